Source: an optimization exercise on an open RTL-to-GDS flow (aim: small area, a short achievable clock period and few clock cycles). Production flows keep margins and buffers that such runs may drop.
Where RTL was checked, it was by simulation tests only, not by an equivalence proof against the original.
Runs are listed by start time; runs that overlapped did not see each other's results, and the first one shown may already differ from the original design.
Not every run is shown, and edits may drop behaviour that the tests do not exercise.
Function not checked in runs 3 to 6, 15, 16 and 22: the RTL went through the layout flow alone.
Power is estimated from default activity; no workload was simulated.

**flow/design.v**
```verilog
typedef enum logic [2:0] {
	S_IDLE,
	S_UART_RX,
	S_Milestone2,
	S_Milestone1
} top_state_type;
typedef enum logic [31:0] {
	M1_IDLE,
	LI_0,
	LI_1,
	LI_2,
	LI_3,
	LI_4,
	LI_5,
	LI_6,
	LI_7,
	LI_8,
	LI_9,
	CC_10,
	CC_11,
	CC_12,
	CC_13,
	CC_14,
	CC_15,
	CC_16,
	CC_17,
	CC_18,
	CC_19,
	CC_20,
	CC_21,
	CC_22,	
	CC_23,
	CC_24,
	CC_25,
	CC_26,
	CC_27,
	CC_28,
	CC_29,
	LO_30,
	LO_31,
	LO_32,
	LO_33,
	LO_34,
	LO_35,
	LO_36,
	LO_37,
	LO_38,
	LO_39,
	LO_40,
	LO_41,
	LO_42,
	LO_43,
	LO_44,
	LO_45,
	LO_46,
	LO_47,
	LO_48,
	LO_49,
	LO_50,
	LO_51,
	LO_52,
	LO_53,
	LO_54,
	LO_55,
	LO_56,
	LO_57,
	LO_58,
	LO_59,
	LO_60,
	LO_61,
	LO_62,
	LO_63,
	LO_64,
	LO_65,
	LO_66,
	LO_finish,
	M1_finish
} M1_state_type;
typedef enum logic [31:0] {
	M2_IDLE,
	LI_FS_0,
	LI_FS_1,
	CC_FS_2,
	CC_FS_3,
	CC_FS_4,
	CC_FS_5,
	CC_FS_6,
	CC_FS_7,
	CC_FS_8,
	CC_FS_9,
	LO_FS_10,
	LO_FS_11,
	LO_FS_12,
	LO_FS_13,
	LO_FS_14,
	LO_FS_15,
	LO_FS_16,
	LO_FS_17,
	LO_FS_17_5,
	LI_CT_18,
	LI_CT_19,
	CC_CT_20,
	CC_CT_21,
	CC_CT_22,
	CC_CT_23,
	CC_CT_24,
	CC_CT_25,
	CC_CT_26,
	CC_CT_27,
	LO_CT_28,
	LO_CT_29,
	LO_CT_30,
	LO_CT_31,
	LO_CT_32,
	LO_CT_33,
	LO_CT_34,
	LI_CS_FS_35,
	LI_CS_FS_35_5,
	LI_CS_FS_36,
	LI_CS_FS_37,
	CC_CS_FS_38,
	CC_CS_FS_39,
	CC_CS_FS_40,
	CC_CS_FS_41,
	CC_CS_FS_42,
	CC_CS_FS_43,
	CC_CS_FS_44,
	CC_CS_FS_45,
	LO_CS_FS_46,
	LO_CS_FS_47,
	LO_CS_FS_48,
	LO_CS_FS_49,
	LO_CS_FS_50,
	LO_CS_FS_51,
	LO_CS_FS_52,
	LI_WS_CT_53,
	LI_WS_CT_54,
	LI_WS_CT_55,
	CC_WS_CT_56,
	CC_WS_CT_57,
	CC_WS_CT_58,
	CC_WS_CT_59,
	CC_WS_CT_60,
	CC_WS_CT_61,
	CC_WS_CT_62,
	CC_WS_CT_63,
	LO_WS_CT_64,
	LO_WS_CT_65,
	LO_WS_CT_66,
	LO_WS_CT_67,
	LO_WS_CT_68,
	LO_WS_CT_69,
	LO_WS_CT_70,
	LO_IF_71,
	L2_finish,
	M2_finish
} M2_state_type;
typedef enum logic [1:0] {
	S_RXC_IDLE,
	S_RXC_SYNC,
	S_RXC_ASSEMBLE_DATA,
	S_RXC_STOP_BIT
} RX_Controller_state_type;
typedef enum logic [2:0] {
	S_US_IDLE,
	S_US_STRIP_FILE_HEADER_1,
	S_US_STRIP_FILE_HEADER_2,
	S_US_START_FIRST_BYTE_RECEIVE,
	S_US_WRITE_FIRST_BYTE,
	S_US_START_SECOND_BYTE_RECEIVE,
	S_US_WRITE_SECOND_BYTE
} UART_SRAM_state_type;
typedef enum logic [3:0] {
	S_VS_WAIT_NEW_PIXEL_ROW,
	S_VS_NEW_PIXEL_ROW_DELAY_1,
	S_VS_NEW_PIXEL_ROW_DELAY_2,
	S_VS_NEW_PIXEL_ROW_DELAY_3,
	S_VS_NEW_PIXEL_ROW_DELAY_4,
	S_VS_NEW_PIXEL_ROW_DELAY_5,
	S_VS_FETCH_PIXEL_DATA_0,
	S_VS_FETCH_PIXEL_DATA_1,
	S_VS_FETCH_PIXEL_DATA_2,
	S_VS_FETCH_PIXEL_DATA_3
} VGA_SRAM_state_type;
`timescale 1ns/100ps
`default_nettype none
module Milestone1(
	 input logic Clock,
	 input logic resetn,
	 input logic start,
	 input logic  [15:0] SRAM_read_data,
	 output logic [15:0] SRAM_write_data,
	 output logic done,
	 output logic SRAM_we_n,
	 output logic [17:0] SRAM_address 
);
M1_state_type M1_state;
logic [17:0] data_counter;  
logic [17:0] y_counter;  
logic [17:0] y_loop_counter;
logic [17:0] RGB_write_counter;
logic [7:0] Y,U,V;  
logic [31:0] Uj,Vj; 
logic [7:0] u_6;  
logic [7:0] u_5;
logic [7:0] u_4;
logic [7:0] u_3;
logic [7:0] u_2;
logic [7:0] u_1;  
logic [7:0] v_6;
logic [7:0] v_5;
logic [7:0] v_4;
logic [7:0] v_3;
logic [7:0] v_2;
logic [7:0] v_1;
parameter 
		U_START_ADDRESS   = 18'd38400,  
		V_START_ADDRESS   = 18'd57600,  
		RGB_START_ADDRESS = 18'd146944,  
		Y_START_ADDRESS = 18'd0;  
logic [17:0] RGB_address;
logic signed[31:0] coeff;  
logic [8:0]  Mult_op_U;  		 
logic signed[8:0] Mult_op_C;   
logic [8:0]  Mult_op_V;  		 
logic [31:0] Mult_op_UVY;  	 
logic [31:0] op_UVY_math;   
logic [31:0] MULTI_RGB; 
logic [15:0] RGB_data[2:0];  
logic [15:0] UVY_data[2:0]; 
logic [31:0] Mult_result_U, Mult_result_V;
logic [63:0] Mult_result_long_U, Mult_result_long_V;
logic [31:0] op_U_extended, op_V_extended, op_C_extended;
logic [31:0] Reven, Geven, Beven, Rodd, Godd, Bodd;
logic [31:0] RE, GE, BE, RO, GO, BO;
always @(posedge Clock or negedge resetn) begin
    if (~resetn)begin
		Mult_op_U <= 9'd0;
		Mult_op_C <= 9'sd0;
		Mult_op_V <= 9'd0;
		Mult_op_UVY <= 32'd0;
		Reven <= 32'd0;
		Geven <= 32'd0;
		Beven <= 32'd0;
		Rodd <= 32'd0;
		Godd <= 32'd0;
		Bodd <= 32'd0;
		UVY_data[0] <= 16'd0;
		UVY_data[1] <= 16'd0;
		UVY_data[2] <= 16'd0;
		coeff <= 32'sd0;
		SRAM_we_n <= 1'b1;	
		SRAM_address <= 18'd0;
		SRAM_write_data <= 16'd0;
		done <= 1'b0;		
		u_6 <= 8'd0;
		u_5 <= 8'd0;
		u_4 <= 8'd0;
		u_3 <= 8'd0;
		u_2 <= 8'd0;
		u_1 <= 8'd0;
		v_6 <= 8'd0;
		v_5 <= 8'd0;
		v_4 <= 8'd0;
		v_3 <= 8'd0;
		v_2 <= 8'd0;
		v_1 <= 8'd0;
		Uj <= 32'd0;
		Vj <= 32'd0;
		Y <= 8'd0;
		U <= 8'd0;
		V <= 8'd0;
		data_counter <= 18'd0;
		y_counter <= 18'd0;
		y_loop_counter <= 18'd0;
		RGB_write_counter <= 18'd0;
		RGB_address <= RGB_START_ADDRESS;
		M1_state <= M1_IDLE;		
	end else begin
		case (M1_state)
		M1_IDLE: begin
			done <= 1'b0;
			if (start) begin
				M1_state <= LI_0;
				SRAM_we_n <= 1'b1;  
				SRAM_address <= data_counter + U_START_ADDRESS;  
				Mult_op_U <= 9'd0;
				Mult_op_C <= 9'sd0;
				Mult_op_V <= 9'd0;
				Mult_op_UVY <= 32'd0;
				Reven <= 32'd0;
				Geven <= 32'd0;
				Beven <= 32'd0;
				Rodd <= 32'd0;
				Godd <= 32'd0;
				Bodd <= 32'd0;
				coeff <= 32'sd0;
				done <= 1'b0;		
				u_6 <= 8'd0;
				u_5 <= 8'd0;
				u_4 <= 8'd0;
				u_3 <= 8'd0;
				u_2 <= 8'd0;
				u_1 <= 8'd0;
				v_6 <= 8'd0;
				v_5 <= 8'd0;
				v_4 <= 8'd0;
				v_3 <= 8'd0;
				v_2 <= 8'd0;
				v_1 <= 8'd0;
				Uj <= 32'd0;
				Vj <= 32'd0;
				Y <= 8'd0;
				U <= 8'd0;
				V <= 8'd0;
			end
		end 
		LI_0: begin
			SRAM_address <= data_counter + V_START_ADDRESS; 
            M1_state <= LI_1;			
		end
		LI_1 : begin
			SRAM_address <= y_counter + Y_START_ADDRESS; 
			data_counter <= data_counter + 18'd1;
			M1_state <= LI_2;
		end
		LI_2 : begin
			UVY_data[2] <= SRAM_read_data; 
			u_4 <= SRAM_read_data[7:0]; 
			u_3 <= SRAM_read_data[15:8]; 
			u_2 <= SRAM_read_data[15:8]; 
			u_1 <= SRAM_read_data[15:8]; 
			Uj <= 32'd128;
			Vj <= 32'd128;
			y_counter <= y_counter + 18'd1;
			M1_state <= LI_3;
		end		
		LI_3 : begin
		   SRAM_address <= data_counter + U_START_ADDRESS; 
			UVY_data[1] <= SRAM_read_data; 
			v_4 <= SRAM_read_data[7:0]; 
			v_3 <= SRAM_read_data[15:8]; 
			v_2 <= SRAM_read_data[15:8]; 
			v_1 <= SRAM_read_data[15:8]; 
			Mult_op_U <= u_1;  
			Mult_op_C <= 9'sd21; 
			Mult_op_V <= SRAM_read_data[15:8]; 
			M1_state <= LI_4;
		end		
		LI_4 : begin
			SRAM_address <= data_counter + V_START_ADDRESS; 
			UVY_data[0] <= SRAM_read_data; 
			Mult_op_U <= u_2;    
			Mult_op_C <= -9'sd52; 
			Mult_op_V <= v_2;
			Uj <= Uj + Mult_result_U;
			Vj <= Vj + Mult_result_V;
			M1_state <= LI_5;	
		end	
		LI_5 : begin
		   Mult_op_U <= u_3;   
			Mult_op_C <= 9'sd159; 
			Mult_op_V <= v_3;
			Uj <= Uj + Mult_result_U;
			Vj <= Vj + Mult_result_V;
			Y <= UVY_data[0][15:8]; 
			U <= UVY_data[2][15:8]; 
			V <= UVY_data[1][15:8]; 
			coeff <= 32'sd76284;  
			Mult_op_UVY <= UVY_data[0][15:8]; 
			data_counter <= data_counter + 18'd1;
			M1_state <= LI_6;
		end	
		LI_6 : begin
		   UVY_data[2] <= SRAM_read_data; 
		   Mult_op_U <= u_4;   
			Mult_op_C <= 9'sd159; 
			Mult_op_V <= v_4;
			Uj <= Uj + Mult_result_U;
			Vj <= Vj + Mult_result_V;
			u_6 <= SRAM_read_data[7:0]; 
			u_5 <= SRAM_read_data[15:8]; 
			coeff <= 32'sd104595;  
			Mult_op_UVY <= V;  
			Reven <= 32'd0 + MULTI_RGB; 
			Geven <= 32'd0 + MULTI_RGB; 
			Beven <= 32'd0 + MULTI_RGB; 
			M1_state <= LI_7;
		end
		LI_7 : begin
		   UVY_data[1] <= SRAM_read_data; 
		   Mult_op_U <= u_5;  
			Mult_op_C <= -9'sd52; 
			Mult_op_V <= SRAM_read_data[15:8]; 
			Uj <= Uj + Mult_result_U;
			Vj <= Vj + Mult_result_V;
			v_6 <= SRAM_read_data[7:0]; 
			v_5 <= SRAM_read_data[15:8]; 
			coeff <= -32'sd25624;  
			Mult_op_UVY <= U;
			Reven <= Reven + MULTI_RGB; 
			M1_state <= LI_8;
		end
		LI_8 : begin
		   Mult_op_U <= u_6;   
			Mult_op_C <= 9'sd21; 
			Mult_op_V <= v_6;
			Uj <= Uj + Mult_result_U;
			Vj <= Vj + Mult_result_V;
			coeff <= -32'sd53281;  
			Mult_op_UVY <= V;
			Geven <= Geven + MULTI_RGB; 
			M1_state <= LI_9;
		end
		LI_9 : begin
			SRAM_address <= data_counter + U_START_ADDRESS; 
			Uj <= (Uj + Mult_result_U) >>> 8;
			Vj <= (Vj + Mult_result_V) >>> 8;
			coeff <= 32'sd132251;  
			Mult_op_UVY <= U;
			Geven <= Geven + MULTI_RGB; 
			M1_state <= CC_10;
		end
		CC_10: begin
			SRAM_address <= data_counter + V_START_ADDRESS; 
			Y <= UVY_data[0][7:0]; 
			U <= Uj[7:0]; 
			V <= Vj[7:0]; 
			u_1 <= u_2; 
			u_2 <= u_3; 
			u_3 <= u_4; 
			u_4 <= u_5; 
			u_5 <= u_6; 
			v_1 <= v_2; 
			v_2 <= v_3; 
			v_3 <= v_4; 
			v_4 <= v_5; 
			v_5 <= v_6; 
			coeff <= 32'sd76284;  
			Mult_op_UVY <= UVY_data[0][7:0];  
			Beven <= Beven + MULTI_RGB; 
			M1_state <= CC_11;
		end
		CC_11: begin
			SRAM_address <= y_counter + Y_START_ADDRESS; 
			Uj <= 32'd128;
			Vj <= 32'd128;
			coeff <= 32'sd104595;  
			Mult_op_UVY <= V;
			Rodd <= 32'd0 + MULTI_RGB; 
			Godd <= 32'd0 + MULTI_RGB; 
			Bodd <= 32'd0 + MULTI_RGB; 
			data_counter <= data_counter + 18'd1;
			M1_state <= CC_12;
		end
		CC_12: begin
			UVY_data[2] <= SRAM_read_data; 
			Mult_op_U <= u_1; 
			Mult_op_C <= 9'sd21; 
			Mult_op_V <= v_1; 
			coeff <= -32'sd25624;  
			Mult_op_UVY <= U;
			Rodd <= Rodd + MULTI_RGB; 
			y_counter <= y_counter + 18'd1;
			M1_state <= CC_13;
		end	
		CC_13: begin
			UVY_data[1] <= SRAM_read_data; 
			u_6 <= UVY_data[2][15:8]; 
			Mult_op_U <= u_2;   
			Mult_op_C <= -9'sd52; 
			Mult_op_V <= v_2;
			Uj <= Uj + Mult_result_U;
			Vj <= Vj + Mult_result_V;
			coeff <= -32'sd53281;  
			Mult_op_UVY <= V;
			Godd <= Godd + MULTI_RGB; 
			M1_state <= CC_14;
		end
		CC_14: begin
			SRAM_address <= RGB_address + RGB_write_counter;
			RGB_write_counter <= RGB_write_counter + 18'd1;
			SRAM_we_n <= 1'b0;  
			SRAM_write_data <= {RE[7:0], GE[7:0]};
			UVY_data[0] <= SRAM_read_data; 
			v_6 <= UVY_data[1][15:8]; 
		   Mult_op_U <= u_3;   
			Mult_op_C <= 9'sd159; 
			Mult_op_V <= v_3;
			Uj <= Uj + Mult_result_U;
			Vj <= Vj + Mult_result_V;
			coeff <= 32'sd132251;  
			Mult_op_UVY <= U;
			Godd <= Godd + MULTI_RGB; 
			M1_state <= CC_15;
		end
		CC_15 : begin
			SRAM_address <= RGB_address + RGB_write_counter;
			RGB_write_counter <= RGB_write_counter + 18'd1;
			SRAM_write_data <= {BE[7:0], RO[7:0]};
			Y <= UVY_data[0][15:8]; 
			U <= u_3; 
			V <= v_3; 
		   Mult_op_U <= u_4;   
			Mult_op_C <= 9'sd159; 
			Mult_op_V <= v_4;
			Uj <= Uj + Mult_result_U;
			Vj <= Vj + Mult_result_V;
			coeff <= 32'sd76284;  
			Mult_op_UVY <= UVY_data[0][15:8]; 
			Bodd <= Bodd + MULTI_RGB; 
			M1_state <= CC_16;
		end
		CC_16 : begin
			SRAM_address <= RGB_address + RGB_write_counter;
			RGB_write_counter <= RGB_write_counter + 18'd1;
			SRAM_write_data <= {GO[7:0], BO[7:0]};
		   Mult_op_U <= u_5;   
			Mult_op_C <= -9'sd52; 
			Mult_op_V <= v_5; 
			Uj <= Uj + Mult_result_U;
			Vj <= Vj + Mult_result_V;
			coeff <= 32'sd104595;  
			Mult_op_UVY <= V;
			Reven <= 32'd0 + MULTI_RGB; 
			Geven <= 32'd0 + MULTI_RGB; 
			Beven <= 32'd0 + MULTI_RGB; 
			M1_state <= CC_17;
		end
		CC_17 : begin
			SRAM_we_n <= 1'b1;  
		   Mult_op_U <= u_6;   
			Mult_op_C <= 9'sd21; 
			Mult_op_V <= v_6;
			Uj <= Uj + Mult_result_U;
			Vj <= Vj + Mult_result_V;
			coeff <= -32'sd25624;  
			Mult_op_UVY <= U;
			Reven <= Reven + MULTI_RGB; 
			M1_state <= CC_18;
		end
		CC_18: begin
			coeff <= -32'sd53281;  
			Mult_op_UVY <= V;
			Geven <= Geven + MULTI_RGB; 
			M1_state <= CC_19;
		end
		CC_19: begin
			Uj <= (Uj + Mult_result_U) >>> 8;
			Vj <= (Vj + Mult_result_V) >>> 8;
			coeff <= 32'sd132251;  
			Mult_op_UVY <= U;
			Geven <= Geven + MULTI_RGB; 
			M1_state <= CC_20;
		end
		CC_20: begin
			Y <= UVY_data[0][7:0]; 
			U <= Uj[7:0]; 
			V <= Vj[7:0]; 
			u_1 <= u_2; 
			u_2 <= u_3; 
			u_3 <= u_4; 
			u_4 <= u_5; 
			u_5 <= u_6; 
			v_1 <= v_2; 
			v_2 <= v_3; 
			v_3 <= v_4; 
			v_4 <= v_5; 
			v_5 <= v_6; 
			coeff <= 32'sd76284;  
			Mult_op_UVY <= UVY_data[0][7:0];  
			Beven <= Beven + MULTI_RGB; 
			M1_state <= CC_21;
		end
		CC_21: begin
			SRAM_address <= y_counter + Y_START_ADDRESS; 
			Uj <= 32'd128;
			Vj <= 32'd128;
			coeff <= 32'sd104595;  
			Mult_op_UVY <= V;
			Rodd <= 32'd0 + MULTI_RGB; 
			Godd <= 32'd0 + MULTI_RGB; 
			Bodd <= 32'd0 + MULTI_RGB; 
			M1_state <= CC_22;
		end
		CC_22: begin
			Mult_op_U <= u_1; 
			Mult_op_C <= 9'sd21; 
			Mult_op_V <= v_1; 
			coeff <= -32'sd25624;  
			Mult_op_UVY <= U;
			Rodd <= Rodd + MULTI_RGB; 
			y_counter <= y_counter + 18'd1;
			M1_state <= CC_23;
		end	
		CC_23: begin
			u_6 <= UVY_data[2][7:0]; 
			Mult_op_U <= u_2;   
			Mult_op_C <= -9'sd52; 
			Mult_op_V <= v_2;
			Uj <= Uj + Mult_result_U;
			Vj <= Vj + Mult_result_V;
			coeff <= -32'sd53281;  
			Mult_op_UVY <= V;
			Godd <= Godd + MULTI_RGB; 
			M1_state <= CC_24;
		end
		CC_24: begin
			SRAM_address <= RGB_address + RGB_write_counter;
			RGB_write_counter <= RGB_write_counter + 18'd1;
			SRAM_we_n <= 1'b0;  
			SRAM_write_data <= {RE[7:0], GE[7:0]};
			UVY_data[0] <= SRAM_read_data; 
			v_6 <= UVY_data[1][7:0]; 
		   Mult_op_U <= u_3;   
			Mult_op_C <= 9'sd159; 
			Mult_op_V <= v_3;
			Uj <= Uj + Mult_result_U;
			Vj <= Vj + Mult_result_V;
			coeff <= 32'sd132251;  
			Mult_op_UVY <= U;
			Godd <= Godd + MULTI_RGB; 
			M1_state <= CC_25;
		end
		CC_25 : begin
			SRAM_address <= RGB_address + RGB_write_counter;
			RGB_write_counter <= RGB_write_counter + 18'd1;
			SRAM_write_data <= {BE[7:0], RO[7:0]};
			Y <= UVY_data[0][15:8]; 
			U <= u_3; 
			V <= v_3; 
		   Mult_op_U <= u_4;   
			Mult_op_C <= 9'sd159; 
			Mult_op_V <= v_4;
			Uj <= Uj + Mult_result_U;
			Vj <= Vj + Mult_result_V;
			coeff <= 32'sd76284;  
			Mult_op_UVY <= UVY_data[0][15:8]; 
			Bodd <= Bodd + MULTI_RGB; 
			M1_state <= CC_26;
		end
		CC_26 : begin
			SRAM_address <= RGB_address + RGB_write_counter;
			RGB_write_counter <= RGB_write_counter + 18'd1;
			SRAM_write_data <= {GO[7:0], BO[7:0]};
		   Mult_op_U <= u_5;   
			Mult_op_C <= -9'sd52; 
			Mult_op_V <= v_5; 
			Uj <= Uj + Mult_result_U;
			Vj <= Vj + Mult_result_V;
			coeff <= 32'sd104595;  
			Mult_op_UVY <= V;
			Reven <= 32'd0 + MULTI_RGB; 
			Geven <= 32'd0 + MULTI_RGB; 
			Beven <= 32'd0 + MULTI_RGB; 
			M1_state <= CC_27;
		end
		CC_27 : begin
			SRAM_we_n <= 1'b1;  
		   Mult_op_U <= u_6;   
			Mult_op_C <= 9'sd21; 
			Mult_op_V <= v_6;
			Uj <= Uj + Mult_result_U;
			Vj <= Vj + Mult_result_V;
			coeff <= -32'sd25624;  
			Mult_op_UVY <= U;
			Reven <= Reven + MULTI_RGB; 
			M1_state <= CC_28;
		end
		CC_28 : begin
			coeff <= -32'sd53281;  
			Mult_op_UVY <= V;
			Geven <= Geven + MULTI_RGB; 
			M1_state <= CC_29;
		end
		CC_29 : begin
			Uj <= (Uj + Mult_result_U) >>> 8;
			Vj <= (Vj + Mult_result_V) >>> 8;
			coeff <= 32'sd132251;  
			Mult_op_UVY <= U;
			Geven <= Geven + MULTI_RGB; 
			if (y_counter - y_loop_counter == 18'd157) begin
				M1_state <= LO_30;  
			end else begin
				M1_state <= CC_10;  
				SRAM_address <= data_counter + U_START_ADDRESS; 
			end
		end
		LO_30: begin
			Y <= UVY_data[0][7:0]; 
			U <= Uj[7:0]; 
			V <= Vj[7:0]; 
			u_1 <= u_2; 
			u_2 <= u_3; 
			u_3 <= u_4; 
			u_4 <= u_5; 
			u_5 <= u_6; 
			u_6 <= u_6; 
			v_1 <= v_2; 
			v_2 <= v_3; 
			v_3 <= v_4; 
			v_4 <= v_5; 
			v_5 <= v_6; 
			v_6 <= v_6; 
			coeff <= 32'sd76284;  
			Mult_op_UVY <= UVY_data[0][7:0];  
			Beven <= Beven + MULTI_RGB; 
			M1_state <= LO_31;
		end
		LO_31: begin
			SRAM_address <= y_counter + Y_START_ADDRESS; 
			Uj <= 32'd128;
			Vj <= 32'd128;
			coeff <= 32'sd104595;  
			Mult_op_UVY <= V;
			Rodd <= 32'd0 + MULTI_RGB; 
			Godd <= 32'd0 + MULTI_RGB; 
			Bodd <= 32'd0 + MULTI_RGB; 
			data_counter <= data_counter + 18'd1;
			M1_state <= LO_32;
		end
		LO_32: begin
			Mult_op_U <= u_1; 
			Mult_op_C <= 9'sd21; 
			Mult_op_V <= v_1; 
			coeff <= -32'sd25624;  
			Mult_op_UVY <= U;
			Rodd <= Rodd + MULTI_RGB; 
			y_counter <= y_counter + 18'd1;
			M1_state <= LO_33;
		end	
		LO_33: begin
			Mult_op_U <= u_2;   
			Mult_op_C <= -9'sd52; 
			Mult_op_V <= v_2;
			Uj <= Uj + Mult_result_U;
			Vj <= Vj + Mult_result_V;
			coeff <= -32'sd53281;  
			Mult_op_UVY <= V;
			Godd <= Godd + MULTI_RGB; 
			M1_state <= LO_34;
		end
		LO_34: begin
			SRAM_address <= RGB_address + RGB_write_counter;
			RGB_write_counter <= RGB_write_counter + 18'd1;
			SRAM_we_n <= 1'b0;  
			SRAM_write_data <= {RE[7:0], GE[7:0]};
			UVY_data[0] <= SRAM_read_data; 
		   Mult_op_U <= u_3;   
			Mult_op_C <= 9'sd159; 
			Mult_op_V <= v_3;
			Uj <= Uj + Mult_result_U;
			Vj <= Vj + Mult_result_V;
			coeff <= 32'sd132251;  
			Mult_op_UVY <= U;
			Godd <= Godd + MULTI_RGB; 
			M1_state <= LO_35;
		end
		LO_35 : begin
			SRAM_address <= RGB_address + RGB_write_counter;
			RGB_write_counter <= RGB_write_counter + 18'd1;
			SRAM_write_data <= {BE[7:0], RO[7:0]};
			Y <= UVY_data[0][15:8]; 
			U <= u_3; 
			V <= v_3; 
		   Mult_op_U <= u_4;   
			Mult_op_C <= 9'sd159; 
			Mult_op_V <= v_4;
			Uj <= Uj + Mult_result_U;
			Vj <= Vj + Mult_result_V;
			coeff <= 32'sd76284;  
			Mult_op_UVY <= UVY_data[0][15:8]; 
			Bodd <= Bodd + MULTI_RGB; 
			M1_state <= LO_36;
		end
		LO_36 : begin
			SRAM_address <= RGB_address + RGB_write_counter;
			RGB_write_counter <= RGB_write_counter + 18'd1;
			SRAM_write_data <= {GO[7:0], BO[7:0]};
		   Mult_op_U <= u_5;   
			Mult_op_C <= -9'sd52; 
			Mult_op_V <= v_5; 
			Uj <= Uj + Mult_result_U;
			Vj <= Vj + Mult_result_V;
			coeff <= 32'sd104595;  
			Mult_op_UVY <= V;
			Reven <= 32'd0 + MULTI_RGB; 
			Geven <= 32'd0 + MULTI_RGB; 
			Beven <= 32'd0 + MULTI_RGB; 
			M1_state <= LO_37;
		end
		LO_37 : begin
			SRAM_we_n <= 1'b1;  
		   Mult_op_U <= u_6;   
			Mult_op_C <= 9'sd21; 
			Mult_op_V <= v_6;
			Uj <= Uj + Mult_result_U;
			Vj <= Vj + Mult_result_V;
			coeff <= -32'sd25624;  
			Mult_op_UVY <= U;
			Reven <= Reven + MULTI_RGB; 
			M1_state <= LO_38;
		end
		LO_38: begin
			coeff <= -32'sd53281;  
			Mult_op_UVY <= V;
			Geven <= Geven + MULTI_RGB; 
			M1_state <= LO_39;
		end
		LO_39: begin
			Uj <= (Uj + Mult_result_U) >>> 8;
			Vj <= (Vj + Mult_result_V) >>> 8;
			coeff <= 32'sd132251;  
			Mult_op_UVY <= U;
			Geven <= Geven + MULTI_RGB; 
			M1_state <= LO_40;
		end
		LO_40: begin
			Y <= UVY_data[0][7:0]; 
			U <= Uj[7:0]; 
			V <= Vj[7:0]; 
			u_1 <= u_2; 
			u_2 <= u_3; 
			u_3 <= u_4; 
			u_4 <= u_5; 
			u_5 <= u_6; 
			u_6 <= u_6; 
			v_1 <= v_2; 
			v_2 <= v_3; 
			v_3 <= v_4; 
			v_4 <= v_5; 
			v_5 <= v_6; 
			v_6 <= v_6; 
			coeff <= 32'sd76284;  
			Mult_op_UVY <= UVY_data[0][7:0];  
			Beven <= Beven + MULTI_RGB; 
			M1_state <= LO_41;
		end
		LO_41: begin
			SRAM_address <= y_counter + Y_START_ADDRESS; 
			Uj <= 32'd128;
			Vj <= 32'd128;
			coeff <= 32'sd104595;  
			Mult_op_UVY <= V;
			Rodd <= 32'd0 + MULTI_RGB; 
			Godd <= 32'd0 + MULTI_RGB; 
			Bodd <= 32'd0 + MULTI_RGB; 
			M1_state <= LO_42;
		end
		LO_42: begin
			Mult_op_U <= u_1; 
			Mult_op_C <= 9'sd21; 
			Mult_op_V <= v_1; 
			coeff <= -32'sd25624;  
			Mult_op_UVY <= U;
			Rodd <= Rodd + MULTI_RGB; 
			y_counter <= y_counter + 18'd1;
			M1_state <= LO_43;
		end	
		LO_43: begin
			Mult_op_U <= u_2;   
			Mult_op_C <= -9'sd52; 
			Mult_op_V <= v_2;
			Uj <= Uj + Mult_result_U;
			Vj <= Vj + Mult_result_V;
			coeff <= -32'sd53281;  
			Mult_op_UVY <= V;
			Godd <= Godd + MULTI_RGB; 
			M1_state <= LO_44;
		end
		LO_44: begin
			SRAM_address <= RGB_address + RGB_write_counter;
			RGB_write_counter <= RGB_write_counter + 18'd1;
			SRAM_we_n <= 1'b0;  
			SRAM_write_data <= {RE[7:0], GE[7:0]};
			UVY_data[0] <= SRAM_read_data; 
		   Mult_op_U <= u_3;   
			Mult_op_C <= 9'sd159; 
			Mult_op_V <= v_3;
			Uj <= Uj + Mult_result_U;
			Vj <= Vj + Mult_result_V;
			coeff <= 32'sd132251;  
			Mult_op_UVY <= U;
			Godd <= Godd + MULTI_RGB; 
			M1_state <= LO_45;
		end
		LO_45 : begin
			SRAM_address <= RGB_address + RGB_write_counter;
			RGB_write_counter <= RGB_write_counter + 18'd1;
			SRAM_write_data <= {BE[7:0], RO[7:0]};
			Y <= UVY_data[0][15:8]; 
			U <= u_3; 
			V <= v_3; 
		   Mult_op_U <= u_4;   
			Mult_op_C <= 9'sd159; 
			Mult_op_V <= v_4;
			Uj <= Uj + Mult_result_U;
			Vj <= Vj + Mult_result_V;
			coeff <= 32'sd76284;  
			Mult_op_UVY <= UVY_data[0][15:8]; 
			Bodd <= Bodd + MULTI_RGB; 
			M1_state <= LO_46;
		end
		LO_46 : begin
			SRAM_address <= RGB_address + RGB_write_counter;
			RGB_write_counter <= RGB_write_counter + 18'd1;
			SRAM_write_data <= {GO[7:0], BO[7:0]};
		   Mult_op_U <= u_5;   
			Mult_op_C <= -9'sd52; 
			Mult_op_V <= v_5; 
			Uj <= Uj + Mult_result_U;
			Vj <= Vj + Mult_result_V;
			coeff <= 32'sd104595;  
			Mult_op_UVY <= V;
			Reven <= 32'd0 + MULTI_RGB; 
			Geven <= 32'd0 + MULTI_RGB; 
			Beven <= 32'd0 + MULTI_RGB; 
			M1_state <= LO_47;
		end
		LO_47 : begin
			SRAM_we_n <= 1'b1;  
		   Mult_op_U <= u_6;   
			Mult_op_C <= 9'sd21; 
			Mult_op_V <= v_6;
			Uj <= Uj + Mult_result_U;
			Vj <= Vj + Mult_result_V;
			coeff <= -32'sd25624;  
			Mult_op_UVY <= U;
			Reven <= Reven + MULTI_RGB; 
			M1_state <= LO_48;
		end
		LO_48 : begin	
			coeff <= -32'sd53281;  
			Mult_op_UVY <= V;
			Geven <= Geven + MULTI_RGB; 
			M1_state <= LO_49;
		end
		LO_49 : begin
			Uj <= (Uj + Mult_result_U) >>> 8;
			Vj <= (Vj + Mult_result_V) >>> 8;
			coeff <= 32'sd132251;  
			Mult_op_UVY <= U;
			Geven <= Geven + MULTI_RGB; 
			M1_state <= LO_50;
		end
		LO_50: begin
			Y <= UVY_data[0][7:0]; 
			U <= Uj[7:0]; 
			V <= Vj[7:0]; 
			u_1 <= u_2; 
			u_2 <= u_3; 
			u_3 <= u_4; 
			u_4 <= u_5; 
			u_5 <= u_6; 
			u_6 <= u_6; 
			v_1 <= v_2; 
			v_2 <= v_3; 
			v_3 <= v_4; 
			v_4 <= v_5; 
			v_5 <= v_6; 
			v_6 <= v_6; 
			coeff <= 32'sd76284;  
			Mult_op_UVY <= UVY_data[0][7:0];  
			Beven <= Beven + MULTI_RGB; 
			M1_state <= LO_51;
		end
		LO_51: begin
			SRAM_address <= y_counter + Y_START_ADDRESS; 
			Uj <= 32'd128;
			Vj <= 32'd128;
			coeff <= 32'sd104595;  
			Mult_op_UVY <= V;
			Rodd <= 32'd0 + MULTI_RGB; 
			Godd <= 32'd0 + MULTI_RGB; 
			Bodd <= 32'd0 + MULTI_RGB; 
			data_counter <= data_counter + 18'd1;
			M1_state <= LO_52;
		end
		LO_52: begin
			Mult_op_U <= u_1; 
			Mult_op_C <= 9'sd21; 
			Mult_op_V <= v_1; 
			coeff <= -32'sd25624;  
			Mult_op_UVY <= U;
			Rodd <= Rodd + MULTI_RGB; 
			y_counter <= y_counter + 18'd1;
			M1_state <= LO_53;
		end	
		LO_53: begin
			Mult_op_U <= u_2;   
			Mult_op_C <= -9'sd52; 
			Mult_op_V <= v_2;
			Uj <= Uj + Mult_result_U;
			Vj <= Vj + Mult_result_V;
			coeff <= -32'sd53281;  
			Mult_op_UVY <= V;
			Godd <= Godd + MULTI_RGB; 
			M1_state <= LO_54;
		end
		LO_54: begin
			SRAM_address <= RGB_address + RGB_write_counter;
			RGB_write_counter <= RGB_write_counter + 18'd1;
			SRAM_we_n <= 1'b0;  
			SRAM_write_data <= {RE[7:0], GE[7:0]};
			UVY_data[0] <= SRAM_read_data; 
		   Mult_op_U <= u_3;   
			Mult_op_C <= 9'sd159; 
			Mult_op_V <= v_3;
			Uj <= Uj + Mult_result_U;
			Vj <= Vj + Mult_result_V;
			coeff <= 32'sd132251;  
			Mult_op_UVY <= U;
			Godd <= Godd + MULTI_RGB; 
			M1_state <= LO_55;
		end
		LO_55 : begin
			SRAM_address <= RGB_address + RGB_write_counter;
			RGB_write_counter <= RGB_write_counter + 18'd1;
			SRAM_write_data <= {BE[7:0], RO[7:0]};
			Y <= UVY_data[0][15:8]; 
			U <= u_3; 
			V <= v_3; 
		   Mult_op_U <= u_4;   
			Mult_op_C <= 9'sd159; 
			Mult_op_V <= v_4;
			Uj <= Uj + Mult_result_U;
			Vj <= Vj + Mult_result_V;
			coeff <= 32'sd76284;  
			Mult_op_UVY <= UVY_data[0][15:8]; 
			Bodd <= Bodd + MULTI_RGB; 
			M1_state <= LO_56;
		end
		LO_56 : begin
			SRAM_address <= RGB_address + RGB_write_counter;
			RGB_write_counter <= RGB_write_counter + 18'd1;
			SRAM_write_data <= {GO[7:0], BO[7:0]};
		   Mult_op_U <= u_5;   
			Mult_op_C <= -9'sd52; 
			Mult_op_V <= v_5; 
			Uj <= Uj + Mult_result_U;
			Vj <= Vj + Mult_result_V;
			coeff <= 32'sd104595;  
			Mult_op_UVY <= V;
			Reven <= 32'd0 + MULTI_RGB; 
			Geven <= 32'd0 + MULTI_RGB; 
			Beven <= 32'd0 + MULTI_RGB; 
			M1_state <= LO_57;
		end
		LO_57 : begin
			SRAM_we_n <= 1'b1;  
		   Mult_op_U <= u_6;   
			Mult_op_C <= 9'sd21; 
			Mult_op_V <= v_6;
			Uj <= Uj + Mult_result_U;
			Vj <= Vj + Mult_result_V;
			coeff <= -32'sd25624;  
			Mult_op_UVY <= U;
			Reven <= Reven + MULTI_RGB; 
			M1_state <= LO_58;
		end
		LO_58: begin
			coeff <= -32'sd53281;  
			Mult_op_UVY <= V;
			Geven <= Geven + MULTI_RGB; 
			M1_state <= LO_59;
		end
		LO_59: begin
			Uj <= (Uj + Mult_result_U) >>> 8;
			Vj <= (Vj + Mult_result_V) >>> 8;
			coeff <= 32'sd132251;  
			Mult_op_UVY <= U;
			Geven <= Geven + MULTI_RGB; 
			M1_state <= LO_60;
		end
		LO_60: begin
			Y <= UVY_data[0][7:0]; 
			U <= Uj[7:0]; 
			V <= Vj[7:0]; 
			coeff <= 32'sd76284;  
			Mult_op_UVY <= UVY_data[0][7:0];  
			Beven <= Beven + MULTI_RGB; 
			M1_state <= LO_61;
		end
		LO_61: begin
			coeff <= 32'sd104595;  
			Mult_op_UVY <= V;
			Rodd <= 32'd0 + MULTI_RGB; 
			Godd <= 32'd0 + MULTI_RGB; 
			Bodd <= 32'd0 + MULTI_RGB; 
			M1_state <= LO_62;
		end
		LO_62: begin
			coeff <= -32'sd25624;  
			Mult_op_UVY <= U;
			Rodd <= Rodd + MULTI_RGB; 
			M1_state <= LO_63;
		end	
		LO_63: begin
			coeff <= -32'sd53281;  
			Mult_op_UVY <= V;
			Godd <= Godd + MULTI_RGB; 
			M1_state <= LO_64;
		end
		LO_64: begin
			SRAM_address <= RGB_address + RGB_write_counter;
			RGB_write_counter <= RGB_write_counter + 18'd1;
			SRAM_we_n <= 1'b0;  
			SRAM_write_data <= {RE[7:0], GE[7:0]};
			coeff <= 32'sd132251;  
			Mult_op_UVY <= U;
			Godd <= Godd + MULTI_RGB; 
			M1_state <= LO_65;
		end
		LO_65 : begin
			SRAM_address <= RGB_address + RGB_write_counter;
			RGB_write_counter <= RGB_write_counter + 18'd1;
			SRAM_write_data <= {BE[7:0], RO[7:0]};
			coeff <= 32'sd76284;  
			Mult_op_UVY <= UVY_data[0][15:8]; 
			Bodd <= Bodd + MULTI_RGB; 
			M1_state <= LO_66;
		end
		LO_66 : begin
			SRAM_address <= RGB_address + RGB_write_counter;
			RGB_write_counter <= RGB_write_counter + 18'd1;
			SRAM_write_data <= {GO[7:0], BO[7:0]};
			M1_state <= LO_finish;
		end
      LO_finish : begin
			SRAM_we_n <= 1'b1;  
			if (y_counter == 18'd38400) begin  
				M1_state <= M1_finish;
			end
			else begin  
				data_counter <= data_counter - 18'd2;
				y_loop_counter <= y_counter;
				M1_state <= M1_IDLE;
			end
		end
		M1_finish : begin
			done <= 1'b1;
			M1_state <= M1_IDLE;
		end
		default : M1_state <= M1_IDLE;
		endcase
	end  
end
assign op_U_extended = {23'd0, Mult_op_U};  
assign op_C_extended = {{23{Mult_op_C[8]}},Mult_op_C};  
assign op_V_extended = {23'd0, Mult_op_V};  
assign Mult_result_long_U = op_U_extended * op_C_extended;
assign Mult_result_U = Mult_result_long_U[31:0];
assign Mult_result_long_V = op_V_extended * op_C_extended;
assign Mult_result_V = Mult_result_long_V[31:0];
assign op_UVY_math = (coeff == 32'sd76284) ? Mult_op_UVY - 32'd16 : Mult_op_UVY - 32'd128; 
assign MULTI_RGB = coeff * op_UVY_math;  
assign RE = (Reven[31]) ? 8'd0 : (|Reven[30:24]) ? 8'd255 : Reven[23:16];
assign GE = (Geven[31]) ? 8'd0 : (|Geven[30:24]) ? 8'd255 : Geven[23:16];
assign BE = (Beven[31]) ? 8'd0 : (|Beven[30:24]) ? 8'd255 : Beven[23:16];
assign RO = (Rodd[31]) ? 8'd0 : (|Rodd[30:24]) ? 8'd255 : Rodd[23:16];
assign GO = (Godd[31]) ? 8'd0 : (|Godd[30:24]) ? 8'd255 : Godd[23:16];
assign BO = (Bodd[31]) ? 8'd0 : (|Bodd[30:24]) ? 8'd255 : Bodd[23:16];
endmodule
```
**flow/run.sh**
```bash
#!/bin/bash
# synth_recipe.tcl (not shown) runs the flow's synth.tcl, then flattens the netlist and writes it again
# the make line also repeats each setting of config.mk as NAME=value (left out here)
make -C /OpenROAD-flow-scripts/flow DESIGN_CONFIG=/design/flow/config.mk WORK_HOME=/design/flow/orfs CLKGATE_MAP_FILE= SYNTH_SCRIPT=/design/flow/synth_recipe.tcl finish
```
**flow/config.mk**
```make
export PLATFORM = sky130hd
export DESIGN_NAME = Milestone1
export DESIGN_NICKNAME = Milestone1
export VERILOG_FILES = /design/flow/design.v
export SDC_FILE = /design/flow/constraint.sdc
export NUM_CORES = 4
export LEC_CHECK = 0
export CAP_MARGIN = 20
export CORE_MARGIN = 2
export CORE_UTILIZATION = 40
export SLEW_MARGIN = 20
```
**flow/constraint.sdc**
```tcl
create_clock -name core_clock -period 11.0 [get_ports {Clock}]
set_input_delay 2.2000 -clock core_clock [delete_from_list [all_inputs] [get_ports {Clock}]]
set_output_delay 2.2000 -clock core_clock [all_outputs]
set_load 0.01 [all_outputs]
```
==> qor.yml, run 1 <==
timing:
  hold_viol: 0
  tns_ps: 0
  fmax_mhz: 96.7
  slew-limit-headroom_pct: 26.4
  finalCritPeriodShare_pct: 94.0
  period_minus_slack_ps: 10340
  fin_skew_ps: 48.7
  tightest_slew_ps: 1100
  setup_viol: 0
  grt_setup_unrepaired: "no"
  drv_slew: 0
detailed_routing:
  drc: 0
  ant_nets: 0
  first_pass_iters: 7
  routed_via_density: 5.64
  wl_um: 158000
  dr_total_vias: 43400
  wire_per_inst_um: 20.6
  drt_iter0_markers: 3733
logic_synthesis:
  yosysMostFrequentCell: "inv_1"
  ys_async_sr_fraction_pct: 100
  synth_top_area_share_pct: 25.9
  synth_area_per_cell_um2: 9.50
  ys.flop_type: "dfrtp_1"
  yosysTopAreaCell: "dfrtp_1"
  ys_top_cells_by_count: "771 x inv_1, 571 x dfrtp_1, 509 x fa_1"
  yosys_warnings: 2
  synth_area_um2: 55200
  synth_edf_count: 0
  yosysSeqAreaShare_pct: 25.9
  synth_area_leaders: "dfrtp_1 26%, fa_1 18%, ha_1 11%, inv_1 5.2%, xnor2_1 3.6%"
  synth_cells: 5813
  ys_ff_latch: 572
  ys_types: 98
die:
  core-area_um2: 137000
  die_w_um: 376
  die_area_um2: 141000
  initial_utilization_pct: 40.2
  rows: 136
  ioPinCount: 55
  die_h_um: 376
hold_path:
  min_path_cells: 2
  hp-class: "reg -> reg"
  min_delay_worst_endpoint: "U[5]"
  hold_start: "U[5]"
clock_network:
  cts_tree: "built"
  clkSinkCount: 572
  numCtsBuffers: 71
  clk_pin_slew_ps: 60
  clk_path_buf_depth: 3
  root_buffer: "clkbuf_16"
  h-tree-depth: 3
  insertion_delay_ps: 690
global_routing:
  grt_overflow: 0
  grt_usage_pct: 22.5
  antenna_found_initial: 11
  grt_pass1_vias: 44400
  grt_max_degree: 162
  grt_pass1_wl_um: 252000
worst_setup_path:
  crit_fanout: 13
  r2r_cells: 37
  r2r_start: "coeff[17]"
  rrSetupSlack_ps: 660
  crit_top_cell: "fa_1"
  critPathKind: "reg -> reg"
  critical_path_arrival_ps: 10880
  critPathLaunchType: "register"
  critPathRequiredTime_ps: 11540
  cp_slowest_cell: "fa_1"
  r2r-end: "Rodd[31]"
  crit_path_max_incr_delay_ps: 590
  cp-end-kind: "register"
placed_design:
  hpwl_um: 121000
  gp_congestion: 0.936
  portBuffers: 54
layout:
  area_growth_pct: 9.71
  antenna_cells: 0
  final_nets: 6844
  fill_cells: 13100
  drive_gt1_share_pct: 6.16
flow_run:
  cap_violations: 0
outcome:
  outcome: "complete, no violations"
[layout make-up]
type,instances,area (µm²),share of cell area [%]
tap,1794,2240,3.70
clock inverter,27,413,0.681
inverter,774,2910,4.80
multi-input combinational,4277,37400,61.8
timing repair buffer,140,1220,2.01
clock buffer,104,2070,3.42
sequential,572,14300,23.6
[flip-flops by register name (all words and copies together), names as in the netlist, 18 cells and up]
signal             count
Godd                  32
Uj                    32
Geven                 32
Vj                    32
UVY_data              48
SRAM_address          18
Bodd                  32
y_counter             18
Beven                 32
RGB_write_counter     18
data_counter          18
y_loop_counter        18
Reven                 32
Rodd                  32
[through the flow]
| stage | area [µm²] | setup slack (ps) | hold WS (ps) | instances | utilization [%] |
|---|---|---|---|---|---|
| finish | 60600 | 656 | 475 | 7688 | 44.1 |
| global route | 60600 | 9.26 | 495 | 7688 | 44.1 |
| CTS | 60500 | 373 | 478 | 7686 | 44.1 |
| detailed placement | 58000 | 419 | 462 | 7555 | 42.2 |
| global placement | 58000 | 573 | 459 | 7555 | 42.2 |
| floorplan | 55200 | 1500 | 446 | 5818 | - |
[critical path: cells and delay by family, from the launching register on]
kind | cells | cell delay, ps
buffers and inverters | 7 | 920
adder cells (fa/ha/maj) | 10 | 4600
AND/OR/NAND/NOR | 9 | 1460
AO/OA/AOI/OAI | 10 | 2300
XOR/XNOR | 1 | 350
flip-flops | 1 | 550
[layout by cell type (no fill, tap or decap), drive strengths merged, types with 16 or more instances in the layout]
cell	netlist	layout
xor2	123	123
nor2	277	277
and2	184	184
mux2	75	75
buf	46	87
and3	33	33
clkdlybuf4s50	0	53
a31oi	29	29
nor2b	42	42
dfrtp	571	571
a22oi	53	53
nand2	503	503
nor4	26	26
nor3b	17	17
inv	772	777
xnor2	232	232
a221o	163	163
o211ai	51	51
a21o	90	90
or3	33	33
a21oi	280	280
nand3	88	88
a41oi	32	32
o31ai	16	16
fa	509	509
nand2b	67	67
a22o	19	19
clkbuf	149	104
or2	24	24
o21ai	308	308
nor3	83	83
o21a	37	37
a222oi	103	103
o21bai	41	41
nand4	27	27
ha	480	480
a211oi	36	36
o221ai	16	16
[repair_timing]
item                       CTS  global route
hold endpoints to repair     0             0
resized for setup            0            10
hold buffers                 0             0
setup endpoints to repair    0            14
buffers inserted             0             2
[per-layer routing]
layer  share of wire [%]  global-route usage (%)  vias to the layer above
li1                    -                       -                    20300
met1                  45                    30.6                    21600
met2                  47                    37.1                     1154
met3                 5.0                    3.04                      279
met4                 3.0                    7.05                       14
met5               0.054                       0                        -
[logic make-up (layout without fill, tap and decap cells)]
logic type	Yosys count	in the layout	synth area share, %
AO/OA/AOI/OAI	1392	1392	17.9
XOR/XNOR	355	355	5.66
adder cells (fa/ha/maj)	989	989	29.3
buffers and inverters	969	1045	6.71
flip-flops	572	572	25.9
multiplexers	88	88	1.78
other	1	6	0.00679
AND/OR/NAND/NOR	1447	1447	12.7
[worst max-delay path by stage]
| stage | from | to | cells past startpoint |
|---|---|---|---|
| floorplan | coeff[30] | Bodd[31] | 38 |
| CTS | coeff[30] | Bodd[31] | 37 |
| finish | coeff[17] | Rodd[31] | 37 |
| global route | coeff[17] | Bodd[31] | 35 |
| global placement | coeff[17] | Godd[31] | 32 |
| detailed placement | coeff[30] | Godd[31] | 38 |
Testbench counts, summed over its fixed seeds: cycles 2,316,966.
Power of run 1 is not shown: default switching activity piles up to over one toggle a cycle in this logic, so the estimate is an artifact.
==> inputs of run 2 (changes only) <==
==> flow/design.v (replaced) <==
typedef enum logic [2:0] {
	S_IDLE,
	S_UART_RX,
	S_Milestone2,
	S_Milestone1
} top_state_type;
typedef enum logic [31:0] {
	M1_IDLE,
	LI_0,
	LI_1,
	LI_2,
	LI_3,
	LI_4,
	LI_5,
	LI_6,
	LI_7,
	LI_8,
	LI_9,
	CC_10,
	CC_11,
	CC_12,
	CC_13,
	CC_14,
	CC_15,
	CC_16,
	CC_17,
	CC_18,
	CC_19,
	CC_20,
	CC_21,
	CC_22,	
	CC_23,
	CC_24,
	CC_25,
	CC_26,
	CC_27,
	CC_28,
	CC_29,
	LO_30,
	LO_31,
	LO_32,
	LO_33,
	LO_34,
	LO_35,
	LO_36,
	LO_37,
	LO_38,
	LO_39,
	LO_40,
	LO_41,
	LO_42,
	LO_43,
	LO_44,
	LO_45,
	LO_46,
	LO_47,
	LO_48,
	LO_49,
	LO_50,
	LO_51,
	LO_52,
	LO_53,
	LO_54,
	LO_55,
	LO_56,
	LO_57,
	LO_58,
	LO_59,
	LO_60,
	LO_61,
	LO_62,
	LO_63,
	LO_64,
	LO_65,
	LO_66,
	LO_finish,
	M1_finish
} M1_state_type;
typedef enum logic [31:0] {
	M2_IDLE,
	LI_FS_0,
	LI_FS_1,
	CC_FS_2,
	CC_FS_3,
	CC_FS_4,
	CC_FS_5,
	CC_FS_6,
	CC_FS_7,
	CC_FS_8,
	CC_FS_9,
	LO_FS_10,
	LO_FS_11,
	LO_FS_12,
	LO_FS_13,
	LO_FS_14,
	LO_FS_15,
	LO_FS_16,
	LO_FS_17,
	LO_FS_17_5,
	LI_CT_18,
	LI_CT_19,
	CC_CT_20,
	CC_CT_21,
	CC_CT_22,
	CC_CT_23,
	CC_CT_24,
	CC_CT_25,
	CC_CT_26,
	CC_CT_27,
	LO_CT_28,
	LO_CT_29,
	LO_CT_30,
	LO_CT_31,
	LO_CT_32,
	LO_CT_33,
	LO_CT_34,
	LI_CS_FS_35,
	LI_CS_FS_35_5,
	LI_CS_FS_36,
	LI_CS_FS_37,
	CC_CS_FS_38,
	CC_CS_FS_39,
	CC_CS_FS_40,
	CC_CS_FS_41,
	CC_CS_FS_42,
	CC_CS_FS_43,
	CC_CS_FS_44,
	CC_CS_FS_45,
	LO_CS_FS_46,
	LO_CS_FS_47,
	LO_CS_FS_48,
	LO_CS_FS_49,
	LO_CS_FS_50,
	LO_CS_FS_51,
	LO_CS_FS_52,
	LI_WS_CT_53,
	LI_WS_CT_54,
	LI_WS_CT_55,
	CC_WS_CT_56,
	CC_WS_CT_57,
	CC_WS_CT_58,
	CC_WS_CT_59,
	CC_WS_CT_60,
	CC_WS_CT_61,
	CC_WS_CT_62,
	CC_WS_CT_63,
	LO_WS_CT_64,
	LO_WS_CT_65,
	LO_WS_CT_66,
	LO_WS_CT_67,
	LO_WS_CT_68,
	LO_WS_CT_69,
	LO_WS_CT_70,
	LO_IF_71,
	L2_finish,
	M2_finish
} M2_state_type;
typedef enum logic [1:0] {
	S_RXC_IDLE,
	S_RXC_SYNC,
	S_RXC_ASSEMBLE_DATA,
	S_RXC_STOP_BIT
} RX_Controller_state_type;
typedef enum logic [2:0] {
	S_US_IDLE,
	S_US_STRIP_FILE_HEADER_1,
	S_US_STRIP_FILE_HEADER_2,
	S_US_START_FIRST_BYTE_RECEIVE,
	S_US_WRITE_FIRST_BYTE,
	S_US_START_SECOND_BYTE_RECEIVE,
	S_US_WRITE_SECOND_BYTE
} UART_SRAM_state_type;
typedef enum logic [3:0] {
	S_VS_WAIT_NEW_PIXEL_ROW,
	S_VS_NEW_PIXEL_ROW_DELAY_1,
	S_VS_NEW_PIXEL_ROW_DELAY_2,
	S_VS_NEW_PIXEL_ROW_DELAY_3,
	S_VS_NEW_PIXEL_ROW_DELAY_4,
	S_VS_NEW_PIXEL_ROW_DELAY_5,
	S_VS_FETCH_PIXEL_DATA_0,
	S_VS_FETCH_PIXEL_DATA_1,
	S_VS_FETCH_PIXEL_DATA_2,
	S_VS_FETCH_PIXEL_DATA_3
} VGA_SRAM_state_type;
`timescale 1ns/100ps
`default_nettype none
module Milestone1(
	 input logic Clock,
	 input logic resetn,
	 input logic start,
	 input logic  [15:0] SRAM_read_data,
	 output logic [15:0] SRAM_write_data,
	 output logic done,
	 output logic SRAM_we_n,
	 output logic [17:0] SRAM_address
);
localparam logic [17:0] U_START   = 18'd38400;
localparam logic [17:0] V_START   = 18'd57600;
localparam logic [17:0] RGB_START = 18'd146944;
logic        run, fin;
logic [2:0]  ph;           
logic        odd;          
logic        wr_en;        
logic [15:0] yaddr;        
logic [14:0] cw;           
logic [17:0] waddr;        
logic [7:0]  qw;           
logic [7:0]  uw0, uw1, uw2, uw3, uw4, uw5;
logic [7:0]  vw0, vw1, vw2, vw3, vw4, vw5;
logic [7:0]  ustage;
logic [15:0] vstage;
logic [15:0] yreg;
logic [7:0]  uodd, vodd;
logic [7:0] iw0, iw1, iw2, iw3, iw4, iw5;
logic [7:0] e0, e1, e2, e3, e4, e5;
logic [15:0] isum;
logic [7:0]  iout;
assign iw0 = (ph == 3'd4) ? uw0 : vw0;
assign iw1 = (ph == 3'd4) ? uw1 : vw1;
assign iw2 = (ph == 3'd4) ? uw2 : vw2;
assign iw3 = (ph == 3'd4) ? uw3 : vw3;
assign iw4 = (ph == 3'd4) ? uw4 : vw4;
assign iw5 = (ph == 3'd4) ? uw5 : vw5;
wire q_first  = (qw == 8'd0);
wire q_second = (qw == 8'd1);
wire q_157    = (qw == 8'd157);
wire q_158    = (qw == 8'd158);
wire q_last   = (qw == 8'd159);
assign e0 = q_first ? iw2 : q_second ? iw1 : iw0;
assign e1 = q_first ? iw2 : iw1;
assign e2 = iw2;
assign e3 = q_last ? iw2 : iw3;
assign e4 = q_last ? iw2 : q_158 ? iw3 : iw4;
assign e5 = q_last ? iw2 : q_158 ? iw3 : q_157 ? iw4 : iw5;
assign isum = 16'd159 * ({8'd0, e2} + {8'd0, e3})
            - 16'd52  * ({8'd0, e1} + {8'd0, e4})
            + 16'd21  * ({8'd0, e0} + {8'd0, e5})
            + 16'd128;
assign iout = isum[15:8];
function automatic [7:0] clip(input logic [27:0] x);
	clip = x[27] ? 8'd0 : (|x[26:24]) ? 8'd255 : x[23:16];
endfunction
function automatic [7:0] f_r(input logic [7:0] y, input logic [7:0] v);
	logic [7:0] yn, vn;
	logic [27:0] s;
	yn = ~y; vn = ~v;
	s = ({20'd0, yn} << 2) + ({20'd0, y} << 9) + ({20'd0, y} << 11) + ({20'd0, y} << 13) + ({20'd0, y} << 16)
	  + {20'd0, vn} + ({20'd0, v} << 2) + ({20'd0, v} << 4) + ({20'd0, v} << 7) + ({20'd0, vn} << 11)
	  + ({20'd0, v} << 13) + ({20'd0, vn} << 15) + ({20'd0, v} << 17) + 28'd244947397;
	f_r = clip(s);
endfunction
function automatic [7:0] f_g(input logic [7:0] y, input logic [7:0] u, input logic [7:0] v);
	logic [7:0] yn, un, vn;
	logic [27:0] s;
	yn = ~y; un = ~u; vn = ~v;
	s = ({20'd0, yn} << 2) + ({20'd0, y} << 9) + ({20'd0, y} << 11) + ({20'd0, y} << 13) + ({20'd0, y} << 16)
	  + ({20'd0, u} << 3) + ({20'd0, un} << 5) + ({20'd0, un} << 10) + ({20'd0, u} << 13) + ({20'd0, un} << 15)
	  + {20'd0, vn} + ({20'd0, vn} << 5) + ({20'd0, vn} << 12) + ({20'd0, v} << 14) + ({20'd0, vn} << 16)
	  + 28'd250924037;
	f_g = clip(s);
endfunction
function automatic [7:0] f_b(input logic [7:0] y, input logic [7:0] u);
	logic [7:0] yn, un;
	logic [27:0] s;
	yn = ~y; un = ~u;
	s = ({20'd0, yn} << 2) + ({20'd0, y} << 9) + ({20'd0, y} << 11) + ({20'd0, y} << 13) + ({20'd0, y} << 16)
	  + {20'd0, un} + ({20'd0, un} << 2) + ({20'd0, u} << 5) + ({20'd0, u} << 7) + ({20'd0, u} << 10)
	  + ({20'd0, u} << 17) + 28'd250284489;
	f_b = clip(s);
endfunction
wire r_odd = (ph == 3'd2);
wire g_odd = (ph == 3'd3);
wire b_odd = (ph == 3'd3);
wire [7:0] r_out = f_r(r_odd ? yreg[7:0] : yreg[15:8], r_odd ? vodd : vw2);
wire [7:0] g_out = f_g(g_odd ? yreg[7:0] : yreg[15:8], g_odd ? uodd : uw2, g_odd ? vodd : vw2);
wire [7:0] b_out = f_b(b_odd ? yreg[7:0] : yreg[15:8], b_odd ? uodd : uw2);
wire        last_pair = (yaddr == 16'd38400);
wire [14:0] cw_next   = odd ? cw : cw + 15'd1;    
wire [17:0] u_addr    = U_START + {3'd0, cw_next};
wire [17:0] v_addr    = V_START + {3'd0, cw_next};
always_ff @(posedge Clock) begin
	if (ph == 3'd2) begin
		uw0 <= uw1; uw1 <= uw2; uw2 <= uw3; uw3 <= uw4; uw4 <= uw5;
		vw0 <= vw1; vw1 <= vw2; vw2 <= vw3; vw3 <= vw4; vw4 <= vw5;
		if (!odd) begin
			uw5 <= SRAM_read_data[15:8];
			ustage <= SRAM_read_data[7:0];
			vw5 <= vstage[15:8];
		end else begin
			uw5 <= ustage;
			vw5 <= vstage[7:0];
			vstage <= SRAM_read_data;
		end
	end
	if (ph == 3'd3) yreg <= SRAM_read_data;
	if (ph == 3'd4) uodd <= iout;
	if (ph == 3'd0) vodd <= iout;
	case (ph)
		3'd1:    SRAM_write_data <= {r_out, g_out};
		3'd2:    SRAM_write_data <= {b_out, r_out};
		default: SRAM_write_data <= {g_out, b_out};
	endcase
end
always_ff @(posedge Clock or negedge resetn) begin
	if (!resetn) begin
		run   <= 1'b0;
		fin   <= 1'b0;
		done  <= 1'b0;
		ph    <= 3'd4;
		odd   <= 1'b0;         
		wr_en <= 1'b0;
		yaddr <= 16'hFFFB;     
		cw    <= 15'h7FFF;     
		waddr <= RGB_START;
		qw    <= 8'd155;       
		SRAM_we_n <= 1'b1;
		SRAM_address <= 18'd0;
	end else begin
		done <= 1'b0;
		if ((run || (start && !fin)) && !(run && ph == 3'd4 && last_pair)) begin
			if (!run) run <= 1'b1;
			ph <= (ph == 3'd4) ? 3'd0 : ph + 3'd1;
			case (ph)
				3'd4: begin  
					odd   <= ~odd;
					cw    <= cw_next;
					yaddr <= yaddr + 16'd1;
					if (yaddr == 16'd0) wr_en <= 1'b1;
					SRAM_we_n <= 1'b1;
					SRAM_address <= odd ? u_addr : v_addr;
				end
				3'd0: begin  
					SRAM_we_n <= 1'b1;
					SRAM_address <= {2'd0, yaddr};
				end
				default: begin  
					SRAM_we_n <= ~wr_en;
					SRAM_address <= waddr;
					if (wr_en) waddr <= waddr + 18'd1;
					if (ph == 3'd2) qw <= (qw == 8'd159) ? 8'd0 : qw + 8'd1;
				end
			endcase
		end else if (run) begin
			run  <= 1'b0;
			fin  <= 1'b1;
			done <= 1'b1;
			SRAM_we_n <= 1'b1;
		end
	end
end
endmodule
==> qor.yml, run 2 <==
outcome:
  outcome: "complete, no violations"
layout:
  largest_registers: "SRAM_address x18, waddr x18"
  final_cell_area_um2: 27500  # -55%
  final_nets: 3004  # -56%
  final_common_cell: "ha_1"
  layout_common_cells: "366 x ha_1, 360 x inv_1, 216 x fa_1"
  antenna_cells: 0  # unchanged
  drive_gt1_share_pct: 9.24  # +3.1 points
  area_growth_pct: 9.60  # about the same
global_routing:
  grt_usage_pct: 19.0  # -3.4 points
  antenna_found_initial: 2  # -9
  grt_pass1_wl_um: 97000  # -61%
  grt_max_degree: 85  # -48%
  grt_pass1_vias: 17700  # -60%
  grt_overflow: 0  # unchanged
logic_synthesis:
  ys_top_cells_by_count: "367 x ha_1, 361 x inv_1, 216 x fa_1"
  synth_area_leaders: "ha_1 18%, edfxtp_1 18%, fa_1 17%, inv_1 5.4%, dfstp_2 4.5%"
  ys_types: 100  # +2.0%
  synth_fa_ha_area_share_pct: 35.5  # +6.2 points
  synth_xor_area_share_pct: 5.00  # -0.66 points
  yosysSeqAreaShare_pct: 28.0  # +2.1 points
  yosys_warnings: 1  # -1
  yosysTopAreaCell: "ha_1"
  synth_edf_count: 152  # +152
  ys_ff_latch: 252  # -56%
  ys.flop_type: "edfxtp_1"
  synth_top_family_by_area: "adder cells"
  synth_top_area_share_pct: 18.3  # -7.6 points
  yosysMostFrequentCell: "ha_1"
  ys_async_sr_fraction_pct: 33.3  # -67 points
  synth_area_per_cell_um2: 10.7  # +12%
  synth_area_um2: 25100  # -54%
  synthMuxAreaShare_pct: 5.57  # +3.8 points
  synth_cells: 2353  # -60%
  yosys.area_share.simple_pct: 8.71  # -4.0 points
  synth_compound_area_share_pct: 10.9  # -7.0 points
detailed_routing:
  first_pass_iters: 6  # -1
  drt_iter0_markers: 1213  # -68%
  drc: 0  # unchanged
  routed_via_density: 5.30  # -6.0%
  wl_um: 60200  # -62%
  ant_nets: 0  # unchanged
  dr_total_vias: 17300  # -60%
  wire_per_inst_um: 18.5  # -10%
placed_design:
  gp_congestion: 0.906  # -3.2%
  hpwl_um: 49300  # -59%
  portBuffers: 54  # unchanged
  dpl_cell_area_um2: 26600  # -54%
  place_ws_ps: 1210  # +787 ps
worst_setup_path:
  cp-startpoint: "qw[3]"
  r2r_start: "qw[3]"
  critPathKind: "reg -> reg"
  critPathLaunchType: "register"
  cp_slowest_cell: "nor4_1"
  critPathRequiredTime_ps: 11300  # -240 ps
  r2r_cells: 32  # -14%
  crit_fanout: 24  # +11
  crit_top_cell: "fa_1"
  crit_path_max_incr_delay_ps: 570  # -20 ps
  rrSetupSlack_ps: 1170  # +510 ps
  cp-end-kind: "register"
  r2r-end: "uodd[7]"
  critical_path_arrival_ps: 10130  # -750 ps
timing:
  drv_slew: 0  # unchanged
  fin_skew_ps: 11.9  # -36.8 ps
  hold_viol: 0  # unchanged
  worst_hold_slack_ps: 444  # -30.2 ps
  period_minus_slack_ps: 9830  # -512 ps
  setup_viol: 0  # unchanged
  grt_setup_unrepaired: "no"
  tightest_slew_ps: 1020  # -80.5 ps
  finalCritPeriodShare_pct: 89.4  # -4.7 points
  fmax_mhz: 102  # +5.2%
  slew-limit-headroom_pct: 31.5  # +5.2 points
  tns_ps: 0  # unchanged
  setup_ws_ps: 1170  # +512 ps
clock_network:
  clk_path_buf_depth: 3  # unchanged
  post_cts_buffers: 0  # unchanged
  insertion_delay_ps: 560  # -130 ps
  cts_resized: 0  # unchanged
  root_buffer: "clkbuf_16"
  clk_pin_slew_ps: 60  # about the same
  h-tree-depth: 1  # -2
  cts_hold_buf: 0  # unchanged
  numCtsBuffers: 27  # -62%
  cts_tree: "built"
  clkSinkCount: 252  # -56%
die:
  core-area_um2: 61900  # -55%
  die_w_um: 255  # -32%
  die_area_um2: 64900  # -54%
  rows: 91  # -33%
  die_h_um: 255  # -32%
  ioPinCount: 55  # unchanged
  initial_utilization_pct: 40.6  # +0.36 points
hold_path:
  min_delay_worst_endpoint: "uw2[5]"
  hp-class: "reg -> reg"
  hold_start: "uw3[5]"
  min_path_cells: 0  # -2
flow_run:
  cap_violations: 0  # unchanged
## run 2: cell count changes after synthesis, moves of 119 or more
cell	delta
a21oi_1	-154
a221o_1	-163
and2_1	-174
clkbuf_1	-119
dfrtp_1	-530
edfxtp_1	+152
fa_1	-293
inv_1	-410
nand2_1	-367
nor2_1	-170
o21ai_0	-218
xnor2_1	-129
## run 2: how the worst max path moves through the flow
| stage | end | cells past startpoint |
|---|---|---|
| after floorplan | uodd[6] | 34 |
| after global placement | uodd[6] | 32 |
| after detailed placement | vodd[7] | 32 |
| after CTS | uodd[7] | 32 |
| after global routing | uodd[7] | 32 |
| final | uodd[7] | 32 |
## run 2: layout make-up
type | instances | area (µm²)
Multi-Input combinational cell | 1686 | 16500
Timing Repair Buffer | 71 | 669
Clock inverter | 19 | 210
Clock buffer | 31 | 711
Sequential cell | 252 | 7040
Tap cell | 837 | 1050
Fill cell | 5890 | 34400
Inverter | 364 | 1370
## run 2: cell families after synthesis
family / Yosys count
adder cells (fa/ha/maj): 583
AND/OR/NAND/NOR: 440
flip-flops: 252
XOR/XNOR: 140
AO/OA/AOI/OAI: 409
buffers and inverters: 415
multiplexers: 114
## run 2: worst max-delay path, delay by kind of cell (launching register included)
family,cells,cell delay [ps]
fa+ha+maj,11,4470
mux,1,310
compound gates,7,1450
xor+xnor,3,480
simple gates,5,1950
buf+inv,5,360
flops,1,550
## run 2: metrics by stage
step | util [%] | cells
after floorplan | - | 2353
after global placement | 43.0 | 3210
after detailed placement | 43.0 | 3210
after CTS | 44.5 | 3260
after global routing | 44.5 | 3260
final | 44.5 | 3260
## run 2: per-layer routing
layer	vias to the layer above	global-route usage [%]	part of all wire, %
li1	8223	-	-
met1	8583	26.9	46
met2	404	30.3	46
met3	64	3.70	6.0
met4	2	4.33	2.1
met5	-	0	0.018
Testbench counts for the RTL of run 2, summed over its fixed seeds: cycles 1,152,156.
Power of run 2 is left out for the same reason.
==> inputs of run 3 (changes only) <==
==> flow/design.v (replaced) <==
typedef enum logic [2:0] {
	S_IDLE,
	S_UART_RX,
	S_Milestone2,
	S_Milestone1
} top_state_type;
typedef enum logic [31:0] {
	M1_IDLE,
	LI_0,
	LI_1,
	LI_2,
	LI_3,
	LI_4,
	LI_5,
	LI_6,
	LI_7,
	LI_8,
	LI_9,
	CC_10,
	CC_11,
	CC_12,
	CC_13,
	CC_14,
	CC_15,
	CC_16,
	CC_17,
	CC_18,
	CC_19,
	CC_20,
	CC_21,
	CC_22,	
	CC_23,
	CC_24,
	CC_25,
	CC_26,
	CC_27,
	CC_28,
	CC_29,
	LO_30,
	LO_31,
	LO_32,
	LO_33,
	LO_34,
	LO_35,
	LO_36,
	LO_37,
	LO_38,
	LO_39,
	LO_40,
	LO_41,
	LO_42,
	LO_43,
	LO_44,
	LO_45,
	LO_46,
	LO_47,
	LO_48,
	LO_49,
	LO_50,
	LO_51,
	LO_52,
	LO_53,
	LO_54,
	LO_55,
	LO_56,
	LO_57,
	LO_58,
	LO_59,
	LO_60,
	LO_61,
	LO_62,
	LO_63,
	LO_64,
	LO_65,
	LO_66,
	LO_finish,
	M1_finish
} M1_state_type;
typedef enum logic [31:0] {
	M2_IDLE,
	LI_FS_0,
	LI_FS_1,
	CC_FS_2,
	CC_FS_3,
	CC_FS_4,
	CC_FS_5,
	CC_FS_6,
	CC_FS_7,
	CC_FS_8,
	CC_FS_9,
	LO_FS_10,
	LO_FS_11,
	LO_FS_12,
	LO_FS_13,
	LO_FS_14,
	LO_FS_15,
	LO_FS_16,
	LO_FS_17,
	LO_FS_17_5,
	LI_CT_18,
	LI_CT_19,
	CC_CT_20,
	CC_CT_21,
	CC_CT_22,
	CC_CT_23,
	CC_CT_24,
	CC_CT_25,
	CC_CT_26,
	CC_CT_27,
	LO_CT_28,
	LO_CT_29,
	LO_CT_30,
	LO_CT_31,
	LO_CT_32,
	LO_CT_33,
	LO_CT_34,
	LI_CS_FS_35,
	LI_CS_FS_35_5,
	LI_CS_FS_36,
	LI_CS_FS_37,
	CC_CS_FS_38,
	CC_CS_FS_39,
	CC_CS_FS_40,
	CC_CS_FS_41,
	CC_CS_FS_42,
	CC_CS_FS_43,
	CC_CS_FS_44,
	CC_CS_FS_45,
	LO_CS_FS_46,
	LO_CS_FS_47,
	LO_CS_FS_48,
	LO_CS_FS_49,
	LO_CS_FS_50,
	LO_CS_FS_51,
	LO_CS_FS_52,
	LI_WS_CT_53,
	LI_WS_CT_54,
	LI_WS_CT_55,
	CC_WS_CT_56,
	CC_WS_CT_57,
	CC_WS_CT_58,
	CC_WS_CT_59,
	CC_WS_CT_60,
	CC_WS_CT_61,
	CC_WS_CT_62,
	CC_WS_CT_63,
	LO_WS_CT_64,
	LO_WS_CT_65,
	LO_WS_CT_66,
	LO_WS_CT_67,
	LO_WS_CT_68,
	LO_WS_CT_69,
	LO_WS_CT_70,
	LO_IF_71,
	L2_finish,
	M2_finish
} M2_state_type;
typedef enum logic [1:0] {
	S_RXC_IDLE,
	S_RXC_SYNC,
	S_RXC_ASSEMBLE_DATA,
	S_RXC_STOP_BIT
} RX_Controller_state_type;
typedef enum logic [2:0] {
	S_US_IDLE,
	S_US_STRIP_FILE_HEADER_1,
	S_US_STRIP_FILE_HEADER_2,
	S_US_START_FIRST_BYTE_RECEIVE,
	S_US_WRITE_FIRST_BYTE,
	S_US_START_SECOND_BYTE_RECEIVE,
	S_US_WRITE_SECOND_BYTE
} UART_SRAM_state_type;
typedef enum logic [3:0] {
	S_VS_WAIT_NEW_PIXEL_ROW,
	S_VS_NEW_PIXEL_ROW_DELAY_1,
	S_VS_NEW_PIXEL_ROW_DELAY_2,
	S_VS_NEW_PIXEL_ROW_DELAY_3,
	S_VS_NEW_PIXEL_ROW_DELAY_4,
	S_VS_NEW_PIXEL_ROW_DELAY_5,
	S_VS_FETCH_PIXEL_DATA_0,
	S_VS_FETCH_PIXEL_DATA_1,
	S_VS_FETCH_PIXEL_DATA_2,
	S_VS_FETCH_PIXEL_DATA_3
} VGA_SRAM_state_type;
`timescale 1ns/100ps
`default_nettype none
module Milestone1(
	 input logic Clock,
	 input logic resetn,
	 input logic start,
	 input logic  [15:0] SRAM_read_data,
	 output logic [15:0] SRAM_write_data,
	 output logic done,
	 output logic SRAM_we_n,
	 output logic [17:0] SRAM_address
);
localparam logic [17:0] U_START   = 18'd38400;
localparam logic [17:0] V_START   = 18'd57600;
localparam logic [17:0] RGB_START = 18'd146944;
logic        run, fin;
logic [4:0]  ph;           
logic        odd;          
logic        wr_en;        
logic [15:0] yaddr;        
logic [17:0] waddr;        
logic [7:0]  qw;           
logic [7:0]  uw0, uw1, uw2, uw3, uw4, uw5;
logic [7:0]  vw0, vw1, vw2, vw3, vw4, vw5;
logic [7:0]  ustage;
logic [15:0] vstage;
logic [15:0] yreg;
logic [7:0]  uodd, vodd;
logic [7:0] iw0, iw1, iw2, iw3, iw4, iw5;
logic [7:0] e0, e1, e2, e3, e4, e5;
logic [8:0] ip1, ip2, ip3;       
logic [7:0] iout;
wire isel_u = ph[3];
assign iw0 = isel_u ? uw0 : vw0;
assign iw1 = isel_u ? uw1 : vw1;
assign iw2 = isel_u ? uw2 : vw2;
assign iw3 = isel_u ? uw3 : vw3;
assign iw4 = isel_u ? uw4 : vw4;
assign iw5 = isel_u ? uw5 : vw5;
wire q_first  = (qw == 8'd0);
wire q_second = (qw == 8'd1);
wire q_157    = (qw == 8'd157);
wire q_158    = (qw == 8'd158);
wire q_last   = (qw == 8'd159);
assign e0 = q_first ? iw2 : q_second ? iw1 : iw0;
assign e1 = q_first ? iw2 : iw1;
assign e2 = iw2;
assign e3 = q_last ? iw2 : iw3;
assign e4 = q_last ? iw2 : q_158 ? iw3 : iw4;
assign e5 = q_last ? iw2 : q_158 ? iw3 : q_157 ? iw4 : iw5;
always_ff @(posedge Clock) begin
	ip1 <= {1'b0, e2} + {1'b0, e3};
	ip2 <= {1'b0, e1} + {1'b0, e4};
	ip3 <= {1'b0, e0} + {1'b0, e5};
end
interp_tree u_interp (.p1(ip1), .p2(ip2), .p3(ip3), .o(iout));
wire r_odd = ph[2];
wire g_odd = ph[3];
wire b_odd = ph[3];
logic [7:0] r_out, g_out, b_out;
csc_r u_r (.y(r_odd ? yreg[7:0] : yreg[15:8]), .v(r_odd ? vodd : vw2), .o(r_out));
csc_g u_g (.y(g_odd ? yreg[7:0] : yreg[15:8]), .u(g_odd ? uodd : uw2), .v(g_odd ? vodd : vw2), .o(g_out));
csc_b u_b (.y(b_odd ? yreg[7:0] : yreg[15:8]), .u(b_odd ? uodd : uw2), .o(b_out));
wire        last_pair = (yaddr == 16'd38400);
wire        y_neg     = yaddr[15] & ~wr_en;    
wire [17:0] c_addr    = {{3{y_neg}}, yaddr[15:1]} + (odd ? U_START + 18'd2 : V_START + 18'd3);
always_ff @(posedge Clock) begin
	if (ph[2]) begin
		uw0 <= uw1; uw1 <= uw2; uw2 <= uw3; uw3 <= uw4; uw4 <= uw5;
		vw0 <= vw1; vw1 <= vw2; vw2 <= vw3; vw3 <= vw4; vw4 <= vw5;
		if (!odd) begin
			uw5 <= SRAM_read_data[15:8];
			ustage <= SRAM_read_data[7:0];
			vw5 <= vstage[15:8];
		end else begin
			uw5 <= ustage;
			vw5 <= vstage[7:0];
			vstage <= SRAM_read_data;
		end
	end
	if (ph[3]) yreg <= SRAM_read_data;
	if (ph[4]) uodd <= iout;
	if (ph[0]) vodd <= iout;
	SRAM_write_data <= ph[1] ? {r_out, g_out} : ph[2] ? {b_out, r_out} : {g_out, b_out};
end
always_ff @(posedge Clock) begin
	if (ph[4]) SRAM_address <= c_addr;
	else if (ph[0]) SRAM_address <= {2'd0, yaddr};
	else SRAM_address <= waddr;
end
always_ff @(posedge Clock or negedge resetn) begin
	if (!resetn) begin
		run   <= 1'b0;
		fin   <= 1'b0;
		done  <= 1'b0;
		ph    <= 5'b10000;
		odd   <= 1'b0;         
		wr_en <= 1'b0;
		yaddr <= 16'hFFFB;     
		waddr <= RGB_START;
		qw    <= 8'd155;       
		SRAM_we_n <= 1'b1;
	end else begin
		done <= 1'b0;
		if ((run || (start && !fin)) && !(run && ph[4] && last_pair)) begin
			if (!run) run <= 1'b1;
			ph <= {ph[3:0], ph[4]};
			if (ph[4]) begin  
				odd   <= ~odd;
				yaddr <= yaddr + 16'd1;
				if (yaddr == 16'd0) wr_en <= 1'b1;
			end
			if (ph[4] || ph[0]) SRAM_we_n <= 1'b1;
			else begin  
				SRAM_we_n <= ~wr_en;
				if (wr_en) waddr <= waddr + 18'd1;
			end
			if (ph[2]) qw <= (qw == 8'd159) ? 8'd0 : qw + 8'd1;
		end else if (run) begin
			run  <= 1'b0;
			fin  <= 1'b1;
			done <= 1'b1;
			SRAM_we_n <= 1'b1;
		end
	end
end
endmodule
module csc_r(input logic [7:0] y, input logic [7:0] v, output logic [7:0] o);
wire r_0 = y[6] ^ y[4];
wire r_1 = y[6] & y[4];
wire r_2 = y[7] ^ y[5] ^ y[3];
wire r_3 = (y[7] & y[5]) | (y[7] & y[3]) | (y[5] & y[3]);
wire r_4 = y[0] ^ ~v[5];
wire r_5 = y[0] & ~v[5];
wire r_6 = y[6] ^ y[4] ^ y[1];
wire r_7 = (y[6] & y[4]) | (y[6] & y[1]) | (y[4] & y[1]);
wire r_8 = ~v[6] ^ v[4];
wire r_9 = ~v[6] & v[4];
wire r_10 = y[7] ^ y[5] ^ y[2];
wire r_11 = (y[7] & y[5]) | (y[7] & y[2]) | (y[5] & y[2]);
wire r_12 = ~v[7] ^ v[5];
wire r_13 = ~v[7] & v[5];
wire r_14 = y[6] ^ y[3] ^ v[6];
wire r_15 = (y[6] & y[3]) | (y[6] & v[6]) | (y[3] & v[6]);
wire r_16 = y[7] ^ y[4];
wire r_17 = y[7] & y[4];
wire r_18 = ~y[4] ^ ~v[6];
wire r_19 = ~y[4] & ~v[6];
wire r_20 = ~y[5] ^ ~v[7] ^ v[5];
wire r_21 = (~y[5] & ~v[7]) | (~y[5] & v[5]) | (~v[7] & v[5]);
wire r_22 = v[3] ^ v[0];
wire r_23 = v[3] & v[0];
wire r_24 = ~y[6] ^ v[6] ^ v[4];
wire r_25 = (~y[6] & v[6]) | (~y[6] & v[4]) | (v[6] & v[4]);
wire r_26 = ~v[1];
wire r_27 = ~y[7] ^ y[0] ^ v[7];
wire r_28 = (~y[7] & y[0]) | (~y[7] & v[7]) | (y[0] & v[7]);
wire r_29 = v[5] ^ v[2];
wire r_30 = v[5] & v[2];
wire r_31 = y[1] ^ v[6];
wire r_32 = y[1] & v[6];
wire r_33 = y[2] ^ y[0] ^ v[7];
wire r_34 = (y[2] & y[0]) | (y[2] & v[7]) | (y[0] & v[7]);
wire r_35 = v[4] ^ ~v[0];
wire r_36 = v[4] & ~v[0];
wire r_37 = y[3] ^ y[1] ^ v[5];
wire r_38 = (y[3] & y[1]) | (y[3] & v[5]) | (y[1] & v[5]);
wire r_39 = ~~v[1];
wire r_40 = y[4] ^ y[2] ^ y[0];
wire r_41 = (y[4] & y[2]) | (y[4] & y[0]) | (y[2] & y[0]);
wire r_42 = v[6] ^ ~v[2] ^ v[0];
wire r_43 = (v[6] & ~v[2]) | (v[6] & v[0]) | (~v[2] & v[0]);
wire r_44 = y[5] ^ y[3] ^ y[1];
wire r_45 = (y[5] & y[3]) | (y[5] & y[1]) | (y[3] & y[1]);
wire r_46 = v[7] ^ ~v[3] ^ v[1];
wire r_47 = (v[7] & ~v[3]) | (v[7] & v[1]) | (~v[3] & v[1]);
wire r_48 = r_0 ^ y[2] ^ ~v[4];
wire r_49 = (r_0 & y[2]) | (r_0 & ~v[4]) | (y[2] & ~v[4]);
wire r_50 = ~(v[2] ^ ~v[0]);
wire r_51 = v[2] | ~v[0];
wire r_52 = r_1 ^ r_2 ^ r_4;
wire r_53 = (r_1 & r_2) | (r_1 & r_4) | (r_2 & r_4);
wire r_54 = ~(v[3] ^ ~v[1]);
wire r_55 = v[3] | ~v[1];
wire r_56 = r_3 ^ r_5 ^ r_6;
wire r_57 = (r_3 & r_5) | (r_3 & r_6) | (r_5 & r_6);
wire r_58 = r_8 ^ ~v[2] ^ v[0];
wire r_59 = (r_8 & ~v[2]) | (r_8 & v[0]) | (~v[2] & v[0]);
wire r_60 = r_7 ^ r_9 ^ r_10;
wire r_61 = (r_7 & r_9) | (r_7 & r_10) | (r_9 & r_10);
wire r_62 = r_12 ^ ~v[3] ^ v[1];
wire r_63 = (r_12 & ~v[3]) | (r_12 & v[1]) | (~v[3] & v[1]);
wire r_64 = r_11 ^ r_13 ^ r_14;
wire r_65 = (r_11 & r_13) | (r_11 & r_14) | (r_13 & r_14);
wire r_66 = ~(~v[4] ^ v[2]);
wire r_67 = ~v[4] | v[2];
wire r_68 = r_15 ^ r_16 ^ v[7];
wire r_69 = (r_15 & r_16) | (r_15 & v[7]) | (r_16 & v[7]);
wire r_70 = ~(~v[5] ^ v[3]);
wire r_71 = ~v[5] | v[3];
wire r_72 = r_17 ^ y[5] ^ ~v[6];
wire r_73 = (r_17 & y[5]) | (r_17 & ~v[6]) | (y[5] & ~v[6]);
wire r_74 = ~y[0] ^ ~v[2];
wire r_75 = ~y[0] & ~v[2];
wire r_76 = ~y[1] ^ ~v[3];
wire r_77 = ~y[1] & ~v[3];
wire r_78 = ~y[2] ^ ~v[4] ^ v[2];
wire r_79 = (~y[2] & ~v[4]) | (~y[2] & v[2]) | (~v[4] & v[2]);
wire r_80 = ~y[3] ^ ~v[5] ^ v[3];
wire r_81 = (~y[3] & ~v[5]) | (~y[3] & v[3]) | (~v[5] & v[3]);
wire r_82 = r_18 ^ v[4] ^ v[2];
wire r_83 = (r_18 & v[4]) | (r_18 & v[2]) | (v[4] & v[2]);
wire r_84 = r_19 ^ r_20 ^ r_22;
wire r_85 = (r_19 & r_20) | (r_19 & r_22) | (r_20 & r_22);
wire r_86 = r_21 ^ r_23 ^ r_24;
wire r_87 = (r_21 & r_23) | (r_21 & r_24) | (r_23 & r_24);
wire r_88 = r_25 ^ v[1] ^ r_27;
wire r_89 = (r_25 & v[1]) | (r_25 & r_27) | (v[1] & r_27);
wire r_90 = r_28 ^ r_30 ^ r_31;
wire r_91 = (r_28 & r_30) | (r_28 & r_31) | (r_30 & r_31);
wire r_92 = r_32 ^ r_33 ^ r_35;
wire r_93 = (r_32 & r_33) | (r_32 & r_35) | (r_33 & r_35);
wire r_94 = r_34 ^ r_36 ^ r_37;
wire r_95 = (r_34 & r_36) | (r_34 & r_37) | (r_36 & r_37);
wire r_96 = r_38 ^ ~v[1] ^ r_40;
wire r_97 = (r_38 & ~v[1]) | (r_38 & r_40) | (~v[1] & r_40);
wire r_98 = r_41 ^ r_43 ^ r_44;
wire r_99 = (r_41 & r_43) | (r_41 & r_44) | (r_43 & r_44);
wire r_100 = r_45 ^ r_47 ^ r_48;
wire r_101 = (r_45 & r_47) | (r_45 & r_48) | (r_47 & r_48);
wire r_102 = r_49 ^ r_51 ^ r_52;
wire r_103 = (r_49 & r_51) | (r_49 & r_52) | (r_51 & r_52);
wire r_104 = r_53 ^ r_55 ^ r_56;
wire r_105 = (r_53 & r_55) | (r_53 & r_56) | (r_55 & r_56);
wire r_106 = r_57 ^ r_59 ^ r_60;
wire r_107 = (r_57 & r_59) | (r_57 & r_60) | (r_59 & r_60);
wire r_108 = r_61 ^ r_63 ^ r_64;
wire r_109 = (r_61 & r_63) | (r_61 & r_64) | (r_63 & r_64);
wire r_110 = r_65 ^ r_67 ^ r_68;
wire r_111 = (r_65 & r_67) | (r_65 & r_68) | (r_67 & r_68);
wire r_112 = r_69 ^ r_71 ^ r_72;
wire r_113 = (r_69 & r_71) | (r_69 & r_72) | (r_71 & r_72);
wire r_114 = r_73 ^ y[6] ^ ~v[7];
wire r_115 = (r_73 & y[6]) | (r_73 & ~v[7]) | (y[6] & ~v[7]);
wire r_116 = y[7] ^ v[6];
wire r_117 = y[7] & v[6];
wire r_118 = r_74 ^ v[0];
wire r_119 = r_74 & v[0];
wire r_120 = r_75 ^ r_76 ^ v[1];
wire r_121 = (r_75 & r_76) | (r_75 & v[1]) | (r_76 & v[1]);
wire r_122 = r_77 ^ r_78 ^ v[0];
wire r_123 = (r_77 & r_78) | (r_77 & v[0]) | (r_78 & v[0]);
wire r_124 = r_79 ^ r_80 ^ v[1];
wire r_125 = (r_79 & r_80) | (r_79 & v[1]) | (r_80 & v[1]);
wire r_126 = ~(r_81 ^ r_82);
wire r_127 = r_81 | r_82;
wire r_128 = ~(r_83 ^ r_84);
wire r_129 = r_83 | r_84;
wire r_130 = r_85 ^ r_86 ^ r_26;
wire r_131 = (r_85 & r_86) | (r_85 & r_26) | (r_86 & r_26);
wire r_132 = r_87 ^ r_88 ^ r_29;
wire r_133 = (r_87 & r_88) | (r_87 & r_29) | (r_88 & r_29);
wire r_134 = r_89 ^ r_90 ^ v[3];
wire r_135 = (r_89 & r_90) | (r_89 & v[3]) | (r_90 & v[3]);
wire r_136 = ~(r_91 ^ r_92);
wire r_137 = r_91 | r_92;
wire r_138 = r_93 ^ r_94 ^ r_39;
wire r_139 = (r_93 & r_94) | (r_93 & r_39) | (r_94 & r_39);
wire r_140 = r_95 ^ r_96 ^ r_42;
wire r_141 = (r_95 & r_96) | (r_95 & r_42) | (r_96 & r_42);
wire r_142 = r_97 ^ r_98 ^ r_46;
wire r_143 = (r_97 & r_98) | (r_97 & r_46) | (r_98 & r_46);
wire r_144 = r_99 ^ r_100 ^ r_50;
wire r_145 = (r_99 & r_100) | (r_99 & r_50) | (r_100 & r_50);
wire r_146 = r_101 ^ r_102 ^ r_54;
wire r_147 = (r_101 & r_102) | (r_101 & r_54) | (r_102 & r_54);
wire r_148 = r_103 ^ r_104 ^ r_58;
wire r_149 = (r_103 & r_104) | (r_103 & r_58) | (r_104 & r_58);
wire r_150 = r_105 ^ r_106 ^ r_62;
wire r_151 = (r_105 & r_106) | (r_105 & r_62) | (r_106 & r_62);
wire r_152 = r_107 ^ r_108 ^ r_66;
wire r_153 = (r_107 & r_108) | (r_107 & r_66) | (r_108 & r_66);
wire r_154 = r_109 ^ r_110 ^ r_70;
wire r_155 = (r_109 & r_110) | (r_109 & r_70) | (r_110 & r_70);
wire r_156 = r_111 ^ r_112 ^ v[4];
wire r_157 = (r_111 & r_112) | (r_111 & v[4]) | (r_112 & v[4]);
wire r_158 = r_113 ^ r_114 ^ v[5];
wire r_159 = (r_113 & r_114) | (r_113 & v[5]) | (r_114 & v[5]);
wire r_160 = ~(r_115 ^ r_116);
wire r_161 = r_115 | r_116;
wire r_162 = r_117 ^ v[7];
wire r_163 = r_117 & v[7];
wire [27:0] r_a = {1'b1, 1'b1, r_163, r_161, r_159, r_157, r_155, r_153, r_151, r_149, r_147, r_145, r_143, r_141, r_139, r_137, r_135, r_133, r_131, r_129, r_127, r_125, r_123, r_121, r_119, r_118, ~v[1], ~v[0]};
wire [27:0] r_b = {1'b0, 1'b0, 1'b1, r_162, r_160, r_158, r_156, r_154, r_152, r_150, r_148, r_146, r_144, r_142, r_140, r_138, r_136, r_134, r_132, r_130, r_128, r_126, r_124, r_122, r_120, 1'b1, 1'b0, 1'b1};
wire [27:0] r_s = r_a + r_b;
assign o = r_s[27] ? 8'd0 : (|r_s[26:24]) ? 8'd255 : r_s[23:16];
endmodule
module csc_g(input logic [7:0] y, input logic [7:0] u, input logic [7:0] v, output logic [7:0] o);
wire g_0 = y[7] ^ y[5];
wire g_1 = y[7] & y[5];
wire g_2 = y[6] ^ y[4];
wire g_3 = y[6] & y[4];
wire g_4 = y[7] ^ y[5];
wire g_5 = y[7] & y[5];
wire g_6 = y[5] ^ y[3] ^ y[1];
wire g_7 = (y[5] & y[3]) | (y[5] & y[1]) | (y[3] & y[1]);
wire g_8 = y[6] ^ y[4] ^ y[2];
wire g_9 = (y[6] & y[4]) | (y[6] & y[2]) | (y[4] & y[2]);
wire g_10 = ~u[5] ^ u[2] ^ ~u[0];
wire g_11 = (~u[5] & u[2]) | (~u[5] & ~u[0]) | (u[2] & ~u[0]);
wire g_12 = g_0 ^ y[3] ^ y[0];
wire g_13 = (g_0 & y[3]) | (g_0 & y[0]) | (y[3] & y[0]);
wire g_14 = ~u[6] ^ u[3] ^ ~u[1];
wire g_15 = (~u[6] & u[3]) | (~u[6] & ~u[1]) | (u[3] & ~u[1]);
wire g_16 = ~v[4] ^ v[2];
wire g_17 = ~v[4] & v[2];
wire g_18 = g_1 ^ g_2 ^ y[1];
wire g_19 = (g_1 & g_2) | (g_1 & y[1]) | (g_2 & y[1]);
wire g_20 = ~u[7] ^ u[4] ^ ~u[2];
wire g_21 = (~u[7] & u[4]) | (~u[7] & ~u[2]) | (u[4] & ~u[2]);
wire g_22 = ~v[5] ^ v[3] ^ ~v[1];
wire g_23 = (~v[5] & v[3]) | (~v[5] & ~v[1]) | (v[3] & ~v[1]);
wire g_24 = g_3 ^ g_4 ^ y[2];
wire g_25 = (g_3 & g_4) | (g_3 & y[2]) | (g_4 & y[2]);
wire g_26 = u[5] ^ ~u[3] ^ ~v[6];
wire g_27 = (u[5] & ~u[3]) | (u[5] & ~v[6]) | (~u[3] & ~v[6]);
wire g_28 = ~(v[4] ^ ~v[2]);
wire g_29 = v[4] | ~v[2];
wire g_30 = g_5 ^ y[6] ^ y[3];
wire g_31 = (g_5 & y[6]) | (g_5 & y[3]) | (y[6] & y[3]);
wire g_32 = u[6] ^ ~u[4] ^ ~v[7];
wire g_33 = (u[6] & ~u[4]) | (u[6] & ~v[7]) | (~u[4] & ~v[7]);
wire g_34 = v[5] ^ ~v[3];
wire g_35 = v[5] & ~v[3];
wire g_36 = y[7] ^ y[4] ^ u[7];
wire g_37 = (y[7] & y[4]) | (y[7] & u[7]) | (y[4] & u[7]);
wire g_38 = ~u[5] ^ v[6] ^ ~v[4];
wire g_39 = (~u[5] & v[6]) | (~u[5] & ~v[4]) | (v[6] & ~v[4]);
wire g_40 = y[5] ^ ~u[6];
wire g_41 = y[5] & ~u[6];
wire g_42 = ~y[3] ^ u[2];
wire g_43 = ~y[3] & u[2];
wire g_44 = ~y[4] ^ u[3] ^ ~u[1];
wire g_45 = (~y[4] & u[3]) | (~y[4] & ~u[1]) | (u[3] & ~u[1]);
wire g_46 = ~y[5] ^ u[4] ^ ~u[2];
wire g_47 = (~y[5] & u[4]) | (~y[5] & ~u[2]) | (u[4] & ~u[2]);
wire g_48 = ~y[6] ^ u[5];
wire g_49 = ~y[6] & u[5];
wire g_50 = ~y[7] ^ y[0] ^ u[6];
wire g_51 = (~y[7] & y[0]) | (~y[7] & u[6]) | (y[0] & u[6]);
wire g_52 = y[1] ^ u[7] ^ ~u[5];
wire g_53 = (y[1] & u[7]) | (y[1] & ~u[5]) | (u[7] & ~u[5]);
wire g_54 = ~u[0] ^ ~v[5];
wire g_55 = ~u[0] & ~v[5];
wire g_56 = y[2] ^ y[0] ^ ~u[6];
wire g_57 = (y[2] & y[0]) | (y[2] & ~u[6]) | (y[0] & ~u[6]);
wire g_58 = ~(~u[1] ^ ~v[6]);
wire g_59 = ~u[1] | ~v[6];
wire g_60 = y[3] ^ y[1] ^ ~u[7];
wire g_61 = (y[3] & y[1]) | (y[3] & ~u[7]) | (y[1] & ~u[7]);
wire g_62 = ~u[2] ^ ~v[7] ^ ~v[0];
wire g_63 = (~u[2] & ~v[7]) | (~u[2] & ~v[0]) | (~v[7] & ~v[0]);
wire g_64 = y[4] ^ y[2] ^ y[0];
wire g_65 = (y[4] & y[2]) | (y[4] & y[0]) | (y[2] & y[0]);
wire g_66 = ~u[3] ^ u[0] ^ ~v[1];
wire g_67 = (~u[3] & u[0]) | (~u[3] & ~v[1]) | (u[0] & ~v[1]);
wire g_68 = g_6 ^ ~u[4] ^ u[1];
wire g_69 = (g_6 & ~u[4]) | (g_6 & u[1]) | (~u[4] & u[1]);
wire g_70 = ~(~v[2] ^ v[0]);
wire g_71 = ~v[2] | v[0];
wire g_72 = g_7 ^ g_8 ^ g_10;
wire g_73 = (g_7 & g_8) | (g_7 & g_10) | (g_8 & g_10);
wire g_74 = ~(~v[3] ^ v[1]);
wire g_75 = ~v[3] | v[1];
wire g_76 = g_9 ^ g_11 ^ g_12;
wire g_77 = (g_9 & g_11) | (g_9 & g_12) | (g_11 & g_12);
wire g_78 = g_14 ^ g_16 ^ ~v[0];
wire g_79 = (g_14 & g_16) | (g_14 & ~v[0]) | (g_16 & ~v[0]);
wire g_80 = g_13 ^ g_15 ^ g_17;
wire g_81 = (g_13 & g_15) | (g_13 & g_17) | (g_15 & g_17);
wire g_82 = g_18 ^ g_20 ^ g_22;
wire g_83 = (g_18 & g_20) | (g_18 & g_22) | (g_20 & g_22);
wire g_84 = g_19 ^ g_21 ^ g_23;
wire g_85 = (g_19 & g_21) | (g_19 & g_23) | (g_21 & g_23);
wire g_86 = g_24 ^ g_26 ^ g_28;
wire g_87 = (g_24 & g_26) | (g_24 & g_28) | (g_26 & g_28);
wire g_88 = g_25 ^ g_27 ^ g_29;
wire g_89 = (g_25 & g_27) | (g_25 & g_29) | (g_27 & g_29);
wire g_90 = g_30 ^ g_32 ^ g_34;
wire g_91 = (g_30 & g_32) | (g_30 & g_34) | (g_32 & g_34);
wire g_92 = g_31 ^ g_33 ^ g_35;
wire g_93 = (g_31 & g_33) | (g_31 & g_35) | (g_33 & g_35);
wire g_94 = ~(g_36 ^ g_38);
wire g_95 = g_36 | g_38;
wire g_96 = g_37 ^ g_39 ^ g_40;
wire g_97 = (g_37 & g_39) | (g_37 & g_40) | (g_39 & g_40);
wire g_98 = ~(v[7] ^ ~v[5]);
wire g_99 = v[7] | ~v[5];
wire g_100 = g_41 ^ y[6] ^ ~u[7];
wire g_101 = (g_41 & y[6]) | (g_41 & ~u[7]) | (y[6] & ~u[7]);
wire g_102 = ~~v[6];
wire g_103 = y[7] ^ ~v[7];
wire g_104 = y[7] & ~v[7];
wire g_105 = g_42 ^ ~u[0];
wire g_106 = g_42 & ~u[0];
wire g_107 = g_43 ^ g_44 ^ ~v[6];
wire g_108 = (g_43 & g_44) | (g_43 & ~v[6]) | (g_44 & ~v[6]);
wire g_109 = g_45 ^ g_46 ^ ~v[7];
wire g_110 = (g_45 & g_46) | (g_45 & ~v[7]) | (g_46 & ~v[7]);
wire g_111 = g_47 ^ g_48 ^ ~u[3];
wire g_112 = (g_47 & g_48) | (g_47 & ~u[3]) | (g_48 & ~u[3]);
wire g_113 = g_49 ^ g_50 ^ ~u[4];
wire g_114 = (g_49 & g_50) | (g_49 & ~u[4]) | (g_50 & ~u[4]);
wire g_115 = g_51 ^ g_52 ^ g_54;
wire g_116 = (g_51 & g_52) | (g_51 & g_54) | (g_52 & g_54);
wire g_117 = g_53 ^ g_55 ^ g_56;
wire g_118 = (g_53 & g_55) | (g_53 & g_56) | (g_55 & g_56);
wire g_119 = g_57 ^ g_59 ^ g_60;
wire g_120 = (g_57 & g_59) | (g_57 & g_60) | (g_59 & g_60);
wire g_121 = g_61 ^ g_63 ^ g_64;
wire g_122 = (g_61 & g_63) | (g_61 & g_64) | (g_63 & g_64);
wire g_123 = g_65 ^ g_67 ^ g_68;
wire g_124 = (g_65 & g_67) | (g_65 & g_68) | (g_67 & g_68);
wire g_125 = g_69 ^ g_71 ^ g_72;
wire g_126 = (g_69 & g_71) | (g_69 & g_72) | (g_71 & g_72);
wire g_127 = g_73 ^ g_75 ^ g_76;
wire g_128 = (g_73 & g_75) | (g_73 & g_76) | (g_75 & g_76);
wire g_129 = g_77 ^ g_79 ^ g_80;
wire g_130 = (g_77 & g_79) | (g_77 & g_80) | (g_79 & g_80);
wire g_131 = g_81 ^ g_83 ^ g_84;
wire g_132 = (g_81 & g_83) | (g_81 & g_84) | (g_83 & g_84);
wire g_133 = g_85 ^ g_87 ^ g_88;
wire g_134 = (g_85 & g_87) | (g_85 & g_88) | (g_87 & g_88);
wire g_135 = g_89 ^ g_91 ^ g_92;
wire g_136 = (g_89 & g_91) | (g_89 & g_92) | (g_91 & g_92);
wire g_137 = g_93 ^ g_95 ^ g_96;
wire g_138 = (g_93 & g_95) | (g_93 & g_96) | (g_95 & g_96);
wire g_139 = g_97 ^ g_99 ^ g_100;
wire g_140 = (g_97 & g_99) | (g_97 & g_100) | (g_99 & g_100);
wire g_141 = g_101 ^ ~v[6] ^ g_103;
wire g_142 = (g_101 & ~v[6]) | (g_101 & g_103) | (~v[6] & g_103);
wire g_143 = ~y[0] ^ ~v[2];
wire g_144 = ~y[0] & ~v[2];
wire g_145 = ~y[1] ^ u[0] ^ ~v[3];
wire g_146 = (~y[1] & u[0]) | (~y[1] & ~v[3]) | (u[0] & ~v[3]);
wire g_147 = ~y[2] ^ u[1] ^ ~v[4];
wire g_148 = (~y[2] & u[1]) | (~y[2] & ~v[4]) | (u[1] & ~v[4]);
wire g_149 = g_105 ^ ~v[5] ^ ~v[0];
wire g_150 = (g_105 & ~v[5]) | (g_105 & ~v[0]) | (~v[5] & ~v[0]);
wire g_151 = g_106 ^ g_107 ^ ~v[1];
wire g_152 = (g_106 & g_107) | (g_106 & ~v[1]) | (g_107 & ~v[1]);
wire g_153 = g_108 ^ g_109 ^ ~v[2];
wire g_154 = (g_108 & g_109) | (g_108 & ~v[2]) | (g_109 & ~v[2]);
wire g_155 = g_110 ^ g_111 ^ ~v[3];
wire g_156 = (g_110 & g_111) | (g_110 & ~v[3]) | (g_111 & ~v[3]);
wire g_157 = g_112 ^ g_113 ^ ~v[4];
wire g_158 = (g_112 & g_113) | (g_112 & ~v[4]) | (g_113 & ~v[4]);
wire g_159 = ~(g_114 ^ g_115);
wire g_160 = g_114 | g_115;
wire g_161 = g_116 ^ g_117 ^ g_58;
wire g_162 = (g_116 & g_117) | (g_116 & g_58) | (g_117 & g_58);
wire g_163 = g_118 ^ g_119 ^ g_62;
wire g_164 = (g_118 & g_119) | (g_118 & g_62) | (g_119 & g_62);
wire g_165 = g_120 ^ g_121 ^ g_66;
wire g_166 = (g_120 & g_121) | (g_120 & g_66) | (g_121 & g_66);
wire g_167 = g_122 ^ g_123 ^ g_70;
wire g_168 = (g_122 & g_123) | (g_122 & g_70) | (g_123 & g_70);
wire g_169 = g_124 ^ g_125 ^ g_74;
wire g_170 = (g_124 & g_125) | (g_124 & g_74) | (g_125 & g_74);
wire g_171 = g_126 ^ g_127 ^ g_78;
wire g_172 = (g_126 & g_127) | (g_126 & g_78) | (g_127 & g_78);
wire g_173 = g_128 ^ g_129 ^ g_82;
wire g_174 = (g_128 & g_129) | (g_128 & g_82) | (g_129 & g_82);
wire g_175 = g_130 ^ g_131 ^ g_86;
wire g_176 = (g_130 & g_131) | (g_130 & g_86) | (g_131 & g_86);
wire g_177 = g_132 ^ g_133 ^ g_90;
wire g_178 = (g_132 & g_133) | (g_132 & g_90) | (g_133 & g_90);
wire g_179 = g_134 ^ g_135 ^ g_94;
wire g_180 = (g_134 & g_135) | (g_134 & g_94) | (g_135 & g_94);
wire g_181 = g_136 ^ g_137 ^ g_98;
wire g_182 = (g_136 & g_137) | (g_136 & g_98) | (g_137 & g_98);
wire g_183 = g_138 ^ g_139 ^ g_102;
wire g_184 = (g_138 & g_139) | (g_138 & g_102) | (g_139 & g_102);
wire g_185 = ~(g_140 ^ g_141);
wire g_186 = g_140 | g_141;
wire g_187 = g_142 ^ g_104;
wire g_188 = g_142 & g_104;
wire [27:0] g_a = {1'b1, 1'b1, g_188, g_186, g_184, g_182, g_180, g_178, g_176, g_174, g_172, g_170, g_168, g_166, g_164, g_162, g_160, g_158, g_156, g_154, g_152, g_150, g_148, g_146, g_144, g_143, ~v[1], ~v[0]};
wire [27:0] g_b = {1'b0, 1'b0, 1'b1, g_187, g_185, g_183, g_181, g_179, g_177, g_175, g_173, g_171, g_169, g_167, g_165, g_163, g_161, g_159, g_157, g_155, g_153, g_151, g_149, g_147, g_145, 1'b1, 1'b0, 1'b1};
wire [27:0] g_s = g_a + g_b;
assign o = g_s[27] ? 8'd0 : (|g_s[26:24]) ? 8'd255 : g_s[23:16];
endmodule
module csc_b(input logic [7:0] y, input logic [7:0] u, output logic [7:0] o);
wire b_0 = ~y[4] ^ ~u[6];
wire b_1 = ~y[4] & ~u[6];
wire b_2 = ~y[5] ^ ~u[7] ^ ~u[5];
wire b_3 = (~y[5] & ~u[7]) | (~y[5] & ~u[5]) | (~u[7] & ~u[5]);
wire b_4 = u[2] ^ u[0];
wire b_5 = u[2] & u[0];
wire b_6 = ~y[6] ^ ~u[6] ^ u[3];
wire b_7 = (~y[6] & ~u[6]) | (~y[6] & u[3]) | (~u[6] & u[3]);
wire b_8 = ~u[1];
wire b_9 = ~y[7] ^ y[0] ^ ~u[7];
wire b_10 = (~y[7] & y[0]) | (~y[7] & ~u[7]) | (y[0] & ~u[7]);
wire b_11 = u[4] ^ u[2];
wire b_12 = u[4] & u[2];
wire b_13 = y[1] ^ u[5] ^ u[3];
wire b_14 = (y[1] & u[5]) | (y[1] & u[3]) | (u[5] & u[3]);
wire b_15 = y[2] ^ y[0] ^ u[6];
wire b_16 = (y[2] & y[0]) | (y[2] & u[6]) | (y[0] & u[6]);
wire b_17 = u[4] ^ u[1];
wire b_18 = u[4] & u[1];
wire b_19 = y[3] ^ y[1] ^ u[7];
wire b_20 = (y[3] & y[1]) | (y[3] & u[7]) | (y[1] & u[7]);
wire b_21 = u[5] ^ u[2];
wire b_22 = u[5] & u[2];
wire b_23 = y[4] ^ y[2] ^ y[0];
wire b_24 = (y[4] & y[2]) | (y[4] & y[0]) | (y[2] & y[0]);
wire b_25 = u[6] ^ u[3];
wire b_26 = u[6] & u[3];
wire b_27 = y[5] ^ y[3] ^ y[1];
wire b_28 = (y[5] & y[3]) | (y[5] & y[1]) | (y[3] & y[1]);
wire b_29 = u[7] ^ u[4];
wire b_30 = u[7] & u[4];
wire b_31 = y[6] ^ y[4] ^ y[2];
wire b_32 = (y[6] & y[4]) | (y[6] & y[2]) | (y[4] & y[2]);
wire b_33 = y[7] ^ y[5] ^ y[3];
wire b_34 = (y[7] & y[5]) | (y[7] & y[3]) | (y[5] & y[3]);
wire b_35 = y[0] ^ u[6];
wire b_36 = y[0] & u[6];
wire b_37 = y[6] ^ y[4] ^ y[1];
wire b_38 = (y[6] & y[4]) | (y[6] & y[1]) | (y[4] & y[1]);
wire b_39 = ~(u[7] ^ u[0]);
wire b_40 = u[7] | u[0];
wire b_41 = y[7] ^ y[5] ^ y[2];
wire b_42 = (y[7] & y[5]) | (y[7] & y[2]) | (y[5] & y[2]);
wire b_43 = y[6] ^ y[3];
wire b_44 = y[6] & y[3];
wire b_45 = ~y[1] ^ ~u[3];
wire b_46 = ~y[1] & ~u[3];
wire b_47 = ~y[2] ^ ~u[4];
wire b_48 = ~y[2] & ~u[4];
wire b_49 = ~y[3] ^ ~u[5] ^ ~u[3];
wire b_50 = (~y[3] & ~u[5]) | (~y[3] & ~u[3]) | (~u[5] & ~u[3]);
wire b_51 = b_0 ^ ~u[4] ^ u[1];
wire b_52 = (b_0 & ~u[4]) | (b_0 & u[1]) | (~u[4] & u[1]);
wire b_53 = b_1 ^ b_2 ^ b_4;
wire b_54 = (b_1 & b_2) | (b_1 & b_4) | (b_2 & b_4);
wire b_55 = b_3 ^ b_5 ^ b_6;
wire b_56 = (b_3 & b_5) | (b_3 & b_6) | (b_5 & b_6);
wire b_57 = b_7 ^ u[1] ^ b_9;
wire b_58 = (b_7 & u[1]) | (b_7 & b_9) | (u[1] & b_9);
wire b_59 = b_10 ^ b_12 ^ b_13;
wire b_60 = (b_10 & b_12) | (b_10 & b_13) | (b_12 & b_13);
wire b_61 = b_14 ^ b_15 ^ b_17;
wire b_62 = (b_14 & b_15) | (b_14 & b_17) | (b_15 & b_17);
wire b_63 = b_16 ^ b_18 ^ b_19;
wire b_64 = (b_16 & b_18) | (b_16 & b_19) | (b_18 & b_19);
wire b_65 = b_20 ^ b_22 ^ b_23;
wire b_66 = (b_20 & b_22) | (b_20 & b_23) | (b_22 & b_23);
wire b_67 = b_24 ^ b_26 ^ b_27;
wire b_68 = (b_24 & b_26) | (b_24 & b_27) | (b_26 & b_27);
wire b_69 = b_28 ^ b_30 ^ b_31;
wire b_70 = (b_28 & b_30) | (b_28 & b_31) | (b_30 & b_31);
wire b_71 = b_32 ^ b_33 ^ b_35;
wire b_72 = (b_32 & b_33) | (b_32 & b_35) | (b_33 & b_35);
wire b_73 = b_34 ^ b_36 ^ b_37;
wire b_74 = (b_34 & b_36) | (b_34 & b_37) | (b_36 & b_37);
wire b_75 = b_38 ^ b_40 ^ b_41;
wire b_76 = (b_38 & b_40) | (b_38 & b_41) | (b_40 & b_41);
wire b_77 = b_42 ^ b_43 ^ u[2];
wire b_78 = (b_42 & b_43) | (b_42 & u[2]) | (b_43 & u[2]);
wire b_79 = b_44 ^ y[7] ^ y[4];
wire b_80 = (b_44 & y[7]) | (b_44 & y[4]) | (y[7] & y[4]);
wire b_81 = y[5] ^ u[4];
wire b_82 = y[5] & u[4];
wire b_83 = y[6] ^ u[5];
wire b_84 = y[6] & u[5];
wire b_85 = y[7] ^ u[6];
wire b_86 = y[7] & u[6];
wire b_87 = ~y[0] ^ ~u[2];
wire b_88 = ~y[0] & ~u[2];
wire b_89 = ~(b_45 ^ ~u[1]);
wire b_90 = b_45 | ~u[1];
wire b_91 = b_46 ^ b_47 ^ ~u[2];
wire b_92 = (b_46 & b_47) | (b_46 & ~u[2]) | (b_47 & ~u[2]);
wire b_93 = b_48 ^ b_49 ^ u[0];
wire b_94 = (b_48 & b_49) | (b_48 & u[0]) | (b_49 & u[0]);
wire b_95 = ~(b_50 ^ b_51);
wire b_96 = b_50 | b_51;
wire b_97 = ~(b_52 ^ b_53);
wire b_98 = b_52 | b_53;
wire b_99 = b_54 ^ b_55 ^ b_8;
wire b_100 = (b_54 & b_55) | (b_54 & b_8) | (b_55 & b_8);
wire b_101 = b_56 ^ b_57 ^ b_11;
wire b_102 = (b_56 & b_57) | (b_56 & b_11) | (b_57 & b_11);
wire b_103 = b_58 ^ b_59 ^ u[0];
wire b_104 = (b_58 & b_59) | (b_58 & u[0]) | (b_59 & u[0]);
wire b_105 = ~(b_60 ^ b_61);
wire b_106 = b_60 | b_61;
wire b_107 = b_62 ^ b_63 ^ b_21;
wire b_108 = (b_62 & b_63) | (b_62 & b_21) | (b_63 & b_21);
wire b_109 = b_64 ^ b_65 ^ b_25;
wire b_110 = (b_64 & b_65) | (b_64 & b_25) | (b_65 & b_25);
wire b_111 = b_66 ^ b_67 ^ b_29;
wire b_112 = (b_66 & b_67) | (b_66 & b_29) | (b_67 & b_29);
wire b_113 = b_68 ^ b_69 ^ u[5];
wire b_114 = (b_68 & b_69) | (b_68 & u[5]) | (b_69 & u[5]);
wire b_115 = ~(b_70 ^ b_71);
wire b_116 = b_70 | b_71;
wire b_117 = b_72 ^ b_73 ^ b_39;
wire b_118 = (b_72 & b_73) | (b_72 & b_39) | (b_73 & b_39);
wire b_119 = b_74 ^ b_75 ^ u[1];
wire b_120 = (b_74 & b_75) | (b_74 & u[1]) | (b_75 & u[1]);
wire b_121 = ~(b_76 ^ b_77);
wire b_122 = b_76 | b_77;
wire b_123 = b_78 ^ b_79 ^ u[3];
wire b_124 = (b_78 & b_79) | (b_78 & u[3]) | (b_79 & u[3]);
wire b_125 = ~(b_80 ^ b_81);
wire b_126 = b_80 | b_81;
wire b_127 = ~(b_82 ^ b_83);
wire b_128 = b_82 | b_83;
wire b_129 = ~(b_84 ^ b_85);
wire b_130 = b_84 | b_85;
wire b_131 = b_86 ^ u[7];
wire b_132 = b_86 & u[7];
wire [27:0] b_a = {1'b1, 1'b1, b_132, b_130, b_128, b_126, b_124, b_122, b_120, b_118, b_116, b_114, b_112, b_110, b_108, b_106, b_104, b_102, b_100, b_98, b_96, b_94, b_92, b_90, b_88, b_87, ~u[1], ~u[0]};
wire [27:0] b_b = {1'b0, 1'b0, 1'b1, b_131, b_129, b_127, b_125, b_123, b_121, b_119, b_117, b_115, b_113, b_111, b_109, b_107, b_105, b_103, b_101, b_99, b_97, b_95, b_93, b_91, b_89, ~u[0], 1'b0, 1'b1};
wire [27:0] b_s = b_a + b_b;
assign o = b_s[27] ? 8'd0 : (|b_s[26:24]) ? 8'd255 : b_s[23:16];
endmodule
module interp_tree(input logic [8:0] p1, input logic [8:0] p2, input logic [8:0] p3, output logic [7:0] o);
wire it_0 = ~p1[7] ^ p1[2];
wire it_1 = ~p1[7] & p1[2];
wire it_2 = ~p1[8] ^ p1[3];
wire it_3 = ~p1[8] & p1[3];
wire it_4 = ~p1[5] ^ p1[0];
wire it_5 = ~p1[5] & p1[0];
wire it_6 = ~p1[6] ^ p1[1] ^ ~p2[4];
wire it_7 = (~p1[6] & p1[1]) | (~p1[6] & ~p2[4]) | (p1[1] & ~p2[4]);
wire it_8 = p2[2] ^ ~p2[0] ^ p3[6];
wire it_9 = (p2[2] & ~p2[0]) | (p2[2] & p3[6]) | (~p2[0] & p3[6]);
wire it_10 = it_0 ^ p1[0] ^ ~p2[5];
wire it_11 = (it_0 & p1[0]) | (it_0 & ~p2[5]) | (p1[0] & ~p2[5]);
wire it_12 = p2[3] ^ ~p2[1] ^ p3[7];
wire it_13 = (p2[3] & ~p2[1]) | (p2[3] & p3[7]) | (~p2[1] & p3[7]);
wire it_14 = p3[5] ^ p3[3];
wire it_15 = p3[5] & p3[3];
wire it_16 = it_1 ^ it_2 ^ p1[1];
wire it_17 = (it_1 & it_2) | (it_1 & p1[1]) | (it_2 & p1[1]);
wire it_18 = ~p2[6] ^ p2[4] ^ ~p2[2];
wire it_19 = (~p2[6] & p2[4]) | (~p2[6] & ~p2[2]) | (p2[4] & ~p2[2]);
wire it_20 = p3[8] ^ p3[6] ^ p3[4];
wire it_21 = (p3[8] & p3[6]) | (p3[8] & p3[4]) | (p3[6] & p3[4]);
wire it_22 = it_3 ^ p1[4] ^ p1[2];
wire it_23 = (it_3 & p1[4]) | (it_3 & p1[2]) | (p1[4] & p1[2]);
wire it_24 = ~p2[7] ^ p2[5] ^ ~p2[3];
wire it_25 = (~p2[7] & p2[5]) | (~p2[7] & ~p2[3]) | (p2[5] & ~p2[3]);
wire it_26 = ~(p3[7] ^ p3[5]);
wire it_27 = p3[7] | p3[5];
wire it_28 = p1[5] ^ p1[3] ^ ~p2[8];
wire it_29 = (p1[5] & p1[3]) | (p1[5] & ~p2[8]) | (p1[3] & ~p2[8]);
wire it_30 = p2[6] ^ ~p2[4] ^ p3[8];
wire it_31 = (p2[6] & ~p2[4]) | (p2[6] & p3[8]) | (~p2[4] & p3[8]);
wire it_32 = ~p3[6];
wire it_33 = p1[6] ^ p1[4] ^ p2[7];
wire it_34 = (p1[6] & p1[4]) | (p1[6] & p2[7]) | (p1[4] & p2[7]);
wire it_35 = p1[7] ^ p1[5];
wire it_36 = p1[7] & p1[5];
wire it_37 = ~p1[2] ^ ~p2[0];
wire it_38 = ~p1[2] & ~p2[0];
wire it_39 = ~p1[3] ^ ~p2[1];
wire it_40 = ~p1[3] & ~p2[1];
wire it_41 = ~p1[4] ^ ~p2[2] ^ p2[0];
wire it_42 = (~p1[4] & ~p2[2]) | (~p1[4] & p2[0]) | (~p2[2] & p2[0]);
wire it_43 = p3[4] ^ p3[2];
wire it_44 = p3[4] & p3[2];
wire it_45 = it_4 ^ ~p2[3] ^ p2[1];
wire it_46 = (it_4 & ~p2[3]) | (it_4 & p2[1]) | (~p2[3] & p2[1]);
wire it_47 = p3[5] ^ p3[3] ^ p3[1];
wire it_48 = (p3[5] & p3[3]) | (p3[5] & p3[1]) | (p3[3] & p3[1]);
wire it_49 = it_5 ^ it_6 ^ it_8;
wire it_50 = (it_5 & it_6) | (it_5 & it_8) | (it_6 & it_8);
wire it_51 = ~(p3[4] ^ p3[2]);
wire it_52 = p3[4] | p3[2];
wire it_53 = it_7 ^ it_9 ^ it_10;
wire it_54 = (it_7 & it_9) | (it_7 & it_10) | (it_9 & it_10);
wire it_55 = ~(it_12 ^ it_14);
wire it_56 = it_12 | it_14;
wire it_57 = it_11 ^ it_13 ^ it_15;
wire it_58 = (it_11 & it_13) | (it_11 & it_15) | (it_13 & it_15);
wire it_59 = it_16 ^ it_18 ^ it_20;
wire it_60 = (it_16 & it_18) | (it_16 & it_20) | (it_18 & it_20);
wire it_61 = it_17 ^ it_19 ^ it_21;
wire it_62 = (it_17 & it_19) | (it_17 & it_21) | (it_19 & it_21);
wire it_63 = it_22 ^ it_24 ^ it_26;
wire it_64 = (it_22 & it_24) | (it_22 & it_26) | (it_24 & it_26);
wire it_65 = it_23 ^ it_25 ^ it_27;
wire it_66 = (it_23 & it_25) | (it_23 & it_27) | (it_25 & it_27);
wire it_67 = it_28 ^ it_30 ^ it_32;
wire it_68 = (it_28 & it_30) | (it_28 & it_32) | (it_30 & it_32);
wire it_69 = it_29 ^ it_31 ^ p3[6];
wire it_70 = (it_29 & it_31) | (it_29 & p3[6]) | (it_31 & p3[6]);
wire it_71 = it_33 ^ ~p2[5] ^ p3[7];
wire it_72 = (it_33 & ~p2[5]) | (it_33 & p3[7]) | (~p2[5] & p3[7]);
wire it_73 = it_34 ^ it_35 ^ p2[8];
wire it_74 = (it_34 & it_35) | (it_34 & p2[8]) | (it_35 & p2[8]);
wire it_75 = ~(~p2[6] ^ p3[8]);
wire it_76 = ~p2[6] | p3[8];
wire it_77 = it_36 ^ p1[8] ^ p1[6];
wire it_78 = (it_36 & p1[8]) | (it_36 & p1[6]) | (p1[8] & p1[6]);
wire it_79 = ~~p2[7];
wire it_80 = p1[7] ^ ~p2[8];
wire it_81 = p1[7] & ~p2[8];
wire it_82 = it_37 ^ p3[2];
wire it_83 = it_37 & p3[2];
wire it_84 = it_38 ^ it_39 ^ p3[3];
wire it_85 = (it_38 & it_39) | (it_38 & p3[3]) | (it_39 & p3[3]);
wire it_86 = it_40 ^ it_41 ^ it_43;
wire it_87 = (it_40 & it_41) | (it_40 & it_43) | (it_41 & it_43);
wire it_88 = it_42 ^ it_44 ^ it_45;
wire it_89 = (it_42 & it_44) | (it_42 & it_45) | (it_44 & it_45);
wire it_90 = it_46 ^ it_48 ^ it_49;
wire it_91 = (it_46 & it_48) | (it_46 & it_49) | (it_48 & it_49);
wire it_92 = it_50 ^ it_52 ^ it_53;
wire it_93 = (it_50 & it_52) | (it_50 & it_53) | (it_52 & it_53);
wire it_94 = it_54 ^ it_56 ^ it_57;
wire it_95 = (it_54 & it_56) | (it_54 & it_57) | (it_56 & it_57);
wire it_96 = it_58 ^ it_60 ^ it_61;
wire it_97 = (it_58 & it_60) | (it_58 & it_61) | (it_60 & it_61);
wire it_98 = it_62 ^ it_64 ^ it_65;
wire it_99 = (it_62 & it_64) | (it_62 & it_65) | (it_64 & it_65);
wire it_100 = it_66 ^ it_68 ^ it_69;
wire it_101 = (it_66 & it_68) | (it_66 & it_69) | (it_68 & it_69);
wire it_102 = it_70 ^ it_72 ^ it_73;
wire it_103 = (it_70 & it_72) | (it_70 & it_73) | (it_72 & it_73);
wire it_104 = it_74 ^ it_76 ^ it_77;
wire it_105 = (it_74 & it_76) | (it_74 & it_77) | (it_76 & it_77);
wire it_106 = it_78 ^ ~p2[7] ^ it_80;
wire it_107 = (it_78 & ~p2[7]) | (it_78 & it_80) | (~p2[7] & it_80);
wire it_108 = ~p1[0] ^ p3[0];
wire it_109 = ~p1[0] & p3[0];
wire it_110 = ~p1[1] ^ p3[1];
wire it_111 = ~p1[1] & p3[1];
wire it_112 = ~(it_82 ^ p3[0]);
wire it_113 = it_82 | p3[0];
wire it_114 = it_83 ^ it_84 ^ p3[1];
wire it_115 = (it_83 & it_84) | (it_83 & p3[1]) | (it_84 & p3[1]);
wire it_116 = it_85 ^ it_86 ^ p3[0];
wire it_117 = (it_85 & it_86) | (it_85 & p3[0]) | (it_86 & p3[0]);
wire it_118 = it_87 ^ it_88 ^ it_47;
wire it_119 = (it_87 & it_88) | (it_87 & it_47) | (it_88 & it_47);
wire it_120 = it_89 ^ it_90 ^ it_51;
wire it_121 = (it_89 & it_90) | (it_89 & it_51) | (it_90 & it_51);
wire it_122 = it_91 ^ it_92 ^ it_55;
wire it_123 = (it_91 & it_92) | (it_91 & it_55) | (it_92 & it_55);
wire it_124 = it_93 ^ it_94 ^ it_59;
wire it_125 = (it_93 & it_94) | (it_93 & it_59) | (it_94 & it_59);
wire it_126 = it_95 ^ it_96 ^ it_63;
wire it_127 = (it_95 & it_96) | (it_95 & it_63) | (it_96 & it_63);
wire it_128 = it_97 ^ it_98 ^ it_67;
wire it_129 = (it_97 & it_98) | (it_97 & it_67) | (it_98 & it_67);
wire it_130 = it_99 ^ it_100 ^ it_71;
wire it_131 = (it_99 & it_100) | (it_99 & it_71) | (it_100 & it_71);
wire it_132 = it_101 ^ it_102 ^ it_75;
wire it_133 = (it_101 & it_102) | (it_101 & it_75) | (it_102 & it_75);
wire it_134 = it_103 ^ it_104 ^ it_79;
wire it_135 = (it_103 & it_104) | (it_103 & it_79) | (it_104 & it_79);
wire it_136 = ~(it_105 ^ it_106);
wire it_137 = it_105 | it_106;
wire it_138 = it_107 ^ it_81 ^ p1[8];
wire it_139 = (it_107 & it_81) | (it_107 & p1[8]) | (it_81 & p1[8]);
wire [15:0] it_a = {it_137, it_135, it_133, it_131, it_129, it_127, it_125, it_123, it_121, it_119, it_117, it_115, it_113, it_111, it_109, it_108};
wire [15:0] it_b = {it_138, it_136, it_134, it_132, it_130, it_128, it_126, it_124, it_122, it_120, it_118, it_116, it_114, it_112, it_110, 1'b1};
wire [15:0] it_s = it_a + it_b;
assign o = it_s[15:8];
endmodule
==> qor.yml, run 3 <==
worst_setup_path:
  r2r-end: "SRAM_write_data[8]"
  r2r_cells: 22  # -31%
  crit_path_max_incr_delay_ps: 920  # +350 ps
  critical_path_arrival_ps: 7840  # -2290 ps
  rrSetupSlack_ps: 3580  # +2410 ps
  crit_top_cell: "inv_1"
  cp_slowest_cell: "dfrtp_4"
  critPathKind: "reg -> reg"
  worstPathCellList: "buf_4, mux2i_1, buf_4, inv_1, fa_1, inv_1, fa_1, inv_1, fa_1, inv_1, fa_1, inv_1, ha_1, nand3_1, nor3_1, nand3_1, o21ai_0, o211ai_1, a221oi_1, nand2_1, o21ai_0, o211ai_1"
  r2r_start: "ph[3]"
  crit_fanout: 55  # +130%
  critPathLaunchType: "register"
  critPathRequiredTime_ps: 11420  # +120 ps
  cp-end-kind: "register"
placed_design:
  portBuffers: 54  # unchanged
  hpwl_um: 45700  # -7.3%
  place_ws_ps: 3310  # +2100 ps
  dpl.cell_count: 2900  # -9.7%
  gp_congestion: 0.938  # +3.4%
layout:
  area_growth_pct: 10.6
  drive_gt1_share_pct: 7.50  # -1.7 points
  antenna_cells: 0  # unchanged
  final_common_cell: "inv_1"
  fill_cells: 5285  # -10%
  fin_util_pct: 44.8  # +0.33 points
  layout_common_cells: "439 x inv_1, 222 x ha_1, 216 x fa_1"
  final_nets: 2639  # -12%
  finalNonFillerCells: 2948  # -9.6%
  largest_registers: "SRAM_address x18, waddr x18"
global_routing:
  met3_usage_pct: 2.33  # -1.4 points
  top_usage_layer: "met2"
  antenna_found_initial: 0  # -2
  grt_max_degree: 69  # -19%
  grt_overflow: 0  # unchanged
  gr-usage-met2_pct: 33.0  # +2.7 points
  grt_usage_pct: 19.8  # +0.75 points
  grt_pass1_vias: 15700  # -11%
  grt_pass1_wl_um: 88700  # -8.6%
  use_met1_pct: 28.0  # +1.2 points
timing:
  grt_setup_unrepaired: "no"
  finalCritPeriodShare_pct: 67.5  # -22 points
  hold_viol: 0  # unchanged
  setup_viol: 0  # unchanged
  tns_ps: 0  # unchanged
  slew-limit-headroom_pct: 27.3  # -4.2 points
  period_minus_slack_ps: 7420  # -2410 ps
  fin_skew_ps: 25.5  # +13.7 ps
  setup_ws_ps: 3580  # +2410 ps
  drv_slew: 0  # unchanged
  fmax_mhz: 135  # +32%
  tightest_slew_ps: 1060  # +40.3 ps
detailed_routing:
  wire_per_inst_um: 18.9  # +2.3%
  drc: 0  # unchanged
  dr_total_vias: 15300  # -12%
  ant_nets: 0  # unchanged
  routed_via_density: 5.19  # -2.1%
  drt_iter0_markers: 983  # -19%
  first_pass_iters: 5  # -1
  wl_um: 55700  # -7.5%
logic_synthesis:
  synth_area_per_cell_um2: 10.5  # -1.4%
  yosysMostFrequentCell: "inv_1"
  synth_area_leaders: "edfxtp_1 20%, fa_1 19%, ha_1 12%, inv_1 7.4%, dfxtp_1 5.5%"
  synth_top_area_share_pct: 20.4  # +2.2 points
  ys_async_sr_fraction_pct: 19.9  # -13 points
  yosys_warnings: 1  # unchanged
  synth_cells: 2120  # -9.9%
  ys_top_cells_by_count: "439 x inv_1, 222 x ha_1, 216 x fa_1"
  ys_types: 75  # -25%
  yosysTopAreaCell: "edfxtp_1"
  synth_area_um2: 22300  # -11%
  yosysSeqAreaShare_pct: 32.0  # +4.0 points
  synth_edf_count: 152  # unchanged
  ys_ff_latch: 266  # +5.6%
  ys.flop_type: "edfxtp_1"
flow_run:
  cap_violations: 0  # unchanged
clock_network:
  cts_hold_buf: 0  # unchanged
  clkSinkCount: 266  # +5.6%
  post_cts_buffers: 0  # unchanged
  insertion_delay_ps: 560  # about the same
  cts_tree: "built"
  root_buffer: "clkbuf_16"
  clk_path_buf_depth: 3  # unchanged
  cts_resized: 0  # unchanged
  clk_pin_slew_ps: 80  # +20 ps
  numCtsBuffers: 27  # unchanged
  h-tree-depth: 1  # unchanged
die:
  initial_utilization_pct: 40.5  # -0.061 points
  die_w_um: 240  # -5.7%
  ioPinCount: 55  # unchanged
  core-area_um2: 55100  # -11%
  rows: 86  # -5.5%
  die_area_um2: 57700  # -11%
  die_h_um: 240  # -5.7%
hold_path:
  hold_start: "uw3[7]"
  hp-class: "reg -> reg"
  min_path_cells: 0  # unchanged
  min_delay_worst_endpoint: "uw2[7]"
outcome:
  outcome: "complete, no violations"
-- run 3: cell types whose count changed after synthesis, moves of 12 or more --
cell	before	now
dfstp_2	43	28
o21ai_1	24	3
nand2_1	134	111
xnor2_1	101	75
ha_1	367	222
a21oi_1	124	112
dfrtp_1	41	25
nor2_1	107	67
inv_1	361	439
o21ai_0	70	97
dfxtp_1	16	61
-- run 3: how the worst max path moves through the flow --
stage	start	end	cells after the start
after CTS	ph[3]	SRAM_write_data[8]	19
after detailed placement	ph[3]	SRAM_write_data[8]	19
after floorplan	ph[2]	SRAM_write_data[11]	22
after global routing	ph[3]	SRAM_write_data[0]	22
after global placement	ph[3]	SRAM_write_data[0]	19
final	ph[3]	SRAM_write_data[8]	22
-- run 3: metrics by stage --
stage | hold slack [ps] | instance area [µm²]
6_report | 443 | 24700
5_1_grt | 459 | 24700
4_1_cts | 443 | 24700
3_5_place_dp | 433 | 23800
3_3_place_gp | 430 | 23800
2_1_floorplan | 421 | 22300
-- run 3: worst max-delay path, delay by kind of cell, from the launching register on --
| family | cells | cell delay (ps) |
|---|---|---|
| adders and majority gates | 5 | 2430 |
| AOI/OAI and AO/OA | 5 | 1820 |
| buffers and inverters | 7 | 1140 |
| DFF | 1 | 920 |
| and+or+nand+nor | 4 | 680 |
| muxes | 1 | 270 |
-- run 3: per-layer routing --
| layer | share of wire (%) | vias up |
|---|---|---|
| met1 | 46 | 7687 |
| li1 | - | 7229 |
| met4 | 1.5 | 0 |
| met3 | 4.8 | 49 |
| met2 | 48 | 323 |
| met5 | 0 | - |
-- run 3: layout make-up --
cell class	count	area, µm²	share of cell area, %
clock inverters	18	188	0.760
clock buffers	29	683	2.77
multi-input cells	1367	13300	54.1
flip-flops and latches	266	7150	29.0
well taps	748	936	3.79
inverters	440	1650	6.69
repair buffers	80	728	2.95
-- run 3: cell families (layout without fill, tap and decap cells) --
logic type / after synthesis / count (layout) / share of synthesized area, %
AO/OA/AOI/OAI: 383 / 383 / 10.7
XOR/XNOR: 100 / 100 / 3.92
adder cells (fa/ha/maj): 438 / 438 / 31.8
buffers and inverters: 487 / 567 / 8.25
flip-flops: 266 / 266 / 32.0
multiplexers: 104 / 104 / 5.75
AND/OR/NAND/NOR: 342 / 342 / 7.53
Power of run 3 is left out for the same reason.
==> inputs of run 4 (changes only) <==
--- a/flow/config.mk
+++ b/flow/config.mk
@@ -5,7 +5,9 @@
 export SDC_FILE = /design/flow/constraint.sdc
 export NUM_CORES = 4
 export LEC_CHECK = 0
+export ABC_CLOCK_PERIOD_IN_PS = 5000
 export CAP_MARGIN = 20
 export CORE_MARGIN = 2
-export CORE_UTILIZATION = 40
+export CORE_UTILIZATION = 60
+export SETUP_SLACK_MARGIN = 5
 export SLEW_MARGIN = 20
==> qor.yml, run 4 <==
timing:
  tns_ps: 0  # unchanged
  fmax_mhz: 171  # +27%
  fin_skew_ps: 63.9  # +38.3 ps
  grt_setup_unrepaired: "yes"
  drv_slew: 0  # unchanged
  finalCritPeriodShare_pct: 53.2  # -14 points
  setup_ws_ps: 5150  # +1570 ps
  worst_hold_slack_ps: 452  # +8.60 ps
  setup_viol: 0  # unchanged
  tightest_slew_ps: 921  # -139 ps
  hold_viol: 0  # unchanged
  slew-limit-headroom_pct: 38.6  # +11 points
  period_minus_slack_ps: 5850  # -1570 ps
clock_network:
  cts_tree: "built"
  numCtsBuffers: 28  # +3.7%
  root_buffer: "clkbuf_16"
  clk_path_buf_depth: 3  # unchanged
  clk_pin_slew_ps: 70  # about the same
  insertion_delay_ps: 600  # +40 ps
  h-tree-depth: 1  # unchanged
  clkSinkCount: 266  # unchanged
logic_synthesis:
  synth_edf_count: 152  # unchanged
  yosysSeqAreaShare_pct: 32.0  # unchanged
  yosysMostFrequentCell: "inv_1"
  yosys_warnings: 1  # unchanged
  synth_area_per_cell_um2: 10.5  # unchanged
  ys_ff_latch: 266  # unchanged
  synth_area_um2: 22300  # unchanged
  ys_top_cells_by_count: "439 x inv_1, 222 x ha_1, 216 x fa_1"
  ys_async_sr_fraction_pct: 19.9  # unchanged
  synth_cells: 2120  # unchanged
  yosysTopAreaCell: "edfxtp_1"
  synth_area_leaders: "edfxtp_1 20%, fa_1 19%, ha_1 12%, inv_1 7.4%, dfxtp_1 5.5%"
  synth_top_area_share_pct: 20.4  # unchanged
  ys.flop_type: "edfxtp_1"
  ys_types: 75  # unchanged
detailed_routing:
  wl_um: 55600  # -0.19%
  drt_iter0_markers: 1146  # +17%
  ant_nets: 0  # unchanged
  first_pass_iters: 5  # unchanged
  wire_per_inst_um: 20.5  # +8.8%
  dr_total_vias: 15600  # +1.9%
  drc: 0  # unchanged
  routed_via_density: 5.76  # +11%
die:
  die_w_um: 197  # -18%
  ioPinCount: 55  # unchanged
  rows: 70  # -19%
  die_h_um: 197  # -18%
  initial_utilization_pct: 61.0  # +20 points
  die_area_um2: 38800  # -33%
  core-area_um2: 36600  # -34%
layout:
  antenna_cells: 0  # unchanged
  largest_registers: "SRAM_address x18, waddr x18"
  final_common_cell: "inv_1"
  layout_common_cells: "430 x inv_1, 222 x ha_1, 215 x fa_1"
  area_growth_pct: 12.9
  fill_cells: 2857  # -46%
  drive_gt1_share_pct: 11.2  # +3.7 points
  final_nets: 2672  # +1.3%
outcome:
  outcome: "complete, no violations"
worst_setup_path:
  cp-end-kind: "register"
  r2r-end: "SRAM_write_data[14]"
  cp_slowest_cell: "fa_1"
  critPathLaunchType: "register"
  crit_top_cell: "fa_1"
  path_buf_inv: 4  # -3
  critical_path_arrival_ps: 6300  # -1540 ps
  crit_path_max_incr_delay_ps: 560  # -360 ps
  critPathKind: "reg -> reg"
  cp_num_cells: 17  # -23%
  r2r_start: "ph[3]"
  critPathRequiredTime_ps: 11460  # +40 ps
  r2r_cells: 17  # -23%
  critPathTopFamily: "adder cells"
  rrSetupSlack_ps: 5150  # +1570 ps
  crit_fanout: 10  # -82%
  worstPathCellList: "buf_12, mux2i_4, clkinvlp_4, fa_1, inv_1, fa_1, inv_1, fa_1, ha_1, nand4_1, or4_1, or4_4, and2_4, a211o_1, a21o_1, o32ai_2, a211oi_2"
  cp-startpoint: "ph[3]"
placed_design:
  gp_congestion: 0.925  # -1.3%
  portBuffers: 54  # unchanged
  place_ws_ps: 3890  # +576 ps
  hpwl_um: 43800  # -4.3%
global_routing:
  gr-usage-met2_pct: 47.1  # +14 points
  grt_pass1_wl_um: 88300  # -0.48%
  grt_overflow: 0  # unchanged
  antenna_found_initial: 0  # unchanged
  use_met1_pct: 41.3  # +13 points
  grt_max_degree: 58  # -16%
  met3_usage_pct: 6.88  # +4.5 points
  top_usage_layer: "met2"
  grt_usage_pct: 29.7  # +9.9 points
  grt_pass1_vias: 16100  # +2.3%
hold_path:
  hp-class: "reg -> reg"
  min_delay_worst_endpoint: "uw2[0]"
  hold_start: "uw3[0]"
  min_path_cells: 0  # unchanged
flow_run:
  cap_violations: 0  # unchanged
-- run 4: logic make-up (layout without fill, tap and decap cells) --
family	Yosys count	count (layout)	share of synthesized area (%)
adders and majority gates	438	438	31.8
buffers and inverters	487	604	8.25
DFF	266	266	32.0
muxes	104	104	5.75
xor gates and xnor gates	100	100	3.92
and+or+nand+nor	342	342	7.53
AOI/OAI and AO/OA	383	383	10.7
-- run 4: worst reg2reg max path, delay by kind of cell (launching register included) --
kind | cells | cell delay (ps)
adders and majority gates | 4 | 1890
muxes | 1 | 330
DFF | 1 | 510
buffers and inverters | 4 | 570
and+or+nand+nor | 4 | 1400
AOI/OAI and AO/OA | 4 | 1020
-- run 4: how the worst max path moves through the flow --
stage / to
2_1_floorplan: SRAM_write_data[0]
3_3_place_gp: SRAM_write_data[0]
3_5_place_dp: SRAM_write_data[8]
4_1_cts: SRAM_write_data[14]
5_1_grt: SRAM_write_data[14]
6_report: SRAM_write_data[14]
-- run 4: layer usage --
metal / up-vias / share of wire (%)
li1: 7306 / -
met2: 485 / 46
met4: 0 / 2.8
met5: - / 0
met3: 102 / 7.5
met1: 7688 / 44
-- run 4: timing repair --
action	4_1_cts	5_1_grt
pin swaps	0	5
gates resized for setup	26	36
hold buffers	0	0
cloned	1	0
endpoints found under the setup margin	16	16
setup buffers	19	21
-- run 4: through the flow --
| stage | utilization, % | std cells | area [µm²] |
|---|---|---|---|
| 2_1_floorplan | - | 2120 | 22500 |
| 3_5_place_dp | 64.3 | 2612 | 23500 |
| 4_1_cts | 68.0 | 2684 | 24900 |
| 6_report | 68.8 | 2705 | 25200 |
| 5_1_grt | 68.8 | 2705 | 25200 |
| 3_3_place_gp | 64.3 | 2612 | 23500 |
-- run 4: area by class of cell --
cell class	count	area [µm²]	share of cell area (%)
tap	468	586	2.32
clock buffer	35	811	3.22
multi-input combinational	1367	13700	54.3
clock inverter	17	194	0.770
inverter	440	1670	6.64
sequential	266	7150	28.4
timing repair buffer	112	1090	4.34
Power of run 4 is left out for the same reason.
==> inputs of run 5 (changes only) <==
--- a/flow/design.v
+++ b/flow/design.v
@@ -212,20 +212,16 @@
 logic [7:0]  uodd, vodd;
 logic [7:0] iw0, iw1, iw2, iw3, iw4, iw5;
 logic [7:0] e0, e1, e2, e3, e4, e5;
-logic [8:0] ip1, ip2, ip3;       
+logic [8:0] ip1, ip2, ip3;
 logic [7:0] iout;
-wire isel_u = ph[3];
-assign iw0 = isel_u ? uw0 : vw0;
-assign iw1 = isel_u ? uw1 : vw1;
-assign iw2 = isel_u ? uw2 : vw2;
-assign iw3 = isel_u ? uw3 : vw3;
-assign iw4 = isel_u ? uw4 : vw4;
-assign iw5 = isel_u ? uw5 : vw5;
-wire q_first  = (qw == 8'd0);
-wire q_second = (qw == 8'd1);
-wire q_157    = (qw == 8'd157);
-wire q_158    = (qw == 8'd158);
-wire q_last   = (qw == 8'd159);
+logic       q_first, q_second, q_157, q_158, q_last;    
+wire isel_v = ph[3];
+assign iw0 = isel_v ? vw0 : uw0;
+assign iw1 = isel_v ? vw1 : uw1;
+assign iw2 = isel_v ? vw2 : uw2;
+assign iw3 = isel_v ? vw3 : uw3;
+assign iw4 = isel_v ? vw4 : uw4;
+assign iw5 = isel_v ? vw5 : uw5;
 assign e0 = q_first ? iw2 : q_second ? iw1 : iw0;
 assign e1 = q_first ? iw2 : iw1;
 assign e2 = iw2;
@@ -238,13 +234,24 @@
 	ip3 <= {1'b0, e0} + {1'b0, e5};
 end
 interp_tree u_interp (.p1(ip1), .p2(ip2), .p3(ip3), .o(iout));
-wire r_odd = ph[2];
-wire g_odd = ph[3];
-wire b_odd = ph[3];
+logic [7:0] ry, rv, gy, gu, gv, by, bu;
 logic [7:0] r_out, g_out, b_out;
-csc_r u_r (.y(r_odd ? yreg[7:0] : yreg[15:8]), .v(r_odd ? vodd : vw2), .o(r_out));
-csc_g u_g (.y(g_odd ? yreg[7:0] : yreg[15:8]), .u(g_odd ? uodd : uw2), .v(g_odd ? vodd : vw2), .o(g_out));
-csc_b u_b (.y(b_odd ? yreg[7:0] : yreg[15:8]), .u(b_odd ? uodd : uw2), .o(b_out));
+logic [7:0] ro, go, bo;
+always_ff @(posedge Clock) begin
+	ry <= ph[0] ? yreg[7:0] : yreg[15:8];
+	rv <= ph[0] ? vodd : vw2;
+	gy <= ph[1] ? yreg[7:0] : yreg[15:8];
+	gu <= ph[1] ? uodd : uw2;
+	gv <= ph[1] ? vodd : vw2;
+	by <= ph[1] ? yreg[7:0] : yreg[15:8];
+	bu <= ph[1] ? uodd : uw2;
+	ro <= r_out;
+	go <= g_out;
+	bo <= b_out;
+end
+csc_r u_r (.y(ry), .v(rv), .o(r_out));
+csc_g u_g (.y(gy), .u(gu), .v(gv), .o(g_out));
+csc_b u_b (.y(by), .u(bu), .o(b_out));
 wire        last_pair = (yaddr == 16'd38400);
 wire        y_neg     = yaddr[15] & ~wr_en;    
 wire [17:0] c_addr    = {{3{y_neg}}, yaddr[15:1]} + (odd ? U_START + 18'd2 : V_START + 18'd3);
@@ -263,9 +270,9 @@
 		end
 	end
 	if (ph[3]) yreg <= SRAM_read_data;
-	if (ph[4]) uodd <= iout;
-	if (ph[0]) vodd <= iout;
-	SRAM_write_data <= ph[1] ? {r_out, g_out} : ph[2] ? {b_out, r_out} : {g_out, b_out};
+	if (ph[0]) uodd <= iout;
+	if (ph[4]) vodd <= iout;
+	SRAM_write_data <= ph[1] ? {ro, go} : ph[2] ? {bo, ro} : {go, bo};
 end
 always_ff @(posedge Clock) begin
 	if (ph[4]) SRAM_address <= c_addr;
@@ -283,6 +290,11 @@
 		yaddr <= 16'hFFFB;     
 		waddr <= RGB_START;
 		qw    <= 8'd155;       
+		q_first  <= 1'b0;
+		q_second <= 1'b0;
+		q_157    <= 1'b0;
+		q_158    <= 1'b0;
+		q_last   <= 1'b0;
 		SRAM_we_n <= 1'b1;
 	end else begin
 		done <= 1'b0;
@@ -299,7 +311,14 @@
 				SRAM_we_n <= ~wr_en;
 				if (wr_en) waddr <= waddr + 18'd1;
 			end
-			if (ph[2]) qw <= (qw == 8'd159) ? 8'd0 : qw + 8'd1;
+			if (ph[2]) begin
+				qw       <= q_last ? 8'd0 : qw + 8'd1;
+				q_first  <= q_last;
+				q_second <= q_first;
+				q_157    <= (qw == 8'd156);
+				q_158    <= q_157;
+				q_last   <= q_158;
+			end
 		end else if (run) begin
 			run  <= 1'b0;
 			fin  <= 1'b1;
==> qor.yml, run 5 <==
clock_network:
  clkSinkCount: 335  # +26%
  h-tree-depth: 2  # +1
  clk_pin_slew_ps: 60  # about the same
  cts_tree: "built"
  root_buffer: "clkbuf_16"
  clk_path_buf_depth: 3  # unchanged
  cts_resized: 0  # -100%
  numCtsBuffers: 37  # +32%
  insertion_delay_ps: 560  # -40 ps
  cts_hold_buf: 0  # unchanged
  post_cts_buffers: 0  # -19
layout:
  layout_common_cells: "421 x inv_1, 219 x fa_1, 219 x ha_1"
  finalNonFillerCells: 2698  # -0.26%
  final_common_cell: "inv_1"
  final_nets: 2608  # -2.4%
  area_growth_pct: 9.95
  drive_gt1_share_pct: 9.63  # -1.6 points
  antenna_cells: 0  # unchanged
  fill_cells: 2938  # +2.8%
  largest_registers: "SRAM_address x18, waddr x18"
  fin_util_pct: 67.0  # -1.9 points
detailed_routing:
  drt_iter0_markers: 920  # -20%
  dr_total_vias: 14900  # -4.3%
  first_pass_iters: 5  # unchanged
  drc: 0  # unchanged
  ant_nets: 0  # unchanged
  wl_um: 52800  # -5.0%
  wire_per_inst_um: 19.6  # -4.7%
  routed_via_density: 5.53  # -4.1%
logic_synthesis:
  ys_ff_latch: 335  # +26%
  yosys.area_share.simple_pct: 5.82  # -1.7 points
  synthMuxAreaShare_pct: 7.13  # +1.4 points
  yosysMostFrequentCell: "inv_1"
  ys.flop_type: "edfxtp_1"
  yosysTopAreaCell: "edfxtp_1"
  ys_async_sr_fraction_pct: 17.3  # -2.6 points
  synth_area_per_cell_um2: 11.2  # +6.4%
  synth_xor_area_share_pct: 3.87  # -0.054 points
  ys_top_cells_by_count: "421 x inv_1, 219 x fa_1, 219 x ha_1"
  ys_types: 72  # -4.0%
  synth_top_family_by_area: "adder cells"
  synth_compound_area_share_pct: 9.05  # -1.7 points
  yosys_warnings: 1  # unchanged
  synth_fa_ha_area_share_pct: 30.3  # -1.6 points
  synth_area_um2: 23500  # +5.5%
  yosysSeqAreaShare_pct: 36.3  # +4.3 points
  synth_edf_count: 152  # unchanged
  synth_cells: 2102  # -0.85%
  synth_area_leaders: "edfxtp_1 19%, fa_1 19%, ha_1 12%, dfxtp_1 11%, inv_1 6.7%"
  synth_top_area_share_pct: 19.4  # -1.1 points
hold_path:
  hp-class: "reg -> reg"
worst_setup_path:
  cp-end-kind: "register"
  critical_path_arrival_ps: 5700  # -600 ps
  crit_path_max_incr_delay_ps: 760  # +200 ps
  critPathLaunchType: "register"
  path_buf_inv: 4  # unchanged
  critPathRequiredTime_ps: 11420  # -40 ps
  crit_fanout: 11  # +1
  rrSetupSlack_ps: 5720  # +560 ps
  cp_slowest_cell: "dfxtp_1"
  critPathTopFamily: "adder cells"
  critPathKind: "reg -> reg"
  worstPathCellList: "inv_1, fa_1, fa_1, inv_1, fa_1, inv_1, fa_1, inv_1, ha_1, a21oi_1, nand2_1, o31a_4, a41oi_4, nor3b_4, a31oi_1"
placed_design:
  hpwl_um: 42000  # -4.1%
  place_ws_ps: 5730  # +1850 ps
  portBuffers: 54  # unchanged
  gp_congestion: 0.932  # +0.77%
  dpl.cell_count: 2630  # +0.69%
timing:
  period_minus_slack_ps: 5280  # -565 ps
  tns_ps: 0  # unchanged
  grt_setup_unrepaired: "no"
  tightest_slew_ps: 994  # +73.3 ps
  setup_viol: 0  # unchanged
  setup_ws_ps: 5720  # +565 ps
  drv_slew: 0  # unchanged
  fmax_mhz: 189  # +11%
  fin_skew_ps: 13.6  # -50.2 ps
  finalCritPeriodShare_pct: 48.0  # -5.1 points
  hold_viol: 0  # unchanged
  slew-limit-headroom_pct: 33.7  # -4.9 points
die:
  core-area_um2: 38600  # +5.6%
  die_h_um: 202  # +2.6%
  die_area_um2: 40800  # +5.3%
  die_w_um: 202  # +2.6%
  rows: 72  # +2.9%
  initial_utilization_pct: 60.9  # about the same
  ioPinCount: 55  # unchanged
global_routing:
  antenna_found_initial: 2  # +2
  grt_usage_pct: 27.1  # -2.6 points
  grt_pass1_vias: 15500  # -3.6%
  grt_overflow: 0  # unchanged
  grt_max_degree: 68  # +17%
  grt_pass1_wl_um: 84800  # -3.9%
flow_run:
  cap_violations: 0  # unchanged
outcome:
  outcome: "complete, no violations"
==> run 5: area by class of cell <==
| cell class | instances | area [µm²] | share of cell area (%) |
|---|---|---|---|
| clock buffer | 45 | 998 | 3.86 |
| clock inverter | 23 | 310 | 1.20 |
| inverter | 421 | 1580 | 6.11 |
| multi-input combinational | 1298 | 13200 | 51.1 |
| sequential | 335 | 8570 | 33.1 |
| tap | 518 | 648 | 2.50 |
| timing repair buffer | 58 | 566 | 2.19 |
==> run 5: worst reg2reg max path: stages, from the launching register on <==
cell,delay (ps)
dfxtp_1,760
inv_1,360
fa_1,500
fa_1,520
inv_1,50
fa_1,470
inv_1,50
fa_1,490
inv_1,40
ha_1,370
a21oi_1,300
nand2_1,120
o31a_4,380
a41oi_4,260
nor3b_4,380
a31oi_1,90
==> run 5: worst paths after layout <==
| path | from | to | cells after the start |
|---|---|---|---|
| max in group asynchronous | resetn | ph[3] | 2 |
| hold / removal | fin | fin | 2 |
| min in group asynchronous | resetn | waddr[2] | 2 |
| setup reg to reg | bu[4] | go[7] | 15 |
| setup / recovery | bu[4] | go[7] | 15 |
| hold reg to reg | fin | fin | 2 |
==> run 5: logic make-up (layout without fill, tap and decap cells) <==
family,after synthesis,in the layout
fa+ha+maj,438,438
mux,138,138
flops,335,335
xor+xnor,104,104
compound gates,333,333
buf+inv,469,547
simple gates,285,285
==> run 5: layer usage <==
layer | routed length (µm) | global-route usage [%] | up-vias | part of all wire, %
li1 | - | - | 7063 | -
met1 | 23500 | 36.7 | 7454 | 44
met2 | 25600 | 45.2 | 320 | 49
met3 | 2480 | 4.89 | 68 | 4.7
met4 | 1190 | 7.27 | 2 | 2.3
met5 | 13 | 0 | - | 0.025
==> run 5: through the flow <==
step / hold WS, ps / area [µm²]
6_report: 445 / 25900
5_1_grt: 460 / 25900
4_1_cts: 448 / 25900
3_5_place_dp: 431 / 24600
3_3_place_gp: 427 / 24600
2_1_floorplan: 414 / 23500
Power of run 5 is left out for the same reason.
==> inputs of run 6 (changes only) <==
--- a/flow/config.mk
+++ b/flow/config.mk
@@ -5,7 +5,7 @@
 export SDC_FILE = /design/flow/constraint.sdc
 export NUM_CORES = 4
 export LEC_CHECK = 0
-export ABC_CLOCK_PERIOD_IN_PS = 5000
+export ABC_CLOCK_PERIOD_IN_PS = 3500
 export CAP_MARGIN = 20
 export CORE_MARGIN = 2
 export CORE_UTILIZATION = 60
==> qor.yml, run 6 <==
flow_run:
  cap_violations: 0  # unchanged
layout:
  final_common_cell: "inv_1"
  final_nets: 2608  # unchanged
  fin_util_pct: 67.0  # unchanged
  fill_cells: 2938  # unchanged
  largest_registers: "SRAM_address x18, waddr x18"
  ff_latch_area_um2: 8570  # unchanged
  multiInputGateArea_um2: 13200  # unchanged
  area_growth_pct: 9.95  # unchanged
  layout_common_cells: "421 x inv_1, 219 x fa_1, 219 x ha_1"
  antenna_cells: 0  # unchanged
  drive_gt1_share_pct: 9.63  # unchanged
logic_synthesis:
  synth_area_leaders: "edfxtp_1 19%, fa_1 19%, ha_1 12%, dfxtp_1 11%, inv_1 6.7%"
  yosysMostFrequentCell: "inv_1"
  synth_compound_area_share_pct: 9.05  # unchanged
  yosysSeqAreaShare_pct: 36.3  # unchanged
  ys_async_sr_fraction_pct: 17.3  # unchanged
  synth_area_per_cell_um2: 11.2  # unchanged
  ys_types: 72  # unchanged
  yosys.area_share.simple_pct: 5.82  # unchanged
  synth_xor_area_share_pct: 3.87  # unchanged
  ys.flop_type: "edfxtp_1"
  synthMuxAreaShare_pct: 7.13  # unchanged
  synth_area_um2: 23500  # unchanged
  ys_top_cells_by_count: "421 x inv_1, 219 x fa_1, 219 x ha_1"
  synth_cells: 2102  # unchanged
  synth_fa_ha_area_share_pct: 30.3  # unchanged
  synth_top_family_by_area: "adder cells"
  ys_ff_latch: 335  # unchanged
  yosysTopAreaCell: "edfxtp_1"
  yosys_warnings: 1  # unchanged
  synth_edf_count: 152  # unchanged
  synth_top_area_share_pct: 19.4  # unchanged
die:
  rows: 72  # unchanged
  die_w_um: 202  # unchanged
  die_h_um: 202  # unchanged
  initial_utilization_pct: 60.9  # unchanged
  die_area_um2: 40800  # unchanged
  core-area_um2: 38600  # unchanged
  ioPinCount: 55  # unchanged
timing:
  period_minus_slack_ps: 5280  # unchanged
  finalCritPeriodShare_pct: 48.0  # unchanged
  fmax_mhz: 189  # unchanged
  slew-limit-headroom_pct: 33.7  # unchanged
  fin_skew_ps: 13.6  # unchanged
  setup_viol: 0  # unchanged
  tns_ps: 0  # unchanged
  drv_slew: 0  # unchanged
  hold_viol: 0  # unchanged
  grt_setup_unrepaired: "no"
  tightest_slew_ps: 994  # unchanged
detailed_routing:
  wire_per_inst_um: 19.6  # unchanged
  routed_via_density: 5.53  # unchanged
  ant_nets: 0  # unchanged
  drt_iter0_markers: 920  # unchanged
  drc: 0  # unchanged
  wl_um: 52800  # unchanged
  dr_total_vias: 14900  # unchanged
  first_pass_iters: 5  # unchanged
clock_network:
  cts_resized: 0  # unchanged
  clk_path_buf_depth: 3  # unchanged
  clkSinkCount: 335  # unchanged
  cts_hold_buf: 0  # unchanged
  root_buffer: "clkbuf_16"
  cts_tree: "built"
  numCtsBuffers: 37  # unchanged
  insertion_delay_ps: 560  # about the same
  post_cts_buffers: 0  # unchanged
  clk_pin_slew_ps: 60  # about the same
  h-tree-depth: 2  # unchanged
global_routing:
  grt_usage_pct: 27.1  # unchanged
  grt_pass1_vias: 15500  # unchanged
  grt_max_degree: 68  # unchanged
  grt_overflow: 0  # unchanged
  antenna_found_initial: 2  # unchanged
  grt_pass1_wl_um: 84800  # unchanged
worst_setup_path:
  rrSetupSlack_ps: 5720  # about the same
  critPathRequiredTime_ps: 11420  # about the same
  critPathLaunchType: "register"
  critPathKind: "reg -> reg"
  cp-end-kind: "register"
  crit_fanout: 11  # unchanged
  critical_path_arrival_ps: 5700  # about the same
placed_design:
  hpwl_um: 42000  # unchanged
  portBuffers: 54  # unchanged
  gp_congestion: 0.932  # unchanged
outcome:
  outcome: "complete, no violations"
hold_path:
  hp-class: "reg -> reg"
-- run 6: cell counts in the layout (fill, tap and decap cells not counted) --
Identical to the previous run, type by type.
-- run 6: worst paths after layout --
check / end / cells after the start / startpoint
hold / removal: fin / 2 / fin
hold reg to reg: fin / 2 / fin
max in group asynchronous: ph[3] / 2 / resetn
min in group asynchronous: waddr[2] / 2 / resetn
setup / recovery: go[7] / 15 / bu[4]
setup reg to reg: go[7] / 15 / bu[4]
-- run 6: stage by stage --
stage	instance area [µm²]	instances	setup WS, ps	hold WS, ps
6_report	25900	2698	5720	445
5_1_grt	25900	2698	5370	460
3_5_place_dp	24600	2630	5730	431
3_3_place_gp	24600	2630	5790	427
4_1_cts	25900	2698	5710	448
2_1_floorplan	23500	2102	6120	414
-- run 6: layout make-up --
type                       count  share of cell area, %
multi-input combinational   1298                   51.1
sequential                   335                   33.1
inverter                     421                   6.11
clock buffer                  45                   3.86
tap                          518                   2.50
timing repair buffer          58                   2.19
clock inverter                23                   1.20
-- run 6: kinds of logic (layout without fill, tap and decap cells) --
family	count (synthesis)	after routing
multiplexers	138	138
AND/OR/NAND/NOR	285	285
flip-flops	335	335
XOR/XNOR	104	104
adder cells (fa/ha/maj)	438	438
AO/OA/AOI/OAI	333	333
buffers and inverters	469	547
-- run 6: critical path, stage by stage (launching register included) --
cell,delay (ps)
dfxtp_1,760
inv_1,350
fa_1,500
fa_1,520
inv_1,50
fa_1,470
inv_1,50
fa_1,490
inv_1,40
ha_1,370
a21oi_1,300
nand2_1,120
o31a_4,380
a41oi_4,260
nor3b_4,380
a31oi_1,90
-- run 6: per-layer routing --
layer / up-vias / GRT usage (%) / part of all wire, %
met3: 68 / 4.89 / 4.7
met2: 320 / 45.2 / 49
met5: - / 0 / 0.025
met4: 2 / 7.27 / 2.3
li1: 7063 / - / -
met1: 7454 / 36.7 / 44
Power of run 6 is left out for the same reason.
==> inputs of run 7 (changes only) <==
--- a/flow/design.v
+++ b/flow/design.v
@@ -198,6 +198,7 @@
 localparam logic [17:0] V_START   = 18'd57600;
 localparam logic [17:0] RGB_START = 18'd146944;
 logic        run, fin;
+logic        start_r;      
 logic [4:0]  ph;           
 logic        odd;          
 logic        wr_en;        
@@ -235,8 +236,11 @@
 end
 interp_tree u_interp (.p1(ip1), .p2(ip2), .p3(ip3), .o(iout));
 logic [7:0] ry, rv, gy, gu, gv, by, bu;
-logic [7:0] r_out, g_out, b_out;
-logic [7:0] ro, go, bo;
+logic [11:0] r_out, g_out, b_out;    
+logic [11:0] ro, go, bo;
+function automatic [7:0] clip(input logic [11:0] x);
+	clip = x[11] ? 8'd0 : (|x[10:8]) ? 8'd255 : x[7:0];
+endfunction
 always_ff @(posedge Clock) begin
 	ry <= ph[0] ? yreg[7:0] : yreg[15:8];
 	rv <= ph[0] ? vodd : vw2;
@@ -272,7 +276,7 @@
 	if (ph[3]) yreg <= SRAM_read_data;
 	if (ph[0]) uodd <= iout;
 	if (ph[4]) vodd <= iout;
-	SRAM_write_data <= ph[1] ? {ro, go} : ph[2] ? {bo, ro} : {go, bo};
+	SRAM_write_data <= ph[1] ? {clip(ro), clip(go)} : ph[2] ? {clip(bo), clip(ro)} : {clip(go), clip(bo)};
 end
 always_ff @(posedge Clock) begin
 	if (ph[4]) SRAM_address <= c_addr;
@@ -284,6 +288,7 @@
 		run   <= 1'b0;
 		fin   <= 1'b0;
 		done  <= 1'b0;
+		start_r <= 1'b0;
 		ph    <= 5'b10000;
 		odd   <= 1'b0;         
 		wr_en <= 1'b0;
@@ -298,7 +303,8 @@
 		SRAM_we_n <= 1'b1;
 	end else begin
 		done <= 1'b0;
-		if ((run || (start && !fin)) && !(run && ph[4] && last_pair)) begin
+		start_r <= start;
+		if ((run || (start_r && !fin)) && !(run && ph[4] && last_pair)) begin
 			if (!run) run <= 1'b1;
 			ph <= {ph[3:0], ph[4]};
 			if (ph[4]) begin  
@@ -328,7 +334,7 @@
 	end
 end
 endmodule
-module csc_r(input logic [7:0] y, input logic [7:0] v, output logic [7:0] o);
+module csc_r(input logic [7:0] y, input logic [7:0] v, output logic [11:0] o);
 wire r_0 = y[6] ^ y[4];
 wire r_1 = y[6] & y[4];
 wire r_2 = y[7] ^ y[5] ^ y[3];
@@ -496,9 +502,9 @@
 wire [27:0] r_a = {1'b1, 1'b1, r_163, r_161, r_159, r_157, r_155, r_153, r_151, r_149, r_147, r_145, r_143, r_141, r_139, r_137, r_135, r_133, r_131, r_129, r_127, r_125, r_123, r_121, r_119, r_118, ~v[1], ~v[0]};
 wire [27:0] r_b = {1'b0, 1'b0, 1'b1, r_162, r_160, r_158, r_156, r_154, r_152, r_150, r_148, r_146, r_144, r_142, r_140, r_138, r_136, r_134, r_132, r_130, r_128, r_126, r_124, r_122, r_120, 1'b1, 1'b0, 1'b1};
 wire [27:0] r_s = r_a + r_b;
-assign o = r_s[27] ? 8'd0 : (|r_s[26:24]) ? 8'd255 : r_s[23:16];
+assign o = r_s[27:16];
 endmodule
-module csc_g(input logic [7:0] y, input logic [7:0] u, input logic [7:0] v, output logic [7:0] o);
+module csc_g(input logic [7:0] y, input logic [7:0] u, input logic [7:0] v, output logic [11:0] o);
 wire g_0 = y[7] ^ y[5];
 wire g_1 = y[7] & y[5];
 wire g_2 = y[6] ^ y[4];
@@ -691,9 +697,9 @@
 wire [27:0] g_a = {1'b1, 1'b1, g_188, g_186, g_184, g_182, g_180, g_178, g_176, g_174, g_172, g_170, g_168, g_166, g_164, g_162, g_160, g_158, g_156, g_154, g_152, g_150, g_148, g_146, g_144, g_143, ~v[1], ~v[0]};
 wire [27:0] g_b = {1'b0, 1'b0, 1'b1, g_187, g_185, g_183, g_181, g_179, g_177, g_175, g_173, g_171, g_169, g_167, g_165, g_163, g_161, g_159, g_157, g_155, g_153, g_151, g_149, g_147, g_145, 1'b1, 1'b0, 1'b1};
 wire [27:0] g_s = g_a + g_b;
-assign o = g_s[27] ? 8'd0 : (|g_s[26:24]) ? 8'd255 : g_s[23:16];
+assign o = g_s[27:16];
 endmodule
-module csc_b(input logic [7:0] y, input logic [7:0] u, output logic [7:0] o);
+module csc_b(input logic [7:0] y, input logic [7:0] u, output logic [11:0] o);
 wire b_0 = ~y[4] ^ ~u[6];
 wire b_1 = ~y[4] & ~u[6];
 wire b_2 = ~y[5] ^ ~u[7] ^ ~u[5];
@@ -830,7 +836,7 @@
 wire [27:0] b_a = {1'b1, 1'b1, b_132, b_130, b_128, b_126, b_124, b_122, b_120, b_118, b_116, b_114, b_112, b_110, b_108, b_106, b_104, b_102, b_100, b_98, b_96, b_94, b_92, b_90, b_88, b_87, ~u[1], ~u[0]};
 wire [27:0] b_b = {1'b0, 1'b0, 1'b1, b_131, b_129, b_127, b_125, b_123, b_121, b_119, b_117, b_115, b_113, b_111, b_109, b_107, b_105, b_103, b_101, b_99, b_97, b_95, b_93, b_91, b_89, ~u[0], 1'b0, 1'b1};
 wire [27:0] b_s = b_a + b_b;
-assign o = b_s[27] ? 8'd0 : (|b_s[26:24]) ? 8'd255 : b_s[23:16];
+assign o = b_s[27:16];
 endmodule
 module interp_tree(input logic [8:0] p1, input logic [8:0] p2, input logic [8:0] p3, output logic [7:0] o);
 wire it_0 = ~p1[7] ^ p1[2];
--- a/flow/config.mk
+++ b/flow/config.mk
@@ -5,7 +5,6 @@
 export SDC_FILE = /design/flow/constraint.sdc
 export NUM_CORES = 4
 export LEC_CHECK = 0
-export ABC_CLOCK_PERIOD_IN_PS = 3500
 export CAP_MARGIN = 20
 export CORE_MARGIN = 2
 export CORE_UTILIZATION = 60
==> qor.yml, run 7 <==
global_routing:
  grt_overflow: 0  # unchanged
  antenna_found_initial: 0  # -2
  grt_pass1_wl_um: 85100  # +0.29%
  grt_max_degree: 77  # +13%
  grt_pass1_vias: 15600  # +0.48%
  grt_usage_pct: 26.9  # -0.18 points
logic_synthesis:
  yosysSeqAreaShare_pct: 36.9  # +0.60 points
  synth_cells: 2163  # +2.9%
  ys_ff_latch: 348  # +3.9%
  yosysMostFrequentCell: "inv_1"
  synth_area_um2: 23900  # +1.4%
  synth_edf_count: 152  # unchanged
  synth_area_per_cell_um2: 11.0  # -1.4%
  synth_area_leaders: "edfxtp_1 19%, fa_1 18%, dfxtp_1 11%, ha_1 11%, inv_1 6.8%"
  ys_top_cells_by_count: "433 x inv_1, 219 x fa_1, 219 x ha_1"
  synth_top_area_share_pct: 19.1  # -0.27 points
  ys_types: 80  # +11%
  yosysTopAreaCell: "edfxtp_1"
  ys_async_sr_fraction_pct: 17.0  # -0.36 points
  ys.flop_type: "edfxtp_1"
  yosys_warnings: 1  # unchanged
layout:
  final_common_cell: "inv_1"
  final_nets: 2664  # +2.1%
  ff_latch_area_um2: 8830  # +3.1%
  antenna_cells: 0  # unchanged
  largest_registers: "SRAM_address x18, waddr x18"
  final_cell_area_um2: 26000  # +0.58%
  multiInputGateArea_um2: 13200  # -0.46%
  layout_common_cells: "433 x inv_1, 219 x fa_1, 219 x ha_1"
  drive_gt1_share_pct: 9.97  # +0.34 points
  fill_cells: 3114  # +6.0%
  area_growth_pct: 9.04
die:
  initial_utilization_pct: 60.5  # -0.40 points
  core-area_um2: 39500  # +2.1%
  die_h_um: 203  # +0.69%
  ioPinCount: 55  # unchanged
  die_w_um: 203  # +0.69%
  die_area_um2: 41400  # +1.4%
  rows: 73  # +1.4%
flow_run:
  cap_violations: 0  # unchanged
placed_design:
  portBuffers: 54  # unchanged
  place_ws_ps: 6070  # +332 ps
  gp_congestion: 0.936  # +0.46%
  dpl_cell_area_um2: 24800  # +1.1%
  hpwl_um: 42000  # about the same
timing:
  grt_setup_unrepaired: "no"
  setup_ws_ps: 6020  # +304 ps
  fin_skew_ps: 19.9  # +6.25 ps
  finalCritPeriodShare_pct: 45.3  # -2.8 points
  slew-limit-headroom_pct: 25.3  # -8.4 points
  period_minus_slack_ps: 4980  # -304 ps
  fmax_mhz: 201  # +6.1%
  setup_viol: 0  # unchanged
  tightest_slew_ps: 1110  # +112 ps
  hold_viol: 0  # unchanged
  drv_slew: 0  # unchanged
  tns_ps: 0  # unchanged
clock_network:
  root_buffer: "clkbuf_16"
  cts_hold_buf: 0  # unchanged
  post_cts_buffers: 0  # unchanged
  cts_resized: 0  # unchanged
  cts_tree: "built"
  clk_pin_slew_ps: 60  # about the same
  clkSinkCount: 348  # +3.9%
  clk_path_buf_depth: 3  # unchanged
  insertion_delay_ps: 560  # about the same
  h-tree-depth: 2  # unchanged
  numCtsBuffers: 39  # +5.4%
detailed_routing:
  dr_total_vias: 15100  # +1.2%
  ant_nets: 0  # unchanged
  drt_iter0_markers: 789  # -14%
  drc: 0  # unchanged
  wire_per_inst_um: 19.3  # -1.5%
  wl_um: 53200  # +0.85%
  first_pass_iters: 5  # unchanged
  routed_via_density: 5.46  # -1.2%
worst_setup_path:
  path_buf_inv: 1  # -3
  rrSetupSlack_ps: 6020  # +300 ps
  crit_fanout: 7  # -4
  crit_path_max_incr_delay_ps: 640  # -120 ps
  critPathLaunchType: "register"
  worstPathCellList: "inv_1, fa_1, xor2_1, xnor2_1, fa_1, fa_1, ha_1, and3_1, a221oi_1, nor2_1, a31oi_1, a21bo_2, nand3_1, a211oi_1"
  cp_slowest_cell: "fa_1"
  cp-end-kind: "register"
  critical_path_arrival_ps: 5450  # -250 ps
  critPathTopFamily: "adder cells"
  crit_top_cell: "fa_1"
  critPathRequiredTime_ps: 11470  # +50 ps
  critPathKind: "reg -> reg"
hold_path:
  hp-class: "reg -> reg"
outcome:
  outcome: "complete, no violations"
## run 7: routing by layer
metal  wire [µm]  track usage (%)  part of all wire (%)
met1       23700             36.2                    44
met2       25600             44.7                    48
met3        2280             4.35                   4.3
met4        1700             9.15                   3.2
met5           0                0                     0
## run 7: final timing paths
path,to,cells past startpoint,startpoint
worst min-delay path,uw2[5],0,uw3[5]
worst max-delay path,go[11],14,by[2]
worst min register to register,uw2[5],0,uw3[5]
min in group asynchronous,fin,2,resetn
max in group asynchronous,ph[3],2,resetn
worst max register to register,go[11],14,by[2]
## run 7: cell type report
class	instances	area share, %
Inverter	433	6.24
Timing Repair Buffer	59	2.20
Clock buffer	43	3.81
Tap cell	525	2.52
Multi-Input combinational cell	1326	50.5
Sequential cell	348	33.9
Clock inverter	28	0.774
## run 7: stage by stage
step	hold slack (ps)	cells	util, %
after floorplan	418	2163	-
after global placement	433	2691	62.9
after detailed placement	435	2691	62.9
after CTS	447	2762	66.0
after global routing	456	2762	66.0
final	445	2762	66.0
## run 7: cell families after synthesis
logic type | synth area share [%]
mux | 6.39
simple gates | 7.48
flops | 36.9
xor+xnor | 3.74
compound gates | 7.64
buf+inv | 7.97
fa+ha+maj | 29.8
## run 7: worst register-to-register path: cells and delay by family (launching register included)
kind                       cells  cell delay (ps)
adders and majority gates      4             1900
xor gates and xnor gates       2              420
AOI/OAI and AO/OA              4             1360
DFF                            1              550
and+or+nand+nor                3              400
buffers and inverters          1              270
Testbench counts for the RTL of run 7, summed over its fixed seeds: cycles 1,152,162.
Power of run 7 is not shown: the default activity estimate is doubtful for this run.
==> inputs of run 8 (changes only) <==
==> flow/flow/run.sh (new file) <==
#!/bin/bash
# Standard layout (standard.sh) with a larger setup repair margin, so
# that timing repair aims for a shorter clock period than the constraint.
set -euo pipefail
MARGIN=${MARGIN:-7}
sed -e "s/SETUP_SLACK_MARGIN=[0-9.]*/SETUP_SLACK_MARGIN=$MARGIN/" standard.sh > standard_margin.sh
grep -q "SETUP_SLACK_MARGIN=$MARGIN" standard_margin.sh
bash standard_margin.sh > layout.log 2>&1
==> flow/standard.sh (new file) <==
#!/bin/bash
# synth_recipe.tcl (not shown) runs the flow's synth.tcl, then flattens the netlist and writes it again
# the make line also repeats each setting of config.mk as NAME=value (left out here)
make -C /OpenROAD-flow-scripts/flow DESIGN_CONFIG=/design/flow/config.mk WORK_HOME=/design/flow/orfs CLKGATE_MAP_FILE= SYNTH_SCRIPT=/design/flow/synth_recipe.tcl "${@:-finish}"
removed: flow/run.sh
==> qor.yml, run 8 <==
logic_synthesis:
  synth_area_um2: 23900  # unchanged
  synth_xor_area_share_pct: 3.74  # unchanged
  ys.flop_type: "edfxtp_1"
  yosysSeqAreaShare_pct: 36.9  # unchanged
  synth_area_per_cell_um2: 11.0  # unchanged
  yosys_warnings: 1  # unchanged
  ys_top_cells_by_count: "433 x inv_1, 219 x fa_1, 219 x ha_1"
  synth_fa_ha_area_share_pct: 29.8  # unchanged
  yosysTopAreaCell: "edfxtp_1"
  synth_cells: 2163  # unchanged
  synth_top_area_share_pct: 19.1  # unchanged
  synth_area_leaders: "edfxtp_1 19%, fa_1 18%, dfxtp_1 11%, ha_1 11%, inv_1 6.8%"
  ys_async_sr_fraction_pct: 17.0  # unchanged
  yosysMostFrequentCell: "inv_1"
  yosys.area_share.simple_pct: 7.48  # unchanged
  synth_edf_count: 152  # unchanged
  synth_top_family_by_area: "adder cells"
  synth_compound_area_share_pct: 7.64  # unchanged
  ys_types: 80  # unchanged
  ys_ff_latch: 348  # unchanged
  synthMuxAreaShare_pct: 6.39  # unchanged
clock_network:
  clk_path_buf_depth: 3  # unchanged
  insertion_delay_ps: 540  # -20 ps
  numCtsBuffers: 37  # -5.1%
  clk_pin_slew_ps: 60  # about the same
  root_buffer: "clkbuf_16"
  cts_tree: "built"
  clkSinkCount: 348  # unchanged
  h-tree-depth: 2  # unchanged
global_routing:
  grt_max_degree: 91  # +18%
  gr-usage-met2_pct: 46.9  # +2.3 points
  met3_usage_pct: 3.15  # -1.2 points
  grt_pass1_vias: 16100  # +3.0%
  grt_overflow: 0  # unchanged
  grt_pass1_wl_um: 88500  # +4.0%
  antenna_found_initial: 0  # unchanged
  grt_usage_pct: 27.7  # +0.78 points
  top_usage_layer: "met2"
  use_met1_pct: 38.3  # +2.1 points
worst_setup_path:
  r2r-end: "go[11]"
  rrSetupSlack_ps: 6850  # +830 ps
  crit_fanout: 6  # -1
  critical_path_arrival_ps: 4600  # -850 ps
  cp-end-kind: "register"
  critPathLaunchType: "register"
  critPathRequiredTime_ps: 11440  # -30 ps
  r2r_cells: 15  # +1
  critPathKind: "reg -> reg"
  r2r_start: "by[5]"
placed_design:
  hpwl_um: 41200  # -1.8%
  dpl_cell_area_um2: 24900  # +0.35%
  place_ws_ps: 6350  # +288 ps
  dpl.cell_count: 2690  # -0.037%
  gp_congestion: 0.911  # -2.7%
  portBuffers: 54  # unchanged
hold_path:
  hold_start: "vw3[7]"
  min_path_cells: 0  # unchanged
  hp-class: "reg -> reg"
  min_delay_worst_endpoint: "vw2[7]"
die:
  die_h_um: 203  # unchanged
  die_area_um2: 41400  # unchanged
  initial_utilization_pct: 60.5  # unchanged
  core-area_um2: 39500  # unchanged
  ioPinCount: 55  # unchanged
  die_w_um: 203  # unchanged
  rows: 73  # unchanged
detailed_routing:
  drc: 0  # unchanged
  ant_nets: 0  # unchanged
  dr_total_vias: 15500  # +2.9%
  routed_via_density: 5.46  # about the same
  drt_iter0_markers: 769  # -2.5%
  wl_um: 55700  # +4.6%
  wire_per_inst_um: 19.6  # +1.5%
  first_pass_iters: 5  # unchanged
timing:
  grt_setup_unrepaired: "yes"
  tightest_slew_ps: 1020  # -82.4 ps
  drv_slew: 0  # unchanged
  tns_ps: 0  # unchanged
  slew-limit-headroom_pct: 31.8  # +6.4 points
  finalCritPeriodShare_pct: 37.8  # -7.5 points
  fin_skew_ps: 19.4  # -0.416 ps
  fmax_mhz: 241  # +20%
  setup_ws_ps: 6850  # +827 ps
  period_minus_slack_ps: 4150  # -827 ps
  setup_viol: 0  # unchanged
  hold_viol: 0  # unchanged
layout:
  layout_common_cells: "390 x inv_1, 204 x fa_1, 185 x ha_1"
  finalNonFillerCells: 2845  # +3.0%
  area_growth_pct: 17.4
  antenna_cells: 0  # unchanged
  final_nets: 2748  # +3.2%
  drive_gt1_share_pct: 22.0  # +12 points
  ff_latch_area_um2: 8950  # +1.4%
  largest_registers: "SRAM_address x18, waddr x18"
  fill_cells: 2899  # -6.9%
  final_cell_area_um2: 28000  # +7.7%
  multiInputGateArea_um2: 14200  # +7.9%
  final_common_cell: "inv_1"
flow_run:
  cap_violations: 0  # unchanged
outcome:
  outcome: "complete, no violations"
run 8: worst max-delay path: stages, from the launching register on:
cell and delay [ps]:
dfxtp_4 420, ha_4 240, fa_2 390, fa_1 430, fa_1 540, inv_1 50
fa_1 490, inv_2 50, ha_4 250, a21o_1 170, a21o_1 160, a21oi_2 120
o21ai_2 90, a32oi_2 280, nand3_4 130, a211oi_2 260
run 8: what timing repair did:
action                                  CTS  global route
resized for setup                       151           122
hold buffers                              0             0
endpoints found under the setup margin   45            43
pin swaps                                68            96
buffers inserted                         44            42
run 8: kinds of logic (layout without fill, tap and decap cells):
kind of cell             after synthesis  in the layout
AND/OR/NAND/NOR                      367            367
multiplexers                         124            124
adder cells (fa/ha/maj)              438            438
buffers and inverters                489            646
XOR/XNOR                             102            102
AO/OA/AOI/OAI                        295            295
flip-flops                           348            348
run 8: final cells by class:
cell class,instances,area share [%]
clock buffers,49,3.76
repair buffers,145,4.68
multi-input cells,1326,50.6
inverters,433,5.96
flip-flops and latches,348,31.9
well taps,525,2.34
clock inverters,19,0.679
run 8: worst max path at each step:
stage	slack, ps	depth (start not counted)	endpoint	from
finish	6850	15	go[11]	by[5]
global route	6660	14	go[11]	by[2]
CTS	6820	17	uodd[5]	ip1[7]
detailed placement	6350	15	go[11]	bu[0]
global placement	6490	15	go[11]	bu[0]
floorplan	6980	15	go[11]	bu[1]
run 8: per-layer routing:
| metal | vias up | part of all wire [%] |
|---|---|---|
| li1 | 7366 | - |
| met1 | 7787 | 45 |
| met2 | 284 | 50 |
| met3 | 84 | 3.5 |
| met4 | 0 | 2.4 |
| met5 | - | 0 |
run 8: through the flow:
| stage | util [%] | hold slack, ps |
|---|---|---|
| 6_report | 71.0 | 452 |
| 2_1_floorplan | - | 418 |
| 4_1_cts | 68.8 | 452 |
| 5_1_grt | 71.0 | 465 |
| 3_5_place_dp | 63.2 | 436 |
| 3_3_place_gp | 63.2 | 431 |
Power of run 8 is not shown: the default activity estimate is doubtful for this run.
==> inputs of run 9 (changes only) <==
==> flow/design.v (replaced) <==
typedef enum logic [2:0] {
	S_IDLE,
	S_UART_RX,
	S_Milestone2,
	S_Milestone1
} top_state_type;
typedef enum logic [31:0] {
	M1_IDLE,
	LI_0,
	LI_1,
	LI_2,
	LI_3,
	LI_4,
	LI_5,
	LI_6,
	LI_7,
	LI_8,
	LI_9,
	CC_10,
	CC_11,
	CC_12,
	CC_13,
	CC_14,
	CC_15,
	CC_16,
	CC_17,
	CC_18,
	CC_19,
	CC_20,
	CC_21,
	CC_22,	
	CC_23,
	CC_24,
	CC_25,
	CC_26,
	CC_27,
	CC_28,
	CC_29,
	LO_30,
	LO_31,
	LO_32,
	LO_33,
	LO_34,
	LO_35,
	LO_36,
	LO_37,
	LO_38,
	LO_39,
	LO_40,
	LO_41,
	LO_42,
	LO_43,
	LO_44,
	LO_45,
	LO_46,
	LO_47,
	LO_48,
	LO_49,
	LO_50,
	LO_51,
	LO_52,
	LO_53,
	LO_54,
	LO_55,
	LO_56,
	LO_57,
	LO_58,
	LO_59,
	LO_60,
	LO_61,
	LO_62,
	LO_63,
	LO_64,
	LO_65,
	LO_66,
	LO_finish,
	M1_finish
} M1_state_type;
typedef enum logic [31:0] {
	M2_IDLE,
	LI_FS_0,
	LI_FS_1,
	CC_FS_2,
	CC_FS_3,
	CC_FS_4,
	CC_FS_5,
	CC_FS_6,
	CC_FS_7,
	CC_FS_8,
	CC_FS_9,
	LO_FS_10,
	LO_FS_11,
	LO_FS_12,
	LO_FS_13,
	LO_FS_14,
	LO_FS_15,
	LO_FS_16,
	LO_FS_17,
	LO_FS_17_5,
	LI_CT_18,
	LI_CT_19,
	CC_CT_20,
	CC_CT_21,
	CC_CT_22,
	CC_CT_23,
	CC_CT_24,
	CC_CT_25,
	CC_CT_26,
	CC_CT_27,
	LO_CT_28,
	LO_CT_29,
	LO_CT_30,
	LO_CT_31,
	LO_CT_32,
	LO_CT_33,
	LO_CT_34,
	LI_CS_FS_35,
	LI_CS_FS_35_5,
	LI_CS_FS_36,
	LI_CS_FS_37,
	CC_CS_FS_38,
	CC_CS_FS_39,
	CC_CS_FS_40,
	CC_CS_FS_41,
	CC_CS_FS_42,
	CC_CS_FS_43,
	CC_CS_FS_44,
	CC_CS_FS_45,
	LO_CS_FS_46,
	LO_CS_FS_47,
	LO_CS_FS_48,
	LO_CS_FS_49,
	LO_CS_FS_50,
	LO_CS_FS_51,
	LO_CS_FS_52,
	LI_WS_CT_53,
	LI_WS_CT_54,
	LI_WS_CT_55,
	CC_WS_CT_56,
	CC_WS_CT_57,
	CC_WS_CT_58,
	CC_WS_CT_59,
	CC_WS_CT_60,
	CC_WS_CT_61,
	CC_WS_CT_62,
	CC_WS_CT_63,
	LO_WS_CT_64,
	LO_WS_CT_65,
	LO_WS_CT_66,
	LO_WS_CT_67,
	LO_WS_CT_68,
	LO_WS_CT_69,
	LO_WS_CT_70,
	LO_IF_71,
	L2_finish,
	M2_finish
} M2_state_type;
typedef enum logic [1:0] {
	S_RXC_IDLE,
	S_RXC_SYNC,
	S_RXC_ASSEMBLE_DATA,
	S_RXC_STOP_BIT
} RX_Controller_state_type;
typedef enum logic [2:0] {
	S_US_IDLE,
	S_US_STRIP_FILE_HEADER_1,
	S_US_STRIP_FILE_HEADER_2,
	S_US_START_FIRST_BYTE_RECEIVE,
	S_US_WRITE_FIRST_BYTE,
	S_US_START_SECOND_BYTE_RECEIVE,
	S_US_WRITE_SECOND_BYTE
} UART_SRAM_state_type;
typedef enum logic [3:0] {
	S_VS_WAIT_NEW_PIXEL_ROW,
	S_VS_NEW_PIXEL_ROW_DELAY_1,
	S_VS_NEW_PIXEL_ROW_DELAY_2,
	S_VS_NEW_PIXEL_ROW_DELAY_3,
	S_VS_NEW_PIXEL_ROW_DELAY_4,
	S_VS_NEW_PIXEL_ROW_DELAY_5,
	S_VS_FETCH_PIXEL_DATA_0,
	S_VS_FETCH_PIXEL_DATA_1,
	S_VS_FETCH_PIXEL_DATA_2,
	S_VS_FETCH_PIXEL_DATA_3
} VGA_SRAM_state_type;
`timescale 1ns/100ps
`default_nettype none
module Milestone1(
	 input logic Clock,
	 input logic resetn,
	 input logic start,
	 input logic  [15:0] SRAM_read_data,
	 output logic [15:0] SRAM_write_data,
	 output logic done,
	 output logic SRAM_we_n,
	 output logic [17:0] SRAM_address
);
localparam logic [17:0] U_START   = 18'd38400;
localparam logic [17:0] V_START   = 18'd57600;
localparam logic [17:0] RGB_START = 18'd146944;
logic        run, fin;
logic        start_r;      
logic [4:0]  ph;           
logic        odd;          
logic        wr_en;        
logic [15:0] yaddr;        
logic [17:0] waddr;        
logic [7:0]  qw;           
logic [7:0]  uw0, uw1, uw2, uw3, uw4, uw5;
logic [7:0]  vw0, vw1, vw2, vw3, vw4, vw5;
logic [7:0]  ustage;
logic [15:0] vstage;
logic [15:0] yreg;
logic [7:0]  uodd, vodd;
logic [7:0] iw0, iw1, iw2, iw3, iw4, iw5;
logic [7:0] e0, e1, e2, e3, e4, e5;
logic [8:0] ip1, ip2, ip3;
logic [7:0] ia, ib;              
logic       ic;                  
logic [7:0] it_a, it_b;
logic       it_c;
logic [7:0] iout;
logic       q_first, q_second, q_156, q_157, q_158, q_last;    
wire [7:0] vnew = odd ? vstage[7:0] : vstage[15:8];
wire isel_v = ph[2];
assign iw0 = isel_v ? vw1  : uw0;
assign iw1 = isel_v ? vw2  : uw1;
assign iw2 = isel_v ? vw3  : uw2;
assign iw3 = isel_v ? vw4  : uw3;
assign iw4 = isel_v ? vw5  : uw4;
assign iw5 = isel_v ? vnew : uw5;
wire c_first  = isel_v ? q_last   : q_first;
wire c_second = isel_v ? q_first  : q_second;
wire c_157    = isel_v ? q_156    : q_157;
wire c_158    = isel_v ? q_157    : q_158;
wire c_last   = isel_v ? q_158    : q_last;
assign e0 = c_first ? iw2 : c_second ? iw1 : iw0;
assign e1 = c_first ? iw2 : iw1;
assign e2 = iw2;
assign e3 = c_last ? iw2 : iw3;
assign e4 = c_last ? iw2 : c_158 ? iw3 : iw4;
assign e5 = c_last ? iw2 : c_158 ? iw3 : c_157 ? iw4 : iw5;
always_ff @(posedge Clock) begin
	ip1 <= {1'b0, e2} + {1'b0, e3};
	ip2 <= {1'b0, e1} + {1'b0, e4};
	ip3 <= {1'b0, e0} + {1'b0, e5};
	ia  <= it_a;
	ib  <= it_b;
	ic  <= it_c;
end
interp_tree u_interp (.p1(ip1), .p2(ip2), .p3(ip3), .a(it_a), .b(it_b), .c(it_c));
assign iout = ia + ib + {7'd0, ic};
logic [7:0] ry, rv, gy, gu, gv, by, bu;
logic [8:0] gs;       
logic [11:0] r_out, g_out, b_out;    
logic [11:0] ro, go, bo;
function automatic [7:0] clip(input logic [11:0] x);
	clip = x[11] ? 8'd0 : (|x[10:8]) ? 8'd255 : x[7:0];
endfunction
always_ff @(posedge Clock) begin
	ry <= ph[0] ? yreg[7:0] : yreg[15:8];
	rv <= ph[0] ? vodd : vw2;
	gy <= ph[1] ? yreg[7:0] : yreg[15:8];
	gu <= ph[1] ? uodd : uw2;
	gv <= ph[1] ? vodd : vw2;
	gs <= ph[1] ? {1'b0, uodd} + {1'b0, vodd} : {1'b0, uw2} + {1'b0, vw2};
	by <= ph[1] ? yreg[7:0] : yreg[15:8];
	bu <= ph[1] ? uodd : uw2;
	ro <= r_out;
	go <= g_out;
	bo <= b_out;
end
csc_r u_r (.y(ry), .v(rv), .o(r_out));
csc_g u_g (.y(gy), .u(gu), .v(gv), .s(gs), .o(g_out));
csc_b u_b (.y(by), .u(bu), .o(b_out));
wire        last_pair = (yaddr == 16'd38400);
wire        y_neg     = yaddr[15] & ~wr_en;    
wire [17:0] c_addr    = {{3{y_neg}}, yaddr[15:1]} + (odd ? U_START + 18'd2 : V_START + 18'd3);
always_ff @(posedge Clock) begin
	if (ph[2]) begin
		uw0 <= uw1; uw1 <= uw2; uw2 <= uw3; uw3 <= uw4; uw4 <= uw5;
		vw0 <= vw1; vw1 <= vw2; vw2 <= vw3; vw3 <= vw4; vw4 <= vw5;
		if (!odd) begin
			uw5 <= SRAM_read_data[15:8];
			ustage <= SRAM_read_data[7:0];
			vw5 <= vstage[15:8];
		end else begin
			uw5 <= ustage;
			vw5 <= vstage[7:0];
			vstage <= SRAM_read_data;
		end
	end
	if (ph[3]) yreg <= SRAM_read_data;
	if (ph[0]) uodd <= iout;
	if (ph[4]) vodd <= iout;
	SRAM_write_data <= ph[1] ? {clip(ro), clip(go)} : ph[2] ? {clip(bo), clip(ro)} : {clip(go), clip(bo)};
end
always_ff @(posedge Clock) begin
	if (ph[4]) SRAM_address <= c_addr;
	else if (ph[0]) SRAM_address <= {2'd0, yaddr};
	else SRAM_address <= waddr;
end
always_ff @(posedge Clock or negedge resetn) begin
	if (!resetn) begin
		run   <= 1'b0;
		fin   <= 1'b0;
		done  <= 1'b0;
		start_r <= 1'b0;
		ph    <= 5'b10000;
		odd   <= 1'b0;         
		wr_en <= 1'b0;
		yaddr <= 16'hFFFB;     
		waddr <= RGB_START;
		qw    <= 8'd155;       
		q_first  <= 1'b0;
		q_second <= 1'b0;
		q_156    <= 1'b0;
		q_157    <= 1'b0;
		q_158    <= 1'b0;
		q_last   <= 1'b0;
		SRAM_we_n <= 1'b1;
	end else begin
		done <= 1'b0;
		start_r <= start;
		if ((run || (start_r && !fin)) && !(run && ph[4] && last_pair)) begin
			if (!run) run <= 1'b1;
			ph <= {ph[3:0], ph[4]};
			if (ph[4]) begin  
				odd   <= ~odd;
				yaddr <= yaddr + 16'd1;
				if (yaddr == 16'd0) wr_en <= 1'b1;
			end
			if (ph[4] || ph[0]) SRAM_we_n <= 1'b1;
			else begin  
				SRAM_we_n <= ~wr_en;
				if (wr_en) waddr <= waddr + 18'd1;
			end
			if (ph[2]) begin
				qw       <= q_last ? 8'd0 : qw + 8'd1;
				q_first  <= q_last;
				q_second <= q_first;
				q_156    <= (qw == 8'd155);
				q_157    <= q_156;
				q_158    <= q_157;
				q_last   <= q_158;
			end
		end else if (run) begin
			run  <= 1'b0;
			fin  <= 1'b1;
			done <= 1'b1;
			SRAM_we_n <= 1'b1;
		end
	end
end
endmodule
module csc_r(input logic [7:0] y, input logic [7:0] v, output logic [11:0] o);
wire r_0 = y[7] ^ y[5] ^ y[3];
wire r_1 = (y[7] & y[5]) | (y[7] & y[3]) | (y[5] & y[3]);
wire r_2 = y[0] ^ v[5];
wire r_3 = y[0] & v[5];
wire r_4 = y[6] ^ y[4] ^ y[1];
wire r_5 = (y[6] & y[4]) | (y[6] & y[1]) | (y[4] & y[1]);
wire r_6 = v[6] ^ v[5];
wire r_7 = v[6] & v[5];
wire r_8 = y[7] ^ y[5] ^ y[2];
wire r_9 = (y[7] & y[5]) | (y[7] & y[2]) | (y[5] & y[2]);
wire r_10 = v[7] ^ v[6];
wire r_11 = v[7] & v[6];
wire r_12 = y[6] ^ y[3];
wire r_13 = y[6] & y[3];
wire r_14 = ~y[4] ^ v[6];
wire r_15 = ~y[4] & v[6];
wire r_16 = ~y[5] ^ v[7] ^ v[6];
wire r_17 = (~y[5] & v[7]) | (~y[5] & v[6]) | (v[7] & v[6]);
wire r_18 = v[3] ^ v[0];
wire r_19 = v[3] & v[0];
wire r_20 = ~y[6] ^ v[7] ^ v[4];
wire r_21 = (~y[6] & v[7]) | (~y[6] & v[4]) | (v[7] & v[4]);
wire r_22 = ~y[7] ^ y[0] ^ v[5];
wire r_23 = (~y[7] & y[0]) | (~y[7] & v[5]) | (y[0] & v[5]);
wire r_24 = y[2] ^ y[0];
wire r_25 = y[2] & y[0];
wire r_26 = y[3] ^ y[1] ^ v[5];
wire r_27 = (y[3] & y[1]) | (y[3] & v[5]) | (y[1] & v[5]);
wire r_28 = v[1] ^ v[0];
wire r_29 = v[1] & v[0];
wire r_30 = y[4] ^ y[2] ^ y[0];
wire r_31 = (y[4] & y[2]) | (y[4] & y[0]) | (y[2] & y[0]);
wire r_32 = v[6] ^ v[2] ^ v[1];
wire r_33 = (v[6] & v[2]) | (v[6] & v[1]) | (v[2] & v[1]);
wire r_34 = y[5] ^ y[3] ^ y[1];
wire r_35 = (y[5] & y[3]) | (y[5] & y[1]) | (y[3] & y[1]);
wire r_36 = v[7] ^ v[3] ^ v[2];
wire r_37 = (v[7] & v[3]) | (v[7] & v[2]) | (v[3] & v[2]);
wire r_38 = y[6] ^ y[4] ^ y[2];
wire r_39 = (y[6] & y[4]) | (y[6] & y[2]) | (y[4] & y[2]);
wire r_40 = v[4] ^ v[3] ^ v[0];
wire r_41 = (v[4] & v[3]) | (v[4] & v[0]) | (v[3] & v[0]);
wire r_42 = r_0 ^ r_2 ^ v[4];
wire r_43 = (r_0 & r_2) | (r_0 & v[4]) | (r_2 & v[4]);
wire r_44 = ~(v[1] ^ v[0]);
wire r_45 = v[1] | v[0];
wire r_46 = r_1 ^ r_3 ^ r_4;
wire r_47 = (r_1 & r_3) | (r_1 & r_4) | (r_3 & r_4);
wire r_48 = r_6 ^ v[2] ^ v[1];
wire r_49 = (r_6 & v[2]) | (r_6 & v[1]) | (v[2] & v[1]);
wire r_50 = r_5 ^ r_7 ^ r_8;
wire r_51 = (r_5 & r_7) | (r_5 & r_8) | (r_7 & r_8);
wire r_52 = r_10 ^ v[3] ^ v[2];
wire r_53 = (r_10 & v[3]) | (r_10 & v[2]) | (v[3] & v[2]);
wire r_54 = r_9 ^ r_11 ^ r_12;
wire r_55 = (r_9 & r_11) | (r_9 & r_12) | (r_11 & r_12);
wire r_56 = v[7] ^ v[4] ^ v[3];
wire r_57 = (v[7] & v[4]) | (v[7] & v[3]) | (v[4] & v[3]);
wire r_58 = r_13 ^ y[7] ^ y[4];
wire r_59 = (r_13 & y[7]) | (r_13 & y[4]) | (y[7] & y[4]);
wire r_60 = v[5] ^ v[4];
wire r_61 = v[5] & v[4];
wire r_62 = y[5] ^ v[6] ^ v[5];
wire r_63 = (y[5] & v[6]) | (y[5] & v[5]) | (v[6] & v[5]);
wire r_64 = ~y[0] ^ v[2];
wire r_65 = ~y[0] & v[2];
wire r_66 = ~y[1] ^ v[3];
wire r_67 = ~y[1] & v[3];
wire r_68 = ~y[2] ^ v[4] ^ v[3];
wire r_69 = (~y[2] & v[4]) | (~y[2] & v[3]) | (v[4] & v[3]);
wire r_70 = ~y[3] ^ v[5] ^ v[4];
wire r_71 = (~y[3] & v[5]) | (~y[3] & v[4]) | (v[5] & v[4]);
wire r_72 = r_14 ^ v[5] ^ v[2];
wire r_73 = (r_14 & v[5]) | (r_14 & v[2]) | (v[5] & v[2]);
wire r_74 = r_15 ^ r_16 ^ r_18;
wire r_75 = (r_15 & r_16) | (r_15 & r_18) | (r_16 & r_18);
wire r_76 = r_17 ^ r_19 ^ r_20;
wire r_77 = (r_17 & r_19) | (r_17 & r_20) | (r_19 & r_20);
wire r_78 = r_21 ^ r_22 ^ v[2];
wire r_79 = (r_21 & r_22) | (r_21 & v[2]) | (r_22 & v[2]);
wire r_80 = r_23 ^ y[1] ^ v[6];
wire r_81 = (r_23 & y[1]) | (r_23 & v[6]) | (y[1] & v[6]);
wire r_82 = r_24 ^ v[7] ^ v[4];
wire r_83 = (r_24 & v[7]) | (r_24 & v[4]) | (v[7] & v[4]);
wire r_84 = r_25 ^ r_26 ^ r_28;
wire r_85 = (r_25 & r_26) | (r_25 & r_28) | (r_26 & r_28);
wire r_86 = r_27 ^ r_29 ^ r_30;
wire r_87 = (r_27 & r_29) | (r_27 & r_30) | (r_29 & r_30);
wire r_88 = r_31 ^ r_33 ^ r_34;
wire r_89 = (r_31 & r_33) | (r_31 & r_34) | (r_33 & r_34);
wire r_90 = r_35 ^ r_37 ^ r_38;
wire r_91 = (r_35 & r_37) | (r_35 & r_38) | (r_37 & r_38);
wire r_92 = r_39 ^ r_41 ^ r_42;
wire r_93 = (r_39 & r_41) | (r_39 & r_42) | (r_41 & r_42);
wire r_94 = r_43 ^ r_45 ^ r_46;
wire r_95 = (r_43 & r_45) | (r_43 & r_46) | (r_45 & r_46);
wire r_96 = r_47 ^ r_49 ^ r_50;
wire r_97 = (r_47 & r_49) | (r_47 & r_50) | (r_49 & r_50);
wire r_98 = r_51 ^ r_53 ^ r_54;
wire r_99 = (r_51 & r_53) | (r_51 & r_54) | (r_53 & r_54);
wire r_100 = r_55 ^ r_57 ^ r_58;
wire r_101 = (r_55 & r_57) | (r_55 & r_58) | (r_57 & r_58);
wire r_102 = r_59 ^ r_61 ^ r_62;
wire r_103 = (r_59 & r_61) | (r_59 & r_62) | (r_61 & r_62);
wire r_104 = r_63 ^ y[6] ^ v[7];
wire r_105 = (r_63 & y[6]) | (r_63 & v[7]) | (y[6] & v[7]);
wire r_106 = r_64 ^ v[1];
wire r_107 = r_64 & v[1];
wire r_108 = r_65 ^ r_66 ^ v[2];
wire r_109 = (r_65 & r_66) | (r_65 & v[2]) | (r_66 & v[2]);
wire r_110 = r_67 ^ r_68 ^ v[0];
wire r_111 = (r_67 & r_68) | (r_67 & v[0]) | (r_68 & v[0]);
wire r_112 = r_69 ^ r_70 ^ v[1];
wire r_113 = (r_69 & r_70) | (r_69 & v[1]) | (r_70 & v[1]);
wire r_114 = ~(r_71 ^ r_72);
wire r_115 = r_71 | r_72;
wire r_116 = ~(r_73 ^ r_74);
wire r_117 = r_73 | r_74;
wire r_118 = r_75 ^ r_76 ^ v[1];
wire r_119 = (r_75 & r_76) | (r_75 & v[1]) | (r_76 & v[1]);
wire r_120 = ~(r_77 ^ r_78);
wire r_121 = r_77 | r_78;
wire r_122 = r_79 ^ r_80 ^ v[3];
wire r_123 = (r_79 & r_80) | (r_79 & v[3]) | (r_80 & v[3]);
wire r_124 = r_81 ^ r_82 ^ v[0];
wire r_125 = (r_81 & r_82) | (r_81 & v[0]) | (r_82 & v[0]);
wire r_126 = ~(r_83 ^ r_84);
wire r_127 = r_83 | r_84;
wire r_128 = r_85 ^ r_86 ^ r_32;
wire r_129 = (r_85 & r_86) | (r_85 & r_32) | (r_86 & r_32);
wire r_130 = r_87 ^ r_88 ^ r_36;
wire r_131 = (r_87 & r_88) | (r_87 & r_36) | (r_88 & r_36);
wire r_132 = r_89 ^ r_90 ^ r_40;
wire r_133 = (r_89 & r_90) | (r_89 & r_40) | (r_90 & r_40);
wire r_134 = r_91 ^ r_92 ^ r_44;
wire r_135 = (r_91 & r_92) | (r_91 & r_44) | (r_92 & r_44);
wire r_136 = r_93 ^ r_94 ^ r_48;
wire r_137 = (r_93 & r_94) | (r_93 & r_48) | (r_94 & r_48);
wire r_138 = r_95 ^ r_96 ^ r_52;
wire r_139 = (r_95 & r_96) | (r_95 & r_52) | (r_96 & r_52);
wire r_140 = r_97 ^ r_98 ^ r_56;
wire r_141 = (r_97 & r_98) | (r_97 & r_56) | (r_98 & r_56);
wire r_142 = r_99 ^ r_100 ^ r_60;
wire r_143 = (r_99 & r_100) | (r_99 & r_60) | (r_100 & r_60);
wire r_144 = ~(r_101 ^ r_102);
wire r_145 = r_101 | r_102;
wire r_146 = r_103 ^ r_104 ^ v[6];
wire r_147 = (r_103 & r_104) | (r_103 & v[6]) | (r_104 & v[6]);
wire r_148 = r_105 ^ y[7] ^ v[7];
wire r_149 = (r_105 & y[7]) | (r_105 & v[7]) | (y[7] & v[7]);
wire [27:0] r_a = {1'b1, 1'b1, 1'b1, r_149, r_147, r_145, r_143, r_141, r_139, r_137, r_135, r_133, r_131, r_129, r_127, r_125, r_123, r_121, r_119, r_117, r_115, r_113, r_111, r_109, r_107, r_106, v[1], v[0]};
wire [27:0] r_b = {1'b0, 1'b0, 1'b0, 1'b1, r_148, r_146, r_144, r_142, r_140, r_138, r_136, r_134, r_132, r_130, r_128, r_126, r_124, r_122, r_120, r_118, r_116, r_114, r_112, r_110, r_108, 1'b1, v[0], 1'b0};
wire [27:0] r_s = r_a + r_b;
assign o = r_s[27:16];
endmodule
module csc_g(input logic [7:0] y, input logic [7:0] u, input logic [7:0] v, input logic [8:0] s, output logic [11:0] o);
wire g_0 = y[4] ^ y[2];
wire g_1 = y[4] & y[2];
wire g_2 = y[5] ^ y[3] ^ y[1];
wire g_3 = (y[5] & y[3]) | (y[5] & y[1]) | (y[3] & y[1]);
wire g_4 = y[6] ^ y[4] ^ y[2];
wire g_5 = (y[6] & y[4]) | (y[6] & y[2]) | (y[4] & y[2]);
wire g_6 = ~u[5] ^ u[2];
wire g_7 = ~u[5] & u[2];
wire g_8 = y[7] ^ y[5] ^ y[3];
wire g_9 = (y[7] & y[5]) | (y[7] & y[3]) | (y[5] & y[3]);
wire g_10 = y[0] ^ ~u[6] ^ u[3];
wire g_11 = (y[0] & ~u[6]) | (y[0] & u[3]) | (~u[6] & u[3]);
wire g_12 = ~v[4] ^ ~v[2];
wire g_13 = ~v[4] & ~v[2];
wire g_14 = y[6] ^ y[4] ^ y[1];
wire g_15 = (y[6] & y[4]) | (y[6] & y[1]) | (y[4] & y[1]);
wire g_16 = ~u[7] ^ u[4] ^ ~v[5];
wire g_17 = (~u[7] & u[4]) | (~u[7] & ~v[5]) | (u[4] & ~v[5]);
wire g_18 = ~v[3] ^ ~s[2];
wire g_19 = ~v[3] & ~s[2];
wire g_20 = y[7] ^ y[5] ^ y[2];
wire g_21 = (y[7] & y[5]) | (y[7] & y[2]) | (y[5] & y[2]);
wire g_22 = u[5] ^ ~v[6] ^ ~v[4];
wire g_23 = (u[5] & ~v[6]) | (u[5] & ~v[4]) | (~v[6] & ~v[4]);
wire g_24 = ~~s[3];
wire g_25 = y[6] ^ y[3] ^ u[6];
wire g_26 = (y[6] & y[3]) | (y[6] & u[6]) | (y[3] & u[6]);
wire g_27 = ~v[7] ^ ~v[5];
wire g_28 = ~v[7] & ~v[5];
wire g_29 = y[7] ^ y[4] ^ u[7];
wire g_30 = (y[7] & y[4]) | (y[7] & u[7]) | (y[4] & u[7]);
wire g_31 = ~y[3] ^ u[2];
wire g_32 = ~y[3] & u[2];
wire g_33 = ~y[4] ^ u[3] ^ ~v[6];
wire g_34 = (~y[4] & u[3]) | (~y[4] & ~v[6]) | (u[3] & ~v[6]);
wire g_35 = ~y[5] ^ u[4] ^ ~v[7];
wire g_36 = (~y[5] & u[4]) | (~y[5] & ~v[7]) | (u[4] & ~v[7]);
wire g_37 = ~y[6] ^ u[5];
wire g_38 = ~y[6] & u[5];
wire g_39 = ~y[7] ^ y[0] ^ u[6];
wire g_40 = (~y[7] & y[0]) | (~y[7] & u[6]) | (y[0] & u[6]);
wire g_41 = y[1] ^ u[7];
wire g_42 = y[1] & u[7];
wire g_43 = y[2] ^ y[0] ^ ~u[1];
wire g_44 = (y[2] & y[0]) | (y[2] & ~u[1]) | (y[0] & ~u[1]);
wire g_45 = y[3] ^ y[1] ^ ~u[2];
wire g_46 = (y[3] & y[1]) | (y[3] & ~u[2]) | (y[1] & ~u[2]);
wire g_47 = g_0 ^ y[0] ^ ~u[3];
wire g_48 = (g_0 & y[0]) | (g_0 & ~u[3]) | (y[0] & ~u[3]);
wire g_49 = u[0] ^ ~v[1];
wire g_50 = u[0] & ~v[1];
wire g_51 = g_1 ^ g_2 ^ ~u[4];
wire g_52 = (g_1 & g_2) | (g_1 & ~u[4]) | (g_2 & ~u[4]);
wire g_53 = u[1] ^ ~v[2] ^ ~v[0];
wire g_54 = (u[1] & ~v[2]) | (u[1] & ~v[0]) | (~v[2] & ~v[0]);
wire g_55 = g_3 ^ g_4 ^ g_6;
wire g_56 = (g_3 & g_4) | (g_3 & g_6) | (g_4 & g_6);
wire g_57 = ~v[3] ^ ~v[1] ^ ~s[0];
wire g_58 = (~v[3] & ~v[1]) | (~v[3] & ~s[0]) | (~v[1] & ~s[0]);
wire g_59 = g_5 ^ g_7 ^ g_8;
wire g_60 = (g_5 & g_7) | (g_5 & g_8) | (g_7 & g_8);
wire g_61 = g_10 ^ g_12 ^ ~s[1];
wire g_62 = (g_10 & g_12) | (g_10 & ~s[1]) | (g_12 & ~s[1]);
wire g_63 = g_9 ^ g_11 ^ g_13;
wire g_64 = (g_9 & g_11) | (g_9 & g_13) | (g_11 & g_13);
wire g_65 = g_14 ^ g_16 ^ g_18;
wire g_66 = (g_14 & g_16) | (g_14 & g_18) | (g_16 & g_18);
wire g_67 = g_15 ^ g_17 ^ g_19;
wire g_68 = (g_15 & g_17) | (g_15 & g_19) | (g_17 & g_19);
wire g_69 = g_20 ^ g_22 ^ g_24;
wire g_70 = (g_20 & g_22) | (g_20 & g_24) | (g_22 & g_24);
wire g_71 = g_21 ^ g_23 ^ ~s[3];
wire g_72 = (g_21 & g_23) | (g_21 & ~s[3]) | (g_23 & ~s[3]);
wire g_73 = g_25 ^ g_27 ^ ~s[4];
wire g_74 = (g_25 & g_27) | (g_25 & ~s[4]) | (g_27 & ~s[4]);
wire g_75 = g_26 ^ g_28 ^ g_29;
wire g_76 = (g_26 & g_28) | (g_26 & g_29) | (g_28 & g_29);
wire g_77 = ~(~v[6] ^ ~s[5]);
wire g_78 = ~v[6] | ~s[5];
wire g_79 = g_30 ^ y[5] ^ ~v[7];
wire g_80 = (g_30 & y[5]) | (g_30 & ~v[7]) | (y[5] & ~v[7]);
wire g_81 = ~~s[6];
wire g_82 = g_31 ^ ~v[5];
wire g_83 = g_31 & ~v[5];
wire g_84 = g_32 ^ g_33 ^ ~s[1];
wire g_85 = (g_32 & g_33) | (g_32 & ~s[1]) | (g_33 & ~s[1]);
wire g_86 = g_34 ^ g_35 ^ ~s[2];
wire g_87 = (g_34 & g_35) | (g_34 & ~s[2]) | (g_35 & ~s[2]);
wire g_88 = g_36 ^ g_37 ^ ~s[3];
wire g_89 = (g_36 & g_37) | (g_36 & ~s[3]) | (g_37 & ~s[3]);
wire g_90 = g_38 ^ g_39 ^ ~s[4];
wire g_91 = (g_38 & g_39) | (g_38 & ~s[4]) | (g_39 & ~s[4]);
wire g_92 = g_40 ^ g_41 ^ ~u[0];
wire g_93 = (g_40 & g_41) | (g_40 & ~u[0]) | (g_41 & ~u[0]);
wire g_94 = g_42 ^ g_43 ^ ~s[6];
wire g_95 = (g_42 & g_43) | (g_42 & ~s[6]) | (g_43 & ~s[6]);
wire g_96 = g_44 ^ g_45 ^ ~v[0];
wire g_97 = (g_44 & g_45) | (g_44 & ~v[0]) | (g_45 & ~v[0]);
wire g_98 = g_46 ^ g_47 ^ g_49;
wire g_99 = (g_46 & g_47) | (g_46 & g_49) | (g_47 & g_49);
wire g_100 = g_48 ^ g_50 ^ g_51;
wire g_101 = (g_48 & g_50) | (g_48 & g_51) | (g_50 & g_51);
wire g_102 = g_52 ^ g_54 ^ g_55;
wire g_103 = (g_52 & g_54) | (g_52 & g_55) | (g_54 & g_55);
wire g_104 = g_56 ^ g_58 ^ g_59;
wire g_105 = (g_56 & g_58) | (g_56 & g_59) | (g_58 & g_59);
wire g_106 = g_60 ^ g_62 ^ g_63;
wire g_107 = (g_60 & g_62) | (g_60 & g_63) | (g_62 & g_63);
wire g_108 = g_64 ^ g_66 ^ g_67;
wire g_109 = (g_64 & g_66) | (g_64 & g_67) | (g_66 & g_67);
wire g_110 = g_68 ^ g_70 ^ g_71;
wire g_111 = (g_68 & g_70) | (g_68 & g_71) | (g_70 & g_71);
wire g_112 = g_72 ^ g_74 ^ g_75;
wire g_113 = (g_72 & g_74) | (g_72 & g_75) | (g_74 & g_75);
wire g_114 = g_76 ^ g_78 ^ g_79;
wire g_115 = (g_76 & g_78) | (g_76 & g_79) | (g_78 & g_79);
wire g_116 = g_80 ^ ~s[6] ^ y[6];
wire g_117 = (g_80 & ~s[6]) | (g_80 & y[6]) | (~s[6] & y[6]);
wire g_118 = ~y[0] ^ ~v[2];
wire g_119 = ~y[0] & ~v[2];
wire g_120 = ~y[1] ^ u[0] ^ ~v[3];
wire g_121 = (~y[1] & u[0]) | (~y[1] & ~v[3]) | (u[0] & ~v[3]);
wire g_122 = ~y[2] ^ u[1] ^ ~v[4];
wire g_123 = (~y[2] & u[1]) | (~y[2] & ~v[4]) | (u[1] & ~v[4]);
wire g_124 = ~(g_82 ^ ~s[0]);
wire g_125 = g_82 | ~s[0];
wire g_126 = ~(g_83 ^ g_84);
wire g_127 = g_83 | g_84;
wire g_128 = ~(g_85 ^ g_86);
wire g_129 = g_85 | g_86;
wire g_130 = ~(g_87 ^ g_88);
wire g_131 = g_87 | g_88;
wire g_132 = ~(g_89 ^ g_90);
wire g_133 = g_89 | g_90;
wire g_134 = g_91 ^ g_92 ^ ~s[5];
wire g_135 = (g_91 & g_92) | (g_91 & ~s[5]) | (g_92 & ~s[5]);
wire g_136 = ~(g_93 ^ g_94);
wire g_137 = g_93 | g_94;
wire g_138 = g_95 ^ g_96 ^ ~s[7];
wire g_139 = (g_95 & g_96) | (g_95 & ~s[7]) | (g_96 & ~s[7]);
wire g_140 = g_97 ^ g_98 ^ ~s[8];
wire g_141 = (g_97 & g_98) | (g_97 & ~s[8]) | (g_98 & ~s[8]);
wire g_142 = g_99 ^ g_100 ^ g_53;
wire g_143 = (g_99 & g_100) | (g_99 & g_53) | (g_100 & g_53);
wire g_144 = g_101 ^ g_102 ^ g_57;
wire g_145 = (g_101 & g_102) | (g_101 & g_57) | (g_102 & g_57);
wire g_146 = g_103 ^ g_104 ^ g_61;
wire g_147 = (g_103 & g_104) | (g_103 & g_61) | (g_104 & g_61);
wire g_148 = g_105 ^ g_106 ^ g_65;
wire g_149 = (g_105 & g_106) | (g_105 & g_65) | (g_106 & g_65);
wire g_150 = g_107 ^ g_108 ^ g_69;
wire g_151 = (g_107 & g_108) | (g_107 & g_69) | (g_108 & g_69);
wire g_152 = g_109 ^ g_110 ^ g_73;
wire g_153 = (g_109 & g_110) | (g_109 & g_73) | (g_110 & g_73);
wire g_154 = g_111 ^ g_112 ^ g_77;
wire g_155 = (g_111 & g_112) | (g_111 & g_77) | (g_112 & g_77);
wire g_156 = g_113 ^ g_114 ^ g_81;
wire g_157 = (g_113 & g_114) | (g_113 & g_81) | (g_114 & g_81);
wire g_158 = g_115 ^ g_116 ^ ~s[7];
wire g_159 = (g_115 & g_116) | (g_115 & ~s[7]) | (g_116 & ~s[7]);
wire g_160 = g_117 ^ y[7] ^ ~s[8];
wire g_161 = (g_117 & y[7]) | (g_117 & ~s[8]) | (y[7] & ~s[8]);
wire [27:0] g_a = {1'b1, 1'b1, 1'b1, g_161, g_159, g_157, g_155, g_153, g_151, g_149, g_147, g_145, g_143, g_141, g_139, g_137, g_135, g_133, g_131, g_129, g_127, g_125, g_123, g_121, g_119, g_118, ~v[1], ~v[0]};
wire [27:0] g_b = {1'b0, 1'b0, 1'b0, 1'b1, g_160, g_158, g_156, g_154, g_152, g_150, g_148, g_146, g_144, g_142, g_140, g_138, g_136, g_134, g_132, g_130, g_128, g_126, g_124, g_122, g_120, 1'b1, 1'b0, 1'b1};
wire [27:0] g_s = g_a + g_b;
assign o = g_s[27:16];
endmodule
module csc_b(input logic [7:0] y, input logic [7:0] u, output logic [11:0] o);
wire b_0 = ~y[4] ^ ~u[6];
wire b_1 = ~y[4] & ~u[6];
wire b_2 = ~y[5] ^ ~u[7] ^ ~u[5];
wire b_3 = (~y[5] & ~u[7]) | (~y[5] & ~u[5]) | (~u[7] & ~u[5]);
wire b_4 = u[2] ^ u[0];
wire b_5 = u[2] & u[0];
wire b_6 = ~y[6] ^ ~u[6] ^ u[3];
wire b_7 = (~y[6] & ~u[6]) | (~y[6] & u[3]) | (~u[6] & u[3]);
wire b_8 = ~u[1];
wire b_9 = ~y[7] ^ y[0] ^ ~u[7];
wire b_10 = (~y[7] & y[0]) | (~y[7] & ~u[7]) | (y[0] & ~u[7]);
wire b_11 = u[4] ^ u[2];
wire b_12 = u[4] & u[2];
wire b_13 = y[1] ^ u[5] ^ u[3];
wire b_14 = (y[1] & u[5]) | (y[1] & u[3]) | (u[5] & u[3]);
wire b_15 = y[2] ^ y[0] ^ u[6];
wire b_16 = (y[2] & y[0]) | (y[2] & u[6]) | (y[0] & u[6]);
wire b_17 = u[4] ^ u[1];
wire b_18 = u[4] & u[1];
wire b_19 = y[3] ^ y[1] ^ u[7];
wire b_20 = (y[3] & y[1]) | (y[3] & u[7]) | (y[1] & u[7]);
wire b_21 = u[5] ^ u[2];
wire b_22 = u[5] & u[2];
wire b_23 = y[4] ^ y[2] ^ y[0];
wire b_24 = (y[4] & y[2]) | (y[4] & y[0]) | (y[2] & y[0]);
wire b_25 = u[6] ^ u[3];
wire b_26 = u[6] & u[3];
wire b_27 = y[5] ^ y[3] ^ y[1];
wire b_28 = (y[5] & y[3]) | (y[5] & y[1]) | (y[3] & y[1]);
wire b_29 = u[7] ^ u[4];
wire b_30 = u[7] & u[4];
wire b_31 = y[6] ^ y[4] ^ y[2];
wire b_32 = (y[6] & y[4]) | (y[6] & y[2]) | (y[4] & y[2]);
wire b_33 = y[7] ^ y[5] ^ y[3];
wire b_34 = (y[7] & y[5]) | (y[7] & y[3]) | (y[5] & y[3]);
wire b_35 = y[0] ^ u[6];
wire b_36 = y[0] & u[6];
wire b_37 = y[6] ^ y[4] ^ y[1];
wire b_38 = (y[6] & y[4]) | (y[6] & y[1]) | (y[4] & y[1]);
wire b_39 = ~(u[7] ^ u[0]);
wire b_40 = u[7] | u[0];
wire b_41 = y[7] ^ y[5] ^ y[2];
wire b_42 = (y[7] & y[5]) | (y[7] & y[2]) | (y[5] & y[2]);
wire b_43 = y[6] ^ y[3];
wire b_44 = y[6] & y[3];
wire b_45 = ~y[1] ^ ~u[3];
wire b_46 = ~y[1] & ~u[3];
wire b_47 = ~y[2] ^ ~u[4];
wire b_48 = ~y[2] & ~u[4];
wire b_49 = ~y[3] ^ ~u[5] ^ ~u[3];
wire b_50 = (~y[3] & ~u[5]) | (~y[3] & ~u[3]) | (~u[5] & ~u[3]);
wire b_51 = b_0 ^ ~u[4] ^ u[1];
wire b_52 = (b_0 & ~u[4]) | (b_0 & u[1]) | (~u[4] & u[1]);
wire b_53 = b_1 ^ b_2 ^ b_4;
wire b_54 = (b_1 & b_2) | (b_1 & b_4) | (b_2 & b_4);
wire b_55 = b_3 ^ b_5 ^ b_6;
wire b_56 = (b_3 & b_5) | (b_3 & b_6) | (b_5 & b_6);
wire b_57 = b_7 ^ u[1] ^ b_9;
wire b_58 = (b_7 & u[1]) | (b_7 & b_9) | (u[1] & b_9);
wire b_59 = b_10 ^ b_12 ^ b_13;
wire b_60 = (b_10 & b_12) | (b_10 & b_13) | (b_12 & b_13);
wire b_61 = b_14 ^ b_15 ^ b_17;
wire b_62 = (b_14 & b_15) | (b_14 & b_17) | (b_15 & b_17);
wire b_63 = b_16 ^ b_18 ^ b_19;
wire b_64 = (b_16 & b_18) | (b_16 & b_19) | (b_18 & b_19);
wire b_65 = b_20 ^ b_22 ^ b_23;
wire b_66 = (b_20 & b_22) | (b_20 & b_23) | (b_22 & b_23);
wire b_67 = b_24 ^ b_26 ^ b_27;
wire b_68 = (b_24 & b_26) | (b_24 & b_27) | (b_26 & b_27);
wire b_69 = b_28 ^ b_30 ^ b_31;
wire b_70 = (b_28 & b_30) | (b_28 & b_31) | (b_30 & b_31);
wire b_71 = b_32 ^ b_33 ^ b_35;
wire b_72 = (b_32 & b_33) | (b_32 & b_35) | (b_33 & b_35);
wire b_73 = b_34 ^ b_36 ^ b_37;
wire b_74 = (b_34 & b_36) | (b_34 & b_37) | (b_36 & b_37);
wire b_75 = b_38 ^ b_40 ^ b_41;
wire b_76 = (b_38 & b_40) | (b_38 & b_41) | (b_40 & b_41);
wire b_77 = b_42 ^ b_43 ^ u[2];
wire b_78 = (b_42 & b_43) | (b_42 & u[2]) | (b_43 & u[2]);
wire b_79 = b_44 ^ y[7] ^ y[4];
wire b_80 = (b_44 & y[7]) | (b_44 & y[4]) | (y[7] & y[4]);
wire b_81 = y[5] ^ u[4];
wire b_82 = y[5] & u[4];
wire b_83 = y[6] ^ u[5];
wire b_84 = y[6] & u[5];
wire b_85 = y[7] ^ u[6];
wire b_86 = y[7] & u[6];
wire b_87 = ~y[0] ^ ~u[2];
wire b_88 = ~y[0] & ~u[2];
wire b_89 = ~(b_45 ^ ~u[1]);
wire b_90 = b_45 | ~u[1];
wire b_91 = b_46 ^ b_47 ^ ~u[2];
wire b_92 = (b_46 & b_47) | (b_46 & ~u[2]) | (b_47 & ~u[2]);
wire b_93 = b_48 ^ b_49 ^ u[0];
wire b_94 = (b_48 & b_49) | (b_48 & u[0]) | (b_49 & u[0]);
wire b_95 = ~(b_50 ^ b_51);
wire b_96 = b_50 | b_51;
wire b_97 = ~(b_52 ^ b_53);
wire b_98 = b_52 | b_53;
wire b_99 = b_54 ^ b_55 ^ b_8;
wire b_100 = (b_54 & b_55) | (b_54 & b_8) | (b_55 & b_8);
wire b_101 = b_56 ^ b_57 ^ b_11;
wire b_102 = (b_56 & b_57) | (b_56 & b_11) | (b_57 & b_11);
wire b_103 = b_58 ^ b_59 ^ u[0];
wire b_104 = (b_58 & b_59) | (b_58 & u[0]) | (b_59 & u[0]);
wire b_105 = ~(b_60 ^ b_61);
wire b_106 = b_60 | b_61;
wire b_107 = b_62 ^ b_63 ^ b_21;
wire b_108 = (b_62 & b_63) | (b_62 & b_21) | (b_63 & b_21);
wire b_109 = b_64 ^ b_65 ^ b_25;
wire b_110 = (b_64 & b_65) | (b_64 & b_25) | (b_65 & b_25);
wire b_111 = b_66 ^ b_67 ^ b_29;
wire b_112 = (b_66 & b_67) | (b_66 & b_29) | (b_67 & b_29);
wire b_113 = b_68 ^ b_69 ^ u[5];
wire b_114 = (b_68 & b_69) | (b_68 & u[5]) | (b_69 & u[5]);
wire b_115 = ~(b_70 ^ b_71);
wire b_116 = b_70 | b_71;
wire b_117 = b_72 ^ b_73 ^ b_39;
wire b_118 = (b_72 & b_73) | (b_72 & b_39) | (b_73 & b_39);
wire b_119 = b_74 ^ b_75 ^ u[1];
wire b_120 = (b_74 & b_75) | (b_74 & u[1]) | (b_75 & u[1]);
wire b_121 = ~(b_76 ^ b_77);
wire b_122 = b_76 | b_77;
wire b_123 = b_78 ^ b_79 ^ u[3];
wire b_124 = (b_78 & b_79) | (b_78 & u[3]) | (b_79 & u[3]);
wire b_125 = ~(b_80 ^ b_81);
wire b_126 = b_80 | b_81;
wire b_127 = ~(b_82 ^ b_83);
wire b_128 = b_82 | b_83;
wire b_129 = ~(b_84 ^ b_85);
wire b_130 = b_84 | b_85;
wire b_131 = b_86 ^ u[7];
wire b_132 = b_86 & u[7];
wire [27:0] b_a = {1'b1, 1'b1, b_132, b_130, b_128, b_126, b_124, b_122, b_120, b_118, b_116, b_114, b_112, b_110, b_108, b_106, b_104, b_102, b_100, b_98, b_96, b_94, b_92, b_90, b_88, b_87, ~u[1], ~u[0]};
wire [27:0] b_b = {1'b0, 1'b0, 1'b1, b_131, b_129, b_127, b_125, b_123, b_121, b_119, b_117, b_115, b_113, b_111, b_109, b_107, b_105, b_103, b_101, b_99, b_97, b_95, b_93, b_91, b_89, ~u[0], 1'b0, 1'b1};
wire [27:0] b_s = b_a + b_b;
assign o = b_s[27:16];
endmodule
module interp_tree(input logic [8:0] p1, input logic [8:0] p2, input logic [8:0] p3,
                   output logic [7:0] a, output logic [7:0] b, output logic c);
wire it_0 = ~p1[7] ^ p1[2];
wire it_1 = ~p1[7] & p1[2];
wire it_2 = ~p1[8] ^ p1[3];
wire it_3 = ~p1[8] & p1[3];
wire it_4 = ~p1[5] ^ p1[0];
wire it_5 = ~p1[5] & p1[0];
wire it_6 = ~p1[6] ^ p1[1] ^ ~p2[4];
wire it_7 = (~p1[6] & p1[1]) | (~p1[6] & ~p2[4]) | (p1[1] & ~p2[4]);
wire it_8 = p2[2] ^ ~p2[0] ^ p3[6];
wire it_9 = (p2[2] & ~p2[0]) | (p2[2] & p3[6]) | (~p2[0] & p3[6]);
wire it_10 = it_0 ^ p1[0] ^ ~p2[5];
wire it_11 = (it_0 & p1[0]) | (it_0 & ~p2[5]) | (p1[0] & ~p2[5]);
wire it_12 = p2[3] ^ ~p2[1] ^ p3[7];
wire it_13 = (p2[3] & ~p2[1]) | (p2[3] & p3[7]) | (~p2[1] & p3[7]);
wire it_14 = p3[5] ^ p3[3];
wire it_15 = p3[5] & p3[3];
wire it_16 = it_1 ^ it_2 ^ p1[1];
wire it_17 = (it_1 & it_2) | (it_1 & p1[1]) | (it_2 & p1[1]);
wire it_18 = ~p2[6] ^ p2[4] ^ ~p2[2];
wire it_19 = (~p2[6] & p2[4]) | (~p2[6] & ~p2[2]) | (p2[4] & ~p2[2]);
wire it_20 = p3[8] ^ p3[6] ^ p3[4];
wire it_21 = (p3[8] & p3[6]) | (p3[8] & p3[4]) | (p3[6] & p3[4]);
wire it_22 = it_3 ^ p1[4] ^ p1[2];
wire it_23 = (it_3 & p1[4]) | (it_3 & p1[2]) | (p1[4] & p1[2]);
wire it_24 = ~p2[7] ^ p2[5] ^ ~p2[3];
wire it_25 = (~p2[7] & p2[5]) | (~p2[7] & ~p2[3]) | (p2[5] & ~p2[3]);
wire it_26 = ~(p3[7] ^ p3[5]);
wire it_27 = p3[7] | p3[5];
wire it_28 = p1[5] ^ p1[3] ^ ~p2[8];
wire it_29 = (p1[5] & p1[3]) | (p1[5] & ~p2[8]) | (p1[3] & ~p2[8]);
wire it_30 = p2[6] ^ ~p2[4] ^ p3[8];
wire it_31 = (p2[6] & ~p2[4]) | (p2[6] & p3[8]) | (~p2[4] & p3[8]);
wire it_32 = ~p3[6];
wire it_33 = p1[6] ^ p1[4] ^ p2[7];
wire it_34 = (p1[6] & p1[4]) | (p1[6] & p2[7]) | (p1[4] & p2[7]);
wire it_35 = p1[7] ^ p1[5];
wire it_36 = p1[7] & p1[5];
wire it_37 = ~p1[2] ^ ~p2[0];
wire it_38 = ~p1[2] & ~p2[0];
wire it_39 = ~p1[3] ^ ~p2[1];
wire it_40 = ~p1[3] & ~p2[1];
wire it_41 = ~p1[4] ^ ~p2[2] ^ p2[0];
wire it_42 = (~p1[4] & ~p2[2]) | (~p1[4] & p2[0]) | (~p2[2] & p2[0]);
wire it_43 = p3[4] ^ p3[2];
wire it_44 = p3[4] & p3[2];
wire it_45 = it_4 ^ ~p2[3] ^ p2[1];
wire it_46 = (it_4 & ~p2[3]) | (it_4 & p2[1]) | (~p2[3] & p2[1]);
wire it_47 = p3[5] ^ p3[3] ^ p3[1];
wire it_48 = (p3[5] & p3[3]) | (p3[5] & p3[1]) | (p3[3] & p3[1]);
wire it_49 = it_5 ^ it_6 ^ it_8;
wire it_50 = (it_5 & it_6) | (it_5 & it_8) | (it_6 & it_8);
wire it_51 = ~(p3[4] ^ p3[2]);
wire it_52 = p3[4] | p3[2];
wire it_53 = it_7 ^ it_9 ^ it_10;
wire it_54 = (it_7 & it_9) | (it_7 & it_10) | (it_9 & it_10);
wire it_55 = ~(it_12 ^ it_14);
wire it_56 = it_12 | it_14;
wire it_57 = it_11 ^ it_13 ^ it_15;
wire it_58 = (it_11 & it_13) | (it_11 & it_15) | (it_13 & it_15);
wire it_59 = it_16 ^ it_18 ^ it_20;
wire it_60 = (it_16 & it_18) | (it_16 & it_20) | (it_18 & it_20);
wire it_61 = it_17 ^ it_19 ^ it_21;
wire it_62 = (it_17 & it_19) | (it_17 & it_21) | (it_19 & it_21);
wire it_63 = it_22 ^ it_24 ^ it_26;
wire it_64 = (it_22 & it_24) | (it_22 & it_26) | (it_24 & it_26);
wire it_65 = it_23 ^ it_25 ^ it_27;
wire it_66 = (it_23 & it_25) | (it_23 & it_27) | (it_25 & it_27);
wire it_67 = it_28 ^ it_30 ^ it_32;
wire it_68 = (it_28 & it_30) | (it_28 & it_32) | (it_30 & it_32);
wire it_69 = it_29 ^ it_31 ^ p3[6];
wire it_70 = (it_29 & it_31) | (it_29 & p3[6]) | (it_31 & p3[6]);
wire it_71 = it_33 ^ ~p2[5] ^ p3[7];
wire it_72 = (it_33 & ~p2[5]) | (it_33 & p3[7]) | (~p2[5] & p3[7]);
wire it_73 = it_34 ^ it_35 ^ p2[8];
wire it_74 = (it_34 & it_35) | (it_34 & p2[8]) | (it_35 & p2[8]);
wire it_75 = ~(~p2[6] ^ p3[8]);
wire it_76 = ~p2[6] | p3[8];
wire it_77 = it_36 ^ p1[8] ^ p1[6];
wire it_78 = (it_36 & p1[8]) | (it_36 & p1[6]) | (p1[8] & p1[6]);
wire it_79 = ~~p2[7];
wire it_80 = p1[7] ^ ~p2[8];
wire it_81 = p1[7] & ~p2[8];
wire it_82 = it_37 ^ p3[2];
wire it_83 = it_37 & p3[2];
wire it_84 = it_38 ^ it_39 ^ p3[3];
wire it_85 = (it_38 & it_39) | (it_38 & p3[3]) | (it_39 & p3[3]);
wire it_86 = it_40 ^ it_41 ^ it_43;
wire it_87 = (it_40 & it_41) | (it_40 & it_43) | (it_41 & it_43);
wire it_88 = it_42 ^ it_44 ^ it_45;
wire it_89 = (it_42 & it_44) | (it_42 & it_45) | (it_44 & it_45);
wire it_90 = it_46 ^ it_48 ^ it_49;
wire it_91 = (it_46 & it_48) | (it_46 & it_49) | (it_48 & it_49);
wire it_92 = it_50 ^ it_52 ^ it_53;
wire it_93 = (it_50 & it_52) | (it_50 & it_53) | (it_52 & it_53);
wire it_94 = it_54 ^ it_56 ^ it_57;
wire it_95 = (it_54 & it_56) | (it_54 & it_57) | (it_56 & it_57);
wire it_96 = it_58 ^ it_60 ^ it_61;
wire it_97 = (it_58 & it_60) | (it_58 & it_61) | (it_60 & it_61);
wire it_98 = it_62 ^ it_64 ^ it_65;
wire it_99 = (it_62 & it_64) | (it_62 & it_65) | (it_64 & it_65);
wire it_100 = it_66 ^ it_68 ^ it_69;
wire it_101 = (it_66 & it_68) | (it_66 & it_69) | (it_68 & it_69);
wire it_102 = it_70 ^ it_72 ^ it_73;
wire it_103 = (it_70 & it_72) | (it_70 & it_73) | (it_72 & it_73);
wire it_104 = it_74 ^ it_76 ^ it_77;
wire it_105 = (it_74 & it_76) | (it_74 & it_77) | (it_76 & it_77);
wire it_106 = it_78 ^ ~p2[7] ^ it_80;
wire it_107 = (it_78 & ~p2[7]) | (it_78 & it_80) | (~p2[7] & it_80);
wire it_108 = ~p1[0] ^ p3[0];
wire it_109 = ~p1[0] & p3[0];
wire it_110 = ~p1[1] ^ p3[1];
wire it_111 = ~p1[1] & p3[1];
wire it_112 = ~(it_82 ^ p3[0]);
wire it_113 = it_82 | p3[0];
wire it_114 = it_83 ^ it_84 ^ p3[1];
wire it_115 = (it_83 & it_84) | (it_83 & p3[1]) | (it_84 & p3[1]);
wire it_116 = it_85 ^ it_86 ^ p3[0];
wire it_117 = (it_85 & it_86) | (it_85 & p3[0]) | (it_86 & p3[0]);
wire it_118 = it_87 ^ it_88 ^ it_47;
wire it_119 = (it_87 & it_88) | (it_87 & it_47) | (it_88 & it_47);
wire it_120 = it_89 ^ it_90 ^ it_51;
wire it_121 = (it_89 & it_90) | (it_89 & it_51) | (it_90 & it_51);
wire it_122 = it_91 ^ it_92 ^ it_55;
wire it_123 = (it_91 & it_92) | (it_91 & it_55) | (it_92 & it_55);
wire it_124 = it_93 ^ it_94 ^ it_59;
wire it_125 = (it_93 & it_94) | (it_93 & it_59) | (it_94 & it_59);
wire it_126 = it_95 ^ it_96 ^ it_63;
wire it_127 = (it_95 & it_96) | (it_95 & it_63) | (it_96 & it_63);
wire it_128 = it_97 ^ it_98 ^ it_67;
wire it_129 = (it_97 & it_98) | (it_97 & it_67) | (it_98 & it_67);
wire it_130 = it_99 ^ it_100 ^ it_71;
wire it_131 = (it_99 & it_100) | (it_99 & it_71) | (it_100 & it_71);
wire it_132 = it_101 ^ it_102 ^ it_75;
wire it_133 = (it_101 & it_102) | (it_101 & it_75) | (it_102 & it_75);
wire it_134 = it_103 ^ it_104 ^ it_79;
wire it_135 = (it_103 & it_104) | (it_103 & it_79) | (it_104 & it_79);
wire it_136 = ~(it_105 ^ it_106);
wire it_137 = it_105 | it_106;
wire it_138 = it_107 ^ it_81 ^ p1[8];
wire it_139 = (it_107 & it_81) | (it_107 & p1[8]) | (it_81 & p1[8]);
wire [15:0] it_a = {it_137, it_135, it_133, it_131, it_129, it_127, it_125, it_123, it_121, it_119, it_117, it_115, it_113, it_111, it_109, it_108};
wire [15:0] it_b = {it_138, it_136, it_134, it_132, it_130, it_128, it_126, it_124, it_122, it_120, it_118, it_116, it_114, it_112, it_110, 1'b1};
wire [8:0] it_lo = {1'b0, it_a[7:0]} + {1'b0, it_b[7:0]};
assign a = it_a[15:8];
assign b = it_b[15:8];
assign c = it_lo[8];
endmodule
==> qor.yml, run 9 <==
outcome:
  outcome: "complete, no violations"
placed_design:
  place_ws_ps: 6420  # +69.8 ps
  dpl_cell_area_um2: 25400  # +1.9%
  gp_congestion: 0.929  # +2.0%
  hpwl_um: 43400  # +5.1%
  portBuffers: 54  # unchanged
layout:
  final_nets: 2838  # +3.3%
  area_growth_pct: 13.7
  multiInputGateArea_um2: 13700  # -3.1%
  layout_common_cells: "422 x inv_1, 205 x ha_1, 200 x fa_1"
  fill_cells: 3042  # +4.9%
  ff_latch_area_um2: 9160  # +2.3%
  final_common_cell: "inv_1"
  drive_gt1_share_pct: 14.7  # -7.3 points
  largest_registers: "SRAM_address x18, waddr x18"
  final_cell_area_um2: 27700  # -1.1%
worst_setup_path:
  r2r-end: "go[5]"
  crit_fanout: 4  # -2
  critPathLaunchType: "register"
  critPathKind: "reg -> reg"
  critical_path_arrival_ps: 4450  # -150 ps
  crit_path_max_incr_delay_ps: 510  # -30 ps
  cp-end-kind: "register"
  worstPathCellList: "clkinvlp_4, fa_2, fa_1, inv_2, fa_1, inv_2, fa_1, inv_2, ha_4, a21o_1, a21oi_2, nor2b_1, a311oi_2, a21oi_1, xor2_1"
  rrSetupSlack_ps: 6990  # +150 ps
  critPathRequiredTime_ps: 11450  # about the same
  r2r_cells: 15  # unchanged
  cp_slowest_cell: "fa_1"
  r2r_start: "by[5]"
timing:
  finalCritPeriodShare_pct: 36.4  # -1.3 points
  drv_slew: 0  # unchanged
  period_minus_slack_ps: 4010  # -147 ps
  setup_viol: 0  # unchanged
  setup_ws_ps: 6990  # +147 ps
  tns_ps: 0  # unchanged
  fmax_mhz: 250  # +3.7%
  tightest_slew_ps: 970  # -53.6 ps
  fin_skew_ps: 47.2  # +27.8 ps
  grt_setup_unrepaired: "yes"
  hold_viol: 0  # unchanged
  slew-limit-headroom_pct: 35.3  # +3.6 points
logic_synthesis:
  yosysMostFrequentCell: "inv_1"
  synth_cells: 2298  # +6.2%
  yosysTopAreaCell: "edfxtp_1"
  ys_async_sr_fraction_pct: 16.4  # -0.52 points
  synth_area_per_cell_um2: 10.6  # -3.9%
  ys_ff_latch: 365  # +4.9%
  synth_top_area_share_pct: 17.7  # -1.4 points
  synth_area_leaders: "edfxtp_1 18%, fa_1 17%, dfxtp_1 13%, ha_1 11%, inv_1 6.9%"
  ys_types: 85  # +6.3%
  synth_edf_count: 144  # -5.3%
  yosysSeqAreaShare_pct: 37.3  # +0.35 points
  ys_top_cells_by_count: "446 x inv_1, 220 x ha_1, 207 x fa_1"
  yosys_warnings: 1  # unchanged
  ys.flop_type: "dfxtp_1"
  synth_area_um2: 24400  # +2.1%
die:
  die_w_um: 206  # +1.0%
  rows: 73  # unchanged
  die_h_um: 206  # +1.0%
  core-area_um2: 39900  # +1.2%
  ioPinCount: 55  # unchanged
  initial_utilization_pct: 61.0  # +0.54 points
  die_area_um2: 42200  # +2.0%
pwr:
  ir_drop_mv: 0.286
  leakage_nw: 12.2
  powerDensity_nw_per_um2: 146
  power_mw: 4.04
detailed_routing:
  drc: 0  # unchanged
  wire_per_inst_um: 19.2  # -1.9%
  wl_um: 56600  # +1.7%
  ant_nets: 0  # unchanged
  dr_total_vias: 16100  # +3.7%
  drt_iter0_markers: 874  # +14%
  first_pass_iters: 5  # unchanged
  routed_via_density: 5.46  # about the same
clock_network:
  cts_tree: "built"
  clkSinkCount: 365  # +4.9%
  clk_pin_slew_ps: 60  # about the same
  h-tree-depth: 2  # unchanged
  root_buffer: "clkbuf_16"
  numCtsBuffers: 42  # +14%
  clk_path_buf_depth: 3  # unchanged
  insertion_delay_ps: 600  # +60 ps
  cts_hold_buf: 0  # unchanged
flow_run:
  cap_violations: 0  # unchanged
hold_path:
  hold_start: "uw4[1]"
  min_delay_worst_endpoint: "uw3[1]"
  min_path_cells: 0  # unchanged
  hp-class: "reg -> reg"
global_routing:
  grt_overflow: 0  # unchanged
  grt_pass1_vias: 16900  # +5.1%
  grt_usage_pct: 27.9  # +0.20 points
  grt_max_degree: 76  # -16%
  antenna_found_initial: 1  # +1
  grt_pass1_wl_um: 90000  # +1.7%
[run 9: layout make-up]
class / instances / share of cell area [%]
Inverter: 448 / 6.23
Multi-Input combinational cell: 1428 / 49.6
Tap cell: 525 / 2.37
Timing Repair Buffer: 107 / 3.54
Clock buffer: 60 / 4.18
Clock inverter: 17 / 0.993
Sequential cell: 365 / 33.1
Antenna cell: 1 / 0.00903
[run 9: worst max-delay path by stage]
stage	start	end	slack [ps]
after global placement	ph[2]	ip3[8]	6560
after CTS	by[7]	go[8]	6990
after floorplan	by[6]	go[5]	7000
final	by[5]	go[5]	6990
after global routing	by[5]	go[4]	6850
after detailed placement	ph[2]	ip3[8]	6420
[run 9: kinds of logic (layout without fill, tap and decap cells)]
family          count (synthesis)  after routing  share of synthesized area [%]
compound gates                353            353                           8.95
xor+xnor                      112            112                           4.03
fa+ha+maj                     429            429                           28.4
buf+inv                       505            632                           7.94
flops                         365            365                           37.3
mux                           127            127                           5.63
other cells                     0              1                              0
simple gates                  407            407                           7.78
[run 9: per-layer routing]
layer / GRT usage [%] / routed length, µm / up-vias / part of all wire [%]
met2: 47.0 / 27300 / 344 / 48
met5: 0 / 0 / - / 0
met4: 10.6 / 2070 / 0 / 3.7
met1: 36.4 / 24600 / 7900 / 43
met3: 4.32 / 2690 / 119 / 4.8
li1: - / - / 7737 / -
[run 9: worst max-delay path: cells and delay by family, from the launching register on]
kind	cells	cell delay [ps]
compound gates	4	820
xor+xnor	1	150
fa+ha+maj	5	2210
buf+inv	4	270
flops	1	370
simple gates	1	70
[run 9: stage by stage]
stage	instances	utilization (%)	hold slack, ps
detailed placement	2830	63.7	425
finish	2951	69.4	435
floorplan	2298	-	414
CTS	2935	68.5	438
global route	2951	69.4	455
global placement	2830	63.7	424
[run 9: repair_timing]
item	in CTS	in global routing
resized for setup	74	61
pin swaps	14	22
endpoints found under the setup margin	45	30
setup buffers	28	15
[run 9: power breakdown]
group	switching [mW]	total (mW)	internal, mW	leakage, nW
sequential	0.0477	1.57	1.52	3.37
clock	0.573	1.43	0.858	0.680
combinational	0.582	1.04	0.457	8.13
total	1.20	4.04	2.83	12.2
Testbench counts for the RTL of run 9, summed over its fixed seeds: cycles 1,152,162.
==> inputs of run 10 (changes only) <==
==> flow/flow/run.sh (replaced) <==
#!/bin/bash
# The standard layout (standard.sh) with two changes:
#  - timing repair aims MARGIN ns below the clock period (SETUP_SLACK_MARGIN);
#  - after the standard synthesis, flow/polarity.py removes inverters around
#    full adders (a full adder with all inputs and outputs inverted is the
#    same full adder); registers are untouched.
set -euo pipefail
MARGIN=${MARGIN:-7.3}
sed -e "s/SETUP_SLACK_MARGIN=[0-9.]*/SETUP_SLACK_MARGIN=$MARGIN/" standard.sh > standard_margin.sh
grep -q "SETUP_SLACK_MARGIN=$MARGIN" standard_margin.sh
bash standard_margin.sh synth > synth.log 2>&1
RES=orfs/results/${FLOW_PLATFORM}/Milestone1/base
cp $RES/1_2_yosys.v 1_2_yosys.orig.v
python3 flow/polarity.py 1_2_yosys.orig.v $RES/1_2_yosys.v > polarity.log 2>&1
rm -f $RES/1_synth.odb $RES/1_synth.sdc
bash standard_margin.sh > layout.log 2>&1
==> flow/flow/polarity.py (new file) <==
#!/usr/bin/env python3
"""Removes inverters around full adders in a mapped sky130 netlist.

A full adder is self-dual: FA(~a, ~b, ~c) = (~sum, ~cout). Yosys' adder
extraction often leaves inverters on full-adder inputs and outputs; this
pass chooses, per full adder, whether to use it "flipped" (inverted inputs
and outputs) so that as few inverters as possible remain, then rewrites the
netlist. Registers and all other cells are untouched; the logic function of
every register input and output port is unchanged.

usage: polarity.py in.v out.v
"""
import re, sys, random

OUT_PINS = {"X", "Y", "Q", "Q_N", "SUM", "COUT", "HI", "LO"}
FA_IN = ("A", "B", "CIN")
INV = "sky130_fd_sc_hd__inv_1"

src = open(sys.argv[1]).read()
cell_re = re.compile(r"^  (sky130_fd_sc_hd__\w+) (\\\S+ |\S+) \((.*?)\n  \);\n", re.S | re.M)
pin_re = re.compile(r"\.(\w+)\(([^()]*)\)")

cells = []   # [type, name, [(pin, net)], span]
for m in cell_re.finditer(src):
    pins = [(p, n.strip()) for p, n in pin_re.findall(m.group(3))]
    cells.append([m.group(1), m.group(2), pins, m.span()])

# module ports: never rename or remove the nets they are on
hdr = src[:cells[0][3][0]]
ports = set()
for m in re.finditer(r"^\s*(input|output)\s*(\[\d+:\d+\])?\s*(\S+);", hdr, re.M):
    ports.add(m.group(3))
def is_port(net):
    return net.split("[")[0].lstrip("\\").strip() in ports or net.startswith("\\") and net[1:].split("[")[0] in ports

driver = {}
loads = {}
for i, (t, name, pins, _) in enumerate(cells):
    for p, n in pins:
        if p in OUT_PINS:
            driver[n] = (i, p)
        else:
            loads.setdefault(n, []).append((i, p))

# removable inverters: output net internal
removable = set()
for i, (t, name, pins, _) in enumerate(cells):
    if t == INV:
        d = dict(pins)
        if not is_port(d["Y"]) and d["Y"] not in ("1'h0", "1'h1"):
            removable.add(i)

def lit(net, depth=0):
    """(base net, polarity) of a net through removable inverters."""
    if net in driver and driver[net][0] in removable and depth < 50:
        a = dict(cells[driver[net][0]][2])["A"]
        b, p = lit(a, depth + 1)
        return b, p ^ 1
    return net, 0

# consumers of every base net
cons = {}          # base -> list of (cell, pin, r)
for i, (t, name, pins, _) in enumerate(cells):
    if i in removable:
        continue
    for p, n in pins:
        if p in OUT_PINS:
            continue
        b, r = lit(n)
        cons.setdefault(b, []).append((i, p, r))
# ports that are driven through an inverter chain: keep these inverters (skip)
fa = [i for i, c in enumerate(cells) if c[0] == "sky130_fd_sc_hd__fa_1" or c[0].startswith("sky130_fd_sc_hd__fa_")]
faset = set(fa)
flip = {i: 0 for i in fa}

def drv_flip(b):
    if b in driver and driver[b][0] in faset:
        return flip[driver[b][0]]
    return 0

def need_inv(b):
    d = drv_flip(b)
    for (i, p, r) in cons.get(b, []):
        rr = r ^ (flip[i] if (i in faset and p in FA_IN) else 0)
        if rr != d:
            return 1
    return 0

# nets touched by each FA
touch = {}
for i in fa:
    d = dict(cells[i][2])
    s = set()
    for p in FA_IN:
        s.add(lit(d[p])[0])
    s.add(d["SUM"]); s.add(d["COUT"])
    touch[i] = s

base_nets = set(cons.keys())
before = sum(need_inv(b) for b in base_nets)
improved = True
rounds = 0
while improved and rounds < 50:
    improved = False
    rounds += 1
    for i in fa:
        nets = touch[i]
        c0 = sum(need_inv(b) for b in nets)
        flip[i] ^= 1
        c1 = sum(need_inv(b) for b in nets)
        if c1 < c0:
            improved = True
        else:
            flip[i] ^= 1
after = sum(need_inv(b) for b in base_nets)

# rewrite
new_inv = {}    # base -> inverted net name
decls = []
k = [0]
def inv_net(b):
    if b not in new_inv:
        n = f"_polinv_{k[0]}_"
        k[0] += 1
        new_inv[b] = n
        decls.append(f"  wire {n};\n")
    return new_inv[b]

def esc(n):
    return n + " " if n.startswith("\\") else n


out_cells = {}
for i, (t, name, pins, span) in enumerate(cells):
    if i in removable:
        out_cells[i] = ""
        continue
    newpins = []
    for p, n in pins:
        if p in OUT_PINS:
            newpins.append((p, n))
            continue
        b, r = lit(n)
        rr = r ^ (flip[i] if (i in faset and p in FA_IN) else 0)
        d = drv_flip(b)
        newpins.append((p, b if rr == d else inv_net(b)))
    body = ",\n".join(f"    .{p}({esc(n)})" for p, n in newpins)
    out_cells[i] = f"  {t} {name} (\n{body}\n  );\n"

inv_cells = []
for j, (b, n) in enumerate(sorted(new_inv.items(), key=lambda x: x[1])):
    inv_cells.append(f"  {INV} _polinv_cell_{j}_ (\n    .A({esc(b)}),\n    .Y({n})\n  );\n")

res = []
pos = 0
for i, (t, name, pins, span) in enumerate(cells):
    if i == 0:
        res.append(src[pos:span[0]])
        res.extend(decls)
    else:
        res.append(src[pos:span[0]])
    res.append(out_cells[i])
    pos = span[1]
    if i == len(cells) - 1:
        res.extend(inv_cells)
res.append(src[pos:])
open(sys.argv[2], "w").write("".join(res))
print(f"full adders {len(fa)}, flipped {sum(flip.values())}; inverters: {len(removable)} removable,"
      f" needed before {before}, after {after}, written {len(new_inv)}")
==> qor.yml, run 10 <==
clock_network:
  clk_pin_slew_ps: 60  # about the same
  numCtsBuffers: 39  # -7.1%
  clk_path_buf_depth: 3  # unchanged
  h-tree-depth: 2  # unchanged
  root_buffer: "clkbuf_16"
  cts_tree: "built"
  clkSinkCount: 365  # unchanged
  insertion_delay_ps: 550  # -50 ps
timing:
  grt_setup_unrepaired: "yes"
  slew-limit-headroom_pct: 44.0  # +8.7 points
  period_minus_slack_ps: 3960  # -41.7 ps
  finalCritPeriodShare_pct: 36.0  # -0.38 points
  hold_viol: 0  # unchanged
  drv_slew: 0  # unchanged
  fin_skew_ps: 20.9  # -26.3 ps
  tns_ps: 0  # unchanged
  fmax_mhz: 252  # +1.1%
  setup_viol: 0  # unchanged
  tightest_slew_ps: 840  # -130 ps
detailed_routing:
  first_pass_iters: 5  # unchanged
  drt_iter0_markers: 984  # +13%
  routed_via_density: 5.62  # +3.1%
  wire_per_inst_um: 20.1  # +4.7%
  drc: 0  # unchanged
  ant_nets: 0  # unchanged
  dr_total_vias: 15600  # -3.1%
  wl_um: 55700  # -1.6%
global_routing:
  grt_max_degree: 84  # +11%
  antenna_found_initial: 1  # unchanged
  grt_overflow: 0  # unchanged
  grt_pass1_vias: 16300  # -3.4%
  grt_pass1_wl_um: 88800  # -1.3%
  grt_usage_pct: 27.9  # +0.042 points
layout:
  largest_registers: "SRAM_address x18, waddr x18"
  area_growth_pct: 16.7
  final_cell_area_um2: 27600  # -0.51%
  final_nets: 2675  # -5.7%
  final_common_cell: "inv_1"
  drive_gt1_share_pct: 19.2  # +4.5 points
  layout_common_cells: "237 x inv_1, 197 x ha_1, 188 x fa_1"
  antenna_cells: 0  # -1
worst_setup_path:
  crit_path_max_incr_delay_ps: 600  # +90 ps
  critPathKind: "reg -> reg"
  path_buf_inv: 1  # -3
  worstPathCellList: "buf_6, fa_2, fa_1, fa_2, fa_1, ha_4, a21o_1, a21oi_2, nor2b_1, a311oi_2, a21oi_1, xor2_1"
  cp_slowest_cell: "fa_1"
  critPathLaunchType: "register"
  rrSetupSlack_ps: 7040  # +40 ps
  critPathTopFamily: "adder cells"
  critical_path_arrival_ps: 4390  # -60 ps
  crit_fanout: 3  # -1
  cp-end-kind: "register"
  critPathRequiredTime_ps: 11420  # -30 ps
outcome:
  outcome: "complete, no violations"
logic_synthesis:
  synth_cells: 2103  # -8.5%
  synth_area_um2: 23600  # -3.0%
  synth_area_per_cell_um2: 11.2  # +6.0%
  yosys_warnings: 1  # unchanged
die:
  die_h_um: 202  # -1.5%
  core-area_um2: 38700  # -2.9%
  die_w_um: 202  # -1.5%
  initial_utilization_pct: 61.0  # about the same
  die_area_um2: 41000  # -2.9%
  rows: 72  # -1.4%
  ioPinCount: 55  # unchanged
pwr:
  leakage_nw: 11.5  # -6.0%
  ir_drop_mv: 0.277  # -3.3%
  powerDensity_nw_per_um2: 144  # -1.4%
hold_path:
  hp-class: "reg -> reg"
placed_design:
  hpwl_um: 41600  # -4.1%
  dpl_cell_area_um2: 24700  # -2.6%
  gp_congestion: 0.900  # -3.1%
  portBuffers: 54  # unchanged
flow_run:
  cap_violations: 0  # unchanged
## run 10: routing by layer
layer | part of all wire, % | vias up | global-route usage [%]
met5 | 0 | - | 0
met4 | 2.5 | 0 | 7.14
met3 | 4.5 | 88 | 3.37
met2 | 48 | 357 | 47.5
met1 | 45 | 7747 | 38.4
li1 | - | 7411 | -
## run 10: final cells by class
type | instances | area [µm²]
Clock buffer | 55 | 1160
Clock inverter | 14 | 146
Fill cell | 2800 | 11200
Inverter | 253 | 978
Multi-Input combinational cell | 1429 | 14100
Sequential cell | 365 | 9180
Tap cell | 518 | 648
Timing Repair Buffer | 141 | 1350
## run 10: timing repair
action | 4_1_cts | 5_1_grt
setup endpoints to repair | 58 | 39
pin swaps | 56 | 61
gates cloned | 1 | 2
buffers inserted | 40 | 36
hold buffers | 0 | 0
gates resized for setup | 119 | 64
## run 10: stage by stage
stage	setup WS (ps)	util [%]	cells	power [mW]	hold WS (ps)
2_1_floorplan	7300	-	2103	2.32	414
6_report	7040	71.2	2775	3.96	449
3_3_place_gp	5890	63.9	2627	2.62	426
3_5_place_dp	5810	63.9	2627	2.66	431
5_1_grt	6910	71.2	2775	4.23	463
4_1_cts	7090	69.5	2737	4.00	443
## run 10: worst reg2reg max path, stage by stage (launching register included)
cell      delay [ps]
dfxtp_4          370
buf_6            130
fa_2             490
fa_1             600
fa_2             450
fa_1             600
ha_4             220
a21o_1           180
a21oi_2          110
nor2b_1           60
a311oi_2         310
a21oi_1          140
xor2_1           190
## run 10: report_power, final
group | leakage [nW] | total (mW) | switching, mW | internal [mW]
registers | 3.37 | 1.57 | 0.0557 | 1.52
logic | 7.44 | 1.06 | 0.583 | 0.476
clock network | 0.645 | 1.33 | 0.543 | 0.787
total | 11.5 | 3.96 | 1.18 | 2.78
## run 10: worst paths after layout
| path | startpoint | end | cells after the start |
|---|---|---|---|
| min in group asynchronous | resetn | waddr[2] | 2 |
| hold reg to reg | vw4[7] | vw3[7] | 0 |
| max in group asynchronous | resetn | ph[2] | 2 |
| setup reg to reg | by[5] | go[5] | 12 |
| setup / recovery | by[5] | go[5] | 12 |
| hold / removal | vw4[7] | vw3[7] | 0 |
==> inputs of run 11 (changes only) <==
--- a/flow/flow/run.sh
+++ b/flow/flow/run.sh
@@ -5,7 +5,7 @@
 #    full adders (a full adder with all inputs and outputs inverted is the
 #    same full adder); registers are untouched.
 set -euo pipefail
-MARGIN=${MARGIN:-7.3}
+MARGIN=${MARGIN:-7}
 sed -e "s/SETUP_SLACK_MARGIN=[0-9.]*/SETUP_SLACK_MARGIN=$MARGIN/" standard.sh > standard_margin.sh
 grep -q "SETUP_SLACK_MARGIN=$MARGIN" standard_margin.sh
 bash standard_margin.sh synth > synth.log 2>&1
==> qor.yml, run 11 <==
detailed_routing:
  wire_per_inst_um: 19.9  # -1.1%
  ant_nets: 0  # unchanged
  wl_um: 54500  # -2.2%
  drt_iter0_markers: 906  # -7.9%
  drc: 0  # unchanged
  dr_total_vias: 15400  # -1.4%
  routed_via_density: 5.61  # -0.29%
  first_pass_iters: 5  # unchanged
global_routing:
  gr-usage-met2_pct: 45.5  # -2.0 points
  antenna_found_initial: 1  # unchanged
  use_met1_pct: 36.4  # -1.9 points
  grt_pass1_vias: 15800  # -3.4%
  grt_pass1_wl_um: 85900  # -3.3%
  met3_usage_pct: 3.90  # +0.53 points
  grt_overflow: 0  # unchanged
  top_usage_layer: "met2"
  grt_usage_pct: 27.3  # -0.67 points
  grt_max_degree: 76  # -9.5%
timing:
  tightest_slew_ps: 847  # +6.85 ps
  drv_slew: 0  # unchanged
  setup_viol: 0  # unchanged
  hold_viol: 0  # unchanged
  finalCritPeriodShare_pct: 36.3  # +0.22 points
  fmax_mhz: 251  # -0.61%
  tns_ps: 0  # unchanged
  worst_hold_slack_ps: 436  # -12.2 ps
  grt_setup_unrepaired: "yes"
  slew-limit-headroom_pct: 43.5  # -0.46 points
  period_minus_slack_ps: 3990  # +24.2 ps
  fin_skew_ps: 23.2  # +2.24 ps
layout:
  final_common_cell: "inv_1"
  final_nets: 2639  # -1.3%
  largest_registers: "SRAM_address x18, waddr x18"
  drive_gt1_share_pct: 14.8  # -4.4 points
  layout_common_cells: "241 x inv_1, 206 x ha_1, 199 x fa_1"
  area_growth_pct: 13.1
clock_network:
  clkSinkCount: 365  # unchanged
  cts_tree: "built"
  numCtsBuffers: 41  # +5.1%
  root_buffer: "clkbuf_16"
  h-tree-depth: 2  # unchanged
  cts_hold_buf: 0  # unchanged
  clk_pin_slew_ps: 60  # about the same
  clk_path_buf_depth: 3  # unchanged
  insertion_delay_ps: 580  # +30 ps
worst_setup_path:
  critPathRequiredTime_ps: 11440  # +20 ps
  cp-end-kind: "register"
  critPathTopFamily: "adder cells"
  worstPathCellList: "clkinvlp_4, fa_2, inv_2, ha_4, xor2_1, inv_1, fa_1, fa_1, ha_4, o21a_1, a21oi_2, o21ai_2, a211oi_2, o21bai_2, xnor2_1"
  crit_path_max_incr_delay_ps: 560  # -40 ps
  critical_path_arrival_ps: 4430  # +40 ps
  critPathKind: "reg -> reg"
  critPathLaunchType: "register"
  crit_fanout: 6  # +3
  path_buf_inv: 3  # +2
  cp_slowest_cell: "fa_1"
placed_design:
  gp_congestion: 0.892  # -0.87%
  portBuffers: 54  # unchanged
  hpwl_um: 41900  # +0.58%
die:
  die_h_um: 202  # unchanged
  ioPinCount: 55  # unchanged
  core-area_um2: 38700  # unchanged
  die_w_um: 202  # unchanged
  initial_utilization_pct: 61.0  # unchanged
  rows: 72  # unchanged
  die_area_um2: 41000  # unchanged
flow_run:
  cap_violations: 0  # unchanged
logic_synthesis:
  synth_cells: 2103  # unchanged
  yosys_warnings: 1  # unchanged
  synth_area_um2: 23600  # unchanged
  synth_area_per_cell_um2: 11.2  # unchanged
hold_path:
  hp-class: "reg -> reg"
pwr:
  power_mw: 3.96  # -0.13%
  ir_drop_mv: 0.370  # +34%
  leakage_nw: 11.2  # -2.5%
  powerDensity_nw_per_um2: 148  # +3.0%
outcome:
  outcome: "complete, no violations"
==> run 11: worst register-to-register path: cells and delay by family (launching register included) <==
family / cells / cell delay [ps]
flops: 1 / 410
xor+xnor: 2 / 270
buf+inv: 3 / 260
fa+ha+maj: 5 / 2060
compound gates: 5 / 850
==> run 11: report_power, final <==
part / switching, mW / internal, mW / total, mW / leakage [nW]
Sequential: 0.0516 / 1.52 / 1.57 / 3.37
Combinational: 0.575 / 0.464 / 1.04 / 7.15
Clock: 0.567 / 0.781 / 1.35 / 0.653
==> run 11: worst paths after layout <==
check / cells past startpoint / end / from / slack (ps)
setup / recovery: 15 / go[8] / by[5] / 7010
hold / removal: 0 / uw2[4] / uw3[4] / 440
setup reg to reg: 15 / go[8] / by[5] / 7010
hold reg to reg: 0 / uw2[4] / uw3[4] / 440
max in group asynchronous: 2 / ph[2] / resetn / 8630
min in group asynchronous: 2 / waddr[5] / resetn / 1770
==> run 11: repair_timing <==
| action | 4_1_cts | 5_1_grt |
|---|---|---|
| gates resized for setup | 43 | 64 |
| pin swaps | 4 | 25 |
| gates cloned | 0 | 1 |
| endpoints found under the setup margin | 39 | 36 |
| buffers inserted | 10 | 28 |
==> run 11: layout make-up <==
type	instances	area, µm²
Multi-Input combinational cell	1428	13600
Clock inverter	23	220
Clock buffer	53	1130
Sequential cell	365	9170
Inverter	253	970
Tap cell	518	648
Antenna cell	1	2.50
Timing Repair Buffer	104	976
Fill cell	2908	12000
==> run 11: per-layer routing <==
layer  share of wire, %  up-vias
met5                  0        -
met4                3.9        0
met3                4.0      108
met2                 48      332
met1                 44     7611
li1                   -     7338
==> run 11: through the flow <==
stage,setup slack [ps],utilization [%],instance area (µm²),cells
2_1_floorplan,7000,-,23600,2103
5_1_grt,6850,69.0,26700,2745
3_3_place_gp,6660,63.7,24700,2629
3_5_place_dp,6600,63.7,24700,2629
6_report,7010,69.0,26700,2745
4_1_cts,7000,67.7,26200,2715
==> inputs of run 12 (changes only) <==
--- a/flow/design.v
+++ b/flow/design.v
@@ -228,11 +228,11 @@
 assign iw3 = isel_v ? vw4  : uw3;
 assign iw4 = isel_v ? vw5  : uw4;
 assign iw5 = isel_v ? vnew : uw5;
-wire c_first  = isel_v ? q_last   : q_first;
-wire c_second = isel_v ? q_first  : q_second;
-wire c_157    = isel_v ? q_156    : q_157;
-wire c_158    = isel_v ? q_157    : q_158;
-wire c_last   = isel_v ? q_158    : q_last;
+wire c_first  = q_first;
+wire c_second = q_second;
+wire c_157    = q_157;
+wire c_158    = q_158;
+wire c_last   = q_last;
 assign e0 = c_first ? iw2 : c_second ? iw1 : iw0;
 assign e1 = c_first ? iw2 : iw1;
 assign e2 = iw2;
@@ -251,9 +251,11 @@
 assign iout = ia + ib + {7'd0, ic};
 logic [7:0] ry, rv, gy, gu, gv, by, bu;
 logic [8:0] gs;       
-logic [11:0] r_out, g_out, b_out;    
-logic [11:0] ro, go, bo;
-function automatic [7:0] clip(input logic [11:0] x);
+logic [24:0] r_out, g_out, b_out;
+logic [24:0] ro, go, bo;
+function automatic [7:0] clip(input logic [24:0] t);
+	logic [11:0] x;
+	x = t[24:13] + t[12:1] + {11'd0, t[0]};
 	clip = x[11] ? 8'd0 : (|x[10:8]) ? 8'd255 : x[7:0];
 endfunction
 always_ff @(posedge Clock) begin
@@ -334,7 +336,7 @@
 				SRAM_we_n <= ~wr_en;
 				if (wr_en) waddr <= waddr + 18'd1;
 			end
-			if (ph[2]) begin
+			if (ph[1]) begin
 				qw       <= q_last ? 8'd0 : qw + 8'd1;
 				q_first  <= q_last;
 				q_second <= q_first;
@@ -352,7 +354,7 @@
 	end
 end
 endmodule
-module csc_r(input logic [7:0] y, input logic [7:0] v, output logic [11:0] o);
+module csc_r(input logic [7:0] y, input logic [7:0] v, output logic [24:0] o);
 wire r_0 = y[7] ^ y[5] ^ y[3];
 wire r_1 = (y[7] & y[5]) | (y[7] & y[3]) | (y[5] & y[3]);
 wire r_2 = y[0] ^ v[5];
@@ -505,10 +507,10 @@
 wire r_149 = (r_105 & y[7]) | (r_105 & v[7]) | (y[7] & v[7]);
 wire [27:0] r_a = {1'b1, 1'b1, 1'b1, r_149, r_147, r_145, r_143, r_141, r_139, r_137, r_135, r_133, r_131, r_129, r_127, r_125, r_123, r_121, r_119, r_117, r_115, r_113, r_111, r_109, r_107, r_106, v[1], v[0]};
 wire [27:0] r_b = {1'b0, 1'b0, 1'b0, 1'b1, r_148, r_146, r_144, r_142, r_140, r_138, r_136, r_134, r_132, r_130, r_128, r_126, r_124, r_122, r_120, r_118, r_116, r_114, r_112, r_110, r_108, 1'b1, v[0], 1'b0};
-wire [27:0] r_s = r_a + r_b;
-assign o = r_s[27:16];
+wire [16:0] r_lo = {1'b0, r_a[15:0]} + {1'b0, r_b[15:0]};
+assign o = {r_a[27:16], r_b[27:16], r_lo[16]};
 endmodule
-module csc_g(input logic [7:0] y, input logic [7:0] u, input logic [7:0] v, input logic [8:0] s, output logic [11:0] o);
+module csc_g(input logic [7:0] y, input logic [7:0] u, input logic [7:0] v, input logic [8:0] s, output logic [24:0] o);
 wire g_0 = y[4] ^ y[2];
 wire g_1 = y[4] & y[2];
 wire g_2 = y[5] ^ y[3] ^ y[1];
@@ -673,10 +675,10 @@
 wire g_161 = (g_117 & y[7]) | (g_117 & ~s[8]) | (y[7] & ~s[8]);
 wire [27:0] g_a = {1'b1, 1'b1, 1'b1, g_161, g_159, g_157, g_155, g_153, g_151, g_149, g_147, g_145, g_143, g_141, g_139, g_137, g_135, g_133, g_131, g_129, g_127, g_125, g_123, g_121, g_119, g_118, ~v[1], ~v[0]};
 wire [27:0] g_b = {1'b0, 1'b0, 1'b0, 1'b1, g_160, g_158, g_156, g_154, g_152, g_150, g_148, g_146, g_144, g_142, g_140, g_138, g_136, g_134, g_132, g_130, g_128, g_126, g_124, g_122, g_120, 1'b1, 1'b0, 1'b1};
-wire [27:0] g_s = g_a + g_b;
-assign o = g_s[27:16];
+wire [16:0] g_lo = {1'b0, g_a[15:0]} + {1'b0, g_b[15:0]};
+assign o = {g_a[27:16], g_b[27:16], g_lo[16]};
 endmodule
-module csc_b(input logic [7:0] y, input logic [7:0] u, output logic [11:0] o);
+module csc_b(input logic [7:0] y, input logic [7:0] u, output logic [24:0] o);
 wire b_0 = ~y[4] ^ ~u[6];
 wire b_1 = ~y[4] & ~u[6];
 wire b_2 = ~y[5] ^ ~u[7] ^ ~u[5];
@@ -812,8 +814,8 @@
 wire b_132 = b_86 & u[7];
 wire [27:0] b_a = {1'b1, 1'b1, b_132, b_130, b_128, b_126, b_124, b_122, b_120, b_118, b_116, b_114, b_112, b_110, b_108, b_106, b_104, b_102, b_100, b_98, b_96, b_94, b_92, b_90, b_88, b_87, ~u[1], ~u[0]};
 wire [27:0] b_b = {1'b0, 1'b0, 1'b1, b_131, b_129, b_127, b_125, b_123, b_121, b_119, b_117, b_115, b_113, b_111, b_109, b_107, b_105, b_103, b_101, b_99, b_97, b_95, b_93, b_91, b_89, ~u[0], 1'b0, 1'b1};
-wire [27:0] b_s = b_a + b_b;
-assign o = b_s[27:16];
+wire [16:0] b_lo = {1'b0, b_a[15:0]} + {1'b0, b_b[15:0]};
+assign o = {b_a[27:16], b_b[27:16], b_lo[16]};
 endmodule
 module interp_tree(input logic [8:0] p1, input logic [8:0] p2, input logic [8:0] p3,
                    output logic [7:0] a, output logic [7:0] b, output logic c);
--- a/flow/flow/run.sh
+++ b/flow/flow/run.sh
@@ -5,7 +5,7 @@
 #    full adders (a full adder with all inputs and outputs inverted is the
 #    same full adder); registers are untouched.
 set -euo pipefail
-MARGIN=${MARGIN:-7}
+MARGIN=${MARGIN:-7.3}
 sed -e "s/SETUP_SLACK_MARGIN=[0-9.]*/SETUP_SLACK_MARGIN=$MARGIN/" standard.sh > standard_margin.sh
 grep -q "SETUP_SLACK_MARGIN=$MARGIN" standard_margin.sh
 bash standard_margin.sh synth > synth.log 2>&1
--- a/flow/flow/polarity.py
+++ b/flow/flow/polarity.py
@@ -98,20 +98,36 @@
 
 base_nets = set(cons.keys())
 before = sum(need_inv(b) for b in base_nets)
-improved = True
-rounds = 0
-while improved and rounds < 50:
-    improved = False
-    rounds += 1
-    for i in fa:
-        nets = touch[i]
-        c0 = sum(need_inv(b) for b in nets)
+def greedy():
+    improved = True
+    rounds = 0
+    while improved and rounds < 50:
+        improved = False
+        rounds += 1
+        for i in fa:
+            nets = touch[i]
+            c0 = sum(need_inv(b) for b in nets)
+            flip[i] ^= 1
+            c1 = sum(need_inv(b) for b in nets)
+            if c1 < c0:
+                improved = True
+            else:
+                flip[i] ^= 1
+
+# greedy descent, then random perturbations (kept when not worse)
+greedy()
+cur = sum(need_inv(b) for b in base_nets)
+rng = random.Random(1)
+for it in range(300):
+    saved = dict(flip)
+    for i in rng.sample(fa, min(len(fa), 4)):
         flip[i] ^= 1
-        c1 = sum(need_inv(b) for b in nets)
-        if c1 < c0:
-            improved = True
-        else:
-            flip[i] ^= 1
+    greedy()
+    c = sum(need_inv(b) for b in base_nets)
+    if c <= cur:
+        cur = c
+    else:
+        flip.clear(); flip.update(saved)
 after = sum(need_inv(b) for b in base_nets)
 
 # rewrite
==> qor.yml, run 12 <==
detailed_routing:
  wire_per_inst_um: 20.1  # +1.2%
  first_pass_iters: 7  # +2
  routed_via_density: 5.65  # +0.73%
  ant_nets: 0  # unchanged
  dr_total_vias: 14600  # -5.4%
  drt_iter0_markers: 897  # -0.99%
  drc: 0  # unchanged
  wl_um: 51800  # -5.0%
worst_setup_path:
  critPathTopFamily: "buffers and inverters"
  critPathKind: "reg -> out"
  cp-end-kind: "output pin"
  worstPathCellList: "clkdlybuf4s50_1"
  path_buf_inv: 1  # -2
  critPathRequiredTime_ps: 8800  # -2640 ps
  crit_path_max_incr_delay_ps: 550  # about the same
  critPathLaunchType: "register"
  crit_fanout: 1  # -5
  cp_slowest_cell: "clkdlybuf4s50_1"
  critical_path_arrival_ps: 1470  # -2960 ps
global_routing:
  grt_max_degree: 67  # -12%
  grt_usage_pct: 26.6  # -0.66 points
  antenna_found_initial: 0  # -1
  grt_pass1_wl_um: 83500  # -2.8%
  grt_overflow: 0  # unchanged
  grt_pass1_vias: 15200  # -3.7%
clock_network:
  cts_hold_buf: 0  # unchanged
  clk_path_buf_depth: 3  # unchanged
  clk_pin_slew_ps: 60  # about the same
  insertion_delay_ps: 570  # about the same
  root_buffer: "clkbuf_16"
  numCtsBuffers: 42  # +2.4%
  h-tree-depth: 2  # unchanged
  cts_tree: "built"
  clkSinkCount: 387  # +6.0%
timing:
  period_minus_slack_ps: 3670  # -316 ps
  grt_setup_unrepaired: "yes"
  drv_slew: 0  # unchanged
  slew-limit-headroom_pct: 46.4  # +2.8 points
  finalCritPeriodShare_pct: 33.4  # -2.9 points
  hold_viol: 0  # unchanged
  tns_ps: 0  # unchanged
  setup_viol: 0  # unchanged
  fmax_mhz: 272  # +8.6%
  fin_skew_ps: 15.5  # -7.67 ps
  tightest_slew_ps: 805  # -42.4 ps
placed_design:
  dpl.cell_count: 2495  # -5.1%
  portBuffers: 54  # unchanged
  dpl_cell_area_um2: 24500  # -0.61%
  hpwl_um: 41000  # -2.1%
  gp_congestion: 0.937  # +5.1%
layout:
  layout_common_cells: "230 x inv_1, 216 x fa_1, 214 x ha_1"
  finalNonFillerCells: 2579  # -6.0%
  antenna_cells: 0  # -1
  drive_gt1_share_pct: 10.7  # -4.1 points
  final_cell_area_um2: 26000  # -2.9%
  final_nets: 2476  # -6.2%
  fin_util_pct: 67.2  # -1.9 points
  area_growth_pct: 10.6
  largest_reg_flops: 20
  final_common_cell: "inv_1"
  regMostFlops: "bo"
logic_synthesis:
  synth_cells: 1960  # -6.8%
  synth_area_per_cell_um2: 12.0  # +6.6%
  yosys_warnings: 1  # unchanged
  synth_area_um2: 23500  # -0.67%
die:
  initial_utilization_pct: 60.7  # -0.27 points
  ioPinCount: 55  # unchanged
  die_w_um: 202  # -0.33%
  rows: 72  # unchanged
  die_area_um2: 40700  # -0.66%
  die_h_um: 202  # -0.33%
  core-area_um2: 38600  # -0.23%
outcome:
  outcome: "complete, no violations"
flow_run:
  cap_violations: 0  # unchanged
hold_path:
  hp-class: "reg -> reg"
==> run 12: cell types whose count changed in the layout (fill, tap and decap cells not counted), sizes merged, moves of 13 or more <==
cell   previous run  this run
inv             248       233
o21ai           105       133
buf              50        15
a21oi           124        70
dfxtp           161       183
mux2i            46        28
nor2            160        64
xor2             34        21
==> run 12: final timing paths <==
path	start	end	slack, ps	depth (start not counted)
setup / recovery	SRAM_write_data[6]	SRAM_write_data[6]	7330	1
hold / removal	uw4[5]	uw3[5]	440	0
setup reg to reg	ph[2]	ip3[8]	7410	15
hold reg to reg	uw4[5]	uw3[5]	440	0
max in group asynchronous	resetn	ph[2]	8580	2
min in group asynchronous	resetn	ph[3]	1790	2
==> run 12: final cells by class <==
| type | count | area (µm²) |
|---|---|---|
| Multi-Input combinational cell | 1296 | 12900 |
| Fill cell | 2955 | 12700 |
| Sequential cell | 387 | 9540 |
| Clock buffer | 59 | 1190 |
| Inverter | 232 | 872 |
| Timing Repair Buffer | 68 | 687 |
| Tap cell | 518 | 648 |
| Clock inverter | 19 | 154 |
==> run 12: timing repair <==
| item | 4_1_cts | 5_1_grt |
|---|---|---|
| endpoints found under the setup margin | 14 | 9 |
| buffers inserted | 1 | 5 |
| resized for setup | 6 | 11 |
| cloned | 0 | 0 |
| pin swaps | 0 | 0 |
==> run 12: per-layer routing <==
metal  GRT usage (%)  up-vias  part of all wire (%)
li1                -     6855                     -
met1            36.4     7268                    44
met2            44.1      350                    48
met3            3.24       91                   4.1
met4            9.59        0                   3.4
met5               0        -                     0
==> run 12: per-stage QoR <==
step / hold WS [ps] / setup WS, ps
finish: 444 / 7330
global route: 455 / 7190
CTS: 443 / 7230
detailed placement: 431 / 6770
global placement: 424 / 6990
floorplan: 414 / 7310
Testbench counts for the RTL of run 12, summed over its fixed seeds: cycles 1,152,162.
Power of run 12 is not shown: the default activity estimate is doubtful for this run.
==> inputs of run 13 (changes only) <==
--- a/flow/flow/run.sh
+++ b/flow/flow/run.sh
@@ -5,7 +5,7 @@
 #    full adders (a full adder with all inputs and outputs inverted is the
 #    same full adder); registers are untouched.
 set -euo pipefail
-MARGIN=${MARGIN:-7.3}
+MARGIN=${MARGIN:-7.6}
 sed -e "s/SETUP_SLACK_MARGIN=[0-9.]*/SETUP_SLACK_MARGIN=$MARGIN/" standard.sh > standard_margin.sh
 grep -q "SETUP_SLACK_MARGIN=$MARGIN" standard_margin.sh
 bash standard_margin.sh synth > synth.log 2>&1
==> qor.yml, run 13 <==
timing:
  fmax_mhz: 294  # +8.1%
  grt_setup_unrepaired: "yes"
  setup_viol: 0  # unchanged
  slew-limit-headroom_pct: 46.5  # +0.12 points
  period_minus_slack_ps: 3400  # -275 ps
  drv_slew: 0  # unchanged
  tightest_slew_ps: 803  # -1.80 ps
  tns_ps: 0  # unchanged
  fin_skew_ps: 14.5  # -0.946 ps
  finalCritPeriodShare_pct: 30.9  # -2.5 points
  hold_viol: 0  # unchanged
layout:
  drive_gt1_share_pct: 14.2  # +3.5 points
  layout_common_cells: "226 x inv_1, 213 x fa_1, 210 x ha_1"
  regMostFlops: "bo"
  area_growth_pct: 12.0
  final_nets: 2504  # +1.1%
  largest_reg_flops: 20  # unchanged
  antenna_cells: 0  # unchanged
  final_common_cell: "inv_1"
clock_network:
  clkSinkCount: 387  # unchanged
  insertion_delay_ps: 570  # about the same
  clk_pin_slew_ps: 60  # about the same
  h-tree-depth: 2  # unchanged
  cts_hold_buf: 0  # unchanged
  cts_tree: "built"
  clk_path_buf_depth: 3  # unchanged
  numCtsBuffers: 42  # unchanged
  root_buffer: "clkbuf_16"
worst_setup_path:
  cp-end-kind: "output pin"
  r2r_cells: 11  # -4
  path_buf_inv: 1  # unchanged
  critPathKind: "reg -> out"
  r2r_start: "bu[7]"
  rrSetupSlack_ps: 7730  # +320 ps
  cp_slowest_cell: "dfstp_2"
  worstPathCellList: "buf_6"
  critical_path_arrival_ps: 1200  # -270 ps
  critPathRequiredTime_ps: 8800  # about the same
  r2r-end: "bo[0]"
  cp-startpoint: "SRAM_we_n"
  critPathTopFamily: "flip-flops"
  critPathLaunchType: "register"
  crit_path_max_incr_delay_ps: 540  # about the same
  crit_fanout: 2  # +1
logic_synthesis:
  synth_area_um2: 23500  # unchanged
  yosys_warnings: 1  # unchanged
  synth_area_per_cell_um2: 12.0  # unchanged
  synth_cells: 1960  # unchanged
global_routing:
  grt_usage_pct: 26.2  # -0.40 points
  grt_overflow: 0  # unchanged
  grt_max_degree: 65  # -3.0%
  grt_pass1_wl_um: 82500  # -1.2%
  grt_pass1_vias: 15300  # +0.70%
  antenna_found_initial: 0  # unchanged
detailed_routing:
  ant_nets: 0  # unchanged
  wire_per_inst_um: 19.8  # -1.4%
  drc: 0  # unchanged
  wl_um: 51700  # -0.29%
  routed_via_density: 5.61  # -0.67%
  drt_iter0_markers: 842  # -6.1%
  dr_total_vias: 14600  # +0.41%
  first_pass_iters: 5  # -2
hold_path:
  hp-class: "reg -> reg"
  hold_start: "fin"
  min_delay_worst_endpoint: "fin"
  min_path_cells: 2  # +2
die:
  die_h_um: 202  # unchanged
  die_w_um: 202  # unchanged
  core-area_um2: 38600  # unchanged
  ioPinCount: 55  # unchanged
  die_area_um2: 40700  # unchanged
  rows: 72  # unchanged
  initial_utilization_pct: 60.7  # unchanged
placed_design:
  portBuffers: 54  # unchanged
  gp_congestion: 0.860  # -8.3%
  hpwl_um: 39600  # -3.4%
flow_run:
  cap_violations: 0  # unchanged
outcome:
  outcome: "complete, no violations"
-- run 13: worst max-delay path by stage --
stage                            to  cells past startpoint  slack (ps)
after floorplan              ip2[8]                     17        7570
after global placement       ip3[8]                     12        6990
after detailed placement     ip3[8]                     12        6920
after CTS                 SRAM_we_n                      1        7560
after global routing      SRAM_we_n                      1        7550
final                     SRAM_we_n                      1        7600
-- run 13: timing repair --
| item | 4_1_cts | 5_1_grt |
|---|---|---|
| endpoints found under the setup margin | 56 | 24 |
| hold endpoints to repair | 0 | 0 |
| pin swaps | 0 | 5 |
| cloned | 0 | 2 |
| resized for setup | 74 | 38 |
| buffers inserted | 1 | 33 |
-- run 13: per-stage QoR --
| step | instance area [µm²] | worst slack [ps] | util, % | hold slack [ps] | instances |
|---|---|---|---|---|---|
| 2_1_floorplan | 23500 | 7570 | - | 414 | 1960 |
| 3_5_place_dp | 24500 | 6920 | 63.4 | 429 | 2493 |
| 5_1_grt | 26300 | 7550 | 68.0 | 458 | 2607 |
| 4_1_cts | 25900 | 7560 | 67.1 | 443 | 2572 |
| 3_3_place_gp | 24500 | 6990 | 63.4 | 427 | 2493 |
| 6_report | 26300 | 7600 | 68.0 | 443 | 2607 |
-- run 13: final cells by class --
type	count	area, µm²
clock inverters	29	272
repair inverters	1	5.00
flip-flops and latches	387	9590
clock buffers	49	1120
repair buffers	95	853
multi-input cells	1296	12900
inverters	232	890
fillers	2865	12300
well taps	518	648
-- run 13: layer usage --
layer / GRT usage, % / wire length, µm / vias to the layer above
met5: 0 / 0 / -
met4: 8.64 / 1630 / 0
li1: - / - / 6917
met2: 44.6 / 25600 / 312
met3: 3.77 / 2120 / 87
met1: 34.7 / 22400 / 7308
Power of run 13 is not shown: the default activity estimate is doubtful for this run.
==> inputs of run 14 (changes only) <==
--- a/flow/config.mk
+++ b/flow/config.mk
@@ -8,5 +8,7 @@
 export CAP_MARGIN = 20
 export CORE_MARGIN = 2
 export CORE_UTILIZATION = 60
+export CTS_CLUSTER_DIAMETER = 80
+export CTS_CLUSTER_SIZE = 24
 export SETUP_SLACK_MARGIN = 5
 export SLEW_MARGIN = 20
==> qor.yml, run 14 <==
outcome:
  outcome: "complete, no violations"
detailed_routing:
  dr_total_vias: 14500  # -1.1%
  drt_iter0_markers: 756  # -10%
  ant_nets: 0  # unchanged
  wl_um: 50800  # -1.6%
  drc: 0  # unchanged
  wire_per_inst_um: 19.8  # -0.19%
  routed_via_density: 5.63  # +0.39%
  first_pass_iters: 5  # unchanged
global_routing:
  grt_pass1_vias: 15200  # -0.84%
  grt_overflow: 0  # unchanged
  grt_pass1_wl_um: 81700  # -0.96%
  grt_max_degree: 65  # unchanged
  antenna_found_initial: 0  # unchanged
  grt_usage_pct: 25.8  # -0.43 points
worst_setup_path:
  critPathLaunchType: "register"
  critical_path_arrival_ps: 1200  # about the same
  crit_path_max_incr_delay_ps: 550  # about the same
  critPathKind: "reg -> out"
  cp_slowest_cell: "dfstp_2"
  critPathRequiredTime_ps: 8800  # about the same
  path_buf_inv: 1  # unchanged
  crit_fanout: 2  # unchanged
  critPathTopFamily: "flip-flops"
  worstPathCellList: "buf_6"
  cp-end-kind: "output pin"
layout:
  final_common_cell: "inv_1"
  drive_gt1_share_pct: 12.8  # -1.4 points
  regMostFlops: "bo"
  fill_cells: 2934  # +2.4%
  antenna_cells: 0  # unchanged
  ff_latch_area_um2: 9590  # unchanged
  final_nets: 2482  # -0.88%
  layout_common_cells: "226 x inv_1, 210 x ha_1, 209 x fa_1"
  area_growth_pct: 9.40
  multiInputGateArea_um2: 12900  # about the same
  largest_reg_flops: 20  # unchanged
hold_path:
  hp-class: "reg -> reg"
die:
  core-area_um2: 38600  # unchanged
  die_w_um: 202  # unchanged
  ioPinCount: 55  # unchanged
  rows: 72  # unchanged
  die_area_um2: 40700  # unchanged
  initial_utilization_pct: 60.7  # unchanged
  die_h_um: 202  # unchanged
timing:
  period_minus_slack_ps: 3400  # +5.23 ps
  setup_ws_ps: 7600  # -5.23 ps
  fin_skew_ps: 28.3  # +13.7 ps
  setup_viol: 0  # unchanged
  tightest_slew_ps: 848  # +45.1 ps
  slew-limit-headroom_pct: 43.5  # -3.0 points
  hold_viol: 0  # unchanged
  finalCritPeriodShare_pct: 30.9  # +0.048 points
  fmax_mhz: 294  # -0.15%
  grt_setup_unrepaired: "yes"
  tns_ps: 0  # unchanged
  drv_slew: 0  # unchanged
clock_network:
  h-tree-depth: 1  # -1
  clk_path_buf_depth: 3  # unchanged
  insertion_delay_ps: 570  # about the same
  cts_tree: "built"
  clk_pin_slew_ps: 100  # +40 ps
  clkSinkCount: 387  # unchanged
  cts_hold_buf: 0  # unchanged
  root_buffer: "clkbuf_16"
  numCtsBuffers: 24  # -43%
logic_synthesis:
  synth_area_per_cell_um2: 12.0  # unchanged
  synth_cells: 1960  # unchanged
  synth_area_um2: 23500  # unchanged
  yosys_warnings: 1  # unchanged
placed_design:
  gp_congestion: 0.860  # unchanged
  place_ws_ps: 6920  # unchanged
  hpwl_um: 39600  # unchanged
  portBuffers: 54  # unchanged
flow_run:
  cap_violations: 0  # unchanged
## run 14: cell types whose count changed in the layout (fill, tap and decap cells not counted), sizes merged
cell	previous run	this run
dlygate4sd2	26	28
clkinvlp	8	7
clkbuf	53	35
clkinv	20	4
buf	42	38
clkdlybuf4s15	6	5
bufinv	4	0
inv	230	234
## run 14: worst paths after layout
kind | from | endpoint | slack (ps) | cells after the start
setup / recovery | SRAM_we_n | SRAM_we_n | 7600 | 1
hold / removal | vw3[7] | vw2[7] | 450 | 0
setup reg to reg | bu[6] | bo[0] | 7660 | 11
hold reg to reg | vw3[7] | vw2[7] | 450 | 0
max in group asynchronous | resetn | ph[2] | 8640 | 2
min in group asynchronous | resetn | waddr[16] | 1790 | 2
## run 14: timing repair
action,CTS,global route
pin swaps,1,5
setup buffers,3,27
gates cloned,0,2
gates resized for setup,74,37
setup endpoints to repair,57,22
## run 14: cell type report
class                   count  share of cell area (%)
multi-input cells        1296                    50.3
inverters                 232                    3.46
repair buffers             91                    3.19
flip-flops and latches    387                    37.4
repair inverters            1                  0.0195
well taps                 518                    2.52
clock inverters            12                   0.585
clock buffers              32                    2.54
## run 14: stage by stage
step           cell area, µm²  hold slack [ps]  utilization, %  instances
3_5_place_dp            24500              429            63.4       2493
4_1_cts                 25400              452            65.6       2540
6_report                25700              450            66.4       2569
2_1_floorplan           23500              414               -       1960
5_1_grt                 25700              466            66.4       2569
3_3_place_gp            24500              427            63.4       2493
## run 14: metal layers
metal	wire, µm	track usage [%]
met5	0	0
met4	1530	8.11
met3	1790	2.55
met2	25400	44.8
met1	22100	34.4
Power of run 14 is not shown: the default activity estimate is doubtful for this run.
==> inputs of run 15 (changes only) <==
--- a/flow/design.v
+++ b/flow/design.v
@@ -199,6 +199,8 @@
 localparam logic [17:0] RGB_START = 18'd146944;
 logic        run, fin;
 logic        start_r;      
+logic        we;           
+assign SRAM_we_n = ~we;
 logic [4:0]  ph;           
 logic        odd;          
 logic        wr_en;        
@@ -319,7 +321,7 @@
 		q_157    <= 1'b0;
 		q_158    <= 1'b0;
 		q_last   <= 1'b0;
-		SRAM_we_n <= 1'b1;
+		we    <= 1'b0;
 	end else begin
 		done <= 1'b0;
 		start_r <= start;
@@ -331,9 +333,9 @@
 				yaddr <= yaddr + 16'd1;
 				if (yaddr == 16'd0) wr_en <= 1'b1;
 			end
-			if (ph[4] || ph[0]) SRAM_we_n <= 1'b1;
+			if (ph[4] || ph[0]) we <= 1'b0;
 			else begin  
-				SRAM_we_n <= ~wr_en;
+				we <= wr_en;
 				if (wr_en) waddr <= waddr + 18'd1;
 			end
 			if (ph[1]) begin
@@ -349,7 +351,7 @@
 			run  <= 1'b0;
 			fin  <= 1'b1;
 			done <= 1'b1;
-			SRAM_we_n <= 1'b1;
+			we   <= 1'b0;
 		end
 	end
 end
==> flow/flow/run.sh (replaced) <==
#!/bin/bash
# The standard layout (standard.sh) with three changes:
#  - timing repair aims MARGIN ns below the clock period (SETUP_SLACK_MARGIN);
#  - the port buffers are buf_2 cells (the default picks a delay buffer);
#  - after the standard synthesis, flow/polarity.py removes inverters around
#    full adders (a full adder with all inputs and outputs inverted is the
#    same full adder); registers are untouched.
set -euo pipefail
MARGIN=${MARGIN:-7.8}
sed -e "s/SETUP_SLACK_MARGIN=[0-9.]*/SETUP_SLACK_MARGIN=$MARGIN/" \
    -e "s/CLKGATE_MAP_FILE= /CLKGATE_MAP_FILE= 'BUFFER_PORTS_ARGS=-buffer_cell sky130_fd_sc_hd__buf_2' /" \
    standard.sh > standard_margin.sh
grep -q "BUFFER_PORTS_ARGS" standard_margin.sh
grep -q "SETUP_SLACK_MARGIN=$MARGIN" standard_margin.sh
bash standard_margin.sh synth > synth.log 2>&1
RES=orfs/results/${FLOW_PLATFORM}/Milestone1/base
cp $RES/1_2_yosys.v 1_2_yosys.orig.v
python3 flow/polarity.py 1_2_yosys.orig.v $RES/1_2_yosys.v > polarity.log 2>&1
rm -f $RES/1_synth.odb $RES/1_synth.sdc
bash standard_margin.sh > layout.log 2>&1
==> qor.yml, run 15 <==
detailed_routing:
  first_pass_iters: 4  # -1
  dr_total_vias: 14400  # -0.55%
  wire_per_inst_um: 19.9  # +0.49%
  drc: 0  # unchanged
  drt_iter0_markers: 873  # +15%
  routed_via_density: 5.59  # -0.78%
  wl_um: 51200  # +0.72%
  ant_nets: 0  # unchanged
logic_synthesis:
  synth_cells: 1962  # +0.10%
  synth_area_um2: 23500  # about the same
  synth_area_per_cell_um2: 12.0  # about the same
  yosys_warnings: 1  # unchanged
die:
  die_area_um2: 40700  # about the same
  die_h_um: 202  # about the same
  initial_utilization_pct: 60.8  # about the same
  core-area_um2: 38600  # unchanged
  ioPinCount: 55  # unchanged
  die_w_um: 202  # about the same
  rows: 72  # unchanged
placed_design:
  place_ws_ps: 6970  # +58.1 ps
  gp_congestion: 0.905  # +5.3%
  portBuffers: 54  # unchanged
  hpwl_um: 39800  # +0.56%
clock_network:
  clk_pin_slew_ps: 100  # about the same
  cts_hold_buf: 0  # unchanged
  cts_tree: "built"
  h-tree-depth: 1  # unchanged
  insertion_delay_ps: 590  # +20 ps
  root_buffer: "clkbuf_16"
  clk_path_buf_depth: 3  # unchanged
  numCtsBuffers: 26  # +8.3%
  clkSinkCount: 387  # unchanged
layout:
  layout_common_cells: "230 x inv_1, 211 x fa_1, 209 x ha_1"
  drive_gt1_share_pct: 16.4  # +3.6 points
  regMostFlops: "bo"
  fin_util_pct: 66.8  # +0.38 points
  largest_reg_flops: 20  # unchanged
  fill_cells: 2900  # -1.2%
  final_nets: 2486  # +0.16%
  antenna_cells: 0  # unchanged
  area_growth_pct: 9.95
  final_common_cell: "inv_1"
timing:
  finalCritPeriodShare_pct: 30.5  # -0.44 points
  drv_slew: 0  # unchanged
  slew-limit-headroom_pct: 31.3  # -12 points
  tns_ps: 0  # unchanged
  fmax_mhz: 298  # +1.4%
  fin_skew_ps: 34.4  # +6.07 ps
  setup_viol: 0  # unchanged
  setup_ws_ps: 7650  # +48.0 ps
  hold_viol: 0  # unchanged
  tightest_slew_ps: 1030  # +182 ps
  grt_setup_unrepaired: "yes"
  period_minus_slack_ps: 3350  # -48.0 ps
worst_setup_path:
  critPathLaunchType: "register"
  endpoint: "SRAM_we_n"
  cp-end-kind: "output pin"
  r2r-end: "ic"
  critical_path_arrival_ps: 1150  # -50 ps
  cp-startpoint: "we"
  r2r_start: "ip1[7]"
  rrSetupSlack_ps: 7790  # +130 ps
  r2r_cells: 11  # unchanged
  critPathRequiredTime_ps: 8800  # about the same
  crit_fanout: 2  # unchanged
  critPathKind: "reg -> out"
global_routing:
  grt_pass1_wl_um: 82000  # +0.35%
  grt_usage_pct: 26.0  # +0.22 points
  grt_overflow: 0  # unchanged
  grt_pass1_vias: 14900  # -1.4%
  grt_max_degree: 61  # -6.2%
  antenna_found_initial: 0  # unchanged
outcome:
  outcome: "complete, no violations"
flow_run:
  cap_violations: 0  # unchanged
hold_path:
  hp-class: "reg -> reg"
-- run 15: changes by cell type in the layout (fill, tap and decap cells not counted), sizes merged, moves of 8 or more --
cell / change
dlygate4sd2: -28
clkdlybuf4s50: -17
xnor2: -8
clkinv: +8
o21ai: -14
buf: +56
-- run 15: layout make-up --
class	instances	area (µm²)	share of cell area (%)
multi-input cells	1293	13000	50.2
flip-flops and latches	387	9640	37.3
inverters	234	887	3.43
repair buffers	95	722	2.80
clock buffers	28	658	2.55
well taps	518	648	2.51
clock inverters	20	304	1.18
-- run 15: what timing repair did --
item / CTS / global route
gates cloned: 1 / 0
pin swaps: 3 / 10
setup buffers: 9 / 25
endpoints found under the setup margin: 74 / 62
resized for setup: 50 / 49
-- run 15: worst max-delay path, stage by stage, from the launching register on --
cell	delay [ps]
dfrtp_1	400
inv_1	50
buf_2	120
-- run 15: worst min-delay path by stage --
| stage | start | to | cells past startpoint |
|---|---|---|---|
| global placement | fin | fin | 2 |
| finish | uw4[4] | uw3[4] | 0 |
| global route | vw3[5] | vw2[5] | 0 |
| CTS | vw5[4] | vw4[4] | 0 |
| floorplan | fin | fin | 2 |
| detailed placement | vw5[4] | vw4[4] | 0 |
-- run 15: per-layer routing --
layer  up-vias  wire, µm  global-route usage (%)
li1       6860         -                       -
met1      7205     22600                    34.8
met2       253     25900                    46.2
met3        70      1610                    2.55
met4         0      1140                    5.62
met5         -         0                       0
-- run 15: per-stage QoR --
step	cells	cell area, µm²	hold WS, ps
3_5_place_dp	2492	24300	428
5_1_grt	2575	25800	469
4_1_cts	2550	25500	451
3_3_place_gp	2492	24300	427
6_report	2575	25800	449
2_1_floorplan	1962	23600	414
Power of run 15 is not shown: the default activity estimate is doubtful for this run.
==> inputs of run 16 (changes only) <==
--- a/flow/design.v
+++ b/flow/design.v
@@ -260,15 +260,21 @@
 	x = t[24:13] + t[12:1] + {11'd0, t[0]};
 	clip = x[11] ? 8'd0 : (|x[10:8]) ? 8'd255 : x[7:0];
 endfunction
+wire [7:0] gy_n = ph[1] ? yreg[7:0] : yreg[15:8];
+wire [7:0] gu_n = ph[1] ? uodd : uw2;
+wire [7:0] gv_n = ph[1] ? vodd : vw2;
+wire [7:0] r_c = clip(ro);
+wire [7:0] g_c = clip(go);
+wire [7:0] b_c = clip(bo);
 always_ff @(posedge Clock) begin
 	ry <= ph[0] ? yreg[7:0] : yreg[15:8];
 	rv <= ph[0] ? vodd : vw2;
-	gy <= ph[1] ? yreg[7:0] : yreg[15:8];
-	gu <= ph[1] ? uodd : uw2;
-	gv <= ph[1] ? vodd : vw2;
-	gs <= ph[1] ? {1'b0, uodd} + {1'b0, vodd} : {1'b0, uw2} + {1'b0, vw2};
-	by <= ph[1] ? yreg[7:0] : yreg[15:8];
-	bu <= ph[1] ? uodd : uw2;
+	gy <= gy_n;
+	gu <= gu_n;
+	gv <= gv_n;
+	gs <= {1'b0, gu_n} + {1'b0, gv_n};
+	by <= gy_n;
+	bu <= gu_n;
 	ro <= r_out;
 	go <= g_out;
 	bo <= b_out;
@@ -296,7 +302,7 @@
 	if (ph[3]) yreg <= SRAM_read_data;
 	if (ph[0]) uodd <= iout;
 	if (ph[4]) vodd <= iout;
-	SRAM_write_data <= ph[1] ? {clip(ro), clip(go)} : ph[2] ? {clip(bo), clip(ro)} : {clip(go), clip(bo)};
+	SRAM_write_data <= ph[1] ? {r_c, g_c} : ph[2] ? {b_c, r_c} : {g_c, b_c};
 end
 always_ff @(posedge Clock) begin
 	if (ph[4]) SRAM_address <= c_addr;
==> qor.yml, run 16 <==
die:
  rows: 72  # unchanged
  core-area_um2: 38400  # -0.70%
  die_h_um: 201  # -0.64%
  die_w_um: 201  # -0.64%
  die_area_um2: 40200  # -1.3%
  initial_utilization_pct: 60.4  # -0.37 points
  ioPinCount: 55  # unchanged
worst_setup_path:
  path_buf_inv: 1  # -1
  critPathRequiredTime_ps: 8800  # about the same
  rrSetupSlack_ps: 7800  # about the same
  critPathLaunchType: "register"
  worstPathCellList: "buf_2"
  cp-end-kind: "output pin"
  critical_path_arrival_ps: 1110  # -40 ps
  critPathTopFamily: "flip-flops"
  crit_path_max_incr_delay_ps: 410  # about the same
  cp_slowest_cell: "dfrtp_1"
  crit_fanout: 1  # -1
  critPathKind: "reg -> out"
clock_network:
  clk_path_buf_depth: 3  # unchanged
  cts_tree: "built"
  h-tree-depth: 1  # unchanged
  cts_hold_buf: 0  # unchanged
  clk_pin_slew_ps: 90  # about the same
  clkSinkCount: 387  # unchanged
  numCtsBuffers: 25  # -3.8%
  root_buffer: "clkbuf_16"
  insertion_delay_ps: 570  # -20 ps
global_routing:
  antenna_found_initial: 0  # unchanged
  grt_usage_pct: 26.7  # +0.70 points
  grt_overflow: 0  # unchanged
  met3_usage_pct: 2.68  # +0.13 points
  grt_pass1_vias: 14900  # -0.047%
  top_usage_layer: "met2"
  use_met1_pct: 36.9  # +2.1 points
  grt_pass1_wl_um: 83600  # +2.0%
  grt_max_degree: 75  # +23%
  gr-usage-met2_pct: 46.2  # +0.047 points
detailed_routing:
  wire_per_inst_um: 20.4  # +2.7%
  drc: 0  # unchanged
  routed_via_density: 5.64  # +0.96%
  wl_um: 51900  # +1.3%
  drt_iter0_markers: 1096  # +26%
  first_pass_iters: 5  # +1
  dr_total_vias: 14300  # -0.41%
  ant_nets: 0  # unchanged
layout:
  drive_gt1_share_pct: 17.6  # +1.2 points
  fill_cells: 3068  # +5.8%
  final_nets: 2443  # -1.7%
  antenna_cells: 0  # unchanged
  largest_reg_flops: 20  # unchanged
  regMostFlops: "bo"
  layout_common_cells: "212 x inv_1, 210 x fa_1, 199 x ha_1"
  final_common_cell: "inv_1"
  area_growth_pct: 10.1
  fin_util_pct: 66.5  # -0.33 points
  finalNonFillerCells: 2540  # -1.4%
logic_synthesis:
  synth_cells: 1922  # -2.0%
  synth_area_per_cell_um2: 12.1  # +0.75%
  synth_area_um2: 23200  # -1.3%
  yosys_warnings: 1  # unchanged
timing:
  setup_viol: 0  # unchanged
  drv_slew: 0  # unchanged
  setup_ws_ps: 7690  # +40.8 ps
  period_minus_slack_ps: 3310  # -40.8 ps
  tightest_slew_ps: 932  # -98.4 ps
  finalCritPeriodShare_pct: 30.1  # -0.37 points
  grt_setup_unrepaired: "yes"
  fmax_mhz: 302  # +1.2%
  tns_ps: 0  # unchanged
  hold_viol: 0  # unchanged
  slew-limit-headroom_pct: 37.9  # +6.6 points
  fin_skew_ps: 19.3  # -15.1 ps
placed_design:
  place_ws_ps: 6610  # -365 ps
  portBuffers: 54  # unchanged
  hpwl_um: 40100  # +0.71%
  gp_congestion: 0.839  # -7.3%
  dpl.cell_count: 2456  # -1.4%
hold_path:
  hp-class: "reg -> reg"
outcome:
  outcome: "complete, no violations"
flow_run:
  cap_violations: 0  # unchanged
## run 16: cell count changes in the layout (fill, tap and decap cells not counted), moves of 8 or more
cell,change
inv_1,-18
nand2_1,-16
o21ai_0,+13
o21ai_1,-12
dfxtp_2,+11
nor3_1,+11
ha_1,-10
dfxtp_1,-9
a21oi_1,-8
nand3_1,+8
## run 16: timing repair
item,CTS,global route
endpoints found under the setup margin,98,56
gates resized for setup,48,52
gates cloned,0,1
pin swaps,10,1
buffers inserted,20,17
## run 16: final cells by class
type                    instances  area (µm²)  share of cell area (%)
clock buffers                  32         652                    2.55
clock inverters                14         178                   0.696
inverters                     218         831                    3.26
multi-input cells            1271       12800                    50.1
flip-flops and latches        387        9630                    37.8
well taps                     518         648                    2.54
repair buffers                100         786                    3.08
## run 16: layer usage
metal,routed length (µm),vias to the layer above
met5,0,-
met4,949,0
met3,2060,66
met2,25900,278
met1,23000,7190
li1,-,6795
## run 16: per-stage QoR
step	hold WS [ps]	area, µm²
floorplan	420	23300
global placement	426	24100
detailed placement	430	24100
CTS	436	25200
global route	444	25500
finish	448	25500
## run 16: worst register-to-register path: cells and delay by family, from the launching register on
kind | cells | cell delay, ps
adders and majority gates | 4 | 1760
AOI/OAI and AO/OA | 5 | 720
DFF | 1 | 380
buffers and inverters | 1 | 150
and+or+nand+nor | 1 | 70
## run 16: worst paths after layout
kind	startpoint	cells after the start	to
setup reg to reg	by[7]	11	bo[0]
hold / removal	vw3[6]	0	vw2[6]
min in group asynchronous	resetn	2	we
setup / recovery	done	1	done
max in group asynchronous	resetn	2	ph[2]
hold reg to reg	vw3[6]	0	vw2[6]
Power of run 16 is not shown: the default activity estimate is doubtful for this run.
==> inputs of run 17 (changes only) <==
--- a/flow/design.v
+++ b/flow/design.v
@@ -242,9 +242,9 @@
 assign e4 = c_last ? iw2 : c_158 ? iw3 : iw4;
 assign e5 = c_last ? iw2 : c_158 ? iw3 : c_157 ? iw4 : iw5;
 always_ff @(posedge Clock) begin
-	ip1 <= {1'b0, e2} + {1'b0, e3};
+	ip1 <= {1'b0, e2} + {1'b0, e3} + 9'd1;
 	ip2 <= {1'b0, e1} + {1'b0, e4};
-	ip3 <= {1'b0, e0} + {1'b0, e5};
+	ip3 <= {1'b0, e0} + {1'b0, e5} + 9'd1;
 	ia  <= it_a;
 	ib  <= it_b;
 	ic  <= it_c;
@@ -827,148 +827,131 @@
 endmodule
 module interp_tree(input logic [8:0] p1, input logic [8:0] p2, input logic [8:0] p3,
                    output logic [7:0] a, output logic [7:0] b, output logic c);
-wire it_0 = ~p1[7] ^ p1[2];
-wire it_1 = ~p1[7] & p1[2];
-wire it_2 = ~p1[8] ^ p1[3];
-wire it_3 = ~p1[8] & p1[3];
-wire it_4 = ~p1[5] ^ p1[0];
-wire it_5 = ~p1[5] & p1[0];
-wire it_6 = ~p1[6] ^ p1[1] ^ ~p2[4];
-wire it_7 = (~p1[6] & p1[1]) | (~p1[6] & ~p2[4]) | (p1[1] & ~p2[4]);
-wire it_8 = p2[2] ^ ~p2[0] ^ p3[6];
-wire it_9 = (p2[2] & ~p2[0]) | (p2[2] & p3[6]) | (~p2[0] & p3[6]);
-wire it_10 = it_0 ^ p1[0] ^ ~p2[5];
-wire it_11 = (it_0 & p1[0]) | (it_0 & ~p2[5]) | (p1[0] & ~p2[5]);
-wire it_12 = p2[3] ^ ~p2[1] ^ p3[7];
-wire it_13 = (p2[3] & ~p2[1]) | (p2[3] & p3[7]) | (~p2[1] & p3[7]);
-wire it_14 = p3[5] ^ p3[3];
-wire it_15 = p3[5] & p3[3];
-wire it_16 = it_1 ^ it_2 ^ p1[1];
-wire it_17 = (it_1 & it_2) | (it_1 & p1[1]) | (it_2 & p1[1]);
-wire it_18 = ~p2[6] ^ p2[4] ^ ~p2[2];
-wire it_19 = (~p2[6] & p2[4]) | (~p2[6] & ~p2[2]) | (p2[4] & ~p2[2]);
-wire it_20 = p3[8] ^ p3[6] ^ p3[4];
-wire it_21 = (p3[8] & p3[6]) | (p3[8] & p3[4]) | (p3[6] & p3[4]);
-wire it_22 = it_3 ^ p1[4] ^ p1[2];
-wire it_23 = (it_3 & p1[4]) | (it_3 & p1[2]) | (p1[4] & p1[2]);
-wire it_24 = ~p2[7] ^ p2[5] ^ ~p2[3];
-wire it_25 = (~p2[7] & p2[5]) | (~p2[7] & ~p2[3]) | (p2[5] & ~p2[3]);
-wire it_26 = ~(p3[7] ^ p3[5]);
-wire it_27 = p3[7] | p3[5];
-wire it_28 = p1[5] ^ p1[3] ^ ~p2[8];
-wire it_29 = (p1[5] & p1[3]) | (p1[5] & ~p2[8]) | (p1[3] & ~p2[8]);
-wire it_30 = p2[6] ^ ~p2[4] ^ p3[8];
-wire it_31 = (p2[6] & ~p2[4]) | (p2[6] & p3[8]) | (~p2[4] & p3[8]);
-wire it_32 = ~p3[6];
-wire it_33 = p1[6] ^ p1[4] ^ p2[7];
-wire it_34 = (p1[6] & p1[4]) | (p1[6] & p2[7]) | (p1[4] & p2[7]);
-wire it_35 = p1[7] ^ p1[5];
-wire it_36 = p1[7] & p1[5];
-wire it_37 = ~p1[2] ^ ~p2[0];
-wire it_38 = ~p1[2] & ~p2[0];
-wire it_39 = ~p1[3] ^ ~p2[1];
-wire it_40 = ~p1[3] & ~p2[1];
-wire it_41 = ~p1[4] ^ ~p2[2] ^ p2[0];
-wire it_42 = (~p1[4] & ~p2[2]) | (~p1[4] & p2[0]) | (~p2[2] & p2[0]);
-wire it_43 = p3[4] ^ p3[2];
-wire it_44 = p3[4] & p3[2];
-wire it_45 = it_4 ^ ~p2[3] ^ p2[1];
-wire it_46 = (it_4 & ~p2[3]) | (it_4 & p2[1]) | (~p2[3] & p2[1]);
-wire it_47 = p3[5] ^ p3[3] ^ p3[1];
-wire it_48 = (p3[5] & p3[3]) | (p3[5] & p3[1]) | (p3[3] & p3[1]);
-wire it_49 = it_5 ^ it_6 ^ it_8;
-wire it_50 = (it_5 & it_6) | (it_5 & it_8) | (it_6 & it_8);
-wire it_51 = ~(p3[4] ^ p3[2]);
-wire it_52 = p3[4] | p3[2];
-wire it_53 = it_7 ^ it_9 ^ it_10;
-wire it_54 = (it_7 & it_9) | (it_7 & it_10) | (it_9 & it_10);
-wire it_55 = ~(it_12 ^ it_14);
-wire it_56 = it_12 | it_14;
-wire it_57 = it_11 ^ it_13 ^ it_15;
-wire it_58 = (it_11 & it_13) | (it_11 & it_15) | (it_13 & it_15);
-wire it_59 = it_16 ^ it_18 ^ it_20;
-wire it_60 = (it_16 & it_18) | (it_16 & it_20) | (it_18 & it_20);
-wire it_61 = it_17 ^ it_19 ^ it_21;
-wire it_62 = (it_17 & it_19) | (it_17 & it_21) | (it_19 & it_21);
-wire it_63 = it_22 ^ it_24 ^ it_26;
-wire it_64 = (it_22 & it_24) | (it_22 & it_26) | (it_24 & it_26);
-wire it_65 = it_23 ^ it_25 ^ it_27;
-wire it_66 = (it_23 & it_25) | (it_23 & it_27) | (it_25 & it_27);
-wire it_67 = it_28 ^ it_30 ^ it_32;
-wire it_68 = (it_28 & it_30) | (it_28 & it_32) | (it_30 & it_32);
-wire it_69 = it_29 ^ it_31 ^ p3[6];
-wire it_70 = (it_29 & it_31) | (it_29 & p3[6]) | (it_31 & p3[6]);
-wire it_71 = it_33 ^ ~p2[5] ^ p3[7];
-wire it_72 = (it_33 & ~p2[5]) | (it_33 & p3[7]) | (~p2[5] & p3[7]);
-wire it_73 = it_34 ^ it_35 ^ p2[8];
-wire it_74 = (it_34 & it_35) | (it_34 & p2[8]) | (it_35 & p2[8]);
-wire it_75 = ~(~p2[6] ^ p3[8]);
-wire it_76 = ~p2[6] | p3[8];
-wire it_77 = it_36 ^ p1[8] ^ p1[6];
-wire it_78 = (it_36 & p1[8]) | (it_36 & p1[6]) | (p1[8] & p1[6]);
-wire it_79 = ~~p2[7];
-wire it_80 = p1[7] ^ ~p2[8];
-wire it_81 = p1[7] & ~p2[8];
-wire it_82 = it_37 ^ p3[2];
-wire it_83 = it_37 & p3[2];
-wire it_84 = it_38 ^ it_39 ^ p3[3];
-wire it_85 = (it_38 & it_39) | (it_38 & p3[3]) | (it_39 & p3[3]);
-wire it_86 = it_40 ^ it_41 ^ it_43;
-wire it_87 = (it_40 & it_41) | (it_40 & it_43) | (it_41 & it_43);
-wire it_88 = it_42 ^ it_44 ^ it_45;
-wire it_89 = (it_42 & it_44) | (it_42 & it_45) | (it_44 & it_45);
-wire it_90 = it_46 ^ it_48 ^ it_49;
-wire it_91 = (it_46 & it_48) | (it_46 & it_49) | (it_48 & it_49);
-wire it_92 = it_50 ^ it_52 ^ it_53;
-wire it_93 = (it_50 & it_52) | (it_50 & it_53) | (it_52 & it_53);
-wire it_94 = it_54 ^ it_56 ^ it_57;
-wire it_95 = (it_54 & it_56) | (it_54 & it_57) | (it_56 & it_57);
-wire it_96 = it_58 ^ it_60 ^ it_61;
-wire it_97 = (it_58 & it_60) | (it_58 & it_61) | (it_60 & it_61);
-wire it_98 = it_62 ^ it_64 ^ it_65;
-wire it_99 = (it_62 & it_64) | (it_62 & it_65) | (it_64 & it_65);
-wire it_100 = it_66 ^ it_68 ^ it_69;
-wire it_101 = (it_66 & it_68) | (it_66 & it_69) | (it_68 & it_69);
-wire it_102 = it_70 ^ it_72 ^ it_73;
-wire it_103 = (it_70 & it_72) | (it_70 & it_73) | (it_72 & it_73);
-wire it_104 = it_74 ^ it_76 ^ it_77;
-wire it_105 = (it_74 & it_76) | (it_74 & it_77) | (it_76 & it_77);
-wire it_106 = it_78 ^ ~p2[7] ^ it_80;
-wire it_107 = (it_78 & ~p2[7]) | (it_78 & it_80) | (~p2[7] & it_80);
-wire it_108 = ~p1[0] ^ p3[0];
-wire it_109 = ~p1[0] & p3[0];
-wire it_110 = ~p1[1] ^ p3[1];
-wire it_111 = ~p1[1] & p3[1];
-wire it_112 = ~(it_82 ^ p3[0]);
-wire it_113 = it_82 | p3[0];
-wire it_114 = it_83 ^ it_84 ^ p3[1];
-wire it_115 = (it_83 & it_84) | (it_83 & p3[1]) | (it_84 & p3[1]);
-wire it_116 = it_85 ^ it_86 ^ p3[0];
-wire it_117 = (it_85 & it_86) | (it_85 & p3[0]) | (it_86 & p3[0]);
-wire it_118 = it_87 ^ it_88 ^ it_47;
-wire it_119 = (it_87 & it_88) | (it_87 & it_47) | (it_88 & it_47);
-wire it_120 = it_89 ^ it_90 ^ it_51;
-wire it_121 = (it_89 & it_90) | (it_89 & it_51) | (it_90 & it_51);
-wire it_122 = it_91 ^ it_92 ^ it_55;
-wire it_123 = (it_91 & it_92) | (it_91 & it_55) | (it_92 & it_55);
-wire it_124 = it_93 ^ it_94 ^ it_59;
-wire it_125 = (it_93 & it_94) | (it_93 & it_59) | (it_94 & it_59);
-wire it_126 = it_95 ^ it_96 ^ it_63;
-wire it_127 = (it_95 & it_96) | (it_95 & it_63) | (it_96 & it_63);
-wire it_128 = it_97 ^ it_98 ^ it_67;
-wire it_129 = (it_97 & it_98) | (it_97 & it_67) | (it_98 & it_67);
-wire it_130 = it_99 ^ it_100 ^ it_71;
-wire it_131 = (it_99 & it_100) | (it_99 & it_71) | (it_100 & it_71);
-wire it_132 = it_101 ^ it_102 ^ it_75;
-wire it_133 = (it_101 & it_102) | (it_101 & it_75) | (it_102 & it_75);
-wire it_134 = it_103 ^ it_104 ^ it_79;
-wire it_135 = (it_103 & it_104) | (it_103 & it_79) | (it_104 & it_79);
-wire it_136 = ~(it_105 ^ it_106);
-wire it_137 = it_105 | it_106;
-wire it_138 = it_107 ^ it_81 ^ p1[8];
-wire it_139 = (it_107 & it_81) | (it_107 & p1[8]) | (it_81 & p1[8]);
-wire [15:0] it_a = {it_137, it_135, it_133, it_131, it_129, it_127, it_125, it_123, it_121, it_119, it_117, it_115, it_113, it_111, it_109, it_108};
-wire [15:0] it_b = {it_138, it_136, it_134, it_132, it_130, it_128, it_126, it_124, it_122, it_120, it_118, it_116, it_114, it_112, it_110, 1'b1};
+wire it_0 = ~p1[5] ^ p1[0] ^ ~p2[3];
+wire it_1 = (~p1[5] & p1[0]) | (~p1[5] & ~p2[3]) | (p1[0] & ~p2[3]);
+wire it_2 = ~p1[6] ^ p1[1] ^ ~p2[4];
+wire it_3 = (~p1[6] & p1[1]) | (~p1[6] & ~p2[4]) | (p1[1] & ~p2[4]);
+wire it_4 = ~p2[2] ^ ~p2[1];
+wire it_5 = ~p2[2] & ~p2[1];
+wire it_6 = ~p1[7] ^ p1[2] ^ p1[0];
+wire it_7 = (~p1[7] & p1[2]) | (~p1[7] & p1[0]) | (p1[2] & p1[0]);
+wire it_8 = ~p2[5] ^ ~p2[3] ^ ~p2[2];
+wire it_9 = (~p2[5] & ~p2[3]) | (~p2[5] & ~p2[2]) | (~p2[3] & ~p2[2]);
+wire it_10 = p3[7] ^ p3[5];
+wire it_11 = p3[7] & p3[5];
+wire it_12 = ~p1[8] ^ p1[3] ^ p1[1];
+wire it_13 = (~p1[8] & p1[3]) | (~p1[8] & p1[1]) | (p1[3] & p1[1]);
+wire it_14 = ~p2[6] ^ ~p2[4] ^ ~p2[3];
+wire it_15 = (~p2[6] & ~p2[4]) | (~p2[6] & ~p2[3]) | (~p2[4] & ~p2[3]);
+wire it_16 = p3[8] ^ p3[6] ^ p3[4];
+wire it_17 = (p3[8] & p3[6]) | (p3[8] & p3[4]) | (p3[6] & p3[4]);
+wire it_18 = p1[4] ^ p1[2] ^ ~p2[7];
+wire it_19 = (p1[4] & p1[2]) | (p1[4] & ~p2[7]) | (p1[2] & ~p2[7]);
+wire it_20 = ~p2[5] ^ ~p2[4] ^ p3[7];
+wire it_21 = (~p2[5] & ~p2[4]) | (~p2[5] & p3[7]) | (~p2[4] & p3[7]);
+wire it_22 = ~p3[5];
+wire it_23 = p1[5] ^ p1[3] ^ ~p2[8];
+wire it_24 = (p1[5] & p1[3]) | (p1[5] & ~p2[8]) | (p1[3] & ~p2[8]);
+wire it_25 = ~p2[6] ^ ~p2[5] ^ p3[8];
+wire it_26 = (~p2[6] & ~p2[5]) | (~p2[6] & p3[8]) | (~p2[5] & p3[8]);
+wire it_27 = ~p3[6];
+wire it_28 = p1[6] ^ p1[4] ^ ~p2[7];
+wire it_29 = (p1[6] & p1[4]) | (p1[6] & ~p2[7]) | (p1[4] & ~p2[7]);
+wire it_30 = p1[7] ^ p1[5];
+wire it_31 = p1[7] & p1[5];
+wire it_32 = ~p1[4] ^ ~p2[2] ^ ~p2[0];
+wire it_33 = (~p1[4] & ~p2[2]) | (~p1[4] & ~p2[0]) | (~p2[2] & ~p2[0]);
+wire it_34 = it_0 ^ ~p2[1] ^ ~p2[0];
+wire it_35 = (it_0 & ~p2[1]) | (it_0 & ~p2[0]) | (~p2[1] & ~p2[0]);
+wire it_36 = p3[5] ^ p3[3];
+wire it_37 = p3[5] & p3[3];
+wire it_38 = it_1 ^ it_2 ^ it_4;
+wire it_39 = (it_1 & it_2) | (it_1 & it_4) | (it_2 & it_4);
+wire it_40 = p3[6] ^ p3[4] ^ p3[2];
+wire it_41 = (p3[6] & p3[4]) | (p3[6] & p3[2]) | (p3[4] & p3[2]);
+wire it_42 = it_3 ^ it_5 ^ it_6;
+wire it_43 = (it_3 & it_5) | (it_3 & it_6) | (it_5 & it_6);
+wire it_44 = it_8 ^ it_10 ^ p3[3];
+wire it_45 = (it_8 & it_10) | (it_8 & p3[3]) | (it_10 & p3[3]);
+wire it_46 = it_7 ^ it_9 ^ it_11;
+wire it_47 = (it_7 & it_9) | (it_7 & it_11) | (it_9 & it_11);
+wire it_48 = it_12 ^ it_14 ^ it_16;
+wire it_49 = (it_12 & it_14) | (it_12 & it_16) | (it_14 & it_16);
+wire it_50 = it_13 ^ it_15 ^ it_17;
+wire it_51 = (it_13 & it_15) | (it_13 & it_17) | (it_15 & it_17);
+wire it_52 = it_18 ^ it_20 ^ it_22;
+wire it_53 = (it_18 & it_20) | (it_18 & it_22) | (it_20 & it_22);
+wire it_54 = it_19 ^ it_21 ^ p3[5];
+wire it_55 = (it_19 & it_21) | (it_19 & p3[5]) | (it_21 & p3[5]);
+wire it_56 = it_23 ^ it_25 ^ it_27;
+wire it_57 = (it_23 & it_25) | (it_23 & it_27) | (it_25 & it_27);
+wire it_58 = it_24 ^ it_26 ^ p3[6];
+wire it_59 = (it_24 & it_26) | (it_24 & p3[6]) | (it_26 & p3[6]);
+wire it_60 = it_28 ^ ~p2[6] ^ p3[7];
+wire it_61 = (it_28 & ~p2[6]) | (it_28 & p3[7]) | (~p2[6] & p3[7]);
+wire it_62 = it_29 ^ it_30 ^ ~p2[8];
+wire it_63 = (it_29 & it_30) | (it_29 & ~p2[8]) | (it_30 & ~p2[8]);
+wire it_64 = ~(~p2[7] ^ p3[8]);
+wire it_65 = ~p2[7] | p3[8];
+wire it_66 = it_31 ^ p1[8] ^ p1[6];
+wire it_67 = (it_31 & p1[8]) | (it_31 & p1[6]) | (p1[8] & p1[6]);
+wire it_68 = ~p1[2] ^ ~p2[0];
+wire it_69 = ~p1[2] & ~p2[0];
+wire it_70 = ~p1[3] ^ ~p2[1] ^ p3[3];
+wire it_71 = (~p1[3] & ~p2[1]) | (~p1[3] & p3[3]) | (~p2[1] & p3[3]);
+wire it_72 = it_32 ^ p3[4] ^ p3[2];
+wire it_73 = (it_32 & p3[4]) | (it_32 & p3[2]) | (p3[4] & p3[2]);
+wire it_74 = it_33 ^ it_34 ^ it_36;
+wire it_75 = (it_33 & it_34) | (it_33 & it_36) | (it_34 & it_36);
+wire it_76 = it_35 ^ it_37 ^ it_38;
+wire it_77 = (it_35 & it_37) | (it_35 & it_38) | (it_37 & it_38);
+wire it_78 = it_39 ^ it_41 ^ it_42;
+wire it_79 = (it_39 & it_41) | (it_39 & it_42) | (it_41 & it_42);
+wire it_80 = it_43 ^ it_45 ^ it_46;
+wire it_81 = (it_43 & it_45) | (it_43 & it_46) | (it_45 & it_46);
+wire it_82 = it_47 ^ it_49 ^ it_50;
+wire it_83 = (it_47 & it_49) | (it_47 & it_50) | (it_49 & it_50);
+wire it_84 = it_51 ^ it_53 ^ it_54;
+wire it_85 = (it_51 & it_53) | (it_51 & it_54) | (it_53 & it_54);
+wire it_86 = it_55 ^ it_57 ^ it_58;
+wire it_87 = (it_55 & it_57) | (it_55 & it_58) | (it_57 & it_58);
+wire it_88 = it_59 ^ it_61 ^ it_62;
+wire it_89 = (it_59 & it_61) | (it_59 & it_62) | (it_61 & it_62);
+wire it_90 = it_63 ^ it_65 ^ it_66;
+wire it_91 = (it_63 & it_65) | (it_63 & it_66) | (it_65 & it_66);
+wire it_92 = ~p1[0] ^ p3[0];
+wire it_93 = ~p1[0] & p3[0];
+wire it_94 = ~p1[1] ^ p3[1];
+wire it_95 = ~p1[1] & p3[1];
+wire it_96 = it_68 ^ p3[2] ^ p3[0];
+wire it_97 = (it_68 & p3[2]) | (it_68 & p3[0]) | (p3[2] & p3[0]);
+wire it_98 = it_69 ^ it_70 ^ p3[1];
+wire it_99 = (it_69 & it_70) | (it_69 & p3[1]) | (it_70 & p3[1]);
+wire it_100 = it_71 ^ it_72 ^ p3[0];
+wire it_101 = (it_71 & it_72) | (it_71 & p3[0]) | (it_72 & p3[0]);
+wire it_102 = it_73 ^ it_74 ^ p3[1];
+wire it_103 = (it_73 & it_74) | (it_73 & p3[1]) | (it_74 & p3[1]);
+wire it_104 = it_75 ^ it_76 ^ it_40;
+wire it_105 = (it_75 & it_76) | (it_75 & it_40) | (it_76 & it_40);
+wire it_106 = it_77 ^ it_78 ^ it_44;
+wire it_107 = (it_77 & it_78) | (it_77 & it_44) | (it_78 & it_44);
+wire it_108 = it_79 ^ it_80 ^ it_48;
+wire it_109 = (it_79 & it_80) | (it_79 & it_48) | (it_80 & it_48);
+wire it_110 = it_81 ^ it_82 ^ it_52;
+wire it_111 = (it_81 & it_82) | (it_81 & it_52) | (it_82 & it_52);
+wire it_112 = it_83 ^ it_84 ^ it_56;
+wire it_113 = (it_83 & it_84) | (it_83 & it_56) | (it_84 & it_56);
+wire it_114 = it_85 ^ it_86 ^ it_60;
+wire it_115 = (it_85 & it_86) | (it_85 & it_60) | (it_86 & it_60);
+wire it_116 = it_87 ^ it_88 ^ it_64;
+wire it_117 = (it_87 & it_88) | (it_87 & it_64) | (it_88 & it_64);
+wire it_118 = it_89 ^ it_90 ^ ~p2[8];
+wire it_119 = (it_89 & it_90) | (it_89 & ~p2[8]) | (it_90 & ~p2[8]);
+wire it_120 = it_91 ^ it_67 ^ p1[7];
+wire it_121 = (it_91 & it_67) | (it_91 & p1[7]) | (it_67 & p1[7]);
+wire it_122 = ~p1[8];
+wire [15:0] it_a = {it_121, it_119, it_117, it_115, it_113, it_111, it_109, it_107, it_105, it_103, it_101, it_99, it_97, it_95, it_93, it_92};
+wire [15:0] it_b = {it_122, it_120, it_118, it_116, it_114, it_112, it_110, it_108, it_106, it_104, it_102, it_100, it_98, it_96, it_94, 1'b1};
 wire [8:0] it_lo = {1'b0, it_a[7:0]} + {1'b0, it_b[7:0]};
 assign a = it_a[15:8];
 assign b = it_b[15:8];
==> qor.yml, run 17 <==
outcome:
  outcome: "complete, no violations"
worst_setup_path:
  r2r_start: "by[6]"
  critical_path_arrival_ps: 1120  # about the same
  crit_fanout: 2  # +1
  critPathLaunchType: "register"
  cp-end-kind: "output pin"
  critPathRequiredTime_ps: 8800  # about the same
  cp-startpoint: "we"
  critPathKind: "reg -> out"
clock_network:
  insertion_delay_ps: 570  # about the same
  clk_path_buf_depth: 3  # unchanged
  numCtsBuffers: 24  # -4.0%
  h-tree-depth: 1  # unchanged
  root_buffer: "clkbuf_16"
  cts_hold_buf: 0  # unchanged
  clk_pin_slew_ps: 100  # about the same
  clkSinkCount: 387  # unchanged
  cts_tree: "built"
die:
  initial_utilization_pct: 60.9  # +0.49 points
  rows: 71  # -1.4%
  die_area_um2: 39700  # -1.3%
  ioPinCount: 55  # unchanged
  die_h_um: 199  # -0.64%
  core-area_um2: 37600  # -2.1%
  die_w_um: 199  # -0.64%
logic_synthesis:
  synth_area_um2: 22900  # -1.3%
  synth_area_per_cell_um2: 12.2  # +1.1%
  yosys_warnings: 1  # unchanged
  synth_cells: 1876  # -2.4%
detailed_routing:
  dr_total_vias: 14000  # -2.1%
  drc: 0  # unchanged
  wire_per_inst_um: 21.6  # +5.6%
  routed_via_density: 5.64  # about the same
  ant_nets: 0  # unchanged
  drt_iter0_markers: 713  # -35%
  wl_um: 53600  # +3.3%
  first_pass_iters: 5  # unchanged
hold_path:
  hp-class: "reg -> reg"
  hold_start: "vw5[6]"
timing:
  drv_slew: 0  # unchanged
  fin_skew_ps: 35.0  # +15.7 ps
  grt_setup_unrepaired: "yes"
  finalCritPeriodShare_pct: 30.2  # about the same
  slew-limit-headroom_pct: 35.7  # -2.2 points
  tns_ps: 0  # unchanged
  hold_viol: 0  # unchanged
  fmax_mhz: 301  # about the same
  period_minus_slack_ps: 3320  # +2.64 ps
  setup_viol: 0  # unchanged
  tightest_slew_ps: 961  # +29.1 ps
layout:
  final_common_cell: "fa_1"
  ff_latch_area_um2: 9640  # about the same
  area_growth_pct: 10.4
  multiInputGateArea_um2: 12600  # -1.6%
  finalNonFillerCells: 2486  # -2.1%
  drive_gt1_share_pct: 17.8  # +0.24 points
  layout_common_cells: "208 x fa_1, 193 x inv_1, 190 x ha_1"
  final_nets: 2386  # -2.3%
  fill_cells: 2831  # -7.7%
  regMostFlops: "bo"
  largest_reg_flops: 20  # unchanged
global_routing:
  grt_overflow: 0  # unchanged
  antenna_found_initial: 6  # +6
  gr-usage-met2_pct: 48.7  # +2.5 points
  grt_max_degree: 66  # -12%
  met3_usage_pct: 4.54  # +1.9 points
  grt_pass1_wl_um: 83100  # -0.60%
  grt_pass1_vias: 14700  # -1.4%
  use_met1_pct: 35.2  # -1.7 points
  top_usage_layer: "met2"
  grt_usage_pct: 28.1  # +1.5 points
flow_run:
  cap_violations: 0  # unchanged
placed_design:
  gp_congestion: 0.907  # +8.0%
  portBuffers: 54  # unchanged
  hpwl_um: 42200  # +5.2%
  dpl.cell_count: 2406  # -2.0%
## run 17: changes by cell type in the layout (fill, tap and decap cells not counted), sizes merged, moves of 8 or more
cell,change
nor2,-11
nor3,-9
a21oi,+8
a211oi,-11
ha,-10
inv,-23
nand3,-10
nand2,+19
## run 17: metrics by stage
step | area (µm²) | hold slack, ps | setup WS (ps) | utilization [%]
2_1_floorplan | 23000 | 408 | 7540 | -
5_1_grt | 25300 | 456 | 7630 | 67.2
4_1_cts | 24900 | 445 | 7650 | 66.2
3_3_place_gp | 23700 | 424 | 7220 | 63.2
3_5_place_dp | 23700 | 431 | 7120 | 63.2
6_report | 25300 | 439 | 7680 | 67.2
## run 17: final cells by class
cell class	instances	share of cell area (%)
clock buffers	32	2.66
multi-input cells	1244	49.8
repair buffers	96	3.16
flip-flops and latches	387	38.1
diodes	3	0.0297
clock inverters	12	0.589
well taps	511	2.53
inverters	201	3.04
## run 17: worst paths after layout
kind                                  end  slack [ps]  cells after the start
worst min register to register     vw4[6]         440                      0
worst min-delay path               vw4[6]         440                      0
worst max register to register      go[0]        7810                      8
min in group asynchronous        waddr[1]        1800                      2
worst max-delay path            SRAM_we_n        7680                      2
max in group asynchronous           ph[2]        8610                      2
## run 17: critical path: stages, from the launching register on
cell	delay [ps]
dfrtp_1	400
inv_1	50
buf_2	110
## run 17: routing by layer
metal / wire, µm / up-vias / share of wire, %
li1: - / 6580 / -
met1: 22000 / 7021 / 41
met2: 26700 / 325 / 50
met3: 2540 / 105 / 4.7
met4: 2360 / 0 / 4.4
met5: 0 / - / 0
## run 17: repair_timing
action                                  CTS  global route
gates cloned                              0             1
resized for setup                        65            58
setup buffers                            16            16
endpoints found under the setup margin   56            52
pin swaps                                18             8
Testbench counts for the RTL of run 17, summed over its fixed seeds: cycles 1,152,162.
Power of run 17 is not shown: the default activity estimate is doubtful for this run.
==> inputs of run 18 (changes only) <==
--- a/flow/flow/run.sh
+++ b/flow/flow/run.sh
@@ -6,7 +6,7 @@
 #    full adders (a full adder with all inputs and outputs inverted is the
 #    same full adder); registers are untouched.
 set -euo pipefail
-MARGIN=${MARGIN:-7.8}
+MARGIN=${MARGIN:-7.7}
 sed -e "s/SETUP_SLACK_MARGIN=[0-9.]*/SETUP_SLACK_MARGIN=$MARGIN/" \
     -e "s/CLKGATE_MAP_FILE= /CLKGATE_MAP_FILE= 'BUFFER_PORTS_ARGS=-buffer_cell sky130_fd_sc_hd__buf_2' /" \
     standard.sh > standard_margin.sh
--- a/flow/config.mk
+++ b/flow/config.mk
@@ -7,8 +7,8 @@
 export LEC_CHECK = 0
 export CAP_MARGIN = 20
 export CORE_MARGIN = 2
-export CORE_UTILIZATION = 60
-export CTS_CLUSTER_DIAMETER = 80
-export CTS_CLUSTER_SIZE = 24
+export CORE_UTILIZATION = 70
+export CTS_CLUSTER_DIAMETER = 100
+export CTS_CLUSTER_SIZE = 32
 export SETUP_SLACK_MARGIN = 5
 export SLEW_MARGIN = 20
==> qor.yml, run 18 <==
clock_network:
  root_buffer: "clkbuf_16"
  clkSinkCount: 387  # unchanged
  clk_pin_slew_ps: 120  # +20 ps
  insertion_delay_ps: 530  # -40 ps
  cts_tree: "built"
  clk_path_buf_depth: 3  # unchanged
  h-tree-depth: 1  # unchanged
  numCtsBuffers: 16  # -33%
  cts_hold_buf: 0  # unchanged
hold_path:
  hold_start: "vw5[5]"
  hp-class: "reg -> reg"
timing:
  finalCritPeriodShare_pct: 30.3  # +0.16 points
  tns_ps: 0  # unchanged
  slew-limit-headroom_pct: 38.6  # +2.9 points
  setup_viol: 0  # unchanged
  period_minus_slack_ps: 3330  # +17.4 ps
  worst_hold_slack_ps: 455  # +15.5 ps
  grt_setup_unrepaired: "yes"
  tightest_slew_ps: 921  # -39.7 ps
  drv_slew: 0  # unchanged
  hold_viol: 0  # unchanged
  fmax_mhz: 300  # -0.52%
  fin_skew_ps: 27.6  # -7.37 ps
worst_setup_path:
  rrSetupSlack_ps: 7670  # -140 ps
  critPathRequiredTime_ps: 11400  # +2600 ps
  crit_path_max_incr_delay_ps: 570  # +170 ps
  cp-startpoint: "bu[7]"
  critPathLaunchType: "register"
  cp_slowest_cell: "fa_1"
  crit_top_cell: "fa_1"
  critPathKind: "reg -> reg"
  cp-end-kind: "register"
  worstPathCellList: "clkinvlp_4, fa_1, fa_1, fa_1, ha_4, a21o_1, a21o_1, a21oi_2, nor2_1, a211oi_1, o31ai_1"
  critical_path_arrival_ps: 3740  # +2620 ps
  r2r_start: "bu[7]"
  crit_fanout: 4  # +2
layout:
  final_common_cell: "fa_1"
  layout_common_cells: "213 x fa_1, 198 x inv_1, 193 x ha_1"
  regMostFlops: "bo"
  drive_gt1_share_pct: 14.4  # -3.5 points
  fill_cells: 2181  # -23%
  area_growth_pct: 6.90
  largest_reg_flops: 20  # unchanged
  final_nets: 2367  # -0.80%
placed_design:
  gp_congestion: 0.950  # +4.8%
  portBuffers: 54  # unchanged
  hpwl_um: 40300  # -4.4%
global_routing:
  grt_pass1_wl_um: 81400  # -2.1%
  grt_max_degree: 71  # +7.6%
  grt_usage_pct: 31.8  # +3.6 points
  antenna_found_initial: 4  # -2
  grt_overflow: 0  # unchanged
  grt_pass1_vias: 14800  # +0.70%
die:
  die_w_um: 185  # -7.3%
  rows: 66  # -7.0%
  die_area_um2: 34200  # -14%
  initial_utilization_pct: 70.7  # +9.8 points
  ioPinCount: 55  # unchanged
  core-area_um2: 32400  # -14%
  die_h_um: 185  # -7.3%
flow_run:
  cap_violations: 0  # unchanged
outcome:
  outcome: "complete, no violations"
logic_synthesis:
  synth_cells: 1876  # unchanged
  synth_area_um2: 22900  # unchanged
  yosys_warnings: 1  # unchanged
  synth_area_per_cell_um2: 12.2  # unchanged
detailed_routing:
  first_pass_iters: 6  # +1
  ant_nets: 0  # unchanged
  drt_iter0_markers: 1007  # +41%
  routed_via_density: 5.89  # +4.4%
  drc: 0  # unchanged
  wire_per_inst_um: 21.7  # +0.73%
  wl_um: 51900  # -3.2%
  dr_total_vias: 14100  # +0.31%
==> run 18: timing repair <==
item	4_1_cts	5_1_grt
gates resized for setup	31	21
setup endpoints to repair	19	20
pin swaps	5	9
setup buffers	7	16
==> run 18: path summary, 6_finish.rpt <==
check                           endpoint  cells past startpoint
min in group asynchronous       waddr[4]                      2
worst max register to register     bo[0]                     11
worst max-delay path               bo[0]                     11
worst min-delay path              vw4[5]                      0
max in group asynchronous          ph[2]                      2
worst min register to register    vw4[5]                      0
==> run 18: stage by stage <==
stage | cell area [µm²] | std cells | utilization, % | setup WS [ps]
5_1_grt | 24500 | 2388 | 75.6 | 7590
2_1_floorplan | 23000 | 1876 | - | 7540
6_report | 24500 | 2388 | 75.6 | 7670
3_5_place_dp | 23600 | 2336 | 73.0 | 7090
4_1_cts | 24300 | 2371 | 74.9 | 7700
3_3_place_gp | 23600 | 2336 | 73.0 | 7160
==> run 18: final cells by class <==
class | count | area (µm²) | share of cell area (%)
Timing Repair Buffer | 85 | 558 | 2.28
Inverter | 201 | 758 | 3.10
Antenna cell | 1 | 2.50 | 0.0102
Clock buffer | 26 | 459 | 1.88
Clock inverter | 2 | 36.3 | 0.148
Multi-Input combinational cell | 1244 | 12500 | 51.1
Tap cell | 442 | 553 | 2.26
Sequential cell | 387 | 9600 | 39.2
==> run 18: layer usage <==
layer	up-vias	wire (µm)	GRT usage, %
met2	411	26100	56.0
met4	0	2380	12.9
met1	7028	20900	40.7
met3	125	2470	3.01
met5	-	0	0
li1	6510	-	-
==> run 18: critical path, delay by kind of cell (launching register included) <==
family	cells	cell delay (ps)
compound gates	5	830
simple gates	1	60
buf+inv	1	140
fa+ha+maj	4	1770
flops	1	410
Power of run 18 is not shown: the default activity estimate is doubtful for this run.
==> inputs of run 19 (changes only) <==
--- a/flow/flow/run.sh
+++ b/flow/flow/run.sh
@@ -6,7 +6,7 @@
 #    full adders (a full adder with all inputs and outputs inverted is the
 #    same full adder); registers are untouched.
 set -euo pipefail
-MARGIN=${MARGIN:-7.7}
+MARGIN=${MARGIN:-7.8}
 sed -e "s/SETUP_SLACK_MARGIN=[0-9.]*/SETUP_SLACK_MARGIN=$MARGIN/" \
     -e "s/CLKGATE_MAP_FILE= /CLKGATE_MAP_FILE= 'BUFFER_PORTS_ARGS=-buffer_cell sky130_fd_sc_hd__buf_2' /" \
     standard.sh > standard_margin.sh
--- a/flow/config.mk
+++ b/flow/config.mk
@@ -8,7 +8,7 @@
 export CAP_MARGIN = 20
 export CORE_MARGIN = 2
 export CORE_UTILIZATION = 70
-export CTS_CLUSTER_DIAMETER = 100
-export CTS_CLUSTER_SIZE = 32
+export CTS_CLUSTER_DIAMETER = 90
+export CTS_CLUSTER_SIZE = 28
 export SETUP_SLACK_MARGIN = 5
 export SLEW_MARGIN = 20
==> qor.yml, run 19 <==
die:
  die_area_um2: 34200  # unchanged
  initial_utilization_pct: 70.7  # unchanged
  die_w_um: 185  # unchanged
  core-area_um2: 32400  # unchanged
  rows: 66  # unchanged
  die_h_um: 185  # unchanged
  ioPinCount: 55  # unchanged
timing:
  period_minus_slack_ps: 3310  # -25.1 ps
  tightest_slew_ps: 803  # -118 ps
  tns_ps: 0  # unchanged
  slew-limit-headroom_pct: 46.4  # +7.9 points
  fin_skew_ps: 43.4  # +15.9 ps
  hold_viol: 0  # unchanged
  grt_setup_unrepaired: "yes"
  setup_viol: 0  # unchanged
  finalCritPeriodShare_pct: 30.1  # -0.23 points
  fmax_mhz: 302  # +0.76%
  drv_slew: 0  # unchanged
placed_design:
  dpl.cell_count: 2334  # -0.086%
  portBuffers: 54  # unchanged
  gp_congestion: 0.943  # -0.72%
  hpwl_um: 39700  # -1.7%
worst_setup_path:
  critical_path_arrival_ps: 1110  # -2630 ps
  crit_fanout: 2  # -2
  cp-end-kind: "output pin"
  critPathKind: "reg -> out"
  critPathRequiredTime_ps: 8800  # -2600 ps
  critPathLaunchType: "register"
layout:
  ff_latch_area_um2: 9640  # +0.47%
  final_nets: 2369  # +0.084%
  finalNonFillerCells: 2396  # +0.34%
  drive_gt1_share_pct: 16.6  # +2.2 points
  largest_reg_flops: 20  # unchanged
  fill_cells: 2111  # -3.2%
  area_growth_pct: 8.57
  final_common_cell: "fa_1"
  regMostFlops: "bo"
  layout_common_cells: "213 x fa_1, 193 x inv_1, 190 x ha_1"
  multiInputGateArea_um2: 12600  # +0.69%
global_routing:
  grt_usage_pct: 31.4  # -0.37 points
  antenna_found_initial: 4  # unchanged
  grt_overflow: 0  # unchanged
  grt_pass1_vias: 14500  # -2.1%
  grt_pass1_wl_um: 80500  # -1.2%
  grt_max_degree: 74  # +4.2%
clock_network:
  clk_pin_slew_ps: 110  # about the same
  h-tree-depth: 1  # unchanged
  cts_tree: "built"
  cts_hold_buf: 0  # unchanged
  root_buffer: "clkbuf_16"
  clk_path_buf_depth: 3  # unchanged
  numCtsBuffers: 18  # +2
  clkSinkCount: 387  # unchanged
  insertion_delay_ps: 560  # +30 ps
detailed_routing:
  first_pass_iters: 5  # -1
  wl_um: 51900  # about the same
  drc: 0  # unchanged
  wire_per_inst_um: 21.7  # -0.26%
  dr_total_vias: 14100  # +0.38%
  ant_nets: 0  # unchanged
  routed_via_density: 5.90  # about the same
  drt_iter0_markers: 862  # -14%
logic_synthesis:
  yosys_warnings: 1  # unchanged
  synth_area_per_cell_um2: 12.2  # unchanged
  synth_area_um2: 22900  # unchanged
  synth_cells: 1876  # unchanged
hold_path:
  hp-class: "reg -> reg"
flow_run:
  cap_violations: 0  # unchanged
outcome:
  outcome: "complete, no violations"
## run 19: repair_timing
item | in CTS | in global routing
gates cloned | 0 | 2
endpoints found under the setup margin | 70 | 51
buffers inserted | 15 | 8
resized for setup | 54 | 63
pin swaps | 14 | 10
## run 19: cell type report
cell class / instances / share of cell area [%]
Clock inverter: 4 / 0.232
Inverter: 201 / 3.11
Timing Repair Buffer: 85 / 2.95
Multi-Input combinational cell: 1244 / 50.7
Sequential cell: 387 / 38.8
Antenna cell: 5 / 0.0504
Tap cell: 442 / 2.23
Clock buffer: 28 / 1.96
## run 19: final timing paths
kind | cells after the start | from | slack, ps | to
max | 2 | we | 7690 | SRAM_we_n
min | 0 | uw4[4] | 440 | uw3[4]
max reg2reg | 8 | by[6] | 7840 | go[0]
min reg2reg | 0 | uw4[4] | 440 | uw3[4]
max in group asynchronous | 2 | resetn | 8640 | odd
min in group asynchronous | 2 | resetn | 1780 | waddr[5]
## run 19: critical path: stages, from the launching register on
cell and delay [ps]:
dfrtp_1 400, inv_1 50, buf_2 110
## run 19: routing by layer
| metal | wire length [µm] | global-route usage (%) | vias to the layer above |
|---|---|---|---|
| met1 | 21000 | 40.2 | 7134 |
| met3 | 1980 | 2.93 | 109 |
| met4 | 2590 | 13.4 | 0 |
| li1 | - | - | 6535 |
| met2 | 26400 | 55.2 | 349 |
| met5 | 0 | 0 | - |
## run 19: metrics by stage
step                      utilization [%]  worst slack [ps]  instance area, µm²  hold slack (ps)
after floorplan                         -              7540               23000              408
after global routing                 76.7              7650               24800              447
final                                76.8              7690               24800              445
after global placement               73.0              6670               23600              424
after detailed placement             73.0              6590               23600              427
after CTS                            75.6              7660               24500              450
Power of run 19 is not shown: the default activity estimate is doubtful for this run.
==> inputs of run 20 (changes only) <==
--- a/flow/config.mk
+++ b/flow/config.mk
@@ -7,7 +7,7 @@
 export LEC_CHECK = 0
 export CAP_MARGIN = 20
 export CORE_MARGIN = 2
-export CORE_UTILIZATION = 70
+export CORE_UTILIZATION = 78
 export CTS_CLUSTER_DIAMETER = 90
 export CTS_CLUSTER_SIZE = 28
 export SETUP_SLACK_MARGIN = 5
==> qor.yml, run 20 <==
outcome:
  outcome: "complete, no violations"
layout:
  fill_cells: 1335  # -37%
  final_nets: 2388  # +0.80%
  largest_reg_flops: 20  # unchanged
  area_growth_pct: 8.82
  drive_gt1_share_pct: 17.7  # +1.1 points
  regMostFlops: "bo"
  final_common_cell: "fa_1"
  final_cell_area_um2: 24900  # +0.24%
  layout_common_cells: "208 x fa_1, 193 x inv_1, 191 x ha_1"
logic_synthesis:
  yosys_warnings: 1  # unchanged
  synth_cells: 1876  # unchanged
  synth_area_per_cell_um2: 12.2  # unchanged
  synth_area_um2: 22900  # unchanged
placed_design:
  dpl_cell_area_um2: 23600  # -0.28%
  hpwl_um: 42600  # +7.3%
  place_ws_ps: 6570  # -21.0 ps
  portBuffers: 54  # unchanged
  gp_congestion: 1.02  # +8.0%
clock_network:
  root_buffer: "clkbuf_16"
  clk_pin_slew_ps: 110  # about the same
  cts_tree: "built"
  insertion_delay_ps: 550  # about the same
  numCtsBuffers: 18  # unchanged
  clkSinkCount: 387  # unchanged
  clk_path_buf_depth: 3  # unchanged
  h-tree-depth: 1  # unchanged
hold_path:
  min_path_cells: 0  # unchanged
  hp-class: "reg -> reg"
  min_delay_worst_endpoint: "uw4[3]"
  hold_start: "uw5[3]"
detailed_routing:
  drc: 0  # unchanged
  wl_met3_um: 5190  # +160%
  top_layer: "met5"
  wl_um: 61200  # +18%
  wire_per_inst_um: 26.0  # +20%
  first_pass_iters: 5  # unchanged
  wl_met2_um: 29900  # +14%
  drt_iter0_markers: 1698  # +97%
  ant_nets: 0  # unchanged
  wl_met1_um: 21000  # +0.24%
  routed_via_density: 6.51  # +10%
  dr_total_vias: 15300  # +8.6%
worst_setup_path:
  r2r_start: "bu[6]"
  critPathLaunchType: "register"
  r2r-end: "go[0]"
  cp-end-kind: "register"
  critPathKind: "reg -> reg"
  crit_fanout: 5  # +3
  critical_path_arrival_ps: 3800  # +2690 ps
  critPathRequiredTime_ps: 11400  # +2600 ps
  r2r_cells: 12  # +4
  rrSetupSlack_ps: 7600  # -240 ps
timing:
  setup_viol: 0  # unchanged
  finalCritPeriodShare_pct: 30.9  # +0.80 points
  grt_setup_unrepaired: "yes"
  tightest_slew_ps: 873  # +69.6 ps
  period_minus_slack_ps: 3400  # +88.2 ps
  slew-limit-headroom_pct: 41.6  # -4.9 points
  fmax_mhz: 294  # -2.6%
  fin_skew_ps: 28.1  # -15.4 ps
  hold_viol: 0  # unchanged
  drv_slew: 0  # unchanged
  tns_ps: 0  # unchanged
  setup_ws_ps: 7600  # -88.2 ps
flow_run:
  cap_violations: 0  # unchanged
die:
  ioPinCount: 55  # unchanged
  die_h_um: 175  # -5.2%
  die_w_um: 175  # -5.2%
  core-area_um2: 28800  # -11%
  rows: 62  # -6.1%
  initial_utilization_pct: 79.5  # +8.8 points
  die_area_um2: 30700  # -10%
global_routing:
  grt_pass1_wl_um: 89000  # +11%
  antenna_found_initial: 7  # +3
  grt_usage_pct: 38.8  # +7.4 points
  grt_overflow: 0  # unchanged
  grt_pass1_vias: 15900  # +9.5%
  grt_max_degree: 61  # -18%
run 20: changes by cell type in the layout (fill, tap and decap cells not counted), sizes merged:
cell and delta:
clkbuf -2, clkinvlp -3, inv +2, buf +20
clkinv +1, bufbuf +1
run 20: metrics by stage:
| stage | hold slack [ps] | std cells | util, % |
|---|---|---|---|
| CTS | 454 | 2328 | 85.2 |
| floorplan | 408 | 1876 | - |
| global route | 471 | 2357 | 86.5 |
| detailed placement | 430 | 2277 | 81.8 |
| global placement | 425 | 2277 | 81.8 |
| finish | 453 | 2357 | 86.5 |
run 20: per-layer routing:
layer	GRT usage, %	vias to the layer above
met3	5.91	303
met1	46.1	7572
met2	66.9	893
met5	0	-
met4	24.0	2
li1	-	6566
run 20: worst max-delay path by stage:
stage	startpoint	end	cells past startpoint	slack, ps
floorplan	ph[2]	ip3[8]	14	7540
global placement	ph[2]	ip3[8]	15	6790
detailed placement	ph[2]	ip3[8]	15	6570
CTS	we	SRAM_we_n	2	7680
global route	bu[5]	go[0]	12	7560
finish	bu[6]	go[0]	12	7600
run 20: repair_timing:
item / 4_1_cts / 5_1_grt
hold buffers: 0 / 0
endpoints found under the setup margin: 65 / 66
cloned: 1 / 0
pin swaps: 14 / 7
resized for setup: 69 / 52
setup buffers: 18 / 24
run 20: cell type report:
type	count	area (µm²)	area share [%]
sequential	387	9640	38.7
antenna	5	12.5	0.0502
clock buffer	28	509	2.04
tap	384	480	1.93
clock inverter	4	40.0	0.161
inverter	201	763	3.06
timing repair buffer	104	850	3.41
multi-input combinational	1244	12600	50.6
run 20: critical path, cell delays in order, from the launching register on:
cell and delay (ps):
dfxtp_4 350, buf_4 170, fa_1 500, fa_1 550, inv_1 50, ha_1 280, inv_1 120, ha_4 220
a21o_1 210, a21o_1 290, a21oi_2 170, o21a_1 200, o211ai_1 140
Power of run 20 is not shown: the default activity estimate is doubtful for this run.
==> inputs of run 21 (changes only) <==
==> flow/config.mk (replaced) <==
export PLATFORM = sky130hd
export DESIGN_NAME = Milestone1
export DESIGN_NICKNAME = Milestone1
export VERILOG_FILES = /design/flow/design.v
export SDC_FILE = /design/flow/constraint.sdc
export NUM_CORES = 4
export LEC_CHECK = 0
export CAP_MARGIN = 0
export CORE_MARGIN = 2
export CORE_UTILIZATION = 70
export CTS_CLUSTER_DIAMETER = 90
export CTS_CLUSTER_SIZE = 28
export SETUP_SLACK_MARGIN = 5
export SLEW_MARGIN = 0
==> qor.yml, run 21 <==
global_routing:
  antenna_found_initial: 4  # -3
  grt_overflow: 0  # unchanged
  grt_usage_pct: 31.4  # -7.4 points
  grt_pass1_wl_um: 80500  # -9.6%
  grt_max_degree: 74  # +21%
  grt_pass1_vias: 14500  # -8.7%
layout:
  final_nets: 2369  # -0.80%
  ff_latch_area_um2: 9640  # unchanged
  multiInputGateArea_um2: 12600  # -0.17%
  area_growth_pct: 8.57
  layout_common_cells: "213 x fa_1, 193 x inv_1, 190 x ha_1"
  final_common_cell: "fa_1"
  largest_reg_flops: 20  # unchanged
  fill_cells: 2111  # +58%
  regMostFlops: "bo"
  drive_gt1_share_pct: 16.6  # -1.1 points
timing:
  period_minus_slack_ps: 3310  # -88.2 ps
  setup_viol: 0  # unchanged
  tns_ps: 0  # unchanged
  finalCritPeriodShare_pct: 30.1  # -0.80 points
  grt_setup_unrepaired: "yes"
  fmax_mhz: 302  # +2.7%
  hold_viol: 0  # unchanged
  fin_skew_ps: 43.4  # +15.4 ps
  slew-limit-headroom_pct: 46.4  # +4.9 points
  tightest_slew_ps: 803  # -69.6 ps
  drv_slew: 0  # unchanged
placed_design:
  portBuffers: 54  # unchanged
  hpwl_um: 39700  # -6.8%
  gp_congestion: 0.943  # -7.4%
clock_network:
  numCtsBuffers: 18  # unchanged
  clk_path_buf_depth: 3  # unchanged
  cts_tree: "built"
  root_buffer: "clkbuf_16"
  insertion_delay_ps: 560  # about the same
  clk_pin_slew_ps: 110  # about the same
  cts_hold_buf: 0  # unchanged
  h-tree-depth: 1  # unchanged
  clkSinkCount: 387  # unchanged
logic_synthesis:
  synth_cells: 1876  # unchanged
  yosys_warnings: 1  # unchanged
  synth_area_per_cell_um2: 12.2  # unchanged
  synth_area_um2: 22900  # unchanged
outcome:
  outcome: "complete, no violations"
detailed_routing:
  first_pass_iters: 5  # unchanged
  drc: 0  # unchanged
  dr_total_vias: 14100  # -7.9%
  routed_via_density: 5.90  # -9.4%
  wire_per_inst_um: 21.7  # -17%
  ant_nets: 0  # unchanged
  wl_um: 51900  # -15%
  drt_iter0_markers: 862  # -49%
worst_setup_path:
  critPathRequiredTime_ps: 8800  # -2600 ps
  r2r_cells: 8  # -4
  r2r_start: "by[6]"
  rrSetupSlack_ps: 7840  # +240 ps
  cp-startpoint: "we"
  critPathKind: "reg -> out"
  endpoint: "SRAM_we_n"
  cp-end-kind: "output pin"
  critical_path_arrival_ps: 1110  # -2690 ps
  r2r-end: "go[0]"
  crit_fanout: 2  # -3
  critPathLaunchType: "register"
die:
  die_h_um: 185  # +5.4%
  initial_utilization_pct: 70.7  # -8.8 points
  core-area_um2: 32400  # +12%
  ioPinCount: 55  # unchanged
  die_w_um: 185  # +5.4%
  rows: 66  # +6.5%
  die_area_um2: 34200  # +11%
hold_path:
  hp-class: "reg -> reg"
flow_run:
  cap_violations: 0  # unchanged
==> run 21: worst min path at each step <==
stage | start | end | slack [ps] | depth (start not counted)
after detailed placement | vw5[4] | vw4[4] | 430 | 0
after global routing | vw5[7] | vw4[7] | 450 | 0
after CTS | uw4[4] | uw3[4] | 450 | 0
after global placement | vw5[4] | vw4[4] | 420 | 0
after floorplan | ip1[8] | ib[7] | 410 | 1
final | uw4[4] | uw3[4] | 440 | 0
==> run 21: critical path: stages, from the launching register on <==
cell and delay (ps):
dfrtp_1 400, inv_1 50, buf_2 110
==> run 21: per-stage QoR <==
stage,hold WS (ps),util (%),worst slack [ps],cell area [µm²],instances
after floorplan,408,-,7540,23000,1876
final,445,76.8,7690,24800,2396
after global placement,424,73.0,6670,23600,2334
after global routing,447,76.7,7650,24800,2395
after detailed placement,427,73.0,6590,23600,2334
after CTS,450,75.6,7660,24500,2381
==> run 21: per-layer routing <==
metal  part of all wire, %  vias to the layer above  GRT usage (%)
met5                     0                        -              0
met4                   5.0                        0           13.4
met3                   3.8                      109           2.93
met2                    51                      349           55.2
met1                    40                     7134           40.2
li1                      -                     6535              -
==> run 21: repair_timing <==
item,CTS,global route
resized for setup,54,63
setup endpoints to repair,70,51
cloned,0,2
pin swaps,14,10
setup buffers,15,8
==> run 21: cell type report <==
cell class / count / share of cell area [%]
Tap cell: 442 / 2.23
Antenna cell: 5 / 0.0504
Inverter: 201 / 3.11
Sequential cell: 387 / 38.8
Multi-Input combinational cell: 1244 / 50.7
Clock buffer: 28 / 1.96
Clock inverter: 4 / 0.232
Timing Repair Buffer: 85 / 2.95
Power of run 21 is not shown: the default activity estimate is doubtful for this run.
==> inputs of run 22 (changes only) <==
--- a/flow/design.v
+++ b/flow/design.v
@@ -253,19 +253,21 @@
 assign iout = ia + ib + {7'd0, ic};
 logic [7:0] ry, rv, gy, gu, gv, by, bu;
 logic [8:0] gs;       
-logic [24:0] r_out, g_out, b_out;
-logic [24:0] ro, go, bo;
+logic [24:0] r_out, g_out;
+logic [24:0] ro, go;
+logic [11:0] b_out, bo;            
+function automatic [7:0] clip12(input logic [11:0] x);
+	clip12 = x[11] ? 8'd0 : (|x[10:8]) ? 8'd255 : x[7:0];
+endfunction
 function automatic [7:0] clip(input logic [24:0] t);
-	logic [11:0] x;
-	x = t[24:13] + t[12:1] + {11'd0, t[0]};
-	clip = x[11] ? 8'd0 : (|x[10:8]) ? 8'd255 : x[7:0];
+	clip = clip12(t[24:13] + t[12:1] + {11'd0, t[0]});
 endfunction
 wire [7:0] gy_n = ph[1] ? yreg[7:0] : yreg[15:8];
 wire [7:0] gu_n = ph[1] ? uodd : uw2;
 wire [7:0] gv_n = ph[1] ? vodd : vw2;
 wire [7:0] r_c = clip(ro);
 wire [7:0] g_c = clip(go);
-wire [7:0] b_c = clip(bo);
+wire [7:0] b_c = clip12(bo);
 always_ff @(posedge Clock) begin
 	ry <= ph[0] ? yreg[7:0] : yreg[15:8];
 	rv <= ph[0] ? vodd : vw2;
@@ -686,7 +688,7 @@
 wire [16:0] g_lo = {1'b0, g_a[15:0]} + {1'b0, g_b[15:0]};
 assign o = {g_a[27:16], g_b[27:16], g_lo[16]};
 endmodule
-module csc_b(input logic [7:0] y, input logic [7:0] u, output logic [24:0] o);
+module csc_b(input logic [7:0] y, input logic [7:0] u, output logic [11:0] o);
 wire b_0 = ~y[4] ^ ~u[6];
 wire b_1 = ~y[4] & ~u[6];
 wire b_2 = ~y[5] ^ ~u[7] ^ ~u[5];
@@ -822,8 +824,8 @@
 wire b_132 = b_86 & u[7];
 wire [27:0] b_a = {1'b1, 1'b1, b_132, b_130, b_128, b_126, b_124, b_122, b_120, b_118, b_116, b_114, b_112, b_110, b_108, b_106, b_104, b_102, b_100, b_98, b_96, b_94, b_92, b_90, b_88, b_87, ~u[1], ~u[0]};
 wire [27:0] b_b = {1'b0, 1'b0, 1'b1, b_131, b_129, b_127, b_125, b_123, b_121, b_119, b_117, b_115, b_113, b_111, b_109, b_107, b_105, b_103, b_101, b_99, b_97, b_95, b_93, b_91, b_89, ~u[0], 1'b0, 1'b1};
-wire [16:0] b_lo = {1'b0, b_a[15:0]} + {1'b0, b_b[15:0]};
-assign o = {b_a[27:16], b_b[27:16], b_lo[16]};
+wire [27:0] b_s = b_a + b_b;
+assign o = b_s[27:16];
 endmodule
 module interp_tree(input logic [8:0] p1, input logic [8:0] p2, input logic [8:0] p3,
                    output logic [7:0] a, output logic [7:0] b, output logic c);
--- a/flow/config.mk
+++ b/flow/config.mk
@@ -5,10 +5,10 @@
 export SDC_FILE = /design/flow/constraint.sdc
 export NUM_CORES = 4
 export LEC_CHECK = 0
-export CAP_MARGIN = 0
+export CAP_MARGIN = 20
 export CORE_MARGIN = 2
 export CORE_UTILIZATION = 70
 export CTS_CLUSTER_DIAMETER = 90
 export CTS_CLUSTER_SIZE = 28
 export SETUP_SLACK_MARGIN = 5
-export SLEW_MARGIN = 0
+export SLEW_MARGIN = 20
==> qor.yml, run 22 <==
die:
  die_area_um2: 34100  # about the same
  die_w_um: 185  # about the same
  initial_utilization_pct: 70.6  # about the same
  die_h_um: 185  # about the same
  rows: 66  # unchanged
  ioPinCount: 55  # unchanged
  core-area_um2: 32400  # unchanged
placed_design:
  portBuffers: 54  # unchanged
  hpwl_um: 37700  # -4.8%
  gp_congestion: 0.945  # +0.15%
timing:
  finalCritPeriodShare_pct: 33.1  # +3.0 points
  tightest_slew_ps: 895  # +91.2 ps
  setup_viol: 0  # unchanged
  period_minus_slack_ps: 3640  # +334 ps
  drv_slew: 0  # unchanged
  fmax_mhz: 274  # -9.2%
  grt_setup_unrepaired: "yes"
  fin_skew_ps: 28.0  # -15.5 ps
  tns_ps: 0  # unchanged
  hold_viol: 0  # unchanged
  slew-limit-headroom_pct: 40.4  # -6.1 points
logic_synthesis:
  yosys_warnings: 1  # unchanged
  synth_area_um2: 22900  # about the same
  synth_cells: 1901  # +1.3%
  synth_area_per_cell_um2: 12.0  # -1.4%
layout:
  final_nets: 2409  # +1.7%
  antenna_cells: 0  # -5
  drive_gt1_share_pct: 18.4  # +1.8 points
  area_growth_pct: 9.60
  layout_common_cells: "204 x fa_1, 192 x inv_1, 181 x ha_1"
  final_common_cell: "fa_1"
worst_setup_path:
  critPathLaunchType: "register"
  critical_path_arrival_ps: 4080  # +2970 ps
  worstPathCellList: "buf_4, fa_2, fa_1, fa_1, ha_4, nand2_1, nor2b_4, nand2_1, o221a_4, a21oi_4, buf_4, buf_6, xor2_1"
  cp_slowest_cell: "fa_2"
  critPathRequiredTime_ps: 11430  # +2630 ps
  crit_fanout: 7  # +5
  path_buf_inv: 3  # +1
  crit_path_max_incr_delay_ps: 610  # +210 ps
  critPathTopFamily: "adder cells"
  critPathKind: "reg -> reg"
  cp-end-kind: "register"
detailed_routing:
  routed_via_density: 5.90  # +0.11%
  ant_nets: 0  # unchanged
  drt_iter0_markers: 910  # +5.6%
  first_pass_iters: 7  # +2
  wl_um: 49600  # -4.5%
  wire_per_inst_um: 20.4  # -5.9%
  dr_total_vias: 14300  # +1.6%
  drc: 0  # unchanged
clock_network:
  clk_pin_slew_ps: 110  # about the same
  insertion_delay_ps: 540  # -20 ps
  numCtsBuffers: 18  # unchanged
  cts_hold_buf: 0  # unchanged
  h-tree-depth: 1  # unchanged
  root_buffer: "clkbuf_16"
  cts_tree: "built"
  clkSinkCount: 379  # -2.1%
  clk_path_buf_depth: 3  # unchanged
global_routing:
  grt_usage_pct: 30.1  # -1.3 points
  grt_pass1_vias: 15000  # +2.9%
  grt_pass1_wl_um: 78400  # -2.5%
  grt_max_degree: 63  # -15%
  grt_overflow: 0  # unchanged
  antenna_found_initial: 1  # -3
hold_path:
  hp-class: "reg -> reg"
outcome:
  outcome: "complete, no violations"
flow_run:
  cap_violations: 0  # unchanged
## run 22: metal layers
metal | track usage (%) | vias to the layer above | share of wire, %
li1 | - | 6639 | -
met1 | 39.6 | 7193 | 41
met2 | 51.6 | 416 | 50
met3 | 4.33 | 101 | 5.3
met4 | 10.5 | 0 | 3.7
met5 | 0 | - | 0
## run 22: path summary, 6_finish.rpt
kind	startpoint	depth (start not counted)	slack, ps	end
setup reg to reg	by[2]	13	7360	bo[7]
max in group asynchronous	resetn	2	8580	ph[2]
setup / recovery	by[2]	13	7360	bo[7]
hold reg to reg	uw4[4]	0	460	uw3[4]
hold / removal	uw4[4]	0	460	uw3[4]
min in group asynchronous	resetn	2	1830	ph[1]
## run 22: final cells by class
| type | instances | area [µm²] |
|---|---|---|
| multi-input combinational | 1268 | 12900 |
| sequential | 379 | 9460 |
| fill | 2116 | 7310 |
| timing repair buffer | 109 | 825 |
| inverter | 201 | 764 |
| tap | 442 | 553 |
| clock buffer | 27 | 494 |
| clock inverter | 5 | 63.8 |
## run 22: stage by stage
step	instance area, µm²	utilization (%)	hold WS (ps)	setup slack (ps)	cells
floorplan	23100	-	408	7510	1901
global placement	23700	73.4	425	7170	2352
detailed placement	23700	73.4	431	7050	2352
CTS	24700	76.3	454	7430	2411
global route	25100	77.4	468	7280	2431
finish	25100	77.4	461	7360	2431
## run 22: repair_timing
| item | CTS | global route |
|---|---|---|
| gates resized for setup | 44 | 48 |
| setup endpoints to repair | 45 | 54 |
| pin swaps | 20 | 31 |
| buffers inserted | 27 | 17 |
| cloned | 0 | 3 |
Power of run 22 is not shown: the default activity estimate is doubtful for this run.
==> inputs of run 23 (changes only) <==
--- a/flow/design.v
+++ b/flow/design.v
@@ -253,21 +253,19 @@
 assign iout = ia + ib + {7'd0, ic};
 logic [7:0] ry, rv, gy, gu, gv, by, bu;
 logic [8:0] gs;       
-logic [24:0] r_out, g_out;
-logic [24:0] ro, go;
-logic [11:0] b_out, bo;            
-function automatic [7:0] clip12(input logic [11:0] x);
-	clip12 = x[11] ? 8'd0 : (|x[10:8]) ? 8'd255 : x[7:0];
-endfunction
+logic [24:0] r_out, g_out, b_out;
+logic [24:0] ro, go, bo;
 function automatic [7:0] clip(input logic [24:0] t);
-	clip = clip12(t[24:13] + t[12:1] + {11'd0, t[0]});
+	logic [11:0] x;
+	x = t[24:13] + t[12:1] + {11'd0, t[0]};
+	clip = x[11] ? 8'd0 : (|x[10:8]) ? 8'd255 : x[7:0];
 endfunction
 wire [7:0] gy_n = ph[1] ? yreg[7:0] : yreg[15:8];
 wire [7:0] gu_n = ph[1] ? uodd : uw2;
 wire [7:0] gv_n = ph[1] ? vodd : vw2;
 wire [7:0] r_c = clip(ro);
 wire [7:0] g_c = clip(go);
-wire [7:0] b_c = clip12(bo);
+wire [7:0] b_c = clip(bo);
 always_ff @(posedge Clock) begin
 	ry <= ph[0] ? yreg[7:0] : yreg[15:8];
 	rv <= ph[0] ? vodd : vw2;
@@ -688,7 +686,7 @@
 wire [16:0] g_lo = {1'b0, g_a[15:0]} + {1'b0, g_b[15:0]};
 assign o = {g_a[27:16], g_b[27:16], g_lo[16]};
 endmodule
-module csc_b(input logic [7:0] y, input logic [7:0] u, output logic [11:0] o);
+module csc_b(input logic [7:0] y, input logic [7:0] u, output logic [24:0] o);
 wire b_0 = ~y[4] ^ ~u[6];
 wire b_1 = ~y[4] & ~u[6];
 wire b_2 = ~y[5] ^ ~u[7] ^ ~u[5];
@@ -824,8 +822,8 @@
 wire b_132 = b_86 & u[7];
 wire [27:0] b_a = {1'b1, 1'b1, b_132, b_130, b_128, b_126, b_124, b_122, b_120, b_118, b_116, b_114, b_112, b_110, b_108, b_106, b_104, b_102, b_100, b_98, b_96, b_94, b_92, b_90, b_88, b_87, ~u[1], ~u[0]};
 wire [27:0] b_b = {1'b0, 1'b0, 1'b1, b_131, b_129, b_127, b_125, b_123, b_121, b_119, b_117, b_115, b_113, b_111, b_109, b_107, b_105, b_103, b_101, b_99, b_97, b_95, b_93, b_91, b_89, ~u[0], 1'b0, 1'b1};
-wire [27:0] b_s = b_a + b_b;
-assign o = b_s[27:16];
+wire [16:0] b_lo = {1'b0, b_a[15:0]} + {1'b0, b_b[15:0]};
+assign o = {b_a[27:16], b_b[27:16], b_lo[16]};
 endmodule
 module interp_tree(input logic [8:0] p1, input logic [8:0] p2, input logic [8:0] p3,
                    output logic [7:0] a, output logic [7:0] b, output logic c);
--- a/flow/flow/run.sh
+++ b/flow/flow/run.sh
@@ -8,7 +8,7 @@
 set -euo pipefail
 MARGIN=${MARGIN:-7.8}
 sed -e "s/SETUP_SLACK_MARGIN=[0-9.]*/SETUP_SLACK_MARGIN=$MARGIN/" \
-    -e "s/CLKGATE_MAP_FILE= /CLKGATE_MAP_FILE= 'BUFFER_PORTS_ARGS=-buffer_cell sky130_fd_sc_hd__buf_2' /" \
+    -e "s/CLKGATE_MAP_FILE= /CLKGATE_MAP_FILE= 'BUFFER_PORTS_ARGS=-buffer_cell sky130_fd_sc_hd__buf_2' 'CTS_ARGS=-sink_clustering_enable -repair_clock_nets -sink_clustering_size 28 -sink_clustering_max_diameter 90 -distance_between_buffers 500 -branching_point_buffers_distance 500' /" \
     standard.sh > standard_margin.sh
 grep -q "BUFFER_PORTS_ARGS" standard_margin.sh
 grep -q "SETUP_SLACK_MARGIN=$MARGIN" standard_margin.sh
==> qor.yml, run 23 <==
outcome:
  outcome: "complete, no violations"
detailed_routing:
  ant_nets: 0  # unchanged
  drc: 0  # unchanged
  wl_um: 51900  # +4.7%
  routed_via_density: 5.90  # -0.11%
  drt_iter0_markers: 862  # -5.3%
  dr_total_vias: 14100  # -1.5%
  wire_per_inst_um: 21.7  # +6.2%
  first_pass_iters: 5  # -2
layout:
  layout_common_cells: "213 x fa_1, 193 x inv_1, 190 x ha_1"
  final_common_cell: "fa_1"
  fill_cells: 2111  # -0.24%
  largest_reg_flops: 20
  regMostFlops: "bo"
  drive_gt1_share_pct: 16.6  # -1.8 points
  area_growth_pct: 8.57
  final_cell_area_um2: 24800  # -0.87%
  final_nets: 2369  # -1.7%
placed_design:
  dpl_cell_area_um2: 23600  # -0.52%
  portBuffers: 54  # unchanged
  hpwl_um: 39700  # +5.1%
  gp_congestion: 0.943  # -0.15%
worst_setup_path:
  critical_path_arrival_ps: 1110  # -2970 ps
  critPathKind: "reg -> out"
  critPathRequiredTime_ps: 8800  # -2630 ps
  crit_fanout: 2  # -5
  critPathLaunchType: "register"
  cp-end-kind: "output pin"
clock_network:
  insertion_delay_ps: 560  # +20 ps
  h-tree-depth: 1  # unchanged
  cts_hold_buf: 0  # unchanged
  root_buffer: "clkbuf_16"
  clk_path_buf_depth: 3  # unchanged
  cts_tree: "built"
  numCtsBuffers: 18  # unchanged
  clkSinkCount: 387  # +2.1%
  clk_pin_slew_ps: 110  # about the same
logic_synthesis:
  synth_area_per_cell_um2: 12.2  # +1.4%
  yosys_warnings: 1  # unchanged
  synth_cells: 1876  # -1.3%
  synth_area_um2: 22900  # about the same
timing:
  hold_viol: 0  # unchanged
  tightest_slew_ps: 803  # -91.2 ps
  grt_setup_unrepaired: "yes"
  worst_hold_slack_ps: 445  # -16.7 ps
  fin_skew_ps: 43.4  # +15.5 ps
  finalCritPeriodShare_pct: 30.1  # -3.0 points
  slew-limit-headroom_pct: 46.4  # +6.1 points
  tns_ps: 0  # unchanged
  fmax_mhz: 302  # +10%
  period_minus_slack_ps: 3310  # -334 ps
  setup_viol: 0  # unchanged
  drv_slew: 0  # unchanged
hold_path:
  hp-class: "reg -> reg"
global_routing:
  gr-usage-met2_pct: 55.2  # +3.6 points
  use_met1_pct: 40.2  # +0.58 points
  antenna_found_initial: 4  # +3
  met3_usage_pct: 2.93  # -1.4 points
  grt_usage_pct: 31.4  # +1.3 points
  top_usage_layer: "met2"
  grt_pass1_wl_um: 80500  # +2.6%
  grt_pass1_vias: 14500  # -2.8%
  grt_max_degree: 74  # +17%
  grt_overflow: 0  # unchanged
die:
  die_area_um2: 34200  # about the same
  die_w_um: 185  # about the same
  rows: 66  # unchanged
  die_h_um: 185  # about the same
  ioPinCount: 55  # unchanged
  initial_utilization_pct: 70.7  # about the same
  core-area_um2: 32400  # unchanged
flow_run:
  cap_violations: 0  # unchanged
[run 23: per-layer routing]
metal  vias up  share of wire, %
met1      7134                40
li1       6535                 -
met2       349                51
met3       109               3.8
met4         0               5.0
met5         -                 0
[run 23: layout make-up]
type	instances	area, µm²	share of cell area, %
flip-flops and latches	387	9640	38.8
diodes	5	12.5	0.0504
clock buffers	28	488	1.96
repair buffers	85	733	2.95
multi-input cells	1244	12600	50.7
inverters	201	773	3.11
clock inverters	4	57.6	0.232
well taps	442	553	2.23
[run 23: worst max-delay path, cell delays in order, from the launching register on]
cell     delay [ps]
dfrtp_1         400
inv_1            50
buf_2           110
[run 23: per-stage QoR]
stage	setup WS (ps)	utilization (%)	std cells
3_3_place_gp	6670	73.0	2334
2_1_floorplan	7540	-	1876
3_5_place_dp	6590	73.0	2334
6_report	7690	76.8	2396
5_1_grt	7650	76.7	2395
4_1_cts	7660	75.6	2381
[run 23: path summary, 6_finish.rpt]
path	start	endpoint	slack [ps]	depth (start not counted)
worst max-delay path	we	SRAM_we_n	7690	2
worst min-delay path	uw4[4]	uw3[4]	440	0
worst max register to register	by[6]	go[0]	7840	8
worst min register to register	uw4[4]	uw3[4]	440	0
max in group asynchronous	resetn	odd	8640	2
min in group asynchronous	resetn	waddr[5]	1780	2
[run 23: repair_timing]
item                                    CTS  global route
setup buffers                            15             8
pin swaps                                14            10
cloned                                    0             2
endpoints found under the setup margin   70            51
gates resized for setup                  54            63
Testbench counts for the RTL of run 23, summed over its fixed seeds: cycles 1,152,162.
Power of run 23 is not shown: the default activity estimate is doubtful for this run.
==> inputs of run 24 (changes only) <==
--- a/flow/flow/run.sh
+++ b/flow/flow/run.sh
@@ -8,7 +8,7 @@
 set -euo pipefail
 MARGIN=${MARGIN:-7.8}
 sed -e "s/SETUP_SLACK_MARGIN=[0-9.]*/SETUP_SLACK_MARGIN=$MARGIN/" \
-    -e "s/CLKGATE_MAP_FILE= /CLKGATE_MAP_FILE= 'BUFFER_PORTS_ARGS=-buffer_cell sky130_fd_sc_hd__buf_2' 'CTS_ARGS=-sink_clustering_enable -repair_clock_nets -sink_clustering_size 28 -sink_clustering_max_diameter 90 -distance_between_buffers 500 -branching_point_buffers_distance 500' /" \
+    -e "s/CLKGATE_MAP_FILE= /CLKGATE_MAP_FILE= 'BUFFER_PORTS_ARGS=-buffer_cell sky130_fd_sc_hd__buf_2' 'CTS_ARGS=-sink_clustering_enable -repair_clock_nets -sink_clustering_size 28 -sink_clustering_max_diameter 90 -sink_clustering_levels 1' /" \
     standard.sh > standard_margin.sh
 grep -q "BUFFER_PORTS_ARGS" standard_margin.sh
 grep -q "SETUP_SLACK_MARGIN=$MARGIN" standard_margin.sh
==> qor.yml, run 24 <==
die:
  rows: 66  # unchanged
  ioPinCount: 55  # unchanged
  die_w_um: 185  # unchanged
  initial_utilization_pct: 70.7  # unchanged
  die_area_um2: 34200  # unchanged
  core-area_um2: 32400  # unchanged
  die_h_um: 185  # unchanged
layout:
  drive_gt1_share_pct: 16.6  # unchanged
  final_common_cell: "fa_1"
  final_nets: 2369  # unchanged
  largest_reg_flops: 20  # unchanged
  layout_common_cells: "213 x fa_1, 193 x inv_1, 190 x ha_1"
  fin_util_pct: 76.8  # unchanged
  regMostFlops: "bo"
  area_growth_pct: 8.57  # unchanged
logic_synthesis:
  yosys_warnings: 1  # unchanged
  synth_area_per_cell_um2: 12.2  # unchanged
  synth_area_um2: 22900  # unchanged
  synth_cells: 1876  # unchanged
global_routing:
  grt_pass1_vias: 14500  # unchanged
  top_usage_layer: "met2"
  gr-usage-met2_pct: 55.2  # unchanged
  use_met1_pct: 40.2  # unchanged
  grt_usage_pct: 31.4  # unchanged
  antenna_found_initial: 4  # unchanged
  met3_usage_pct: 2.93  # unchanged
  grt_pass1_wl_um: 80500  # unchanged
  grt_overflow: 0  # unchanged
  grt_max_degree: 74  # unchanged
clock_network:
  insertion_delay_ps: 560  # about the same
  clk_pin_slew_ps: 110  # about the same
  h-tree-depth: 1  # unchanged
  root_buffer: "clkbuf_16"
  numCtsBuffers: 18  # unchanged
  cts_tree: "built"
  clkSinkCount: 387  # unchanged
  clk_path_buf_depth: 3  # unchanged
placed_design:
  gp_congestion: 0.943  # unchanged
  hpwl_um: 39700  # unchanged
  place_ws_ps: 6590  # unchanged
  portBuffers: 54  # unchanged
timing:
  hold_viol: 0  # unchanged
  fin_skew_ps: 43.4  # unchanged
  grt_setup_unrepaired: "yes"
  setup_ws_ps: 7690  # unchanged
  finalCritPeriodShare_pct: 30.1  # unchanged
  tightest_slew_ps: 803  # unchanged
  period_minus_slack_ps: 3310  # unchanged
  fmax_mhz: 302  # unchanged
  slew-limit-headroom_pct: 46.4  # unchanged
  drv_slew: 0  # unchanged
  tns_ps: 0  # unchanged
  setup_viol: 0  # unchanged
  worst_hold_slack_ps: 445  # unchanged
worst_setup_path:
  crit_fanout: 2  # unchanged
  critPathLaunchType: "register"
  cp-end-kind: "output pin"
  cp_slowest_cell: "dfrtp_1"
  critical_path_arrival_ps: 1110  # about the same
  critPathKind: "reg -> out"
  worstPathCellList: "inv_1, buf_2"
  crit_path_max_incr_delay_ps: 400  # about the same
  critPathRequiredTime_ps: 8800  # about the same
detailed_routing:
  ant_nets: 0  # unchanged
  drc: 0  # unchanged
  routed_via_density: 5.90  # unchanged
  wire_per_inst_um: 21.7  # unchanged
  dr_total_vias: 14100  # unchanged
  first_pass_iters: 5  # unchanged
  drt_iter0_markers: 862  # unchanged
  wl_um: 51900  # unchanged
hold_path:
  hp-class: "reg -> reg"
flow_run:
  cap_violations: 0  # unchanged
outcome:
  outcome: "complete, no violations"
-- run 24: cell counts in the layout (fill, tap and decap cells not counted) --
Identical to the previous run, type by type.
-- run 24: worst paths after layout --
path                         from         to  slack [ps]  depth (start not counted)
setup / recovery               we  SRAM_we_n        7690                          2
setup reg to reg            by[6]      go[0]        7840                          8
hold / removal             uw4[4]     uw3[4]         440                          0
min in group asynchronous  resetn   waddr[5]        1780                          2
hold reg to reg            uw4[4]     uw3[4]         440                          0
max in group asynchronous  resetn        odd        8640                          2
-- run 24: what timing repair did --
action                                 CTS  global route
gates cloned                             0             2
pin swaps                               14            10
endpoints found under the hold margin    0             0
setup endpoints to repair               70            51
buffers inserted                        15             8
gates resized for setup                 54            63
hold buffers                             0             0
-- run 24: routing by layer --
| layer | up-vias | part of all wire [%] |
|---|---|---|
| li1 | 6535 | - |
| met1 | 7134 | 40 |
| met2 | 349 | 51 |
| met3 | 109 | 3.8 |
| met4 | 0 | 5.0 |
| met5 | - | 0 |
-- run 24: area by class of cell --
cell class	count	area [µm²]
clock inverter	4	57.6
tap	442	553
inverter	201	773
antenna	5	12.5
multi-input combinational	1244	12600
fill	2111	7530
timing repair buffer	85	733
clock buffer	28	488
sequential	387	9640
-- run 24: worst max-delay path, delay by kind of cell (launching register included) --
| family | cells | cell delay, ps |
|---|---|---|
| buffers and inverters | 2 | 160 |
| flip-flops | 1 | 400 |
-- run 24: through the flow --
stage	instance area, µm²	std cells
after floorplan	23000	1876
after global placement	23600	2334
after detailed placement	23600	2334
after CTS	24500	2381
after global routing	24800	2395
final	24800	2396
Power of run 24 is not shown: the default activity estimate is doubtful for this run.
==> inputs of run 25 (changes only) <==
--- a/flow/flow/run.sh
+++ b/flow/flow/run.sh
@@ -8,7 +8,7 @@
 set -euo pipefail
 MARGIN=${MARGIN:-7.8}
 sed -e "s/SETUP_SLACK_MARGIN=[0-9.]*/SETUP_SLACK_MARGIN=$MARGIN/" \
-    -e "s/CLKGATE_MAP_FILE= /CLKGATE_MAP_FILE= 'BUFFER_PORTS_ARGS=-buffer_cell sky130_fd_sc_hd__buf_2' 'CTS_ARGS=-sink_clustering_enable -repair_clock_nets -sink_clustering_size 28 -sink_clustering_max_diameter 90 -sink_clustering_levels 1' /" \
+    -e "s/CLKGATE_MAP_FILE= /CLKGATE_MAP_FILE= 'BUFFER_PORTS_ARGS=-buffer_cell sky130_fd_sc_hd__buf_2' /" \
     standard.sh > standard_margin.sh
 grep -q "BUFFER_PORTS_ARGS" standard_margin.sh
 grep -q "SETUP_SLACK_MARGIN=$MARGIN" standard_margin.sh
--- a/flow/config.mk
+++ b/flow/config.mk
@@ -8,7 +8,7 @@
 export CAP_MARGIN = 20
 export CORE_MARGIN = 2
 export CORE_UTILIZATION = 70
-export CTS_CLUSTER_DIAMETER = 90
-export CTS_CLUSTER_SIZE = 28
+export CTS_CLUSTER_DIAMETER = 100
+export CTS_CLUSTER_SIZE = 32
 export SETUP_SLACK_MARGIN = 5
 export SLEW_MARGIN = 20
==> qor.yml, run 25 <==
global_routing:
  grt_pass1_wl_um: 79900  # -0.68%
  grt_max_degree: 74  # unchanged
  grt_pass1_vias: 14500  # +0.069%
  grt_usage_pct: 31.2  # -0.17 points
  grt_overflow: 0  # unchanged
  antenna_found_initial: 6  # +2
timing:
  grt_setup_unrepaired: "yes"
  tightest_slew_ps: 822  # +19.1 ps
  tns_ps: 0  # unchanged
  hold_viol: 0  # unchanged
  fin_skew_ps: 15.6  # -27.8 ps
  fmax_mhz: 304  # +0.50%
  drv_slew: 0  # unchanged
  period_minus_slack_ps: 3290  # -16.5 ps
  slew-limit-headroom_pct: 45.2  # -1.3 points
  setup_viol: 0  # unchanged
  worst_hold_slack_ps: 452  # +7.23 ps
  finalCritPeriodShare_pct: 29.9  # -0.15 points
worst_setup_path:
  crit_fanout: 2  # unchanged
  critPathLaunchType: "register"
  critical_path_arrival_ps: 1090  # -20 ps
  r2r_cells: 8  # unchanged
  cp-end-kind: "output pin"
  critPathKind: "reg -> out"
  crit_path_max_incr_delay_ps: 400  # about the same
  critPathRequiredTime_ps: 8800  # about the same
  r2r-end: "go[0]"
  rrSetupSlack_ps: 7860  # +20 ps
  r2r_start: "by[6]"
  worstPathCellList: "inv_1, buf_2"
  cp_slowest_cell: "dfrtp_1"
die:
  core-area_um2: 32400  # unchanged
  ioPinCount: 55  # unchanged
  die_h_um: 185  # unchanged
  initial_utilization_pct: 70.7  # unchanged
  die_area_um2: 34200  # unchanged
  rows: 66  # unchanged
  die_w_um: 185  # unchanged
detailed_routing:
  wire_per_inst_um: 21.6  # -0.14%
  drc: 0  # unchanged
  wl_um: 51800  # -0.22%
  first_pass_iters: 5  # unchanged
  dr_total_vias: 14100  # -0.22%
  routed_via_density: 5.89  # -0.14%
  drt_iter0_markers: 966  # +12%
  ant_nets: 0  # unchanged
hold_path:
  min_delay_worst_endpoint: "uw3[4]"
  min_path_cells: 0  # unchanged
  hold_start: "uw4[4]"
  hp-class: "reg -> reg"
logic_synthesis:
  synth_cells: 1876  # unchanged
  synth_area_um2: 22900  # unchanged
  synth_area_per_cell_um2: 12.2  # unchanged
  yosys_warnings: 1  # unchanged
layout:
  final_cell_area_um2: 24800  # -0.13%
  drive_gt1_share_pct: 16.5  # -0.086 points
  area_growth_pct: 8.43
  layout_common_cells: "213 x fa_1, 192 x inv_1, 189 x ha_1"
  largest_reg_flops: 20  # unchanged
  final_common_cell: "fa_1"
  regMostFlops: "bo"
  final_nets: 2369  # unchanged
placed_design:
  gp_congestion: 0.943  # unchanged
  hpwl_um: 39700  # unchanged
  dpl_cell_area_um2: 23600  # unchanged
  portBuffers: 54  # unchanged
clock_network:
  cts_hold_buf: 0  # unchanged
  h-tree-depth: 1  # unchanged
  insertion_delay_ps: 530  # -30 ps
  clkSinkCount: 387  # unchanged
  clk_pin_slew_ps: 110  # about the same
  cts_tree: "built"
  numCtsBuffers: 16  # -2
  clk_path_buf_depth: 3  # unchanged
  root_buffer: "clkbuf_16"
outcome:
  outcome: "complete, no violations"
flow_run:
  cap_violations: 0  # unchanged
-- run 25: how the worst max path moves through the flow --
stage,start,cells past startpoint,to,slack (ps)
after floorplan,ph[2],14,ip3[8],7540
after global placement,ph[2],16,ip3[8],6670
after detailed placement,ph[2],16,ip3[8],6590
after CTS,we,2,SRAM_we_n,7690
after global routing,we,2,SRAM_we_n,7670
final,we,2,SRAM_we_n,7710
-- run 25: critical path, delay by kind of cell (launching register included) --
family	cells	cell delay (ps)
buffers and inverters	2	160
flip-flops	1	400
-- run 25: repair_timing --
action / in CTS / in global routing
pin swaps: 12 / 12
cloned: 0 / 2
gates resized for setup: 56 / 60
setup endpoints to repair: 53 / 49
buffers inserted: 17 / 8
-- run 25: layout make-up --
cell class	instances	area, µm²
multi-input cells	1244	12600
flip-flops and latches	387	9640
fillers	2113	7560
inverters	201	773
repair buffers	87	748
well taps	442	553
clock buffers	25	455
clock inverters	3	36.3
diodes	5	12.5
-- run 25: metrics by stage --
stage,instances,worst slack (ps),utilization (%)
after floorplan,1876,7540,-
after global placement,2334,6670,73.0
after detailed placement,2334,6590,73.0
after CTS,2379,7690,75.5
after global routing,2392,7670,76.6
final,2394,7710,76.7
-- run 25: per-layer routing --
| layer | wire length, µm | global-route usage (%) | vias up |
|---|---|---|---|
| met4 | 2560 | 13.3 | 0 |
| met2 | 26200 | 54.6 | 379 |
| met5 | 0 | 0 | - |
| met1 | 20800 | 40.2 | 7075 |
| li1 | - | - | 6531 |
| met3 | 2240 | 3.01 | 111 |
Power of run 25 is not shown: the default activity estimate is doubtful for this run.
==> inputs of run 26 (changes only) <==
--- a/flow/flow/run.sh
+++ b/flow/flow/run.sh
@@ -8,7 +8,7 @@
 set -euo pipefail
 MARGIN=${MARGIN:-7.8}
 sed -e "s/SETUP_SLACK_MARGIN=[0-9.]*/SETUP_SLACK_MARGIN=$MARGIN/" \
-    -e "s/CLKGATE_MAP_FILE= /CLKGATE_MAP_FILE= 'BUFFER_PORTS_ARGS=-buffer_cell sky130_fd_sc_hd__buf_2' /" \
+    -e "s/CLKGATE_MAP_FILE= /CLKGATE_MAP_FILE= 'BUFFER_PORTS_ARGS=-buffer_cell sky130_fd_sc_hd__buf_2' 'CTS_ARGS=-sink_clustering_enable -repair_clock_nets -sink_clustering_size 28 -sink_clustering_max_diameter 90 -dont_use_dummy_load' /" \
     standard.sh > standard_margin.sh
 grep -q "BUFFER_PORTS_ARGS" standard_margin.sh
 grep -q "SETUP_SLACK_MARGIN=$MARGIN" standard_margin.sh
--- a/flow/config.mk
+++ b/flow/config.mk
@@ -8,7 +8,7 @@
 export CAP_MARGIN = 20
 export CORE_MARGIN = 2
 export CORE_UTILIZATION = 70
-export CTS_CLUSTER_DIAMETER = 100
-export CTS_CLUSTER_SIZE = 32
+export CTS_CLUSTER_DIAMETER = 90
+export CTS_CLUSTER_SIZE = 28
 export SETUP_SLACK_MARGIN = 5
 export SLEW_MARGIN = 20
==> qor.yml, run 26 <==
global_routing:
  grt_max_degree: 74  # unchanged
  grt_pass1_vias: 14500  # -0.33%
  grt_pass1_wl_um: 80100  # +0.27%
  antenna_found_initial: 6  # unchanged
  grt_overflow: 0  # unchanged
  grt_usage_pct: 31.3  # +0.064 points
clock_network:
  insertion_delay_ps: 550  # +20 ps
  cts_hold_buf: 0  # unchanged
  clkSinkCount: 387  # unchanged
  clk_pin_slew_ps: 110  # about the same
  clk_path_buf_depth: 3  # unchanged
  numCtsBuffers: 18  # +2
  root_buffer: "clkbuf_16"
  h-tree-depth: 1  # unchanged
  cts_tree: "built"
die:
  core-area_um2: 32400  # unchanged
  die_area_um2: 34200  # unchanged
  die_h_um: 185  # unchanged
  die_w_um: 185  # unchanged
  ioPinCount: 55  # unchanged
  rows: 66  # unchanged
  initial_utilization_pct: 70.7  # unchanged
worst_setup_path:
  critical_path_arrival_ps: 1110  # +20 ps
  endpoint: "SRAM_we_n"
  r2r-end: "go[0]"
  cp-end-kind: "output pin"
  cp-startpoint: "we"
  r2r_start: "by[7]"
  r2r_cells: 13  # +5
  critPathKind: "reg -> out"
  crit_fanout: 2  # unchanged
  critPathRequiredTime_ps: 8800  # about the same
  critPathLaunchType: "register"
  rrSetupSlack_ps: 7810  # -50 ps
detailed_routing:
  drc: 0  # unchanged
  wl_um: 51800  # about the same
  wire_per_inst_um: 21.7  # +0.30%
  ant_nets: 0  # unchanged
  first_pass_iters: 7  # +2
  drt_iter0_markers: 906  # -6.2%
  routed_via_density: 5.90  # +0.24%
  dr_total_vias: 14100  # -0.092%
timing:
  hold_viol: 0  # unchanged
  period_minus_slack_ps: 3310  # +14.2 ps
  tns_ps: 0  # unchanged
  setup_viol: 0  # unchanged
  tightest_slew_ps: 821  # -1.25 ps
  drv_slew: 0  # unchanged
  finalCritPeriodShare_pct: 30.1  # +0.13 points
  fmax_mhz: 302  # -0.43%
  grt_setup_unrepaired: "yes"
  slew-limit-headroom_pct: 45.3  # +0.084 points
  fin_skew_ps: 80.0  # +64.5 ps
layout:
  drive_gt1_share_pct: 16.4  # -0.087 points
  fin_util_pct: 76.4  # -0.28 points
  final_nets: 2373  # +0.17%
  final_cell_area_um2: 24700  # -0.37%
  area_growth_pct: 8.03
  layout_common_cells: "212 x fa_1, 193 x inv_1, 190 x ha_1"
  regMostFlops: "bo"
  final_common_cell: "fa_1"
  finalNonFillerCells: 2386  # -0.33%
  largest_reg_flops: 20  # unchanged
placed_design:
  portBuffers: 54  # unchanged
  dpl.cell_count: 2334  # unchanged
  dpl_cell_area_um2: 23600  # unchanged
  hpwl_um: 39700  # unchanged
  gp_congestion: 0.943  # unchanged
logic_synthesis:
  yosys_warnings: 1  # unchanged
  synth_area_per_cell_um2: 12.2  # unchanged
  synth_cells: 1876  # unchanged
  synth_area_um2: 22900  # unchanged
outcome:
  outcome: "complete, no violations"
hold_path:
  min_path_cells: 0  # unchanged
  hp-class: "reg -> reg"
flow_run:
  cap_violations: 0  # unchanged
run 26: through the flow:
step | hold slack [ps] | worst slack (ps)
2_1_floorplan | 408 | 7540
3_3_place_gp | 424 | 6670
3_5_place_dp | 427 | 6590
4_1_cts | 425 | 7660
5_1_grt | 419 | 7650
6_report | 422 | 7690
run 26: worst min path at each step:
stage	startpoint	to	slack, ps
finish	vw5[7]	vw4[7]	420
global route	vw5[7]	vw4[7]	420
CTS	vw5[7]	vw4[7]	420
detailed placement	vw5[4]	vw4[4]	430
global placement	vw5[4]	vw4[4]	420
floorplan	ip1[8]	ib[7]	410
run 26: area by class of cell:
class	instances	area [µm²]
inverter	201	773
sequential	387	9640
clock buffer	18	450
timing repair buffer	89	707
tap	442	553
multi-input combinational	1244	12600
fill	2134	7650
antenna	5	12.5
run 26: layer usage:
metal / up-vias / part of all wire [%] / track usage [%]
met1: 7066 / 40 / 40.1
li1: 6526 / - / -
met4: 0 / 4.5 / 12.8
met3: 97 / 4.0 / 2.65
met2: 394 / 51 / 55.4
met5: - / 0 / 0
run 26: repair_timing:
item	4_1_cts	5_1_grt
gates resized for setup	54	50
cloned	0	2
setup endpoints to repair	67	44
pin swaps	16	11
buffers inserted	17	10
run 26: critical path, stage by stage, from the launching register on:
cell and delay [ps]:
dfrtp_1 400, inv_1 50, buf_2 110
Power of run 26 is not shown: the default activity estimate is doubtful for this run.
==> inputs of run 27 (changes only) <==
--- a/flow/flow/run.sh
+++ b/flow/flow/run.sh
@@ -8,7 +8,7 @@
 set -euo pipefail
 MARGIN=${MARGIN:-7.8}
 sed -e "s/SETUP_SLACK_MARGIN=[0-9.]*/SETUP_SLACK_MARGIN=$MARGIN/" \
-    -e "s/CLKGATE_MAP_FILE= /CLKGATE_MAP_FILE= 'BUFFER_PORTS_ARGS=-buffer_cell sky130_fd_sc_hd__buf_2' 'CTS_ARGS=-sink_clustering_enable -repair_clock_nets -sink_clustering_size 28 -sink_clustering_max_diameter 90 -dont_use_dummy_load' /" \
+    -e "s/CLKGATE_MAP_FILE= /CLKGATE_MAP_FILE= 'BUFFER_PORTS_ARGS=-buffer_cell sky130_fd_sc_hd__buf_2' 'CTS_ARGS=-sink_clustering_enable -repair_clock_nets -sink_clustering_size 32 -sink_clustering_max_diameter 100 -dont_use_dummy_load' /" \
     standard.sh > standard_margin.sh
 grep -q "BUFFER_PORTS_ARGS" standard_margin.sh
 grep -q "SETUP_SLACK_MARGIN=$MARGIN" standard_margin.sh
--- a/flow/config.mk
+++ b/flow/config.mk
@@ -8,7 +8,7 @@
 export CAP_MARGIN = 20
 export CORE_MARGIN = 2
 export CORE_UTILIZATION = 70
-export CTS_CLUSTER_DIAMETER = 90
-export CTS_CLUSTER_SIZE = 28
+export CTS_CLUSTER_DIAMETER = 100
+export CTS_CLUSTER_SIZE = 32
 export SETUP_SLACK_MARGIN = 5
 export SLEW_MARGIN = 20
==> qor.yml, run 27 <==
detailed_routing:
  first_pass_iters: 5  # -2
  wl_um: 51700  # -0.13%
  dr_total_vias: 14100  # +0.050%
  drc: 0  # unchanged
  routed_via_density: 5.92  # +0.30%
  drt_iter0_markers: 851  # -6.1%
  wire_per_inst_um: 21.7  # +0.12%
  ant_nets: 0  # unchanged
clock_network:
  h-tree-depth: 1  # unchanged
  cts_hold_buf: 0  # unchanged
  insertion_delay_ps: 530  # -20 ps
  clkSinkCount: 387  # unchanged
  root_buffer: "clkbuf_16"
  clk_pin_slew_ps: 120  # about the same
  clk_path_buf_depth: 3  # unchanged
  numCtsBuffers: 16  # -2
  cts_tree: "built"
placed_design:
  hpwl_um: 39700  # unchanged
  gp_congestion: 0.943  # unchanged
  portBuffers: 54  # unchanged
layout:
  regMostFlops: "bo"
  largest_reg_flops: 20  # unchanged
  area_growth_pct: 7.77
  multiInputGateArea_um2: 12600  # about the same
  layout_common_cells: "211 x fa_1, 192 x inv_1, 190 x ha_1"
  drive_gt1_share_pct: 16.3  # -0.061 points
  final_nets: 2368  # -0.21%
  ff_latch_area_um2: 9630  # about the same
  final_common_cell: "fa_1"
  fill_cells: 2129  # -0.23%
worst_setup_path:
  crit_fanout: 2  # unchanged
  rrSetupSlack_ps: 7810  # about the same
  critical_path_arrival_ps: 1070  # -40 ps
  cp_slowest_cell: "dfrtp_1"
  cp-end-kind: "output pin"
  critPathLaunchType: "register"
  path_buf_inv: 2  # unchanged
  worstPathCellList: "inv_1, buf_2"
  crit_path_max_incr_delay_ps: 400  # about the same
  critPathRequiredTime_ps: 8800  # about the same
  critPathKind: "reg -> out"
  critPathTopFamily: "flip-flops"
timing:
  finalCritPeriodShare_pct: 29.7  # -0.32 points
  setup_viol: 0  # unchanged
  fin_skew_ps: 40.4  # -39.6 ps
  drv_slew: 0  # unchanged
  tightest_slew_ps: 811  # -10.4 ps
  hold_viol: 0  # unchanged
  fmax_mhz: 306  # +1.1%
  slew-limit-headroom_pct: 45.9  # +0.69 points
  period_minus_slack_ps: 3270  # -35.2 ps
  grt_setup_unrepaired: "yes"
  tns_ps: 0  # unchanged
die:
  initial_utilization_pct: 70.7  # unchanged
  die_h_um: 185  # unchanged
  rows: 66  # unchanged
  die_area_um2: 34200  # unchanged
  ioPinCount: 55  # unchanged
  core-area_um2: 32400  # unchanged
  die_w_um: 185  # unchanged
logic_synthesis:
  yosys_warnings: 1  # unchanged
  synth_area_per_cell_um2: 12.2  # unchanged
  synth_cells: 1876  # unchanged
  synth_area_um2: 22900  # unchanged
global_routing:
  grt_pass1_wl_um: 79800  # -0.38%
  grt_pass1_vias: 14600  # +0.48%
  grt_usage_pct: 31.2  # -0.10 points
  grt_max_degree: 74  # unchanged
  grt_overflow: 0  # unchanged
  antenna_found_initial: 7  # +1
hold_path:
  hp-class: "reg -> reg"
flow_run:
  cap_violations: 0  # unchanged
outcome:
  outcome: "complete, no violations"
-- run 27: routing by layer --
metal	vias up	wire (µm)	track usage, %
li1	6513	-	-
met1	7049	20900	40.0
met2	423	26000	53.9
met3	105	2210	3.19
met4	0	2520	14.6
met5	-	0	0
-- run 27: area by class of cell --
type                       instances  area share, %
multi-input combinational       1244           51.0
clock buffer                      16           1.62
antenna                            4         0.0406
sequential                       387           39.1
tap                              442           2.24
inverter                         201           3.14
timing repair buffer              86           2.85
-- run 27: per-stage QoR --
stage / worst slack [ps] / instances / util [%] / instance area [µm²] / hold WS [ps]
3_5_place_dp: 6590 / 2334 / 73.0 / 23600 / 427
5_1_grt: 7680 / 2380 / 76.2 / 24700 / 422
4_1_cts: 7700 / 2368 / 75.3 / 24400 / 423
3_3_place_gp: 6670 / 2334 / 73.0 / 23600 / 424
2_1_floorplan: 7540 / 1876 / - / 23000 / 408
6_report: 7730 / 2380 / 76.2 / 24700 / 423
-- run 27: path summary, 6_finish.rpt --
| check | endpoint | start | cells after the start |
|---|---|---|---|
| hold / removal | vw4[7] | vw5[7] | 0 |
| hold reg to reg | vw4[7] | vw5[7] | 0 |
| min in group asynchronous | waddr[3] | resetn | 2 |
| setup reg to reg | go[0] | by[6] | 8 |
| max in group asynchronous | odd | resetn | 2 |
| setup / recovery | SRAM_we_n | we | 2 |
-- run 27: what timing repair did --
item                                    in CTS  in global routing
endpoints found under the setup margin      51                 41
setup buffers                               18                  6
pin swaps                                   18                  7
cloned                                       0                  2
resized for setup                           59                 50
Power of run 27 is not shown: the default activity estimate is doubtful for this run.
==> inputs of run 28 (changes only) <==
--- a/flow/flow/run.sh
+++ b/flow/flow/run.sh
@@ -1,7 +1,8 @@
 #!/bin/bash
-# The standard layout (standard.sh) with three changes:
+# The standard layout (standard.sh) with four changes:
 #  - timing repair aims MARGIN ns below the clock period (SETUP_SLACK_MARGIN);
 #  - the port buffers are buf_2 cells (the default picks a delay buffer);
+#  - clock tree synthesis with the flow's own arguments plus -dont_use_dummy_load;
 #  - after the standard synthesis, flow/polarity.py removes inverters around
 #    full adders (a full adder with all inputs and outputs inverted is the
 #    same full adder); registers are untouched.
==> qor.yml, run 28 <==
worst_setup_path:
  critPathKind: "reg -> out"
  worstPathCellList: "inv_1, buf_2"
  critPathRequiredTime_ps: 8800  # about the same
  crit_path_max_incr_delay_ps: 400  # about the same
  critPathLaunchType: "register"
  critical_path_arrival_ps: 1070  # about the same
  crit_fanout: 2  # unchanged
  cp-end-kind: "output pin"
  cp_slowest_cell: "dfrtp_1"
clock_network:
  insertion_delay_ps: 530  # about the same
  root_buffer: "clkbuf_16"
  clk_path_buf_depth: 3  # unchanged
  numCtsBuffers: 16  # unchanged
  clk_pin_slew_ps: 120  # about the same
  h-tree-depth: 1  # unchanged
  cts_hold_buf: 0  # unchanged
  cts_tree: "built"
  clkSinkCount: 387  # unchanged
detailed_routing:
  dr_total_vias: 14100  # unchanged
  wl_um: 51700  # unchanged
  wire_per_inst_um: 21.7  # unchanged
  first_pass_iters: 5  # unchanged
  drt_iter0_markers: 851  # unchanged
  drc: 0  # unchanged
  routed_via_density: 5.92  # unchanged
  ant_nets: 0  # unchanged
die:
  die_area_um2: 34200  # unchanged
  die_w_um: 185  # unchanged
  ioPinCount: 55  # unchanged
  core-area_um2: 32400  # unchanged
  initial_utilization_pct: 70.7  # unchanged
  die_h_um: 185  # unchanged
  rows: 66  # unchanged
placed_design:
  gp_congestion: 0.943  # unchanged
  portBuffers: 54  # unchanged
  place_ws_ps: 6590  # unchanged
  hpwl_um: 39700  # unchanged
layout:
  drive_gt1_share_pct: 16.3  # unchanged
  largest_reg_flops: 20  # unchanged
  area_growth_pct: 7.77  # unchanged
  final_nets: 2368  # unchanged
  layout_common_cells: "211 x fa_1, 192 x inv_1, 190 x ha_1"
  final_common_cell: "fa_1"
  regMostFlops: "bo"
global_routing:
  grt_pass1_vias: 14600  # unchanged
  grt_overflow: 0  # unchanged
  grt_usage_pct: 31.2  # unchanged
  grt_pass1_wl_um: 79800  # unchanged
  grt_max_degree: 74  # unchanged
  antenna_found_initial: 7  # unchanged
timing:
  finalCritPeriodShare_pct: 29.7  # unchanged
  grt_setup_unrepaired: "yes"
  fmax_mhz: 306  # unchanged
  slew-limit-headroom_pct: 45.9  # unchanged
  period_minus_slack_ps: 3270  # unchanged
  setup_viol: 0  # unchanged
  tightest_slew_ps: 811  # unchanged
  tns_ps: 0  # unchanged
  fin_skew_ps: 40.4  # unchanged
  drv_slew: 0  # unchanged
  hold_viol: 0  # unchanged
  setup_ws_ps: 7730  # unchanged
logic_synthesis:
  synth_area_per_cell_um2: 12.2  # unchanged
  yosys_warnings: 1  # unchanged
  synth_cells: 1876  # unchanged
  synth_area_um2: 22900  # unchanged
hold_path:
  hp-class: "reg -> reg"
flow_run:
  cap_violations: 0  # unchanged
outcome:
  outcome: "complete, no violations"
[run 28: worst max-delay path: cells and delay by family, from the launching register on]
family / cells / cell delay, ps
buf+inv: 2 / 160
flops: 1 / 400
[run 28: timing repair]
item                                    4_1_cts  5_1_grt
buffers inserted                             18        6
cloned                                        0        2
endpoints found under the setup margin       51       41
resized for setup                            59       50
pin swaps                                    18        7
[run 28: area by class of cell]
type                       instances  area, µm²
inverter                         201        773
fill                            2129       7710
antenna                            4       10.0
sequential                       387       9630
clock buffer                      16        400
multi-input combinational       1244      12600
timing repair buffer              86        703
tap                              442        553
[run 28: worst paths after layout]
check / cells after the start / end / from / slack [ps]
worst max-delay path: 2 / SRAM_we_n / we / 7730
worst max register to register: 8 / go[0] / by[6] / 7810
min in group asynchronous: 2 / waddr[3] / resetn / 1820
worst min-delay path: 0 / vw4[7] / vw5[7] / 420
max in group asynchronous: 2 / odd / resetn / 8610
worst min register to register: 0 / vw4[7] / vw5[7] / 420
[run 28: stage by stage]
step                      hold WS [ps]  std cells  instance area (µm²)  util [%]
final                              423       2380                24700      76.2
after global routing               422       2380                24700      76.2
after CTS                          423       2368                24400      75.3
after floorplan                    408       1876                23000         -
after global placement             424       2334                23600      73.0
after detailed placement           427       2334                23600      73.0
[run 28: metal layers]
layer,share of wire (%),GRT usage [%],vias to the layer above
met2,50,53.9,423
met5,0,0,-
met3,4.3,3.19,105
met1,40,40.0,7049
li1,-,-,6513
met4,4.9,14.6,0
Power of run 28 is not shown: the default activity estimate is doubtful for this run.

port drivers added, routing unchanged:
The results above use ideal ports. As a check the final layouts listed here were re-extracted and re-timed, cells and wires unchanged.
Step 1: set_driving_cell puts a clkbuf_16 on Clock and a buf_2 on each other input, an assumption about the parent block.
Step 2 times the ports against the registers' clock, not the clock port: input delays grow and output delays shrink by t, the midpoint of the rising clock arrivals with the driver on.
a / b / c = ideal ports / drivers / drivers and shift; a / b = the first two.
run | shift t [ns] | slack for setup (ns) | worst hold slack (ns) | worst setup path after step 2 | worst data-port slew with drivers (ns)
run 1 | 0.746 | 0.656 / 0.656 / 0.656 | 0.475 / 0.475 / 0.475 | register to register | 0.10
run 2 | 0.614 | 1.168 / 1.168 / 1.168 | 0.444 / 0.444 / 0.444 | register to register | 0.08
run 3 | 0.597 | 3.577 / 3.577 / 3.577 | 0.443 / 0.443 / 0.443 | register to register | 0.03
run 4 | 0.618 | 5.151 / 5.151 / 5.151 | 0.452 / 0.452 / 0.452 | register to register | 0.07
run 5 | 0.607 | 5.716 / 5.716 / 5.716 | 0.445 / 0.445 / 0.445 | register to register | 0.04
run 6 | 0.607 | 5.716 / 5.716 / 5.716 | 0.445 / 0.445 / 0.445 | register to register | 0.04
run 7 | 0.607 | 6.020 / 6.020 / 6.020 | 0.445 / 0.445 / 0.445 | register to register | 0.05
run 8 | 0.587 | 6.847 / 6.847 / 6.847 | 0.452 / 0.452 / 0.452 | register to register | 0.04
run 9 | 0.638 | 6.994 / 6.994 / 6.994 | 0.435 / 0.435 / 0.435 | register to register | 0.07
run 10 | 0.600 | 7.036 / 7.036 / 7.036 | 0.449 / 0.449 / 0.449 | register to register | 0.06
run 11 | 0.624 | 7.011 / 7.011 / 7.011 | 0.436 / 0.436 / 0.436 | register to register | 0.07
run 12 | 0.613 | 7.327 / 7.276 / 7.409 | 0.444 / 0.444 / 0.444 | register to register | 0.09
run 13 | 0.620 | 7.602 / 7.548 / 7.637 | 0.443 / 0.443 / 0.443 | input to register | 0.09
run 14 | 0.605 | 7.597 / 7.544 / 7.650 | 0.450 / 0.450 / 0.450 | input to register | 0.09
run 15 | 0.623 | 7.645 / 7.589 / 7.793 | 0.449 / 0.449 / 0.449 | register to register | 0.06
run 16 | 0.613 | 7.686 / 7.633 / 7.796 | 0.448 / 0.448 / 0.448 | register to register | 0.04
run 17 | 0.611 | 7.683 / 7.626 / 7.810 | 0.439 / 0.439 / 0.439 | register to register | 0.13
run 18 | 0.569 | 7.666 / 7.666 / 7.666 | 0.455 / 0.455 / 0.455 | register to register | 0.13
run 19 | 0.587 | 7.691 / 7.638 / 7.841 | 0.445 / 0.445 / 0.445 | register to register | 0.18
run 20 | 0.583 | 7.603 / 7.603 / 7.603 | 0.453 / 0.453 / 0.453 | register to register | 0.15
run 21 | 0.587 | 7.691 / 7.638 / 7.841 | 0.445 / 0.445 / 0.445 | register to register | 0.18
run 22 | 0.574 | 7.357 / 7.357 / 7.357 | 0.461 / 0.461 / 0.461 | register to register | 0.05
run 23 | 0.587 | 7.691 / 7.638 / 7.841 | 0.445 / 0.445 / 0.445 | register to register | 0.18
run 24 | 0.587 | 7.691 / 7.638 / 7.841 | 0.445 / 0.445 / 0.445 | register to register | 0.18
run 25 | 0.572 | 7.707 / 7.656 / 7.856 | 0.452 / 0.452 / 0.452 | register to register | 0.18
run 26 | 0.566 | 7.693 / 7.640 / 7.815 | 0.422 / 0.422 / 0.422 | register to register | 0.16
run 27 | 0.557 | 7.728 / 7.676 / 7.810 | 0.423 / 0.423 / 0.423 | register to register | 0.14
run 28 | 0.557 | 7.728 / 7.676 / 7.810 | 0.423 / 0.423 / 0.423 | register to register | 0.14
After both steps setup and hold are still met in every run listed.
